Source: an optimization exercise on an open RTL-to-GDS flow (aim: small area). Production flows keep margins and buffers that such runs may drop. Where RTL was checked, it was by simulation tests only, not by an equivalence proof against the original. Order is by start time. A run may have started before the one above it ended, and the first run may already hold edits. Some runs may be left out. An edit can pass the tests and still lose a function that they never use. No functional check of the RTL was part of runs 1, 6 and 8.

<file path="flow/run.sh">
#!/bin/bash
# synth_recipe.tcl (not shown) runs the flow's synth.tcl, then flattens the netlist and writes it again
# the make line also repeats each setting of config.mk as NAME=value (left out here)
make -C /OpenROAD-flow-scripts/flow DESIGN_CONFIG=/design/flow/config.mk WORK_HOME=/design/flow/orfs CLKGATE_MAP_FILE= SYNTH_SCRIPT=/design/flow/synth_recipe.tcl finish
</file>
<file path="flow/config.mk">
export PLATFORM = sky130hd
export DESIGN_NAME = logicGateNet
export DESIGN_NICKNAME = logicGateNet
export VERILOG_FILES = /design/flow/design.v
export SDC_FILE = /design/flow/constraint.sdc
export NUM_CORES = 4
export LEC_CHECK = 0
export CAP_MARGIN = 20
export CORE_MARGIN = 2
export CORE_UTILIZATION = 40
export SLEW_MARGIN = 20
</file>
<file path="flow/constraint.sdc">
create_clock -name core_clock -period 20.0 [get_ports {clk}]
set_input_delay 4.0000 -clock core_clock [delete_from_list [all_inputs] [get_ports {clk}]]
set_output_delay 4.0000 -clock core_clock [all_outputs]
set_load 0.01 [all_outputs]
</file>
<file path="flow/design.v">
module uart_rx (
 input                          i_Clock,
 input                          i_Rst,
 input [CONFIG_DATA_WIDTH-1:0]  uart_config_data,
 input                          i_Rx_Serial,
 output                         o_Rx_DV,
 output [UART_DATA_WIDTH-1:0]   o_Rx_Byte
);
parameter UART_DATA_WIDTH   = 8;
parameter CONFIG_DATA_WIDTH = 32;
reg [CONFIG_DATA_WIDTH-1:0] r_Clock_Count;
reg [2:0]                   r_Bit_Index;
reg [UART_DATA_WIDTH:0]     r_Rx_Byte;
reg                         r_Rx_DV;
wire [CONFIG_DATA_WIDTH-1:0] r_config_data = 32'd437;
reg [2:0]  r_SM_Main;
localparam s_IDLE         = 3'b000;
localparam s_RX_START_BIT = 3'b001;
localparam s_RX_DATA_BITS = 3'b010;
localparam s_RX_STOP_BIT  = 3'b011;
localparam s_CLEANUP      = 3'b100;
reg           r_Rx_Data_R;
reg           r_Rx_Data;
always @(posedge i_Clock) begin
  r_Rx_Data_R <= i_Rx_Serial;
  r_Rx_Data   <= r_Rx_Data_R;
  if (i_Rst) begin
    r_Rx_Data_R   <= 1'b1;
    r_Rx_Data     <= 1'b1;
    r_Rx_DV       <= 1'b0;
    r_Clock_Count <= 0;
    r_Bit_Index   <= 0;
    r_SM_Main     <= s_IDLE;
  end else
  case (r_SM_Main)
    s_IDLE : begin
      r_Rx_DV       <= 1'b0;
      r_Clock_Count <= 0;
      r_Bit_Index   <= 0;
      if (r_Rx_Data == 1'b0) begin   
        r_SM_Main <= s_RX_START_BIT;
      end else begin
        r_SM_Main <= s_IDLE;
      end
    end
    s_RX_START_BIT : begin
      if (r_Clock_Count == (r_config_data >> 1)) begin
        if (r_Rx_Data == 1'b0) begin
          r_Clock_Count <= 0;   
          r_SM_Main     <= s_RX_DATA_BITS;
        end else begin
          r_SM_Main <= s_IDLE;
        end
      end else begin
        r_Clock_Count <= r_Clock_Count + 1;
        r_SM_Main     <= s_RX_START_BIT;
      end
    end
    s_RX_DATA_BITS : begin
      if (r_Clock_Count < r_config_data) begin
        r_Clock_Count <= r_Clock_Count + 1;
        r_SM_Main     <= s_RX_DATA_BITS;
      end else begin
        r_Clock_Count          <= 0;
        r_Rx_Byte[r_Bit_Index] <= r_Rx_Data;
        if (r_Bit_Index < 7) begin
          r_Bit_Index <= r_Bit_Index + 1;
          r_SM_Main   <= s_RX_DATA_BITS;
        end else begin
          r_Bit_Index <= 0;
          r_SM_Main   <= s_RX_STOP_BIT;
        end
      end
    end
    s_RX_STOP_BIT : begin
      if (r_Clock_Count < r_config_data) begin
        r_Clock_Count <= r_Clock_Count + 1;
        r_SM_Main     <= s_RX_STOP_BIT;
      end else begin
        r_Rx_DV       <= 1'b1;
        r_Clock_Count <= 0;
        r_SM_Main     <= s_CLEANUP;
      end
    end
    s_CLEANUP : begin
      r_SM_Main <= s_IDLE;
      r_Rx_DV   <= 1'b0;
    end
    default : r_SM_Main <= s_IDLE;
  endcase
end
assign o_Rx_DV   = r_Rx_DV;
assign o_Rx_Byte = r_Rx_DV ? r_Rx_Byte : 0;
endmodule
module uart_tx (
    input                           i_Clock,
    input                           i_Rst,
    input [CONFIG_DATA_WIDTH-1:0]   uart_config_data,
    input                           i_Tx_DV,
    input [UART_DATA_WIDTH-1:0]     i_Tx_Byte,
    output                          o_Tx_Active,
    output reg                      o_Tx_Serial,
    output                          o_Tx_Done
);
parameter UART_DATA_WIDTH   = 8;
parameter CONFIG_DATA_WIDTH = 32;
reg [CONFIG_DATA_WIDTH-1:0] r_Clock_Count;
reg [2:0]                   r_Bit_Index;
reg [UART_DATA_WIDTH-1:0]   r_Tx_Data;
reg                         r_Tx_Done;
reg                         r_Tx_Active;
wire [CONFIG_DATA_WIDTH-1:0] r_config_data = 32'd437;
reg [2:0] r_SM_Main;
localparam s_IDLE           = 3'b000;
localparam s_TX_START_BIT   = 3'b001;
localparam s_TX_DATA_BITS   = 3'b010;
localparam s_TX_STOP_BIT    = 3'b011;
localparam s_CLEANUP        = 3'b100;
always @(posedge i_Clock) begin
    if (i_Rst) begin
        o_Tx_Serial   <= 1'b1;
        r_Tx_Done     <= 1'b0;
        r_Tx_Active   <= 1'b0;
        r_Clock_Count <= 0;
        r_Bit_Index   <= 0;
        r_SM_Main     <= s_IDLE;
    end else
    case (r_SM_Main)
        s_IDLE: begin
            o_Tx_Serial <= 1'b1;
            r_Tx_Done <= 1'b0;
            r_Clock_Count <= 0;
            r_Bit_Index <= 0;
            if (i_Tx_DV == 1'b1) begin
                r_Tx_Active <= 1'b1;
                r_Tx_Data <= i_Tx_Byte;
                r_SM_Main <= s_TX_START_BIT;
            end else begin
                r_SM_Main <= s_IDLE;
            end
        end  
        s_TX_START_BIT: begin
            o_Tx_Serial <= 1'b0;
            if (r_Clock_Count < r_config_data) begin
                r_Clock_Count <= r_Clock_Count + 1;
                r_SM_Main <= s_TX_START_BIT;
            end else begin
                r_Clock_Count <= 0;
                r_SM_Main <= s_TX_DATA_BITS;
            end
        end  
        s_TX_DATA_BITS: begin
            o_Tx_Serial <= r_Tx_Data[r_Bit_Index];
            if (r_Clock_Count < r_config_data) begin
                r_Clock_Count <= r_Clock_Count + 1;
                r_SM_Main <= s_TX_DATA_BITS;
            end else begin
                r_Clock_Count <= 0;
                if (r_Bit_Index < 7) begin
                    r_Bit_Index <= r_Bit_Index + 1;
                    r_SM_Main <= s_TX_DATA_BITS;
                end else begin
                    r_Bit_Index <= 0;
                    r_SM_Main <= s_TX_STOP_BIT;
                end
            end
        end  
        s_TX_STOP_BIT: begin
            o_Tx_Serial <= 1'b1;
            if (r_Clock_Count < r_config_data) begin
                r_Clock_Count <= r_Clock_Count + 1;
                r_SM_Main <= s_TX_STOP_BIT;
            end else begin
                r_Tx_Done <= 1'b1;
                r_Clock_Count <= 0;
                r_SM_Main <= s_CLEANUP;
                r_Tx_Active <= 1'b0;
            end
        end  
        s_CLEANUP: begin
            r_Tx_Done <= 1'b1;
            r_SM_Main <= s_IDLE;
        end
        default: r_SM_Main <= s_IDLE;
    endcase
end
assign o_Tx_Active = r_Tx_Active;
assign o_Tx_Done = r_Tx_Done;
endmodule
module logic_network (    input wire [399:0] x,
    output wire [49:0] y
);
      wire [199:0] layer0_out;
      wire [199:0] layer1_out;
      wire [199:0] layer2_out;
      wire [199:0] layer3_out;
    assign layer0_out[0] = ~x[306];
    assign layer0_out[1] = ~(x[164] | x[165]);
    assign layer0_out[2] = ~(x[150] | x[151]);
    assign layer0_out[3] = x[46] | x[47];
    assign layer0_out[4] = x[291] & ~x[290];
    assign layer0_out[5] = ~x[311] | x[310];
    assign layer0_out[6] = ~x[80] | x[81];
    assign layer0_out[7] = ~(x[176] | x[177]);
    assign layer0_out[8] = 1'b0;
    assign layer0_out[9] = x[142] | x[143];
    assign layer0_out[10] = x[274] | x[275];
    assign layer0_out[11] = 1'b1;
    assign layer0_out[12] = ~x[93];
    assign layer0_out[13] = 1'b1;
    assign layer0_out[14] = 1'b1;
    assign layer0_out[15] = ~x[84];
    assign layer0_out[16] = x[82] ^ x[83];
    assign layer0_out[17] = x[266] | x[267];
    assign layer0_out[18] = 1'b1;
    assign layer0_out[19] = ~(x[184] | x[185]);
    assign layer0_out[20] = 1'b0;
    assign layer0_out[21] = x[129];
    assign layer0_out[22] = 1'b1;
    assign layer0_out[23] = x[190];
    assign layer0_out[24] = 1'b0;
    assign layer0_out[25] = 1'b1;
    assign layer0_out[26] = x[216] | x[217];
    assign layer0_out[27] = ~(x[300] | x[301]);
    assign layer0_out[28] = ~(x[188] | x[189]);
    assign layer0_out[29] = x[364] | x[365];
    assign layer0_out[30] = 1'b1;
    assign layer0_out[31] = ~(x[250] | x[251]);
    assign layer0_out[32] = x[76] | x[77];
    assign layer0_out[33] = x[194] & x[195];
    assign layer0_out[34] = 1'b1;
    assign layer0_out[35] = x[104] | x[105];
    assign layer0_out[36] = ~(x[248] | x[249]);
    assign layer0_out[37] = 1'b0;
    assign layer0_out[38] = x[236] | x[237];
    assign layer0_out[39] = ~(x[238] | x[239]);
    assign layer0_out[40] = x[15];
    assign layer0_out[41] = ~x[6] | x[7];
    assign layer0_out[42] = x[346];
    assign layer0_out[43] = x[172];
    assign layer0_out[44] = x[140] & ~x[141];
    assign layer0_out[45] = x[271];
    assign layer0_out[46] = 1'b0;
    assign layer0_out[47] = 1'b0;
    assign layer0_out[48] = x[348];
    assign layer0_out[49] = 1'b0;
    assign layer0_out[50] = x[278] | x[279];
    assign layer0_out[51] = x[74] | x[75];
    assign layer0_out[52] = x[334] | x[335];
    assign layer0_out[53] = x[262] | x[263];
    assign layer0_out[54] = ~(x[386] | x[387]);
    assign layer0_out[55] = ~(x[90] | x[91]);
    assign layer0_out[56] = ~x[317] | x[316];
    assign layer0_out[57] = x[181];
    assign layer0_out[58] = 1'b0;
    assign layer0_out[59] = ~(x[394] | x[395]);
    assign layer0_out[60] = ~x[41] | x[40];
    assign layer0_out[61] = x[242] | x[243];
    assign layer0_out[62] = x[158] | x[159];
    assign layer0_out[63] = x[3] & ~x[2];
    assign layer0_out[64] = x[44] | x[45];
    assign layer0_out[65] = x[264] | x[265];
    assign layer0_out[66] = x[370] & x[371];
    assign layer0_out[67] = x[350] | x[351];
    assign layer0_out[68] = 1'b1;
    assign layer0_out[69] = x[166] | x[167];
    assign layer0_out[70] = x[204] | x[205];
    assign layer0_out[71] = ~x[138];
    assign layer0_out[72] = ~x[110];
    assign layer0_out[73] = 1'b0;
    assign layer0_out[74] = ~(x[30] | x[31]);
    assign layer0_out[75] = ~x[168];
    assign layer0_out[76] = ~x[235];
    assign layer0_out[77] = ~(x[246] | x[247]);
    assign layer0_out[78] = 1'b0;
    assign layer0_out[79] = ~(x[284] | x[285]);
    assign layer0_out[80] = ~(x[124] | x[125]);
    assign layer0_out[81] = x[201];
    assign layer0_out[82] = x[118] ^ x[119];
    assign layer0_out[83] = ~x[29];
    assign layer0_out[84] = x[207];
    assign layer0_out[85] = 1'b0;
    assign layer0_out[86] = ~(x[202] | x[203]);
    assign layer0_out[87] = ~x[148];
    assign layer0_out[88] = ~x[113];
    assign layer0_out[89] = ~(x[152] | x[153]);
    assign layer0_out[90] = ~x[9] | x[8];
    assign layer0_out[91] = x[34] & x[35];
    assign layer0_out[92] = 1'b1;
    assign layer0_out[93] = 1'b1;
    assign layer0_out[94] = ~(x[170] | x[171]);
    assign layer0_out[95] = x[240] | x[241];
    assign layer0_out[96] = ~x[100] | x[101];
    assign layer0_out[97] = 1'b0;
    assign layer0_out[98] = ~(x[20] ^ x[21]);
    assign layer0_out[99] = x[126];
    assign layer0_out[100] = x[372] | x[373];
    assign layer0_out[101] = ~(x[106] | x[107]);
    assign layer0_out[102] = 1'b0;
    assign layer0_out[103] = ~(x[302] | x[303]);
    assign layer0_out[104] = ~(x[382] & x[383]);
    assign layer0_out[105] = ~(x[282] | x[283]);
    assign layer0_out[106] = ~x[221];
    assign layer0_out[107] = ~x[27];
    assign layer0_out[108] = x[280] | x[281];
    assign layer0_out[109] = x[322] | x[323];
    assign layer0_out[110] = 1'b1;
    assign layer0_out[111] = x[342] | x[343];
    assign layer0_out[112] = 1'b1;
    assign layer0_out[113] = x[344] | x[345];
    assign layer0_out[114] = 1'b0;
    assign layer0_out[115] = ~(x[218] | x[219]);
    assign layer0_out[116] = x[198] | x[199];
    assign layer0_out[117] = ~(x[222] | x[223]);
    assign layer0_out[118] = ~x[333];
    assign layer0_out[119] = x[276] | x[277];
    assign layer0_out[120] = x[48];
    assign layer0_out[121] = 1'b1;
    assign layer0_out[122] = x[286] | x[287];
    assign layer0_out[123] = x[53];
    assign layer0_out[124] = ~(x[54] | x[55]);
    assign layer0_out[125] = x[186] | x[187];
    assign layer0_out[126] = ~(x[174] | x[175]);
    assign layer0_out[127] = x[340] | x[341];
    assign layer0_out[128] = ~x[390];
    assign layer0_out[129] = x[388] | x[389];
    assign layer0_out[130] = ~(x[42] & x[43]);
    assign layer0_out[131] = x[154] | x[155];
    assign layer0_out[132] = ~(x[356] | x[357]);
    assign layer0_out[133] = ~(x[298] | x[299]);
    assign layer0_out[134] = ~(x[320] | x[321]);
    assign layer0_out[135] = x[366] | x[367];
    assign layer0_out[136] = ~(x[244] | x[245]);
    assign layer0_out[137] = ~x[209];
    assign layer0_out[138] = 1'b1;
    assign layer0_out[139] = x[324] | x[325];
    assign layer0_out[140] = x[147];
    assign layer0_out[141] = ~(x[0] ^ x[1]);
    assign layer0_out[142] = ~x[61];
    assign layer0_out[143] = ~x[259] | x[258];
    assign layer0_out[144] = x[224] | x[225];
    assign layer0_out[145] = x[36] | x[37];
    assign layer0_out[146] = ~(x[380] | x[381]);
    assign layer0_out[147] = 1'b1;
    assign layer0_out[148] = ~(x[136] | x[137]);
    assign layer0_out[149] = x[294] | x[295];
    assign layer0_out[150] = 1'b1;
    assign layer0_out[151] = ~(x[256] | x[257]);
    assign layer0_out[152] = x[318] | x[319];
    assign layer0_out[153] = 1'b1;
    assign layer0_out[154] = 1'b1;
    assign layer0_out[155] = x[162] | x[163];
    assign layer0_out[156] = ~(x[22] ^ x[23]);
    assign layer0_out[157] = x[98] & ~x[99];
    assign layer0_out[158] = x[308] | x[309];
    assign layer0_out[159] = ~(x[96] | x[97]);
    assign layer0_out[160] = ~(x[254] | x[255]);
    assign layer0_out[161] = x[229];
    assign layer0_out[162] = x[12] | x[13];
    assign layer0_out[163] = 1'b0;
    assign layer0_out[164] = ~(x[24] | x[25]);
    assign layer0_out[165] = ~(x[66] | x[67]);
    assign layer0_out[166] = ~(x[296] | x[297]);
    assign layer0_out[167] = x[196] | x[197];
    assign layer0_out[168] = ~(x[358] & x[359]);
    assign layer0_out[169] = x[134] | x[135];
    assign layer0_out[170] = x[95];
    assign layer0_out[171] = x[313];
    assign layer0_out[172] = ~(x[132] | x[133]);
    assign layer0_out[173] = x[114] | x[115];
    assign layer0_out[174] = ~x[17] | x[16];
    assign layer0_out[175] = x[272];
    assign layer0_out[176] = x[233];
    assign layer0_out[177] = ~(x[384] | x[385]);
    assign layer0_out[178] = x[56] | x[57];
    assign layer0_out[179] = x[116] | x[117];
    assign layer0_out[180] = ~x[59];
    assign layer0_out[181] = 1'b0;
    assign layer0_out[182] = ~(x[288] | x[289]);
    assign layer0_out[183] = x[32] & x[33];
    assign layer0_out[184] = x[304];
    assign layer0_out[185] = ~(x[38] | x[39]);
    assign layer0_out[186] = 1'b1;
    assign layer0_out[187] = ~x[399] | x[398];
    assign layer0_out[188] = x[378] | x[379];
    assign layer0_out[189] = 1'b0;
    assign layer0_out[190] = x[130] | x[131];
    assign layer0_out[191] = ~x[102];
    assign layer0_out[192] = x[214] | x[215];
    assign layer0_out[193] = x[336] | x[337];
    assign layer0_out[194] = 1'b0;
    assign layer0_out[195] = x[355];
    assign layer0_out[196] = ~x[231];
    assign layer0_out[197] = x[368] & x[369];
    assign layer0_out[198] = x[78] | x[79];
    assign layer0_out[199] = x[226];
    assign layer1_out[0] = layer0_out[188];
    assign layer1_out[1] = ~layer0_out[61];
    assign layer1_out[2] = layer0_out[4] & ~layer0_out[5];
    assign layer1_out[3] = layer0_out[15] & ~layer0_out[16];
    assign layer1_out[4] = 1'b0;
    assign layer1_out[5] = layer0_out[166];
    assign layer1_out[6] = layer0_out[139];
    assign layer1_out[7] = ~(layer0_out[52] | layer0_out[53]);
    assign layer1_out[8] = ~layer0_out[116] | layer0_out[117];
    assign layer1_out[9] = layer0_out[111];
    assign layer1_out[10] = ~layer0_out[174] | layer0_out[173];
    assign layer1_out[11] = 1'b0;
    assign layer1_out[12] = ~layer0_out[45];
    assign layer1_out[13] = ~layer0_out[135];
    assign layer1_out[14] = ~layer0_out[131];
    assign layer1_out[15] = layer0_out[155];
    assign layer1_out[16] = ~(layer0_out[89] | layer0_out[90]);
    assign layer1_out[17] = layer0_out[185];
    assign layer1_out[18] = ~(layer0_out[47] | layer0_out[48]);
    assign layer1_out[19] = ~(layer0_out[141] ^ layer0_out[142]);
    assign layer1_out[20] = ~(layer0_out[79] & layer0_out[80]);
    assign layer1_out[21] = layer0_out[94];
    assign layer1_out[22] = layer0_out[67];
    assign layer1_out[23] = ~layer0_out[135] | layer0_out[136];
    assign layer1_out[24] = 1'b1;
    assign layer1_out[25] = ~layer0_out[113];
    assign layer1_out[26] = 1'b1;
    assign layer1_out[27] = ~layer0_out[86];
    assign layer1_out[28] = ~layer0_out[7];
    assign layer1_out[29] = ~(layer0_out[69] | layer0_out[70]);
    assign layer1_out[30] = ~layer0_out[146];
    assign layer1_out[31] = layer0_out[95];
    assign layer1_out[32] = layer0_out[152];
    assign layer1_out[33] = ~layer0_out[91];
    assign layer1_out[34] = layer0_out[106] & ~layer0_out[107];
    assign layer1_out[35] = layer0_out[182];
    assign layer1_out[36] = layer0_out[19];
    assign layer1_out[37] = ~(layer0_out[49] & layer0_out[50]);
    assign layer1_out[38] = ~layer0_out[164] | layer0_out[165];
    assign layer1_out[39] = layer0_out[13] | layer0_out[14];
    assign layer1_out[40] = ~layer0_out[77];
    assign layer1_out[41] = layer0_out[102] | layer0_out[103];
    assign layer1_out[42] = layer0_out[142];
    assign layer1_out[43] = 1'b1;
    assign layer1_out[44] = 1'b0;
    assign layer1_out[45] = 1'b1;
    assign layer1_out[46] = layer0_out[17];
    assign layer1_out[47] = ~layer0_out[101];
    assign layer1_out[48] = ~layer0_out[133] | layer0_out[134];
    assign layer1_out[49] = layer0_out[51] & ~layer0_out[50];
    assign layer1_out[50] = layer0_out[148] & layer0_out[149];
    assign layer1_out[51] = ~layer0_out[66];
    assign layer1_out[52] = ~(layer0_out[190] | layer0_out[191]);
    assign layer1_out[53] = layer0_out[0];
    assign layer1_out[54] = ~layer0_out[122];
    assign layer1_out[55] = ~layer0_out[151];
    assign layer1_out[56] = layer0_out[191] & ~layer0_out[192];
    assign layer1_out[57] = ~layer0_out[79];
    assign layer1_out[58] = layer0_out[160];
    assign layer1_out[59] = layer0_out[132] & layer0_out[133];
    assign layer1_out[60] = layer0_out[55] ^ layer0_out[56];
    assign layer1_out[61] = ~(layer0_out[73] ^ layer0_out[74]);
    assign layer1_out[62] = layer0_out[185];
    assign layer1_out[63] = ~layer0_out[123];
    assign layer1_out[64] = 1'b0;
    assign layer1_out[65] = layer0_out[41] & ~layer0_out[42];
    assign layer1_out[66] = ~(layer0_out[37] & layer0_out[38]);
    assign layer1_out[67] = layer0_out[19];
    assign layer1_out[68] = layer0_out[172];
    assign layer1_out[69] = layer0_out[44] & layer0_out[45];
    assign layer1_out[70] = ~(layer0_out[0] & layer0_out[2]);
    assign layer1_out[71] = layer0_out[17] & layer0_out[18];
    assign layer1_out[72] = ~layer0_out[126] | layer0_out[127];
    assign layer1_out[73] = layer0_out[35];
    assign layer1_out[74] = layer0_out[36] | layer0_out[37];
    assign layer1_out[75] = ~layer0_out[65];
    assign layer1_out[76] = layer0_out[83] & ~layer0_out[82];
    assign layer1_out[77] = layer0_out[193];
    assign layer1_out[78] = 1'b1;
    assign layer1_out[79] = layer0_out[129] & layer0_out[130];
    assign layer1_out[80] = layer0_out[109];
    assign layer1_out[81] = ~layer0_out[163] | layer0_out[164];
    assign layer1_out[82] = layer0_out[166] & ~layer0_out[167];
    assign layer1_out[83] = layer0_out[48] & ~layer0_out[49];
    assign layer1_out[84] = ~layer0_out[130] | layer0_out[131];
    assign layer1_out[85] = layer0_out[186] | layer0_out[187];
    assign layer1_out[86] = layer0_out[27] & ~layer0_out[26];
    assign layer1_out[87] = ~layer0_out[5] | layer0_out[6];
    assign layer1_out[88] = layer0_out[62];
    assign layer1_out[89] = layer0_out[117] & ~layer0_out[118];
    assign layer1_out[90] = ~layer0_out[29];
    assign layer1_out[91] = ~(layer0_out[169] | layer0_out[170]);
    assign layer1_out[92] = ~layer0_out[27] | layer0_out[28];
    assign layer1_out[93] = layer0_out[107] & ~layer0_out[108];
    assign layer1_out[94] = ~layer0_out[21];
    assign layer1_out[95] = layer0_out[125];
    assign layer1_out[96] = layer0_out[9];
    assign layer1_out[97] = layer0_out[151] & ~layer0_out[152];
    assign layer1_out[98] = ~(layer0_out[179] | layer0_out[180]);
    assign layer1_out[99] = layer0_out[32];
    assign layer1_out[100] = layer0_out[64] & ~layer0_out[65];
    assign layer1_out[101] = layer0_out[137];
    assign layer1_out[102] = 1'b0;
    assign layer1_out[103] = layer0_out[10];
    assign layer1_out[104] = layer0_out[170] | layer0_out[171];
    assign layer1_out[105] = layer0_out[178] | layer0_out[179];
    assign layer1_out[106] = layer0_out[28] & ~layer0_out[29];
    assign layer1_out[107] = layer0_out[81];
    assign layer1_out[108] = layer0_out[193];
    assign layer1_out[109] = ~layer0_out[8] | layer0_out[9];
    assign layer1_out[110] = layer0_out[85];
    assign layer1_out[111] = layer0_out[149] & layer0_out[150];
    assign layer1_out[112] = ~layer0_out[92];
    assign layer1_out[113] = layer0_out[129];
    assign layer1_out[114] = layer0_out[182];
    assign layer1_out[115] = ~layer0_out[120];
    assign layer1_out[116] = ~layer0_out[43] | layer0_out[44];
    assign layer1_out[117] = layer0_out[162];
    assign layer1_out[118] = layer0_out[22] & ~layer0_out[23];
    assign layer1_out[119] = layer0_out[69];
    assign layer1_out[120] = ~(layer0_out[140] & layer0_out[141]);
    assign layer1_out[121] = layer0_out[71] & ~layer0_out[70];
    assign layer1_out[122] = layer0_out[197];
    assign layer1_out[123] = layer0_out[195];
    assign layer1_out[124] = layer0_out[61] | layer0_out[62];
    assign layer1_out[125] = ~layer0_out[58];
    assign layer1_out[126] = layer0_out[12];
    assign layer1_out[127] = ~layer0_out[72];
    assign layer1_out[128] = layer0_out[104] & layer0_out[105];
    assign layer1_out[129] = ~layer0_out[54] | layer0_out[53];
    assign layer1_out[130] = layer0_out[155];
    assign layer1_out[131] = layer0_out[91] & ~layer0_out[92];
    assign layer1_out[132] = ~layer0_out[78];
    assign layer1_out[133] = ~layer0_out[120] | layer0_out[119];
    assign layer1_out[134] = ~(layer0_out[153] | layer0_out[154]);
    assign layer1_out[135] = layer0_out[54] & layer0_out[55];
    assign layer1_out[136] = layer0_out[196];
    assign layer1_out[137] = layer0_out[59];
    assign layer1_out[138] = ~(layer0_out[72] | layer0_out[73]);
    assign layer1_out[139] = ~layer0_out[138] | layer0_out[139];
    assign layer1_out[140] = ~layer0_out[181] | layer0_out[180];
    assign layer1_out[141] = 1'b0;
    assign layer1_out[142] = ~(layer0_out[198] | layer0_out[199]);
    assign layer1_out[143] = ~layer0_out[3];
    assign layer1_out[144] = ~(layer0_out[35] | layer0_out[36]);
    assign layer1_out[145] = ~(layer0_out[105] & layer0_out[106]);
    assign layer1_out[146] = 1'b0;
    assign layer1_out[147] = layer0_out[6] & layer0_out[7];
    assign layer1_out[148] = ~(layer0_out[127] & layer0_out[128]);
    assign layer1_out[149] = ~(layer0_out[75] & layer0_out[76]);
    assign layer1_out[150] = layer0_out[58];
    assign layer1_out[151] = ~(layer0_out[158] & layer0_out[159]);
    assign layer1_out[152] = layer0_out[43];
    assign layer1_out[153] = layer0_out[51] & ~layer0_out[52];
    assign layer1_out[154] = layer0_out[167] & layer0_out[168];
    assign layer1_out[155] = layer0_out[23];
    assign layer1_out[156] = layer0_out[74] | layer0_out[75];
    assign layer1_out[157] = layer0_out[172];
    assign layer1_out[158] = ~layer0_out[144];
    assign layer1_out[159] = ~layer0_out[24] | layer0_out[25];
    assign layer1_out[160] = layer0_out[63] | layer0_out[64];
    assign layer1_out[161] = layer0_out[125] | layer0_out[126];
    assign layer1_out[162] = layer0_out[113];
    assign layer1_out[163] = layer0_out[12] | layer0_out[13];
    assign layer1_out[164] = layer0_out[100] & ~layer0_out[99];
    assign layer1_out[165] = layer0_out[147];
    assign layer1_out[166] = 1'b1;
    assign layer1_out[167] = layer0_out[158];
    assign layer1_out[168] = layer0_out[30];
    assign layer1_out[169] = ~layer0_out[177] | layer0_out[178];
    assign layer1_out[170] = layer0_out[168] & ~layer0_out[169];
    assign layer1_out[171] = ~layer0_out[159] | layer0_out[160];
    assign layer1_out[172] = layer0_out[144] & ~layer0_out[145];
    assign layer1_out[173] = 1'b0;
    assign layer1_out[174] = layer0_out[175];
    assign layer1_out[175] = ~(layer0_out[176] | layer0_out[177]);
    assign layer1_out[176] = layer0_out[146] & ~layer0_out[145];
    assign layer1_out[177] = ~layer0_out[88];
    assign layer1_out[178] = layer0_out[138] & ~layer0_out[137];
    assign layer1_out[179] = layer0_out[88] & layer0_out[89];
    assign layer1_out[180] = layer0_out[93] | layer0_out[94];
    assign layer1_out[181] = 1'b1;
    assign layer1_out[182] = layer0_out[184];
    assign layer1_out[183] = ~layer0_out[124] | layer0_out[123];
    assign layer1_out[184] = ~(layer0_out[196] | layer0_out[197]);
    assign layer1_out[185] = layer0_out[80] & ~layer0_out[81];
    assign layer1_out[186] = layer0_out[39] & ~layer0_out[38];
    assign layer1_out[187] = ~layer0_out[2] | layer0_out[1];
    assign layer1_out[188] = ~layer0_out[84] | layer0_out[83];
    assign layer1_out[189] = ~layer0_out[118] | layer0_out[119];
    assign layer1_out[190] = ~(layer0_out[39] & layer0_out[40]);
    assign layer1_out[191] = layer0_out[109] & layer0_out[110];
    assign layer1_out[192] = ~layer0_out[31];
    assign layer1_out[193] = ~layer0_out[115] | layer0_out[116];
    assign layer1_out[194] = ~layer0_out[87];
    assign layer1_out[195] = 1'b0;
    assign layer1_out[196] = ~layer0_out[111];
    assign layer1_out[197] = layer0_out[103] & layer0_out[104];
    assign layer1_out[198] = layer0_out[2];
    assign layer1_out[199] = 1'b1;
    assign layer2_out[0] = ~layer1_out[15];
    assign layer2_out[1] = ~layer1_out[113];
    assign layer2_out[2] = layer1_out[27];
    assign layer2_out[3] = layer1_out[25];
    assign layer2_out[4] = layer1_out[198];
    assign layer2_out[5] = ~layer1_out[198];
    assign layer2_out[6] = layer1_out[83];
    assign layer2_out[7] = ~layer1_out[120] | layer1_out[119];
    assign layer2_out[8] = layer1_out[194] & ~layer1_out[193];
    assign layer2_out[9] = layer1_out[14];
    assign layer2_out[10] = layer1_out[46];
    assign layer2_out[11] = layer1_out[167];
    assign layer2_out[12] = ~layer1_out[100];
    assign layer2_out[13] = layer1_out[17] | layer1_out[18];
    assign layer2_out[14] = layer1_out[188] & ~layer1_out[187];
    assign layer2_out[15] = 1'b1;
    assign layer2_out[16] = layer1_out[155] & ~layer1_out[154];
    assign layer2_out[17] = layer1_out[51];
    assign layer2_out[18] = layer1_out[79] | layer1_out[80];
    assign layer2_out[19] = layer1_out[96];
    assign layer2_out[20] = ~(layer1_out[108] ^ layer1_out[109]);
    assign layer2_out[21] = layer1_out[121];
    assign layer2_out[22] = layer1_out[91];
    assign layer2_out[23] = ~layer1_out[114];
    assign layer2_out[24] = layer1_out[182];
    assign layer2_out[25] = ~layer1_out[44] | layer1_out[45];
    assign layer2_out[26] = ~layer1_out[119];
    assign layer2_out[27] = ~(layer1_out[180] | layer1_out[181]);
    assign layer2_out[28] = ~layer1_out[153];
    assign layer2_out[29] = ~layer1_out[103];
    assign layer2_out[30] = ~layer1_out[41] | layer1_out[40];
    assign layer2_out[31] = ~(layer1_out[196] & layer1_out[197]);
    assign layer2_out[32] = layer1_out[186];
    assign layer2_out[33] = ~layer1_out[89];
    assign layer2_out[34] = layer1_out[126];
    assign layer2_out[35] = layer1_out[3] ^ layer1_out[4];
    assign layer2_out[36] = layer1_out[97];
    assign layer2_out[37] = ~layer1_out[20];
    assign layer2_out[38] = layer1_out[50];
    assign layer2_out[39] = layer1_out[141];
    assign layer2_out[40] = layer1_out[58];
    assign layer2_out[41] = ~(layer1_out[10] ^ layer1_out[11]);
    assign layer2_out[42] = layer1_out[12] | layer1_out[13];
    assign layer2_out[43] = ~layer1_out[109];
    assign layer2_out[44] = ~layer1_out[167];
    assign layer2_out[45] = layer1_out[156];
    assign layer2_out[46] = ~layer1_out[128];
    assign layer2_out[47] = layer1_out[7] & layer1_out[8];
    assign layer2_out[48] = layer1_out[29];
    assign layer2_out[49] = layer1_out[90] & ~layer1_out[89];
    assign layer2_out[50] = ~(layer1_out[173] & layer1_out[174]);
    assign layer2_out[51] = layer1_out[135];
    assign layer2_out[52] = 1'b0;
    assign layer2_out[53] = layer1_out[118];
    assign layer2_out[54] = layer1_out[57];
    assign layer2_out[55] = layer1_out[116];
    assign layer2_out[56] = layer1_out[121];
    assign layer2_out[57] = layer1_out[128];
    assign layer2_out[58] = layer1_out[72] | layer1_out[73];
    assign layer2_out[59] = ~layer1_out[46];
    assign layer2_out[60] = ~layer1_out[194];
    assign layer2_out[61] = ~(layer1_out[104] | layer1_out[105]);
    assign layer2_out[62] = layer1_out[151] & layer1_out[152];
    assign layer2_out[63] = ~layer1_out[6];
    assign layer2_out[64] = ~(layer1_out[150] & layer1_out[151]);
    assign layer2_out[65] = ~layer1_out[67];
    assign layer2_out[66] = layer1_out[92];
    assign layer2_out[67] = layer1_out[196];
    assign layer2_out[68] = layer1_out[154];
    assign layer2_out[69] = layer1_out[51] & ~layer1_out[50];
    assign layer2_out[70] = ~layer1_out[175];
    assign layer2_out[71] = ~layer1_out[174];
    assign layer2_out[72] = layer1_out[136] & ~layer1_out[135];
    assign layer2_out[73] = layer1_out[111];
    assign layer2_out[74] = ~layer1_out[53];
    assign layer2_out[75] = ~layer1_out[100] | layer1_out[99];
    assign layer2_out[76] = layer1_out[62];
    assign layer2_out[77] = layer1_out[64] & layer1_out[65];
    assign layer2_out[78] = layer1_out[144] & ~layer1_out[145];
    assign layer2_out[79] = layer1_out[186] & ~layer1_out[187];
    assign layer2_out[80] = layer1_out[38];
    assign layer2_out[81] = layer1_out[94] & layer1_out[95];
    assign layer2_out[82] = layer1_out[114] | layer1_out[115];
    assign layer2_out[83] = ~layer1_out[171] | layer1_out[172];
    assign layer2_out[84] = layer1_out[26] | layer1_out[27];
    assign layer2_out[85] = layer1_out[170];
    assign layer2_out[86] = ~layer1_out[111];
    assign layer2_out[87] = ~layer1_out[164];
    assign layer2_out[88] = ~(layer1_out[48] & layer1_out[49]);
    assign layer2_out[89] = layer1_out[144];
    assign layer2_out[90] = layer1_out[136] & layer1_out[137];
    assign layer2_out[91] = layer1_out[59] & layer1_out[60];
    assign layer2_out[92] = ~layer1_out[93];
    assign layer2_out[93] = ~(layer1_out[123] | layer1_out[124]);
    assign layer2_out[94] = ~layer1_out[67];
    assign layer2_out[95] = layer1_out[184] & ~layer1_out[185];
    assign layer2_out[96] = layer1_out[15] & ~layer1_out[16];
    assign layer2_out[97] = ~layer1_out[188] | layer1_out[189];
    assign layer2_out[98] = layer1_out[176] | layer1_out[177];
    assign layer2_out[99] = ~layer1_out[157];
    assign layer2_out[100] = ~layer1_out[183];
    assign layer2_out[101] = ~(layer1_out[34] | layer1_out[35]);
    assign layer2_out[102] = layer1_out[79];
    assign layer2_out[103] = layer1_out[54];
    assign layer2_out[104] = layer1_out[57];
    assign layer2_out[105] = layer1_out[88];
    assign layer2_out[106] = ~layer1_out[162];
    assign layer2_out[107] = layer1_out[98] ^ layer1_out[99];
    assign layer2_out[108] = ~layer1_out[193];
    assign layer2_out[109] = ~(layer1_out[41] & layer1_out[42]);
    assign layer2_out[110] = layer1_out[23];
    assign layer2_out[111] = layer1_out[162];
    assign layer2_out[112] = layer1_out[137];
    assign layer2_out[113] = layer1_out[179];
    assign layer2_out[114] = ~(layer1_out[158] ^ layer1_out[159]);
    assign layer2_out[115] = ~(layer1_out[190] & layer1_out[191]);
    assign layer2_out[116] = layer1_out[108] & ~layer1_out[107];
    assign layer2_out[117] = layer1_out[33] & layer1_out[34];
    assign layer2_out[118] = layer1_out[64];
    assign layer2_out[119] = ~layer1_out[65];
    assign layer2_out[120] = ~(layer1_out[18] & layer1_out[19]);
    assign layer2_out[121] = ~layer1_out[81] | layer1_out[80];
    assign layer2_out[122] = ~(layer1_out[141] & layer1_out[142]);
    assign layer2_out[123] = layer1_out[28];
    assign layer2_out[124] = ~(layer1_out[95] | layer1_out[96]);
    assign layer2_out[125] = layer1_out[139] ^ layer1_out[140];
    assign layer2_out[126] = 1'b1;
    assign layer2_out[127] = ~layer1_out[25];
    assign layer2_out[128] = 1'b0;
    assign layer2_out[129] = layer1_out[133] | layer1_out[134];
    assign layer2_out[130] = ~layer1_out[48] | layer1_out[47];
    assign layer2_out[131] = ~layer1_out[129] | layer1_out[130];
    assign layer2_out[132] = ~layer1_out[166] | layer1_out[165];
    assign layer2_out[133] = ~(layer1_out[55] | layer1_out[56]);
    assign layer2_out[134] = ~layer1_out[156];
    assign layer2_out[135] = ~layer1_out[169];
    assign layer2_out[136] = layer1_out[42] & ~layer1_out[43];
    assign layer2_out[137] = layer1_out[148] & layer1_out[149];
    assign layer2_out[138] = layer1_out[81] ^ layer1_out[82];
    assign layer2_out[139] = ~(layer1_out[147] ^ layer1_out[148]);
    assign layer2_out[140] = ~layer1_out[22] | layer1_out[21];
    assign layer2_out[141] = layer1_out[86];
    assign layer2_out[142] = ~(layer1_out[32] ^ layer1_out[33]);
    assign layer2_out[143] = ~(layer1_out[101] ^ layer1_out[102]);
    assign layer2_out[144] = ~layer1_out[178];
    assign layer2_out[145] = ~(layer1_out[142] & layer1_out[143]);
    assign layer2_out[146] = ~layer1_out[8] | layer1_out[9];
    assign layer2_out[147] = ~layer1_out[17];
    assign layer2_out[148] = layer1_out[37] & layer1_out[38];
    assign layer2_out[149] = layer1_out[76];
    assign layer2_out[150] = ~(layer1_out[70] | layer1_out[71]);
    assign layer2_out[151] = ~layer1_out[132] | layer1_out[133];
    assign layer2_out[152] = layer1_out[75];
    assign layer2_out[153] = ~layer1_out[106] | layer1_out[107];
    assign layer2_out[154] = layer1_out[105] | layer1_out[106];
    assign layer2_out[155] = layer1_out[83];
    assign layer2_out[156] = layer1_out[86];
    assign layer2_out[157] = layer1_out[61] & ~layer1_out[60];
    assign layer2_out[158] = layer1_out[11] ^ layer1_out[12];
    assign layer2_out[159] = ~layer1_out[44] | layer1_out[43];
    assign layer2_out[160] = layer1_out[70];
    assign layer2_out[161] = layer1_out[36];
    assign layer2_out[162] = ~layer1_out[0] | layer1_out[1];
    assign layer2_out[163] = layer1_out[74];
    assign layer2_out[164] = layer1_out[139];
    assign layer2_out[165] = layer1_out[7];
    assign layer2_out[166] = layer1_out[130];
    assign layer2_out[167] = ~layer1_out[93];
    assign layer2_out[168] = layer1_out[2];
    assign layer2_out[169] = layer1_out[177];
    assign layer2_out[170] = ~layer1_out[170];
    assign layer2_out[171] = ~(layer1_out[146] & layer1_out[147]);
    assign layer2_out[172] = layer1_out[10] & ~layer1_out[9];
    assign layer2_out[173] = ~layer1_out[116];
    assign layer2_out[174] = layer1_out[172] | layer1_out[173];
    assign layer2_out[175] = layer1_out[161] & ~layer1_out[160];
    assign layer2_out[176] = ~layer1_out[68];
    assign layer2_out[177] = ~layer1_out[72];
    assign layer2_out[178] = ~layer1_out[40];
    assign layer2_out[179] = layer1_out[145];
    assign layer2_out[180] = layer1_out[31] & ~layer1_out[32];
    assign layer2_out[181] = layer1_out[5];
    assign layer2_out[182] = layer1_out[124];
    assign layer2_out[183] = layer1_out[30];
    assign layer2_out[184] = layer1_out[123];
    assign layer2_out[185] = ~layer1_out[192] | layer1_out[191];
    assign layer2_out[186] = layer1_out[84] ^ layer1_out[85];
    assign layer2_out[187] = ~layer1_out[76];
    assign layer2_out[188] = ~layer1_out[20];
    assign layer2_out[189] = layer1_out[3];
    assign layer2_out[190] = layer1_out[36];
    assign layer2_out[191] = layer1_out[1] & ~layer1_out[2];
    assign layer2_out[192] = ~layer1_out[159] | layer1_out[160];
    assign layer2_out[193] = layer1_out[54] & layer1_out[55];
    assign layer2_out[194] = ~layer1_out[149] | layer1_out[150];
    assign layer2_out[195] = layer1_out[125];
    assign layer2_out[196] = ~layer1_out[23];
    assign layer2_out[197] = ~layer1_out[103];
    assign layer2_out[198] = layer1_out[61];
    assign layer2_out[199] = layer1_out[131] & ~layer1_out[132];
    assign layer3_out[0] = ~layer2_out[181] | layer2_out[180];
    assign layer3_out[1] = layer2_out[65];
    assign layer3_out[2] = layer2_out[31] & ~layer2_out[32];
    assign layer3_out[3] = layer2_out[121];
    assign layer3_out[4] = layer2_out[90] & ~layer2_out[89];
    assign layer3_out[5] = ~(layer2_out[122] ^ layer2_out[123]);
    assign layer3_out[6] = layer2_out[14];
    assign layer3_out[7] = layer2_out[144] & ~layer2_out[143];
    assign layer3_out[8] = layer2_out[68];
    assign layer3_out[9] = ~layer2_out[156];
    assign layer3_out[10] = layer2_out[111];
    assign layer3_out[11] = ~layer2_out[99];
    assign layer3_out[12] = ~layer2_out[86];
    assign layer3_out[13] = layer2_out[182];
    assign layer3_out[14] = ~layer2_out[106];
    assign layer3_out[15] = layer2_out[146];
    assign layer3_out[16] = layer2_out[127];
    assign layer3_out[17] = ~layer2_out[21];
    assign layer3_out[18] = layer2_out[164] & ~layer2_out[165];
    assign layer3_out[19] = ~(layer2_out[114] & layer2_out[115]);
    assign layer3_out[20] = layer2_out[91];
    assign layer3_out[21] = layer2_out[177];
    assign layer3_out[22] = layer2_out[78];
    assign layer3_out[23] = layer2_out[98] & ~layer2_out[97];
    assign layer3_out[24] = layer2_out[22] & layer2_out[23];
    assign layer3_out[25] = layer2_out[48];
    assign layer3_out[26] = layer2_out[143];
    assign layer3_out[27] = layer2_out[47] & layer2_out[48];
    assign layer3_out[28] = layer2_out[125];
    assign layer3_out[29] = layer2_out[194];
    assign layer3_out[30] = layer2_out[61];
    assign layer3_out[31] = layer2_out[23] & ~layer2_out[24];
    assign layer3_out[32] = layer2_out[188];
    assign layer3_out[33] = layer2_out[41] & layer2_out[42];
    assign layer3_out[34] = ~layer2_out[92];
    assign layer3_out[35] = layer2_out[21] & layer2_out[22];
    assign layer3_out[36] = layer2_out[160] & layer2_out[161];
    assign layer3_out[37] = ~layer2_out[145];
    assign layer3_out[38] = layer2_out[101];
    assign layer3_out[39] = ~layer2_out[58];
    assign layer3_out[40] = layer2_out[55] & layer2_out[56];
    assign layer3_out[41] = layer2_out[184];
    assign layer3_out[42] = layer2_out[124] & ~layer2_out[125];
    assign layer3_out[43] = ~layer2_out[158];
    assign layer3_out[44] = ~(layer2_out[102] | layer2_out[103]);
    assign layer3_out[45] = ~layer2_out[33];
    assign layer3_out[46] = layer2_out[116];
    assign layer3_out[47] = layer2_out[53];
    assign layer3_out[48] = layer2_out[66] & ~layer2_out[65];
    assign layer3_out[49] = layer2_out[117];
    assign layer3_out[50] = layer2_out[133];
    assign layer3_out[51] = ~layer2_out[137];
    assign layer3_out[52] = layer2_out[41];
    assign layer3_out[53] = ~layer2_out[175];
    assign layer3_out[54] = layer2_out[66] & ~layer2_out[67];
    assign layer3_out[55] = ~layer2_out[115] | layer2_out[116];
    assign layer3_out[56] = layer2_out[119];
    assign layer3_out[57] = ~layer2_out[178];
    assign layer3_out[58] = ~layer2_out[154];
    assign layer3_out[59] = ~(layer2_out[2] | layer2_out[3]);
    assign layer3_out[60] = layer2_out[193];
    assign layer3_out[61] = layer2_out[62];
    assign layer3_out[62] = layer2_out[0] & ~layer2_out[2];
    assign layer3_out[63] = layer2_out[50] ^ layer2_out[51];
    assign layer3_out[64] = layer2_out[71];
    assign layer3_out[65] = ~(layer2_out[10] | layer2_out[11]);
    assign layer3_out[66] = ~(layer2_out[12] & layer2_out[13]);
    assign layer3_out[67] = ~layer2_out[14];
    assign layer3_out[68] = layer2_out[167] & ~layer2_out[166];
    assign layer3_out[69] = layer2_out[193];
    assign layer3_out[70] = layer2_out[73] & ~layer2_out[74];
    assign layer3_out[71] = ~layer2_out[69];
    assign layer3_out[72] = ~layer2_out[87];
    assign layer3_out[73] = ~(layer2_out[29] | layer2_out[30]);
    assign layer3_out[74] = layer2_out[5];
    assign layer3_out[75] = layer2_out[114] & ~layer2_out[113];
    assign layer3_out[76] = ~layer2_out[140];
    assign layer3_out[77] = layer2_out[37];
    assign layer3_out[78] = layer2_out[120];
    assign layer3_out[79] = layer2_out[185];
    assign layer3_out[80] = ~layer2_out[190];
    assign layer3_out[81] = ~layer2_out[18];
    assign layer3_out[82] = layer2_out[63];
    assign layer3_out[83] = ~(layer2_out[198] ^ layer2_out[199]);
    assign layer3_out[84] = layer2_out[95] | layer2_out[96];
    assign layer3_out[85] = layer2_out[17] & ~layer2_out[18];
    assign layer3_out[86] = layer2_out[44];
    assign layer3_out[87] = layer2_out[36] & ~layer2_out[35];
    assign layer3_out[88] = layer2_out[57] & ~layer2_out[56];
    assign layer3_out[89] = ~layer2_out[0];
    assign layer3_out[90] = layer2_out[169];
    assign layer3_out[91] = layer2_out[51];
    assign layer3_out[92] = layer2_out[171] & layer2_out[172];
    assign layer3_out[93] = ~layer2_out[198];
    assign layer3_out[94] = ~layer2_out[155];
    assign layer3_out[95] = layer2_out[126] & ~layer2_out[127];
    assign layer3_out[96] = ~(layer2_out[49] ^ layer2_out[50]);
    assign layer3_out[97] = ~layer2_out[167];
    assign layer3_out[98] = layer2_out[81];
    assign layer3_out[99] = ~layer2_out[158];
    assign layer3_out[100] = ~(layer2_out[75] & layer2_out[76]);
    assign layer3_out[101] = ~layer2_out[170];
    assign layer3_out[102] = layer2_out[147];
    assign layer3_out[103] = layer2_out[185] & ~layer2_out[184];
    assign layer3_out[104] = ~layer2_out[141] | layer2_out[142];
    assign layer3_out[105] = layer2_out[103] & ~layer2_out[104];
    assign layer3_out[106] = layer2_out[32];
    assign layer3_out[107] = layer2_out[59] & ~layer2_out[60];
    assign layer3_out[108] = layer2_out[191] & ~layer2_out[190];
    assign layer3_out[109] = ~layer2_out[99];
    assign layer3_out[110] = layer2_out[72];
    assign layer3_out[111] = layer2_out[94];
    assign layer3_out[112] = layer2_out[163] & layer2_out[164];
    assign layer3_out[113] = layer2_out[36] & ~layer2_out[37];
    assign layer3_out[114] = layer2_out[130];
    assign layer3_out[115] = ~layer2_out[76];
    assign layer3_out[116] = layer2_out[96];
    assign layer3_out[117] = ~(layer2_out[105] | layer2_out[106]);
    assign layer3_out[118] = layer2_out[79];
    assign layer3_out[119] = layer2_out[9] & ~layer2_out[10];
    assign layer3_out[120] = layer2_out[100];
    assign layer3_out[121] = layer2_out[38];
    assign layer3_out[122] = ~layer2_out[1];
    assign layer3_out[123] = ~layer2_out[110];
    assign layer3_out[124] = ~layer2_out[192];
    assign layer3_out[125] = ~(layer2_out[169] | layer2_out[170]);
    assign layer3_out[126] = layer2_out[83] & layer2_out[84];
    assign layer3_out[127] = layer2_out[85];
    assign layer3_out[128] = layer2_out[129];
    assign layer3_out[129] = layer2_out[179] ^ layer2_out[180];
    assign layer3_out[130] = ~layer2_out[5];
    assign layer3_out[131] = layer2_out[113];
    assign layer3_out[132] = layer2_out[6];
    assign layer3_out[133] = ~layer2_out[42];
    assign layer3_out[134] = ~layer2_out[40];
    assign layer3_out[135] = layer2_out[174] & ~layer2_out[173];
    assign layer3_out[136] = ~layer2_out[16];
    assign layer3_out[137] = layer2_out[34] & layer2_out[35];
    assign layer3_out[138] = layer2_out[148] & layer2_out[149];
    assign layer3_out[139] = ~layer2_out[152];
    assign layer3_out[140] = ~(layer2_out[24] & layer2_out[25]);
    assign layer3_out[141] = layer2_out[107] & layer2_out[108];
    assign layer3_out[142] = layer2_out[140];
    assign layer3_out[143] = layer2_out[45];
    assign layer3_out[144] = ~layer2_out[160];
    assign layer3_out[145] = ~(layer2_out[27] | layer2_out[28]);
    assign layer3_out[146] = ~(layer2_out[137] | layer2_out[138]);
    assign layer3_out[147] = layer2_out[156] & layer2_out[157];
    assign layer3_out[148] = ~layer2_out[94];
    assign layer3_out[149] = layer2_out[178] & ~layer2_out[179];
    assign layer3_out[150] = ~(layer2_out[72] | layer2_out[73]);
    assign layer3_out[151] = ~layer2_out[88];
    assign layer3_out[152] = layer2_out[165];
    assign layer3_out[153] = layer2_out[26];
    assign layer3_out[154] = layer2_out[3] & layer2_out[4];
    assign layer3_out[155] = ~(layer2_out[128] ^ layer2_out[129]);
    assign layer3_out[156] = ~layer2_out[151] | layer2_out[150];
    assign layer3_out[157] = ~layer2_out[12];
    assign layer3_out[158] = layer2_out[152] & ~layer2_out[153];
    assign layer3_out[159] = ~layer2_out[146];
    assign layer3_out[160] = ~layer2_out[131];
    assign layer3_out[161] = layer2_out[162] ^ layer2_out[163];
    assign layer3_out[162] = ~layer2_out[135];
    assign layer3_out[163] = layer2_out[29];
    assign layer3_out[164] = layer2_out[54] & ~layer2_out[55];
    assign layer3_out[165] = ~(layer2_out[149] | layer2_out[150]);
    assign layer3_out[166] = layer2_out[108] & layer2_out[109];
    assign layer3_out[167] = ~layer2_out[110];
    assign layer3_out[168] = layer2_out[92];
    assign layer3_out[169] = layer2_out[62] & ~layer2_out[63];
    assign layer3_out[170] = ~layer2_out[26];
    assign layer3_out[171] = layer2_out[69] & ~layer2_out[70];
    assign layer3_out[172] = layer2_out[8];
    assign layer3_out[173] = layer2_out[16];
    assign layer3_out[174] = layer2_out[196] & layer2_out[197];
    assign layer3_out[175] = ~layer2_out[188];
    assign layer3_out[176] = layer2_out[104];
    assign layer3_out[177] = layer2_out[81];
    assign layer3_out[178] = layer2_out[196];
    assign layer3_out[179] = ~layer2_out[47] | layer2_out[46];
    assign layer3_out[180] = ~(layer2_out[45] | layer2_out[46]);
    assign layer3_out[181] = layer2_out[172];
    assign layer3_out[182] = ~(layer2_out[182] | layer2_out[183]);
    assign layer3_out[183] = layer2_out[134];
    assign layer3_out[184] = layer2_out[187];
    assign layer3_out[185] = ~layer2_out[85];
    assign layer3_out[186] = ~layer2_out[119];
    assign layer3_out[187] = ~layer2_out[80];
    assign layer3_out[188] = ~layer2_out[161];
    assign layer3_out[189] = ~(layer2_out[30] | layer2_out[31]);
    assign layer3_out[190] = layer2_out[134];
    assign layer3_out[191] = ~layer2_out[54];
    assign layer3_out[192] = ~layer2_out[74];
    assign layer3_out[193] = ~(layer2_out[82] | layer2_out[83]);
    assign layer3_out[194] = layer2_out[19];
    assign layer3_out[195] = layer2_out[139] & ~layer2_out[138];
    assign layer3_out[196] = layer2_out[7];
    assign layer3_out[197] = layer2_out[176];
    assign layer3_out[198] = ~layer2_out[124];
    assign layer3_out[199] = layer2_out[57] & layer2_out[58];
      wire [199:0] last_layer_output;
      assign last_layer_output = layer3_out;
      wire [4:0] res [9:0];
      assign res[0] = last_layer_output[0] + last_layer_output[1] + last_layer_output[2] + last_layer_output[3] + last_layer_output[4] + last_layer_output[5] + last_layer_output[6] + last_layer_output[7] + last_layer_output[8] + last_layer_output[9] + last_layer_output[10] + last_layer_output[11] + last_layer_output[12] + last_layer_output[13] + last_layer_output[14] + last_layer_output[15] + last_layer_output[16] + last_layer_output[17] + last_layer_output[18] + last_layer_output[19];
      assign res[1] = last_layer_output[20] + last_layer_output[21] + last_layer_output[22] + last_layer_output[23] + last_layer_output[24] + last_layer_output[25] + last_layer_output[26] + last_layer_output[27] + last_layer_output[28] + last_layer_output[29] + last_layer_output[30] + last_layer_output[31] + last_layer_output[32] + last_layer_output[33] + last_layer_output[34] + last_layer_output[35] + last_layer_output[36] + last_layer_output[37] + last_layer_output[38] + last_layer_output[39];
      assign res[2] = last_layer_output[40] + last_layer_output[41] + last_layer_output[42] + last_layer_output[43] + last_layer_output[44] + last_layer_output[45] + last_layer_output[46] + last_layer_output[47] + last_layer_output[48] + last_layer_output[49] + last_layer_output[50] + last_layer_output[51] + last_layer_output[52] + last_layer_output[53] + last_layer_output[54] + last_layer_output[55] + last_layer_output[56] + last_layer_output[57] + last_layer_output[58] + last_layer_output[59];
      assign res[3] = last_layer_output[60] + last_layer_output[61] + last_layer_output[62] + last_layer_output[63] + last_layer_output[64] + last_layer_output[65] + last_layer_output[66] + last_layer_output[67] + last_layer_output[68] + last_layer_output[69] + last_layer_output[70] + last_layer_output[71] + last_layer_output[72] + last_layer_output[73] + last_layer_output[74] + last_layer_output[75] + last_layer_output[76] + last_layer_output[77] + last_layer_output[78] + last_layer_output[79];
      assign res[4] = last_layer_output[80] + last_layer_output[81] + last_layer_output[82] + last_layer_output[83] + last_layer_output[84] + last_layer_output[85] + last_layer_output[86] + last_layer_output[87] + last_layer_output[88] + last_layer_output[89] + last_layer_output[90] + last_layer_output[91] + last_layer_output[92] + last_layer_output[93] + last_layer_output[94] + last_layer_output[95] + last_layer_output[96] + last_layer_output[97] + last_layer_output[98] + last_layer_output[99];
      assign res[5] = last_layer_output[100] + last_layer_output[101] + last_layer_output[102] + last_layer_output[103] + last_layer_output[104] + last_layer_output[105] + last_layer_output[106] + last_layer_output[107] + last_layer_output[108] + last_layer_output[109] + last_layer_output[110] + last_layer_output[111] + last_layer_output[112] + last_layer_output[113] + last_layer_output[114] + last_layer_output[115] + last_layer_output[116] + last_layer_output[117] + last_layer_output[118] + last_layer_output[119];
      assign res[6] = last_layer_output[120] + last_layer_output[121] + last_layer_output[122] + last_layer_output[123] + last_layer_output[124] + last_layer_output[125] + last_layer_output[126] + last_layer_output[127] + last_layer_output[128] + last_layer_output[129] + last_layer_output[130] + last_layer_output[131] + last_layer_output[132] + last_layer_output[133] + last_layer_output[134] + last_layer_output[135] + last_layer_output[136] + last_layer_output[137] + last_layer_output[138] + last_layer_output[139];
      assign res[7] = last_layer_output[140] + last_layer_output[141] + last_layer_output[142] + last_layer_output[143] + last_layer_output[144] + last_layer_output[145] + last_layer_output[146] + last_layer_output[147] + last_layer_output[148] + last_layer_output[149] + last_layer_output[150] + last_layer_output[151] + last_layer_output[152] + last_layer_output[153] + last_layer_output[154] + last_layer_output[155] + last_layer_output[156] + last_layer_output[157] + last_layer_output[158] + last_layer_output[159];
      assign res[8] = last_layer_output[160] + last_layer_output[161] + last_layer_output[162] + last_layer_output[163] + last_layer_output[164] + last_layer_output[165] + last_layer_output[166] + last_layer_output[167] + last_layer_output[168] + last_layer_output[169] + last_layer_output[170] + last_layer_output[171] + last_layer_output[172] + last_layer_output[173] + last_layer_output[174] + last_layer_output[175] + last_layer_output[176] + last_layer_output[177] + last_layer_output[178] + last_layer_output[179];
      assign res[9] = last_layer_output[180] + last_layer_output[181] + last_layer_output[182] + last_layer_output[183] + last_layer_output[184] + last_layer_output[185] + last_layer_output[186] + last_layer_output[187] + last_layer_output[188] + last_layer_output[189] + last_layer_output[190] + last_layer_output[191] + last_layer_output[192] + last_layer_output[193] + last_layer_output[194] + last_layer_output[195] + last_layer_output[196] + last_layer_output[197] + last_layer_output[198] + last_layer_output[199];
      assign y[49:45]=res[0];
      assign y[44:40]=res[1];
      assign y[39:35]=res[2];
      assign y[34:30]=res[3];
      assign y[29:25]=res[4];
      assign y[24:20]=res[5];
      assign y[19:15]=res[6];
      assign y[14:10]=res[7];
      assign y[9:5]=res[8];
      assign y[4:0]=res[9];
endmodule
module logicGateNet(
    input clk,
    input rst,
    input rx,
    output tx
);
    wire [7:0] rx_data;
    wire rx_ready;
    reg [399:0] input_bits;
    wire [49:0] output_bits;
    wire [55:0] output_bytes = {output_bits, 6'b000000};
    reg [7:0] tx_data;
    reg send;
    wire tx_active;
    wire tx_done;
    reg data_pass_flag;
    integer byte_count;
    integer byte2_count;
    integer delay_counter;
    uart_rx uart_rx_inst (
        .i_Clock(clk),
        .i_Rst(rst),
        .uart_config_data(32'd438),
        .i_Rx_Serial(rx),
        .o_Rx_Byte(rx_data),
        .o_Rx_DV(rx_ready)
    );
    always @(posedge clk) begin
        if (rst) begin
            data_pass_flag <= 1'b0;
            byte_count     <= 0;
            byte2_count    <= 0;
            delay_counter  <= 0;
            send           <= 1'b0;
        end else begin
            send <= 1'b0;
            if (!data_pass_flag && rx_ready && byte_count < 50) begin
                input_bits[(399 - 8*byte_count) -: 8] <= rx_data;
                byte_count <= byte_count + 1;
            end
            if (byte_count == 50 && !data_pass_flag) begin
                data_pass_flag <= 1'b1;
                delay_counter  <= 0;
            end
            if (data_pass_flag && delay_counter < 1) begin
                delay_counter <= delay_counter + 1;
            end
            if (data_pass_flag && delay_counter >= 1 && !send && !tx_active) begin
                tx_data     <= output_bytes[(55 - 8*byte2_count) -: 8];
                send        <= 1'b1;
                byte2_count <= byte2_count + 1;
                if (byte2_count == 6) begin
                    data_pass_flag <= 1'b0;
                    byte_count     <= 0;
                    byte2_count    <= 0;
                    delay_counter  <= 0;
                end
            end
        end
    end
    logic_network logic_net_inst (
        .x(input_bits),
        .y(output_bits)
    );
    uart_tx uart_tx_inst (
        .i_Clock(clk),
        .i_Rst(rst),
        .uart_config_data(32'd438),
        .i_Tx_Byte(tx_data),
        .i_Tx_DV(send),
        .o_Tx_Active(tx_active),
        .o_Tx_Serial(tx),
        .o_Tx_Done(tx_done)
    );
endmodule
</file>
==> flow_metrics.env, run 1 <==
export IMPL_outcome="complete, no violations"
export IMPL_mostFrequentLayoutCell="nor2_1"
export IMPL_tightest_slew_ns=1.25
export IMPL_detailedPlacementHpwl_um=62300
export IMPL_final_cell_mix="nor2_1, edfxtp_1, mux2_2"
export IMPL_synth_xor_xnor_area_share=0.0502
export IMPL_synthDistinctLibCells=87
export IMPL_grt_util_met2=0.354
export IMPL_cts_root_to_sink_buffers=3
export IMPL_place_congestion=0.980
export IMPL_multi_input_comb_area_um2=15800
export IMPL_critical_path_required_ns=20.20
export IMPL_final_net_count=2964
export IMPL_class_of_the_worst_hold_path="flip-flop to flip-flop"
export IMPL_max_freq_mhz=146
export IMPL_worst_setup_path_end_kind="flip-flop"
export IMPL_cts_htree_levels=2
export IMPL_max_slew_margin_rel=0.162
export IMPL_holdBufCountCts=0
export IMPL_cts_post_setup_buffers_inserted=0
export IMPL_die_width_um=273
export IMPL_final_antenna_net_count=0
export IMPL_filler_cell_count=6759
export IMPL_period_share=0.343
export IMPL_cp_max_fo=92
export IMPL_setup_viol=0
export IMPL_post_synth_mux_area_share=0.113
export IMPL_placement_cell_area_um2=30000
export IMPL_cts_sinks=461
export IMPL_mapped_cells=2763
export IMPL_post_route_min_period_ns=6.86
export IMPL_drt_first_pass_iters=7
export IMPL_setup_repair_after_global_routing_missed_its_margin="no"
export IMPL_max_transition_viols_final=0
export IMPL_worst_ep_arrival_time_ns=7.07
export IMPL_largest_family_of_logic_cells_by_synthesized_area="simple AND/OR/NAND/NOR gates"
export IMPL_number_of_global_route_vias_before_repair=20900
export IMPL_area_of_all_placed_cells_without_fillers_um2=31700
export IMPL_numCtsBuffers=52
export IMPL_die_area_um2=74800
export IMPL_adder_cell_share_of_the_synthesized_area=0.130
export IMPL_cp_buffers_inverters=5
export IMPL_crit_path_max_incr_delay_ns=0.72
export IMPL_port_buffers=3
export IMPL_wire_length_per_cell_um=22.4
export IMPL_timing_max_cap_violations=0
export IMPL_synth_simple_gate_area_frac=0.182
export IMPL_cts_tree="yes"
export IMPL_gr_max_usage_layer="met2"
export IMPL_clock_skew_final_ns=0.0348
export IMPL_drive_above_1_share=0.162
export IMPL_avg_cell_area_syn_um2=10.5
export IMPL_crit_path_cell_trace="clkdlybuf4s50_1 -> buf_4 -> inv_1 -> and2_4 -> buf_4 -> buf_6"
export IMPL_cp_common_cell="buf_4"
export IMPL_grt_met3_usage=0.0326
export IMPL_global_route_congestion_overflow_total=0
export IMPL_synth_edf_count=282
export IMPL_core_rowCount=98
export IMPL_synth_sequential_area_ratio=0.415
export IMPL_proportion_of_register_bits_with_asynchronous_set_or_reset_after_synthesis=0
export IMPL_global_route_usage_over_all_layers=0.222
export IMPL_clock_root_buffer="clkbuf_16"
export IMPL_yosys_register_bits=461
export IMPL_path_clk_slew_ns=0.06
export IMPL_synthesis_nets=2992
export IMPL_design_portCount=4
export IMPL_timing_setup_tns_ns=0
export IMPL_dpl_worst_slack_ns=12.37
export IMPL_detail_route_iter0_violations=1960
export IMPL_syn_area_um2=29000
export IMPL_routed_via_count=21300
export IMPL_area_overhead_of_the_layout_relative_to_synthesis_pct=9.19
export IMPL_critical_path_s_top_delay_family="buffers and inverters"
export IMPL_dominantRegCellSynth="edfxtp_1"
export IMPL_use_met1=0.302
export IMPL_core_um2=71700
export IMPL_synth_warning_count=4
export IMPL_crit_type="input port to flip-flop"
export IMPL_routed_wl_um=83500
export IMPL_timing_final_hold_violations=0
export IMPL_maximum_number_of_pins_on_one_net_before_global_route_repair=95
export IMPL_grt_antenna_before_repair=2
export IMPL_chipHeight_um=273
export IMPL_startpoint_type="input port"
export IMPL_clk_latency_ns=0.62
export IMPL_synth_compound_gate_area_share=0.0691
export IMPL_effective_utilization_at_floorplan=0.405
export IMPL_crit_slowest_cell="buf_6"
export IMPL_post_drt_via_cell_ratio=5.71
export IMPL_grt_first_pass_wirelength_um=127000
export IMPL_finalWorstSetupSlack_ns=13.14
export IMPL_post_cts_resized=0
export IMPL_sequential_cell_area_um2=12100
export IMPL_drt_drc_violations_left=0
worst paths after layout:
kind | start | endpoint | slack [ns] | depth (start not counted)
worst max-delay path | rst | input_bits[202]$_DFFE_PP_ | 13.14 | 6
worst min-delay path | tx_data[4]$_DFFE_PP_ | uart_tx_inst.r_Tx_Data[4]$_DFFE_PP_ | 0.41 | 0
worst max register to register | input_bits[285]$_DFFE_PP_ | tx_data[0]$_DFFE_PP_ | 13.53 | 14
worst min register to register | tx_data[4]$_DFFE_PP_ | uart_tx_inst.r_Tx_Data[4]$_DFFE_PP_ | 0.41 | 0
cell usage after synthesis (all sizes together), types with 7 or more instances:
cell type / n / area share
and2: 28 / 0.0060
a21o: 21 / 0.0054
nor4: 50 / 0.012
o211ai: 15 / 0.0039
nor4b: 7 / 0.0021
o21ai: 62 / 0.011
nor3b: 9 / 0.0023
or2: 32 / 0.0069
inv: 199 / 0.026
xnor2: 77 / 0.023
fa: 127 / 0.088
o22ai: 9 / 0.0019
clkbuf: 91 / 0.012
mux2: 269 / 0.11
dfxtp: 179 / 0.12
edfxtp: 282 / 0.29
ha: 99 / 0.043
nand2: 216 / 0.028
mux2i: 14 / 0.0048
nand3: 81 / 0.014
a31oi: 21 / 0.0045
or3: 35 / 0.0077
xor2: 87 / 0.026
and3: 43 / 0.0093
and4: 14 / 0.0042
o32ai: 9 / 0.0027
a21oi: 80 / 0.014
buf: 17 / 0.0032
nor3: 94 / 0.025
or4: 20 / 0.0052
nor2b: 14 / 0.0030
nor2: 296 / 0.038
o31ai: 8 / 0.0021
a211oi: 10 / 0.0026
nand4: 36 / 0.0083
nand2b: 23 / 0.0050
layout make-up:
cell class | instances | area share
sequential | 461 | 0.380
clock inverter | 28 | 0.00888
multi-input combinational | 1994 | 0.499
inverter | 200 | 0.0237
antenna | 1 | 0.0000789
timing repair buffer | 26 | 0.00663
tap | 950 | 0.0375
clock buffer | 68 | 0.0439
stage by stage:
| stage | hold WS (ns) | util | std cells |
|---|---|---|---|
| after CTS | 0.418 | 0.442 | 3727 |
| after floorplan | 0.389 | - | 2763 |
| after detailed placement | 0.406 | 0.418 | 3631 |
| after global placement | 0.406 | 0.418 | 3631 |
| final | 0.412 | 0.442 | 3728 |
| after global routing | 0.418 | 0.442 | 3727 |
logic make-up after synthesis:
kind of cell / count (synthesis)
AO/OA/AOI/OAI: 304
XOR/XNOR: 165
adder cells (fa/ha/maj): 226
buffers and inverters: 308
flip-flops: 461
multiplexers: 287
AND/OR/NAND/NOR: 1012
routing by layer:
| layer | wire (um) | part of all wire |
|---|---|---|
| met5 | 0 | 0 |
| met4 | 3780 | 0.045 |
| met3 | 4930 | 0.059 |
| met2 | 37700 | 0.45 |
| met1 | 37100 | 0.44 |
sequential cells by signal (all words and copies together), names as in the netlist, 8 cells and up:
name and cells:
byte_count 32, uart_rx_inst.r_Rx_Byte 8, byte2_count 32, uart_rx_inst.r_Clock_Count 32, uart_tx_inst.r_Clock_Count 32, tx_data 8
delay_counter 32, uart_tx_inst.r_Tx_Data 8, input_bits 258
Power of run 1 is not shown: the default activity estimate is doubtful for this run.
==> run 2, diff against run 1 <==
==> flow/design.v (replaced) <==
module lgn_l0(input [7:0] P, input a, input b, output reg st, output reg v);
  always @(*) begin
    st = 1'b0; v = a | b;
    case (P)
      8'd1: begin st = 1'b1; v = a | b; end
      8'd4: begin st = 1'b1; v = a | b; end
      8'd5: begin st = 1'b1; v = a | b; end
      8'd6: begin st = 1'b1; v = a | b; end
      8'd7: begin st = 1'b1; v = a; end
      8'd9: begin st = 1'b1; v = a | b; end
      8'd10: begin st = 1'b1; v = a | b; end
      8'd11: begin st = 1'b1; v = a & b; end
      8'd12: begin st = 1'b1; v = a & b; end
      8'd13: begin st = 1'b1; v = a & b; end
      8'd14: begin st = 1'b1; v = a | b; end
      8'd18: begin st = 1'b1; v = a | b; end
      8'd19: begin st = 1'b1; v = a | b; end
      8'd21: begin st = 1'b1; v = b; end
      8'd22: begin st = 1'b1; v = a | b; end
      8'd23: begin st = 1'b1; v = a & b; end
      8'd24: begin st = 1'b1; v = a | b; end
      8'd25: begin st = 1'b1; v = a; end
      8'd26: begin st = 1'b1; v = a; end
      8'd27: begin st = 1'b1; v = a | b; end
      8'd28: begin st = 1'b1; v = a | b; end
      8'd30: begin st = 1'b1; v = a | b; end
      8'd31: begin st = 1'b1; v = a | b; end
      8'd34: begin st = 1'b1; v = b; end
      8'd35: begin st = 1'b1; v = a | b; end
      8'd36: begin st = 1'b1; v = a | b; end
      8'd37: begin st = 1'b1; v = a | b; end
      8'd38: begin st = 1'b1; v = a | b; end
      8'd40: begin st = 1'b1; v = b; end
      8'd42: begin st = 1'b1; v = ~a & b; end
      8'd43: begin st = 1'b1; v = a | b; end
      8'd44: begin st = 1'b1; v = a; end
      8'd45: begin st = 1'b1; v = a; end
      8'd46: begin st = 1'b1; v = a | b; end
      8'd47: begin st = 1'b1; v = ~a & b; end
      8'd48: begin st = 1'b1; v = a | b; end
      8'd49: begin st = 1'b1; v = a | b; end
      8'd50: begin st = 1'b1; v = a | b; end
      8'd51: begin st = 1'b1; v = a | b; end
      8'd52: begin st = 1'b1; v = a | b; end
      8'd53: begin st = 1'b1; v = ~a & b; end
      8'd55: begin st = 1'b1; v = a | b; end
      8'd56: begin st = 1'b1; v = a | b; end
      8'd57: begin st = 1'b1; v = a | b; end
      8'd58: begin st = 1'b1; v = a | b; end
      8'd59: begin st = 1'b1; v = a | b; end
      8'd60: begin st = 1'b1; v = a; end
      8'd61: begin st = 1'b1; v = a | b; end
      8'd62: begin st = 1'b1; v = a | b; end
      8'd63: begin st = 1'b1; v = a | b; end
      8'd64: begin st = 1'b1; v = a | b; end
      8'd65: begin st = 1'b1; v = a | b; end
      8'd67: begin st = 1'b1; v = b; end
      8'd68: begin st = 1'b1; v = a | b; end
      8'd71: begin st = 1'b1; v = a | b; end
      8'd72: begin st = 1'b1; v = a | b; end
      8'd73: begin st = 1'b1; v = a | b; end
      8'd75: begin st = 1'b1; v = a | b; end
      8'd76: begin st = 1'b1; v = a | b; end
      8'd77: begin st = 1'b1; v = a | b; end
      8'd78: begin st = 1'b1; v = a | b; end
      8'd79: begin st = 1'b1; v = a | b; end
      8'd80: begin st = 1'b1; v = b; end
      8'd81: begin st = 1'b1; v = b; end
      8'd82: begin st = 1'b1; v = a | b; end
      8'd83: begin st = 1'b1; v = a | b; end
      8'd84: begin st = 1'b1; v = a | b; end
      8'd85: begin st = 1'b1; v = a; end
      8'd87: begin st = 1'b1; v = b; end
      8'd88: begin st = 1'b1; v = a | b; end
      8'd89: begin st = 1'b1; v = a | b; end
      8'd90: begin st = 1'b1; v = b; end
      8'd91: begin st = 1'b1; v = a | b; end
      8'd92: begin st = 1'b1; v = b; end
      8'd95: begin st = 1'b1; v = a | b; end
      8'd96: begin st = 1'b1; v = b; end
      8'd97: begin st = 1'b1; v = a | b; end
      8'd98: begin st = 1'b1; v = a | b; end
      8'd99: begin st = 1'b1; v = b; end
      8'd102: begin st = 1'b1; v = a | b; end
      8'd103: begin st = 1'b1; v = a | b; end
      8'd104: begin st = 1'b1; v = a | b; end
      8'd105: begin st = 1'b1; v = a | b; end
      8'd106: begin st = 1'b1; v = a | b; end
      8'd107: begin st = 1'b1; v = a; end
      8'd108: begin st = 1'b1; v = a | b; end
      8'd112: begin st = 1'b1; v = a; end
      8'd113: begin st = 1'b1; v = a | b; end
      8'd114: begin st = 1'b1; v = a; end
      8'd115: begin st = 1'b1; v = a | b; end
      8'd117: begin st = 1'b1; v = a | b; end
      8'd118: begin st = 1'b1; v = a | b; end
      8'd119: begin st = 1'b1; v = a | b; end
      8'd120: begin st = 1'b1; v = a | b; end
      8'd121: begin st = 1'b1; v = a | b; end
      8'd123: begin st = 1'b1; v = a | b; end
      8'd125: begin st = 1'b1; v = b; end
      8'd126: begin st = 1'b1; v = a; end
      8'd127: begin st = 1'b1; v = a | b; end
      8'd128: begin st = 1'b1; v = a | b; end
      8'd129: begin st = 1'b1; v = a; end
      8'd130: begin st = 1'b1; v = a & ~b; end
      8'd131: begin st = 1'b1; v = a | b; end
      8'd132: begin st = 1'b1; v = b; end
      8'd134: begin st = 1'b1; v = a | b; end
      8'd135: begin st = 1'b1; v = a | b; end
      8'd138: begin st = 1'b1; v = a | b; end
      8'd139: begin st = 1'b1; v = a; end
      8'd140: begin st = 1'b1; v = b; end
      8'd141: begin st = 1'b1; v = a | b; end
      8'd142: begin st = 1'b1; v = a | b; end
      8'd143: begin st = 1'b1; v = a ^ b; end
      8'd144: begin st = 1'b1; v = a | b; end
      8'd145: begin st = 1'b1; v = a | b; end
      8'd148: begin st = 1'b1; v = a | b; end
      8'd151: begin st = 1'b1; v = a; end
      8'd153: begin st = 1'b1; v = a | b; end
      8'd154: begin st = 1'b1; v = b; end
      8'd155: begin st = 1'b1; v = b; end
      8'd156: begin st = 1'b1; v = a & ~b; end
      8'd157: begin st = 1'b1; v = a ^ b; end
      8'd158: begin st = 1'b1; v = a; end
      8'd161: begin st = 1'b1; v = a | b; end
      8'd162: begin st = 1'b1; v = a | b; end
      8'd163: begin st = 1'b1; v = a | b; end
      8'd165: begin st = 1'b1; v = a | b; end
      8'd168: begin st = 1'b1; v = a | b; end
      8'd169: begin st = 1'b1; v = b; end
      8'd170: begin st = 1'b1; v = b; end
      8'd172: begin st = 1'b1; v = a; end
      8'd174: begin st = 1'b1; v = b; end
      8'd175: begin st = 1'b1; v = a | b; end
      8'd177: begin st = 1'b1; v = a & b; end
      8'd178: begin st = 1'b1; v = a | b; end
      8'd179: begin st = 1'b1; v = a | b; end
      8'd181: begin st = 1'b1; v = a & b; end
      8'd182: begin st = 1'b1; v = a | b; end
      8'd183: begin st = 1'b1; v = a | b; end
      8'd184: begin st = 1'b1; v = a | b; end
      8'd185: begin st = 1'b1; v = b; end
      8'd186: begin st = 1'b1; v = b; end
      8'd187: begin st = 1'b1; v = a | b; end
      8'd188: begin st = 1'b1; v = ~a & b; end
      8'd192: begin st = 1'b1; v = ~a & b; end
      8'd195: begin st = 1'b1; v = b; end
      8'd196: begin st = 1'b1; v = a ^ b; end
      8'd197: begin st = 1'b1; v = ~a & b; end
      8'd199: begin st = 1'b1; v = a & ~b; end
      default: ;
    endcase
  end
endmodule
module lgn_net(input [151:0] q, output [199:0] l3);
  wire [199:0] layer0_out, layer1_out, layer2_out, layer3_out;
  assign layer0_out[0] = ~q[14];
  assign layer0_out[1] = ~q[64];
  assign layer0_out[2] = ~q[44];
  assign layer0_out[3] = q[116];
  assign layer0_out[4] = q[13];
  assign layer0_out[5] = ~q[52];
  assign layer0_out[6] = ~q[137];
  assign layer0_out[7] = ~q[103];
  assign layer0_out[8] = 1'b0;
  assign layer0_out[9] = q[120];
  assign layer0_out[10] = q[146];
  assign layer0_out[11] = 1'b1;
  assign layer0_out[12] = ~q[99];
  assign layer0_out[13] = 1'b1;
  assign layer0_out[14] = 1'b1;
  assign layer0_out[15] = ~q[22];
  assign layer0_out[16] = q[3];
  assign layer0_out[17] = q[69];
  assign layer0_out[18] = 1'b1;
  assign layer0_out[19] = ~q[27];
  assign layer0_out[20] = 1'b0;
  assign layer0_out[21] = q[139];
  assign layer0_out[22] = 1'b1;
  assign layer0_out[23] = q[84];
  assign layer0_out[24] = 1'b0;
  assign layer0_out[25] = 1'b1;
  assign layer0_out[26] = q[105];
  assign layer0_out[27] = ~q[109];
  assign layer0_out[28] = ~q[65];
  assign layer0_out[29] = q[74];
  assign layer0_out[30] = 1'b1;
  assign layer0_out[31] = ~q[11];
  assign layer0_out[32] = q[60];
  assign layer0_out[33] = 1'b0;
  assign layer0_out[34] = 1'b1;
  assign layer0_out[35] = q[4];
  assign layer0_out[36] = ~q[145];
  assign layer0_out[37] = 1'b0;
  assign layer0_out[38] = q[10];
  assign layer0_out[39] = ~q[29];
  assign layer0_out[40] = q[0];
  assign layer0_out[41] = ~q[57];
  assign layer0_out[42] = q[35];
  assign layer0_out[43] = q[7];
  assign layer0_out[44] = q[101];
  assign layer0_out[45] = q[88];
  assign layer0_out[46] = 1'b0;
  assign layer0_out[47] = 1'b0;
  assign layer0_out[48] = q[54];
  assign layer0_out[49] = 1'b0;
  assign layer0_out[50] = q[31];
  assign layer0_out[51] = q[41];
  assign layer0_out[52] = q[15];
  assign layer0_out[53] = q[126];
  assign layer0_out[54] = ~q[56];
  assign layer0_out[55] = ~q[80];
  assign layer0_out[56] = ~q[110];
  assign layer0_out[57] = 1'b0;
  assign layer0_out[58] = 1'b0;
  assign layer0_out[59] = ~q[18];
  assign layer0_out[60] = 1'b0;
  assign layer0_out[61] = q[68];
  assign layer0_out[62] = q[140];
  assign layer0_out[63] = q[38];
  assign layer0_out[64] = q[97];
  assign layer0_out[65] = q[50];
  assign layer0_out[66] = q[36];
  assign layer0_out[67] = q[73];
  assign layer0_out[68] = 1'b1;
  assign layer0_out[69] = q[83];
  assign layer0_out[70] = q[104];
  assign layer0_out[71] = ~q[82];
  assign layer0_out[72] = 1'b0;
  assign layer0_out[73] = 1'b0;
  assign layer0_out[74] = ~q[96];
  assign layer0_out[75] = ~q[122];
  assign layer0_out[76] = ~q[144];
  assign layer0_out[77] = ~q[106];
  assign layer0_out[78] = 1'b0;
  assign layer0_out[79] = ~q[89];
  assign layer0_out[80] = ~q[43];
  assign layer0_out[81] = q[66];
  assign layer0_out[82] = q[138];
  assign layer0_out[83] = ~q[77];
  assign layer0_out[84] = q[123];
  assign layer0_out[85] = 1'b0;
  assign layer0_out[86] = ~q[85];
  assign layer0_out[87] = ~q[25];
  assign layer0_out[88] = ~q[81];
  assign layer0_out[89] = ~q[102];
  assign layer0_out[90] = ~q[134];
  assign layer0_out[91] = q[135];
  assign layer0_out[92] = 1'b1;
  assign layer0_out[93] = 1'b1;
  assign layer0_out[94] = ~q[141];
  assign layer0_out[95] = q[49];
  assign layer0_out[96] = 1'b0;
  assign layer0_out[97] = 1'b0;
  assign layer0_out[98] = 1'b0;
  assign layer0_out[99] = q[62];
  assign layer0_out[100] = q[55];
  assign layer0_out[101] = ~q[23];
  assign layer0_out[102] = 1'b0;
  assign layer0_out[103] = ~q[128];
  assign layer0_out[104] = ~q[151];
  assign layer0_out[105] = ~q[70];
  assign layer0_out[106] = ~q[143];
  assign layer0_out[107] = ~q[58];
  assign layer0_out[108] = q[51];
  assign layer0_out[109] = q[53];
  assign layer0_out[110] = 1'b1;
  assign layer0_out[111] = q[130];
  assign layer0_out[112] = 1'b1;
  assign layer0_out[113] = q[16];
  assign layer0_out[114] = 1'b0;
  assign layer0_out[115] = ~q[124];
  assign layer0_out[116] = q[8];
  assign layer0_out[117] = ~q[9];
  assign layer0_out[118] = ~q[149];
  assign layer0_out[119] = q[12];
  assign layer0_out[120] = q[21];
  assign layer0_out[121] = 1'b1;
  assign layer0_out[122] = q[108];
  assign layer0_out[123] = q[40];
  assign layer0_out[124] = ~q[59];
  assign layer0_out[125] = q[46];
  assign layer0_out[126] = ~q[26];
  assign layer0_out[127] = q[111];
  assign layer0_out[128] = ~q[94];
  assign layer0_out[129] = q[75];
  assign layer0_out[130] = ~q[78];
  assign layer0_out[131] = q[121];
  assign layer0_out[132] = ~q[131];
  assign layer0_out[133] = ~q[90];
  assign layer0_out[134] = ~q[34];
  assign layer0_out[135] = q[93];
  assign layer0_out[136] = ~q[87];
  assign layer0_out[137] = ~q[28];
  assign layer0_out[138] = 1'b1;
  assign layer0_out[139] = q[72];
  assign layer0_out[140] = q[6];
  assign layer0_out[141] = ~q[19];
  assign layer0_out[142] = ~q[2];
  assign layer0_out[143] = 1'b0;
  assign layer0_out[144] = q[48];
  assign layer0_out[145] = q[1];
  assign layer0_out[146] = ~q[132];
  assign layer0_out[147] = 1'b1;
  assign layer0_out[148] = ~q[63];
  assign layer0_out[149] = q[32];
  assign layer0_out[150] = 1'b1;
  assign layer0_out[151] = ~q[107];
  assign layer0_out[152] = q[129];
  assign layer0_out[153] = 1'b1;
  assign layer0_out[154] = 1'b1;
  assign layer0_out[155] = q[45];
  assign layer0_out[156] = 1'b0;
  assign layer0_out[157] = 1'b0;
  assign layer0_out[158] = q[33];
  assign layer0_out[159] = ~q[42];
  assign layer0_out[160] = ~q[30];
  assign layer0_out[161] = 1'b0;
  assign layer0_out[162] = 1'b0;
  assign layer0_out[163] = 1'b0;
  assign layer0_out[164] = ~q[39];
  assign layer0_out[165] = ~q[98];
  assign layer0_out[166] = ~q[71];
  assign layer0_out[167] = q[142];
  assign layer0_out[168] = ~q[150];
  assign layer0_out[169] = q[24];
  assign layer0_out[170] = q[118];
  assign layer0_out[171] = q[91];
  assign layer0_out[172] = ~q[5];
  assign layer0_out[173] = q[100];
  assign layer0_out[174] = ~q[115];
  assign layer0_out[175] = q[127];
  assign layer0_out[176] = q[125];
  assign layer0_out[177] = ~q[37];
  assign layer0_out[178] = q[117];
  assign layer0_out[179] = q[119];
  assign layer0_out[180] = ~q[136];
  assign layer0_out[181] = 1'b0;
  assign layer0_out[182] = ~q[147];
  assign layer0_out[183] = 1'b0;
  assign layer0_out[184] = q[148];
  assign layer0_out[185] = ~q[20];
  assign layer0_out[186] = 1'b1;
  assign layer0_out[187] = 1'b0;
  assign layer0_out[188] = q[113];
  assign layer0_out[189] = 1'b0;
  assign layer0_out[190] = 1'b0;
  assign layer0_out[191] = ~q[61];
  assign layer0_out[192] = q[47];
  assign layer0_out[193] = q[92];
  assign layer0_out[194] = 1'b0;
  assign layer0_out[195] = q[112];
  assign layer0_out[196] = ~q[86];
  assign layer0_out[197] = q[17];
  assign layer0_out[198] = q[79];
  assign layer0_out[199] = q[67];
  assign layer1_out[0] = layer0_out[188];
  assign layer1_out[1] = ~layer0_out[61];
  assign layer1_out[2] = layer0_out[4] & ~layer0_out[5];
  assign layer1_out[3] = layer0_out[15] & ~layer0_out[16];
  assign layer1_out[4] = 1'b0;
  assign layer1_out[5] = layer0_out[166];
  assign layer1_out[6] = layer0_out[139];
  assign layer1_out[7] = ~(layer0_out[52] | layer0_out[53]);
  assign layer1_out[8] = ~layer0_out[116] | layer0_out[117];
  assign layer1_out[9] = layer0_out[111];
  assign layer1_out[10] = ~layer0_out[174] | layer0_out[173];
  assign layer1_out[11] = 1'b0;
  assign layer1_out[12] = ~layer0_out[45];
  assign layer1_out[13] = ~layer0_out[135];
  assign layer1_out[14] = ~layer0_out[131];
  assign layer1_out[15] = layer0_out[155];
  assign layer1_out[16] = ~(layer0_out[89] | layer0_out[90]);
  assign layer1_out[17] = layer0_out[185];
  assign layer1_out[18] = ~(layer0_out[47] | layer0_out[48]);
  assign layer1_out[19] = ~(layer0_out[141] ^ layer0_out[142]);
  assign layer1_out[20] = ~(layer0_out[79] & layer0_out[80]);
  assign layer1_out[21] = layer0_out[94];
  assign layer1_out[22] = layer0_out[67];
  assign layer1_out[23] = ~layer0_out[135] | layer0_out[136];
  assign layer1_out[24] = 1'b1;
  assign layer1_out[25] = ~layer0_out[113];
  assign layer1_out[26] = 1'b1;
  assign layer1_out[27] = ~layer0_out[86];
  assign layer1_out[28] = ~layer0_out[7];
  assign layer1_out[29] = ~(layer0_out[69] | layer0_out[70]);
  assign layer1_out[30] = ~layer0_out[146];
  assign layer1_out[31] = layer0_out[95];
  assign layer1_out[32] = layer0_out[152];
  assign layer1_out[33] = ~layer0_out[91];
  assign layer1_out[34] = layer0_out[106] & ~layer0_out[107];
  assign layer1_out[35] = layer0_out[182];
  assign layer1_out[36] = layer0_out[19];
  assign layer1_out[37] = ~(layer0_out[49] & layer0_out[50]);
  assign layer1_out[38] = ~layer0_out[164] | layer0_out[165];
  assign layer1_out[39] = layer0_out[13] | layer0_out[14];
  assign layer1_out[40] = ~layer0_out[77];
  assign layer1_out[41] = layer0_out[102] | layer0_out[103];
  assign layer1_out[42] = layer0_out[142];
  assign layer1_out[43] = 1'b1;
  assign layer1_out[44] = 1'b0;
  assign layer1_out[45] = 1'b1;
  assign layer1_out[46] = layer0_out[17];
  assign layer1_out[47] = ~layer0_out[101];
  assign layer1_out[48] = ~layer0_out[133] | layer0_out[134];
  assign layer1_out[49] = layer0_out[51] & ~layer0_out[50];
  assign layer1_out[50] = layer0_out[148] & layer0_out[149];
  assign layer1_out[51] = ~layer0_out[66];
  assign layer1_out[52] = ~(layer0_out[190] | layer0_out[191]);
  assign layer1_out[53] = layer0_out[0];
  assign layer1_out[54] = ~layer0_out[122];
  assign layer1_out[55] = ~layer0_out[151];
  assign layer1_out[56] = layer0_out[191] & ~layer0_out[192];
  assign layer1_out[57] = ~layer0_out[79];
  assign layer1_out[58] = layer0_out[160];
  assign layer1_out[59] = layer0_out[132] & layer0_out[133];
  assign layer1_out[60] = layer0_out[55] ^ layer0_out[56];
  assign layer1_out[61] = ~(layer0_out[73] ^ layer0_out[74]);
  assign layer1_out[62] = layer0_out[185];
  assign layer1_out[63] = ~layer0_out[123];
  assign layer1_out[64] = 1'b0;
  assign layer1_out[65] = layer0_out[41] & ~layer0_out[42];
  assign layer1_out[66] = ~(layer0_out[37] & layer0_out[38]);
  assign layer1_out[67] = layer0_out[19];
  assign layer1_out[68] = layer0_out[172];
  assign layer1_out[69] = layer0_out[44] & layer0_out[45];
  assign layer1_out[70] = ~(layer0_out[0] & layer0_out[2]);
  assign layer1_out[71] = layer0_out[17] & layer0_out[18];
  assign layer1_out[72] = ~layer0_out[126] | layer0_out[127];
  assign layer1_out[73] = layer0_out[35];
  assign layer1_out[74] = layer0_out[36] | layer0_out[37];
  assign layer1_out[75] = ~layer0_out[65];
  assign layer1_out[76] = layer0_out[83] & ~layer0_out[82];
  assign layer1_out[77] = layer0_out[193];
  assign layer1_out[78] = 1'b1;
  assign layer1_out[79] = layer0_out[129] & layer0_out[130];
  assign layer1_out[80] = layer0_out[109];
  assign layer1_out[81] = ~layer0_out[163] | layer0_out[164];
  assign layer1_out[82] = layer0_out[166] & ~layer0_out[167];
  assign layer1_out[83] = layer0_out[48] & ~layer0_out[49];
  assign layer1_out[84] = ~layer0_out[130] | layer0_out[131];
  assign layer1_out[85] = layer0_out[186] | layer0_out[187];
  assign layer1_out[86] = layer0_out[27] & ~layer0_out[26];
  assign layer1_out[87] = ~layer0_out[5] | layer0_out[6];
  assign layer1_out[88] = layer0_out[62];
  assign layer1_out[89] = layer0_out[117] & ~layer0_out[118];
  assign layer1_out[90] = ~layer0_out[29];
  assign layer1_out[91] = ~(layer0_out[169] | layer0_out[170]);
  assign layer1_out[92] = ~layer0_out[27] | layer0_out[28];
  assign layer1_out[93] = layer0_out[107] & ~layer0_out[108];
  assign layer1_out[94] = ~layer0_out[21];
  assign layer1_out[95] = layer0_out[125];
  assign layer1_out[96] = layer0_out[9];
  assign layer1_out[97] = layer0_out[151] & ~layer0_out[152];
  assign layer1_out[98] = ~(layer0_out[179] | layer0_out[180]);
  assign layer1_out[99] = layer0_out[32];
  assign layer1_out[100] = layer0_out[64] & ~layer0_out[65];
  assign layer1_out[101] = layer0_out[137];
  assign layer1_out[102] = 1'b0;
  assign layer1_out[103] = layer0_out[10];
  assign layer1_out[104] = layer0_out[170] | layer0_out[171];
  assign layer1_out[105] = layer0_out[178] | layer0_out[179];
  assign layer1_out[106] = layer0_out[28] & ~layer0_out[29];
  assign layer1_out[107] = layer0_out[81];
  assign layer1_out[108] = layer0_out[193];
  assign layer1_out[109] = ~layer0_out[8] | layer0_out[9];
  assign layer1_out[110] = layer0_out[85];
  assign layer1_out[111] = layer0_out[149] & layer0_out[150];
  assign layer1_out[112] = ~layer0_out[92];
  assign layer1_out[113] = layer0_out[129];
  assign layer1_out[114] = layer0_out[182];
  assign layer1_out[115] = ~layer0_out[120];
  assign layer1_out[116] = ~layer0_out[43] | layer0_out[44];
  assign layer1_out[117] = layer0_out[162];
  assign layer1_out[118] = layer0_out[22] & ~layer0_out[23];
  assign layer1_out[119] = layer0_out[69];
  assign layer1_out[120] = ~(layer0_out[140] & layer0_out[141]);
  assign layer1_out[121] = layer0_out[71] & ~layer0_out[70];
  assign layer1_out[122] = layer0_out[197];
  assign layer1_out[123] = layer0_out[195];
  assign layer1_out[124] = layer0_out[61] | layer0_out[62];
  assign layer1_out[125] = ~layer0_out[58];
  assign layer1_out[126] = layer0_out[12];
  assign layer1_out[127] = ~layer0_out[72];
  assign layer1_out[128] = layer0_out[104] & layer0_out[105];
  assign layer1_out[129] = ~layer0_out[54] | layer0_out[53];
  assign layer1_out[130] = layer0_out[155];
  assign layer1_out[131] = layer0_out[91] & ~layer0_out[92];
  assign layer1_out[132] = ~layer0_out[78];
  assign layer1_out[133] = ~layer0_out[120] | layer0_out[119];
  assign layer1_out[134] = ~(layer0_out[153] | layer0_out[154]);
  assign layer1_out[135] = layer0_out[54] & layer0_out[55];
  assign layer1_out[136] = layer0_out[196];
  assign layer1_out[137] = layer0_out[59];
  assign layer1_out[138] = ~(layer0_out[72] | layer0_out[73]);
  assign layer1_out[139] = ~layer0_out[138] | layer0_out[139];
  assign layer1_out[140] = ~layer0_out[181] | layer0_out[180];
  assign layer1_out[141] = 1'b0;
  assign layer1_out[142] = ~(layer0_out[198] | layer0_out[199]);
  assign layer1_out[143] = ~layer0_out[3];
  assign layer1_out[144] = ~(layer0_out[35] | layer0_out[36]);
  assign layer1_out[145] = ~(layer0_out[105] & layer0_out[106]);
  assign layer1_out[146] = 1'b0;
  assign layer1_out[147] = layer0_out[6] & layer0_out[7];
  assign layer1_out[148] = ~(layer0_out[127] & layer0_out[128]);
  assign layer1_out[149] = ~(layer0_out[75] & layer0_out[76]);
  assign layer1_out[150] = layer0_out[58];
  assign layer1_out[151] = ~(layer0_out[158] & layer0_out[159]);
  assign layer1_out[152] = layer0_out[43];
  assign layer1_out[153] = layer0_out[51] & ~layer0_out[52];
  assign layer1_out[154] = layer0_out[167] & layer0_out[168];
  assign layer1_out[155] = layer0_out[23];
  assign layer1_out[156] = layer0_out[74] | layer0_out[75];
  assign layer1_out[157] = layer0_out[172];
  assign layer1_out[158] = ~layer0_out[144];
  assign layer1_out[159] = ~layer0_out[24] | layer0_out[25];
  assign layer1_out[160] = layer0_out[63] | layer0_out[64];
  assign layer1_out[161] = layer0_out[125] | layer0_out[126];
  assign layer1_out[162] = layer0_out[113];
  assign layer1_out[163] = layer0_out[12] | layer0_out[13];
  assign layer1_out[164] = layer0_out[100] & ~layer0_out[99];
  assign layer1_out[165] = layer0_out[147];
  assign layer1_out[166] = 1'b1;
  assign layer1_out[167] = layer0_out[158];
  assign layer1_out[168] = layer0_out[30];
  assign layer1_out[169] = ~layer0_out[177] | layer0_out[178];
  assign layer1_out[170] = layer0_out[168] & ~layer0_out[169];
  assign layer1_out[171] = ~layer0_out[159] | layer0_out[160];
  assign layer1_out[172] = layer0_out[144] & ~layer0_out[145];
  assign layer1_out[173] = 1'b0;
  assign layer1_out[174] = layer0_out[175];
  assign layer1_out[175] = ~(layer0_out[176] | layer0_out[177]);
  assign layer1_out[176] = layer0_out[146] & ~layer0_out[145];
  assign layer1_out[177] = ~layer0_out[88];
  assign layer1_out[178] = layer0_out[138] & ~layer0_out[137];
  assign layer1_out[179] = layer0_out[88] & layer0_out[89];
  assign layer1_out[180] = layer0_out[93] | layer0_out[94];
  assign layer1_out[181] = 1'b1;
  assign layer1_out[182] = layer0_out[184];
  assign layer1_out[183] = ~layer0_out[124] | layer0_out[123];
  assign layer1_out[184] = ~(layer0_out[196] | layer0_out[197]);
  assign layer1_out[185] = layer0_out[80] & ~layer0_out[81];
  assign layer1_out[186] = layer0_out[39] & ~layer0_out[38];
  assign layer1_out[187] = ~layer0_out[2] | layer0_out[1];
  assign layer1_out[188] = ~layer0_out[84] | layer0_out[83];
  assign layer1_out[189] = ~layer0_out[118] | layer0_out[119];
  assign layer1_out[190] = ~(layer0_out[39] & layer0_out[40]);
  assign layer1_out[191] = layer0_out[109] & layer0_out[110];
  assign layer1_out[192] = ~layer0_out[31];
  assign layer1_out[193] = ~layer0_out[115] | layer0_out[116];
  assign layer1_out[194] = ~layer0_out[87];
  assign layer1_out[195] = 1'b0;
  assign layer1_out[196] = ~layer0_out[111];
  assign layer1_out[197] = layer0_out[103] & layer0_out[104];
  assign layer1_out[198] = layer0_out[2];
  assign layer1_out[199] = 1'b1;
  assign layer2_out[0] = ~layer1_out[15];
  assign layer2_out[1] = ~layer1_out[113];
  assign layer2_out[2] = layer1_out[27];
  assign layer2_out[3] = layer1_out[25];
  assign layer2_out[4] = layer1_out[198];
  assign layer2_out[5] = ~layer1_out[198];
  assign layer2_out[6] = layer1_out[83];
  assign layer2_out[7] = ~layer1_out[120] | layer1_out[119];
  assign layer2_out[8] = layer1_out[194] & ~layer1_out[193];
  assign layer2_out[9] = layer1_out[14];
  assign layer2_out[10] = layer1_out[46];
  assign layer2_out[11] = layer1_out[167];
  assign layer2_out[12] = ~layer1_out[100];
  assign layer2_out[13] = layer1_out[17] | layer1_out[18];
  assign layer2_out[14] = layer1_out[188] & ~layer1_out[187];
  assign layer2_out[15] = 1'b1;
  assign layer2_out[16] = layer1_out[155] & ~layer1_out[154];
  assign layer2_out[17] = layer1_out[51];
  assign layer2_out[18] = layer1_out[79] | layer1_out[80];
  assign layer2_out[19] = layer1_out[96];
  assign layer2_out[20] = ~(layer1_out[108] ^ layer1_out[109]);
  assign layer2_out[21] = layer1_out[121];
  assign layer2_out[22] = layer1_out[91];
  assign layer2_out[23] = ~layer1_out[114];
  assign layer2_out[24] = layer1_out[182];
  assign layer2_out[25] = ~layer1_out[44] | layer1_out[45];
  assign layer2_out[26] = ~layer1_out[119];
  assign layer2_out[27] = ~(layer1_out[180] | layer1_out[181]);
  assign layer2_out[28] = ~layer1_out[153];
  assign layer2_out[29] = ~layer1_out[103];
  assign layer2_out[30] = ~layer1_out[41] | layer1_out[40];
  assign layer2_out[31] = ~(layer1_out[196] & layer1_out[197]);
  assign layer2_out[32] = layer1_out[186];
  assign layer2_out[33] = ~layer1_out[89];
  assign layer2_out[34] = layer1_out[126];
  assign layer2_out[35] = layer1_out[3] ^ layer1_out[4];
  assign layer2_out[36] = layer1_out[97];
  assign layer2_out[37] = ~layer1_out[20];
  assign layer2_out[38] = layer1_out[50];
  assign layer2_out[39] = layer1_out[141];
  assign layer2_out[40] = layer1_out[58];
  assign layer2_out[41] = ~(layer1_out[10] ^ layer1_out[11]);
  assign layer2_out[42] = layer1_out[12] | layer1_out[13];
  assign layer2_out[43] = ~layer1_out[109];
  assign layer2_out[44] = ~layer1_out[167];
  assign layer2_out[45] = layer1_out[156];
  assign layer2_out[46] = ~layer1_out[128];
  assign layer2_out[47] = layer1_out[7] & layer1_out[8];
  assign layer2_out[48] = layer1_out[29];
  assign layer2_out[49] = layer1_out[90] & ~layer1_out[89];
  assign layer2_out[50] = ~(layer1_out[173] & layer1_out[174]);
  assign layer2_out[51] = layer1_out[135];
  assign layer2_out[52] = 1'b0;
  assign layer2_out[53] = layer1_out[118];
  assign layer2_out[54] = layer1_out[57];
  assign layer2_out[55] = layer1_out[116];
  assign layer2_out[56] = layer1_out[121];
  assign layer2_out[57] = layer1_out[128];
  assign layer2_out[58] = layer1_out[72] | layer1_out[73];
  assign layer2_out[59] = ~layer1_out[46];
  assign layer2_out[60] = ~layer1_out[194];
  assign layer2_out[61] = ~(layer1_out[104] | layer1_out[105]);
  assign layer2_out[62] = layer1_out[151] & layer1_out[152];
  assign layer2_out[63] = ~layer1_out[6];
  assign layer2_out[64] = ~(layer1_out[150] & layer1_out[151]);
  assign layer2_out[65] = ~layer1_out[67];
  assign layer2_out[66] = layer1_out[92];
  assign layer2_out[67] = layer1_out[196];
  assign layer2_out[68] = layer1_out[154];
  assign layer2_out[69] = layer1_out[51] & ~layer1_out[50];
  assign layer2_out[70] = ~layer1_out[175];
  assign layer2_out[71] = ~layer1_out[174];
  assign layer2_out[72] = layer1_out[136] & ~layer1_out[135];
  assign layer2_out[73] = layer1_out[111];
  assign layer2_out[74] = ~layer1_out[53];
  assign layer2_out[75] = ~layer1_out[100] | layer1_out[99];
  assign layer2_out[76] = layer1_out[62];
  assign layer2_out[77] = layer1_out[64] & layer1_out[65];
  assign layer2_out[78] = layer1_out[144] & ~layer1_out[145];
  assign layer2_out[79] = layer1_out[186] & ~layer1_out[187];
  assign layer2_out[80] = layer1_out[38];
  assign layer2_out[81] = layer1_out[94] & layer1_out[95];
  assign layer2_out[82] = layer1_out[114] | layer1_out[115];
  assign layer2_out[83] = ~layer1_out[171] | layer1_out[172];
  assign layer2_out[84] = layer1_out[26] | layer1_out[27];
  assign layer2_out[85] = layer1_out[170];
  assign layer2_out[86] = ~layer1_out[111];
  assign layer2_out[87] = ~layer1_out[164];
  assign layer2_out[88] = ~(layer1_out[48] & layer1_out[49]);
  assign layer2_out[89] = layer1_out[144];
  assign layer2_out[90] = layer1_out[136] & layer1_out[137];
  assign layer2_out[91] = layer1_out[59] & layer1_out[60];
  assign layer2_out[92] = ~layer1_out[93];
  assign layer2_out[93] = ~(layer1_out[123] | layer1_out[124]);
  assign layer2_out[94] = ~layer1_out[67];
  assign layer2_out[95] = layer1_out[184] & ~layer1_out[185];
  assign layer2_out[96] = layer1_out[15] & ~layer1_out[16];
  assign layer2_out[97] = ~layer1_out[188] | layer1_out[189];
  assign layer2_out[98] = layer1_out[176] | layer1_out[177];
  assign layer2_out[99] = ~layer1_out[157];
  assign layer2_out[100] = ~layer1_out[183];
  assign layer2_out[101] = ~(layer1_out[34] | layer1_out[35]);
  assign layer2_out[102] = layer1_out[79];
  assign layer2_out[103] = layer1_out[54];
  assign layer2_out[104] = layer1_out[57];
  assign layer2_out[105] = layer1_out[88];
  assign layer2_out[106] = ~layer1_out[162];
  assign layer2_out[107] = layer1_out[98] ^ layer1_out[99];
  assign layer2_out[108] = ~layer1_out[193];
  assign layer2_out[109] = ~(layer1_out[41] & layer1_out[42]);
  assign layer2_out[110] = layer1_out[23];
  assign layer2_out[111] = layer1_out[162];
  assign layer2_out[112] = layer1_out[137];
  assign layer2_out[113] = layer1_out[179];
  assign layer2_out[114] = ~(layer1_out[158] ^ layer1_out[159]);
  assign layer2_out[115] = ~(layer1_out[190] & layer1_out[191]);
  assign layer2_out[116] = layer1_out[108] & ~layer1_out[107];
  assign layer2_out[117] = layer1_out[33] & layer1_out[34];
  assign layer2_out[118] = layer1_out[64];
  assign layer2_out[119] = ~layer1_out[65];
  assign layer2_out[120] = ~(layer1_out[18] & layer1_out[19]);
  assign layer2_out[121] = ~layer1_out[81] | layer1_out[80];
  assign layer2_out[122] = ~(layer1_out[141] & layer1_out[142]);
  assign layer2_out[123] = layer1_out[28];
  assign layer2_out[124] = ~(layer1_out[95] | layer1_out[96]);
  assign layer2_out[125] = layer1_out[139] ^ layer1_out[140];
  assign layer2_out[126] = 1'b1;
  assign layer2_out[127] = ~layer1_out[25];
  assign layer2_out[128] = 1'b0;
  assign layer2_out[129] = layer1_out[133] | layer1_out[134];
  assign layer2_out[130] = ~layer1_out[48] | layer1_out[47];
  assign layer2_out[131] = ~layer1_out[129] | layer1_out[130];
  assign layer2_out[132] = ~layer1_out[166] | layer1_out[165];
  assign layer2_out[133] = ~(layer1_out[55] | layer1_out[56]);
  assign layer2_out[134] = ~layer1_out[156];
  assign layer2_out[135] = ~layer1_out[169];
  assign layer2_out[136] = layer1_out[42] & ~layer1_out[43];
  assign layer2_out[137] = layer1_out[148] & layer1_out[149];
  assign layer2_out[138] = layer1_out[81] ^ layer1_out[82];
  assign layer2_out[139] = ~(layer1_out[147] ^ layer1_out[148]);
  assign layer2_out[140] = ~layer1_out[22] | layer1_out[21];
  assign layer2_out[141] = layer1_out[86];
  assign layer2_out[142] = ~(layer1_out[32] ^ layer1_out[33]);
  assign layer2_out[143] = ~(layer1_out[101] ^ layer1_out[102]);
  assign layer2_out[144] = ~layer1_out[178];
  assign layer2_out[145] = ~(layer1_out[142] & layer1_out[143]);
  assign layer2_out[146] = ~layer1_out[8] | layer1_out[9];
  assign layer2_out[147] = ~layer1_out[17];
  assign layer2_out[148] = layer1_out[37] & layer1_out[38];
  assign layer2_out[149] = layer1_out[76];
  assign layer2_out[150] = ~(layer1_out[70] | layer1_out[71]);
  assign layer2_out[151] = ~layer1_out[132] | layer1_out[133];
  assign layer2_out[152] = layer1_out[75];
  assign layer2_out[153] = ~layer1_out[106] | layer1_out[107];
  assign layer2_out[154] = layer1_out[105] | layer1_out[106];
  assign layer2_out[155] = layer1_out[83];
  assign layer2_out[156] = layer1_out[86];
  assign layer2_out[157] = layer1_out[61] & ~layer1_out[60];
  assign layer2_out[158] = layer1_out[11] ^ layer1_out[12];
  assign layer2_out[159] = ~layer1_out[44] | layer1_out[43];
  assign layer2_out[160] = layer1_out[70];
  assign layer2_out[161] = layer1_out[36];
  assign layer2_out[162] = ~layer1_out[0] | layer1_out[1];
  assign layer2_out[163] = layer1_out[74];
  assign layer2_out[164] = layer1_out[139];
  assign layer2_out[165] = layer1_out[7];
  assign layer2_out[166] = layer1_out[130];
  assign layer2_out[167] = ~layer1_out[93];
  assign layer2_out[168] = layer1_out[2];
  assign layer2_out[169] = layer1_out[177];
  assign layer2_out[170] = ~layer1_out[170];
  assign layer2_out[171] = ~(layer1_out[146] & layer1_out[147]);
  assign layer2_out[172] = layer1_out[10] & ~layer1_out[9];
  assign layer2_out[173] = ~layer1_out[116];
  assign layer2_out[174] = layer1_out[172] | layer1_out[173];
  assign layer2_out[175] = layer1_out[161] & ~layer1_out[160];
  assign layer2_out[176] = ~layer1_out[68];
  assign layer2_out[177] = ~layer1_out[72];
  assign layer2_out[178] = ~layer1_out[40];
  assign layer2_out[179] = layer1_out[145];
  assign layer2_out[180] = layer1_out[31] & ~layer1_out[32];
  assign layer2_out[181] = layer1_out[5];
  assign layer2_out[182] = layer1_out[124];
  assign layer2_out[183] = layer1_out[30];
  assign layer2_out[184] = layer1_out[123];
  assign layer2_out[185] = ~layer1_out[192] | layer1_out[191];
  assign layer2_out[186] = layer1_out[84] ^ layer1_out[85];
  assign layer2_out[187] = ~layer1_out[76];
  assign layer2_out[188] = ~layer1_out[20];
  assign layer2_out[189] = layer1_out[3];
  assign layer2_out[190] = layer1_out[36];
  assign layer2_out[191] = layer1_out[1] & ~layer1_out[2];
  assign layer2_out[192] = ~layer1_out[159] | layer1_out[160];
  assign layer2_out[193] = layer1_out[54] & layer1_out[55];
  assign layer2_out[194] = ~layer1_out[149] | layer1_out[150];
  assign layer2_out[195] = layer1_out[125];
  assign layer2_out[196] = ~layer1_out[23];
  assign layer2_out[197] = ~layer1_out[103];
  assign layer2_out[198] = layer1_out[61];
  assign layer2_out[199] = layer1_out[131] & ~layer1_out[132];
  assign layer3_out[0] = ~layer2_out[181] | layer2_out[180];
  assign layer3_out[1] = layer2_out[65];
  assign layer3_out[2] = layer2_out[31] & ~layer2_out[32];
  assign layer3_out[3] = layer2_out[121];
  assign layer3_out[4] = layer2_out[90] & ~layer2_out[89];
  assign layer3_out[5] = ~(layer2_out[122] ^ layer2_out[123]);
  assign layer3_out[6] = layer2_out[14];
  assign layer3_out[7] = layer2_out[144] & ~layer2_out[143];
  assign layer3_out[8] = layer2_out[68];
  assign layer3_out[9] = ~layer2_out[156];
  assign layer3_out[10] = layer2_out[111];
  assign layer3_out[11] = ~layer2_out[99];
  assign layer3_out[12] = ~layer2_out[86];
  assign layer3_out[13] = layer2_out[182];
  assign layer3_out[14] = ~layer2_out[106];
  assign layer3_out[15] = layer2_out[146];
  assign layer3_out[16] = layer2_out[127];
  assign layer3_out[17] = ~layer2_out[21];
  assign layer3_out[18] = layer2_out[164] & ~layer2_out[165];
  assign layer3_out[19] = ~(layer2_out[114] & layer2_out[115]);
  assign layer3_out[20] = layer2_out[91];
  assign layer3_out[21] = layer2_out[177];
  assign layer3_out[22] = layer2_out[78];
  assign layer3_out[23] = layer2_out[98] & ~layer2_out[97];
  assign layer3_out[24] = layer2_out[22] & layer2_out[23];
  assign layer3_out[25] = layer2_out[48];
  assign layer3_out[26] = layer2_out[143];
  assign layer3_out[27] = layer2_out[47] & layer2_out[48];
  assign layer3_out[28] = layer2_out[125];
  assign layer3_out[29] = layer2_out[194];
  assign layer3_out[30] = layer2_out[61];
  assign layer3_out[31] = layer2_out[23] & ~layer2_out[24];
  assign layer3_out[32] = layer2_out[188];
  assign layer3_out[33] = layer2_out[41] & layer2_out[42];
  assign layer3_out[34] = ~layer2_out[92];
  assign layer3_out[35] = layer2_out[21] & layer2_out[22];
  assign layer3_out[36] = layer2_out[160] & layer2_out[161];
  assign layer3_out[37] = ~layer2_out[145];
  assign layer3_out[38] = layer2_out[101];
  assign layer3_out[39] = ~layer2_out[58];
  assign layer3_out[40] = layer2_out[55] & layer2_out[56];
  assign layer3_out[41] = layer2_out[184];
  assign layer3_out[42] = layer2_out[124] & ~layer2_out[125];
  assign layer3_out[43] = ~layer2_out[158];
  assign layer3_out[44] = ~(layer2_out[102] | layer2_out[103]);
  assign layer3_out[45] = ~layer2_out[33];
  assign layer3_out[46] = layer2_out[116];
  assign layer3_out[47] = layer2_out[53];
  assign layer3_out[48] = layer2_out[66] & ~layer2_out[65];
  assign layer3_out[49] = layer2_out[117];
  assign layer3_out[50] = layer2_out[133];
  assign layer3_out[51] = ~layer2_out[137];
  assign layer3_out[52] = layer2_out[41];
  assign layer3_out[53] = ~layer2_out[175];
  assign layer3_out[54] = layer2_out[66] & ~layer2_out[67];
  assign layer3_out[55] = ~layer2_out[115] | layer2_out[116];
  assign layer3_out[56] = layer2_out[119];
  assign layer3_out[57] = ~layer2_out[178];
  assign layer3_out[58] = ~layer2_out[154];
  assign layer3_out[59] = ~(layer2_out[2] | layer2_out[3]);
  assign layer3_out[60] = layer2_out[193];
  assign layer3_out[61] = layer2_out[62];
  assign layer3_out[62] = layer2_out[0] & ~layer2_out[2];
  assign layer3_out[63] = layer2_out[50] ^ layer2_out[51];
  assign layer3_out[64] = layer2_out[71];
  assign layer3_out[65] = ~(layer2_out[10] | layer2_out[11]);
  assign layer3_out[66] = ~(layer2_out[12] & layer2_out[13]);
  assign layer3_out[67] = ~layer2_out[14];
  assign layer3_out[68] = layer2_out[167] & ~layer2_out[166];
  assign layer3_out[69] = layer2_out[193];
  assign layer3_out[70] = layer2_out[73] & ~layer2_out[74];
  assign layer3_out[71] = ~layer2_out[69];
  assign layer3_out[72] = ~layer2_out[87];
  assign layer3_out[73] = ~(layer2_out[29] | layer2_out[30]);
  assign layer3_out[74] = layer2_out[5];
  assign layer3_out[75] = layer2_out[114] & ~layer2_out[113];
  assign layer3_out[76] = ~layer2_out[140];
  assign layer3_out[77] = layer2_out[37];
  assign layer3_out[78] = layer2_out[120];
  assign layer3_out[79] = layer2_out[185];
  assign layer3_out[80] = ~layer2_out[190];
  assign layer3_out[81] = ~layer2_out[18];
  assign layer3_out[82] = layer2_out[63];
  assign layer3_out[83] = ~(layer2_out[198] ^ layer2_out[199]);
  assign layer3_out[84] = layer2_out[95] | layer2_out[96];
  assign layer3_out[85] = layer2_out[17] & ~layer2_out[18];
  assign layer3_out[86] = layer2_out[44];
  assign layer3_out[87] = layer2_out[36] & ~layer2_out[35];
  assign layer3_out[88] = layer2_out[57] & ~layer2_out[56];
  assign layer3_out[89] = ~layer2_out[0];
  assign layer3_out[90] = layer2_out[169];
  assign layer3_out[91] = layer2_out[51];
  assign layer3_out[92] = layer2_out[171] & layer2_out[172];
  assign layer3_out[93] = ~layer2_out[198];
  assign layer3_out[94] = ~layer2_out[155];
  assign layer3_out[95] = layer2_out[126] & ~layer2_out[127];
  assign layer3_out[96] = ~(layer2_out[49] ^ layer2_out[50]);
  assign layer3_out[97] = ~layer2_out[167];
  assign layer3_out[98] = layer2_out[81];
  assign layer3_out[99] = ~layer2_out[158];
  assign layer3_out[100] = ~(layer2_out[75] & layer2_out[76]);
  assign layer3_out[101] = ~layer2_out[170];
  assign layer3_out[102] = layer2_out[147];
  assign layer3_out[103] = layer2_out[185] & ~layer2_out[184];
  assign layer3_out[104] = ~layer2_out[141] | layer2_out[142];
  assign layer3_out[105] = layer2_out[103] & ~layer2_out[104];
  assign layer3_out[106] = layer2_out[32];
  assign layer3_out[107] = layer2_out[59] & ~layer2_out[60];
  assign layer3_out[108] = layer2_out[191] & ~layer2_out[190];
  assign layer3_out[109] = ~layer2_out[99];
  assign layer3_out[110] = layer2_out[72];
  assign layer3_out[111] = layer2_out[94];
  assign layer3_out[112] = layer2_out[163] & layer2_out[164];
  assign layer3_out[113] = layer2_out[36] & ~layer2_out[37];
  assign layer3_out[114] = layer2_out[130];
  assign layer3_out[115] = ~layer2_out[76];
  assign layer3_out[116] = layer2_out[96];
  assign layer3_out[117] = ~(layer2_out[105] | layer2_out[106]);
  assign layer3_out[118] = layer2_out[79];
  assign layer3_out[119] = layer2_out[9] & ~layer2_out[10];
  assign layer3_out[120] = layer2_out[100];
  assign layer3_out[121] = layer2_out[38];
  assign layer3_out[122] = ~layer2_out[1];
  assign layer3_out[123] = ~layer2_out[110];
  assign layer3_out[124] = ~layer2_out[192];
  assign layer3_out[125] = ~(layer2_out[169] | layer2_out[170]);
  assign layer3_out[126] = layer2_out[83] & layer2_out[84];
  assign layer3_out[127] = layer2_out[85];
  assign layer3_out[128] = layer2_out[129];
  assign layer3_out[129] = layer2_out[179] ^ layer2_out[180];
  assign layer3_out[130] = ~layer2_out[5];
  assign layer3_out[131] = layer2_out[113];
  assign layer3_out[132] = layer2_out[6];
  assign layer3_out[133] = ~layer2_out[42];
  assign layer3_out[134] = ~layer2_out[40];
  assign layer3_out[135] = layer2_out[174] & ~layer2_out[173];
  assign layer3_out[136] = ~layer2_out[16];
  assign layer3_out[137] = layer2_out[34] & layer2_out[35];
  assign layer3_out[138] = layer2_out[148] & layer2_out[149];
  assign layer3_out[139] = ~layer2_out[152];
  assign layer3_out[140] = ~(layer2_out[24] & layer2_out[25]);
  assign layer3_out[141] = layer2_out[107] & layer2_out[108];
  assign layer3_out[142] = layer2_out[140];
  assign layer3_out[143] = layer2_out[45];
  assign layer3_out[144] = ~layer2_out[160];
  assign layer3_out[145] = ~(layer2_out[27] | layer2_out[28]);
  assign layer3_out[146] = ~(layer2_out[137] | layer2_out[138]);
  assign layer3_out[147] = layer2_out[156] & layer2_out[157];
  assign layer3_out[148] = ~layer2_out[94];
  assign layer3_out[149] = layer2_out[178] & ~layer2_out[179];
  assign layer3_out[150] = ~(layer2_out[72] | layer2_out[73]);
  assign layer3_out[151] = ~layer2_out[88];
  assign layer3_out[152] = layer2_out[165];
  assign layer3_out[153] = layer2_out[26];
  assign layer3_out[154] = layer2_out[3] & layer2_out[4];
  assign layer3_out[155] = ~(layer2_out[128] ^ layer2_out[129]);
  assign layer3_out[156] = ~layer2_out[151] | layer2_out[150];
  assign layer3_out[157] = ~layer2_out[12];
  assign layer3_out[158] = layer2_out[152] & ~layer2_out[153];
  assign layer3_out[159] = ~layer2_out[146];
  assign layer3_out[160] = ~layer2_out[131];
  assign layer3_out[161] = layer2_out[162] ^ layer2_out[163];
  assign layer3_out[162] = ~layer2_out[135];
  assign layer3_out[163] = layer2_out[29];
  assign layer3_out[164] = layer2_out[54] & ~layer2_out[55];
  assign layer3_out[165] = ~(layer2_out[149] | layer2_out[150]);
  assign layer3_out[166] = layer2_out[108] & layer2_out[109];
  assign layer3_out[167] = ~layer2_out[110];
  assign layer3_out[168] = layer2_out[92];
  assign layer3_out[169] = layer2_out[62] & ~layer2_out[63];
  assign layer3_out[170] = ~layer2_out[26];
  assign layer3_out[171] = layer2_out[69] & ~layer2_out[70];
  assign layer3_out[172] = layer2_out[8];
  assign layer3_out[173] = layer2_out[16];
  assign layer3_out[174] = layer2_out[196] & layer2_out[197];
  assign layer3_out[175] = ~layer2_out[188];
  assign layer3_out[176] = layer2_out[104];
  assign layer3_out[177] = layer2_out[81];
  assign layer3_out[178] = layer2_out[196];
  assign layer3_out[179] = ~layer2_out[47] | layer2_out[46];
  assign layer3_out[180] = ~(layer2_out[45] | layer2_out[46]);
  assign layer3_out[181] = layer2_out[172];
  assign layer3_out[182] = ~(layer2_out[182] | layer2_out[183]);
  assign layer3_out[183] = layer2_out[134];
  assign layer3_out[184] = layer2_out[187];
  assign layer3_out[185] = ~layer2_out[85];
  assign layer3_out[186] = ~layer2_out[119];
  assign layer3_out[187] = ~layer2_out[80];
  assign layer3_out[188] = ~layer2_out[161];
  assign layer3_out[189] = ~(layer2_out[30] | layer2_out[31]);
  assign layer3_out[190] = layer2_out[134];
  assign layer3_out[191] = ~layer2_out[54];
  assign layer3_out[192] = ~layer2_out[74];
  assign layer3_out[193] = ~(layer2_out[82] | layer2_out[83]);
  assign layer3_out[194] = layer2_out[19];
  assign layer3_out[195] = layer2_out[139] & ~layer2_out[138];
  assign layer3_out[196] = layer2_out[7];
  assign layer3_out[197] = layer2_out[176];
  assign layer3_out[198] = ~layer2_out[124];
  assign layer3_out[199] = layer2_out[57] & layer2_out[58];
  assign l3 = layer3_out;
endmodule
module logicGateNet(
    input clk,
    input rst,
    input rx,
    output tx
);
    localparam NR = 8, RL = 19;
    reg [NR*RL-1:0] ring;
    reg [4:0] ph;        
    reg [8:0] T;         
    reg [8:0] n;         
    reg [7:0] s;         
    reg [1:0] st;        
    reg txm;             
    reg pend;            
    reg a, b;            
    reg rxq;
    reg txq;
    reg [4:0] cnt;       
    reg [4:0] si;        
    localparam S_IDLE = 2'd0, S_START = 2'd1, S_DATA = 2'd2, S_STOP = 2'd3;
    assign tx = txq;
    wire l0_st, l0_v;
    lgn_l0 l0 (.P(n[8:1]), .a(a), .b(b), .st(l0_st), .v(l0_v));
    wire [199:0] l3;
    lgn_net nw (.q(ring), .l3(l3));
    reg [3:0] cc;
    reg [2:0] pp;
    reg vv;
    always @(*) begin
        cc = 4'd0; pp = 3'd0; vv = 1'b0;
        case ({n[6:4], n[2:0]})
      6'd0: begin cc = 4'd1; pp = 3'd2; vv = 1'b1; end
      6'd1: begin cc = 4'd1; pp = 3'd3; vv = 1'b1; end
      6'd2: begin cc = 4'd1; pp = 3'd4; vv = 1'b1; end
      6'd3: begin cc = 4'd0; pp = 3'd0; vv = 1'b1; end
      6'd4: begin cc = 4'd0; pp = 3'd1; vv = 1'b1; end
      6'd5: begin cc = 4'd0; pp = 3'd2; vv = 1'b1; end
      6'd6: begin cc = 4'd0; pp = 3'd3; vv = 1'b1; end
      6'd7: begin cc = 4'd0; pp = 3'd4; vv = 1'b1; end
      6'd8: begin cc = 4'd3; pp = 3'd4; vv = 1'b1; end
      6'd9: begin cc = 4'd2; pp = 3'd0; vv = 1'b1; end
      6'd10: begin cc = 4'd2; pp = 3'd1; vv = 1'b1; end
      6'd11: begin cc = 4'd2; pp = 3'd2; vv = 1'b1; end
      6'd12: begin cc = 4'd2; pp = 3'd3; vv = 1'b1; end
      6'd13: begin cc = 4'd2; pp = 3'd4; vv = 1'b1; end
      6'd14: begin cc = 4'd1; pp = 3'd0; vv = 1'b1; end
      6'd15: begin cc = 4'd1; pp = 3'd1; vv = 1'b1; end
      6'd16: begin cc = 4'd4; pp = 3'd1; vv = 1'b1; end
      6'd17: begin cc = 4'd4; pp = 3'd2; vv = 1'b1; end
      6'd18: begin cc = 4'd4; pp = 3'd3; vv = 1'b1; end
      6'd19: begin cc = 4'd4; pp = 3'd4; vv = 1'b1; end
      6'd20: begin cc = 4'd3; pp = 3'd0; vv = 1'b1; end
      6'd21: begin cc = 4'd3; pp = 3'd1; vv = 1'b1; end
      6'd22: begin cc = 4'd3; pp = 3'd2; vv = 1'b1; end
      6'd23: begin cc = 4'd3; pp = 3'd3; vv = 1'b1; end
      6'd24: begin cc = 4'd6; pp = 3'd3; vv = 1'b1; end
      6'd25: begin cc = 4'd6; pp = 3'd4; vv = 1'b1; end
      6'd26: begin cc = 4'd5; pp = 3'd0; vv = 1'b1; end
      6'd27: begin cc = 4'd5; pp = 3'd1; vv = 1'b1; end
      6'd28: begin cc = 4'd5; pp = 3'd2; vv = 1'b1; end
      6'd29: begin cc = 4'd5; pp = 3'd3; vv = 1'b1; end
      6'd30: begin cc = 4'd5; pp = 3'd4; vv = 1'b1; end
      6'd31: begin cc = 4'd4; pp = 3'd0; vv = 1'b1; end
      6'd32: begin cc = 4'd7; pp = 3'd0; vv = 1'b1; end
      6'd33: begin cc = 4'd7; pp = 3'd1; vv = 1'b1; end
      6'd34: begin cc = 4'd7; pp = 3'd2; vv = 1'b1; end
      6'd35: begin cc = 4'd7; pp = 3'd3; vv = 1'b1; end
      6'd36: begin cc = 4'd7; pp = 3'd4; vv = 1'b1; end
      6'd37: begin cc = 4'd6; pp = 3'd0; vv = 1'b1; end
      6'd38: begin cc = 4'd6; pp = 3'd1; vv = 1'b1; end
      6'd39: begin cc = 4'd6; pp = 3'd2; vv = 1'b1; end
      6'd40: begin cc = 4'd9; pp = 3'd2; vv = 1'b1; end
      6'd41: begin cc = 4'd9; pp = 3'd3; vv = 1'b1; end
      6'd42: begin cc = 4'd9; pp = 3'd4; vv = 1'b1; end
      6'd43: begin cc = 4'd8; pp = 3'd0; vv = 1'b1; end
      6'd44: begin cc = 4'd8; pp = 3'd1; vv = 1'b1; end
      6'd45: begin cc = 4'd8; pp = 3'd2; vv = 1'b1; end
      6'd46: begin cc = 4'd8; pp = 3'd3; vv = 1'b1; end
      6'd47: begin cc = 4'd8; pp = 3'd4; vv = 1'b1; end
      6'd54: begin cc = 4'd9; pp = 3'd0; vv = 1'b1; end
      6'd55: begin cc = 4'd9; pp = 3'd1; vv = 1'b1; end
            default: ;
        endcase
    end
    wire [19:0] cls = l3[20*cc +: 20];
    wire smp = cls[si];
    wire ph0 = (ph == 5'd0);
    wire tend = (T == 9'd437);
    wire ins = pend && (ph == s[7:3]);
    integer r;
    always @(posedge clk) begin
        for (r = 0; r < NR; r = r + 1)
            ring[r*RL +: RL] <= {ring[r*RL +: RL-1],
                (ins && s[2:0] == r) ? l0_v : ring[r*RL + RL-1]};
    end
    always @(posedge clk) begin
        rxq <= rx;
        ph <= (ph == RL-1) ? 5'd0 : ph + 5'd1;
        T <= tend ? 9'd0 : T + 9'd1;
        if (ins) begin
            pend <= 1'b0;
            n <= n + 9'd1;
            s <= s + 8'd1;
        end
        if (txm) begin
            if (tend) begin
                cnt <= 5'd0;
                si <= 5'd0;
                if (n[3:0] == 4'd9) begin
                    n[3:0] <= 4'd0;
                    n[6:4] <= n[6:4] + 3'd1;
                    if (n[6:4] == 3'd6) begin
                        txm <= 1'b0;
                        n <= 9'd0;
                        s <= 8'd0;
                    end else
                        txq <= 1'b0;
                end else begin
                    n[3:0] <= n[3:0] + 4'd1;
                    txq <= (n[3:0] == 4'd8) | (vv & cnt[pp]);
                end
            end else if (ph0 && si != 5'd20) begin
                cnt <= cnt + smp;
                si <= si + 5'd1;
            end
        end else begin
            case (st)
                S_IDLE: begin
                    T <= 9'd219;
                    if (!rxq) st <= S_START;
                end
                S_START: if (tend) st <= rxq ? S_IDLE : S_DATA;
                S_DATA: if (tend) begin
                    a <= b;
                    b <= rxq;
                    if (!n[0]) n <= n + 9'd1;
                    else if (l0_st) pend <= 1'b1;
                    else n <= n + 9'd1;
                    if (n[2:0] == 3'd7) st <= S_STOP;
                end
                S_STOP: if (tend) begin
                    st <= S_IDLE;
                    if (n == 9'd400) begin
                        txm <= 1'b1;
                        txq <= 1'b0;
                        n <= 9'd0;
                        cnt <= 5'd0;
                        si <= 5'd0;
                    end
                end
            endcase
        end
        if (rst) begin
            ph <= 5'd0;
            n <= 9'd0;
            s <= 8'd0;
            st <= S_IDLE;
            txm <= 1'b0;
            pend <= 1'b0;
            txq <= 1'b1;
        end
    end
endmodule
==> run 2 against run 1 <==
Effect of this change:
- still clean on timing, DRC and antenna
- area after synthesis shrank 63%
- sequential cell count shrank 252
- worst hold slack lost 0.089 ns
- clock skew shrank 0.010 ns
- critical path depth grew 5
- sequential share of layout area shrank 1.4 points
==> flow_metrics.env, run 2 <==
export IMPL_outcome="complete, no violations"
export IMPL_timing_max_cap_violations=0
export IMPL_post_drt_via_cell_ratio=6.25
export IMPL_largest_registers="ring: 152 flops, T: 9 flops, n: 9 flops"
export IMPL_holdBufCountCts=0
export IMPL_crit_type="input port to flip-flop"
export IMPL_sequential_cell_area_um2=4310
export IMPL_synth_warning_count=2
export IMPL_cts_htree_levels=1
export IMPL_maximum_number_of_pins_on_one_net_before_global_route_repair=82
export IMPL_detailedPlacementHpwl_um=24900
export IMPL_startpoint_type="input port"
export IMPL_routed_wl_um=34800
export IMPL_timing_reg2reg_worst_path_depth=10
export IMPL_max_transition_viols_final=0
export IMPL_drive_above_1_share=0.0868
export IMPL_max_freq_mhz=146
export IMPL_routed_via_count=9761
export IMPL_area_overhead_of_the_layout_relative_to_synthesis_pct=8.47
export IMPL_final_antenna_net_count=0
export IMPL_tightest_slew_ns=0.844
export IMPL_worst_setup_path_end_kind="flip-flop"
export IMPL_synthesis_nets=1276
export IMPL_cp_max_fo=17
export IMPL_chipHeight_um=169
export IMPL_numCtsBuffers=23
export IMPL_drt_drc_violations_left=0
export IMPL_hold_path_cell_count=0
export IMPL_synth_top_cells_by_area="dfxtp_1, nor2_1, nand2_1"
export IMPL_dominantRegCellSynth="dfxtp_1"
export IMPL_yosysMostFrequentCell="dfxtp_1"
export IMPL_worst_ep_arrival_time_ns=7.23
export IMPL_cts_post_setup_buffers_inserted=0
export IMPL_synthDistinctLibCells=99
export IMPL_post_cts_resized=0
export IMPL_final_cell_mix="dfxtp_1, nor2_1, nand2_1"
export IMPL_detail_route_iter0_violations=1375
export IMPL_path_clk_slew_ns=0.07
export IMPL_number_of_global_route_vias_before_repair=8937
export IMPL_final_net_count=1235
export IMPL_place_congestion=1.03
export IMPL_yosys_register_bits=209
export IMPL_global_route_usage_over_all_layers=0.240
export IMPL_clock_skew_final_ns=0.0247
export IMPL_worst_hold_path_endpoint="ring[115]$_DFF_P_"
export IMPL_mapped_cells=1247
export IMPL_synth_common_cells="dfxtp_1, nor2_1, nand2_1"
export IMPL_proportion_of_register_bits_with_asynchronous_set_or_reset_after_synthesis=0
export IMPL_grt_first_pass_wirelength_um=53300
export IMPL_worst_hold_path_startpoint="ring[114]$_DFF_P_"
export IMPL_area_share_of_the_largest_cell_type_after_synthesis=0.364
export IMPL_wire_length_per_cell_um=22.2
export IMPL_critical_path_required_ns=20.39
export IMPL_setup_viol=0
export IMPL_avg_cell_area_syn_um2=8.70
export IMPL_max_slew_margin_rel=0.437
export IMPL_period_share=0.342
export IMPL_length_of_routed_wiring_on_met1_um=14700
export IMPL_timing_setup_tns_ns=0
export IMPL_clock_root_buffer="clkbuf_16"
export IMPL_synth_edf_count=12
export IMPL_cts_tree="yes"
export IMPL_timing_rr_start="n[8]$_SDFF_PP0_"
export IMPL_worst_r2r_setup_slack_ns=15.48
export IMPL_die_area_um2=28400
export IMPL_multi_input_comb_area_um2=5980
export IMPL_syn_area_um2=10800
export IMPL_mostFrequentLayoutCell="dfxtp_1"
export IMPL_dr_wl_met2_um=14600
export IMPL_port_buffers=3
export IMPL_design_portCount=4
export IMPL_placement_cell_area_um2=11000
export IMPL_filler_cell_count=2598
export IMPL_timing_final_hold_violations=0
export IMPL_cts_root_to_sink_buffers=3
export IMPL_class_of_the_worst_hold_path="flip-flop to flip-flop"
export IMPL_detailroute_wirelength_met3_um=3830
export IMPL_setup_repair_after_global_routing_missed_its_margin="no"
export IMPL_core_rowCount=60
export IMPL_dpl_worst_slack_ns=12.68
export IMPL_largest_register="ring"
export IMPL_global_route_congestion_overflow_total=0
export IMPL_drt_first_pass_iters=5
export IMPL_clk_latency_ns=0.52
export IMPL_grt_antenna_before_repair=1
export IMPL_cts_sinks=209
export IMPL_top_signal_layer_used="met4"
export IMPL_largest_register_ffs=152
export IMPL_core_um2=26800
export IMPL_post_route_min_period_ns=6.84
export IMPL_netlist_top_cell_by_area="dfxtp_1"
export IMPL_finalWorstSetupSlack_ns=13.16
export IMPL_area_of_all_placed_cells_without_fillers_um2=11800
export IMPL_worstReg2RegEnd="pp[2]$_DFF_P_"
export IMPL_effective_utilization_at_floorplan=0.405
export IMPL_die_width_um=169
export IMPL_synth_sequential_area_ratio=0.397
## run 2: changes by cell type in the layout (fill, tap and decap cells not counted), sizes merged, moves of 36 or more
cell / before / now
mux2: 269 / 16
clkbuf: 68 / 29
ha: 99 / 26
nand2: 216 / 104
nor3: 94 / 48
xor2: 87 / 14
nor4: 50 / 14
nor2: 296 / 126
inv: 201 / 41
fa: 127 / 0
xnor2: 77 / 22
edfxtp: 282 / 12
## run 2: cells by family (layout without fill, tap and decap cells)
logic type                 after synthesis  count (layout)  share of synthesized area
and+or+nand+nor                        470             470                      0.223
AOI/OAI and AO/OA                      336             336                      0.211
DFF                                    209             209                      0.397
buffers and inverters                  124              98                     0.0519
muxes                                   46              46                     0.0585
xor gates and xnor gates                36              36                     0.0291
adders and majority gates               26              26                     0.0300
other                                    0               1                          0
## run 2: final cells by class
cell class / count / share of cell area
multi-input cells: 914 / 0.508
flip-flops and latches: 209 / 0.366
clock buffers: 29 / 0.0544
well taps: 341 / 0.0363
inverters: 41 / 0.0132
repair buffers: 17 / 0.0115
clock inverters: 11 / 0.0100
diodes: 1 / 0.000213
## run 2: worst max-delay path by stage
stage,to,slack (ns),startpoint,depth (start not counted)
3_5_place_dp,pp[0]$_DFF_P_,12.68,rst,11
3_3_place_gp,pp[2]$_DFF_P_,12.74,rst,9
2_1_floorplan,pp[0]$_DFF_P_,13.81,rst,11
6_report,pp[0]$_DFF_P_,13.16,rst,11
4_1_cts,pp[0]$_DFF_P_,13.21,rst,11
5_1_grt,pp[2]$_DFF_P_,12.98,rst,9
## run 2: critical path, cell delays in order
cell and delay, ns:
clkdlybuf4s50_1 0.76, nand2b_1 0.37, a2111o_1 0.48, a311oi_4 0.49, inv_2 0.09, ha_1 0.25
inv_1 0.11, mux2i_1 0.09, mux2i_1 0.18, mux2i_1 0.11, a211o_1 0.29
## run 2: metrics by stage
| step | utilization | cells | hold slack [ns] |
|---|---|---|---|
| 2_1_floorplan | - | 1247 | 0.310 |
| 3_3_place_gp | 0.411 | 1522 | 0.310 |
| 3_5_place_dp | 0.411 | 1522 | 0.312 |
| 4_1_cts | 0.439 | 1562 | 0.327 |
| 5_1_grt | 0.439 | 1562 | 0.330 |
| 6_report | 0.439 | 1563 | 0.324 |
## run 2: routing by layer
metal  global-route usage  up-vias
met5                    0        -
met3               0.0592      121
met4               0.0971        0
li1                     -     4522
met1                0.338     4563
met2                0.352      555
Power of run 2 is not shown: the default activity estimate is doubtful for this run.
==> run 3, diff against run 2 <==
--- a/flow/config.mk
+++ b/flow/config.mk
@@ -5,7 +5,10 @@
 export SDC_FILE = /design/flow/constraint.sdc
 export NUM_CORES = 4
 export LEC_CHECK = 0
+export ABC_AREA = 1
 export CAP_MARGIN = 20
 export CORE_MARGIN = 2
 export CORE_UTILIZATION = 40
+export CTS_BUF_LIST = sky130_fd_sc_hd__clkbuf_4
+export CTS_CLUSTER_SIZE = 30
 export SLEW_MARGIN = 20
==> run 3 against run 2 <==
Effect of this change:
- critical path depth unchanged
- utilization up 0.69 points
- routed wire length up 6.5%
- area after synthesis down 4.2%
- sequential cell count unchanged
- worst hold slack worse by 0.014 ns
- global-route usage up 3.5 points
- maximum frequency up 17%
- synthesized cell count up 16%
- register-to-register slack better by 0.54 ns
- non-clock buffer count down 7
- largest cell class unchanged
==> flow_metrics.env, run 3 <==
export IMPL_post_cts_resized=0
export IMPL_cts_post_setup_buffers_inserted=0
export IMPL_crit_slowest_cell="clkdlybuf4s50_1"
export IMPL_largest_family_of_logic_cells_by_synthesized_area="simple AND/OR/NAND/NOR gates"
export IMPL_detail_route_iter0_violations=1169
export IMPL_chipHeight_um=165
export IMPL_cts_sinks=209
export IMPL_synth_sequential_area_ratio=0.415
export IMPL_worst_hold_path_endpoint="ring[92]$_DFF_P_"
export IMPL_routed_wl_um=37000
export IMPL_largest_register="ring"
export IMPL_period_share=0.293
export IMPL_critical_path_required_ns=20.59
export IMPL_port_buffers=3
export IMPL_yosys_register_bits=209
export IMPL_synthesis_nets=1481
export IMPL_startpoint_type="input port"
export IMPL_final_net_count=1494
export IMPL_global_route_usage_over_all_layers=0.275
export IMPL_post_route_min_period_ns=5.86
export IMPL_synthDistinctLibCells=54
export IMPL_worst_hold_path_startpoint="ring[91]$_DFF_P_"
export IMPL_max_slew_margin_rel=0.462
export IMPL_post_synth_mux_area_share=0.00205
export IMPL_final_antenna_net_count=0
export IMPL_die_width_um=165
export IMPL_final_cell_mix="nand2_1, dfxtp_1, nor2_1"
export IMPL_outcome="complete, no violations"
export IMPL_timing_rr_start="n[4]$_SDFF_PP0_"
export IMPL_detailedPlacementHpwl_um=28000
export IMPL_proportion_of_register_bits_with_asynchronous_set_or_reset_after_synthesis=0
export IMPL_synth_warning_count=2
export IMPL_cp_buffers_inverters=3
export IMPL_hold_path_cell_count=0
export IMPL_effective_utilization_at_floorplan=0.410
export IMPL_setup_viol=0
export IMPL_worstReg2RegEnd="pp[1]$_DFF_P_"
export IMPL_largest_registers="ring: 152 flops, T: 9 flops, n: 9 flops"
export IMPL_grt_antenna_before_repair=1
export IMPL_max_freq_mhz=171
export IMPL_numCtsBuffers=54
export IMPL_drt_first_pass_iters=6
export IMPL_grt_first_pass_wirelength_um=56700
export IMPL_worst_ep_arrival_time_ns=6.45
export IMPL_drive_above_1_share=0.0896
export IMPL_holdBufCountCts=0
export IMPL_timing_max_cap_violations=0
export IMPL_drt_drc_violations_left=0
export IMPL_synth_common_cells="nand2_1, dfxtp_1, nor2_1"
export IMPL_worst_setup_path_end_kind="flip-flop"
export IMPL_setup_repair_after_global_routing_missed_its_margin="no"
export IMPL_crit_path_max_incr_delay_ns=0.60
export IMPL_dominantRegCellSynth="dfxtp_1"
export IMPL_netlist_top_cell_by_area="dfxtp_1"
export IMPL_cts_root_to_sink_buffers=3
export IMPL_cts_htree_levels=2
export IMPL_synth_xor_xnor_area_share=0.0152
export IMPL_number_of_global_route_vias_before_repair=10000
export IMPL_clock_skew_final_ns=0.0789
export IMPL_core_rowCount=58
export IMPL_critical_path_s_top_delay_family="buffers and inverters"
export IMPL_post_drt_via_cell_ratio=5.58
export IMPL_global_route_congestion_overflow_total=0
export IMPL_worst_r2r_setup_slack_ns=16.02
export IMPL_area_overhead_of_the_layout_relative_to_synthesis_pct=8.74
export IMPL_synth_edf_count=12
export IMPL_crit_path_cell_trace="clkdlybuf4s50_1 -> inv_1 -> nand2_1 -> a21oi_1 -> ha_1 -> or2_2 -> a21oi_1 -> nor2_1 -> nand2_1 -> nand2_1 -> inv_1"
export IMPL_adder_cell_share_of_the_synthesized_area=0.0313
export IMPL_synth_top_cells_by_area="dfxtp_1, nand2_1, o21ai_0"
export IMPL_area_share_of_the_largest_cell_type_after_synthesis=0.380
export IMPL_mostFrequentLayoutCell="nand2_1"
export IMPL_max_transition_viols_final=0
export IMPL_place_congestion=0.997
export IMPL_avg_cell_area_syn_um2=7.15
export IMPL_dpl_worst_slack_ns=13.53
export IMPL_mapped_cells=1452
export IMPL_cp_max_fo=8
export IMPL_maximum_number_of_pins_on_one_net_before_global_route_repair=70
export IMPL_syn_area_um2=10400
export IMPL_largest_register_ffs=152
export IMPL_clk_latency_ns=0.72
export IMPL_die_area_um2=27300
export IMPL_timing_reg2reg_worst_path_depth=17
export IMPL_class_of_the_worst_hold_path="flip-flop to flip-flop"
export IMPL_synth_compound_gate_area_share=0.175
export IMPL_design_portCount=4
export IMPL_synth_simple_gate_area_frac=0.282
export IMPL_finalWorstSetupSlack_ns=14.14
export IMPL_cts_tree="yes"
export IMPL_clock_root_buffer="clkbuf_4"
export IMPL_yosysMostFrequentCell="nand2_1"
export IMPL_timing_final_hold_violations=0
export IMPL_routed_via_count=10300
export IMPL_wire_length_per_cell_um=20.2
export IMPL_cp_common_cell="nand2_1"
export IMPL_path_clk_slew_ns=0.07
export IMPL_core_um2=25300
export IMPL_tightest_slew_ns=0.802
export IMPL_crit_type="input port to flip-flop"
export IMPL_timing_setup_tns_ns=0
==> run 3: cell count changes after synthesis, moves of 13 or more <==
cell      delta
a21oi_1     +28
nor2_1      +35
a31oi_1     -13
mux2_2      -14
inv_1      +107
xnor2_1     -17
buf_2       -18
nand2b_1    -25
a211oi_1    -18
nand2_1    +221
o21ai_0     +54
mux2i_1     -17
nand3_1     +55
nor2b_1     -23
==> run 3: final cells by class <==
cell class	instances	area, um^2
tap	330	413
clock buffer	73	548
sequential	209	4310
inverter	152	571
multi-input combinational	1038	5250
timing repair buffer	10	82.6
clock inverter	24	118
fill	2722	14000
antenna	1	2.50
==> run 3: kinds of logic after synthesis <==
| family | count (synthesis) |
|---|---|
| compound gates | 315 |
| simple gates | 677 |
| fa+ha+maj | 26 |
| mux | 2 |
| flops | 209 |
| buf+inv | 205 |
| xor+xnor | 18 |
==> run 3: how the worst max path moves through the flow <==
| stage | start | to | slack, ns | cells after the start |
|---|---|---|---|---|
| floorplan | rst | pp[1]$_DFF_P_ | 14.41 | 10 |
| global placement | rst | pp[1]$_DFF_P_ | 13.63 | 10 |
| detailed placement | rst | pp[0]$_DFF_P_ | 13.53 | 11 |
| CTS | rst | pp[0]$_DFF_P_ | 14.22 | 11 |
| global route | rst | pp[0]$_DFF_P_ | 14.03 | 11 |
| finish | rst | pp[0]$_DFF_P_ | 14.14 | 11 |
==> run 3: layer usage <==
| layer | wire (um) | global-route usage | vias to the layer above | share of wire |
|---|---|---|---|---|
| met1 | 14500 | 0.325 | 4691 | 0.39 |
| met4 | 2710 | 0.184 | 0 | 0.073 |
| met5 | 0 | 0 | - | 0 |
| li1 | - | - | 4907 | - |
| met2 | 16900 | 0.453 | 507 | 0.46 |
| met3 | 2900 | 0.0554 | 151 | 0.078 |
==> run 3: worst reg2reg max path, stage by stage, from the launching register on <==
cell	delay, ns
dfxtp_1	0.68
inv_2	0.26
nor2_1	0.52
nand2_1	0.20
nor4_1	0.32
nand3_1	0.25
nand3_1	0.15
nand2_1	0.05
inv_1	0.06
nand2_1	0.12
nand2_1	0.26
inv_1	0.12
ha_1	0.30
or2_2	0.31
nand3_1	0.09
nand2_1	0.05
nor2_1	0.08
a21oi_1	0.04
==> run 3: per-stage QoR <==
step | utilization | hold WS, ns | cells | cell area [um^2]
final | 0.446 | 0.309 | 1837 | 11300
after global routing | 0.446 | 0.317 | 1837 | 11300
after CTS | 0.446 | 0.301 | 1836 | 11300
after detailed placement | 0.419 | 0.312 | 1739 | 10600
after global placement | 0.419 | 0.312 | 1739 | 10600
after floorplan | - | 0.310 | 1452 | 10400
Power of run 3 is not shown: the default activity estimate is doubtful for this run.
==> run 4, diff against run 3 <==
--- a/flow/design.v
+++ b/flow/design.v
@@ -965,6 +965,7 @@
     output tx
 );
     localparam NR = 8, RL = 19;
+    localparam [8:0] T_0 = 9'd1, T_HALF = 9'd347, T_END = 9'd419;
     reg [NR*RL-1:0] ring;
     reg [4:0] ph;        
     reg [8:0] T;         
@@ -976,10 +977,10 @@
     reg a, b;            
     reg rxq;
     reg txq;
-    reg [4:0] cnt;       
-    reg [4:0] si;        
     localparam S_IDLE = 2'd0, S_START = 2'd1, S_DATA = 2'd2, S_STOP = 2'd3;
     assign tx = txq;
+    wire [4:0] cnt = {b, a, s[7:5]};
+    wire [4:0] si = s[4:0];
     wire l0_st, l0_v;
     lgn_l0 l0 (.P(n[8:1]), .a(a), .b(b), .st(l0_st), .v(l0_v));
     wire [199:0] l3;
@@ -1046,7 +1047,7 @@
     wire [19:0] cls = l3[20*cc +: 20];
     wire smp = cls[si];
     wire ph0 = (ph == 5'd0);
-    wire tend = (T == 9'd437);
+    wire tend = (T == T_END);
     wire ins = pend && (ph == s[7:3]);
     integer r;
     always @(posedge clk) begin
@@ -1057,7 +1058,7 @@
     always @(posedge clk) begin
         rxq <= rx;
         ph <= (ph == RL-1) ? 5'd0 : ph + 5'd1;
-        T <= tend ? 9'd0 : T + 9'd1;
+        T <= tend ? T_0 : {T[7:0], T[8] ^ T[4]};
         if (ins) begin
             pend <= 1'b0;
             n <= n + 9'd1;
@@ -1065,15 +1066,15 @@
         end
         if (txm) begin
             if (tend) begin
-                cnt <= 5'd0;
-                si <= 5'd0;
+                s <= 8'd0;
+                a <= 1'b0;
+                b <= 1'b0;
                 if (n[3:0] == 4'd9) begin
                     n[3:0] <= 4'd0;
                     n[6:4] <= n[6:4] + 3'd1;
                     if (n[6:4] == 3'd6) begin
                         txm <= 1'b0;
                         n <= 9'd0;
-                        s <= 8'd0;
                     end else
                         txq <= 1'b0;
                 end else begin
@@ -1081,13 +1082,13 @@
                     txq <= (n[3:0] == 4'd8) | (vv & cnt[pp]);
                 end
             end else if (ph0 && si != 5'd20) begin
-                cnt <= cnt + smp;
-                si <= si + 5'd1;
+                {b, a, s[7:5]} <= cnt + {4'd0, smp};
+                s[4:0] <= si + 5'd1;
             end
         end else begin
             case (st)
                 S_IDLE: begin
-                    T <= 9'd219;
+                    T <= T_HALF;
                     if (!rxq) st <= S_START;
                 end
                 S_START: if (tend) st <= rxq ? S_IDLE : S_DATA;
@@ -1105,8 +1106,9 @@
                         txm <= 1'b1;
                         txq <= 1'b0;
                         n <= 9'd0;
-                        cnt <= 5'd0;
-                        si <= 5'd0;
+                        s <= 8'd0;
+                        a <= 1'b0;
+                        b <= 1'b0;
                     end
                 end
             endcase
==> flow/flow/run.sh (new file) <==
#!/bin/bash
# Layout flow: the standard synthesis, then the combinational logic is
# re-mapped for area with ABC (flip-flops untouched), then the standard
# layout with a smaller clock tree (no dummy loads, fewer leaf buffers).
set -euo pipefail
W=$(pwd)
R=$W/orfs/results/$FLOW_PLATFORM/logicGateNet/base
LIB=$FLOW_HOME/platforms/$FLOW_PLATFORM/lib/sky130_fd_sc_hd__tt_025C_1v80.lib

bash standard.sh synth > $W/log_1_standard_synth.log 2>&1

# re-map combinational logic of the standard netlist
cp $R/1_2_yosys.v $W/std_1_2_yosys.v
DU=$(sed -n '/DONT_USE_CELLS/,/^$/p' $FLOW_HOME/platforms/$FLOW_PLATFORM/config.mk \
     | grep -o 'sky130_fd_sc_hd__[a-z0-9_]*' | sed 's/^/-dont_use /' | tr '\n' ' ')
sed -e "s#@LIB@#$LIB#g" -e "s#@DU@#$DU#g" -e "s#@IN@#$W/std_1_2_yosys.v#g" \
    -e "s#@OUT@#$W/remap_1_2_yosys.v#g" -e "s#@ABC@#$W/flow/area.abc#g" \
    -e "s#@TOP@#$FLOW_TOP#g" $W/flow/remap.ys > $W/remap.ys
yosys -l $W/log_2_remap.log $W/remap.ys > /dev/null 2>&1
cp $W/remap_1_2_yosys.v $R/1_2_yosys.v
rm -f $R/1_synth.odb $R/1_synth.sdc

export CTS_ARGS="-sink_clustering_enable -repair_clock_nets -dont_use_dummy_load -sink_clustering_size 40 -sink_clustering_max_diameter 80 -buf_list sky130_fd_sc_hd__clkbuf_8 -root_buf sky130_fd_sc_hd__clkbuf_8"
bash standard.sh > $W/log_3_standard_layout.log 2>&1
==> flow/flow/area.abc (new file) <==
strash
&get -n
&deepsyn -T 120
&put
dch -f
amap
topo
==> flow/flow/remap.ys (new file) <==
read_liberty -ignore_miss_func @LIB@
blackbox sky130_fd_sc_hd__*df* sky130_fd_sc_hd__*dl* sky130_fd_sc_hd__conb_1
read_verilog @IN@
hierarchy -top @TOP@
tee -o remap_stat_in.txt stat -liberty @LIB@
flatten
opt_clean -purge
abc -script @ABC@ -liberty @LIB@ @DU@
opt_clean -purge
hilomap -singleton -hicell sky130_fd_sc_hd__conb_1 HI -locell sky130_fd_sc_hd__conb_1 LO
insbuf -buf sky130_fd_sc_hd__buf_4 A X
splitnets
opt_clean -purge
hierarchy -top @TOP@
tee -o remap_stat_out.txt stat -liberty @LIB@
write_verilog -noattr -nohex -nodec @OUT@
==> flow/standard.sh (new file) <==
#!/bin/bash
# synth_recipe.tcl (not shown) runs the flow's synth.tcl, then flattens the netlist and writes it again
# the make line also repeats each setting of config.mk as NAME=value (left out here)
make -C /OpenROAD-flow-scripts/flow DESIGN_CONFIG=/design/flow/config.mk WORK_HOME=/design/flow/orfs CLKGATE_MAP_FILE= SYNTH_SCRIPT=/design/flow/synth_recipe.tcl "${@:-finish}"
==> flow/config.mk (replaced) <==
export PLATFORM = sky130hd
export DESIGN_NAME = logicGateNet
export DESIGN_NICKNAME = logicGateNet
export VERILOG_FILES = /design/flow/design.v
export SDC_FILE = /design/flow/constraint.sdc
export NUM_CORES = 4
export LEC_CHECK = 0
export CAP_MARGIN = 20
export CORE_MARGIN = 2
export CORE_UTILIZATION = 40
export SLEW_MARGIN = 20
removed: flow/run.sh
==> run 4 against run 3 <==
Effect of this change:
- still clean on timing, DRC and antenna
- via count is 22% lower
- setup slack worse by 1.5 ns
- clock skew is 0.043 ns lower
- routed wire length is 5.3% lower
- design area is 23% lower
- synthesized cell count is 32% lower
- global-route usage is 5.3 points higher
- largest cell class is now sequential cells
- highest routed layer unchanged
==> flow_metrics.env, run 4 <==
export IMPL_outcome="complete, no violations"
export IMPL_grt_antenna_before_repair=1
export IMPL_synth_warning_count=2
export IMPL_post_drt_via_cell_ratio=6.25
export IMPL_tightest_slew_ns=1.19
export IMPL_finalWorstSetupSlack_ns=12.63
export IMPL_clock_root_buffer="clkbuf_8"
export IMPL_drt_first_pass_iters=16
export IMPL_clk_latency_ns=0.50
export IMPL_routed_wl_um=35100
export IMPL_core_rowCount=51
export IMPL_global_route_usage_over_all_layers=0.329
export IMPL_synthesis_nets=988
export IMPL_effective_utilization_at_floorplan=0.409
export IMPL_setup_repair_after_global_routing_missed_its_margin="no"
export IMPL_grt_first_pass_wirelength_um=50900
export IMPL_max_slew_margin_rel=0.186
export IMPL_core_um2=19500
export IMPL_startpoint_type="input port"
export IMPL_chipHeight_um=145
export IMPL_avg_cell_area_syn_um2=8.12
export IMPL_timing_final_hold_violations=0
export IMPL_critPathLaunch="rst"
export IMPL_timing_setup_tns_ns=0
export IMPL_area_overhead_of_the_layout_relative_to_synthesis_pct=8.45
export IMPL_timing_rr_start="n[5]$_SDFF_PP0_"
export IMPL_critical_path_required_ns=20.37
export IMPL_final_antenna_net_count=0
export IMPL_number_of_global_route_vias_before_repair=7754
export IMPL_final_cell_mix="nor2_1, dfxtp_1, clkinv_1"
export IMPL_period_share=0.369
export IMPL_maximum_number_of_pins_on_one_net_before_global_route_repair=21
export IMPL_cts_tree="yes"
export IMPL_die_width_um=145
export IMPL_cts_post_setup_buffers_inserted=0
export IMPL_post_cts_resized=0
export IMPL_crit_type="input port to flip-flop"
export IMPL_detailedPlacementHpwl_um=26500
export IMPL_path_clk_slew_ns=0.11
export IMPL_cts_sinks=199
export IMPL_clock_skew_final_ns=0.0355
export IMPL_max_transition_viols_final=0
export IMPL_largest_register="ring"
export IMPL_mapped_cells=985
export IMPL_mostFrequentLayoutCell="nor2_1"
export IMPL_drt_drc_violations_left=0
export IMPL_design_portCount=4
export IMPL_multi_input_comb_area_um2=3530
export IMPL_filler_cell_count=2038
export IMPL_port_buffers=3
export IMPL_timing_reg2reg_worst_path_depth=29
export IMPL_routed_via_count=8000
export IMPL_class_of_the_worst_hold_path="flip-flop to flip-flop"
export IMPL_sequential_cell_area_um2=4000
export IMPL_syn_area_um2=8000
export IMPL_post_route_min_period_ns=7.37
export IMPL_global_route_congestion_overflow_total=0
export IMPL_largest_register_ffs=152
export IMPL_worst_setup_path_end_kind="flip-flop"
export IMPL_die_area_um2=21100
export IMPL_drive_above_1_share=0.0276
export IMPL_worst_hold_path_startpoint="ring[105]$_DFF_P_"
export IMPL_cts_root_to_sink_buffers=2
export IMPL_place_congestion=1.09
export IMPL_hold_path_cell_count=0
export IMPL_wire_length_per_cell_um=27.4
export IMPL_timing_max_cap_violations=0
export IMPL_max_freq_mhz=136
export IMPL_final_net_count=1020
export IMPL_holdBufCountCts=0
export IMPL_dpl_worst_slack_ns=12.26
export IMPL_setup_viol=0
export IMPL_detail_route_iter0_violations=1086
export IMPL_cts_htree_levels=4
export IMPL_numCtsBuffers=17
export IMPL_worst_ep_arrival_time_ns=7.74
export IMPL_cp_max_fo=9
export IMPL_largest_registers="ring: 152 flops, T: 9 flops, n: 9 flops"
## run 4: layout make-up
class	instances	area share
Sequential cell	199	0.462
Multi-Input combinational cell	662	0.407
Inverter	124	0.0537
Tap cell	265	0.0382
Clock buffer	17	0.0270
Timing Repair Buffer	13	0.0121
Antenna cell	1	0.000289
## run 4: worst max-delay path: stages
cell	delay [ns]
clkdlybuf4s50_1	0.56
clkinv_1	0.21
nand2_1	0.23
o31ai_1	0.21
clkinv_1	0.26
nor3_1	0.29
clkinv_1	0.14
nor2_1	0.15
nor2_1	0.09
a21oi_1	0.13
o22ai_1	0.13
a31oi_1	0.23
clkinv_1	0.13
o22ai_1	0.25
nand3b_1	0.15
a21oi_1	0.08
nor2_1	0.20
nor2_1	0.06
a211oi_1	0.23
## run 4: final timing paths
kind / endpoint / slack, ns
setup / recovery: pp[1]$_DFF_P_ / 12.63
hold / removal: ring[106]$_DFF_P_ / 0.31
setup reg to reg: pp[1]$_DFF_P_ / 13.63
hold reg to reg: ring[106]$_DFF_P_ / 0.31
## run 4: metal layers
metal / GRT usage / wire length (um)
met1: 0.392 / 13300
met2: 0.534 / 15900
met3: 0.0777 / 3220
met4: 0.211 / 2610
met5: 0 / 0
## run 4: stage by stage
stage	hold WS, ns	instance area [um^2]	utilization	cells
3_3_place_gp	0.311	8430	0.432	1263
6_report	0.314	8670	0.444	1281
4_1_cts	0.315	8670	0.444	1280
2_1_floorplan	0.310	8000	-	985
3_5_place_dp	0.312	8430	0.432	1263
5_1_grt	0.325	8670	0.444	1280
Power of run 4 is not shown: the default activity estimate is doubtful for this run.
==> run 5, diff against run 4 <==
--- a/flow/design.v
+++ b/flow/design.v
@@ -1,6 +1,6 @@
-module lgn_l0(input [7:0] P, input a, input b, output reg st, output reg v);
+module lgn_l0(input [7:0] P, input a, input b, input o, output reg st, output reg adv, output reg v);
   always @(*) begin
-    st = 1'b0; v = a | b;
+    st = 1'b0; adv = 1'b1; v = a | b;
     case (P)
       8'd1: begin st = 1'b1; v = a | b; end
       8'd4: begin st = 1'b1; v = a | b; end
@@ -122,8 +122,8 @@
       8'd154: begin st = 1'b1; v = b; end
       8'd155: begin st = 1'b1; v = b; end
       8'd156: begin st = 1'b1; v = a & ~b; end
-      8'd157: begin st = 1'b1; v = a ^ b; end
-      8'd158: begin st = 1'b1; v = a; end
+      8'd157: begin st = 1'b1; adv = 1'b0; v = a ^ b; end
+      8'd158: begin st = 1'b1; v = ((a) ^ 1'b1) & ~(o ^ 1'b0); end
       8'd161: begin st = 1'b1; v = a | b; end
       8'd162: begin st = 1'b1; v = a | b; end
       8'd163: begin st = 1'b1; v = a | b; end
@@ -132,8 +132,8 @@
       8'd169: begin st = 1'b1; v = b; end
       8'd170: begin st = 1'b1; v = b; end
       8'd172: begin st = 1'b1; v = a; end
-      8'd174: begin st = 1'b1; v = b; end
-      8'd175: begin st = 1'b1; v = a | b; end
+      8'd174: begin st = 1'b1; adv = 1'b0; v = b; end
+      8'd175: begin st = 1'b1; v = ~((a | b) ^ 1'b1) | (o ^ 1'b0); end
       8'd177: begin st = 1'b1; v = a & b; end
       8'd178: begin st = 1'b1; v = a | b; end
       8'd179: begin st = 1'b1; v = a | b; end
@@ -154,212 +154,212 @@
     endcase
   end
 endmodule
-module lgn_net(input [151:0] q, output [199:0] l3);
+module lgn_net(input [145:0] q, output [199:0] l3);
   wire [199:0] layer0_out, layer1_out, layer2_out, layer3_out;
-  assign layer0_out[0] = ~q[14];
-  assign layer0_out[1] = ~q[64];
-  assign layer0_out[2] = ~q[44];
-  assign layer0_out[3] = q[116];
-  assign layer0_out[4] = q[13];
-  assign layer0_out[5] = ~q[52];
-  assign layer0_out[6] = ~q[137];
+  assign layer0_out[0] = ~q[56];
+  assign layer0_out[1] = ~q[100];
+  assign layer0_out[2] = ~q[23];
+  assign layer0_out[3] = q[6];
+  assign layer0_out[4] = q[52];
+  assign layer0_out[5] = ~q[55];
+  assign layer0_out[6] = ~q[86];
   assign layer0_out[7] = ~q[103];
   assign layer0_out[8] = 1'b0;
-  assign layer0_out[9] = q[120];
-  assign layer0_out[10] = q[146];
+  assign layer0_out[9] = q[21];
+  assign layer0_out[10] = q[122];
   assign layer0_out[11] = 1'b1;
-  assign layer0_out[12] = ~q[99];
+  assign layer0_out[12] = ~q[87];
   assign layer0_out[13] = 1'b1;
   assign layer0_out[14] = 1'b1;
-  assign layer0_out[15] = ~q[22];
-  assign layer0_out[16] = q[3];
-  assign layer0_out[17] = q[69];
+  assign layer0_out[15] = 1'b0;
+  assign layer0_out[16] = 1'b0;
+  assign layer0_out[17] = q[120];
   assign layer0_out[18] = 1'b1;
-  assign layer0_out[19] = ~q[27];
+  assign layer0_out[19] = ~q[105];
   assign layer0_out[20] = 1'b0;
-  assign layer0_out[21] = q[139];
+  assign layer0_out[21] = q[94];
   assign layer0_out[22] = 1'b1;
-  assign layer0_out[23] = q[84];
+  assign layer0_out[23] = q[30];
   assign layer0_out[24] = 1'b0;
   assign layer0_out[25] = 1'b1;
-  assign layer0_out[26] = q[105];
-  assign layer0_out[27] = ~q[109];
-  assign layer0_out[28] = ~q[65];
-  assign layer0_out[29] = q[74];
+  assign layer0_out[26] = q[111];
+  assign layer0_out[27] = ~q[127];
+  assign layer0_out[28] = ~q[104];
+  assign layer0_out[29] = q[140];
   assign layer0_out[30] = 1'b1;
-  assign layer0_out[31] = ~q[11];
-  assign layer0_out[32] = q[60];
+  assign layer0_out[31] = ~q[44];
+  assign layer0_out[32] = q[11];
   assign layer0_out[33] = 1'b0;
   assign layer0_out[34] = 1'b1;
-  assign layer0_out[35] = q[4];
-  assign layer0_out[36] = ~q[145];
+  assign layer0_out[35] = q[16];
+  assign layer0_out[36] = ~q[118];
   assign layer0_out[37] = 1'b0;
-  assign layer0_out[38] = q[10];
-  assign layer0_out[39] = ~q[29];
-  assign layer0_out[40] = q[0];
-  assign layer0_out[41] = ~q[57];
-  assign layer0_out[42] = q[35];
-  assign layer0_out[43] = q[7];
-  assign layer0_out[44] = q[101];
-  assign layer0_out[45] = q[88];
+  assign layer0_out[38] = q[40];
+  assign layer0_out[39] = ~q[113];
+  assign layer0_out[40] = q[1];
+  assign layer0_out[41] = ~q[73];
+  assign layer0_out[42] = q[137];
+  assign layer0_out[43] = q[28];
+  assign layer0_out[44] = q[95];
+  assign layer0_out[45] = q[46];
   assign layer0_out[46] = 1'b0;
   assign layer0_out[47] = 1'b0;
-  assign layer0_out[48] = q[54];
+  assign layer0_out[48] = q[63];
   assign layer0_out[49] = 1'b0;
-  assign layer0_out[50] = q[31];
-  assign layer0_out[51] = q[41];
-  assign layer0_out[52] = q[15];
-  assign layer0_out[53] = q[126];
-  assign layer0_out[54] = ~q[56];
-  assign layer0_out[55] = ~q[80];
-  assign layer0_out[56] = ~q[110];
+  assign layer0_out[50] = q[121];
+  assign layer0_out[51] = q[85];
+  assign layer0_out[52] = q[60];
+  assign layer0_out[53] = q[45];
+  assign layer0_out[54] = ~q[71];
+  assign layer0_out[55] = ~q[14];
+  assign layer0_out[56] = ~q[131];
   assign layer0_out[57] = 1'b0;
   assign layer0_out[58] = 1'b0;
-  assign layer0_out[59] = ~q[18];
+  assign layer0_out[59] = ~q[72];
   assign layer0_out[60] = 1'b0;
-  assign layer0_out[61] = q[68];
-  assign layer0_out[62] = q[140];
-  assign layer0_out[63] = q[38];
-  assign layer0_out[64] = q[97];
-  assign layer0_out[65] = q[50];
-  assign layer0_out[66] = q[36];
-  assign layer0_out[67] = q[73];
+  assign layer0_out[61] = q[116];
+  assign layer0_out[62] = q[98];
+  assign layer0_out[63] = q[0];
+  assign layer0_out[64] = q[80];
+  assign layer0_out[65] = q[47];
+  assign layer0_out[66] = q[141];
+  assign layer0_out[67] = q[136];
   assign layer0_out[68] = 1'b1;
-  assign layer0_out[69] = q[83];
-  assign layer0_out[70] = q[104];
-  assign layer0_out[71] = ~q[82];
+  assign layer0_out[69] = q[26];
+  assign layer0_out[70] = q[107];
+  assign layer0_out[71] = ~q[22];
   assign layer0_out[72] = 1'b0;
   assign layer0_out[73] = 1'b0;
-  assign layer0_out[74] = ~q[96];
-  assign layer0_out[75] = ~q[122];
-  assign layer0_out[76] = ~q[144];
-  assign layer0_out[77] = ~q[106];
+  assign layer0_out[74] = ~q[76];
+  assign layer0_out[75] = ~q[29];
+  assign layer0_out[76] = ~q[114];
+  assign layer0_out[77] = ~q[115];
   assign layer0_out[78] = 1'b0;
-  assign layer0_out[79] = ~q[89];
-  assign layer0_out[80] = ~q[43];
-  assign layer0_out[81] = q[66];
-  assign layer0_out[82] = q[138];
-  assign layer0_out[83] = ~q[77];
-  assign layer0_out[84] = q[123];
+  assign layer0_out[79] = ~q[50];
+  assign layer0_out[80] = ~q[19];
+  assign layer0_out[81] = q[108];
+  assign layer0_out[82] = q[90];
+  assign layer0_out[83] = ~q[3];
+  assign layer0_out[84] = q[33];
   assign layer0_out[85] = 1'b0;
-  assign layer0_out[86] = ~q[85];
-  assign layer0_out[87] = ~q[25];
-  assign layer0_out[88] = ~q[81];
-  assign layer0_out[89] = ~q[102];
-  assign layer0_out[90] = ~q[134];
-  assign layer0_out[91] = q[135];
+  assign layer0_out[86] = ~q[34];
+  assign layer0_out[87] = ~q[97];
+  assign layer0_out[88] = ~q[18];
+  assign layer0_out[89] = ~q[99];
+  assign layer0_out[90] = ~q[75];
+  assign layer0_out[91] = q[79];
   assign layer0_out[92] = 1'b1;
   assign layer0_out[93] = 1'b1;
-  assign layer0_out[94] = ~q[141];
-  assign layer0_out[95] = q[49];
+  assign layer0_out[94] = ~q[102];
+  assign layer0_out[95] = q[43];
   assign layer0_out[96] = 1'b0;
   assign layer0_out[97] = 1'b0;
   assign layer0_out[98] = 1'b0;
-  assign layer0_out[99] = q[62];
-  assign layer0_out[100] = q[55];
-  assign layer0_out[101] = ~q[23];
+  assign layer0_out[99] = q[92];
+  assign layer0_out[100] = q[67];
+  assign layer0_out[101] = ~q[89];
   assign layer0_out[102] = 1'b0;
-  assign layer0_out[103] = ~q[128];
-  assign layer0_out[104] = ~q[151];
-  assign layer0_out[105] = ~q[70];
-  assign layer0_out[106] = ~q[143];
-  assign layer0_out[107] = ~q[58];
+  assign layer0_out[103] = ~q[53];
+  assign layer0_out[104] = ~q[142];
+  assign layer0_out[105] = ~q[124];
+  assign layer0_out[106] = ~q[110];
+  assign layer0_out[107] = ~q[77];
   assign layer0_out[108] = q[51];
-  assign layer0_out[109] = q[53];
+  assign layer0_out[109] = q[59];
   assign layer0_out[110] = 1'b1;
-  assign layer0_out[111] = q[130];
+  assign layer0_out[111] = q[61];
   assign layer0_out[112] = 1'b1;
-  assign layer0_out[113] = q[16];
+  assign layer0_out[113] = q[64];
   assign layer0_out[114] = 1'b0;
-  assign layer0_out[115] = ~q[124];
-  assign layer0_out[116] = q[8];
-  assign layer0_out[117] = ~q[9];
-  assign layer0_out[118] = ~q[149];
-  assign layer0_out[119] = q[12];
-  assign layer0_out[120] = q[21];
+  assign layer0_out[115] = ~q[37];
+  assign layer0_out[116] = q[32];
+  assign layer0_out[117] = ~q[36];
+  assign layer0_out[118] = ~q[134];
+  assign layer0_out[119] = q[48];
+  assign layer0_out[120] = q[8];
   assign layer0_out[121] = 1'b1;
-  assign layer0_out[122] = q[108];
-  assign layer0_out[123] = q[40];
-  assign layer0_out[124] = ~q[59];
-  assign layer0_out[125] = q[46];
-  assign layer0_out[126] = ~q[26];
-  assign layer0_out[127] = q[111];
-  assign layer0_out[128] = ~q[94];
-  assign layer0_out[129] = q[75];
-  assign layer0_out[130] = ~q[78];
-  assign layer0_out[131] = q[121];
-  assign layer0_out[132] = ~q[131];
-  assign layer0_out[133] = ~q[90];
-  assign layer0_out[134] = ~q[34];
-  assign layer0_out[135] = q[93];
-  assign layer0_out[136] = ~q[87];
-  assign layer0_out[137] = ~q[28];
+  assign layer0_out[122] = q[123];
+  assign layer0_out[123] = 1'b0;
+  assign layer0_out[124] = 1'b0;
+  assign layer0_out[125] = q[31];
+  assign layer0_out[126] = ~q[101];
+  assign layer0_out[127] = q[135];
+  assign layer0_out[128] = ~q[70];
+  assign layer0_out[129] = q[144];
+  assign layer0_out[130] = ~q[7];
+  assign layer0_out[131] = q[25];
+  assign layer0_out[132] = ~q[65];
+  assign layer0_out[133] = ~q[54];
+  assign layer0_out[134] = ~q[133];
+  assign layer0_out[135] = q[66];
+  assign layer0_out[136] = ~q[42];
+  assign layer0_out[137] = ~q[109];
   assign layer0_out[138] = 1'b1;
-  assign layer0_out[139] = q[72];
-  assign layer0_out[140] = q[6];
-  assign layer0_out[141] = ~q[19];
-  assign layer0_out[142] = ~q[2];
+  assign layer0_out[139] = q[132];
+  assign layer0_out[140] = q[24];
+  assign layer0_out[141] = ~q[74];
+  assign layer0_out[142] = ~q[82];
   assign layer0_out[143] = 1'b0;
-  assign layer0_out[144] = q[48];
-  assign layer0_out[145] = q[1];
-  assign layer0_out[146] = ~q[132];
+  assign layer0_out[144] = q[39];
+  assign layer0_out[145] = q[5];
+  assign layer0_out[146] = ~q[69];
   assign layer0_out[147] = 1'b1;
-  assign layer0_out[148] = ~q[63];
-  assign layer0_out[149] = q[32];
+  assign layer0_out[148] = ~q[96];
+  assign layer0_out[149] = q[125];
   assign layer0_out[150] = 1'b1;
-  assign layer0_out[151] = ~q[107];
-  assign layer0_out[152] = q[129];
+  assign layer0_out[151] = ~q[119];
+  assign layer0_out[152] = q[57];
   assign layer0_out[153] = 1'b1;
   assign layer0_out[154] = 1'b1;
-  assign layer0_out[155] = q[45];
+  assign layer0_out[155] = q[27];
   assign layer0_out[156] = 1'b0;
   assign layer0_out[157] = 1'b0;
-  assign layer0_out[158] = q[33];
-  assign layer0_out[159] = ~q[42];
-  assign layer0_out[160] = ~q[30];
+  assign layer0_out[158] = q[129];
+  assign layer0_out[159] = ~q[15];
+  assign layer0_out[160] = ~q[117];
   assign layer0_out[161] = 1'b0;
   assign layer0_out[162] = 1'b0;
   assign layer0_out[163] = 1'b0;
-  assign layer0_out[164] = ~q[39];
-  assign layer0_out[165] = ~q[98];
-  assign layer0_out[166] = ~q[71];
-  assign layer0_out[167] = q[142];
-  assign layer0_out[168] = ~q[150];
-  assign layer0_out[169] = q[24];
-  assign layer0_out[170] = q[118];
-  assign layer0_out[171] = q[91];
-  assign layer0_out[172] = ~q[5];
-  assign layer0_out[173] = q[100];
-  assign layer0_out[174] = ~q[115];
-  assign layer0_out[175] = q[127];
-  assign layer0_out[176] = q[125];
-  assign layer0_out[177] = ~q[37];
-  assign layer0_out[178] = q[117];
-  assign layer0_out[179] = q[119];
-  assign layer0_out[180] = ~q[136];
+  assign layer0_out[164] = ~q[4];
+  assign layer0_out[165] = ~q[10];
+  assign layer0_out[166] = ~q[128];
+  assign layer0_out[167] = q[106];
+  assign layer0_out[168] = ~q[138];
+  assign layer0_out[169] = q[93];
+  assign layer0_out[170] = q[13];
+  assign layer0_out[171] = q[58];
+  assign layer0_out[172] = ~q[20];
+  assign layer0_out[173] = q[91];
+  assign layer0_out[174] = ~q[2];
+  assign layer0_out[175] = q[49];
+  assign layer0_out[176] = q[41];
+  assign layer0_out[177] = ~q[145];
+  assign layer0_out[178] = q[83];
+  assign layer0_out[179] = q[17];
+  assign layer0_out[180] = ~q[9];
   assign layer0_out[181] = 1'b0;
-  assign layer0_out[182] = ~q[147];
+  assign layer0_out[182] = ~q[126];
   assign layer0_out[183] = 1'b0;
-  assign layer0_out[184] = q[148];
-  assign layer0_out[185] = ~q[20];
+  assign layer0_out[184] = q[130];
+  assign layer0_out[185] = ~q[78];
   assign layer0_out[186] = 1'b1;
   assign layer0_out[187] = 1'b0;
-  assign layer0_out[188] = q[113];
+  assign layer0_out[188] = q[143];
   assign layer0_out[189] = 1'b0;
   assign layer0_out[190] = 1'b0;
-  assign layer0_out[191] = ~q[61];
-  assign layer0_out[192] = q[47];
-  assign layer0_out[193] = q[92];
+  assign layer0_out[191] = ~q[88];
+  assign layer0_out[192] = q[35];
+  assign layer0_out[193] = q[62];
   assign layer0_out[194] = 1'b0;
-  assign layer0_out[195] = q[112];
-  assign layer0_out[196] = ~q[86];
-  assign layer0_out[197] = q[17];
-  assign layer0_out[198] = q[79];
-  assign layer0_out[199] = q[67];
+  assign layer0_out[195] = q[139];
+  assign layer0_out[196] = ~q[38];
+  assign layer0_out[197] = q[68];
+  assign layer0_out[198] = q[84];
+  assign layer0_out[199] = q[112];
   assign layer1_out[0] = layer0_out[188];
   assign layer1_out[1] = ~layer0_out[61];
   assign layer1_out[2] = layer0_out[4] & ~layer0_out[5];
-  assign layer1_out[3] = layer0_out[15] & ~layer0_out[16];
+  assign layer1_out[3] = q[12];
   assign layer1_out[4] = 1'b0;
   assign layer1_out[5] = layer0_out[166];
   assign layer1_out[6] = layer0_out[139];
@@ -539,7 +539,7 @@
   assign layer1_out[180] = layer0_out[93] | layer0_out[94];
   assign layer1_out[181] = 1'b1;
   assign layer1_out[182] = layer0_out[184];
-  assign layer1_out[183] = ~layer0_out[124] | layer0_out[123];
+  assign layer1_out[183] = q[81];
   assign layer1_out[184] = ~(layer0_out[196] | layer0_out[197]);
   assign layer1_out[185] = layer0_out[80] & ~layer0_out[81];
   assign layer1_out[186] = layer0_out[39] & ~layer0_out[38];
@@ -964,111 +964,64 @@
     input rx,
     output tx
 );
-    localparam NR = 8, RL = 19;
-    localparam [8:0] T_0 = 9'd1, T_HALF = 9'd347, T_END = 9'd419;
+    localparam NR = 2, RL = 73;
     reg [NR*RL-1:0] ring;
-    reg [4:0] ph;        
-    reg [8:0] T;         
+    reg [6:0] ph;        
+    reg [2:0] E;         
     reg [8:0] n;         
     reg [7:0] s;         
     reg [1:0] st;        
     reg txm;             
     reg pend;            
     reg a, b;            
-    reg rxq;
     reg txq;
     localparam S_IDLE = 2'd0, S_START = 2'd1, S_DATA = 2'd2, S_STOP = 2'd3;
     assign tx = txq;
-    wire [4:0] cnt = {b, a, s[7:5]};
-    wire [4:0] si = s[4:0];
-    wire l0_st, l0_v;
-    lgn_l0 l0 (.P(n[8:1]), .a(a), .b(b), .st(l0_st), .v(l0_v));
+    wire [4:0] cnt = s[4:0];
+    wire [NR-1:0] rout;
+    genvar g;
+    generate for (g = 0; g < NR; g = g + 1) begin : ro
+        assign rout[g] = ring[g*RL + RL-1];
+    end endgenerate
+    wire l0_st, l0_adv, l0_v;
+    lgn_l0 l0 (.P(n[8:1]), .a(a), .b(b), .o(rout[s[0]]),
+               .st(l0_st), .adv(l0_adv), .v(l0_v));
     wire [199:0] l3;
     lgn_net nw (.q(ring), .l3(l3));
-    reg [3:0] cc;
-    reg [2:0] pp;
-    reg vv;
-    always @(*) begin
-        cc = 4'd0; pp = 3'd0; vv = 1'b0;
-        case ({n[6:4], n[2:0]})
-      6'd0: begin cc = 4'd1; pp = 3'd2; vv = 1'b1; end
-      6'd1: begin cc = 4'd1; pp = 3'd3; vv = 1'b1; end
-      6'd2: begin cc = 4'd1; pp = 3'd4; vv = 1'b1; end
-      6'd3: begin cc = 4'd0; pp = 3'd0; vv = 1'b1; end
-      6'd4: begin cc = 4'd0; pp = 3'd1; vv = 1'b1; end
-      6'd5: begin cc = 4'd0; pp = 3'd2; vv = 1'b1; end
-      6'd6: begin cc = 4'd0; pp = 3'd3; vv = 1'b1; end
-      6'd7: begin cc = 4'd0; pp = 3'd4; vv = 1'b1; end
-      6'd8: begin cc = 4'd3; pp = 3'd4; vv = 1'b1; end
-      6'd9: begin cc = 4'd2; pp = 3'd0; vv = 1'b1; end
-      6'd10: begin cc = 4'd2; pp = 3'd1; vv = 1'b1; end
-      6'd11: begin cc = 4'd2; pp = 3'd2; vv = 1'b1; end
-      6'd12: begin cc = 4'd2; pp = 3'd3; vv = 1'b1; end
-      6'd13: begin cc = 4'd2; pp = 3'd4; vv = 1'b1; end
-      6'd14: begin cc = 4'd1; pp = 3'd0; vv = 1'b1; end
-      6'd15: begin cc = 4'd1; pp = 3'd1; vv = 1'b1; end
-      6'd16: begin cc = 4'd4; pp = 3'd1; vv = 1'b1; end
-      6'd17: begin cc = 4'd4; pp = 3'd2; vv = 1'b1; end
-      6'd18: begin cc = 4'd4; pp = 3'd3; vv = 1'b1; end
-      6'd19: begin cc = 4'd4; pp = 3'd4; vv = 1'b1; end
-      6'd20: begin cc = 4'd3; pp = 3'd0; vv = 1'b1; end
-      6'd21: begin cc = 4'd3; pp = 3'd1; vv = 1'b1; end
-      6'd22: begin cc = 4'd3; pp = 3'd2; vv = 1'b1; end
-      6'd23: begin cc = 4'd3; pp = 3'd3; vv = 1'b1; end
-      6'd24: begin cc = 4'd6; pp = 3'd3; vv = 1'b1; end
-      6'd25: begin cc = 4'd6; pp = 3'd4; vv = 1'b1; end
-      6'd26: begin cc = 4'd5; pp = 3'd0; vv = 1'b1; end
-      6'd27: begin cc = 4'd5; pp = 3'd1; vv = 1'b1; end
-      6'd28: begin cc = 4'd5; pp = 3'd2; vv = 1'b1; end
-      6'd29: begin cc = 4'd5; pp = 3'd3; vv = 1'b1; end
-      6'd30: begin cc = 4'd5; pp = 3'd4; vv = 1'b1; end
-      6'd31: begin cc = 4'd4; pp = 3'd0; vv = 1'b1; end
-      6'd32: begin cc = 4'd7; pp = 3'd0; vv = 1'b1; end
-      6'd33: begin cc = 4'd7; pp = 3'd1; vv = 1'b1; end
-      6'd34: begin cc = 4'd7; pp = 3'd2; vv = 1'b1; end
-      6'd35: begin cc = 4'd7; pp = 3'd3; vv = 1'b1; end
-      6'd36: begin cc = 4'd7; pp = 3'd4; vv = 1'b1; end
-      6'd37: begin cc = 4'd6; pp = 3'd0; vv = 1'b1; end
-      6'd38: begin cc = 4'd6; pp = 3'd1; vv = 1'b1; end
-      6'd39: begin cc = 4'd6; pp = 3'd2; vv = 1'b1; end
-      6'd40: begin cc = 4'd9; pp = 3'd2; vv = 1'b1; end
-      6'd41: begin cc = 4'd9; pp = 3'd3; vv = 1'b1; end
-      6'd42: begin cc = 4'd9; pp = 3'd4; vv = 1'b1; end
-      6'd43: begin cc = 4'd8; pp = 3'd0; vv = 1'b1; end
-      6'd44: begin cc = 4'd8; pp = 3'd1; vv = 1'b1; end
-      6'd45: begin cc = 4'd8; pp = 3'd2; vv = 1'b1; end
-      6'd46: begin cc = 4'd8; pp = 3'd3; vv = 1'b1; end
-      6'd47: begin cc = 4'd8; pp = 3'd4; vv = 1'b1; end
-      6'd54: begin cc = 4'd9; pp = 3'd0; vv = 1'b1; end
-      6'd55: begin cc = 4'd9; pp = 3'd1; vv = 1'b1; end
-            default: ;
-        endcase
-    end
+    wire [5:0] tq = {n[6:4], n[2:0]};
+    wire [3:0] cc;
+    wire [2:0] pp;
+    wire vv;
+    assign cc[0] = (tq == 6'd0) | (tq == 6'd1) | (tq == 6'd2) | (tq == 6'd8) | (tq == 6'd14) | (tq == 6'd15) | (tq == 6'd20) | (tq == 6'd21) | (tq == 6'd22) | (tq == 6'd23) | (tq == 6'd26) | (tq == 6'd27) | (tq == 6'd28) | (tq == 6'd29) | (tq == 6'd30) | (tq == 6'd32) | (tq == 6'd33) | (tq == 6'd34) | (tq == 6'd35) | (tq == 6'd36) | (tq == 6'd40) | (tq == 6'd41) | (tq == 6'd42) | (tq == 6'd54) | (tq == 6'd55);
+    assign cc[1] = (tq == 6'd8) | (tq == 6'd9) | (tq == 6'd10) | (tq == 6'd11) | (tq == 6'd12) | (tq == 6'd13) | (tq == 6'd20) | (tq == 6'd21) | (tq == 6'd22) | (tq == 6'd23) | (tq == 6'd24) | (tq == 6'd25) | (tq == 6'd32) | (tq == 6'd33) | (tq == 6'd34) | (tq == 6'd35) | (tq == 6'd36) | (tq == 6'd37) | (tq == 6'd38) | (tq == 6'd39);
+    assign cc[2] = (tq == 6'd16) | (tq == 6'd17) | (tq == 6'd18) | (tq == 6'd19) | (tq == 6'd24) | (tq == 6'd25) | (tq == 6'd26) | (tq == 6'd27) | (tq == 6'd28) | (tq == 6'd29) | (tq == 6'd30) | (tq == 6'd31) | (tq == 6'd32) | (tq == 6'd33) | (tq == 6'd34) | (tq == 6'd35) | (tq == 6'd36) | (tq == 6'd37) | (tq == 6'd38) | (tq == 6'd39);
+    assign cc[3] = (tq == 6'd40) | (tq == 6'd41) | (tq == 6'd42) | (tq == 6'd43) | (tq == 6'd44) | (tq == 6'd45) | (tq == 6'd46) | (tq == 6'd47) | (tq == 6'd54) | (tq == 6'd55);
+    assign pp[0] = (tq == 6'd1) | (tq == 6'd4) | (tq == 6'd6) | (tq == 6'd10) | (tq == 6'd12) | (tq == 6'd15) | (tq == 6'd16) | (tq == 6'd18) | (tq == 6'd21) | (tq == 6'd23) | (tq == 6'd24) | (tq == 6'd27) | (tq == 6'd29) | (tq == 6'd33) | (tq == 6'd35) | (tq == 6'd38) | (tq == 6'd41) | (tq == 6'd44) | (tq == 6'd46) | (tq == 6'd55);
+    assign pp[1] = (tq == 6'd0) | (tq == 6'd1) | (tq == 6'd5) | (tq == 6'd6) | (tq == 6'd11) | (tq == 6'd12) | (tq == 6'd17) | (tq == 6'd18) | (tq == 6'd22) | (tq == 6'd23) | (tq == 6'd24) | (tq == 6'd28) | (tq == 6'd29) | (tq == 6'd34) | (tq == 6'd35) | (tq == 6'd39) | (tq == 6'd40) | (tq == 6'd41) | (tq == 6'd45) | (tq == 6'd46);
+    assign pp[2] = (tq == 6'd2) | (tq == 6'd7) | (tq == 6'd8) | (tq == 6'd13) | (tq == 6'd19) | (tq == 6'd25) | (tq == 6'd30) | (tq == 6'd36) | (tq == 6'd42) | (tq == 6'd47);
+    assign vv = ~((tq[5:3] == 3'd6) & (tq[2:0] < 3'd6));   
     wire [19:0] cls = l3[20*cc +: 20];
-    wire smp = cls[si];
-    wire ph0 = (ph == 5'd0);
-    wire tend = (T == T_END);
-    wire ins = pend && (ph == s[7:3]);
+    wire [3:0] smp = cls[4*E +: 4];
+    wire ev = (ph == 7'd0);
+    wire bnd = ev && (E == 3'd5);
+    wire ins = pend && (ph == s[7:1]);
     integer r;
     always @(posedge clk) begin
         for (r = 0; r < NR; r = r + 1)
             ring[r*RL +: RL] <= {ring[r*RL +: RL-1],
-                (ins && s[2:0] == r) ? l0_v : ring[r*RL + RL-1]};
+                (ins && s[0] == r) ? l0_v : ring[r*RL + RL-1]};
     end
     always @(posedge clk) begin
-        rxq <= rx;
-        ph <= (ph == RL-1) ? 5'd0 : ph + 5'd1;
-        T <= tend ? T_0 : {T[7:0], T[8] ^ T[4]};
+        ph <= (ph == RL-1) ? 7'd0 : ph + 7'd1;
+        if (ev) E <= (E == 3'd5) ? 3'd0 : E + 3'd1;
         if (ins) begin
             pend <= 1'b0;
             n <= n + 9'd1;
-            s <= s + 8'd1;
+            if (l0_adv) s <= s + 8'd1;
         end
         if (txm) begin
-            if (tend) begin
+            if (bnd) begin
                 s <= 8'd0;
-                a <= 1'b0;
-                b <= 1'b0;
                 if (n[3:0] == 4'd9) begin
                     n[3:0] <= 4'd0;
                     n[6:4] <= n[6:4] + 3'd1;
@@ -1081,40 +1034,37 @@
                     n[3:0] <= n[3:0] + 4'd1;
                     txq <= (n[3:0] == 4'd8) | (vv & cnt[pp]);
                 end
-            end else if (ph0 && si != 5'd20) begin
-                {b, a, s[7:5]} <= cnt + {4'd0, smp};
-                s[4:0] <= si + 5'd1;
+            end else if (ev) begin
+                s[4:0] <= cnt + {4'd0, smp[0]} + {4'd0, smp[1]} + {4'd0, smp[2]} + {4'd0, smp[3]};
             end
         end else begin
             case (st)
                 S_IDLE: begin
-                    T <= T_HALF;
-                    if (!rxq) st <= S_START;
+                    E <= 3'd3;
+                    if (!rx) st <= S_START;
                 end
-                S_START: if (tend) st <= rxq ? S_IDLE : S_DATA;
-                S_DATA: if (tend) begin
+                S_START: if (bnd) st <= rx ? S_IDLE : S_DATA;
+                S_DATA: if (bnd) begin
                     a <= b;
-                    b <= rxq;
+                    b <= rx;
                     if (!n[0]) n <= n + 9'd1;
                     else if (l0_st) pend <= 1'b1;
                     else n <= n + 9'd1;
                     if (n[2:0] == 3'd7) st <= S_STOP;
                 end
-                S_STOP: if (tend) begin
+                S_STOP: if (bnd) begin
                     st <= S_IDLE;
                     if (n == 9'd400) begin
                         txm <= 1'b1;
                         txq <= 1'b0;
                         n <= 9'd0;
                         s <= 8'd0;
-                        a <= 1'b0;
-                        b <= 1'b0;
                     end
                 end
             endcase
         end
         if (rst) begin
-            ph <= 5'd0;
+            ph <= 7'd0;
             n <= 9'd0;
             s <= 8'd0;
             st <= S_IDLE;
==> run 5 against run 4 <==
Effect of this change:
- critical path type is now flip-flop to flip-flop
- sequential share of layout area fell by 1.9 points
- area after synthesis decreased by 5.5%
- worst hold slack gained 0.0089 ns
- synthesized cell count decreased by 2.8%
==> flow_metrics.env, run 5 <==
export IMPL_port_buffers=3
export IMPL_crit_type="flip-flop to flip-flop"
export IMPL_max_freq_mhz=126
export IMPL_cts_root_to_sink_buffers=2
export IMPL_grt_antenna_before_repair=3
export IMPL_filler_cell_count=1909
export IMPL_global_route_usage_over_all_layers=0.350
export IMPL_cts_tree="yes"
export IMPL_largest_registers="ring: 146 flops, n: 9 flops, s: 8 flops"
export IMPL_grt_first_pass_wirelength_um=50400
export IMPL_worst_setup_path_end_kind="flip-flop"
export IMPL_top_signal_layer_used="met4"
export IMPL_routed_via_count=7925
export IMPL_critical_path_required_ns=20.38
export IMPL_wire_length_per_cell_um=28.3
export IMPL_place_congestion=1.08
export IMPL_synthesis_nets=960
export IMPL_synth_warning_count=2
export IMPL_core_rowCount=50
export IMPL_core_um2=18600
export IMPL_mostFrequentLayoutCell="nor2_1"
export IMPL_period_share=0.397
export IMPL_max_transition_viols_final=0
export IMPL_ant_diodes=0
export IMPL_startpoint_type="flip-flop"
export IMPL_cp_common_cell="nor2_1"
export IMPL_avg_cell_area_syn_um2=7.89
export IMPL_max_slew_margin_rel=0.397
export IMPL_drt_drc_violations_left=0
export IMPL_maximum_number_of_pins_on_one_net_before_global_route_repair=21
export IMPL_dr_wl_met2_um=13900
export IMPL_detailroute_wirelength_met3_um=3830
export IMPL_layout_core_utilization=0.439
export IMPL_timing_setup_tns_ns=0
export IMPL_drt_first_pass_iters=7
export IMPL_class_of_the_worst_hold_path="flip-flop to flip-flop"
export IMPL_crit_path_max_incr_delay_ns=0.69
export IMPL_cts_sinks=180
export IMPL_dp_cells=1204
export IMPL_largest_register="ring"
export IMPL_final_cell_mix="nor2_1, dfxtp_1, clkinv_1"
export IMPL_global_route_congestion_overflow_total=0
export IMPL_largest_register_ffs=146
export IMPL_numCtsBuffers=17
export IMPL_final_net_count=992
export IMPL_cts_htree_levels=4
export IMPL_design_portCount=4
export IMPL_area_overhead_of_the_layout_relative_to_synthesis_pct=8.36
export IMPL_detailedPlacementHpwl_um=27300
export IMPL_cts_post_setup_buffers_inserted=0
export IMPL_crit_slowest_cell="dfxtp_1"
export IMPL_outcome="complete, no violations"
export IMPL_cp_buffers_inverters=6
export IMPL_path_clk_slew_ns=0.10
export IMPL_post_drt_via_cell_ratio=6.49
export IMPL_routed_wl_um=34600
export IMPL_critical_path_s_top_delay_family="simple AND/OR/NAND/NOR gates"
export IMPL_cp_max_fo=15
export IMPL_number_of_global_route_vias_before_repair=7378
export IMPL_instances_no_fill=1221
export IMPL_tightest_slew_ns=0.882
export IMPL_clk_latency_ns=0.47
export IMPL_post_route_min_period_ns=7.94
export IMPL_length_of_routed_wiring_on_met1_um=15300
export IMPL_worst_ep_arrival_time_ns=8.33
export IMPL_clock_skew_final_ns=0.0369
export IMPL_timing_max_cap_violations=0
export IMPL_final_antenna_net_count=0
export IMPL_setup_repair_after_global_routing_missed_its_margin="no"
export IMPL_effective_utilization_at_floorplan=0.405
export IMPL_chipHeight_um=141
export IMPL_die_width_um=141
export IMPL_post_cts_resized=0
export IMPL_clock_root_buffer="clkbuf_8"
export IMPL_timing_final_hold_violations=0
export IMPL_detail_route_iter0_violations=1323
export IMPL_setup_viol=0
export IMPL_worst_hold_slack_ns=0.323
export IMPL_syn_area_um2=7550
export IMPL_drive_above_1_share=0.0274
export IMPL_holdBufCountCts=0
export IMPL_die_area_um2=20000
export IMPL_mapped_cells=957
## run 5: changes by cell type in the layout (fill, tap and decap cells not counted), sizes merged, moves of 9 or more
cell    previous run  this run
clkinv           124       103
dfxtp            197       178
nand2             55        71
nand3             23        12
nor2             207       216
nor4              26        17
o21ai             43        54
## run 5: worst paths after layout
check	endpoint	slack, ns	startpoint	depth (start not counted)
setup / recovery	s[4]$_SDFF_PP0_	12.06	n[2]$_SDFF_PP0_	26
hold / removal	ring[101]$_DFF_P_	0.32	ring[100]$_DFF_P_	0
setup reg to reg	s[4]$_SDFF_PP0_	12.06	n[2]$_SDFF_PP0_	26
hold reg to reg	ring[101]$_DFF_P_	0.32	ring[100]$_DFF_P_	0
## run 5: cell type report
type | count | area, um^2 | area share
sequential | 180 | 3620 | 0.443
multi-input combinational | 674 | 3540 | 0.433
inverter | 103 | 387 | 0.0472
tap | 234 | 293 | 0.0358
clock buffer | 17 | 234 | 0.0286
timing repair buffer | 13 | 105 | 0.0128
## run 5: metrics by stage
stage / setup slack, ns / cell area (um^2)
final: 12.06 / 8190
after global routing: 11.40 / 8190
after CTS: 12.48 / 8190
after detailed placement: 12.48 / 7950
after global placement: 12.41 / 7950
after floorplan: 13.89 / 7550
## run 5: layer usage
layer | vias up | track usage
met5 | - | 0
met4 | 0 | 0.149
met3 | 125 | 0.0803
met2 | 605 | 0.489
met1 | 3703 | 0.515
li1 | 3492 | -
## run 5: worst reg2reg max path, delay by kind of cell (launching register included)
family,cells,cell delay (ns)
AND/OR/NAND/NOR,13,3.06
buffers and inverters,6,2.26
AO/OA/AOI/OAI,7,1.87
flip-flops,1,0.69
Power of run 5 is not shown: the default activity estimate is doubtful for this run.
==> run 6, diff against run 5 <==
--- a/flow/design.v
+++ b/flow/design.v
@@ -1,365 +1,513 @@
-module lgn_l0(input [7:0] P, input a, input b, input o, output reg st, output reg adv, output reg v);
+module lgn_l0(input [8:0] m, input x, input o, output reg st, output reg adv, output reg v);
   always @(*) begin
-    st = 1'b0; adv = 1'b1; v = a | b;
-    case (P)
-      8'd1: begin st = 1'b1; v = a | b; end
-      8'd4: begin st = 1'b1; v = a | b; end
-      8'd5: begin st = 1'b1; v = a | b; end
-      8'd6: begin st = 1'b1; v = a | b; end
-      8'd7: begin st = 1'b1; v = a; end
-      8'd9: begin st = 1'b1; v = a | b; end
-      8'd10: begin st = 1'b1; v = a | b; end
-      8'd11: begin st = 1'b1; v = a & b; end
-      8'd12: begin st = 1'b1; v = a & b; end
-      8'd13: begin st = 1'b1; v = a & b; end
-      8'd14: begin st = 1'b1; v = a | b; end
-      8'd18: begin st = 1'b1; v = a | b; end
-      8'd19: begin st = 1'b1; v = a | b; end
-      8'd21: begin st = 1'b1; v = b; end
-      8'd22: begin st = 1'b1; v = a | b; end
-      8'd23: begin st = 1'b1; v = a & b; end
-      8'd24: begin st = 1'b1; v = a | b; end
-      8'd25: begin st = 1'b1; v = a; end
-      8'd26: begin st = 1'b1; v = a; end
-      8'd27: begin st = 1'b1; v = a | b; end
-      8'd28: begin st = 1'b1; v = a | b; end
-      8'd30: begin st = 1'b1; v = a | b; end
-      8'd31: begin st = 1'b1; v = a | b; end
-      8'd34: begin st = 1'b1; v = b; end
-      8'd35: begin st = 1'b1; v = a | b; end
-      8'd36: begin st = 1'b1; v = a | b; end
-      8'd37: begin st = 1'b1; v = a | b; end
-      8'd38: begin st = 1'b1; v = a | b; end
-      8'd40: begin st = 1'b1; v = b; end
-      8'd42: begin st = 1'b1; v = ~a & b; end
-      8'd43: begin st = 1'b1; v = a | b; end
-      8'd44: begin st = 1'b1; v = a; end
-      8'd45: begin st = 1'b1; v = a; end
-      8'd46: begin st = 1'b1; v = a | b; end
-      8'd47: begin st = 1'b1; v = ~a & b; end
-      8'd48: begin st = 1'b1; v = a | b; end
-      8'd49: begin st = 1'b1; v = a | b; end
-      8'd50: begin st = 1'b1; v = a | b; end
-      8'd51: begin st = 1'b1; v = a | b; end
-      8'd52: begin st = 1'b1; v = a | b; end
-      8'd53: begin st = 1'b1; v = ~a & b; end
-      8'd55: begin st = 1'b1; v = a | b; end
-      8'd56: begin st = 1'b1; v = a | b; end
-      8'd57: begin st = 1'b1; v = a | b; end
-      8'd58: begin st = 1'b1; v = a | b; end
-      8'd59: begin st = 1'b1; v = a | b; end
-      8'd60: begin st = 1'b1; v = a; end
-      8'd61: begin st = 1'b1; v = a | b; end
-      8'd62: begin st = 1'b1; v = a | b; end
-      8'd63: begin st = 1'b1; v = a | b; end
-      8'd64: begin st = 1'b1; v = a | b; end
-      8'd65: begin st = 1'b1; v = a | b; end
-      8'd67: begin st = 1'b1; v = b; end
-      8'd68: begin st = 1'b1; v = a | b; end
-      8'd71: begin st = 1'b1; v = a | b; end
-      8'd72: begin st = 1'b1; v = a | b; end
-      8'd73: begin st = 1'b1; v = a | b; end
-      8'd75: begin st = 1'b1; v = a | b; end
-      8'd76: begin st = 1'b1; v = a | b; end
-      8'd77: begin st = 1'b1; v = a | b; end
-      8'd78: begin st = 1'b1; v = a | b; end
-      8'd79: begin st = 1'b1; v = a | b; end
-      8'd80: begin st = 1'b1; v = b; end
-      8'd81: begin st = 1'b1; v = b; end
-      8'd82: begin st = 1'b1; v = a | b; end
-      8'd83: begin st = 1'b1; v = a | b; end
-      8'd84: begin st = 1'b1; v = a | b; end
-      8'd85: begin st = 1'b1; v = a; end
-      8'd87: begin st = 1'b1; v = b; end
-      8'd88: begin st = 1'b1; v = a | b; end
-      8'd89: begin st = 1'b1; v = a | b; end
-      8'd90: begin st = 1'b1; v = b; end
-      8'd91: begin st = 1'b1; v = a | b; end
-      8'd92: begin st = 1'b1; v = b; end
-      8'd95: begin st = 1'b1; v = a | b; end
-      8'd96: begin st = 1'b1; v = b; end
-      8'd97: begin st = 1'b1; v = a | b; end
-      8'd98: begin st = 1'b1; v = a | b; end
-      8'd99: begin st = 1'b1; v = b; end
-      8'd102: begin st = 1'b1; v = a | b; end
-      8'd103: begin st = 1'b1; v = a | b; end
-      8'd104: begin st = 1'b1; v = a | b; end
-      8'd105: begin st = 1'b1; v = a | b; end
-      8'd106: begin st = 1'b1; v = a | b; end
-      8'd107: begin st = 1'b1; v = a; end
-      8'd108: begin st = 1'b1; v = a | b; end
-      8'd112: begin st = 1'b1; v = a; end
-      8'd113: begin st = 1'b1; v = a | b; end
-      8'd114: begin st = 1'b1; v = a; end
-      8'd115: begin st = 1'b1; v = a | b; end
-      8'd117: begin st = 1'b1; v = a | b; end
-      8'd118: begin st = 1'b1; v = a | b; end
-      8'd119: begin st = 1'b1; v = a | b; end
-      8'd120: begin st = 1'b1; v = a | b; end
-      8'd121: begin st = 1'b1; v = a | b; end
-      8'd123: begin st = 1'b1; v = a | b; end
-      8'd125: begin st = 1'b1; v = b; end
-      8'd126: begin st = 1'b1; v = a; end
-      8'd127: begin st = 1'b1; v = a | b; end
-      8'd128: begin st = 1'b1; v = a | b; end
-      8'd129: begin st = 1'b1; v = a; end
-      8'd130: begin st = 1'b1; v = a & ~b; end
-      8'd131: begin st = 1'b1; v = a | b; end
-      8'd132: begin st = 1'b1; v = b; end
-      8'd134: begin st = 1'b1; v = a | b; end
-      8'd135: begin st = 1'b1; v = a | b; end
-      8'd138: begin st = 1'b1; v = a | b; end
-      8'd139: begin st = 1'b1; v = a; end
-      8'd140: begin st = 1'b1; v = b; end
-      8'd141: begin st = 1'b1; v = a | b; end
-      8'd142: begin st = 1'b1; v = a | b; end
-      8'd143: begin st = 1'b1; v = a ^ b; end
-      8'd144: begin st = 1'b1; v = a | b; end
-      8'd145: begin st = 1'b1; v = a | b; end
-      8'd148: begin st = 1'b1; v = a | b; end
-      8'd151: begin st = 1'b1; v = a; end
-      8'd153: begin st = 1'b1; v = a | b; end
-      8'd154: begin st = 1'b1; v = b; end
-      8'd155: begin st = 1'b1; v = b; end
-      8'd156: begin st = 1'b1; v = a & ~b; end
-      8'd157: begin st = 1'b1; adv = 1'b0; v = a ^ b; end
-      8'd158: begin st = 1'b1; v = ((a) ^ 1'b1) & ~(o ^ 1'b0); end
-      8'd161: begin st = 1'b1; v = a | b; end
-      8'd162: begin st = 1'b1; v = a | b; end
-      8'd163: begin st = 1'b1; v = a | b; end
-      8'd165: begin st = 1'b1; v = a | b; end
-      8'd168: begin st = 1'b1; v = a | b; end
-      8'd169: begin st = 1'b1; v = b; end
-      8'd170: begin st = 1'b1; v = b; end
-      8'd172: begin st = 1'b1; v = a; end
-      8'd174: begin st = 1'b1; adv = 1'b0; v = b; end
-      8'd175: begin st = 1'b1; v = ~((a | b) ^ 1'b1) | (o ^ 1'b0); end
-      8'd177: begin st = 1'b1; v = a & b; end
-      8'd178: begin st = 1'b1; v = a | b; end
-      8'd179: begin st = 1'b1; v = a | b; end
-      8'd181: begin st = 1'b1; v = a & b; end
-      8'd182: begin st = 1'b1; v = a | b; end
-      8'd183: begin st = 1'b1; v = a | b; end
-      8'd184: begin st = 1'b1; v = a | b; end
-      8'd185: begin st = 1'b1; v = b; end
-      8'd186: begin st = 1'b1; v = b; end
-      8'd187: begin st = 1'b1; v = a | b; end
-      8'd188: begin st = 1'b1; v = ~a & b; end
-      8'd192: begin st = 1'b1; v = ~a & b; end
-      8'd195: begin st = 1'b1; v = b; end
-      8'd196: begin st = 1'b1; v = a ^ b; end
-      8'd197: begin st = 1'b1; v = ~a & b; end
-      8'd199: begin st = 1'b1; v = a & ~b; end
+    st = 1'b0; adv = 1'b0; v = x;
+    case (m)
+      9'd2: begin st = 1'b1; v = x; end
+      9'd3: begin st = 1'b1; adv = 1'b1; v = o | x; end
+      9'd8: begin st = 1'b1; v = x; end
+      9'd9: begin st = 1'b1; adv = 1'b1; v = o | x; end
+      9'd10: begin st = 1'b1; v = x; end
+      9'd11: begin st = 1'b1; adv = 1'b1; v = o | x; end
+      9'd12: begin st = 1'b1; v = x; end
+      9'd13: begin st = 1'b1; adv = 1'b1; v = o | x; end
+      9'd14: begin st = 1'b1; v = x; end
+      9'd15: begin st = 1'b1; adv = 1'b1; v = o; end
+      9'd18: begin st = 1'b1; v = x; end
+      9'd19: begin st = 1'b1; adv = 1'b1; v = o | x; end
+      9'd20: begin st = 1'b1; v = x; end
+      9'd21: begin st = 1'b1; adv = 1'b1; v = o | x; end
+      9'd22: begin st = 1'b1; v = x; end
+      9'd23: begin st = 1'b1; adv = 1'b1; v = o & x; end
+      9'd24: begin st = 1'b1; v = x; end
+      9'd25: begin st = 1'b1; adv = 1'b1; v = o & x; end
+      9'd26: begin st = 1'b1; v = x; end
+      9'd27: begin st = 1'b1; adv = 1'b1; v = o & x; end
+      9'd28: begin st = 1'b1; v = x; end
+      9'd29: begin st = 1'b1; adv = 1'b1; v = o | x; end
+      9'd36: begin st = 1'b1; v = x; end
+      9'd37: begin st = 1'b1; adv = 1'b1; v = o | x; end
+      9'd38: begin st = 1'b1; v = x; end
+      9'd39: begin st = 1'b1; adv = 1'b1; v = o | x; end
+      9'd42: begin st = 1'b1; v = x; end
+      9'd43: begin st = 1'b1; adv = 1'b1; v = x; end
+      9'd44: begin st = 1'b1; v = x; end
+      9'd45: begin st = 1'b1; adv = 1'b1; v = o | x; end
+      9'd46: begin st = 1'b1; v = x; end
+      9'd47: begin st = 1'b1; adv = 1'b1; v = o & x; end
+      9'd48: begin st = 1'b1; v = x; end
+      9'd49: begin st = 1'b1; adv = 1'b1; v = o | x; end
+      9'd50: begin st = 1'b1; v = x; end
+      9'd51: begin st = 1'b1; adv = 1'b1; v = o; end
+      9'd52: begin st = 1'b1; v = x; end
+      9'd53: begin st = 1'b1; adv = 1'b1; v = o; end
+      9'd54: begin st = 1'b1; v = x; end
+      9'd55: begin st = 1'b1; adv = 1'b1; v = o | x; end
+      9'd56: begin st = 1'b1; v = x; end
+      9'd57: begin st = 1'b1; adv = 1'b1; v = o | x; end
+      9'd60: begin st = 1'b1; v = x; end
+      9'd61: begin st = 1'b1; adv = 1'b1; v = o | x; end
+      9'd62: begin st = 1'b1; v = x; end
+      9'd63: begin st = 1'b1; adv = 1'b1; v = o | x; end
+      9'd68: begin st = 1'b1; v = x; end
+      9'd69: begin st = 1'b1; adv = 1'b1; v = x; end
+      9'd70: begin st = 1'b1; v = x; end
+      9'd71: begin st = 1'b1; adv = 1'b1; v = o | x; end
+      9'd72: begin st = 1'b1; v = x; end
+      9'd73: begin st = 1'b1; adv = 1'b1; v = o | x; end
+      9'd74: begin st = 1'b1; v = x; end
+      9'd75: begin st = 1'b1; adv = 1'b1; v = o | x; end
+      9'd76: begin st = 1'b1; v = x; end
+      9'd77: begin st = 1'b1; adv = 1'b1; v = o | x; end
+      9'd80: begin st = 1'b1; v = x; end
+      9'd81: begin st = 1'b1; adv = 1'b1; v = x; end
+      9'd84: begin st = 1'b1; v = x; end
+      9'd85: begin st = 1'b1; adv = 1'b1; v = ~o & x; end
+      9'd86: begin st = 1'b1; v = x; end
+      9'd87: begin st = 1'b1; adv = 1'b1; v = o | x; end
+      9'd88: begin st = 1'b1; v = x; end
+      9'd89: begin st = 1'b1; adv = 1'b1; v = o; end
+      9'd90: begin st = 1'b1; v = x; end
+      9'd91: begin st = 1'b1; adv = 1'b1; v = o; end
+      9'd92: begin st = 1'b1; v = x; end
+      9'd93: begin st = 1'b1; adv = 1'b1; v = o | x; end
+      9'd94: begin st = 1'b1; v = x; end
+      9'd95: begin st = 1'b1; adv = 1'b1; v = ~o & x; end
+      9'd96: begin st = 1'b1; v = x; end
+      9'd97: begin st = 1'b1; adv = 1'b1; v = o | x; end
+      9'd98: begin st = 1'b1; v = x; end
+      9'd99: begin st = 1'b1; adv = 1'b1; v = o | x; end
+      9'd100: begin st = 1'b1; v = x; end
+      9'd101: begin st = 1'b1; adv = 1'b1; v = o | x; end
+      9'd102: begin st = 1'b1; v = x; end
+      9'd103: begin st = 1'b1; adv = 1'b1; v = o | x; end
+      9'd104: begin st = 1'b1; v = x; end
+      9'd105: begin st = 1'b1; adv = 1'b1; v = o | x; end
+      9'd106: begin st = 1'b1; v = x; end
+      9'd107: begin st = 1'b1; adv = 1'b1; v = ~o & x; end
+      9'd110: begin st = 1'b1; v = x; end
+      9'd111: begin st = 1'b1; adv = 1'b1; v = o | x; end
+      9'd112: begin st = 1'b1; v = x; end
+      9'd113: begin st = 1'b1; adv = 1'b1; v = o | x; end
+      9'd114: begin st = 1'b1; v = x; end
+      9'd115: begin st = 1'b1; adv = 1'b1; v = o | x; end
+      9'd116: begin st = 1'b1; v = x; end
+      9'd117: begin st = 1'b1; adv = 1'b1; v = o | x; end
+      9'd118: begin st = 1'b1; v = x; end
+      9'd119: begin st = 1'b1; adv = 1'b1; v = o | x; end
+      9'd120: begin st = 1'b1; v = x; end
+      9'd121: begin st = 1'b1; adv = 1'b1; v = o; end
+      9'd122: begin st = 1'b1; v = x; end
+      9'd123: begin st = 1'b1; adv = 1'b1; v = o | x; end
+      9'd124: begin st = 1'b1; v = x; end
+      9'd125: begin st = 1'b1; adv = 1'b1; v = o | x; end
+      9'd126: begin st = 1'b1; v = x; end
+      9'd127: begin st = 1'b1; adv = 1'b1; v = o | x; end
+      9'd128: begin st = 1'b1; v = x; end
+      9'd129: begin st = 1'b1; adv = 1'b1; v = o | x; end
+      9'd130: begin st = 1'b1; v = x; end
+      9'd131: begin st = 1'b1; adv = 1'b1; v = o | x; end
+      9'd134: begin st = 1'b1; v = x; end
+      9'd135: begin st = 1'b1; adv = 1'b1; v = x; end
+      9'd136: begin st = 1'b1; v = x; end
+      9'd137: begin st = 1'b1; adv = 1'b1; v = o | x; end
+      9'd142: begin st = 1'b1; v = x; end
+      9'd143: begin st = 1'b1; adv = 1'b1; v = o | x; end
+      9'd144: begin st = 1'b1; v = x; end
+      9'd145: begin st = 1'b1; adv = 1'b1; v = o | x; end
+      9'd146: begin st = 1'b1; v = x; end
+      9'd147: begin st = 1'b1; adv = 1'b1; v = o | x; end
+      9'd150: begin st = 1'b1; v = x; end
+      9'd151: begin st = 1'b1; adv = 1'b1; v = o | x; end
+      9'd152: begin st = 1'b1; v = x; end
+      9'd153: begin st = 1'b1; adv = 1'b1; v = o | x; end
+      9'd154: begin st = 1'b1; v = x; end
+      9'd155: begin st = 1'b1; adv = 1'b1; v = o | x; end
+      9'd156: begin st = 1'b1; v = x; end
+      9'd157: begin st = 1'b1; adv = 1'b1; v = o | x; end
+      9'd158: begin st = 1'b1; v = x; end
+      9'd159: begin st = 1'b1; adv = 1'b1; v = o | x; end
+      9'd160: begin st = 1'b1; v = x; end
+      9'd161: begin st = 1'b1; adv = 1'b1; v = x; end
+      9'd162: begin st = 1'b1; v = x; end
+      9'd163: begin st = 1'b1; adv = 1'b1; v = x; end
+      9'd164: begin st = 1'b1; v = x; end
+      9'd165: begin st = 1'b1; adv = 1'b1; v = o | x; end
+      9'd166: begin st = 1'b1; v = x; end
+      9'd167: begin st = 1'b1; adv = 1'b1; v = o | x; end
+      9'd168: begin st = 1'b1; v = x; end
+      9'd169: begin st = 1'b1; adv = 1'b1; v = o | x; end
+      9'd170: begin st = 1'b1; v = x; end
+      9'd171: begin st = 1'b1; adv = 1'b1; v = o; end
+      9'd174: begin st = 1'b1; v = x; end
+      9'd175: begin st = 1'b1; adv = 1'b1; v = x; end
+      9'd176: begin st = 1'b1; v = x; end
+      9'd177: begin st = 1'b1; adv = 1'b1; v = o | x; end
+      9'd178: begin st = 1'b1; v = x; end
+      9'd179: begin st = 1'b1; adv = 1'b1; v = o | x; end
+      9'd180: begin st = 1'b1; v = x; end
+      9'd181: begin st = 1'b1; adv = 1'b1; v = x; end
+      9'd182: begin st = 1'b1; v = x; end
+      9'd183: begin st = 1'b1; adv = 1'b1; v = o | x; end
+      9'd184: begin st = 1'b1; v = x; end
+      9'd185: begin st = 1'b1; adv = 1'b1; v = x; end
+      9'd190: begin st = 1'b1; v = x; end
+      9'd191: begin st = 1'b1; adv = 1'b1; v = o | x; end
+      9'd192: begin st = 1'b1; v = x; end
+      9'd193: begin st = 1'b1; adv = 1'b1; v = x; end
+      9'd194: begin st = 1'b1; v = x; end
+      9'd195: begin st = 1'b1; adv = 1'b1; v = o | x; end
+      9'd196: begin st = 1'b1; v = x; end
+      9'd197: begin st = 1'b1; adv = 1'b1; v = o | x; end
+      9'd198: begin st = 1'b1; v = x; end
+      9'd199: begin st = 1'b1; adv = 1'b1; v = x; end
+      9'd204: begin st = 1'b1; v = x; end
+      9'd205: begin st = 1'b1; adv = 1'b1; v = o | x; end
+      9'd206: begin st = 1'b1; v = x; end
+      9'd207: begin st = 1'b1; adv = 1'b1; v = o | x; end
+      9'd208: begin st = 1'b1; v = x; end
+      9'd209: begin st = 1'b1; adv = 1'b1; v = o | x; end
+      9'd210: begin st = 1'b1; v = x; end
+      9'd211: begin st = 1'b1; adv = 1'b1; v = o | x; end
+      9'd212: begin st = 1'b1; v = x; end
+      9'd213: begin st = 1'b1; adv = 1'b1; v = o | x; end
+      9'd214: begin st = 1'b1; v = x; end
+      9'd215: begin st = 1'b1; adv = 1'b1; v = o; end
+      9'd216: begin st = 1'b1; v = x; end
+      9'd217: begin st = 1'b1; adv = 1'b1; v = o | x; end
+      9'd224: begin st = 1'b1; v = x; end
+      9'd225: begin st = 1'b1; adv = 1'b1; v = o; end
+      9'd226: begin st = 1'b1; v = x; end
+      9'd227: begin st = 1'b1; adv = 1'b1; v = o | x; end
+      9'd228: begin st = 1'b1; v = x; end
+      9'd229: begin st = 1'b1; adv = 1'b1; v = o; end
+      9'd230: begin st = 1'b1; v = x; end
+      9'd231: begin st = 1'b1; adv = 1'b1; v = o | x; end
+      9'd234: begin st = 1'b1; v = x; end
+      9'd235: begin st = 1'b1; adv = 1'b1; v = o | x; end
+      9'd236: begin st = 1'b1; v = x; end
+      9'd237: begin st = 1'b1; adv = 1'b1; v = o | x; end
+      9'd238: begin st = 1'b1; v = x; end
+      9'd239: begin st = 1'b1; adv = 1'b1; v = o | x; end
+      9'd240: begin st = 1'b1; v = x; end
+      9'd241: begin st = 1'b1; adv = 1'b1; v = o | x; end
+      9'd242: begin st = 1'b1; v = x; end
+      9'd243: begin st = 1'b1; adv = 1'b1; v = o | x; end
+      9'd246: begin st = 1'b1; v = x; end
+      9'd247: begin st = 1'b1; adv = 1'b1; v = o | x; end
+      9'd250: begin st = 1'b1; v = x; end
+      9'd251: begin st = 1'b1; adv = 1'b1; v = x; end
+      9'd252: begin st = 1'b1; v = x; end
+      9'd253: begin st = 1'b1; adv = 1'b1; v = o; end
+      9'd254: begin st = 1'b1; v = x; end
+      9'd255: begin st = 1'b1; adv = 1'b1; v = o | x; end
+      9'd256: begin st = 1'b1; v = x; end
+      9'd257: begin st = 1'b1; adv = 1'b1; v = o | x; end
+      9'd258: begin st = 1'b1; v = x; end
+      9'd259: begin st = 1'b1; adv = 1'b1; v = o; end
+      9'd260: begin st = 1'b1; v = x; end
+      9'd261: begin st = 1'b1; adv = 1'b1; v = o & ~x; end
+      9'd262: begin st = 1'b1; v = x; end
+      9'd263: begin st = 1'b1; adv = 1'b1; v = o | x; end
+      9'd264: begin st = 1'b1; v = x; end
+      9'd265: begin st = 1'b1; adv = 1'b1; v = x; end
+      9'd268: begin st = 1'b1; v = x; end
+      9'd269: begin st = 1'b1; adv = 1'b1; v = o | x; end
+      9'd270: begin st = 1'b1; v = x; end
+      9'd271: begin st = 1'b1; adv = 1'b1; v = o | x; end
+      9'd276: begin st = 1'b1; v = x; end
+      9'd277: begin st = 1'b1; adv = 1'b1; v = o | x; end
+      9'd278: begin st = 1'b1; v = x; end
+      9'd279: begin st = 1'b1; adv = 1'b1; v = o; end
+      9'd280: begin st = 1'b1; v = x; end
+      9'd281: begin st = 1'b1; adv = 1'b1; v = x; end
+      9'd282: begin st = 1'b1; v = x; end
+      9'd283: begin st = 1'b1; adv = 1'b1; v = o | x; end
+      9'd284: begin st = 1'b1; v = x; end
+      9'd285: begin st = 1'b1; adv = 1'b1; v = o | x; end
+      9'd286: begin st = 1'b1; v = x; end
+      9'd287: begin st = 1'b1; adv = 1'b1; v = o ^ x; end
+      9'd288: begin st = 1'b1; v = x; end
+      9'd289: begin st = 1'b1; adv = 1'b1; v = o | x; end
+      9'd290: begin st = 1'b1; v = x; end
+      9'd291: begin st = 1'b1; adv = 1'b1; v = o | x; end
+      9'd296: begin st = 1'b1; v = x; end
+      9'd297: begin st = 1'b1; adv = 1'b1; v = o | x; end
+      9'd302: begin st = 1'b1; v = x; end
+      9'd303: begin st = 1'b1; adv = 1'b1; v = o; end
+      9'd306: begin st = 1'b1; v = x; end
+      9'd307: begin st = 1'b1; adv = 1'b1; v = o | x; end
+      9'd308: begin st = 1'b1; v = x; end
+      9'd309: begin st = 1'b1; adv = 1'b1; v = x; end
+      9'd310: begin st = 1'b1; v = x; end
+      9'd311: begin st = 1'b1; adv = 1'b1; v = x; end
+      9'd312: begin st = 1'b1; v = x; end
+      9'd313: begin st = 1'b1; adv = 1'b1; v = o & ~x; end
+      9'd314: begin st = 1'b1; v = x; end
+      9'd315: begin st = 1'b1; v = o ^ x; end
+      9'd316: begin st = 1'b1; v = ~(o | x); end
+      9'd317: begin st = 1'b1; adv = 1'b1; v = o; end
+      9'd322: begin st = 1'b1; v = x; end
+      9'd323: begin st = 1'b1; adv = 1'b1; v = o | x; end
+      9'd324: begin st = 1'b1; v = x; end
+      9'd325: begin st = 1'b1; adv = 1'b1; v = o | x; end
+      9'd326: begin st = 1'b1; v = x; end
+      9'd327: begin st = 1'b1; adv = 1'b1; v = o | x; end
+      9'd330: begin st = 1'b1; v = x; end
+      9'd331: begin st = 1'b1; adv = 1'b1; v = o | x; end
+      9'd336: begin st = 1'b1; v = x; end
+      9'd337: begin st = 1'b1; adv = 1'b1; v = o | x; end
+      9'd338: begin st = 1'b1; v = x; end
+      9'd339: begin st = 1'b1; adv = 1'b1; v = x; end
+      9'd340: begin st = 1'b1; v = x; end
+      9'd341: begin st = 1'b1; adv = 1'b1; v = x; end
+      9'd344: begin st = 1'b1; v = x; end
+      9'd345: begin st = 1'b1; adv = 1'b1; v = o; end
+      9'd348: begin st = 1'b1; v = x; end
+      9'd349: begin st = 1'b1; v = x; end
+      9'd350: begin st = 1'b1; v = ~(o | x); end
+      9'd351: begin st = 1'b1; adv = 1'b1; v = ~o | x; end
+      9'd354: begin st = 1'b1; v = x; end
+      9'd355: begin st = 1'b1; adv = 1'b1; v = o & x; end
+      9'd356: begin st = 1'b1; v = x; end
+      9'd357: begin st = 1'b1; adv = 1'b1; v = o | x; end
+      9'd358: begin st = 1'b1; v = x; end
+      9'd359: begin st = 1'b1; adv = 1'b1; v = o | x; end
+      9'd362: begin st = 1'b1; v = x; end
+      9'd363: begin st = 1'b1; adv = 1'b1; v = o & x; end
+      9'd364: begin st = 1'b1; v = x; end
+      9'd365: begin st = 1'b1; adv = 1'b1; v = o | x; end
+      9'd366: begin st = 1'b1; v = x; end
+      9'd367: begin st = 1'b1; adv = 1'b1; v = o | x; end
+      9'd368: begin st = 1'b1; v = x; end
+      9'd369: begin st = 1'b1; adv = 1'b1; v = o | x; end
+      9'd370: begin st = 1'b1; v = x; end
+      9'd371: begin st = 1'b1; adv = 1'b1; v = x; end
+      9'd372: begin st = 1'b1; v = x; end
+      9'd373: begin st = 1'b1; adv = 1'b1; v = x; end
+      9'd374: begin st = 1'b1; v = x; end
+      9'd375: begin st = 1'b1; adv = 1'b1; v = o | x; end
+      9'd376: begin st = 1'b1; v = x; end
+      9'd377: begin st = 1'b1; adv = 1'b1; v = ~o & x; end
+      9'd384: begin st = 1'b1; v = x; end
+      9'd385: begin st = 1'b1; adv = 1'b1; v = ~o & x; end
+      9'd390: begin st = 1'b1; v = x; end
+      9'd391: begin st = 1'b1; adv = 1'b1; v = x; end
+      9'd392: begin st = 1'b1; v = x; end
+      9'd393: begin st = 1'b1; adv = 1'b1; v = o ^ x; end
+      9'd394: begin st = 1'b1; v = x; end
+      9'd395: begin st = 1'b1; adv = 1'b1; v = ~o & x; end
+      9'd398: begin st = 1'b1; v = x; end
+      9'd399: begin st = 1'b1; adv = 1'b1; v = o & ~x; end
       default: ;
     endcase
   end
 endmodule
 module lgn_net(input [145:0] q, output [199:0] l3);
   wire [199:0] layer0_out, layer1_out, layer2_out, layer3_out;
-  assign layer0_out[0] = ~q[56];
-  assign layer0_out[1] = ~q[100];
-  assign layer0_out[2] = ~q[23];
-  assign layer0_out[3] = q[6];
-  assign layer0_out[4] = q[52];
-  assign layer0_out[5] = ~q[55];
-  assign layer0_out[6] = ~q[86];
-  assign layer0_out[7] = ~q[103];
+  assign layer0_out[0] = ~q[15];
+  assign layer0_out[1] = ~q[117];
+  assign layer0_out[2] = ~q[48];
+  assign layer0_out[3] = q[65];
+  assign layer0_out[4] = q[19];
+  assign layer0_out[5] = ~q[16];
+  assign layer0_out[6] = ~q[131];
+  assign layer0_out[7] = ~q[114];
   assign layer0_out[8] = 1'b0;
-  assign layer0_out[9] = q[21];
-  assign layer0_out[10] = q[122];
+  assign layer0_out[9] = q[50];
+  assign layer0_out[10] = q[95];
   assign layer0_out[11] = 1'b1;
-  assign layer0_out[12] = ~q[87];
+  assign layer0_out[12] = ~q[130];
   assign layer0_out[13] = 1'b1;
   assign layer0_out[14] = 1'b1;
   assign layer0_out[15] = 1'b0;
   assign layer0_out[16] = 1'b0;
-  assign layer0_out[17] = q[120];
+  assign layer0_out[17] = q[97];
   assign layer0_out[18] = 1'b1;
-  assign layer0_out[19] = ~q[105];
+  assign layer0_out[19] = ~q[112];
   assign layer0_out[20] = 1'b0;
-  assign layer0_out[21] = q[94];
+  assign layer0_out[21] = q[123];
   assign layer0_out[22] = 1'b1;
-  assign layer0_out[23] = q[30];
+  assign layer0_out[23] = q[41];
   assign layer0_out[24] = 1'b0;
   assign layer0_out[25] = 1'b1;
-  assign layer0_out[26] = q[111];
-  assign layer0_out[27] = ~q[127];
-  assign layer0_out[28] = ~q[104];
-  assign layer0_out[29] = q[140];
+  assign layer0_out[26] = q[106];
+  assign layer0_out[27] = ~q[90];
+  assign layer0_out[28] = ~q[113];
+  assign layer0_out[29] = q[77];
   assign layer0_out[30] = 1'b1;
-  assign layer0_out[31] = ~q[44];
-  assign layer0_out[32] = q[11];
+  assign layer0_out[31] = ~q[27];
+  assign layer0_out[32] = q[60];
   assign layer0_out[33] = 1'b0;
   assign layer0_out[34] = 1'b1;
-  assign layer0_out[35] = q[16];
-  assign layer0_out[36] = ~q[118];
+  assign layer0_out[35] = q[55];
+  assign layer0_out[36] = ~q[99];
   assign layer0_out[37] = 1'b0;
-  assign layer0_out[38] = q[40];
-  assign layer0_out[39] = ~q[113];
-  assign layer0_out[40] = q[1];
-  assign layer0_out[41] = ~q[73];
-  assign layer0_out[42] = q[137];
-  assign layer0_out[43] = q[28];
-  assign layer0_out[44] = q[95];
-  assign layer0_out[45] = q[46];
+  assign layer0_out[38] = q[31];
+  assign layer0_out[39] = ~q[104];
+  assign layer0_out[40] = q[70];
+  assign layer0_out[41] = ~q[144];
+  assign layer0_out[42] = q[80];
+  assign layer0_out[43] = q[43];
+  assign layer0_out[44] = q[122];
+  assign layer0_out[45] = q[25];
   assign layer0_out[46] = 1'b0;
   assign layer0_out[47] = 1'b0;
-  assign layer0_out[48] = q[63];
+  assign layer0_out[48] = q[8];
   assign layer0_out[49] = 1'b0;
-  assign layer0_out[50] = q[121];
-  assign layer0_out[51] = q[85];
-  assign layer0_out[52] = q[60];
-  assign layer0_out[53] = q[45];
-  assign layer0_out[54] = ~q[71];
-  assign layer0_out[55] = ~q[14];
-  assign layer0_out[56] = ~q[131];
+  assign layer0_out[50] = q[96];
+  assign layer0_out[51] = q[132];
+  assign layer0_out[52] = q[11];
+  assign layer0_out[53] = q[26];
+  assign layer0_out[54] = ~q[0];
+  assign layer0_out[55] = ~q[57];
+  assign layer0_out[56] = ~q[86];
   assign layer0_out[57] = 1'b0;
   assign layer0_out[58] = 1'b0;
   assign layer0_out[59] = ~q[72];
   assign layer0_out[60] = 1'b0;
-  assign layer0_out[61] = q[116];
-  assign layer0_out[62] = q[98];
-  assign layer0_out[63] = q[0];
-  assign layer0_out[64] = q[80];
-  assign layer0_out[65] = q[47];
-  assign layer0_out[66] = q[141];
-  assign layer0_out[67] = q[136];
+  assign layer0_out[61] = q[101];
+  assign layer0_out[62] = q[119];
+  assign layer0_out[63] = q[71];
+  assign layer0_out[64] = q[137];
+  assign layer0_out[65] = q[24];
+  assign layer0_out[66] = q[76];
+  assign layer0_out[67] = q[81];
   assign layer0_out[68] = 1'b1;
-  assign layer0_out[69] = q[26];
-  assign layer0_out[70] = q[107];
-  assign layer0_out[71] = ~q[22];
+  assign layer0_out[69] = q[45];
+  assign layer0_out[70] = q[110];
+  assign layer0_out[71] = ~q[49];
   assign layer0_out[72] = 1'b0;
   assign layer0_out[73] = 1'b0;
-  assign layer0_out[74] = ~q[76];
-  assign layer0_out[75] = ~q[29];
-  assign layer0_out[76] = ~q[114];
-  assign layer0_out[77] = ~q[115];
+  assign layer0_out[74] = ~q[141];
+  assign layer0_out[75] = ~q[42];
+  assign layer0_out[76] = ~q[103];
+  assign layer0_out[77] = ~q[102];
   assign layer0_out[78] = 1'b0;
-  assign layer0_out[79] = ~q[50];
-  assign layer0_out[80] = ~q[19];
-  assign layer0_out[81] = q[108];
-  assign layer0_out[82] = q[90];
-  assign layer0_out[83] = ~q[3];
-  assign layer0_out[84] = q[33];
+  assign layer0_out[79] = ~q[21];
+  assign layer0_out[80] = ~q[52];
+  assign layer0_out[81] = q[109];
+  assign layer0_out[82] = q[127];
+  assign layer0_out[83] = ~q[68];
+  assign layer0_out[84] = q[38];
   assign layer0_out[85] = 1'b0;
-  assign layer0_out[86] = ~q[34];
-  assign layer0_out[87] = ~q[97];
-  assign layer0_out[88] = ~q[18];
-  assign layer0_out[89] = ~q[99];
-  assign layer0_out[90] = ~q[75];
-  assign layer0_out[91] = q[79];
+  assign layer0_out[86] = ~q[37];
+  assign layer0_out[87] = ~q[120];
+  assign layer0_out[88] = ~q[53];
+  assign layer0_out[89] = ~q[118];
+  assign layer0_out[90] = ~q[142];
+  assign layer0_out[91] = q[138];
   assign layer0_out[92] = 1'b1;
   assign layer0_out[93] = 1'b1;
-  assign layer0_out[94] = ~q[102];
-  assign layer0_out[95] = q[43];
+  assign layer0_out[94] = ~q[115];
+  assign layer0_out[95] = q[28];
   assign layer0_out[96] = 1'b0;
   assign layer0_out[97] = 1'b0;
   assign layer0_out[98] = 1'b0;
-  assign layer0_out[99] = q[92];
-  assign layer0_out[100] = q[67];
-  assign layer0_out[101] = ~q[89];
+  assign layer0_out[99] = q[125];
+  assign layer0_out[100] = q[4];
+  assign layer0_out[101] = ~q[128];
   assign layer0_out[102] = 1'b0;
-  assign layer0_out[103] = ~q[53];
-  assign layer0_out[104] = ~q[142];
-  assign layer0_out[105] = ~q[124];
-  assign layer0_out[106] = ~q[110];
-  assign layer0_out[107] = ~q[77];
-  assign layer0_out[108] = q[51];
-  assign layer0_out[109] = q[59];
+  assign layer0_out[103] = ~q[18];
+  assign layer0_out[104] = ~q[75];
+  assign layer0_out[105] = ~q[93];
+  assign layer0_out[106] = ~q[107];
+  assign layer0_out[107] = ~q[140];
+  assign layer0_out[108] = q[20];
+  assign layer0_out[109] = q[12];
   assign layer0_out[110] = 1'b1;
-  assign layer0_out[111] = q[61];
+  assign layer0_out[111] = q[10];
   assign layer0_out[112] = 1'b1;
-  assign layer0_out[113] = q[64];
+  assign layer0_out[113] = q[7];
   assign layer0_out[114] = 1'b0;
-  assign layer0_out[115] = ~q[37];
-  assign layer0_out[116] = q[32];
-  assign layer0_out[117] = ~q[36];
-  assign layer0_out[118] = ~q[134];
-  assign layer0_out[119] = q[48];
-  assign layer0_out[120] = q[8];
+  assign layer0_out[115] = ~q[34];
+  assign layer0_out[116] = q[39];
+  assign layer0_out[117] = ~q[35];
+  assign layer0_out[118] = ~q[83];
+  assign layer0_out[119] = q[23];
+  assign layer0_out[120] = q[63];
   assign layer0_out[121] = 1'b1;
-  assign layer0_out[122] = q[123];
+  assign layer0_out[122] = q[94];
   assign layer0_out[123] = 1'b0;
   assign layer0_out[124] = 1'b0;
-  assign layer0_out[125] = q[31];
-  assign layer0_out[126] = ~q[101];
-  assign layer0_out[127] = q[135];
-  assign layer0_out[128] = ~q[70];
-  assign layer0_out[129] = q[144];
-  assign layer0_out[130] = ~q[7];
-  assign layer0_out[131] = q[25];
-  assign layer0_out[132] = ~q[65];
-  assign layer0_out[133] = ~q[54];
-  assign layer0_out[134] = ~q[133];
-  assign layer0_out[135] = q[66];
-  assign layer0_out[136] = ~q[42];
-  assign layer0_out[137] = ~q[109];
+  assign layer0_out[125] = q[40];
+  assign layer0_out[126] = ~q[116];
+  assign layer0_out[127] = q[82];
+  assign layer0_out[128] = ~q[1];
+  assign layer0_out[129] = q[73];
+  assign layer0_out[130] = ~q[64];
+  assign layer0_out[131] = q[46];
+  assign layer0_out[132] = ~q[6];
+  assign layer0_out[133] = ~q[17];
+  assign layer0_out[134] = ~q[84];
+  assign layer0_out[135] = q[5];
+  assign layer0_out[136] = ~q[29];
+  assign layer0_out[137] = ~q[108];
   assign layer0_out[138] = 1'b1;
-  assign layer0_out[139] = q[132];
-  assign layer0_out[140] = q[24];
-  assign layer0_out[141] = ~q[74];
-  assign layer0_out[142] = ~q[82];
+  assign layer0_out[139] = q[85];
+  assign layer0_out[140] = q[47];
+  assign layer0_out[141] = ~q[143];
+  assign layer0_out[142] = ~q[135];
   assign layer0_out[143] = 1'b0;
-  assign layer0_out[144] = q[39];
-  assign layer0_out[145] = q[5];
-  assign layer0_out[146] = ~q[69];
+  assign layer0_out[144] = q[32];
+  assign layer0_out[145] = q[66];
+  assign layer0_out[146] = ~q[2];
   assign layer0_out[147] = 1'b1;
-  assign layer0_out[148] = ~q[96];
-  assign layer0_out[149] = q[125];
+  assign layer0_out[148] = ~q[121];
+  assign layer0_out[149] = q[92];
   assign layer0_out[150] = 1'b1;
-  assign layer0_out[151] = ~q[119];
-  assign layer0_out[152] = q[57];
+  assign layer0_out[151] = ~q[98];
+  assign layer0_out[152] = q[14];
   assign layer0_out[153] = 1'b1;
   assign layer0_out[154] = 1'b1;
-  assign layer0_out[155] = q[27];
+  assign layer0_out[155] = q[44];
   assign layer0_out[156] = 1'b0;
   assign layer0_out[157] = 1'b0;
-  assign layer0_out[158] = q[129];
-  assign layer0_out[159] = ~q[15];
-  assign layer0_out[160] = ~q[117];
+  assign layer0_out[158] = q[88];
+  assign layer0_out[159] = ~q[56];
+  assign layer0_out[160] = ~q[100];
   assign layer0_out[161] = 1'b0;
   assign layer0_out[162] = 1'b0;
   assign layer0_out[163] = 1'b0;
-  assign layer0_out[164] = ~q[4];
-  assign layer0_out[165] = ~q[10];
-  assign layer0_out[166] = ~q[128];
-  assign layer0_out[167] = q[106];
-  assign layer0_out[168] = ~q[138];
-  assign layer0_out[169] = q[93];
-  assign layer0_out[170] = q[13];
-  assign layer0_out[171] = q[58];
-  assign layer0_out[172] = ~q[20];
-  assign layer0_out[173] = q[91];
-  assign layer0_out[174] = ~q[2];
-  assign layer0_out[175] = q[49];
-  assign layer0_out[176] = q[41];
+  assign layer0_out[164] = ~q[67];
+  assign layer0_out[165] = ~q[61];
+  assign layer0_out[166] = ~q[89];
+  assign layer0_out[167] = q[111];
+  assign layer0_out[168] = ~q[79];
+  assign layer0_out[169] = q[124];
+  assign layer0_out[170] = q[58];
+  assign layer0_out[171] = q[13];
+  assign layer0_out[172] = ~q[51];
+  assign layer0_out[173] = q[126];
+  assign layer0_out[174] = ~q[69];
+  assign layer0_out[175] = q[22];
+  assign layer0_out[176] = q[30];
   assign layer0_out[177] = ~q[145];
-  assign layer0_out[178] = q[83];
-  assign layer0_out[179] = q[17];
-  assign layer0_out[180] = ~q[9];
+  assign layer0_out[178] = q[134];
+  assign layer0_out[179] = q[54];
+  assign layer0_out[180] = ~q[62];
   assign layer0_out[181] = 1'b0;
-  assign layer0_out[182] = ~q[126];
+  assign layer0_out[182] = ~q[91];
   assign layer0_out[183] = 1'b0;
-  assign layer0_out[184] = q[130];
-  assign layer0_out[185] = ~q[78];
+  assign layer0_out[184] = q[87];
+  assign layer0_out[185] = ~q[139];
   assign layer0_out[186] = 1'b1;
   assign layer0_out[187] = 1'b0;
-  assign layer0_out[188] = q[143];
+  assign layer0_out[188] = q[74];
   assign layer0_out[189] = 1'b0;
   assign layer0_out[190] = 1'b0;
-  assign layer0_out[191] = ~q[88];
-  assign layer0_out[192] = q[35];
-  assign layer0_out[193] = q[62];
+  assign layer0_out[191] = ~q[129];
+  assign layer0_out[192] = q[36];
+  assign layer0_out[193] = q[9];
   assign layer0_out[194] = 1'b0;
-  assign layer0_out[195] = q[139];
-  assign layer0_out[196] = ~q[38];
-  assign layer0_out[197] = q[68];
-  assign layer0_out[198] = q[84];
-  assign layer0_out[199] = q[112];
+  assign layer0_out[195] = q[78];
+  assign layer0_out[196] = ~q[33];
+  assign layer0_out[197] = q[3];
+  assign layer0_out[198] = q[133];
+  assign layer0_out[199] = q[105];
   assign layer1_out[0] = layer0_out[188];
   assign layer1_out[1] = ~layer0_out[61];
   assign layer1_out[2] = layer0_out[4] & ~layer0_out[5];
-  assign layer1_out[3] = q[12];
+  assign layer1_out[3] = q[59];
   assign layer1_out[4] = 1'b0;
   assign layer1_out[5] = layer0_out[166];
   assign layer1_out[6] = layer0_out[139];
@@ -539,7 +687,7 @@
   assign layer1_out[180] = layer0_out[93] | layer0_out[94];
   assign layer1_out[181] = 1'b1;
   assign layer1_out[182] = layer0_out[184];
-  assign layer1_out[183] = q[81];
+  assign layer1_out[183] = q[136];
   assign layer1_out[184] = ~(layer0_out[196] | layer0_out[197]);
   assign layer1_out[185] = layer0_out[80] & ~layer0_out[81];
   assign layer1_out[186] = layer0_out[39] & ~layer0_out[38];
@@ -972,8 +1120,6 @@
     reg [7:0] s;         
     reg [1:0] st;        
     reg txm;             
-    reg pend;            
-    reg a, b;            
     reg txq;
     localparam S_IDLE = 2'd0, S_START = 2'd1, S_DATA = 2'd2, S_STOP = 2'd3;
     assign tx = txq;
@@ -984,7 +1130,7 @@
         assign rout[g] = ring[g*RL + RL-1];
     end endgenerate
     wire l0_st, l0_adv, l0_v;
-    lgn_l0 l0 (.P(n[8:1]), .a(a), .b(b), .o(rout[s[0]]),
+    lgn_l0 l0 (.m(n), .x(rx), .o(rout[s[0]]),
                .st(l0_st), .adv(l0_adv), .v(l0_v));
     wire [199:0] l3;
     lgn_net nw (.q(ring), .l3(l3));
@@ -1004,7 +1150,8 @@
     wire [3:0] smp = cls[4*E +: 4];
     wire ev = (ph == 7'd0);
     wire bnd = ev && (E == 3'd5);
-    wire ins = pend && (ph == s[7:1]);
+    wire win = st[1] && !txm && (E == 3'd0);    
+    wire ins = win && l0_st && (ph == s[7:1]);
     integer r;
     always @(posedge clk) begin
         for (r = 0; r < NR; r = r + 1)
@@ -1012,13 +1159,10 @@
                 (ins && s[0] == r) ? l0_v : ring[r*RL + RL-1]};
     end
     always @(posedge clk) begin
-        ph <= (ph == RL-1) ? 7'd0 : ph + 7'd1;
+        ph <= (ph == 7'd0) ? RL-1 : ph - 7'd1;
         if (ev) E <= (E == 3'd5) ? 3'd0 : E + 3'd1;
-        if (ins) begin
-            pend <= 1'b0;
-            n <= n + 9'd1;
-            if (l0_adv) s <= s + 8'd1;
-        end
+        if (ins && l0_adv) s <= s + 8'd1;
+        if (win && ev) n <= n + 9'd1;
         if (txm) begin
             if (bnd) begin
                 s <= 8'd0;
@@ -1043,15 +1187,11 @@
                     E <= 3'd3;
                     if (!rx) st <= S_START;
                 end
-                S_START: if (bnd) st <= rx ? S_IDLE : S_DATA;
-                S_DATA: if (bnd) begin
-                    a <= b;
-                    b <= rx;
-                    if (!n[0]) n <= n + 9'd1;
-                    else if (l0_st) pend <= 1'b1;
-                    else n <= n + 9'd1;
-                    if (n[2:0] == 3'd7) st <= S_STOP;
+                S_START: if (bnd) begin
+                    st <= rx ? S_IDLE : S_DATA;
+                    E <= 3'd1;
                 end
+                S_DATA: if (bnd && n[2:0] == 3'd7) st <= S_STOP;
                 S_STOP: if (bnd) begin
                     st <= S_IDLE;
                     if (n == 9'd400) begin
@@ -1069,7 +1209,6 @@
             s <= 8'd0;
             st <= S_IDLE;
             txm <= 1'b0;
-            pend <= 1'b0;
             txq <= 1'b1;
         end
     end
==> run 6 against run 5 <==
Effect of this change:
- global-route usage grew 1.8 points
- final cell count rose by 1.1%
- setup slack got worse by 0.31 ns
==> flow_metrics.env, run 6 <==
export IMPL_numCtsBuffers=17
export IMPL_worst_ep_arrival_time_ns=8.66
export IMPL_max_transition_viols_final=0
export IMPL_port_buffers=3
export IMPL_number_of_global_route_vias_before_repair=7567
export IMPL_detail_route_iter0_violations=1463
export IMPL_routed_via_count=8204
export IMPL_path_clk_slew_ns=0.11
export IMPL_syn_area_um2=7580
export IMPL_cts_htree_levels=4
export IMPL_synth_warning_count=2
export IMPL_period_share=0.412
export IMPL_timing_final_hold_violations=0
export IMPL_cts_root_to_sink_buffers=2
export IMPL_outcome="complete, no violations"
export IMPL_clock_skew_final_ns=0.0445
export IMPL_class_of_the_worst_hold_path="flip-flop to flip-flop"
export IMPL_global_route_congestion_overflow_total=0
export IMPL_final_cell_mix="nor2_1, dfxtp_1, clkinv_1"
export IMPL_startpoint_type="flip-flop"
export IMPL_grt_antenna_before_repair=2
export IMPL_max_slew_margin_rel=0.303
export IMPL_global_route_usage_over_all_layers=0.368
export IMPL_cts_post_setup_buffers_inserted=0
export IMPL_timing_max_cap_violations=0
export IMPL_cp_buffers_inverters=5
export IMPL_ant_diodes=0
export IMPL_core_um2=18600
export IMPL_avg_cell_area_syn_um2=7.79
export IMPL_core_rowCount=50
export IMPL_synthesis_nets=976
export IMPL_worst_setup_path_end_kind="flip-flop"
export IMPL_clock_root_buffer="clkbuf_8"
export IMPL_design_portCount=4
export IMPL_final_net_count=1006
export IMPL_largest_register_ffs=146
export IMPL_place_congestion=1.13
export IMPL_crit_path_max_incr_delay_ns=0.82
export IMPL_crit_slowest_cell="nor2_1"
export IMPL_chipHeight_um=142
export IMPL_setup_viol=0
export IMPL_drt_first_pass_iters=6
export IMPL_die_width_um=142
export IMPL_grt_first_pass_wirelength_um=52500
export IMPL_die_area_um2=20100
export IMPL_timing_setup_tns_ns=0
export IMPL_maximum_number_of_pins_on_one_net_before_global_route_repair=26
export IMPL_final_antenna_net_count=0
export IMPL_routed_wl_um=36700
export IMPL_clk_latency_ns=0.48
export IMPL_drive_above_1_share=0.0260
export IMPL_wire_length_per_cell_um=29.7
export IMPL_detailedPlacementHpwl_um=29000
export IMPL_holdBufCountCts=0
export IMPL_cp_common_cell="nor2_1"
export IMPL_effective_utilization_at_floorplan=0.407
export IMPL_drt_drc_violations_left=0
export IMPL_max_freq_mhz=121
export IMPL_cts_sinks=177
export IMPL_post_cts_resized=0
export IMPL_largest_registers="ring: 146 flops, n: 9 flops, s: 8 flops"
export IMPL_crit_type="flip-flop to flip-flop"
export IMPL_post_route_min_period_ns=8.25
export IMPL_cts_tree="yes"
export IMPL_setup_repair_after_global_routing_missed_its_margin="no"
export IMPL_mostFrequentLayoutCell="nor2_1"
export IMPL_cp_max_fo=21
export IMPL_area_overhead_of_the_layout_relative_to_synthesis_pct=8.24
export IMPL_post_drt_via_cell_ratio=6.64
export IMPL_critical_path_s_top_delay_family="simple AND/OR/NAND/NOR gates"
export IMPL_critical_path_required_ns=20.41
export IMPL_tightest_slew_ns=1.03
export IMPL_mapped_cells=973
export IMPL_crit_path_cell_trace="clkinv_1 -> nor2_1 -> clkinv_1 -> o21ai_0 -> clkinv_1 -> nor2_1 -> clkinv_1 -> nor2_1 -> clkinv_1 -> a2111oi_0 -> nor3_1 -> or4_1 -> nor4_1 -> o32ai_1 -> nor2_1 -> a21o_1 -> nor2_1 -> nor2_1 -> nand2_1 -> o21ai_0 -> a21oi_1 -> nor3_1 -> o21ai_0 -> a31oi_1"
export IMPL_largest_register="ring"
-- run 6: final cells by class --
type,instances,area [um^2]
Tap cell,234,293
Fill cell,1959,10400
Sequential cell,177,3540
Inverter,115,432
Multi-Input combinational cell,681,3610
Clock buffer,17,234
Timing Repair Buffer,11,90.1
-- run 6: final timing paths --
| kind | startpoint | to | slack (ns) | cells after the start |
|---|---|---|---|---|
| worst max-delay path | n[6]$_SDFF_PP0_ | s[4]$_SDFF_PP0_ | 11.75 | 24 |
| worst min-delay path | ring[67]$_DFF_P_ | ring[68]$_DFF_P_ | 0.31 | 0 |
| worst max register to register | n[6]$_SDFF_PP0_ | s[4]$_SDFF_PP0_ | 11.75 | 24 |
| worst min register to register | ring[67]$_DFF_P_ | ring[68]$_DFF_P_ | 0.31 | 0 |
-- run 6: metal layers --
metal	vias up	wire [um]	track usage
li1	3517	-	-
met1	3844	15600	0.510
met2	679	14400	0.517
met3	162	4430	0.115
met4	2	2180	0.178
met5	-	13	0
-- run 6: worst reg2reg max path, delay by kind of cell, from the launching register on --
family,cells,cell delay [ns]
flip-flops,1,0.69
AO/OA/AOI/OAI,8,1.74
buffers and inverters,5,2.23
AND/OR/NAND/NOR,11,3.56
-- run 6: metrics by stage --
stage                     setup slack [ns]  instance area (um^2)  utilization  instances  hold WS (ns)
after floorplan                      12.51                  7580            -        973         0.324
after global placement               12.25                  7970        0.427       1218         0.329
after detailed placement             12.16                  7970        0.427       1218         0.331
after CTS                            12.17                  8200        0.440       1235         0.314
after global routing                 11.28                  8200        0.440       1235         0.309
final                                11.75                  8200        0.440       1235         0.311
Power of run 6 is not shown: the default activity estimate is doubtful for this run.
==> run 7, diff against run 6 <==
--- a/flow/design.v
+++ b/flow/design.v
@@ -1,305 +1,167 @@
-module lgn_l0(input [8:0] m, input x, input o, output reg st, output reg adv, output reg v);
+module lgn_l0(input [8:0] m, input x, input o, output reg adv, output reg v);
   always @(*) begin
-    st = 1'b0; adv = 1'b0; v = x;
-    case (m)
-      9'd2: begin st = 1'b1; v = x; end
-      9'd3: begin st = 1'b1; adv = 1'b1; v = o | x; end
-      9'd8: begin st = 1'b1; v = x; end
-      9'd9: begin st = 1'b1; adv = 1'b1; v = o | x; end
-      9'd10: begin st = 1'b1; v = x; end
-      9'd11: begin st = 1'b1; adv = 1'b1; v = o | x; end
-      9'd12: begin st = 1'b1; v = x; end
-      9'd13: begin st = 1'b1; adv = 1'b1; v = o | x; end
-      9'd14: begin st = 1'b1; v = x; end
-      9'd15: begin st = 1'b1; adv = 1'b1; v = o; end
-      9'd18: begin st = 1'b1; v = x; end
-      9'd19: begin st = 1'b1; adv = 1'b1; v = o | x; end
-      9'd20: begin st = 1'b1; v = x; end
-      9'd21: begin st = 1'b1; adv = 1'b1; v = o | x; end
-      9'd22: begin st = 1'b1; v = x; end
-      9'd23: begin st = 1'b1; adv = 1'b1; v = o & x; end
-      9'd24: begin st = 1'b1; v = x; end
-      9'd25: begin st = 1'b1; adv = 1'b1; v = o & x; end
-      9'd26: begin st = 1'b1; v = x; end
-      9'd27: begin st = 1'b1; adv = 1'b1; v = o & x; end
-      9'd28: begin st = 1'b1; v = x; end
-      9'd29: begin st = 1'b1; adv = 1'b1; v = o | x; end
-      9'd36: begin st = 1'b1; v = x; end
-      9'd37: begin st = 1'b1; adv = 1'b1; v = o | x; end
-      9'd38: begin st = 1'b1; v = x; end
-      9'd39: begin st = 1'b1; adv = 1'b1; v = o | x; end
-      9'd42: begin st = 1'b1; v = x; end
-      9'd43: begin st = 1'b1; adv = 1'b1; v = x; end
-      9'd44: begin st = 1'b1; v = x; end
-      9'd45: begin st = 1'b1; adv = 1'b1; v = o | x; end
-      9'd46: begin st = 1'b1; v = x; end
-      9'd47: begin st = 1'b1; adv = 1'b1; v = o & x; end
-      9'd48: begin st = 1'b1; v = x; end
-      9'd49: begin st = 1'b1; adv = 1'b1; v = o | x; end
-      9'd50: begin st = 1'b1; v = x; end
-      9'd51: begin st = 1'b1; adv = 1'b1; v = o; end
-      9'd52: begin st = 1'b1; v = x; end
-      9'd53: begin st = 1'b1; adv = 1'b1; v = o; end
-      9'd54: begin st = 1'b1; v = x; end
-      9'd55: begin st = 1'b1; adv = 1'b1; v = o | x; end
-      9'd56: begin st = 1'b1; v = x; end
-      9'd57: begin st = 1'b1; adv = 1'b1; v = o | x; end
-      9'd60: begin st = 1'b1; v = x; end
-      9'd61: begin st = 1'b1; adv = 1'b1; v = o | x; end
-      9'd62: begin st = 1'b1; v = x; end
-      9'd63: begin st = 1'b1; adv = 1'b1; v = o | x; end
-      9'd68: begin st = 1'b1; v = x; end
-      9'd69: begin st = 1'b1; adv = 1'b1; v = x; end
-      9'd70: begin st = 1'b1; v = x; end
-      9'd71: begin st = 1'b1; adv = 1'b1; v = o | x; end
-      9'd72: begin st = 1'b1; v = x; end
-      9'd73: begin st = 1'b1; adv = 1'b1; v = o | x; end
-      9'd74: begin st = 1'b1; v = x; end
-      9'd75: begin st = 1'b1; adv = 1'b1; v = o | x; end
-      9'd76: begin st = 1'b1; v = x; end
-      9'd77: begin st = 1'b1; adv = 1'b1; v = o | x; end
-      9'd80: begin st = 1'b1; v = x; end
-      9'd81: begin st = 1'b1; adv = 1'b1; v = x; end
-      9'd84: begin st = 1'b1; v = x; end
-      9'd85: begin st = 1'b1; adv = 1'b1; v = ~o & x; end
-      9'd86: begin st = 1'b1; v = x; end
-      9'd87: begin st = 1'b1; adv = 1'b1; v = o | x; end
-      9'd88: begin st = 1'b1; v = x; end
-      9'd89: begin st = 1'b1; adv = 1'b1; v = o; end
-      9'd90: begin st = 1'b1; v = x; end
-      9'd91: begin st = 1'b1; adv = 1'b1; v = o; end
-      9'd92: begin st = 1'b1; v = x; end
-      9'd93: begin st = 1'b1; adv = 1'b1; v = o | x; end
-      9'd94: begin st = 1'b1; v = x; end
-      9'd95: begin st = 1'b1; adv = 1'b1; v = ~o & x; end
-      9'd96: begin st = 1'b1; v = x; end
-      9'd97: begin st = 1'b1; adv = 1'b1; v = o | x; end
-      9'd98: begin st = 1'b1; v = x; end
-      9'd99: begin st = 1'b1; adv = 1'b1; v = o | x; end
-      9'd100: begin st = 1'b1; v = x; end
-      9'd101: begin st = 1'b1; adv = 1'b1; v = o | x; end
-      9'd102: begin st = 1'b1; v = x; end
-      9'd103: begin st = 1'b1; adv = 1'b1; v = o | x; end
-      9'd104: begin st = 1'b1; v = x; end
-      9'd105: begin st = 1'b1; adv = 1'b1; v = o | x; end
-      9'd106: begin st = 1'b1; v = x; end
-      9'd107: begin st = 1'b1; adv = 1'b1; v = ~o & x; end
-      9'd110: begin st = 1'b1; v = x; end
-      9'd111: begin st = 1'b1; adv = 1'b1; v = o | x; end
-      9'd112: begin st = 1'b1; v = x; end
-      9'd113: begin st = 1'b1; adv = 1'b1; v = o | x; end
-      9'd114: begin st = 1'b1; v = x; end
-      9'd115: begin st = 1'b1; adv = 1'b1; v = o | x; end
-      9'd116: begin st = 1'b1; v = x; end
-      9'd117: begin st = 1'b1; adv = 1'b1; v = o | x; end
-      9'd118: begin st = 1'b1; v = x; end
-      9'd119: begin st = 1'b1; adv = 1'b1; v = o | x; end
-      9'd120: begin st = 1'b1; v = x; end
-      9'd121: begin st = 1'b1; adv = 1'b1; v = o; end
-      9'd122: begin st = 1'b1; v = x; end
-      9'd123: begin st = 1'b1; adv = 1'b1; v = o | x; end
-      9'd124: begin st = 1'b1; v = x; end
-      9'd125: begin st = 1'b1; adv = 1'b1; v = o | x; end
-      9'd126: begin st = 1'b1; v = x; end
-      9'd127: begin st = 1'b1; adv = 1'b1; v = o | x; end
-      9'd128: begin st = 1'b1; v = x; end
-      9'd129: begin st = 1'b1; adv = 1'b1; v = o | x; end
-      9'd130: begin st = 1'b1; v = x; end
-      9'd131: begin st = 1'b1; adv = 1'b1; v = o | x; end
-      9'd134: begin st = 1'b1; v = x; end
-      9'd135: begin st = 1'b1; adv = 1'b1; v = x; end
-      9'd136: begin st = 1'b1; v = x; end
-      9'd137: begin st = 1'b1; adv = 1'b1; v = o | x; end
-      9'd142: begin st = 1'b1; v = x; end
-      9'd143: begin st = 1'b1; adv = 1'b1; v = o | x; end
-      9'd144: begin st = 1'b1; v = x; end
-      9'd145: begin st = 1'b1; adv = 1'b1; v = o | x; end
-      9'd146: begin st = 1'b1; v = x; end
-      9'd147: begin st = 1'b1; adv = 1'b1; v = o | x; end
-      9'd150: begin st = 1'b1; v = x; end
-      9'd151: begin st = 1'b1; adv = 1'b1; v = o | x; end
-      9'd152: begin st = 1'b1; v = x; end
-      9'd153: begin st = 1'b1; adv = 1'b1; v = o | x; end
-      9'd154: begin st = 1'b1; v = x; end
-      9'd155: begin st = 1'b1; adv = 1'b1; v = o | x; end
-      9'd156: begin st = 1'b1; v = x; end
-      9'd157: begin st = 1'b1; adv = 1'b1; v = o | x; end
-      9'd158: begin st = 1'b1; v = x; end
-      9'd159: begin st = 1'b1; adv = 1'b1; v = o | x; end
-      9'd160: begin st = 1'b1; v = x; end
-      9'd161: begin st = 1'b1; adv = 1'b1; v = x; end
-      9'd162: begin st = 1'b1; v = x; end
-      9'd163: begin st = 1'b1; adv = 1'b1; v = x; end
-      9'd164: begin st = 1'b1; v = x; end
-      9'd165: begin st = 1'b1; adv = 1'b1; v = o | x; end
-      9'd166: begin st = 1'b1; v = x; end
-      9'd167: begin st = 1'b1; adv = 1'b1; v = o | x; end
-      9'd168: begin st = 1'b1; v = x; end
-      9'd169: begin st = 1'b1; adv = 1'b1; v = o | x; end
-      9'd170: begin st = 1'b1; v = x; end
-      9'd171: begin st = 1'b1; adv = 1'b1; v = o; end
-      9'd174: begin st = 1'b1; v = x; end
-      9'd175: begin st = 1'b1; adv = 1'b1; v = x; end
-      9'd176: begin st = 1'b1; v = x; end
-      9'd177: begin st = 1'b1; adv = 1'b1; v = o | x; end
-      9'd178: begin st = 1'b1; v = x; end
-      9'd179: begin st = 1'b1; adv = 1'b1; v = o | x; end
-      9'd180: begin st = 1'b1; v = x; end
-      9'd181: begin st = 1'b1; adv = 1'b1; v = x; end
-      9'd182: begin st = 1'b1; v = x; end
-      9'd183: begin st = 1'b1; adv = 1'b1; v = o | x; end
-      9'd184: begin st = 1'b1; v = x; end
-      9'd185: begin st = 1'b1; adv = 1'b1; v = x; end
-      9'd190: begin st = 1'b1; v = x; end
-      9'd191: begin st = 1'b1; adv = 1'b1; v = o | x; end
-      9'd192: begin st = 1'b1; v = x; end
-      9'd193: begin st = 1'b1; adv = 1'b1; v = x; end
-      9'd194: begin st = 1'b1; v = x; end
-      9'd195: begin st = 1'b1; adv = 1'b1; v = o | x; end
-      9'd196: begin st = 1'b1; v = x; end
-      9'd197: begin st = 1'b1; adv = 1'b1; v = o | x; end
-      9'd198: begin st = 1'b1; v = x; end
-      9'd199: begin st = 1'b1; adv = 1'b1; v = x; end
-      9'd204: begin st = 1'b1; v = x; end
-      9'd205: begin st = 1'b1; adv = 1'b1; v = o | x; end
-      9'd206: begin st = 1'b1; v = x; end
-      9'd207: begin st = 1'b1; adv = 1'b1; v = o | x; end
-      9'd208: begin st = 1'b1; v = x; end
-      9'd209: begin st = 1'b1; adv = 1'b1; v = o | x; end
-      9'd210: begin st = 1'b1; v = x; end
-      9'd211: begin st = 1'b1; adv = 1'b1; v = o | x; end
-      9'd212: begin st = 1'b1; v = x; end
-      9'd213: begin st = 1'b1; adv = 1'b1; v = o | x; end
-      9'd214: begin st = 1'b1; v = x; end
-      9'd215: begin st = 1'b1; adv = 1'b1; v = o; end
-      9'd216: begin st = 1'b1; v = x; end
-      9'd217: begin st = 1'b1; adv = 1'b1; v = o | x; end
-      9'd224: begin st = 1'b1; v = x; end
-      9'd225: begin st = 1'b1; adv = 1'b1; v = o; end
-      9'd226: begin st = 1'b1; v = x; end
-      9'd227: begin st = 1'b1; adv = 1'b1; v = o | x; end
-      9'd228: begin st = 1'b1; v = x; end
-      9'd229: begin st = 1'b1; adv = 1'b1; v = o; end
-      9'd230: begin st = 1'b1; v = x; end
-      9'd231: begin st = 1'b1; adv = 1'b1; v = o | x; end
-      9'd234: begin st = 1'b1; v = x; end
-      9'd235: begin st = 1'b1; adv = 1'b1; v = o | x; end
-      9'd236: begin st = 1'b1; v = x; end
-      9'd237: begin st = 1'b1; adv = 1'b1; v = o | x; end
-      9'd238: begin st = 1'b1; v = x; end
-      9'd239: begin st = 1'b1; adv = 1'b1; v = o | x; end
-      9'd240: begin st = 1'b1; v = x; end
-      9'd241: begin st = 1'b1; adv = 1'b1; v = o | x; end
-      9'd242: begin st = 1'b1; v = x; end
-      9'd243: begin st = 1'b1; adv = 1'b1; v = o | x; end
-      9'd246: begin st = 1'b1; v = x; end
-      9'd247: begin st = 1'b1; adv = 1'b1; v = o | x; end
-      9'd250: begin st = 1'b1; v = x; end
-      9'd251: begin st = 1'b1; adv = 1'b1; v = x; end
-      9'd252: begin st = 1'b1; v = x; end
-      9'd253: begin st = 1'b1; adv = 1'b1; v = o; end
-      9'd254: begin st = 1'b1; v = x; end
-      9'd255: begin st = 1'b1; adv = 1'b1; v = o | x; end
-      9'd256: begin st = 1'b1; v = x; end
-      9'd257: begin st = 1'b1; adv = 1'b1; v = o | x; end
-      9'd258: begin st = 1'b1; v = x; end
-      9'd259: begin st = 1'b1; adv = 1'b1; v = o; end
-      9'd260: begin st = 1'b1; v = x; end
-      9'd261: begin st = 1'b1; adv = 1'b1; v = o & ~x; end
-      9'd262: begin st = 1'b1; v = x; end
-      9'd263: begin st = 1'b1; adv = 1'b1; v = o | x; end
-      9'd264: begin st = 1'b1; v = x; end
-      9'd265: begin st = 1'b1; adv = 1'b1; v = x; end
-      9'd268: begin st = 1'b1; v = x; end
-      9'd269: begin st = 1'b1; adv = 1'b1; v = o | x; end
-      9'd270: begin st = 1'b1; v = x; end
-      9'd271: begin st = 1'b1; adv = 1'b1; v = o | x; end
-      9'd276: begin st = 1'b1; v = x; end
-      9'd277: begin st = 1'b1; adv = 1'b1; v = o | x; end
-      9'd278: begin st = 1'b1; v = x; end
-      9'd279: begin st = 1'b1; adv = 1'b1; v = o; end
-      9'd280: begin st = 1'b1; v = x; end
-      9'd281: begin st = 1'b1; adv = 1'b1; v = x; end
-      9'd282: begin st = 1'b1; v = x; end
-      9'd283: begin st = 1'b1; adv = 1'b1; v = o | x; end
-      9'd284: begin st = 1'b1; v = x; end
-      9'd285: begin st = 1'b1; adv = 1'b1; v = o | x; end
-      9'd286: begin st = 1'b1; v = x; end
-      9'd287: begin st = 1'b1; adv = 1'b1; v = o ^ x; end
-      9'd288: begin st = 1'b1; v = x; end
-      9'd289: begin st = 1'b1; adv = 1'b1; v = o | x; end
-      9'd290: begin st = 1'b1; v = x; end
-      9'd291: begin st = 1'b1; adv = 1'b1; v = o | x; end
-      9'd296: begin st = 1'b1; v = x; end
-      9'd297: begin st = 1'b1; adv = 1'b1; v = o | x; end
-      9'd302: begin st = 1'b1; v = x; end
-      9'd303: begin st = 1'b1; adv = 1'b1; v = o; end
-      9'd306: begin st = 1'b1; v = x; end
-      9'd307: begin st = 1'b1; adv = 1'b1; v = o | x; end
-      9'd308: begin st = 1'b1; v = x; end
-      9'd309: begin st = 1'b1; adv = 1'b1; v = x; end
-      9'd310: begin st = 1'b1; v = x; end
-      9'd311: begin st = 1'b1; adv = 1'b1; v = x; end
-      9'd312: begin st = 1'b1; v = x; end
-      9'd313: begin st = 1'b1; adv = 1'b1; v = o & ~x; end
-      9'd314: begin st = 1'b1; v = x; end
-      9'd315: begin st = 1'b1; v = o ^ x; end
-      9'd316: begin st = 1'b1; v = ~(o | x); end
-      9'd317: begin st = 1'b1; adv = 1'b1; v = o; end
-      9'd322: begin st = 1'b1; v = x; end
-      9'd323: begin st = 1'b1; adv = 1'b1; v = o | x; end
-      9'd324: begin st = 1'b1; v = x; end
-      9'd325: begin st = 1'b1; adv = 1'b1; v = o | x; end
-      9'd326: begin st = 1'b1; v = x; end
-      9'd327: begin st = 1'b1; adv = 1'b1; v = o | x; end
-      9'd330: begin st = 1'b1; v = x; end
-      9'd331: begin st = 1'b1; adv = 1'b1; v = o | x; end
-      9'd336: begin st = 1'b1; v = x; end
-      9'd337: begin st = 1'b1; adv = 1'b1; v = o | x; end
-      9'd338: begin st = 1'b1; v = x; end
-      9'd339: begin st = 1'b1; adv = 1'b1; v = x; end
-      9'd340: begin st = 1'b1; v = x; end
-      9'd341: begin st = 1'b1; adv = 1'b1; v = x; end
-      9'd344: begin st = 1'b1; v = x; end
-      9'd345: begin st = 1'b1; adv = 1'b1; v = o; end
-      9'd348: begin st = 1'b1; v = x; end
-      9'd349: begin st = 1'b1; v = x; end
-      9'd350: begin st = 1'b1; v = ~(o | x); end
-      9'd351: begin st = 1'b1; adv = 1'b1; v = ~o | x; end
-      9'd354: begin st = 1'b1; v = x; end
-      9'd355: begin st = 1'b1; adv = 1'b1; v = o & x; end
-      9'd356: begin st = 1'b1; v = x; end
-      9'd357: begin st = 1'b1; adv = 1'b1; v = o | x; end
-      9'd358: begin st = 1'b1; v = x; end
-      9'd359: begin st = 1'b1; adv = 1'b1; v = o | x; end
-      9'd362: begin st = 1'b1; v = x; end
-      9'd363: begin st = 1'b1; adv = 1'b1; v = o & x; end
-      9'd364: begin st = 1'b1; v = x; end
-      9'd365: begin st = 1'b1; adv = 1'b1; v = o | x; end
-      9'd366: begin st = 1'b1; v = x; end
-      9'd367: begin st = 1'b1; adv = 1'b1; v = o | x; end
-      9'd368: begin st = 1'b1; v = x; end
-      9'd369: begin st = 1'b1; adv = 1'b1; v = o | x; end
-      9'd370: begin st = 1'b1; v = x; end
-      9'd371: begin st = 1'b1; adv = 1'b1; v = x; end
-      9'd372: begin st = 1'b1; v = x; end
-      9'd373: begin st = 1'b1; adv = 1'b1; v = x; end
-      9'd374: begin st = 1'b1; v = x; end
-      9'd375: begin st = 1'b1; adv = 1'b1; v = o | x; end
-      9'd376: begin st = 1'b1; v = x; end
-      9'd377: begin st = 1'b1; adv = 1'b1; v = ~o & x; end
-      9'd384: begin st = 1'b1; v = x; end
-      9'd385: begin st = 1'b1; adv = 1'b1; v = ~o & x; end
-      9'd390: begin st = 1'b1; v = x; end
-      9'd391: begin st = 1'b1; adv = 1'b1; v = x; end
-      9'd392: begin st = 1'b1; v = x; end
-      9'd393: begin st = 1'b1; adv = 1'b1; v = o ^ x; end
-      9'd394: begin st = 1'b1; v = x; end
-      9'd395: begin st = 1'b1; adv = 1'b1; v = ~o & x; end
-      9'd398: begin st = 1'b1; v = x; end
-      9'd399: begin st = 1'b1; adv = 1'b1; v = o & ~x; end
-      default: ;
-    endcase
+    adv = 1'b0;
+    if (!m[0]) begin
+      v = x;
+      case (m)
+        9'd316: begin v = ~(o | x); end
+        9'd350: begin v = ~(o | x); end
+        default: ;
+      endcase
+    end else begin
+      v = o | x;
+      case (m)
+        9'd3: begin adv = 1'b1; v = o | x; end
+        9'd9: begin adv = 1'b1; v = o | x; end
+        9'd11: begin adv = 1'b1; v = o | x; end
+        9'd13: begin adv = 1'b1; v = o | x; end
+        9'd15: begin adv = 1'b1; v = o; end
+        9'd19: begin adv = 1'b1; v = o | x; end
+        9'd21: begin adv = 1'b1; v = o | x; end
+        9'd23: begin adv = 1'b1; v = o & x; end
+        9'd25: begin adv = 1'b1; v = o & x; end
+        9'd27: begin adv = 1'b1; v = o & x; end
+        9'd29: begin adv = 1'b1; v = o | x; end
+        9'd37: begin adv = 1'b1; v = o | x; end
+        9'd39: begin adv = 1'b1; v = o | x; end
+        9'd43: begin adv = 1'b1; v = x; end
+        9'd45: begin adv = 1'b1; v = o | x; end
+        9'd47: begin adv = 1'b1; v = o & x; end
+        9'd49: begin adv = 1'b1; v = o | x; end
+        9'd51: begin adv = 1'b1; v = o; end
+        9'd53: begin adv = 1'b1; v = o; end
+        9'd55: begin adv = 1'b1; v = o | x; end
+        9'd57: begin adv = 1'b1; v = o | x; end
+        9'd61: begin adv = 1'b1; v = o | x; end
+        9'd63: begin adv = 1'b1; v = o | x; end
+        9'd69: begin adv = 1'b1; v = x; end
+        9'd71: begin adv = 1'b1; v = o | x; end
+        9'd73: begin adv = 1'b1; v = o | x; end
+        9'd75: begin adv = 1'b1; v = o | x; end
+        9'd77: begin adv = 1'b1; v = o | x; end
+        9'd81: begin adv = 1'b1; v = x; end
+        9'd85: begin adv = 1'b1; v = ~o & x; end
+        9'd87: begin adv = 1'b1; v = o | x; end
+        9'd89: begin adv = 1'b1; v = o; end
+        9'd91: begin adv = 1'b1; v = o; end
+        9'd93: begin adv = 1'b1; v = o | x; end
+        9'd95: begin adv = 1'b1; v = ~o & x; end
+        9'd97: begin adv = 1'b1; v = o | x; end
+        9'd99: begin adv = 1'b1; v = o | x; end
+        9'd101: begin adv = 1'b1; v = o | x; end
+        9'd103: begin adv = 1'b1; v = o | x; end
+        9'd105: begin adv = 1'b1; v = o | x; end
+        9'd107: begin adv = 1'b1; v = ~o & x; end
+        9'd111: begin adv = 1'b1; v = o | x; end
+        9'd113: begin adv = 1'b1; v = o | x; end
+        9'd115: begin adv = 1'b1; v = o | x; end
+        9'd117: begin adv = 1'b1; v = o | x; end
+        9'd119: begin adv = 1'b1; v = o | x; end
+        9'd121: begin adv = 1'b1; v = o; end
+        9'd123: begin adv = 1'b1; v = o | x; end
+        9'd125: begin adv = 1'b1; v = o | x; end
+        9'd127: begin adv = 1'b1; v = o | x; end
+        9'd129: begin adv = 1'b1; v = o | x; end
+        9'd131: begin adv = 1'b1; v = o | x; end
+        9'd135: begin adv = 1'b1; v = x; end
+        9'd137: begin adv = 1'b1; v = o | x; end
+        9'd143: begin adv = 1'b1; v = o | x; end
+        9'd145: begin adv = 1'b1; v = o | x; end
+        9'd147: begin adv = 1'b1; v = o | x; end
+        9'd151: begin adv = 1'b1; v = o | x; end
+        9'd153: begin adv = 1'b1; v = o | x; end
+        9'd155: begin adv = 1'b1; v = o | x; end
+        9'd157: begin adv = 1'b1; v = o | x; end
+        9'd159: begin adv = 1'b1; v = o | x; end
+        9'd161: begin adv = 1'b1; v = x; end
+        9'd163: begin adv = 1'b1; v = x; end
+        9'd165: begin adv = 1'b1; v = o | x; end
+        9'd167: begin adv = 1'b1; v = o | x; end
+        9'd169: begin adv = 1'b1; v = o | x; end
+        9'd171: begin adv = 1'b1; v = o; end
+        9'd175: begin adv = 1'b1; v = x; end
+        9'd177: begin adv = 1'b1; v = o | x; end
+        9'd179: begin adv = 1'b1; v = o | x; end
+        9'd181: begin adv = 1'b1; v = x; end
+        9'd183: begin adv = 1'b1; v = o | x; end
+        9'd185: begin adv = 1'b1; v = x; end
+        9'd191: begin adv = 1'b1; v = o | x; end
+        9'd193: begin adv = 1'b1; v = x; end
+        9'd195: begin adv = 1'b1; v = o | x; end
+        9'd197: begin adv = 1'b1; v = o | x; end
+        9'd199: begin adv = 1'b1; v = x; end
+        9'd205: begin adv = 1'b1; v = o | x; end
+        9'd207: begin adv = 1'b1; v = o | x; end
+        9'd209: begin adv = 1'b1; v = o | x; end
+        9'd211: begin adv = 1'b1; v = o | x; end
+        9'd213: begin adv = 1'b1; v = o | x; end
+        9'd215: begin adv = 1'b1; v = o; end
+        9'd217: begin adv = 1'b1; v = o | x; end
+        9'd225: begin adv = 1'b1; v = o; end
+        9'd227: begin adv = 1'b1; v = o | x; end
+        9'd229: begin adv = 1'b1; v = o; end
+        9'd231: begin adv = 1'b1; v = o | x; end
+        9'd235: begin adv = 1'b1; v = o | x; end
+        9'd237: begin adv = 1'b1; v = o | x; end
+        9'd239: begin adv = 1'b1; v = o | x; end
+        9'd241: begin adv = 1'b1; v = o | x; end
+        9'd243: begin adv = 1'b1; v = o | x; end
+        9'd247: begin adv = 1'b1; v = o | x; end
+        9'd251: begin adv = 1'b1; v = x; end
+        9'd253: begin adv = 1'b1; v = o; end
+        9'd255: begin adv = 1'b1; v = o | x; end
+        9'd257: begin adv = 1'b1; v = o | x; end
+        9'd259: begin adv = 1'b1; v = o; end
+        9'd261: begin adv = 1'b1; v = o & ~x; end
+        9'd263: begin adv = 1'b1; v = o | x; end
+        9'd265: begin adv = 1'b1; v = x; end
+        9'd269: begin adv = 1'b1; v = o | x; end
+        9'd271: begin adv = 1'b1; v = o | x; end
+        9'd277: begin adv = 1'b1; v = o | x; end
+        9'd279: begin adv = 1'b1; v = o; end
+        9'd281: begin adv = 1'b1; v = x; end
+        9'd283: begin adv = 1'b1; v = o | x; end
+        9'd285: begin adv = 1'b1; v = o | x; end
+        9'd287: begin adv = 1'b1; v = o ^ x; end
+        9'd289: begin adv = 1'b1; v = o | x; end
+        9'd291: begin adv = 1'b1; v = o | x; end
+        9'd297: begin adv = 1'b1; v = o | x; end
+        9'd303: begin adv = 1'b1; v = o; end
+        9'd307: begin adv = 1'b1; v = o | x; end
+        9'd309: begin adv = 1'b1; v = x; end
+        9'd311: begin adv = 1'b1; v = x; end
+        9'd313: begin adv = 1'b1; v = o & ~x; end
+        9'd315: begin v = o ^ x; end
+        9'd317: begin adv = 1'b1; v = o; end
+        9'd323: begin adv = 1'b1; v = o | x; end
+        9'd325: begin adv = 1'b1; v = o | x; end
+        9'd327: begin adv = 1'b1; v = o | x; end
+        9'd331: begin adv = 1'b1; v = o | x; end
+        9'd337: begin adv = 1'b1; v = o | x; end
+        9'd339: begin adv = 1'b1; v = x; end
+        9'd341: begin adv = 1'b1; v = x; end
+        9'd345: begin adv = 1'b1; v = o; end
+        9'd349: begin v = x; end
+        9'd351: begin adv = 1'b1; v = ~o | x; end
+        9'd355: begin adv = 1'b1; v = o & x; end
+        9'd357: begin adv = 1'b1; v = o | x; end
+        9'd359: begin adv = 1'b1; v = o | x; end
+        9'd363: begin adv = 1'b1; v = o & x; end
+        9'd365: begin adv = 1'b1; v = o | x; end
+        9'd367: begin adv = 1'b1; v = o | x; end
+        9'd369: begin adv = 1'b1; v = o | x; end
+        9'd371: begin adv = 1'b1; v = x; end
+        9'd373: begin adv = 1'b1; v = x; end
+        9'd375: begin adv = 1'b1; v = o | x; end
+        9'd377: begin adv = 1'b1; v = ~o & x; end
+        9'd385: begin adv = 1'b1; v = ~o & x; end
+        9'd391: begin adv = 1'b1; v = x; end
+        9'd393: begin adv = 1'b1; v = o ^ x; end
+        9'd395: begin adv = 1'b1; v = ~o & x; end
+        9'd399: begin adv = 1'b1; v = o & ~x; end
+        default: ;
+      endcase
+    end
   end
 endmodule
 module lgn_net(input [145:0] q, output [199:0] l3);
@@ -1129,9 +991,8 @@
     generate for (g = 0; g < NR; g = g + 1) begin : ro
         assign rout[g] = ring[g*RL + RL-1];
     end endgenerate
-    wire l0_st, l0_adv, l0_v;
-    lgn_l0 l0 (.m(n), .x(rx), .o(rout[s[0]]),
-               .st(l0_st), .adv(l0_adv), .v(l0_v));
+    wire l0_adv, l0_v;
+    lgn_l0 l0 (.m(n), .x(rx), .o(rout[s[0]]), .adv(l0_adv), .v(l0_v));
     wire [199:0] l3;
     lgn_net nw (.q(ring), .l3(l3));
     wire [5:0] tq = {n[6:4], n[2:0]};
@@ -1151,7 +1012,7 @@
     wire ev = (ph == 7'd0);
     wire bnd = ev && (E == 3'd5);
     wire win = st[1] && !txm && (E == 3'd0);    
-    wire ins = win && l0_st && (ph == s[7:1]);
+    wire ins = win && (ph == s[7:1]);
     integer r;
     always @(posedge clk) begin
         for (r = 0; r < NR; r = r + 1)
==> run 7 against run 6 <==
Effect of this change:
- largest cell class is now sequential cells
- sequential share of layout area increased by 0.95 points
- maximum frequency down 0.74%
- non-clock buffer count unchanged
- final cell count is 3.2% lower
- area after synthesis shrank 2.1%
- first-iteration DRC count increased by 5.7%
- synthesized cell count shrank 3.5%
- global-route usage decreased by 0.79 points
==> flow_metrics.env, run 7 <==
export IMPL_timing_max_cap_violations=0
export IMPL_place_congestion=1.14
export IMPL_tightest_slew_ns=1.02
export IMPL_timing_final_hold_violations=0
export IMPL_ant_diodes=0
export IMPL_clock_root_buffer="clkbuf_8"
export IMPL_number_of_global_route_vias_before_repair=7268
export IMPL_largest_register_ffs=146
export IMPL_critical_path_required_ns=20.39
export IMPL_cts_htree_levels=4
export IMPL_final_net_count=972
export IMPL_design_portCount=4
export IMPL_post_cts_resized=0
export IMPL_startpoint_type="flip-flop"
export IMPL_cts_sinks=177
export IMPL_max_transition_viols_final=0
export IMPL_class_of_the_worst_hold_path="flip-flop to flip-flop"
export IMPL_cts_root_to_sink_buffers=2
export IMPL_gr_max_usage_layer="met1"
export IMPL_largest_register="ring"
export IMPL_period_share=0.416
export IMPL_max_slew_margin_rel=0.316
export IMPL_cts_tree="yes"
export IMPL_maximum_number_of_pins_on_one_net_before_global_route_repair=20
export IMPL_final_antenna_net_count=0
export IMPL_global_route_usage_over_all_layers=0.360
export IMPL_grt_met3_usage=0.107
export IMPL_cts_post_setup_buffers_inserted=0
export IMPL_wire_length_per_cell_um=29.3
export IMPL_grt_antenna_before_repair=1
export IMPL_mapped_cells=939
export IMPL_crit_path_end="s[4]$_SDFF_PP0_"
export IMPL_drt_first_pass_iters=6
export IMPL_core_rowCount=49
export IMPL_cp_common_cell="nor2_1"
export IMPL_crit_slowest_cell="o2111ai_1"
export IMPL_mostFrequentLayoutCell="nor2_1"
export IMPL_routed_via_count=7927
export IMPL_crit_path_max_incr_delay_ns=0.86
export IMPL_effective_utilization_at_floorplan=0.410
export IMPL_post_route_min_period_ns=8.31
export IMPL_detailedPlacementHpwl_um=27300
export IMPL_routed_wl_um=35100
export IMPL_global_route_congestion_overflow_total=0
export IMPL_grt_util_met2=0.501
export IMPL_use_met1=0.518
export IMPL_chipHeight_um=140
export IMPL_holdBufCountCts=0
export IMPL_worstReg2RegEnd="s[4]$_SDFF_PP0_"
export IMPL_post_drt_via_cell_ratio=6.63
export IMPL_crit_type="flip-flop to flip-flop"
export IMPL_synth_warning_count=2
export IMPL_area_overhead_of_the_layout_relative_to_synthesis_pct=8.23
export IMPL_timing_setup_tns_ns=0
export IMPL_port_buffers=3
export IMPL_die_area_um2=19600
export IMPL_clock_skew_final_ns=0.0398
export IMPL_syn_area_um2=7420
export IMPL_setup_repair_after_global_routing_missed_its_margin="no"
export IMPL_numCtsBuffers=17
export IMPL_max_freq_mhz=120
export IMPL_drt_drc_violations_left=0
export IMPL_clk_latency_ns=0.48
export IMPL_grt_first_pass_wirelength_um=50600
export IMPL_drive_above_1_share=0.0259
export IMPL_avg_cell_area_syn_um2=7.90
export IMPL_core_um2=18100
export IMPL_path_clk_slew_ns=0.10
export IMPL_timing_reg2reg_worst_path_depth=29
export IMPL_cp_max_fo=14
export IMPL_worst_ep_arrival_time_ns=8.70
export IMPL_timing_rr_start="n[2]$_SDFF_PP0_"
export IMPL_critPathLaunch="n[2]$_SDFF_PP0_"
export IMPL_die_width_um=140
export IMPL_setup_viol=0
export IMPL_detail_route_iter0_violations=1547
export IMPL_worst_setup_path_end_kind="flip-flop"
export IMPL_final_cell_mix="nor2_1, dfxtp_1, clkinv_1"
export IMPL_outcome="complete, no violations"
export IMPL_synthesis_nets=942
export IMPL_largest_registers="ring: 146 flops, n: 9 flops, s: 8 flops"
export IMPL_worst_r2r_setup_slack_ns=11.69
## run 7: area by class of cell
class,instances,area [um^2]
multi-input combinational,660,3490
fill,1853,10100
timing repair buffer,11,90.1
clock buffer,17,234
sequential,177,3540
tap,229,287
inverter,102,383
## run 7: critical path: cells and delay by family, from the launching register on
family	cells	cell delay [ns]
flops	1	0.53
compound gates	9	2.08
simple gates	15	3.29
buf+inv	5	2.34
## run 7: how the worst min path moves through the flow
stage	to	cells after the start	start
after floorplan	ring[5]$_DFF_P_	0	ring[4]$_DFF_P_
after global placement	ring[116]$_DFF_P_	0	ring[115]$_DFF_P_
after detailed placement	ring[116]$_DFF_P_	0	ring[115]$_DFF_P_
after CTS	ring[70]$_DFF_P_	0	ring[69]$_DFF_P_
after global routing	ring[137]$_DFF_P_	0	ring[136]$_DFF_P_
final	ring[70]$_DFF_P_	0	ring[69]$_DFF_P_
## run 7: layer usage
layer,vias to the layer above,share of wire
met1,3749,0.44
met4,0,0.049
met5,-,0
li1,3433,-
met2,606,0.39
met3,139,0.12
## run 7: per-stage QoR
stage	std cells	instance area, um^2	worst slack [ns]	hold WS, ns	util
5_1_grt	1196	8030	11.14	0.341	0.444
4_1_cts	1196	8030	12.18	0.338	0.444
6_report	1196	8030	11.69	0.332	0.444
3_3_place_gp	1179	7790	12.54	0.330	0.431
2_1_floorplan	939	7420	14.30	0.323	-
3_5_place_dp	1179	7790	12.20	0.331	0.431
Power of run 7 is not shown: the default activity estimate is doubtful for this run.
==> run 8, diff against run 7 <==
--- a/flow/design.v
+++ b/flow/design.v
@@ -976,7 +976,8 @@
 );
     localparam NR = 2, RL = 73;
     reg [NR*RL-1:0] ring;
-    reg [6:0] ph;        
+    localparam [6:0] PH_FIRST = 7'd1, PH_LAST = 7'd109;
+    reg [6:0] ph;
     reg [2:0] E;         
     reg [8:0] n;         
     reg [7:0] s;         
@@ -1009,7 +1010,7 @@
     assign vv = ~((tq[5:3] == 3'd6) & (tq[2:0] < 3'd6));   
     wire [19:0] cls = l3[20*cc +: 20];
     wire [3:0] smp = cls[4*E +: 4];
-    wire ev = (ph == 7'd0);
+    wire ev = (ph == PH_LAST);
     wire bnd = ev && (E == 3'd5);
     wire win = st[1] && !txm && (E == 3'd0);    
     wire ins = win && (ph == s[7:1]);
@@ -1020,9 +1021,12 @@
                 (ins && s[0] == r) ? l0_v : ring[r*RL + RL-1]};
     end
     always @(posedge clk) begin
-        ph <= (ph == 7'd0) ? RL-1 : ph - 7'd1;
+        ph <= ev ? PH_FIRST : {ph[5:0], ph[6] ^ ph[5]};
         if (ev) E <= (E == 3'd5) ? 3'd0 : E + 3'd1;
-        if (ins && l0_adv) s <= s + 8'd1;
+        if (ins && l0_adv) begin
+            s[0] <= ~s[0];
+            if (s[0]) s[7:1] <= {s[1] ^ s[7], s[7:2]};    
+        end
         if (win && ev) n <= n + 9'd1;
         if (txm) begin
             if (bnd) begin
@@ -1033,6 +1037,7 @@
                     if (n[6:4] == 3'd6) begin
                         txm <= 1'b0;
                         n <= 9'd0;
+                        s <= {PH_LAST, 1'b0};
                     end else
                         txq <= 1'b0;
                 end else begin
@@ -1065,9 +1070,9 @@
             endcase
         end
         if (rst) begin
-            ph <= 7'd0;
+            ph <= PH_LAST;
             n <= 9'd0;
-            s <= 8'd0;
+            s <= {PH_LAST, 1'b0};
             st <= S_IDLE;
             txm <= 1'b0;
             txq <= 1'b1;
==> run 8 against run 7 <==
Effect of this change:
- critical path depth decreased by 1
- routed wire length decreased by 5.3%
- non-clock buffer count increased by 2
==> flow_metrics.env, run 8 <==
export IMPL_outcome="complete, no violations"
export IMPL_holdBufCountCts=0
export IMPL_max_transition_viols_final=0
export IMPL_routed_wl_um=33200
export IMPL_worst_setup_path_end_kind="flip-flop"
export IMPL_placement_cell_area_um2=7940
export IMPL_timing_max_cap_violations=0
export IMPL_largest_register_ffs=146
export IMPL_area_overhead_of_the_layout_relative_to_synthesis_pct=8.41
export IMPL_clock_root_buffer="clkbuf_8"
export IMPL_chipHeight_um=141
export IMPL_critical_path_required_ns=20.36
export IMPL_hold_path_cell_count=0
export IMPL_sequential_cell_area_um2=3540
export IMPL_path_clk_slew_ns=0.10
export IMPL_mostFrequentLayoutCell="nor2_1"
export IMPL_filler_cell_count=1907
export IMPL_die_area_um2=20000
export IMPL_final_net_count=1003
export IMPL_grt_first_pass_wirelength_um=49100
export IMPL_class_of_the_worst_hold_path="flip-flop to flip-flop"
export IMPL_timing_final_hold_violations=0
export IMPL_cp_max_fo=19
export IMPL_drt_first_pass_iters=6
export IMPL_period_share=0.353
export IMPL_cts_tree="yes"
export IMPL_area_of_all_placed_cells_without_fillers_um2=8180
export IMPL_drive_above_1_share=0.0271
export IMPL_cp_common_cell="nor2_1"
export IMPL_routed_via_count=8054
export IMPL_worst_hold_path_startpoint="ring[9]$_DFF_P_"
export IMPL_cts_post_setup_buffers_inserted=0
export IMPL_startpoint_type="flip-flop"
export IMPL_largest_register="ring"
export IMPL_critical_path_cell_count=28
export IMPL_avg_cell_area_syn_um2=7.79
export IMPL_cts_htree_levels=4
export IMPL_die_width_um=141
export IMPL_detail_route_iter0_violations=1295
export IMPL_mapped_cells=968
export IMPL_design_portCount=4
export IMPL_critical_path_s_top_delay_family="simple AND/OR/NAND/NOR gates"
export IMPL_largest_registers="ring: 146 flops, n: 9 flops, s: 8 flops"
export IMPL_timing_rr_start="n[5]$_SDFF_PP0_"
export IMPL_wire_length_per_cell_um=26.9
export IMPL_place_congestion=1.15
export IMPL_effective_utilization_at_floorplan=0.406
export IMPL_cts_root_to_sink_buffers=2
export IMPL_cts_sinks=177
export IMPL_synthesis_nets=971
export IMPL_synth_warning_count=2
export IMPL_maximum_number_of_pins_on_one_net_before_global_route_repair=25
export IMPL_crit_type="flip-flop to flip-flop"
export IMPL_port_buffers=3
export IMPL_final_cell_mix="nor2_1, dfxtp_1, clkinv_1"
export IMPL_instances_no_fill=1233
export IMPL_timing_setup_tns_ns=0
export IMPL_setup_repair_after_global_routing_missed_its_margin="no"
export IMPL_clock_skew_final_ns=0.0441
export IMPL_core_um2=18600
export IMPL_core_rowCount=50
export IMPL_max_slew_margin_rel=0.387
export IMPL_global_route_usage_over_all_layers=0.337
export IMPL_tightest_slew_ns=0.908
export IMPL_clk_latency_ns=0.48
export IMPL_global_route_congestion_overflow_total=0
export IMPL_critPathLaunch="n[5]$_SDFF_PP0_"
export IMPL_post_route_min_period_ns=7.06
export IMPL_setup_viol=0
export IMPL_worst_ep_arrival_time_ns=7.42
export IMPL_drt_drc_violations_left=0
export IMPL_max_freq_mhz=142
export IMPL_multi_input_comb_area_um2=3610
export IMPL_cp_buffers_inverters=5
export IMPL_numCtsBuffers=17
export IMPL_grt_antenna_before_repair=1
export IMPL_timing_reg2reg_worst_path_depth=28
export IMPL_crit_slowest_cell="dfxtp_1"
export IMPL_syn_area_um2=7540
export IMPL_crit_path_max_incr_delay_ns=0.58
export IMPL_number_of_global_route_vias_before_repair=7490
export IMPL_dp_cells=1215
export IMPL_post_drt_via_cell_ratio=6.53
export IMPL_post_cts_resized=0
export IMPL_detailedPlacementHpwl_um=25800
export IMPL_final_antenna_net_count=0
## run 8: path summary, 6_finish.rpt
kind                      end  slack, ns
max           s[3]$_SDFF_PP1_      12.94
min          ring[10]$_DFF_P_       0.33
max reg2reg   s[3]$_SDFF_PP1_      12.94
min reg2reg  ring[10]$_DFF_P_       0.33
## run 8: cell type report
class	count	area share
Sequential cell	177	0.433
Tap cell	234	0.0358
Antenna cell	1	0.000306
Clock buffer	17	0.0286
Inverter	104	0.0477
Timing Repair Buffer	13	0.0129
Multi-Input combinational cell	687	0.441
## run 8: metal layers
| layer | global-route usage | share of wire | wire length (um) | vias up |
|---|---|---|---|---|
| li1 | - | - | - | 3526 |
| met1 | 0.488 | 0.43 | 14200 | 3786 |
| met2 | 0.454 | 0.39 | 12900 | 596 |
| met3 | 0.104 | 0.13 | 4300 | 144 |
| met4 | 0.158 | 0.055 | 1820 | 2 |
| met5 | 0 | 0.00033 | 11 | - |
## run 8: per-stage QoR
stage | worst slack (ns) | utilization | hold slack [ns]
global route | 12.34 | 0.440 | 0.349
CTS | 13.25 | 0.440 | 0.334
finish | 12.94 | 0.440 | 0.330
detailed placement | 13.26 | 0.427 | 0.330
global placement | 13.17 | 0.427 | 0.327
floorplan | 14.39 | - | 0.322
Power of run 8 is not shown: the default activity estimate is doubtful for this run.
==> run 9, diff against run 8 <==
--- a/flow/design.v
+++ b/flow/design.v
@@ -976,8 +976,7 @@
 );
     localparam NR = 2, RL = 73;
     reg [NR*RL-1:0] ring;
-    localparam [6:0] PH_FIRST = 7'd1, PH_LAST = 7'd109;
-    reg [6:0] ph;
+    reg [6:0] ph;        
     reg [2:0] E;         
     reg [8:0] n;         
     reg [7:0] s;         
@@ -997,20 +996,20 @@
     wire [199:0] l3;
     lgn_net nw (.q(ring), .l3(l3));
     wire [5:0] tq = {n[6:4], n[2:0]};
-    wire [3:0] cc;
+    wire [3:0] cc;       
     wire [2:0] pp;
-    wire vv;
     assign cc[0] = (tq == 6'd0) | (tq == 6'd1) | (tq == 6'd2) | (tq == 6'd8) | (tq == 6'd14) | (tq == 6'd15) | (tq == 6'd20) | (tq == 6'd21) | (tq == 6'd22) | (tq == 6'd23) | (tq == 6'd26) | (tq == 6'd27) | (tq == 6'd28) | (tq == 6'd29) | (tq == 6'd30) | (tq == 6'd32) | (tq == 6'd33) | (tq == 6'd34) | (tq == 6'd35) | (tq == 6'd36) | (tq == 6'd40) | (tq == 6'd41) | (tq == 6'd42) | (tq == 6'd54) | (tq == 6'd55);
-    assign cc[1] = (tq == 6'd8) | (tq == 6'd9) | (tq == 6'd10) | (tq == 6'd11) | (tq == 6'd12) | (tq == 6'd13) | (tq == 6'd20) | (tq == 6'd21) | (tq == 6'd22) | (tq == 6'd23) | (tq == 6'd24) | (tq == 6'd25) | (tq == 6'd32) | (tq == 6'd33) | (tq == 6'd34) | (tq == 6'd35) | (tq == 6'd36) | (tq == 6'd37) | (tq == 6'd38) | (tq == 6'd39);
+    assign cc[1] = (tq == 6'd8) | (tq == 6'd9) | (tq == 6'd10) | (tq == 6'd11) | (tq == 6'd12) | (tq == 6'd13) | (tq == 6'd20) | (tq == 6'd21) | (tq == 6'd22) | (tq == 6'd23) | (tq == 6'd24) | (tq == 6'd25) | (tq == 6'd32) | (tq == 6'd33) | (tq == 6'd34) | (tq == 6'd35) | (tq == 6'd36) | (tq == 6'd37) | (tq == 6'd38) | (tq == 6'd39) | (tq == 6'd48) | (tq == 6'd49) | (tq == 6'd50) | (tq == 6'd51) | (tq == 6'd52) | (tq == 6'd53);
     assign cc[2] = (tq == 6'd16) | (tq == 6'd17) | (tq == 6'd18) | (tq == 6'd19) | (tq == 6'd24) | (tq == 6'd25) | (tq == 6'd26) | (tq == 6'd27) | (tq == 6'd28) | (tq == 6'd29) | (tq == 6'd30) | (tq == 6'd31) | (tq == 6'd32) | (tq == 6'd33) | (tq == 6'd34) | (tq == 6'd35) | (tq == 6'd36) | (tq == 6'd37) | (tq == 6'd38) | (tq == 6'd39);
-    assign cc[3] = (tq == 6'd40) | (tq == 6'd41) | (tq == 6'd42) | (tq == 6'd43) | (tq == 6'd44) | (tq == 6'd45) | (tq == 6'd46) | (tq == 6'd47) | (tq == 6'd54) | (tq == 6'd55);
+    assign cc[3] = (tq == 6'd40) | (tq == 6'd41) | (tq == 6'd42) | (tq == 6'd43) | (tq == 6'd44) | (tq == 6'd45) | (tq == 6'd46) | (tq == 6'd47) | (tq == 6'd48) | (tq == 6'd49) | (tq == 6'd50) | (tq == 6'd51) | (tq == 6'd52) | (tq == 6'd53) | (tq == 6'd54) | (tq == 6'd55);
     assign pp[0] = (tq == 6'd1) | (tq == 6'd4) | (tq == 6'd6) | (tq == 6'd10) | (tq == 6'd12) | (tq == 6'd15) | (tq == 6'd16) | (tq == 6'd18) | (tq == 6'd21) | (tq == 6'd23) | (tq == 6'd24) | (tq == 6'd27) | (tq == 6'd29) | (tq == 6'd33) | (tq == 6'd35) | (tq == 6'd38) | (tq == 6'd41) | (tq == 6'd44) | (tq == 6'd46) | (tq == 6'd55);
     assign pp[1] = (tq == 6'd0) | (tq == 6'd1) | (tq == 6'd5) | (tq == 6'd6) | (tq == 6'd11) | (tq == 6'd12) | (tq == 6'd17) | (tq == 6'd18) | (tq == 6'd22) | (tq == 6'd23) | (tq == 6'd24) | (tq == 6'd28) | (tq == 6'd29) | (tq == 6'd34) | (tq == 6'd35) | (tq == 6'd39) | (tq == 6'd40) | (tq == 6'd41) | (tq == 6'd45) | (tq == 6'd46);
     assign pp[2] = (tq == 6'd2) | (tq == 6'd7) | (tq == 6'd8) | (tq == 6'd13) | (tq == 6'd19) | (tq == 6'd25) | (tq == 6'd30) | (tq == 6'd36) | (tq == 6'd42) | (tq == 6'd47);
-    assign vv = ~((tq[5:3] == 3'd6) & (tq[2:0] < 3'd6));   
-    wire [19:0] cls = l3[20*cc +: 20];
+    wire [319:0] l3p = {120'd0, l3};
+    wire [19:0] cls = l3p[20*cc +: 20];
     wire [3:0] smp = cls[4*E +: 4];
-    wire ev = (ph == PH_LAST);
+    wire ev = (ph == 7'd0);
+    wire [8:0] n_inc = ((txm && n[3:0] == 4'd9) ? {n[8:4], 4'hf} : n) + 9'd1;
     wire bnd = ev && (E == 3'd5);
     wire win = st[1] && !txm && (E == 3'd0);    
     wire ins = win && (ph == s[7:1]);
@@ -1021,29 +1020,22 @@
                 (ins && s[0] == r) ? l0_v : ring[r*RL + RL-1]};
     end
     always @(posedge clk) begin
-        ph <= ev ? PH_FIRST : {ph[5:0], ph[6] ^ ph[5]};
+        ph <= (ph == 7'd0) ? RL-1 : ph - 7'd1;
         if (ev) E <= (E == 3'd5) ? 3'd0 : E + 3'd1;
-        if (ins && l0_adv) begin
-            s[0] <= ~s[0];
-            if (s[0]) s[7:1] <= {s[1] ^ s[7], s[7:2]};    
-        end
-        if (win && ev) n <= n + 9'd1;
+        if (ins && l0_adv) s <= s + 8'd1;
+        if (win && ev) n <= n_inc;
         if (txm) begin
             if (bnd) begin
                 s <= 8'd0;
+                n <= n_inc;
                 if (n[3:0] == 4'd9) begin
-                    n[3:0] <= 4'd0;
-                    n[6:4] <= n[6:4] + 3'd1;
                     if (n[6:4] == 3'd6) begin
                         txm <= 1'b0;
                         n <= 9'd0;
-                        s <= {PH_LAST, 1'b0};
                     end else
                         txq <= 1'b0;
-                end else begin
-                    n[3:0] <= n[3:0] + 4'd1;
-                    txq <= (n[3:0] == 4'd8) | (vv & cnt[pp]);
-                end
+                end else
+                    txq <= (n[3:0] == 4'd8) | cnt[pp];
             end else if (ev) begin
                 s[4:0] <= cnt + {4'd0, smp[0]} + {4'd0, smp[1]} + {4'd0, smp[2]} + {4'd0, smp[3]};
             end
@@ -1070,9 +1062,9 @@
             endcase
         end
         if (rst) begin
-            ph <= PH_LAST;
+            ph <= 7'd0;
             n <= 9'd0;
-            s <= {PH_LAST, 1'b0};
+            s <= 8'd0;
             st <= S_IDLE;
             txm <= 1'b0;
             txq <= 1'b1;
==> flow/flow/run.sh (replaced) <==
#!/bin/bash
# Layout flow: the standard synthesis, then the combinational logic is
# re-mapped for area with ABC (flip-flops untouched; three seeds of ABC's
# deepsyn, the smallest result is kept), then the standard layout with a
# smaller clock tree (no dummy loads, clkbuf_8 only).
set -euo pipefail
W=$(pwd)
R=$W/orfs/results/$FLOW_PLATFORM/logicGateNet/base
LIB=$FLOW_HOME/platforms/$FLOW_PLATFORM/lib/sky130_fd_sc_hd__tt_025C_1v80.lib

bash standard.sh synth > $W/log_1_standard_synth.log 2>&1

# re-map combinational logic of the standard netlist
cp $R/1_2_yosys.v $W/std_1_2_yosys.v
DU=$(sed -n '/DONT_USE_CELLS/,/^$/p' $FLOW_HOME/platforms/$FLOW_PLATFORM/config.mk \
     | grep -o 'sky130_fd_sc_hd__[a-z0-9_]*' | sed 's/^/-dont_use /' | tr '\n' ' ')
for k in 0 1 2; do
  sed -e "s#@SEED@#$k#" $W/flow/area.abc > $W/area_$k.abc
  sed -e "s#@LIB@#$LIB#g" -e "s#@DU@#$DU#g" -e "s#@IN@#$W/std_1_2_yosys.v#g" \
      -e "s#@OUT@#$W/remap_$k.v#g" -e "s#@ABC@#$W/area_$k.abc#g" \
      -e "s#@STAT@#$W/remap_stat_$k.txt#g" -e "s#@TOP@#$FLOW_TOP#g" $W/flow/remap.ys > $W/remap_$k.ys
  yosys -l $W/log_2_remap_$k.log $W/remap_$k.ys > /dev/null 2>&1 &
done
wait
best=""; barea=""
for k in 0 1 2; do
  a=$(grep "Chip area for module" $W/remap_stat_$k.txt | awk '{print $NF}')
  if [[ -z "$best" ]] || awk "BEGIN{exit !($a < $barea)}"; then best=$k; barea=$a; fi
done
echo "remap: seed $best, area $barea" > $W/remap_choice.txt
cp $W/remap_$best.v $R/1_2_yosys.v
rm -f $R/1_synth.odb $R/1_synth.sdc

export CTS_ARGS="-sink_clustering_enable -repair_clock_nets -dont_use_dummy_load -buf_list sky130_fd_sc_hd__clkbuf_8 -root_buf sky130_fd_sc_hd__clkbuf_8"
bash standard.sh > $W/log_3_standard_layout.log 2>&1
==> flow/flow/area.abc (replaced) <==
strash
&get -n
&deepsyn -T 240 -S @SEED@
&put
dch -f
amap
topo
==> flow/flow/remap.ys (replaced) <==
read_liberty -ignore_miss_func @LIB@
blackbox sky130_fd_sc_hd__*df* sky130_fd_sc_hd__*dl* sky130_fd_sc_hd__conb_1
read_verilog @IN@
hierarchy -top @TOP@
tee -o @STAT@.in stat -liberty @LIB@
flatten
opt_clean -purge
abc -script @ABC@ -liberty @LIB@ @DU@
opt_clean -purge
hilomap -singleton -hicell sky130_fd_sc_hd__conb_1 HI -locell sky130_fd_sc_hd__conb_1 LO
insbuf -buf sky130_fd_sc_hd__buf_4 A X
splitnets
opt_clean -purge
hierarchy -top @TOP@
tee -o @STAT@ stat -liberty @LIB@
write_verilog -noattr -nohex -nodec @OUT@
--- a/flow/config.mk
+++ b/flow/config.mk
@@ -8,4 +8,5 @@
 export CAP_MARGIN = 20
 export CORE_MARGIN = 2
 export CORE_UTILIZATION = 40
+export GPL_TIMING_DRIVEN = 0
 export SLEW_MARGIN = 20
==> run 9 against run 8 <==
Effect of this change:
- critical path depth decreased by 2
- register-to-register slack got worse by 2.2 ns
- via count decreased by 3.7%
- critical path type unchanged
- still clean on timing, DRC and antenna
- maximum frequency decreased by 24%
- utilization increased by 0.36 points
- first-iteration DRC count increased by 5.9%
- largest cell class is now sequential cells
- setup slack got worse by 2.2 ns
- routed wire length decreased by 0.76%
- final cell count decreased by 5.0%
==> flow_metrics.env, run 9 <==
export IMPL_sequential_cell_area_um2=3540
export IMPL_mapped_cells=920
export IMPL_class_of_the_worst_hold_path="flip-flop to flip-flop"
export IMPL_drive_above_1_share=0.0276
export IMPL_timing_setup_tns_ns=0
export IMPL_ant_diodes=0
export IMPL_area_of_all_placed_cells_without_fillers_um2=8020
export IMPL_filler_cell_count=1833
export IMPL_clock_root_buffer="clkbuf_8"
export IMPL_cts_post_setup_buffers_inserted=0
export IMPL_maximum_number_of_pins_on_one_net_before_global_route_repair=27
export IMPL_wire_length_per_cell_um=28.1
export IMPL_cp_max_fo=26
export IMPL_grt_first_pass_wirelength_um=47600
export IMPL_max_slew_margin_rel=0.265
export IMPL_post_route_min_period_ns=9.27
export IMPL_core_rowCount=49
export IMPL_timing_max_cap_violations=0
export IMPL_holdBufCountCts=0
export IMPL_final_net_count=947
export IMPL_place_congestion=1.07
export IMPL_final_cell_mix="nor2_1, dfxtp_1, clkinv_1"
export IMPL_global_route_congestion_overflow_total=0
export IMPL_period_share=0.464
export IMPL_largest_register="ring"
export IMPL_clock_skew_final_ns=0.0337
export IMPL_die_width_um=140
export IMPL_routed_wl_um=33000
export IMPL_synth_warning_count=2
export IMPL_detailedPlacementHpwl_um=25400
export IMPL_setup_repair_after_global_routing_missed_its_margin="no"
export IMPL_setup_viol=0
export IMPL_multi_input_comb_area_um2=3540
export IMPL_mostFrequentLayoutCell="nor2_1"
export IMPL_cts_tree="yes"
export IMPL_largest_registers="ring: 146 flops, n: 9 flops, s: 8 flops"
export IMPL_crit_slowest_cell="clkinv_1"
export IMPL_tightest_slew_ns=1.10
export IMPL_max_transition_viols_final=0
export IMPL_chipHeight_um=140
export IMPL_critical_path_s_top_delay_family="simple AND/OR/NAND/NOR gates"
export IMPL_core_um2=18100
export IMPL_drt_drc_violations_left=0
export IMPL_crit_path_max_incr_delay_ns=1.06
export IMPL_placement_cell_area_um2=7790
export IMPL_cts_sinks=177
export IMPL_cts_root_to_sink_buffers=2
export IMPL_critical_path_required_ns=20.37
export IMPL_routed_via_count=7758
export IMPL_clk_latency_ns=0.48
export IMPL_final_antenna_net_count=0
export IMPL_layout_core_utilization=0.444
export IMPL_largest_register_ffs=146
export IMPL_outcome="complete, no violations"
export IMPL_startpoint_type="flip-flop"
export IMPL_cp_common_cell="nor2_1"
export IMPL_path_clk_slew_ns=0.09
export IMPL_synthesis_nets=923
export IMPL_worst_ep_arrival_time_ns=9.65
export IMPL_die_area_um2=19700
export IMPL_post_cts_resized=0
export IMPL_cp_buffers_inverters=5
export IMPL_avg_cell_area_syn_um2=8.08
export IMPL_drt_first_pass_iters=6
export IMPL_area_overhead_of_the_layout_relative_to_synthesis_pct=8.00
export IMPL_post_drt_via_cell_ratio=6.63
export IMPL_worst_hold_slack_ns=0.341
export IMPL_number_of_global_route_vias_before_repair=7027
export IMPL_grt_antenna_before_repair=1
export IMPL_effective_utilization_at_floorplan=0.411
export IMPL_numCtsBuffers=17
export IMPL_port_buffers=3
export IMPL_max_freq_mhz=108
export IMPL_cts_htree_levels=4
export IMPL_global_route_usage_over_all_layers=0.335
export IMPL_detail_route_iter0_violations=1371
export IMPL_timing_final_hold_violations=0
export IMPL_design_portCount=4
export IMPL_worst_setup_path_end_kind="flip-flop"
export IMPL_syn_area_um2=7430
export IMPL_crit_type="flip-flop to flip-flop"
-- run 9: worst reg2reg max path, delay by kind of cell (launching register included) --
kind | cells | cell delay, ns
flip-flops | 1 | 0.70
AND/OR/NAND/NOR | 14 | 3.53
buffers and inverters | 5 | 2.70
AO/OA/AOI/OAI | 7 | 2.26
-- run 9: final cells by class --
cell class	count	share of cell area
clock buffers	17	0.0292
inverters	100	0.0468
multi-input cells	643	0.441
flip-flops and latches	177	0.442
well taps	229	0.0357
repair buffers	5	0.00608
-- run 9: path summary, 6_finish.rpt --
check	start	end	slack, ns	cells after the start
setup reg to reg	n[6]$_SDFF_PP0_	s[4]$_SDFF_PP0_	10.73	26
setup / recovery	n[6]$_SDFF_PP0_	s[4]$_SDFF_PP0_	10.73	26
hold reg to reg	ring[20]$_DFF_P_	ring[21]$_DFF_P_	0.34	0
hold / removal	ring[20]$_DFF_P_	ring[21]$_DFF_P_	0.34	0
-- run 9: per-layer routing --
metal  track usage  wire, um  share of wire  up-vias
met1         0.492     14500           0.44     3617
met2         0.460     12800           0.39      618
li1              -         -              -     3386
met3        0.0903      3900           0.12      135
met5             0        25        0.00076        -
met4         0.141      1740          0.053        2
-- run 9: stage by stage --
stage	cells	setup slack, ns
2_1_floorplan	920	13.92
3_3_place_gp	1152	9.74
3_5_place_dp	1154	10.91
4_1_cts	1171	10.85
5_1_grt	1171	10.28
6_report	1171	10.73
Power of run 9 is not shown: the default activity estimate is doubtful for this run.

-- port drivers added, routing unchanged --
Ports are ideal in the flow. The routed layouts listed here were re-timed in OpenROAD. Step 1 assumes that a clkbuf_16 drives the clock port and a buf_2 every other input. Step 2 adds t to the input delays and takes it off the output delays; t is the mean of the earliest and latest rising clock arrival at the registers after step 1. Input paths then give back, and output paths get back, about the clock's delay inside the block. Slacks: ideal ports / drivers / drivers and shift; pairs: ideal ports / drivers.
| run | shift t [ns] | slack for setup (ns) | hold WS [ns] | worst slew at a driven data input, ns |
|---|---|---|---|---|
| run 1 | 0.657 | 13.138 / 13.172 / 12.515 | 0.412 / 0.412 / 0.412 | 0.04 |
| run 2 | 0.557 | 13.163 / 13.195 / 12.638 | 0.324 / 0.324 / 0.324 | 0.03 |
| run 3 | 0.722 | 14.144 / 14.154 / 13.433 | 0.309 / 0.309 / 0.309 | 0.04 |
| run 4 | 0.517 | 12.629 / 12.651 / 12.134 | 0.314 / 0.314 / 0.314 | 0.03 |
| run 5 | 0.497 | 12.058 / 12.058 / 12.058 | 0.323 / 0.323 / 0.323 | 0.03 |
| run 6 | 0.503 | 11.752 / 11.752 / 11.752 | 0.311 / 0.311 / 0.311 | 0.06 |
| run 7 | 0.510 | 11.690 / 11.690 / 11.690 | 0.332 / 0.332 / 0.332 | 0.04 |
| run 8 | 0.500 | 12.935 / 12.935 / 12.935 | 0.330 / 0.330 / 0.330 | 0.03 |
| run 9 | 0.506 | 10.725 / 10.725 / 10.725 | 0.341 / 0.341 / 0.341 | 0.03 |
After both steps setup and hold are still met in every run listed. The setup slack of run 3, which loses most, moves by +0.010 ns with the drivers and by -0.711 ns with both steps.
